What follows belongs to an exercise in optimizing a design on an open flow for small area; a production flow would make more cautious choices. Function was checked by simulation only, so behaviour that the tests miss may differ from the original. Runs are listed by start time; runs that overlapped did not see each other's results, and the first one shown may already differ from the original design. Some runs may be left out. An edit can pass the tests and still lose a function that they never use. Power figures rest on the tool's default switching activity, not on a simulated workload.

### flow/config.mk
export PLATFORM = sky130hd
export DESIGN_NAME = pe_tile_new_unq1
export DESIGN_NICKNAME = pe_tile_new_unq1
export VERILOG_FILES = /design/flow/design.v
export SDC_FILE = /design/flow/constraint.sdc
export NUM_CORES = 4
export LEC_CHECK = 0
export CAP_MARGIN = 20
export CORE_MARGIN = 2
export CORE_UTILIZATION = 40
export SLEW_MARGIN = 20
### flow/constraint.sdc
create_clock -name core_clock -period 30.0 [get_ports {clk_in}]
set_input_delay 6.0000 -clock core_clock [delete_from_list [all_inputs] [get_ports {clk_in}]]
set_output_delay 6.0000 -clock core_clock [all_outputs]
set_load 0.01 [all_outputs]
### flow/design.v
module test_full_add  #(
  parameter DataWidth = 16
) (
  input  [DataWidth-1:0]        a,
  input  [DataWidth-1:0]        b,
  input                         c_in,
  output logic [DataWidth-1:0]  res,
  output logic                  c_out
);
assign {c_out, res} = a + b + c_in;
endmodule
module  test_cmpr(
  input  a_msb,
  input  b_msb,
  input  diff_msb,
  input  is_signed,
  input  eq,
  output lte,
  output gte
);
logic lte_signed;
logic lte_unsigned;
logic gte_signed;
logic gte_unsigned;
assign lte_unsigned = (~(a_msb ^ b_msb) & diff_msb) |
                      (~a_msb & b_msb) |
                      eq;
assign lte_signed   = (~(a_msb ^ b_msb) & diff_msb) |
                      (a_msb & ~b_msb) |
                      eq;
assign gte_unsigned = (~(a_msb ^ b_msb) & ~diff_msb) |
                      (a_msb & ~b_msb);
assign gte_signed   = (~(a_msb ^ b_msb) & ~diff_msb) |
                      (~a_msb & b_msb);
assign lte = is_signed ? lte_signed : lte_unsigned;
assign gte = is_signed ? gte_signed : gte_unsigned;
endmodule
module  test_mult_add  #(
  parameter DataWidth = 16
) (
  input                  is_signed,
  input  [DataWidth-1:0] a,
  input  [DataWidth-1:0] b,
  output logic [2*DataWidth-1:0] res,
  output logic                   c_out
);
  logic signed [2*(DataWidth+1)-1:0] res_signed;
  logic [1:0] nc_res_signed_msb;
  assign nc_res_signed_msb = res_signed[2*(DataWidth+1)-1:2*(DataWidth+1)-2];
  logic signed [DataWidth:0] a_ext;
  logic signed [DataWidth:0] b_ext;
  assign a_ext = $signed({is_signed & a[DataWidth-1], a});
  assign b_ext = $signed({is_signed & b[DataWidth-1], b});
  assign res_signed = a_ext*b_ext;
  assign res = $unsigned(res_signed[2*DataWidth-1:0]);
  assign c_out = 1'b0;
endmodule
module  test_shifter_unq1  #(
  parameter DataWidth = 16,
  parameter B_MSB = $clog2(DataWidth)-1+0
) (
  input                  is_signed,
  input                  dir_left,
  input  [DataWidth-1:0] a,
  input  [B_MSB:0]       b,
  output logic [DataWidth-1:0] res
);
logic [DataWidth-1:0] lshift_val;
logic [DataWidth-1:0] rshift_val;
logic [DataWidth-1:0] shift_inp;
logic [DataWidth-1:0] shift_res;
logic [DataWidth-1:0] a_reverse;
assign shift_inp = dir_left ? a_reverse : a;
assign shift_res =  is_signed ? (shift_inp >>> b): (shift_inp >> b); 
assign rshift_val = shift_res; 
genvar g_i;
generate
  for(g_i = 0; g_i < DataWidth; g_i++) begin: GEN_L_SHIFT
    assign a_reverse[g_i]  = a[DataWidth-1-g_i];
    assign lshift_val[g_i] = shift_res[DataWidth-1-g_i];
  end
endgenerate
assign res = dir_left ? lshift_val: rshift_val;
endmodule
module   test_pe_comp_unq1  #(
  parameter DataWidth = 16
) (
  input [7:0]                    op_code,
  input  [DataWidth-1:0]         op_a,
  input  [DataWidth-1:0]         op_b,
  input                          op_d_p,
  output logic [0:0]             carry_out,
  output logic [DataWidth-1:0]   res,
  output logic                   ovfl,
  output logic                   res_p
);
localparam DATA_MSB      = DataWidth - 1;
localparam PE_ADD_OP     = 6'h0;
localparam PE_SUB_OP     = 6'h1;
localparam PE_ABS_OP     = 6'h3;
localparam PE_GTE_MAX_OP = 6'h4;
localparam PE_LTE_MIN_OP = 6'h5;
localparam PE_SEL_OP     = 6'h8;
localparam PE_RSHFT_OP   = 6'hF;
localparam PE_LSHFT_OP   = 6'h11;
localparam PE_MULT_0_OP  = 6'hB;
localparam PE_MULT_1_OP  = 6'hC;
localparam PE_MULT_2_OP  = 6'hD;
localparam PE_OR_OP      = 6'h12;
localparam PE_AND_OP     = 6'h13;
localparam PE_XOR_OP     = 6'h14;
logic [2*DataWidth-1:0] mult_res;
logic [7:0]        nc_op_code;
assign             nc_op_code = op_code;
logic [DATA_MSB:0] res_w;
logic              res_p_w;
logic                 is_signed;
logic                 cmpr_lte;
logic                 cmpr_gte;
logic                 cmpr_eq;
localparam NUM_ADDERS = 1;
localparam ADD_MSB = NUM_ADDERS - 1;
logic [DATA_MSB:0]  add_a     [ADD_MSB:0];
logic [DATA_MSB:0]  add_b     [ADD_MSB:0];
logic               add_c_in  [ADD_MSB:0];
wire  [DATA_MSB:0]  add_res   [ADD_MSB:0];
wire                add_c_out [ADD_MSB:0];
genvar ggg;
generate
  for(ggg=0;ggg<NUM_ADDERS;ggg=ggg+1) begin : GEN_ADD
  test_full_add #(.DataWidth(DataWidth)) full_add
    (
      .a     (add_a[ggg]),
      .b     (add_b[ggg]),
      .c_in  (add_c_in[ggg]),
      .res   (add_res[ggg]),
      .c_out (add_c_out[ggg])
    );
  assign carry_out[ggg] = add_c_out[ggg];
  end
endgenerate
assign cmpr_eq   =  ~|(op_a ^ op_b);
test_cmpr  cmpr
(
  .a_msb     (op_a[DATA_MSB]),
  .b_msb     (op_b[DATA_MSB]),
  .diff_msb  (add_res[0][DATA_MSB]),
  .is_signed (is_signed),
  .eq        (cmpr_eq),
  .lte       (cmpr_lte),
  .gte       (cmpr_gte)
);
logic                 mult_c_out;
test_mult_add #(.DataWidth(DataWidth)) test_mult_add
(
  .is_signed (is_signed),
  .a  (op_a),
  .b  (op_b),
  .res   (mult_res),
  .c_out (mult_c_out)
);
logic [DATA_MSB:0] shift_res;
test_shifter_unq1 #(.DataWidth(DataWidth)) test_shifter
(
  .is_signed (is_signed),
  .dir_left(op_code[5:0]==PE_LSHFT_OP),
  .a  (op_a),
  .b   (op_b[$clog2(DataWidth)-1+0:0]),
  .res (shift_res)
);
assign is_signed   = op_code[6];
logic diff_sign;
assign diff_sign = add_res[0][DATA_MSB];
localparam DataMSB = DataWidth-1;
logic [ADD_MSB:0] ovfl_add_signed;
assign ovfl_add_signed[0] = (op_a[DataMSB] == op_b[DataMSB]) &
                            (op_a[DataMSB] != add_res[0][DataMSB]);
logic  ovfl_sub_signed;
always_comb begin
  ovfl_sub_signed = ((op_a[DataMSB] != op_b[DataMSB]) & (op_a[DataMSB] != add_res[0][DataMSB]));
end
always_comb begin : proc_alu
  add_a[0] = op_a;
  add_b[0] = op_b;
  add_c_in[0] = 1'b0;
  res_w   = add_res[ADD_MSB];
  res_p_w = add_c_out[ADD_MSB];
  ovfl = 1'b0;
  unique case (op_code[5:0])
    PE_ADD_OP: begin
        add_c_in[0] = op_d_p;
        res_p_w     = add_c_out[0];
        ovfl        = (is_signed) ? (|ovfl_add_signed) : res_p_w;
      end
    PE_SUB_OP: begin
        add_b[0]    = ~op_b;
        add_c_in[0] = 1'b1;
        ovfl        = (is_signed) ? ovfl_sub_signed : 1'b0;
      end
    PE_ABS_OP: begin
        add_a[0]    = ~op_a;
        add_b[0]    = 0;
        add_c_in[0] = 1'b1;
        res_p_w     = op_a[DATA_MSB];
        res_w       = (diff_sign | !is_signed) ? op_a : add_res[0];
        ovfl        = res_w[DATA_MSB];
    end
    PE_GTE_MAX_OP: begin
        add_b[0]    = ~op_b;
        add_c_in[0] = 1'b1;
        res_p_w     = cmpr_gte;
        res_w       = res_p_w ? op_a : op_b;
      end
    PE_LTE_MIN_OP: begin
        add_b[0]    = ~op_b;
        add_c_in[0] = 1'b1;
        res_p_w     = cmpr_lte;
        res_w       = res_p_w ? op_a : op_b;
      end
      PE_SEL_OP: begin
        res_w = op_d_p ? op_a : op_b;
      end
    PE_RSHFT_OP: begin
        res_w = shift_res;
      end
    PE_LSHFT_OP: begin
        res_w = shift_res;
      end
    PE_MULT_0_OP: begin
        res_w   = mult_res[DATA_MSB:0];
        res_p_w = mult_c_out;
        if (is_signed) begin
          ovfl = (op_a[DATA_MSB] == op_b[DATA_MSB]) ?
                                    mult_res[DATA_MSB] :
                                    ~mult_res[DATA_MSB] & |{op_a, op_b};
        end else begin
          ovfl = |mult_res[2*DataWidth-1:DataWidth];
        end
      end
    PE_MULT_1_OP: begin
        res_w   = mult_res[3*DataWidth/2-1:DataWidth/2];
        res_p_w = mult_c_out;
        if (is_signed) begin
          ovfl = (op_a[DATA_MSB] == op_b[DATA_MSB]) ?
                                    mult_res[DATA_MSB] :
                                    ~mult_res[DATA_MSB] & |{op_a, op_b};
        end else begin
          ovfl = |mult_res[2*DataWidth-1:3*DataWidth/2];
        end
      end
    PE_MULT_2_OP: begin
        res_w   = mult_res[2*DataWidth-1:DataWidth];
        res_p_w = mult_c_out;
        ovfl = 1'b0;
      end
    PE_OR_OP: begin
        res_w = op_a | op_b;
      end
    PE_AND_OP: begin
        res_w = op_a & op_b;
      end
    PE_XOR_OP: begin
        res_w = op_a ^ op_b;
      end
    default: begin
        res_w   = op_a;
        res_p_w = op_d_p;
      end
  endcase
end
assign res   = res_w;
assign res_p = res_p_w;
endmodule
module  test_opt_reg  #(
  parameter DataWidth = 16
) (
  input                  clk,
  input                  clk_en,
  input                  rst_n,
  input                  load,
  input  [DataWidth-1:0] val,
  input  [1:0]           mode,
  input        [DataWidth-1:0] data_in,
  output logic [DataWidth-1:0] res,
  output logic [DataWidth-1:0] reg_data
);
logic [DataWidth-1:0] data_in_reg;
logic [DataWidth-1:0] data_in_reg_next;
logic                 data_in_le;
localparam REG_VALID  = 2'h1;  
localparam REG_BYPASS = 2'h2;  
localparam REG_DELAY  = 2'h3;  
assign data_in_reg_next = load ? val : data_in;
assign data_in_le       = load | (mode == REG_DELAY) |
                          ((mode == REG_VALID) & clk_en);
always_ff @(posedge clk or negedge rst_n) begin
  if(~rst_n) begin
    data_in_reg <= 'h0;
  end else if(data_in_le) begin
    data_in_reg <= data_in_reg_next;
  end
end
assign res = (mode == REG_BYPASS) ? data_in : data_in_reg;
assign reg_data = data_in_reg;
endmodule
module  test_opt_reg_file  #(
  parameter DataWidth = 16
) (
  input                  clk,
  input                  clk_en,
  input                  rst_n,
  input                  load,
  input  [DataWidth-1:0] val,
  input  [2:0]           mode,
  input        [DataWidth-1:0] data_in,
  output logic [DataWidth-1:0] res,
  output logic [DataWidth-1:0] reg_data
);
logic [DataWidth-1:0] data_in_reg [0:0];
logic [DataWidth-1:0] data_in_reg_next;
logic                 data_in_le;
localparam REG_CONST  = 3'h0;  
localparam REG_VALID  = 3'h1;  
localparam REG_BYPASS = 3'h2;  
localparam REG_DELAY  = 3'h3;  
localparam REG_FILE   = 3'h4;
assign data_in_reg_next = load ? val : data_in;
assign data_in_le       = load | (mode == REG_DELAY) |
                          ((mode == REG_VALID) & clk_en);
always_ff @(posedge clk or negedge rst_n) begin
  if(~rst_n) begin
    data_in_reg[0] <= 'h0;
  end else if(data_in_le) begin
    data_in_reg[0] <= data_in_reg_next;
  end
end
assign res = (mode == REG_BYPASS) ? data_in : data_in_reg[0];
assign reg_data = data_in_reg[0];
endmodule
module  test_lut  #(
  parameter DataWidth = 16
) (
  input                  cfg_clk,
  input                  cfg_rst_n,
  input  [31:0]          cfg_d,
  input  [7:0]           cfg_a,
  input                  cfg_en,
  input  [DataWidth-1:0] op_a_in,
  input  [DataWidth-1:0] op_b_in,
  input               op_c_in,
  output logic [31:0] read_data,
  output logic [DataWidth-1:0] res
);
genvar ggg;
generate
  for (ggg = 0; ggg < DataWidth; ggg = ggg +1) begin : GEN_LUT
    logic [7:0] lut;
    always_ff @(posedge cfg_clk or negedge cfg_rst_n) begin
      if(~cfg_rst_n) begin
        lut   <= 8'h0;
      end else if(cfg_en && (cfg_a == $unsigned(ggg/4)) ) begin
        lut   <= cfg_d[7: 0];
      end
    end
    assign res[ggg] = lut[{op_c_in, op_b_in[ggg], op_a_in[ggg]}];
    assign read_data = {24'b0, lut};
  end
endgenerate
logic [31:0] nc_cfg_d;
assign nc_cfg_d = cfg_d;
endmodule
module  test_debug_reg  #(
  parameter DataWidth = 16
) (
  input                  cfg_clk,
  input                  cfg_rst_n,
  input  [DataWidth-1:0] cfg_d,
  input                  cfg_en,
  input  [DataWidth-1:0] data_in,
  output logic           debug_irq,
  output [31:0]          read_data
);
logic [DataWidth-1:0] debug_val;
always_ff @(posedge cfg_clk or negedge cfg_rst_n) begin
  if(~cfg_rst_n) begin
    debug_val <= {DataWidth{1'b0}};
  end else if(cfg_en) begin
    debug_val <= cfg_d[DataWidth-1:0];
  end
end
assign read_data = debug_val;
assign debug_irq = (data_in != debug_val);
logic [15:0] nc_cfg_d;
assign nc_cfg_d = cfg_d;
endmodule
module   test_pe_unq1  #(
  parameter DataWidth = 16
) (
  input                clk,
  input                rst_n,
  input                clk_en,
  input         [31:0] cfg_d,
  input         [7:0]  cfg_a,
  input                cfg_en,
  input  [DataWidth-1:0]        data0, 
  input  [DataWidth-1:0]        data1, 
  input                         bit0, 
  input                         bit1, 
  input                         bit2, 
  output logic [DataWidth-1:0]  res,
  output logic                   irq,
  output logic                   res_p,
  output logic [31:0]  read_data
);
logic  [DataWidth-1:0]        op_a;
logic  [DataWidth-1:0]        op_a_reg;
logic  [DataWidth-1:0]        op_b;
logic  [DataWidth-1:0]        op_b_reg;
logic                         op_d_p;
logic                         op_d_p_reg;
logic                         op_e_p;
logic                         op_e_p_reg;
logic                         op_f_p;
logic                         op_f_p_reg;
logic [DataWidth-1:0] comp_res;
logic                 comp_res_p;
logic                 res_p_w;
  logic [0:0]             carry_out;
logic [15:0] inp_code;
logic [15:0] op_code;
always_ff @(posedge clk or negedge rst_n) begin
  if(~rst_n) begin
    inp_code <= 'h0;
    op_code  <= 'h0;
  end else if(cfg_en && (&cfg_a)) begin  
    inp_code <= cfg_d[31:16];
    op_code  <= cfg_d[15:0];
  end
end
logic [15:0] nc_inp_code;
assign nc_inp_code = inp_code;
logic [15:0] nc_op_code;
assign nc_op_code = op_code;
test_opt_reg #(.DataWidth(DataWidth)) test_opt_reg_a
(
  .clk        (clk),
  .clk_en     (clk_en),
  .rst_n      (rst_n),
  .load       (cfg_en && (cfg_a == 8'hF0)),
  .val        (cfg_d[DataWidth-1:0]),
  .mode       (inp_code[1:0]),
  .data_in    (data0), 
  .res        (op_a),
  .reg_data   (op_a_reg)
);
logic                 op_b_ld;
logic [DataWidth-1:0] op_b_val;
logic en_acc;
assign en_acc = op_code[9:9];
  assign op_b_ld  = (cfg_en && (cfg_a == 8'hF1)) | (clk_en & (en_acc));
  assign op_b_val = (cfg_en && (cfg_a == 8'hF1)) ?
                    cfg_d[DataWidth-1:0] :
                    ((en_acc & op_d_p) ? {DataWidth{1'b0}}: comp_res);
test_opt_reg_file #(.DataWidth(DataWidth)) test_opt_reg_file
(
  .clk        (clk),
  .clk_en     (clk_en),
  .rst_n      (rst_n),
  .load       (op_b_ld),
  .val        (op_b_val),
  .mode       (inp_code[4:2]),
  .data_in    (data1), 
  .res        (op_b),
  .reg_data   (op_b_reg)
);
test_opt_reg #(.DataWidth(1)) test_opt_reg_d
(
  .clk        (clk),
  .clk_en     (clk_en),
  .rst_n      (rst_n),
  .load       (cfg_en && (cfg_a == 8'hF3)),
  .val        (cfg_d[0]),
  .mode       (inp_code[9:8]),
  .data_in    (bit0), 
  .res        (op_d_p),
  .reg_data        (op_d_p_reg)
);
test_opt_reg #(.DataWidth(1)) test_opt_reg_e
(
  .clk        (clk),
  .clk_en     (clk_en),
  .rst_n      (rst_n),
  .load       (cfg_en && (cfg_a == 8'hF4)),
  .val        (cfg_d[0]),
  .mode       (inp_code[11:10]),
  .data_in    (bit1), 
  .res        (op_e_p),
  .reg_data        (op_e_p_reg)
);
test_opt_reg #(.DataWidth(1)) test_opt_reg_f
(
  .clk        (clk),
  .clk_en     (clk_en),
  .rst_n      (rst_n),
  .load       (cfg_en && (cfg_a == 8'hF5)),
  .val        (cfg_d[0]),
  .mode       (inp_code[13:12]),
  .data_in    (bit2), 
  .res        (op_f_p),
  .reg_data        (op_f_p_reg)
);
logic V;
test_pe_comp_unq1  test_pe_comp
(
  .op_code (op_code[7:0]),
  .op_a     (op_a),
  .op_b     (op_b),
  .op_d_p   (op_d_p),
  .carry_out   (carry_out  ),
  .res      (comp_res),
  .ovfl     (V),
  .res_p    (comp_res_p)
);
logic result_flag;
logic res_lut;
    logic Z;
    logic N;
    logic C;
    logic [3:0] flag_sel;
    assign flag_sel = op_code[15: 12];
    assign C = carry_out[0];
    assign Z = ~|comp_res;
    assign N = comp_res[DataWidth-1];
    localparam PE_FLAG_EQ = 4'h0;
    localparam PE_FLAG_NE = 4'h1;
    localparam PE_FLAG_CS = 4'h2;
    localparam PE_FLAG_CC = 4'h3;
    localparam PE_FLAG_MI = 4'h4;
    localparam PE_FLAG_PL = 4'h5;
    localparam PE_FLAG_VS = 4'h6;
    localparam PE_FLAG_VC = 4'h7;
    localparam PE_FLAG_HI = 4'h8;
    localparam PE_FLAG_LS = 4'h9;
    localparam PE_FLAG_GE = 4'hA;
    localparam PE_FLAG_LT = 4'hB;
    localparam PE_FLAG_GT = 4'hC;
    localparam PE_FLAG_LE = 4'hD;
    localparam PE_FLAG_LUT = 4'hE;
    localparam PE_FLAG_PE  = 4'hF;
    always_comb begin
        case (flag_sel)
            PE_FLAG_EQ  : result_flag = Z;
            PE_FLAG_NE  : result_flag = ~Z;
            PE_FLAG_CS  : result_flag = C;
            PE_FLAG_CC  : result_flag = ~C;
            PE_FLAG_MI  : result_flag = N;
            PE_FLAG_PL  : result_flag = ~N;
            PE_FLAG_VS  : result_flag = V;
            PE_FLAG_VC  : result_flag = ~V;
            PE_FLAG_HI  : result_flag = C & ~Z;
            PE_FLAG_LS  : result_flag = ~C | Z;
            PE_FLAG_GE  : result_flag = (N == V);
            PE_FLAG_LT  : result_flag = (N != V);
            PE_FLAG_GT  : result_flag = ~Z & (N == V);
            PE_FLAG_LE  : result_flag = Z | (N != V);
            PE_FLAG_LUT : result_flag = res_lut;
            PE_FLAG_PE  : result_flag = comp_res_p;
            default     : result_flag = comp_res_p;
        endcase
    end
    logic [31:0] read_data_lut;
test_lut #(.DataWidth(1)) test_lut
(
  .cfg_clk  (clk),
  .cfg_rst_n(rst_n),
  .cfg_d    (cfg_d),
  .cfg_a    (cfg_a),
  .cfg_en   (cfg_en),
  .op_a_in  (op_d_p),
  .op_b_in  (op_e_p),
  .op_c_in  (op_f_p),
  .res      (res_lut),
  .read_data (read_data_lut)
);
    assign res   = (en_acc) ? op_b : comp_res;
    always_comb begin
        res_p_w = result_flag;
        res_p = res_p_w;
    end
logic irq_data;
logic irq_bit;
logic [31:0] read_data_debug_data;
test_debug_reg #(.DataWidth(DataWidth)) test_debug_data
(
  .cfg_clk   (clk),
  .cfg_rst_n (rst_n),
  .cfg_d     (cfg_d[DataWidth-1:0]),
  .cfg_en    (cfg_en && (cfg_a == 8'hE0)),
  .data_in   (res),
  .debug_irq (irq_data),
  .read_data (read_data_debug_data)
);
logic [31:0] read_data_debug_bit;
test_debug_reg #(.DataWidth(1)) test_debug_bit
(
  .cfg_clk   (clk),
  .cfg_rst_n (rst_n),
  .cfg_d     (cfg_d[0]),
  .cfg_en    (cfg_en && (cfg_a == 8'hE1)),
  .data_in   (res_p),
  .debug_irq (irq_bit),
  .read_data (read_data_debug_bit)
);
logic [1:0] irq_en;
assign irq_en = op_code[11 :10 ];
assign irq = |({irq_data,irq_bit} & irq_en);
always_comb begin
    case (cfg_a)
        8'h00 : read_data = read_data_lut;
        8'hE0 : read_data = read_data_debug_data;
        8'hE1 : read_data = read_data_debug_bit;
        8'hF0 : read_data = op_a_reg;
        8'hF1 : read_data = op_b_reg;
        8'hF3 : read_data = op_d_p_reg;
        8'hF4 : read_data = op_e_p_reg;
        8'hF5 : read_data = op_f_p_reg;
        8'hFF : read_data = {inp_code, op_code};
        default : read_data = 'h0;
    endcase
end
endmodule
module cb_unq1 (
clk, reset,
in_0,
in_1,
in_2,
in_3,
in_4,
in_5,
in_6,
in_7,
in_8,
in_9,
out,
config_addr,
config_data,
config_en,
read_data
);
  input  clk;
  input  reset;
  input  config_en;
  input [31:0] config_data;
  /*verilator lint_off UNUSED*/
  input [31:0] config_addr;
  /*verilator lint_on UNUSED*/
  output reg [15:0] out;
  input [15:0] in_0;
  input [15:0] in_1;
  input [15:0] in_2;
  input [15:0] in_3;
  input [15:0] in_4;
  input [15:0] in_5;
  input [15:0] in_6;
  input [15:0] in_7;
  input [15:0] in_8;
  input [15:0] in_9;
  output reg [31:0] read_data;
  /*verilator lint_off UNUSED*/
  reg [31:0] config_cb;
  /*verilator lint_on UNUSED*/
  always @(posedge clk or posedge reset) begin
    if (reset==1'b1) begin
        config_cb <= 4'd13;
    end else begin
      if (config_en==1'b1) begin
         case (config_addr[31:24])
           8'd0: config_cb[31:0] <= config_data;
         endcase
      end
    end
  end
  always @(*) begin
    case (config_addr[31:24])
      8'd0: read_data = config_cb[31:0];
      default: read_data = 'h0;
    endcase
  end
  always @(*) begin
    case (config_cb[3:0])
        4'd0: out = in_0;
        4'd1: out = in_1;
        4'd2: out = in_2;
        4'd3: out = in_3;
        4'd4: out = in_4;
        4'd5: out = in_5;
        4'd6: out = in_6;
        4'd7: out = in_7;
        4'd8: out = in_8;
        4'd9: out = in_9;
        default: out = 16'd0;
    endcase
  end
endmodule
module cb_unq2 (
clk, reset,
in_0,
in_1,
in_2,
in_3,
in_4,
in_5,
in_6,
in_7,
in_8,
in_9,
in_10,
in_11,
in_12,
in_13,
out,
config_addr,
config_data,
config_en,
read_data
);
  input  clk;
  input  reset;
  input  config_en;
  input [31:0] config_data;
  /*verilator lint_off UNUSED*/
  input [31:0] config_addr;
  /*verilator lint_on UNUSED*/
  output reg [0:0] out;
  input [0:0] in_0;
  input [0:0] in_1;
  input [0:0] in_2;
  input [0:0] in_3;
  input [0:0] in_4;
  input [0:0] in_5;
  input [0:0] in_6;
  input [0:0] in_7;
  input [0:0] in_8;
  input [0:0] in_9;
  input [0:0] in_10;
  input [0:0] in_11;
  input [0:0] in_12;
  input [0:0] in_13;
  output reg [31:0] read_data;
  /*verilator lint_off UNUSED*/
  reg [31:0] config_cb;
  /*verilator lint_on UNUSED*/
  always @(posedge clk or posedge reset) begin
    if (reset==1'b1) begin
        config_cb <= 4'd13;
    end else begin
      if (config_en==1'b1) begin
         case (config_addr[31:24])
           8'd0: config_cb[31:0] <= config_data;
         endcase
      end
    end
  end
  always @(*) begin
    case (config_addr[31:24])
      8'd0: read_data = config_cb[31:0];
      default: read_data = 'h0;
    endcase
  end
  always @(*) begin
    case (config_cb[3:0])
        4'd0: out = in_0;
        4'd1: out = in_1;
        4'd2: out = in_2;
        4'd3: out = in_3;
        4'd4: out = in_4;
        4'd5: out = in_5;
        4'd6: out = in_6;
        4'd7: out = in_7;
        4'd8: out = in_8;
        4'd9: out = in_9;
        4'd10: out = in_10;
        4'd11: out = in_11;
        4'd12: out = in_12;
        4'd13: out = in_13;
        default: out = 1'd0;
    endcase
  end
endmodule
module sb_unq1 (
clk, clk_en, reset, 
pe_output_0,
out_0_0,
in_0_0,
out_0_1,
in_0_1,
out_0_2,
in_0_2,
out_0_3,
in_0_3,
out_0_4,
in_0_4,
out_1_0,
in_1_0,
out_1_1,
in_1_1,
out_1_2,
in_1_2,
out_1_3,
in_1_3,
out_1_4,
in_1_4,
out_2_0,
in_2_0,
out_2_1,
in_2_1,
out_2_2,
in_2_2,
out_2_3,
in_2_3,
out_2_4,
in_2_4,
out_3_0,
in_3_0,
out_3_1,
in_3_1,
out_3_2,
in_3_2,
out_3_3,
in_3_3,
out_3_4,
in_3_4,
config_addr,
config_data,
config_en,
read_data
);
  input  clk;
  input  clk_en;
  input  reset;
  input  config_en;
  input [31:0] config_data;
  /*verilator lint_off UNUSED*/
  input [31:0] config_addr;
  /*verilator lint_on UNUSED*/
  input [15:0] pe_output_0;
  output [15:0] out_0_0;
  input [15:0] in_0_0;
  output [15:0] out_0_1;
  input [15:0] in_0_1;
  output [15:0] out_0_2;
  input [15:0] in_0_2;
  output [15:0] out_0_3;
  input [15:0] in_0_3;
  output [15:0] out_0_4;
  input [15:0] in_0_4;
  output [15:0] out_1_0;
  input [15:0] in_1_0;
  output [15:0] out_1_1;
  input [15:0] in_1_1;
  output [15:0] out_1_2;
  input [15:0] in_1_2;
  output [15:0] out_1_3;
  input [15:0] in_1_3;
  output [15:0] out_1_4;
  input [15:0] in_1_4;
  output [15:0] out_2_0;
  input [15:0] in_2_0;
  output [15:0] out_2_1;
  input [15:0] in_2_1;
  output [15:0] out_2_2;
  input [15:0] in_2_2;
  output [15:0] out_2_3;
  input [15:0] in_2_3;
  output [15:0] out_2_4;
  input [15:0] in_2_4;
  output [15:0] out_3_0;
  input [15:0] in_3_0;
  output [15:0] out_3_1;
  input [15:0] in_3_1;
  output [15:0] out_3_2;
  input [15:0] in_3_2;
  output [15:0] out_3_3;
  input [15:0] in_3_3;
  output [15:0] out_3_4;
  input [15:0] in_3_4;
  output reg [31:0] read_data;
  reg [63:0] config_sb;
  always @(posedge clk or posedge reset) begin
    if (reset==1'b1) begin
      config_sb <= 64'h000000FFFFFFFFFF;
    end else begin
      if (config_en==1'b1) begin
         case (config_addr[31:24])
           8'd0: config_sb[31:0] <= config_data;
           8'd1: config_sb[63:32] <= config_data;
           default: ;
         endcase
      end
    end
  end
  reg [31:0] config_ungate;
  always @(posedge clk or posedge reset) begin
    if (reset==1'b1) begin
      config_ungate <= 32'h0;
    end else begin
      if (config_en==1'b1) begin
         case (config_addr[31:24])
           8'd2: config_ungate[31:0] <= config_data;
           default: ;
         endcase
      end
    end
  end
  reg [15:0] out_0_0_i;
  always @(*) begin
    case (config_sb[1:0])
        2'd0: out_0_0_i = in_1_0;
        2'd1: out_0_0_i = in_2_0;
        2'd2: out_0_0_i = in_3_0;
        2'd3: out_0_0_i = pe_output_0;
        default: out_0_0_i = 0;
    endcase
  end
  reg [15:0] out_0_0_id1;
  wire out_0_0_le;
  assign out_0_0_le = clk_en | (config_ungate[0]); 
  always @(posedge clk) begin
    if (out_0_0_le)
      out_0_0_id1 <= out_0_0_i;
  end
  assign out_0_0 = config_sb[40]?out_0_0_id1:out_0_0_i; 
  reg [15:0] out_0_1_i;
  always @(*) begin
    case (config_sb[3:2])
        2'd0: out_0_1_i = in_1_1;
        2'd1: out_0_1_i = in_2_1;
        2'd2: out_0_1_i = in_3_1;
        2'd3: out_0_1_i = pe_output_0;
        default: out_0_1_i = 0;
    endcase
  end
  reg [15:0] out_0_1_id1;
  wire out_0_1_le;
  assign out_0_1_le = clk_en | (config_ungate[1]); 
  always @(posedge clk) begin
    if (out_0_1_le)
      out_0_1_id1 <= out_0_1_i;
  end
  assign out_0_1 = config_sb[41]?out_0_1_id1:out_0_1_i; 
  reg [15:0] out_0_2_i;
  always @(*) begin
    case (config_sb[5:4])
        2'd0: out_0_2_i = in_1_2;
        2'd1: out_0_2_i = in_2_2;
        2'd2: out_0_2_i = in_3_2;
        2'd3: out_0_2_i = pe_output_0;
        default: out_0_2_i = 0;
    endcase
  end
  reg [15:0] out_0_2_id1;
  wire out_0_2_le;
  assign out_0_2_le = clk_en | (config_ungate[2]); 
  always @(posedge clk) begin
    if (out_0_2_le)
      out_0_2_id1 <= out_0_2_i;
  end
  assign out_0_2 = config_sb[42]?out_0_2_id1:out_0_2_i; 
  reg [15:0] out_0_3_i;
  always @(*) begin
    case (config_sb[7:6])
        2'd0: out_0_3_i = in_1_3;
        2'd1: out_0_3_i = in_2_3;
        2'd2: out_0_3_i = in_3_3;
        2'd3: out_0_3_i = pe_output_0;
        default: out_0_3_i = 0;
    endcase
  end
  reg [15:0] out_0_3_id1;
  wire out_0_3_le;
  assign out_0_3_le = clk_en | (config_ungate[3]); 
  always @(posedge clk) begin
    if (out_0_3_le)
      out_0_3_id1 <= out_0_3_i;
  end
  assign out_0_3 = config_sb[43]?out_0_3_id1:out_0_3_i; 
  reg [15:0] out_0_4_i;
  always @(*) begin
    case (config_sb[9:8])
        2'd0: out_0_4_i = in_1_4;
        2'd1: out_0_4_i = in_2_4;
        2'd2: out_0_4_i = in_3_4;
        2'd3: out_0_4_i = pe_output_0;
        default: out_0_4_i = 0;
    endcase
  end
  reg [15:0] out_0_4_id1;
  wire out_0_4_le;
  assign out_0_4_le = clk_en | (config_ungate[4]); 
  always @(posedge clk) begin
    if (out_0_4_le)
      out_0_4_id1 <= out_0_4_i;
  end
  assign out_0_4 = config_sb[44]?out_0_4_id1:out_0_4_i; 
  reg [15:0] out_1_0_i;
  always @(*) begin
    case (config_sb[11:10])
        2'd0: out_1_0_i = in_0_0;
        2'd1: out_1_0_i = in_2_0;
        2'd2: out_1_0_i = in_3_0;
        2'd3: out_1_0_i = pe_output_0;
        default: out_1_0_i = 0;
    endcase
  end
  reg [15:0] out_1_0_id1;
  wire out_1_0_le;
  assign out_1_0_le = clk_en | (config_ungate[5]); 
  always @(posedge clk) begin
    if (out_1_0_le)
      out_1_0_id1 <= out_1_0_i;
  end
  assign out_1_0 = config_sb[45]?out_1_0_id1:out_1_0_i; 
  reg [15:0] out_1_1_i;
  always @(*) begin
    case (config_sb[13:12])
        2'd0: out_1_1_i = in_0_1;
        2'd1: out_1_1_i = in_2_1;
        2'd2: out_1_1_i = in_3_1;
        2'd3: out_1_1_i = pe_output_0;
        default: out_1_1_i = 0;
    endcase
  end
  reg [15:0] out_1_1_id1;
  wire out_1_1_le;
  assign out_1_1_le = clk_en | (config_ungate[6]); 
  always @(posedge clk) begin
    if (out_1_1_le)
      out_1_1_id1 <= out_1_1_i;
  end
  assign out_1_1 = config_sb[46]?out_1_1_id1:out_1_1_i; 
  reg [15:0] out_1_2_i;
  always @(*) begin
    case (config_sb[15:14])
        2'd0: out_1_2_i = in_0_2;
        2'd1: out_1_2_i = in_2_2;
        2'd2: out_1_2_i = in_3_2;
        2'd3: out_1_2_i = pe_output_0;
        default: out_1_2_i = 0;
    endcase
  end
  reg [15:0] out_1_2_id1;
  wire out_1_2_le;
  assign out_1_2_le = clk_en | (config_ungate[7]); 
  always @(posedge clk) begin
    if (out_1_2_le)
      out_1_2_id1 <= out_1_2_i;
  end
  assign out_1_2 = config_sb[47]?out_1_2_id1:out_1_2_i; 
  reg [15:0] out_1_3_i;
  always @(*) begin
    case (config_sb[17:16])
        2'd0: out_1_3_i = in_0_3;
        2'd1: out_1_3_i = in_2_3;
        2'd2: out_1_3_i = in_3_3;
        2'd3: out_1_3_i = pe_output_0;
        default: out_1_3_i = 0;
    endcase
  end
  reg [15:0] out_1_3_id1;
  wire out_1_3_le;
  assign out_1_3_le = clk_en | (config_ungate[8]); 
  always @(posedge clk) begin
    if (out_1_3_le)
      out_1_3_id1 <= out_1_3_i;
  end
  assign out_1_3 = config_sb[48]?out_1_3_id1:out_1_3_i; 
  reg [15:0] out_1_4_i;
  always @(*) begin
    case (config_sb[19:18])
        2'd0: out_1_4_i = in_0_4;
        2'd1: out_1_4_i = in_2_4;
        2'd2: out_1_4_i = in_3_4;
        2'd3: out_1_4_i = pe_output_0;
        default: out_1_4_i = 0;
    endcase
  end
  reg [15:0] out_1_4_id1;
  wire out_1_4_le;
  assign out_1_4_le = clk_en | (config_ungate[9]); 
  always @(posedge clk) begin
    if (out_1_4_le)
      out_1_4_id1 <= out_1_4_i;
  end
  assign out_1_4 = config_sb[49]?out_1_4_id1:out_1_4_i; 
  reg [15:0] out_2_0_i;
  always @(*) begin
    case (config_sb[21:20])
        2'd0: out_2_0_i = in_0_0;
        2'd1: out_2_0_i = in_1_0;
        2'd2: out_2_0_i = in_3_0;
        2'd3: out_2_0_i = pe_output_0;
        default: out_2_0_i = 0;
    endcase
  end
  reg [15:0] out_2_0_id1;
  wire out_2_0_le;
  assign out_2_0_le = clk_en | (config_ungate[10]); 
  always @(posedge clk) begin
    if (out_2_0_le)
      out_2_0_id1 <= out_2_0_i;
  end
  assign out_2_0 = config_sb[50]?out_2_0_id1:out_2_0_i; 
  reg [15:0] out_2_1_i;
  always @(*) begin
    case (config_sb[23:22])
        2'd0: out_2_1_i = in_0_1;
        2'd1: out_2_1_i = in_1_1;
        2'd2: out_2_1_i = in_3_1;
        2'd3: out_2_1_i = pe_output_0;
        default: out_2_1_i = 0;
    endcase
  end
  reg [15:0] out_2_1_id1;
  wire out_2_1_le;
  assign out_2_1_le = clk_en | (config_ungate[11]); 
  always @(posedge clk) begin
    if (out_2_1_le)
      out_2_1_id1 <= out_2_1_i;
  end
  assign out_2_1 = config_sb[51]?out_2_1_id1:out_2_1_i; 
  reg [15:0] out_2_2_i;
  always @(*) begin
    case (config_sb[25:24])
        2'd0: out_2_2_i = in_0_2;
        2'd1: out_2_2_i = in_1_2;
        2'd2: out_2_2_i = in_3_2;
        2'd3: out_2_2_i = pe_output_0;
        default: out_2_2_i = 0;
    endcase
  end
  reg [15:0] out_2_2_id1;
  wire out_2_2_le;
  assign out_2_2_le = clk_en | (config_ungate[12]); 
  always @(posedge clk) begin
    if (out_2_2_le)
      out_2_2_id1 <= out_2_2_i;
  end
  assign out_2_2 = config_sb[52]?out_2_2_id1:out_2_2_i; 
  reg [15:0] out_2_3_i;
  always @(*) begin
    case (config_sb[27:26])
        2'd0: out_2_3_i = in_0_3;
        2'd1: out_2_3_i = in_1_3;
        2'd2: out_2_3_i = in_3_3;
        2'd3: out_2_3_i = pe_output_0;
        default: out_2_3_i = 0;
    endcase
  end
  reg [15:0] out_2_3_id1;
  wire out_2_3_le;
  assign out_2_3_le = clk_en | (config_ungate[13]); 
  always @(posedge clk) begin
    if (out_2_3_le)
      out_2_3_id1 <= out_2_3_i;
  end
  assign out_2_3 = config_sb[53]?out_2_3_id1:out_2_3_i; 
  reg [15:0] out_2_4_i;
  always @(*) begin
    case (config_sb[29:28])
        2'd0: out_2_4_i = in_0_4;
        2'd1: out_2_4_i = in_1_4;
        2'd2: out_2_4_i = in_3_4;
        2'd3: out_2_4_i = pe_output_0;
        default: out_2_4_i = 0;
    endcase
  end
  reg [15:0] out_2_4_id1;
  wire out_2_4_le;
  assign out_2_4_le = clk_en | (config_ungate[14]); 
  always @(posedge clk) begin
    if (out_2_4_le)
      out_2_4_id1 <= out_2_4_i;
  end
  assign out_2_4 = config_sb[54]?out_2_4_id1:out_2_4_i; 
  reg [15:0] out_3_0_i;
  always @(*) begin
    case (config_sb[31:30])
        2'd0: out_3_0_i = in_0_0;
        2'd1: out_3_0_i = in_1_0;
        2'd2: out_3_0_i = in_2_0;
        2'd3: out_3_0_i = pe_output_0;
        default: out_3_0_i = 0;
    endcase
  end
  reg [15:0] out_3_0_id1;
  wire out_3_0_le;
  assign out_3_0_le = clk_en | (config_ungate[15]); 
  always @(posedge clk) begin
    if (out_3_0_le)
      out_3_0_id1 <= out_3_0_i;
  end
  assign out_3_0 = config_sb[55]?out_3_0_id1:out_3_0_i; 
  reg [15:0] out_3_1_i;
  always @(*) begin
    case (config_sb[33:32])
        2'd0: out_3_1_i = in_0_1;
        2'd1: out_3_1_i = in_1_1;
        2'd2: out_3_1_i = in_2_1;
        2'd3: out_3_1_i = pe_output_0;
        default: out_3_1_i = 0;
    endcase
  end
  reg [15:0] out_3_1_id1;
  wire out_3_1_le;
  assign out_3_1_le = clk_en | (config_ungate[16]); 
  always @(posedge clk) begin
    if (out_3_1_le)
      out_3_1_id1 <= out_3_1_i;
  end
  assign out_3_1 = config_sb[56]?out_3_1_id1:out_3_1_i; 
  reg [15:0] out_3_2_i;
  always @(*) begin
    case (config_sb[35:34])
        2'd0: out_3_2_i = in_0_2;
        2'd1: out_3_2_i = in_1_2;
        2'd2: out_3_2_i = in_2_2;
        2'd3: out_3_2_i = pe_output_0;
        default: out_3_2_i = 0;
    endcase
  end
  reg [15:0] out_3_2_id1;
  wire out_3_2_le;
  assign out_3_2_le = clk_en | (config_ungate[17]); 
  always @(posedge clk) begin
    if (out_3_2_le)
      out_3_2_id1 <= out_3_2_i;
  end
  assign out_3_2 = config_sb[57]?out_3_2_id1:out_3_2_i; 
  reg [15:0] out_3_3_i;
  always @(*) begin
    case (config_sb[37:36])
        2'd0: out_3_3_i = in_0_3;
        2'd1: out_3_3_i = in_1_3;
        2'd2: out_3_3_i = in_2_3;
        2'd3: out_3_3_i = pe_output_0;
        default: out_3_3_i = 0;
    endcase
  end
  reg [15:0] out_3_3_id1;
  wire out_3_3_le;
  assign out_3_3_le = clk_en | (config_ungate[18]); 
  always @(posedge clk) begin
    if (out_3_3_le)
      out_3_3_id1 <= out_3_3_i;
  end
  assign out_3_3 = config_sb[58]?out_3_3_id1:out_3_3_i; 
  reg [15:0] out_3_4_i;
  always @(*) begin
    case (config_sb[39:38])
        2'd0: out_3_4_i = in_0_4;
        2'd1: out_3_4_i = in_1_4;
        2'd2: out_3_4_i = in_2_4;
        2'd3: out_3_4_i = pe_output_0;
        default: out_3_4_i = 0;
    endcase
  end
  reg [15:0] out_3_4_id1;
  wire out_3_4_le;
  assign out_3_4_le = clk_en | (config_ungate[19]); 
  always @(posedge clk) begin
    if (out_3_4_le)
      out_3_4_id1 <= out_3_4_i;
  end
  assign out_3_4 = config_sb[59]?out_3_4_id1:out_3_4_i; 
  always @ (*) begin
    case (config_addr[31:24])    
         8'd0: read_data = config_sb[31:0];
         8'd1: read_data = config_sb[63:32];
         8'd2: read_data = config_ungate[31:0];
         8'd3 : read_data = out_0_0_id1;
         8'd4 : read_data = out_0_1_id1;
         8'd5 : read_data = out_0_2_id1;
         8'd6 : read_data = out_0_3_id1;
         8'd7 : read_data = out_0_4_id1;
         8'd8 : read_data = out_1_0_id1;
         8'd9 : read_data = out_1_1_id1;
         8'd10 : read_data = out_1_2_id1;
         8'd11 : read_data = out_1_3_id1;
         8'd12 : read_data = out_1_4_id1;
         8'd13 : read_data = out_2_0_id1;
         8'd14 : read_data = out_2_1_id1;
         8'd15 : read_data = out_2_2_id1;
         8'd16 : read_data = out_2_3_id1;
         8'd17 : read_data = out_2_4_id1;
         8'd18 : read_data = out_3_0_id1;
         8'd19 : read_data = out_3_1_id1;
         8'd20 : read_data = out_3_2_id1;
         8'd21 : read_data = out_3_3_id1;
         8'd22 : read_data = out_3_4_id1;
        default : read_data = 'h0;
    endcase
  end
endmodule
module sb_unq2 (
clk, clk_en, reset, 
pe_output_0,
out_0_0,
in_0_0,
out_0_1,
in_0_1,
out_0_2,
in_0_2,
out_0_3,
in_0_3,
out_0_4,
in_0_4,
out_1_0,
in_1_0,
out_1_1,
in_1_1,
out_1_2,
in_1_2,
out_1_3,
in_1_3,
out_1_4,
in_1_4,
out_2_0,
in_2_0,
out_2_1,
in_2_1,
out_2_2,
in_2_2,
out_2_3,
in_2_3,
out_2_4,
in_2_4,
out_3_0,
in_3_0,
out_3_1,
in_3_1,
out_3_2,
in_3_2,
out_3_3,
in_3_3,
out_3_4,
in_3_4,
config_addr,
config_data,
config_en,
read_data
);
  input  clk;
  input  clk_en;
  input  reset;
  input  config_en;
  input [31:0] config_data;
  /*verilator lint_off UNUSED*/
  input [31:0] config_addr;
  /*verilator lint_on UNUSED*/
  input [0:0] pe_output_0;
  output [0:0] out_0_0;
  input [0:0] in_0_0;
  output [0:0] out_0_1;
  input [0:0] in_0_1;
  output [0:0] out_0_2;
  input [0:0] in_0_2;
  output [0:0] out_0_3;
  input [0:0] in_0_3;
  output [0:0] out_0_4;
  input [0:0] in_0_4;
  output [0:0] out_1_0;
  input [0:0] in_1_0;
  output [0:0] out_1_1;
  input [0:0] in_1_1;
  output [0:0] out_1_2;
  input [0:0] in_1_2;
  output [0:0] out_1_3;
  input [0:0] in_1_3;
  output [0:0] out_1_4;
  input [0:0] in_1_4;
  output [0:0] out_2_0;
  input [0:0] in_2_0;
  output [0:0] out_2_1;
  input [0:0] in_2_1;
  output [0:0] out_2_2;
  input [0:0] in_2_2;
  output [0:0] out_2_3;
  input [0:0] in_2_3;
  output [0:0] out_2_4;
  input [0:0] in_2_4;
  output [0:0] out_3_0;
  input [0:0] in_3_0;
  output [0:0] out_3_1;
  input [0:0] in_3_1;
  output [0:0] out_3_2;
  input [0:0] in_3_2;
  output [0:0] out_3_3;
  input [0:0] in_3_3;
  output [0:0] out_3_4;
  input [0:0] in_3_4;
  output reg [31:0] read_data;
  reg [63:0] config_sb;
  always @(posedge clk or posedge reset) begin
    if (reset==1'b1) begin
      config_sb <= 64'h000000FFFFFFFFFF;
    end else begin
      if (config_en==1'b1) begin
         case (config_addr[31:24])
           8'd0: config_sb[31:0] <= config_data;
           8'd1: config_sb[63:32] <= config_data;
           default: ;
         endcase
      end
    end
  end
  reg [31:0] config_ungate;
  always @(posedge clk or posedge reset) begin
    if (reset==1'b1) begin
      config_ungate <= 32'h0;
    end else begin
      if (config_en==1'b1) begin
         case (config_addr[31:24])
           8'd2: config_ungate[31:0] <= config_data;
           default: ;
         endcase
      end
    end
  end
  reg [0:0] out_0_0_i;
  always @(*) begin
    case (config_sb[1:0])
        2'd0: out_0_0_i = in_1_0;
        2'd1: out_0_0_i = in_2_0;
        2'd2: out_0_0_i = in_3_0;
        2'd3: out_0_0_i = pe_output_0;
        default: out_0_0_i = 0;
    endcase
  end
  reg [0:0] out_0_0_id1;
  wire out_0_0_le;
  assign out_0_0_le = clk_en | (config_ungate[0]); 
  always @(posedge clk) begin
    if (out_0_0_le)
      out_0_0_id1 <= out_0_0_i;
  end
  assign out_0_0 = config_sb[40]?out_0_0_id1:out_0_0_i; 
  reg [0:0] out_0_1_i;
  always @(*) begin
    case (config_sb[3:2])
        2'd0: out_0_1_i = in_1_1;
        2'd1: out_0_1_i = in_2_1;
        2'd2: out_0_1_i = in_3_1;
        2'd3: out_0_1_i = pe_output_0;
        default: out_0_1_i = 0;
    endcase
  end
  reg [0:0] out_0_1_id1;
  wire out_0_1_le;
  assign out_0_1_le = clk_en | (config_ungate[1]); 
  always @(posedge clk) begin
    if (out_0_1_le)
      out_0_1_id1 <= out_0_1_i;
  end
  assign out_0_1 = config_sb[41]?out_0_1_id1:out_0_1_i; 
  reg [0:0] out_0_2_i;
  always @(*) begin
    case (config_sb[5:4])
        2'd0: out_0_2_i = in_1_2;
        2'd1: out_0_2_i = in_2_2;
        2'd2: out_0_2_i = in_3_2;
        2'd3: out_0_2_i = pe_output_0;
        default: out_0_2_i = 0;
    endcase
  end
  reg [0:0] out_0_2_id1;
  wire out_0_2_le;
  assign out_0_2_le = clk_en | (config_ungate[2]); 
  always @(posedge clk) begin
    if (out_0_2_le)
      out_0_2_id1 <= out_0_2_i;
  end
  assign out_0_2 = config_sb[42]?out_0_2_id1:out_0_2_i; 
  reg [0:0] out_0_3_i;
  always @(*) begin
    case (config_sb[7:6])
        2'd0: out_0_3_i = in_1_3;
        2'd1: out_0_3_i = in_2_3;
        2'd2: out_0_3_i = in_3_3;
        2'd3: out_0_3_i = pe_output_0;
        default: out_0_3_i = 0;
    endcase
  end
  reg [0:0] out_0_3_id1;
  wire out_0_3_le;
  assign out_0_3_le = clk_en | (config_ungate[3]); 
  always @(posedge clk) begin
    if (out_0_3_le)
      out_0_3_id1 <= out_0_3_i;
  end
  assign out_0_3 = config_sb[43]?out_0_3_id1:out_0_3_i; 
  reg [0:0] out_0_4_i;
  always @(*) begin
    case (config_sb[9:8])
        2'd0: out_0_4_i = in_1_4;
        2'd1: out_0_4_i = in_2_4;
        2'd2: out_0_4_i = in_3_4;
        2'd3: out_0_4_i = pe_output_0;
        default: out_0_4_i = 0;
    endcase
  end
  reg [0:0] out_0_4_id1;
  wire out_0_4_le;
  assign out_0_4_le = clk_en | (config_ungate[4]); 
  always @(posedge clk) begin
    if (out_0_4_le)
      out_0_4_id1 <= out_0_4_i;
  end
  assign out_0_4 = config_sb[44]?out_0_4_id1:out_0_4_i; 
  reg [0:0] out_1_0_i;
  always @(*) begin
    case (config_sb[11:10])
        2'd0: out_1_0_i = in_0_0;
        2'd1: out_1_0_i = in_2_0;
        2'd2: out_1_0_i = in_3_0;
        2'd3: out_1_0_i = pe_output_0;
        default: out_1_0_i = 0;
    endcase
  end
  reg [0:0] out_1_0_id1;
  wire out_1_0_le;
  assign out_1_0_le = clk_en | (config_ungate[5]); 
  always @(posedge clk) begin
    if (out_1_0_le)
      out_1_0_id1 <= out_1_0_i;
  end
  assign out_1_0 = config_sb[45]?out_1_0_id1:out_1_0_i; 
  reg [0:0] out_1_1_i;
  always @(*) begin
    case (config_sb[13:12])
        2'd0: out_1_1_i = in_0_1;
        2'd1: out_1_1_i = in_2_1;
        2'd2: out_1_1_i = in_3_1;
        2'd3: out_1_1_i = pe_output_0;
        default: out_1_1_i = 0;
    endcase
  end
  reg [0:0] out_1_1_id1;
  wire out_1_1_le;
  assign out_1_1_le = clk_en | (config_ungate[6]); 
  always @(posedge clk) begin
    if (out_1_1_le)
      out_1_1_id1 <= out_1_1_i;
  end
  assign out_1_1 = config_sb[46]?out_1_1_id1:out_1_1_i; 
  reg [0:0] out_1_2_i;
  always @(*) begin
    case (config_sb[15:14])
        2'd0: out_1_2_i = in_0_2;
        2'd1: out_1_2_i = in_2_2;
        2'd2: out_1_2_i = in_3_2;
        2'd3: out_1_2_i = pe_output_0;
        default: out_1_2_i = 0;
    endcase
  end
  reg [0:0] out_1_2_id1;
  wire out_1_2_le;
  assign out_1_2_le = clk_en | (config_ungate[7]); 
  always @(posedge clk) begin
    if (out_1_2_le)
      out_1_2_id1 <= out_1_2_i;
  end
  assign out_1_2 = config_sb[47]?out_1_2_id1:out_1_2_i; 
  reg [0:0] out_1_3_i;
  always @(*) begin
    case (config_sb[17:16])
        2'd0: out_1_3_i = in_0_3;
        2'd1: out_1_3_i = in_2_3;
        2'd2: out_1_3_i = in_3_3;
        2'd3: out_1_3_i = pe_output_0;
        default: out_1_3_i = 0;
    endcase
  end
  reg [0:0] out_1_3_id1;
  wire out_1_3_le;
  assign out_1_3_le = clk_en | (config_ungate[8]); 
  always @(posedge clk) begin
    if (out_1_3_le)
      out_1_3_id1 <= out_1_3_i;
  end
  assign out_1_3 = config_sb[48]?out_1_3_id1:out_1_3_i; 
  reg [0:0] out_1_4_i;
  always @(*) begin
    case (config_sb[19:18])
        2'd0: out_1_4_i = in_0_4;
        2'd1: out_1_4_i = in_2_4;
        2'd2: out_1_4_i = in_3_4;
        2'd3: out_1_4_i = pe_output_0;
        default: out_1_4_i = 0;
    endcase
  end
  reg [0:0] out_1_4_id1;
  wire out_1_4_le;
  assign out_1_4_le = clk_en | (config_ungate[9]); 
  always @(posedge clk) begin
    if (out_1_4_le)
      out_1_4_id1 <= out_1_4_i;
  end
  assign out_1_4 = config_sb[49]?out_1_4_id1:out_1_4_i; 
  reg [0:0] out_2_0_i;
  always @(*) begin
    case (config_sb[21:20])
        2'd0: out_2_0_i = in_0_0;
        2'd1: out_2_0_i = in_1_0;
        2'd2: out_2_0_i = in_3_0;
        2'd3: out_2_0_i = pe_output_0;
        default: out_2_0_i = 0;
    endcase
  end
  reg [0:0] out_2_0_id1;
  wire out_2_0_le;
  assign out_2_0_le = clk_en | (config_ungate[10]); 
  always @(posedge clk) begin
    if (out_2_0_le)
      out_2_0_id1 <= out_2_0_i;
  end
  assign out_2_0 = config_sb[50]?out_2_0_id1:out_2_0_i; 
  reg [0:0] out_2_1_i;
  always @(*) begin
    case (config_sb[23:22])
        2'd0: out_2_1_i = in_0_1;
        2'd1: out_2_1_i = in_1_1;
        2'd2: out_2_1_i = in_3_1;
        2'd3: out_2_1_i = pe_output_0;
        default: out_2_1_i = 0;
    endcase
  end
  reg [0:0] out_2_1_id1;
  wire out_2_1_le;
  assign out_2_1_le = clk_en | (config_ungate[11]); 
  always @(posedge clk) begin
    if (out_2_1_le)
      out_2_1_id1 <= out_2_1_i;
  end
  assign out_2_1 = config_sb[51]?out_2_1_id1:out_2_1_i; 
  reg [0:0] out_2_2_i;
  always @(*) begin
    case (config_sb[25:24])
        2'd0: out_2_2_i = in_0_2;
        2'd1: out_2_2_i = in_1_2;
        2'd2: out_2_2_i = in_3_2;
        2'd3: out_2_2_i = pe_output_0;
        default: out_2_2_i = 0;
    endcase
  end
  reg [0:0] out_2_2_id1;
  wire out_2_2_le;
  assign out_2_2_le = clk_en | (config_ungate[12]); 
  always @(posedge clk) begin
    if (out_2_2_le)
      out_2_2_id1 <= out_2_2_i;
  end
  assign out_2_2 = config_sb[52]?out_2_2_id1:out_2_2_i; 
  reg [0:0] out_2_3_i;
  always @(*) begin
    case (config_sb[27:26])
        2'd0: out_2_3_i = in_0_3;
        2'd1: out_2_3_i = in_1_3;
        2'd2: out_2_3_i = in_3_3;
        2'd3: out_2_3_i = pe_output_0;
        default: out_2_3_i = 0;
    endcase
  end
  reg [0:0] out_2_3_id1;
  wire out_2_3_le;
  assign out_2_3_le = clk_en | (config_ungate[13]); 
  always @(posedge clk) begin
    if (out_2_3_le)
      out_2_3_id1 <= out_2_3_i;
  end
  assign out_2_3 = config_sb[53]?out_2_3_id1:out_2_3_i; 
  reg [0:0] out_2_4_i;
  always @(*) begin
    case (config_sb[29:28])
        2'd0: out_2_4_i = in_0_4;
        2'd1: out_2_4_i = in_1_4;
        2'd2: out_2_4_i = in_3_4;
        2'd3: out_2_4_i = pe_output_0;
        default: out_2_4_i = 0;
    endcase
  end
  reg [0:0] out_2_4_id1;
  wire out_2_4_le;
  assign out_2_4_le = clk_en | (config_ungate[14]); 
  always @(posedge clk) begin
    if (out_2_4_le)
      out_2_4_id1 <= out_2_4_i;
  end
  assign out_2_4 = config_sb[54]?out_2_4_id1:out_2_4_i; 
  reg [0:0] out_3_0_i;
  always @(*) begin
    case (config_sb[31:30])
        2'd0: out_3_0_i = in_0_0;
        2'd1: out_3_0_i = in_1_0;
        2'd2: out_3_0_i = in_2_0;
        2'd3: out_3_0_i = pe_output_0;
        default: out_3_0_i = 0;
    endcase
  end
  reg [0:0] out_3_0_id1;
  wire out_3_0_le;
  assign out_3_0_le = clk_en | (config_ungate[15]); 
  always @(posedge clk) begin
    if (out_3_0_le)
      out_3_0_id1 <= out_3_0_i;
  end
  assign out_3_0 = config_sb[55]?out_3_0_id1:out_3_0_i; 
  reg [0:0] out_3_1_i;
  always @(*) begin
    case (config_sb[33:32])
        2'd0: out_3_1_i = in_0_1;
        2'd1: out_3_1_i = in_1_1;
        2'd2: out_3_1_i = in_2_1;
        2'd3: out_3_1_i = pe_output_0;
        default: out_3_1_i = 0;
    endcase
  end
  reg [0:0] out_3_1_id1;
  wire out_3_1_le;
  assign out_3_1_le = clk_en | (config_ungate[16]); 
  always @(posedge clk) begin
    if (out_3_1_le)
      out_3_1_id1 <= out_3_1_i;
  end
  assign out_3_1 = config_sb[56]?out_3_1_id1:out_3_1_i; 
  reg [0:0] out_3_2_i;
  always @(*) begin
    case (config_sb[35:34])
        2'd0: out_3_2_i = in_0_2;
        2'd1: out_3_2_i = in_1_2;
        2'd2: out_3_2_i = in_2_2;
        2'd3: out_3_2_i = pe_output_0;
        default: out_3_2_i = 0;
    endcase
  end
  reg [0:0] out_3_2_id1;
  wire out_3_2_le;
  assign out_3_2_le = clk_en | (config_ungate[17]); 
  always @(posedge clk) begin
    if (out_3_2_le)
      out_3_2_id1 <= out_3_2_i;
  end
  assign out_3_2 = config_sb[57]?out_3_2_id1:out_3_2_i; 
  reg [0:0] out_3_3_i;
  always @(*) begin
    case (config_sb[37:36])
        2'd0: out_3_3_i = in_0_3;
        2'd1: out_3_3_i = in_1_3;
        2'd2: out_3_3_i = in_2_3;
        2'd3: out_3_3_i = pe_output_0;
        default: out_3_3_i = 0;
    endcase
  end
  reg [0:0] out_3_3_id1;
  wire out_3_3_le;
  assign out_3_3_le = clk_en | (config_ungate[18]); 
  always @(posedge clk) begin
    if (out_3_3_le)
      out_3_3_id1 <= out_3_3_i;
  end
  assign out_3_3 = config_sb[58]?out_3_3_id1:out_3_3_i; 
  reg [0:0] out_3_4_i;
  always @(*) begin
    case (config_sb[39:38])
        2'd0: out_3_4_i = in_0_4;
        2'd1: out_3_4_i = in_1_4;
        2'd2: out_3_4_i = in_2_4;
        2'd3: out_3_4_i = pe_output_0;
        default: out_3_4_i = 0;
    endcase
  end
  reg [0:0] out_3_4_id1;
  wire out_3_4_le;
  assign out_3_4_le = clk_en | (config_ungate[19]); 
  always @(posedge clk) begin
    if (out_3_4_le)
      out_3_4_id1 <= out_3_4_i;
  end
  assign out_3_4 = config_sb[59]?out_3_4_id1:out_3_4_i; 
  always @ (*) begin
    case (config_addr[31:24])    
         8'd0: read_data = config_sb[31:0];
         8'd1: read_data = config_sb[63:32];
         8'd2: read_data = config_ungate[31:0];
         8'd3 : read_data = out_0_0_id1;
         8'd4 : read_data = out_0_1_id1;
         8'd5 : read_data = out_0_2_id1;
         8'd6 : read_data = out_0_3_id1;
         8'd7 : read_data = out_0_4_id1;
         8'd8 : read_data = out_1_0_id1;
         8'd9 : read_data = out_1_1_id1;
         8'd10 : read_data = out_1_2_id1;
         8'd11 : read_data = out_1_3_id1;
         8'd12 : read_data = out_1_4_id1;
         8'd13 : read_data = out_2_0_id1;
         8'd14 : read_data = out_2_1_id1;
         8'd15 : read_data = out_2_2_id1;
         8'd16 : read_data = out_2_3_id1;
         8'd17 : read_data = out_2_4_id1;
         8'd18 : read_data = out_3_0_id1;
         8'd19 : read_data = out_3_1_id1;
         8'd20 : read_data = out_3_2_id1;
         8'd21 : read_data = out_3_3_id1;
         8'd22 : read_data = out_3_4_id1;
        default : read_data = 'h0;
    endcase
  end
endmodule
module pe_tile_new_unq1 (
clk_in,
config_addr,
config_data,
config_read,
config_write,
out_BUS1_S0_T0,
in_BUS1_S0_T0,
out_BUS1_S0_T1,
in_BUS1_S0_T1,
out_BUS1_S0_T2,
in_BUS1_S0_T2,
out_BUS1_S0_T3,
in_BUS1_S0_T3,
out_BUS1_S0_T4,
in_BUS1_S0_T4,
out_BUS1_S1_T0,
in_BUS1_S1_T0,
out_BUS1_S1_T1,
in_BUS1_S1_T1,
out_BUS1_S1_T2,
in_BUS1_S1_T2,
out_BUS1_S1_T3,
in_BUS1_S1_T3,
out_BUS1_S1_T4,
in_BUS1_S1_T4,
out_BUS1_S2_T0,
in_BUS1_S2_T0,
out_BUS1_S2_T1,
in_BUS1_S2_T1,
out_BUS1_S2_T2,
in_BUS1_S2_T2,
out_BUS1_S2_T3,
in_BUS1_S2_T3,
out_BUS1_S2_T4,
in_BUS1_S2_T4,
out_BUS1_S3_T0,
in_BUS1_S3_T0,
out_BUS1_S3_T1,
in_BUS1_S3_T1,
out_BUS1_S3_T2,
in_BUS1_S3_T2,
out_BUS1_S3_T3,
in_BUS1_S3_T3,
out_BUS1_S3_T4,
in_BUS1_S3_T4,
out_BUS16_S0_T0,
in_BUS16_S0_T0,
out_BUS16_S0_T1,
in_BUS16_S0_T1,
out_BUS16_S0_T2,
in_BUS16_S0_T2,
out_BUS16_S0_T3,
in_BUS16_S0_T3,
out_BUS16_S0_T4,
in_BUS16_S0_T4,
out_BUS16_S1_T0,
in_BUS16_S1_T0,
out_BUS16_S1_T1,
in_BUS16_S1_T1,
out_BUS16_S1_T2,
in_BUS16_S1_T2,
out_BUS16_S1_T3,
in_BUS16_S1_T3,
out_BUS16_S1_T4,
in_BUS16_S1_T4,
out_BUS16_S2_T0,
in_BUS16_S2_T0,
out_BUS16_S2_T1,
in_BUS16_S2_T1,
out_BUS16_S2_T2,
in_BUS16_S2_T2,
out_BUS16_S2_T3,
in_BUS16_S2_T3,
out_BUS16_S2_T4,
in_BUS16_S2_T4,
out_BUS16_S3_T0,
in_BUS16_S3_T0,
out_BUS16_S3_T1,
in_BUS16_S3_T1,
out_BUS16_S3_T2,
in_BUS16_S3_T2,
out_BUS16_S3_T3,
in_BUS16_S3_T3,
out_BUS16_S3_T4,
in_BUS16_S3_T4,
gin_0,
gin_1,
gin_2,
gin_3,
gout,
reset,
tile_id,
read_data
);
  input clk_in;
  input [31:0] config_addr;
  input [31:0] config_data;
  input config_read;
  input config_write;
  output [0:0] out_BUS1_S0_T0;
  input [0:0] in_BUS1_S0_T0;
  output [0:0] out_BUS1_S0_T1;
  input [0:0] in_BUS1_S0_T1;
  output [0:0] out_BUS1_S0_T2;
  input [0:0] in_BUS1_S0_T2;
  output [0:0] out_BUS1_S0_T3;
  input [0:0] in_BUS1_S0_T3;
  output [0:0] out_BUS1_S0_T4;
  input [0:0] in_BUS1_S0_T4;
  output [0:0] out_BUS1_S1_T0;
  input [0:0] in_BUS1_S1_T0;
  output [0:0] out_BUS1_S1_T1;
  input [0:0] in_BUS1_S1_T1;
  output [0:0] out_BUS1_S1_T2;
  input [0:0] in_BUS1_S1_T2;
  output [0:0] out_BUS1_S1_T3;
  input [0:0] in_BUS1_S1_T3;
  output [0:0] out_BUS1_S1_T4;
  input [0:0] in_BUS1_S1_T4;
  output [0:0] out_BUS1_S2_T0;
  input [0:0] in_BUS1_S2_T0;
  output [0:0] out_BUS1_S2_T1;
  input [0:0] in_BUS1_S2_T1;
  output [0:0] out_BUS1_S2_T2;
  input [0:0] in_BUS1_S2_T2;
  output [0:0] out_BUS1_S2_T3;
  input [0:0] in_BUS1_S2_T3;
  output [0:0] out_BUS1_S2_T4;
  input [0:0] in_BUS1_S2_T4;
  output [0:0] out_BUS1_S3_T0;
  input [0:0] in_BUS1_S3_T0;
  output [0:0] out_BUS1_S3_T1;
  input [0:0] in_BUS1_S3_T1;
  output [0:0] out_BUS1_S3_T2;
  input [0:0] in_BUS1_S3_T2;
  output [0:0] out_BUS1_S3_T3;
  input [0:0] in_BUS1_S3_T3;
  output [0:0] out_BUS1_S3_T4;
  input [0:0] in_BUS1_S3_T4;
  output [15:0] out_BUS16_S0_T0;
  input [15:0] in_BUS16_S0_T0;
  output [15:0] out_BUS16_S0_T1;
  input [15:0] in_BUS16_S0_T1;
  output [15:0] out_BUS16_S0_T2;
  input [15:0] in_BUS16_S0_T2;
  output [15:0] out_BUS16_S0_T3;
  input [15:0] in_BUS16_S0_T3;
  output [15:0] out_BUS16_S0_T4;
  input [15:0] in_BUS16_S0_T4;
  output [15:0] out_BUS16_S1_T0;
  input [15:0] in_BUS16_S1_T0;
  output [15:0] out_BUS16_S1_T1;
  input [15:0] in_BUS16_S1_T1;
  output [15:0] out_BUS16_S1_T2;
  input [15:0] in_BUS16_S1_T2;
  output [15:0] out_BUS16_S1_T3;
  input [15:0] in_BUS16_S1_T3;
  output [15:0] out_BUS16_S1_T4;
  input [15:0] in_BUS16_S1_T4;
  output [15:0] out_BUS16_S2_T0;
  input [15:0] in_BUS16_S2_T0;
  output [15:0] out_BUS16_S2_T1;
  input [15:0] in_BUS16_S2_T1;
  output [15:0] out_BUS16_S2_T2;
  input [15:0] in_BUS16_S2_T2;
  output [15:0] out_BUS16_S2_T3;
  input [15:0] in_BUS16_S2_T3;
  output [15:0] out_BUS16_S2_T4;
  input [15:0] in_BUS16_S2_T4;
  output [15:0] out_BUS16_S3_T0;
  input [15:0] in_BUS16_S3_T0;
  output [15:0] out_BUS16_S3_T1;
  input [15:0] in_BUS16_S3_T1;
  output [15:0] out_BUS16_S3_T2;
  input [15:0] in_BUS16_S3_T2;
  output [15:0] out_BUS16_S3_T3;
  input [15:0] in_BUS16_S3_T3;
  output [15:0] out_BUS16_S3_T4;
  input [15:0] in_BUS16_S3_T4;
  input gin_0;
  input gin_1;
  input gin_2;
  input gin_3;
  output reg gout;
  input [15:0] tile_id;
  input reset;
  output reg [31:0] read_data;
  wire clk_en;
   reg config_en_pe;
   always @(*) begin
     if (reset) begin
        config_en_pe = 1'b0;
     end else begin
        if ((config_addr[15:0]==tile_id)&&(config_addr[23:16]==8'd0)&&config_write) begin
          config_en_pe = 1'b1;
        end else begin
          config_en_pe = 1'b0;
        end
     end
   end
     logic [31:0] read_data_pe;
  reg config_en_cb_data0;
  always @(*) begin
    if (reset) begin
       config_en_cb_data0 = 1'b0;
    end else begin
       if ((config_addr[15:0]==tile_id)&&(config_addr[23:16]==8'd2)&&config_write) begin
         config_en_cb_data0 = 1'b1;
       end else begin
         config_en_cb_data0 = 1'b0;
       end
    end
  end
  logic [31:0] read_data_cb_data0;
  wire [15:0] data0;
  cb_unq1  cb_data0
  (
    .clk(clk_in),
    .reset(reset),
    .out(data0),
    .in_0(in_BUS16_S2_T0),
    .in_1(in_BUS16_S2_T1),
    .in_2(in_BUS16_S2_T2),
    .in_3(in_BUS16_S2_T3),
    .in_4(in_BUS16_S2_T4),
    .in_5(16'd0),
    .in_6(16'd0),
    .in_7(16'd0),
    .in_8(16'd0),
    .in_9(16'd0),
    .config_addr(config_addr),
    .config_data(config_data),
    .config_en(config_en_cb_data0),
    .read_data(read_data_cb_data0)
  );
  reg config_en_cb_data1;
  always @(*) begin
    if (reset) begin
       config_en_cb_data1 = 1'b0;
    end else begin
       if ((config_addr[15:0]==tile_id)&&(config_addr[23:16]==8'd3)&&config_write) begin
         config_en_cb_data1 = 1'b1;
       end else begin
         config_en_cb_data1 = 1'b0;
       end
    end
  end
  logic [31:0] read_data_cb_data1;
  wire [15:0] data1;
  cb_unq1  cb_data1
  (
    .clk(clk_in),
    .reset(reset),
    .out(data1),
    .in_0(in_BUS16_S1_T0),
    .in_1(in_BUS16_S1_T1),
    .in_2(in_BUS16_S1_T2),
    .in_3(in_BUS16_S1_T3),
    .in_4(in_BUS16_S1_T4),
    .in_5(16'd0),
    .in_6(16'd0),
    .in_7(16'd0),
    .in_8(16'd0),
    .in_9(16'd0),
    .config_addr(config_addr),
    .config_data(config_data),
    .config_en(config_en_cb_data1),
    .read_data(read_data_cb_data1)
  );
  reg config_en_cb_bit0;
  always @(*) begin
    if (reset) begin
       config_en_cb_bit0 = 1'b0;
    end else begin
       if ((config_addr[15:0]==tile_id)&&(config_addr[23:16]==8'd4)&&config_write) begin
         config_en_cb_bit0 = 1'b1;
       end else begin
         config_en_cb_bit0 = 1'b0;
       end
    end
  end
  logic [31:0] read_data_cb_bit0;
  wire bit0;
  cb_unq2  cb_bit0
  (
    .clk(clk_in),
    .reset(reset),
    .out(bit0),
    .in_0(in_BUS1_S2_T0),
    .in_1(in_BUS1_S2_T1),
    .in_2(in_BUS1_S2_T2),
    .in_3(in_BUS1_S2_T3),
    .in_4(in_BUS1_S2_T4),
    .in_5(1'b0),
    .in_6(1'b0),
    .in_7(1'b0),
    .in_8(1'b0),
    .in_9(1'b0),
    .in_10(gin_0),
    .in_11(gin_1),
    .in_12(gin_2),
    .in_13(gin_3),
    .config_addr(config_addr),
    .config_data(config_data),
    .config_en(config_en_cb_bit0),
    .read_data(read_data_cb_bit0)
  );
  reg config_en_cb_bit1;
  always @(*) begin
    if (reset) begin
       config_en_cb_bit1 = 1'b0;
    end else begin
       if ((config_addr[15:0]==tile_id)&&(config_addr[23:16]==8'd5)&&config_write) begin
         config_en_cb_bit1 = 1'b1;
       end else begin
         config_en_cb_bit1 = 1'b0;
       end
    end
  end
  logic [31:0] read_data_cb_bit1;
  wire bit1;
  cb_unq2  cb_bit1
  (
    .clk(clk_in),
    .reset(reset),
    .out(bit1),
    .in_0(in_BUS1_S1_T0),
    .in_1(in_BUS1_S1_T1),
    .in_2(in_BUS1_S1_T2),
    .in_3(in_BUS1_S1_T3),
    .in_4(in_BUS1_S1_T4),
    .in_5(1'b0),
    .in_6(1'b0),
    .in_7(1'b0),
    .in_8(1'b0),
    .in_9(1'b0),
    .in_10(gin_0),
    .in_11(gin_1),
    .in_12(gin_2),
    .in_13(gin_3),
    .config_addr(config_addr),
    .config_data(config_data),
    .config_en(config_en_cb_bit1),
    .read_data(read_data_cb_bit1)
  );
  reg config_en_cb_bit2;
  always @(*) begin
    if (reset) begin
       config_en_cb_bit2 = 1'b0;
    end else begin
       if ((config_addr[15:0]==tile_id)&&(config_addr[23:16]==8'd6)&&config_write) begin
         config_en_cb_bit2 = 1'b1;
       end else begin
         config_en_cb_bit2 = 1'b0;
       end
    end
  end
  logic [31:0] read_data_cb_bit2;
  wire bit2;
  cb_unq2  cb_bit2
  (
    .clk(clk_in),
    .reset(reset),
    .out(bit2),
    .in_0(in_BUS1_S2_T0),
    .in_1(in_BUS1_S2_T1),
    .in_2(in_BUS1_S2_T2),
    .in_3(in_BUS1_S2_T3),
    .in_4(in_BUS1_S2_T4),
    .in_5(1'b0),
    .in_6(1'b0),
    .in_7(1'b0),
    .in_8(1'b0),
    .in_9(1'b0),
    .in_10(gin_0),
    .in_11(gin_1),
    .in_12(gin_2),
    .in_13(gin_3),
    .config_addr(config_addr),
    .config_data(config_data),
    .config_en(config_en_cb_bit2),
    .read_data(read_data_cb_bit2)
  );
  reg config_en_cb_cg_en;
  always @(*) begin
    if (reset) begin
       config_en_cb_cg_en = 1'b0;
    end else begin
       if ((config_addr[15:0]==tile_id)&&(config_addr[23:16]==8'd7)&&config_write) begin
         config_en_cb_cg_en = 1'b1;
       end else begin
         config_en_cb_cg_en = 1'b0;
       end
    end
  end
  logic [31:0] read_data_cb_cg_en;
  wire cg_en;
  cb_unq2  cb_cg_en
  (
    .clk(clk_in),
    .reset(reset),
    .out(cg_en),
    .in_0(in_BUS1_S1_T0),
    .in_1(in_BUS1_S1_T1),
    .in_2(in_BUS1_S1_T2),
    .in_3(in_BUS1_S1_T3),
    .in_4(in_BUS1_S1_T4),
    .in_5(out_BUS1_S1_T0),
    .in_6(out_BUS1_S1_T1),
    .in_7(out_BUS1_S1_T2),
    .in_8(out_BUS1_S1_T3),
    .in_9(out_BUS1_S1_T4),
    .in_10(gin_0),
    .in_11(gin_1),
    .in_12(gin_2),
    .in_13(gin_3),
    .config_addr(config_addr),
    .config_data(config_data),
    .config_en(config_en_cb_cg_en),
    .read_data(read_data_cb_cg_en)
  );
    wire pe_out_irq;
  assign clk_en = ~cg_en;
  reg config_en_sb_wide;
  always @(*) begin
    if (reset) begin
       config_en_sb_wide = 1'b0;
    end else begin
       if ((config_addr[15:0]==tile_id)&&(config_addr[23:16]==8'd8)&&config_write) begin
         config_en_sb_wide = 1'b1;
       end else begin
         config_en_sb_wide = 1'b0;
       end
    end
  end
  logic [31:0] read_data_sb_wide;
  wire [15:0] pe_out_res;
  sb_unq1  sb_wide
  (
    .clk(clk_in),
    .clk_en(clk_en),
    .reset(reset),
    .pe_output_0(pe_out_res),
    .out_0_0(out_BUS16_S0_T0),
    .in_0_0(in_BUS16_S0_T0),
    .out_0_1(out_BUS16_S0_T1),
    .in_0_1(in_BUS16_S0_T1),
    .out_0_2(out_BUS16_S0_T2),
    .in_0_2(in_BUS16_S0_T2),
    .out_0_3(out_BUS16_S0_T3),
    .in_0_3(in_BUS16_S0_T3),
    .out_0_4(out_BUS16_S0_T4),
    .in_0_4(in_BUS16_S0_T4),
    .out_1_0(out_BUS16_S1_T0),
    .in_1_0(in_BUS16_S1_T0),
    .out_1_1(out_BUS16_S1_T1),
    .in_1_1(in_BUS16_S1_T1),
    .out_1_2(out_BUS16_S1_T2),
    .in_1_2(in_BUS16_S1_T2),
    .out_1_3(out_BUS16_S1_T3),
    .in_1_3(in_BUS16_S1_T3),
    .out_1_4(out_BUS16_S1_T4),
    .in_1_4(in_BUS16_S1_T4),
    .out_2_0(out_BUS16_S2_T0),
    .in_2_0(in_BUS16_S2_T0),
    .out_2_1(out_BUS16_S2_T1),
    .in_2_1(in_BUS16_S2_T1),
    .out_2_2(out_BUS16_S2_T2),
    .in_2_2(in_BUS16_S2_T2),
    .out_2_3(out_BUS16_S2_T3),
    .in_2_3(in_BUS16_S2_T3),
    .out_2_4(out_BUS16_S2_T4),
    .in_2_4(in_BUS16_S2_T4),
    .out_3_0(out_BUS16_S3_T0),
    .in_3_0(in_BUS16_S3_T0),
    .out_3_1(out_BUS16_S3_T1),
    .in_3_1(in_BUS16_S3_T1),
    .out_3_2(out_BUS16_S3_T2),
    .in_3_2(in_BUS16_S3_T2),
    .out_3_3(out_BUS16_S3_T3),
    .in_3_3(in_BUS16_S3_T3),
    .out_3_4(out_BUS16_S3_T4),
    .in_3_4(in_BUS16_S3_T4),
    .config_addr(config_addr),
    .config_data(config_data),
    .config_en(config_en_sb_wide),
    .read_data(read_data_sb_wide)
  );
  reg config_en_sb_1bit;
  always @(*) begin
    if (reset) begin
       config_en_sb_1bit = 1'b0;
    end else begin
       if ((config_addr[15:0]==tile_id)&&(config_addr[23:16]==8'd9)&&config_write) begin
         config_en_sb_1bit = 1'b1;
       end else begin
         config_en_sb_1bit = 1'b0;
       end
    end
  end
  logic [31:0] read_data_sb_1bit;
  wire pe_out_res_p;
  sb_unq2  sb_1b
  (
    .clk(clk_in),
    .clk_en(clk_en),
    .reset(reset),
    .pe_output_0(pe_out_res_p),
    .out_0_0(out_BUS1_S0_T0),
    .in_0_0(in_BUS1_S0_T0),
    .out_0_1(out_BUS1_S0_T1),
    .in_0_1(in_BUS1_S0_T1),
    .out_0_2(out_BUS1_S0_T2),
    .in_0_2(in_BUS1_S0_T2),
    .out_0_3(out_BUS1_S0_T3),
    .in_0_3(in_BUS1_S0_T3),
    .out_0_4(out_BUS1_S0_T4),
    .in_0_4(in_BUS1_S0_T4),
    .out_1_0(out_BUS1_S1_T0),
    .in_1_0(in_BUS1_S1_T0),
    .out_1_1(out_BUS1_S1_T1),
    .in_1_1(in_BUS1_S1_T1),
    .out_1_2(out_BUS1_S1_T2),
    .in_1_2(in_BUS1_S1_T2),
    .out_1_3(out_BUS1_S1_T3),
    .in_1_3(in_BUS1_S1_T3),
    .out_1_4(out_BUS1_S1_T4),
    .in_1_4(in_BUS1_S1_T4),
    .out_2_0(out_BUS1_S2_T0),
    .in_2_0(in_BUS1_S2_T0),
    .out_2_1(out_BUS1_S2_T1),
    .in_2_1(in_BUS1_S2_T1),
    .out_2_2(out_BUS1_S2_T2),
    .in_2_2(in_BUS1_S2_T2),
    .out_2_3(out_BUS1_S2_T3),
    .in_2_3(in_BUS1_S2_T3),
    .out_2_4(out_BUS1_S2_T4),
    .in_2_4(in_BUS1_S2_T4),
    .out_3_0(out_BUS1_S3_T0),
    .in_3_0(in_BUS1_S3_T0),
    .out_3_1(out_BUS1_S3_T1),
    .in_3_1(in_BUS1_S3_T1),
    .out_3_2(out_BUS1_S3_T2),
    .in_3_2(in_BUS1_S3_T2),
    .out_3_3(out_BUS1_S3_T3),
    .in_3_3(in_BUS1_S3_T3),
    .out_3_4(out_BUS1_S3_T4),
    .in_3_4(in_BUS1_S3_T4),
    .config_addr(config_addr),
    .config_data(config_data),
    .config_en(config_en_sb_1bit),
    .read_data(read_data_sb_1bit)
  );
  reg [0:0] gout_sel;
  always @(posedge clk_in or posedge reset) begin
    if (reset==1'b1) begin
       gout_sel <= 1'd0;
    end else begin
       if ((config_addr[15:0]==tile_id)&&(config_addr[23:16]==8'd10)) begin
         gout_sel  <= config_data[0:0];
       end
    end
  end
  always @(*) begin
    case (gout_sel)
      default: gout = 1'b0;
      1'd0: gout = 1'b0;
      1'd1: gout = pe_out_irq;
    endcase
  end
test_pe_unq1  test_pe
 (
  .clk(clk_in),
  .rst_n(~reset),
  .clk_en(clk_en),
  .cfg_d(config_data[31:0]),
  .cfg_a(config_addr[31:24]),
  .cfg_en(config_en_pe),
  .data0(data0),
  .data1(data1),
  .bit0(bit0),
  .bit1(bit1),
  .bit2(bit2),
  .res(pe_out_res),
  .res_p(pe_out_res_p),
      .irq(pe_out_irq),
  .read_data(read_data_pe)
);
always_comb begin
    if (config_read && (config_addr[15:0]==tile_id)) begin
        case (config_addr[23:16])
          8'd0 : read_data = read_data_pe;
               8'd10 : read_data = gout_sel;
          8'd2 : read_data = read_data_cb_data0;
          8'd3 : read_data = read_data_cb_data1;
          8'd4 : read_data = read_data_cb_bit0;
          8'd5 : read_data = read_data_cb_bit1;
          8'd6 : read_data = read_data_cb_bit2;
          8'd7 : read_data = read_data_cb_cg_en;
          8'd8 : read_data = read_data_sb_wide;
          8'd9 : read_data = read_data_sb_1bit;
          default : read_data = 'd0;
        endcase
    end 
    else
        read_data = 'd0;
end
endmodule
### flow/run.sh
#!/bin/bash
# synth_recipe.tcl (not shown) runs the flow's synth.tcl, then flattens the netlist and writes it again
# the make line also repeats each setting of config.mk as NAME=value (left out here)
make -C /OpenROAD-flow-scripts/flow DESIGN_CONFIG=/design/flow/config.mk WORK_HOME=/design/flow/orfs CLKGATE_MAP_FILE= SYNTH_SCRIPT=/design/flow/synth_recipe.tcl finish
==> summary.txt, run 1 <==
detailed-router iteration count before antenna repair -> 8
startpoint class of the critical path -> input port
Synth Area in XOR/XNOR -> 1.312%
FP Rows -> 149
setup bufs post-CTS -> 0
Clock Tree Root -> clkbuf_16
Max-slew headroom -> 9.224%
total area of multi-input combinational cells -> 40580 um2
vias per cell -> 7.163
dpl ws -> 6246 ps
top cells by count, synth -> mux2_2, inv_1, nor2_1
delay of the slowest cell on the worst path -> 840 ps
Mapped Cells -> 5842
Reg2Reg Depth -> 39
H-tree depth -> 3
CP required -> 24000 ps
overall global routing resource usage -> 44.53%
Worst-Skew Late Latency -> 770 ps
Setup TNS Final -> 0 ps
CORE AREA -> 164400 um2
EDFF count, synth -> 340
CP Capture Type -> output pin
FILL cells -> 15.02k
Sink Count -> 817
Clock Tree Buf Depth -> 3
synth top area cells -> edfxtp_1, dfrtp_1, mux2_2, mux4_2, fa_1
die width -> 410.2 um
final wirelength -> 384700 um
min Tclk post-route -> 24280 ps
sw frac -> 27.72%
PostCTS Resize Cnt -> 0
P_int -> 0.002023 W
critical path's top delay family -> compound AO/OA/AOI/OAI gates
post-synth cell types -> 110
initial antenna violation count -> 66
switching pwr -> 0.0007759 W
reg2reg start -> cb_data1.config_cb[2]
post-synthesis mux area share -> 26.93%
share of the clock period used by the worst path -> 80.94%
CTS buffer count -> 93
Comb pwr share -> 12.9%
peak supply drop -> 0.04520 mV
Final Hold Fails -> 0
Seq cells post-synth -> 817
via count -> 62.69k
yosys warns -> 20
Iter 0 DRT Violations -> 10.70k
number of global-route vias before repair -> 59.84k
syn_area_per_cell -> 11.30 um2
worst-margin pin slew -> 1347 ps
CP max stage cell -> nor2_2
Synth Flop Type -> dfrtp_1
clock share of power -> 43.4%
post-layout util -> 48.67%
post-synthesis compound-gate area fraction -> 13.05%
Antenna Nets Post-Route -> 0
global-route wire length before repair -> 517000 um
detailed placement HPWL -> 289400 um
final number of setup-violating endpoints -> 0
RSZ-0062 raised after global routing -> no
Hold Buf Count CTS -> 0
Synth Cell Area -> 65990 um2
share of layout cells above drive strength 1 -> 26.99%
Ports -> 801
crit path buf inv count -> 7
initial core utilization -> 40.13%
Area after DPL -> 76730 um2
critical path data arrival time -> 18280 ps
PD cells -> 34.98 nW/um2
syn nets -> 6686
Yosys top cell by area -> edfxtp_1
biggest regs -> sb_1b.config_sb x64, sb_wide.config_sb x64
Hold WC Path Type -> reg2reg
most frequent cell after synthesis -> mux2_2
Fmax -> 41.19 MHz
storage element area -> 22270 um2
asr flop ratio synth -> 58.38%
Post-route DRC -> 0
clock skew -> 72.89 ps
largest net degree at the start of global routing -> 139
post-synthesis sequential area ratio -> 33.75%
Worst path depth -> 34
Final Max Tran Viols -> 0
crit path capture -> out_BUS1_S1_T3[0]
register share of total power -> 43.7%
routability cong. -> 1.048
Worst path most repeated cell -> fa_1
fin nets -> 7292
LEAKAGE -> 31.40 nW
Post-Synth Adder-Cell Area -> 11.12%
Die ar. -> 168200 um2
critical path class -> in2out
share of the synthesized area in the top cell type -> 15.47%
grt ovf -> 0
fin area -> 80020 um2
largest family of logic cells by synthesized area -> multiplexers
total power -> 0.002799 W
R2R Path End -> sb_wide.out_1_0_id1[8]
Clk pin slew, worst setup/hold paths -> 60 ps
DR WL/cell -> 43.96 um
Reg2Reg Setup Slack -> 14380 ps
CP Launch Point -> in_BUS16_S1_T2[6]
fin worst setup slack -> 5720 ps
Synth Area in Simple Gates -> 8.523%
outcome -> finished clean
I/O Buffers -> 800
Area Growth Syn to Fin -> 21.27%
CTS tree -> yes
Crit Path Max Fanout -> 14
max-cap viol count -> 0
Die H -> 410.2 um
worst reg2reg max path, delay by kind of cell, from the launching register on:
kind	cells	cell delay [ps]
AOI/OAI and AO/OA	8	3410
buffers and inverters	10	3140
xor gates and xnor gates	1	310
adders and majority gates	7	3200
DFF	1	490
and+or+nand+nor	13	4780
power by group through the flow:
stage	Clock (W)	Combinational (W)	Sequential, W
after floorplan	0	0.000120	0.00123
after global placement	0	0.000341	0.00124
after detailed placement	0	0.000341	0.00124
after CTS	0.00121	0.000343	0.00122
after global routing	0.00125	0.000358	0.00122
final	0.00121	0.000360	0.00122
cell usage in the layout, fill, tap and decap left out, types with 34 or more instances in the layout:
cell type and instances:
a211oi_1 54, a21oi_1 174, a221oi_1 89, a22o_1 67
a22oi_1 241, a31oi_1 53, buf_4 213, clkbuf_16 95
clkdlybuf4s50_1 796, dfrtp_1 379, dfstp_2 97, diode_2 34
edfxtp_1 340, fa_1 284, ha_1 132, inv_1 392
mux2_2 794, mux2i_1 87, mux4_2 342, nand2_1 312
nand2b_1 58, nand3_1 91, nand4_1 63, nor2_1 362
nor3_1 75, o21ai_0 90, o22ai_1 59, xnor2_1 69
metrics by stage:
stage | instances | hold WS, ps
4_1_cts | 8717 | 507.2
3_5_place_dp | 8541 | 493.5
2_1_floorplan | 5842 | 473.7
6_report | 8752 | 503.5
5_1_grt | 8733 | 511.3
3_3_place_gp | 8541 | 482.7
metal layers:
| layer | up-vias | part of all wire [%] | GRT usage, % |
|---|---|---|---|
| met5 | - | 0.12 | 0.3448 |
| met4 | 62 | 9.5 | 34.15 |
| met3 | 1625 | 14 | 17.68 |
| met2 | 5933 | 42 | 64.18 |
| met1 | 31750 | 34 | 53.08 |
| li1 | 23320 | - | - |
area by class of cell:
cell class / count / share of cell area, %
Timing Repair Buffer: 1015 / 12.04
Multi-Input combinational cell: 4111 / 50.71
Clock buffer: 124 / 3.244
Sequential cell: 817 / 27.83
Antenna cell: 34 / 0.1063
Clock inverter: 52 / 0.7130
Tap cell: 2189 / 3.423
Inverter: 410 / 1.936
how the worst min path moves through the flow:
stage / start / endpoint / slack [ps] / cells past startpoint
finish: cb_bit2.config_cb[14] / cb_bit2.config_cb[14] / 500 / 1
global route: cb_bit2.config_cb[14] / cb_bit2.config_cb[14] / 510 / 1
CTS: cb_bit2.config_cb[5] / cb_bit2.config_cb[5] / 510 / 1
detailed placement: cb_bit2.config_cb[25] / cb_bit2.config_cb[25] / 490 / 1
global placement: cb_bit2.config_cb[14] / cb_bit2.config_cb[14] / 480 / 1
floorplan: cb_cg_en.config_cb[14] / cb_cg_en.config_cb[14] / 470 / 1
cell families after synthesis:
| family | Yosys count |
|---|---|
| multiplexers | 1245 |
| flip-flops | 817 |
| XOR/XNOR | 98 |
| adder cells (fa/ha/maj) | 416 |
| AO/OA/AOI/OAI | 1172 |
| AND/OR/NAND/NOR | 1180 |
| buffers and inverters | 914 |
==> run 2, diff against run 1 <==
==> flow/design.v (replaced) <==
module test_mult_add (
  input  [15:0] a,
  input  [15:0] b,
  input         sa,    
  input         sb,    
  output [31:0] p
);
  wire pp1;
  wire pp2;
  wire pp3;
  wire pp4;
  wire pp5;
  wire pp6;
  wire pp7;
  wire pp8;
  wire pp9;
  wire pp10;
  wire pp11;
  wire pp12;
  wire pp13;
  wire pp14;
  wire pp15;
  wire pp16;
  wire pp17;
  wire pp18;
  wire pp19;
  wire pp20;
  wire pp21;
  wire pp22;
  wire pp23;
  wire pp24;
  wire pp25;
  wire pp26;
  wire pp27;
  wire pp28;
  wire pp29;
  wire pp30;
  wire pp31;
  wire pp32;
  wire pp33;
  wire pp34;
  wire pp35;
  wire pp36;
  wire pp37;
  wire pp38;
  wire pp39;
  wire pp40;
  wire pp41;
  wire pp42;
  wire pp43;
  wire pp44;
  wire pp45;
  wire pp46;
  wire pp47;
  wire pp48;
  wire pp49;
  wire pp50;
  wire pp51;
  wire pp52;
  wire pp53;
  wire pp54;
  wire pp55;
  wire pp56;
  wire pp57;
  wire pp58;
  wire pp59;
  wire pp60;
  wire pp61;
  wire pp62;
  wire pp63;
  wire pp64;
  wire pp65;
  wire pp66;
  wire pp67;
  wire pp68;
  wire pp69;
  wire pp70;
  wire pp71;
  wire pp72;
  wire pp73;
  wire pp74;
  wire pp75;
  wire pp76;
  wire pp77;
  wire pp78;
  wire pp79;
  wire pp80;
  wire pp81;
  wire pp82;
  wire pp83;
  wire pp84;
  wire pp85;
  wire pp86;
  wire pp87;
  wire pp88;
  wire pp89;
  wire pp90;
  wire pp91;
  wire pp92;
  wire pp93;
  wire pp94;
  wire pp95;
  wire pp96;
  wire pp97;
  wire pp98;
  wire pp99;
  wire pp100;
  wire pp101;
  wire pp102;
  wire pp103;
  wire pp104;
  wire pp105;
  wire pp106;
  wire pp107;
  wire pp108;
  wire pp109;
  wire pp110;
  wire pp111;
  wire pp112;
  wire pp113;
  wire pp114;
  wire pp115;
  wire pp116;
  wire pp117;
  wire pp118;
  wire pp119;
  wire pp120;
  wire pp121;
  wire pp122;
  wire pp123;
  wire pp124;
  wire pp125;
  wire pp126;
  wire pp127;
  wire pp128;
  wire pp129;
  wire pp130;
  wire pp131;
  wire pp132;
  wire pp133;
  wire pp134;
  wire pp135;
  wire pp136;
  wire pp137;
  wire pp138;
  wire pp139;
  wire pp140;
  wire pp141;
  wire pp142;
  wire pp143;
  wire pp144;
  wire pp145;
  wire pp146;
  wire pp147;
  wire pp148;
  wire pp149;
  wire pp150;
  wire pp151;
  wire pp152;
  wire pp153;
  wire pp154;
  wire pp155;
  wire pp156;
  wire pp157;
  wire pp158;
  wire pp159;
  wire pp160;
  wire pp161;
  wire pp162;
  wire pp163;
  wire pp164;
  wire pp165;
  wire pp166;
  wire pp167;
  wire pp168;
  wire pp169;
  wire pp170;
  wire pp171;
  wire pp172;
  wire pp173;
  wire pp174;
  wire pp175;
  wire pp176;
  wire pp177;
  wire pp178;
  wire pp179;
  wire pp180;
  wire pp181;
  wire pp182;
  wire pp183;
  wire pp184;
  wire pp185;
  wire pp186;
  wire pp187;
  wire pp188;
  wire pp189;
  wire pp190;
  wire pp191;
  wire pp192;
  wire pp193;
  wire pp194;
  wire pp195;
  wire pp196;
  wire pp197;
  wire pp198;
  wire pp199;
  wire pp200;
  wire pp201;
  wire pp202;
  wire pp203;
  wire pp204;
  wire pp205;
  wire pp206;
  wire pp207;
  wire pp208;
  wire pp209;
  wire pp210;
  wire pp211;
  wire pp212;
  wire pp213;
  wire pp214;
  wire pp215;
  wire pp216;
  wire pp217;
  wire pp218;
  wire pp219;
  wire pp220;
  wire pp221;
  wire pp222;
  wire pp223;
  wire pp224;
  wire pp225;
  wire pp226;
  wire pp227;
  wire pp228;
  wire pp229;
  wire pp230;
  wire pp231;
  wire pp232;
  wire pp233;
  wire pp234;
  wire pp235;
  wire pp236;
  wire pp237;
  wire pp238;
  wire pp239;
  wire pp240;
  wire pp241;
  wire pp242;
  wire pp243;
  wire pp244;
  wire pp245;
  wire pp246;
  wire pp247;
  wire pp248;
  wire pp249;
  wire pp250;
  wire pp251;
  wire pp252;
  wire pp253;
  wire pp254;
  wire pp255;
  wire pp256;
  wire cb257;
  wire ca258;
  wire cb259;
  wire ca260;
  wire cb261;
  wire ca262;
  wire cb263;
  wire ca264;
  wire cb265;
  wire ca266;
  wire cb267;
  wire ca268;
  wire cb269;
  wire ca270;
  wire cb271;
  wire ca272;
  wire cb273;
  wire ca274;
  wire cb275;
  wire ca276;
  wire cb277;
  wire ca278;
  wire cb279;
  wire ca280;
  wire cb281;
  wire ca282;
  wire cb283;
  wire ca284;
  wire cb285;
  wire ca286;
  wire cb287;
  wire ca288;
  wire s289;
  wire c290;
  wire s291;
  wire c292;
  wire s293;
  wire c294;
  wire s295;
  wire c296;
  wire s297;
  wire c298;
  wire s299;
  wire c300;
  wire s301;
  wire c302;
  wire s303;
  wire c304;
  wire s305;
  wire c306;
  wire s307;
  wire c308;
  wire s309;
  wire c310;
  wire s311;
  wire c312;
  wire s313;
  wire c314;
  wire s315;
  wire c316;
  wire s317;
  wire c318;
  wire s319;
  wire c320;
  wire s321;
  wire c322;
  wire s323;
  wire c324;
  wire s325;
  wire c326;
  wire s327;
  wire c328;
  wire s329;
  wire c330;
  wire s331;
  wire c332;
  wire s333;
  wire c334;
  wire s335;
  wire c336;
  wire s337;
  wire c338;
  wire s339;
  wire c340;
  wire s341;
  wire c342;
  wire s343;
  wire c344;
  wire s345;
  wire c346;
  wire s347;
  wire c348;
  wire s349;
  wire c350;
  wire s351;
  wire c352;
  wire s353;
  wire c354;
  wire s355;
  wire c356;
  wire s357;
  wire c358;
  wire s359;
  wire c360;
  wire s361;
  wire c362;
  wire s363;
  wire c364;
  wire s365;
  wire c366;
  wire s367;
  wire c368;
  wire s369;
  wire c370;
  wire s371;
  wire c372;
  wire s373;
  wire c374;
  wire s375;
  wire c376;
  wire s377;
  wire c378;
  wire s379;
  wire c380;
  wire s381;
  wire c382;
  wire s383;
  wire c384;
  wire s385;
  wire c386;
  wire s387;
  wire c388;
  wire s389;
  wire c390;
  wire s391;
  wire c392;
  wire s393;
  wire c394;
  wire s395;
  wire c396;
  wire s397;
  wire c398;
  wire s399;
  wire c400;
  wire s401;
  wire c402;
  wire s403;
  wire c404;
  wire s405;
  wire c406;
  wire s407;
  wire c408;
  wire s409;
  wire c410;
  wire s411;
  wire c412;
  wire s413;
  wire c414;
  wire s415;
  wire c416;
  wire s417;
  wire c418;
  wire s419;
  wire c420;
  wire s421;
  wire c422;
  wire s423;
  wire c424;
  wire s425;
  wire c426;
  wire s427;
  wire c428;
  wire s429;
  wire c430;
  wire s431;
  wire c432;
  wire s433;
  wire c434;
  wire s435;
  wire c436;
  wire s437;
  wire c438;
  wire s439;
  wire c440;
  wire s441;
  wire c442;
  wire s443;
  wire c444;
  wire s445;
  wire c446;
  wire s447;
  wire c448;
  wire s449;
  wire c450;
  wire s451;
  wire c452;
  wire s453;
  wire c454;
  wire s455;
  wire c456;
  wire s457;
  wire c458;
  wire s459;
  wire c460;
  wire s461;
  wire c462;
  wire s463;
  wire c464;
  wire s465;
  wire c466;
  wire s467;
  wire c468;
  wire s469;
  wire c470;
  wire s471;
  wire c472;
  wire s473;
  wire c474;
  wire s475;
  wire c476;
  wire s477;
  wire c478;
  wire s479;
  wire c480;
  wire s481;
  wire c482;
  wire s483;
  wire c484;
  wire s485;
  wire c486;
  wire s487;
  wire c488;
  wire s489;
  wire c490;
  wire s491;
  wire c492;
  wire s493;
  wire c494;
  wire s495;
  wire c496;
  wire s497;
  wire c498;
  wire s499;
  wire c500;
  wire s501;
  wire c502;
  wire s503;
  wire c504;
  wire s505;
  wire c506;
  wire s507;
  wire c508;
  wire s509;
  wire c510;
  wire s511;
  wire c512;
  wire s513;
  wire c514;
  wire s515;
  wire c516;
  wire s517;
  wire c518;
  wire s519;
  wire c520;
  wire s521;
  wire c522;
  wire s523;
  wire c524;
  wire s525;
  wire c526;
  wire s527;
  wire c528;
  wire s529;
  wire c530;
  wire s531;
  wire c532;
  wire s533;
  wire c534;
  wire s535;
  wire c536;
  wire s537;
  wire c538;
  wire s539;
  wire c540;
  wire s541;
  wire c542;
  wire s543;
  wire c544;
  wire s545;
  wire c546;
  wire s547;
  wire c548;
  wire s549;
  wire c550;
  wire s551;
  wire c552;
  wire s553;
  wire c554;
  wire s555;
  wire c556;
  wire s557;
  wire c558;
  wire s559;
  wire c560;
  wire s561;
  wire c562;
  wire s563;
  wire c564;
  wire s565;
  wire c566;
  wire s567;
  wire c568;
  wire s569;
  wire c570;
  wire s571;
  wire c572;
  wire s573;
  wire c574;
  wire s575;
  wire c576;
  wire s577;
  wire c578;
  wire s579;
  wire c580;
  wire s581;
  wire c582;
  wire s583;
  wire c584;
  wire s585;
  wire c586;
  wire s587;
  wire c588;
  wire s589;
  wire c590;
  wire s591;
  wire c592;
  wire s593;
  wire c594;
  wire s595;
  wire c596;
  wire s597;
  wire c598;
  wire s599;
  wire c600;
  wire s601;
  wire c602;
  wire s603;
  wire c604;
  wire s605;
  wire c606;
  wire s607;
  wire c608;
  wire s609;
  wire c610;
  wire s611;
  wire c612;
  wire s613;
  wire c614;
  wire s615;
  wire c616;
  wire s617;
  wire c618;
  wire s619;
  wire c620;
  wire s621;
  wire c622;
  wire s623;
  wire c624;
  wire s625;
  wire c626;
  wire s627;
  wire c628;
  wire s629;
  wire c630;
  wire s631;
  wire c632;
  wire s633;
  wire c634;
  wire s635;
  wire c636;
  wire s637;
  wire c638;
  wire s639;
  wire c640;
  wire s641;
  wire c642;
  wire s643;
  wire c644;
  wire s645;
  wire c646;
  wire s647;
  wire c648;
  wire s649;
  wire c650;
  wire s651;
  wire c652;
  wire s653;
  wire c654;
  wire s655;
  wire c656;
  wire s657;
  wire c658;
  wire s659;
  wire c660;
  wire s661;
  wire c662;
  wire s663;
  wire c664;
  wire s665;
  wire c666;
  wire s667;
  wire c668;
  wire s669;
  wire c670;
  wire s671;
  wire c672;
  wire s673;
  wire c674;
  wire s675;
  wire c676;
  wire s677;
  wire c678;
  wire s679;
  wire c680;
  wire s681;
  wire c682;
  wire s683;
  wire c684;
  wire s685;
  wire c686;
  wire s687;
  wire c688;
  wire s689;
  wire c690;
  wire s691;
  wire c692;
  wire s693;
  wire c694;
  wire s695;
  wire c696;
  wire s697;
  wire c698;
  wire s699;
  wire c700;
  wire s701;
  wire c702;
  wire s703;
  wire c704;
  wire s705;
  wire c706;
  wire s707;
  wire c708;
  wire s709;
  wire c710;
  wire s711;
  wire c712;
  wire s713;
  wire c714;
  wire s715;
  wire c716;
  wire s717;
  wire c718;
  wire s719;
  wire c720;
  wire s721;
  wire c722;
  wire s723;
  wire c724;
  wire s725;
  wire c726;
  wire s727;
  wire c728;
  wire s729;
  wire c730;
  wire s731;
  wire c732;
  wire s733;
  wire c734;
  wire s735;
  wire c736;
  wire s737;
  wire c738;
  wire s739;
  wire c740;
  wire s741;
  wire c742;
  wire s743;
  wire c744;
  wire s745;
  wire c746;
  wire s747;
  wire c748;
  wire s749;
  wire c750;
  wire s751;
  wire c752;
  wire s753;
  wire c754;
  wire s755;
  wire c756;
  wire s757;
  wire c758;
  wire s759;
  wire c760;
  wire s761;
  wire c762;
  wire s763;
  wire c764;
  wire s765;
  wire c766;
  wire s767;
  wire c768;
  wire s769;
  wire c770;
  wire s771;
  wire c772;
  wire s773;
  wire c774;
  wire s775;
  wire c776;
  wire s777;
  wire c778;
  wire s779;
  wire c780;
  wire s781;
  wire c782;
  wire s783;
  wire c784;
  wire s785;
  wire c786;
  wire s787;
  wire c788;
  wire s789;
  wire c790;
  wire s791;
  wire c792;
  wire s793;
  wire c794;
  wire s795;
  wire c796;
  wire s797;
  wire c798;
  wire s799;
  wire c800;
  wire s801;
  wire c802;
  wire s803;
  wire c804;
  wire s805;
  wire c806;
  wire s807;
  wire c808;
  wire s809;
  wire c810;
  wire s811;
  wire c812;
  wire s813;
  wire c814;
  wire s815;
  wire c816;
  wire s817;
  wire c818;
  wire s819;
  wire c820;
  wire s821;
  wire c822;
  wire s823;
  wire c824;
  wire s825;
  wire c826;
  wire s827;
  wire c828;
  wire s829;
  wire c830;
  wire cs831;
  wire s832;
  wire c833;
  wire s834;
  wire c835;
  wire s836;
  wire c837;
  wire s838;
  wire c839;
  wire s840;
  wire c841;
  wire s842;
  wire c843;
  wire s844;
  wire c845;
  wire s846;
  wire c847;
  wire s848;
  wire c849;
  wire s850;
  wire c851;
  wire s852;
  wire c853;
  wire s854;
  wire c855;
  wire s856;
  wire c857;
  wire s858;
  wire c859;
  wire s860;
  wire c861;
  wire s862;
  wire c863;
  wire cs864;
  assign pp1 = a[0] & b[0];
  assign pp2 = a[0] & b[1];
  assign pp3 = a[0] & b[2];
  assign pp4 = a[0] & b[3];
  assign pp5 = a[0] & b[4];
  assign pp6 = a[0] & b[5];
  assign pp7 = a[0] & b[6];
  assign pp8 = a[0] & b[7];
  assign pp9 = a[0] & b[8];
  assign pp10 = a[0] & b[9];
  assign pp11 = a[0] & b[10];
  assign pp12 = a[0] & b[11];
  assign pp13 = a[0] & b[12];
  assign pp14 = a[0] & b[13];
  assign pp15 = a[0] & b[14];
  assign pp16 = a[0] & b[15];
  assign pp17 = a[1] & b[0];
  assign pp18 = a[1] & b[1];
  assign pp19 = a[1] & b[2];
  assign pp20 = a[1] & b[3];
  assign pp21 = a[1] & b[4];
  assign pp22 = a[1] & b[5];
  assign pp23 = a[1] & b[6];
  assign pp24 = a[1] & b[7];
  assign pp25 = a[1] & b[8];
  assign pp26 = a[1] & b[9];
  assign pp27 = a[1] & b[10];
  assign pp28 = a[1] & b[11];
  assign pp29 = a[1] & b[12];
  assign pp30 = a[1] & b[13];
  assign pp31 = a[1] & b[14];
  assign pp32 = a[1] & b[15];
  assign pp33 = a[2] & b[0];
  assign pp34 = a[2] & b[1];
  assign pp35 = a[2] & b[2];
  assign pp36 = a[2] & b[3];
  assign pp37 = a[2] & b[4];
  assign pp38 = a[2] & b[5];
  assign pp39 = a[2] & b[6];
  assign pp40 = a[2] & b[7];
  assign pp41 = a[2] & b[8];
  assign pp42 = a[2] & b[9];
  assign pp43 = a[2] & b[10];
  assign pp44 = a[2] & b[11];
  assign pp45 = a[2] & b[12];
  assign pp46 = a[2] & b[13];
  assign pp47 = a[2] & b[14];
  assign pp48 = a[2] & b[15];
  assign pp49 = a[3] & b[0];
  assign pp50 = a[3] & b[1];
  assign pp51 = a[3] & b[2];
  assign pp52 = a[3] & b[3];
  assign pp53 = a[3] & b[4];
  assign pp54 = a[3] & b[5];
  assign pp55 = a[3] & b[6];
  assign pp56 = a[3] & b[7];
  assign pp57 = a[3] & b[8];
  assign pp58 = a[3] & b[9];
  assign pp59 = a[3] & b[10];
  assign pp60 = a[3] & b[11];
  assign pp61 = a[3] & b[12];
  assign pp62 = a[3] & b[13];
  assign pp63 = a[3] & b[14];
  assign pp64 = a[3] & b[15];
  assign pp65 = a[4] & b[0];
  assign pp66 = a[4] & b[1];
  assign pp67 = a[4] & b[2];
  assign pp68 = a[4] & b[3];
  assign pp69 = a[4] & b[4];
  assign pp70 = a[4] & b[5];
  assign pp71 = a[4] & b[6];
  assign pp72 = a[4] & b[7];
  assign pp73 = a[4] & b[8];
  assign pp74 = a[4] & b[9];
  assign pp75 = a[4] & b[10];
  assign pp76 = a[4] & b[11];
  assign pp77 = a[4] & b[12];
  assign pp78 = a[4] & b[13];
  assign pp79 = a[4] & b[14];
  assign pp80 = a[4] & b[15];
  assign pp81 = a[5] & b[0];
  assign pp82 = a[5] & b[1];
  assign pp83 = a[5] & b[2];
  assign pp84 = a[5] & b[3];
  assign pp85 = a[5] & b[4];
  assign pp86 = a[5] & b[5];
  assign pp87 = a[5] & b[6];
  assign pp88 = a[5] & b[7];
  assign pp89 = a[5] & b[8];
  assign pp90 = a[5] & b[9];
  assign pp91 = a[5] & b[10];
  assign pp92 = a[5] & b[11];
  assign pp93 = a[5] & b[12];
  assign pp94 = a[5] & b[13];
  assign pp95 = a[5] & b[14];
  assign pp96 = a[5] & b[15];
  assign pp97 = a[6] & b[0];
  assign pp98 = a[6] & b[1];
  assign pp99 = a[6] & b[2];
  assign pp100 = a[6] & b[3];
  assign pp101 = a[6] & b[4];
  assign pp102 = a[6] & b[5];
  assign pp103 = a[6] & b[6];
  assign pp104 = a[6] & b[7];
  assign pp105 = a[6] & b[8];
  assign pp106 = a[6] & b[9];
  assign pp107 = a[6] & b[10];
  assign pp108 = a[6] & b[11];
  assign pp109 = a[6] & b[12];
  assign pp110 = a[6] & b[13];
  assign pp111 = a[6] & b[14];
  assign pp112 = a[6] & b[15];
  assign pp113 = a[7] & b[0];
  assign pp114 = a[7] & b[1];
  assign pp115 = a[7] & b[2];
  assign pp116 = a[7] & b[3];
  assign pp117 = a[7] & b[4];
  assign pp118 = a[7] & b[5];
  assign pp119 = a[7] & b[6];
  assign pp120 = a[7] & b[7];
  assign pp121 = a[7] & b[8];
  assign pp122 = a[7] & b[9];
  assign pp123 = a[7] & b[10];
  assign pp124 = a[7] & b[11];
  assign pp125 = a[7] & b[12];
  assign pp126 = a[7] & b[13];
  assign pp127 = a[7] & b[14];
  assign pp128 = a[7] & b[15];
  assign pp129 = a[8] & b[0];
  assign pp130 = a[8] & b[1];
  assign pp131 = a[8] & b[2];
  assign pp132 = a[8] & b[3];
  assign pp133 = a[8] & b[4];
  assign pp134 = a[8] & b[5];
  assign pp135 = a[8] & b[6];
  assign pp136 = a[8] & b[7];
  assign pp137 = a[8] & b[8];
  assign pp138 = a[8] & b[9];
  assign pp139 = a[8] & b[10];
  assign pp140 = a[8] & b[11];
  assign pp141 = a[8] & b[12];
  assign pp142 = a[8] & b[13];
  assign pp143 = a[8] & b[14];
  assign pp144 = a[8] & b[15];
  assign pp145 = a[9] & b[0];
  assign pp146 = a[9] & b[1];
  assign pp147 = a[9] & b[2];
  assign pp148 = a[9] & b[3];
  assign pp149 = a[9] & b[4];
  assign pp150 = a[9] & b[5];
  assign pp151 = a[9] & b[6];
  assign pp152 = a[9] & b[7];
  assign pp153 = a[9] & b[8];
  assign pp154 = a[9] & b[9];
  assign pp155 = a[9] & b[10];
  assign pp156 = a[9] & b[11];
  assign pp157 = a[9] & b[12];
  assign pp158 = a[9] & b[13];
  assign pp159 = a[9] & b[14];
  assign pp160 = a[9] & b[15];
  assign pp161 = a[10] & b[0];
  assign pp162 = a[10] & b[1];
  assign pp163 = a[10] & b[2];
  assign pp164 = a[10] & b[3];
  assign pp165 = a[10] & b[4];
  assign pp166 = a[10] & b[5];
  assign pp167 = a[10] & b[6];
  assign pp168 = a[10] & b[7];
  assign pp169 = a[10] & b[8];
  assign pp170 = a[10] & b[9];
  assign pp171 = a[10] & b[10];
  assign pp172 = a[10] & b[11];
  assign pp173 = a[10] & b[12];
  assign pp174 = a[10] & b[13];
  assign pp175 = a[10] & b[14];
  assign pp176 = a[10] & b[15];
  assign pp177 = a[11] & b[0];
  assign pp178 = a[11] & b[1];
  assign pp179 = a[11] & b[2];
  assign pp180 = a[11] & b[3];
  assign pp181 = a[11] & b[4];
  assign pp182 = a[11] & b[5];
  assign pp183 = a[11] & b[6];
  assign pp184 = a[11] & b[7];
  assign pp185 = a[11] & b[8];
  assign pp186 = a[11] & b[9];
  assign pp187 = a[11] & b[10];
  assign pp188 = a[11] & b[11];
  assign pp189 = a[11] & b[12];
  assign pp190 = a[11] & b[13];
  assign pp191 = a[11] & b[14];
  assign pp192 = a[11] & b[15];
  assign pp193 = a[12] & b[0];
  assign pp194 = a[12] & b[1];
  assign pp195 = a[12] & b[2];
  assign pp196 = a[12] & b[3];
  assign pp197 = a[12] & b[4];
  assign pp198 = a[12] & b[5];
  assign pp199 = a[12] & b[6];
  assign pp200 = a[12] & b[7];
  assign pp201 = a[12] & b[8];
  assign pp202 = a[12] & b[9];
  assign pp203 = a[12] & b[10];
  assign pp204 = a[12] & b[11];
  assign pp205 = a[12] & b[12];
  assign pp206 = a[12] & b[13];
  assign pp207 = a[12] & b[14];
  assign pp208 = a[12] & b[15];
  assign pp209 = a[13] & b[0];
  assign pp210 = a[13] & b[1];
  assign pp211 = a[13] & b[2];
  assign pp212 = a[13] & b[3];
  assign pp213 = a[13] & b[4];
  assign pp214 = a[13] & b[5];
  assign pp215 = a[13] & b[6];
  assign pp216 = a[13] & b[7];
  assign pp217 = a[13] & b[8];
  assign pp218 = a[13] & b[9];
  assign pp219 = a[13] & b[10];
  assign pp220 = a[13] & b[11];
  assign pp221 = a[13] & b[12];
  assign pp222 = a[13] & b[13];
  assign pp223 = a[13] & b[14];
  assign pp224 = a[13] & b[15];
  assign pp225 = a[14] & b[0];
  assign pp226 = a[14] & b[1];
  assign pp227 = a[14] & b[2];
  assign pp228 = a[14] & b[3];
  assign pp229 = a[14] & b[4];
  assign pp230 = a[14] & b[5];
  assign pp231 = a[14] & b[6];
  assign pp232 = a[14] & b[7];
  assign pp233 = a[14] & b[8];
  assign pp234 = a[14] & b[9];
  assign pp235 = a[14] & b[10];
  assign pp236 = a[14] & b[11];
  assign pp237 = a[14] & b[12];
  assign pp238 = a[14] & b[13];
  assign pp239 = a[14] & b[14];
  assign pp240 = a[14] & b[15];
  assign pp241 = a[15] & b[0];
  assign pp242 = a[15] & b[1];
  assign pp243 = a[15] & b[2];
  assign pp244 = a[15] & b[3];
  assign pp245 = a[15] & b[4];
  assign pp246 = a[15] & b[5];
  assign pp247 = a[15] & b[6];
  assign pp248 = a[15] & b[7];
  assign pp249 = a[15] & b[8];
  assign pp250 = a[15] & b[9];
  assign pp251 = a[15] & b[10];
  assign pp252 = a[15] & b[11];
  assign pp253 = a[15] & b[12];
  assign pp254 = a[15] & b[13];
  assign pp255 = a[15] & b[14];
  assign pp256 = a[15] & b[15];
  assign cb257 = ~(sa & b[0]);
  assign ca258 = ~(sb & a[0]);
  assign cb259 = ~(sa & b[1]);
  assign ca260 = ~(sb & a[1]);
  assign cb261 = ~(sa & b[2]);
  assign ca262 = ~(sb & a[2]);
  assign cb263 = ~(sa & b[3]);
  assign ca264 = ~(sb & a[3]);
  assign cb265 = ~(sa & b[4]);
  assign ca266 = ~(sb & a[4]);
  assign cb267 = ~(sa & b[5]);
  assign ca268 = ~(sb & a[5]);
  assign cb269 = ~(sa & b[6]);
  assign ca270 = ~(sb & a[6]);
  assign cb271 = ~(sa & b[7]);
  assign ca272 = ~(sb & a[7]);
  assign cb273 = ~(sa & b[8]);
  assign ca274 = ~(sb & a[8]);
  assign cb275 = ~(sa & b[9]);
  assign ca276 = ~(sb & a[9]);
  assign cb277 = ~(sa & b[10]);
  assign ca278 = ~(sb & a[10]);
  assign cb279 = ~(sa & b[11]);
  assign ca280 = ~(sb & a[11]);
  assign cb281 = ~(sa & b[12]);
  assign ca282 = ~(sb & a[12]);
  assign cb283 = ~(sa & b[13]);
  assign ca284 = ~(sb & a[13]);
  assign cb285 = ~(sa & b[14]);
  assign ca286 = ~(sb & a[14]);
  assign cb287 = ~(sa & b[15]);
  assign ca288 = ~(sb & a[15]);
  assign s289 = pp14 ^ pp29;
  assign c290 = pp14 & pp29;
  assign s291 = pp15 ^ pp30 ^ pp45;
  assign c292 = (pp15 & pp30) | (pp15 & pp45) | (pp30 & pp45);
  assign s293 = pp60 ^ pp75;
  assign c294 = pp60 & pp75;
  assign s295 = pp16 ^ pp31 ^ pp46;
  assign c296 = (pp16 & pp31) | (pp16 & pp46) | (pp31 & pp46);
  assign s297 = pp61 ^ pp76 ^ pp91;
  assign c298 = (pp61 & pp76) | (pp61 & pp91) | (pp76 & pp91);
  assign s299 = pp106 ^ pp121;
  assign c300 = pp106 & pp121;
  assign s301 = pp32 ^ pp47 ^ pp62;
  assign c302 = (pp32 & pp47) | (pp32 & pp62) | (pp47 & pp62);
  assign s303 = pp77 ^ pp92 ^ pp107;
  assign c304 = (pp77 & pp92) | (pp77 & pp107) | (pp92 & pp107);
  assign s305 = pp122 ^ pp137 ^ pp152;
  assign c306 = (pp122 & pp137) | (pp122 & pp152) | (pp137 & pp152);
  assign s307 = pp167 ^ pp182;
  assign c308 = pp167 & pp182;
  assign s309 = pp48 ^ pp63 ^ pp78;
  assign c310 = (pp48 & pp63) | (pp48 & pp78) | (pp63 & pp78);
  assign s311 = pp93 ^ pp108 ^ pp123;
  assign c312 = (pp93 & pp108) | (pp93 & pp123) | (pp108 & pp123);
  assign s313 = pp138 ^ pp153 ^ pp168;
  assign c314 = (pp138 & pp153) | (pp138 & pp168) | (pp153 & pp168);
  assign s315 = pp183 ^ pp198 ^ pp213;
  assign c316 = (pp183 & pp198) | (pp183 & pp213) | (pp198 & pp213);
  assign s317 = pp64 ^ pp79 ^ pp94;
  assign c318 = (pp64 & pp79) | (pp64 & pp94) | (pp79 & pp94);
  assign s319 = pp109 ^ pp124 ^ pp139;
  assign c320 = (pp109 & pp124) | (pp109 & pp139) | (pp124 & pp139);
  assign s321 = pp154 ^ pp169 ^ pp184;
  assign c322 = (pp154 & pp169) | (pp154 & pp184) | (pp169 & pp184);
  assign s323 = pp80 ^ pp95 ^ pp110;
  assign c324 = (pp80 & pp95) | (pp80 & pp110) | (pp95 & pp110);
  assign s325 = pp125 ^ pp140 ^ pp155;
  assign c326 = (pp125 & pp140) | (pp125 & pp155) | (pp140 & pp155);
  assign s327 = pp96 ^ pp111 ^ pp126;
  assign c328 = (pp96 & pp111) | (pp96 & pp126) | (pp111 & pp126);
  assign s329 = pp10 ^ pp25;
  assign c330 = pp10 & pp25;
  assign s331 = pp11 ^ pp26 ^ pp41;
  assign c332 = (pp11 & pp26) | (pp11 & pp41) | (pp26 & pp41);
  assign s333 = pp56 ^ pp71;
  assign c334 = pp56 & pp71;
  assign s335 = pp12 ^ pp27 ^ pp42;
  assign c336 = (pp12 & pp27) | (pp12 & pp42) | (pp27 & pp42);
  assign s337 = pp57 ^ pp72 ^ pp87;
  assign c338 = (pp57 & pp72) | (pp57 & pp87) | (pp72 & pp87);
  assign s339 = pp102 ^ pp117;
  assign c340 = pp102 & pp117;
  assign s341 = pp13 ^ pp28 ^ pp43;
  assign c342 = (pp13 & pp28) | (pp13 & pp43) | (pp28 & pp43);
  assign s343 = pp58 ^ pp73 ^ pp88;
  assign c344 = (pp58 & pp73) | (pp58 & pp88) | (pp73 & pp88);
  assign s345 = pp103 ^ pp118 ^ pp133;
  assign c346 = (pp103 & pp118) | (pp103 & pp133) | (pp118 & pp133);
  assign s347 = pp148 ^ pp163;
  assign c348 = pp148 & pp163;
  assign s349 = s289 ^ pp44 ^ pp59;
  assign c350 = (s289 & pp44) | (s289 & pp59) | (pp44 & pp59);
  assign s351 = pp74 ^ pp89 ^ pp104;
  assign c352 = (pp74 & pp89) | (pp74 & pp104) | (pp89 & pp104);
  assign s353 = pp119 ^ pp134 ^ pp149;
  assign c354 = (pp119 & pp134) | (pp119 & pp149) | (pp134 & pp149);
  assign s355 = pp164 ^ pp179 ^ pp194;
  assign c356 = (pp164 & pp179) | (pp164 & pp194) | (pp179 & pp194);
  assign s357 = s291 ^ s293 ^ pp90;
  assign c358 = (s291 & s293) | (s291 & pp90) | (s293 & pp90);
  assign s359 = pp105 ^ pp120 ^ pp135;
  assign c360 = (pp105 & pp120) | (pp105 & pp135) | (pp120 & pp135);
  assign s361 = pp150 ^ pp165 ^ pp180;
  assign c362 = (pp150 & pp165) | (pp150 & pp180) | (pp165 & pp180);
  assign s363 = pp195 ^ pp210 ^ pp225;
  assign c364 = (pp195 & pp210) | (pp195 & pp225) | (pp210 & pp225);
  assign s365 = s295 ^ s297 ^ s299;
  assign c366 = (s295 & s297) | (s295 & s299) | (s297 & s299);
  assign s367 = pp136 ^ pp151 ^ pp166;
  assign c368 = (pp136 & pp151) | (pp136 & pp166) | (pp151 & pp166);
  assign s369 = pp181 ^ pp196 ^ pp211;
  assign c370 = (pp181 & pp196) | (pp181 & pp211) | (pp196 & pp211);
  assign s371 = pp226 ^ pp241 ^ c292;
  assign c372 = (pp226 & pp241) | (pp226 & c292) | (pp241 & c292);
  assign s373 = s301 ^ s303 ^ s305;
  assign c374 = (s301 & s303) | (s301 & s305) | (s303 & s305);
  assign s375 = s307 ^ pp197 ^ pp212;
  assign c376 = (s307 & pp197) | (s307 & pp212) | (pp197 & pp212);
  assign s377 = pp227 ^ pp242 ^ cb257;
  assign c378 = (pp227 & pp242) | (pp227 & cb257) | (pp242 & cb257);
  assign s379 = ca258 ^ c296 ^ c298;
  assign c380 = (ca258 & c296) | (ca258 & c298) | (c296 & c298);
  assign s381 = s309 ^ s311 ^ s313;
  assign c382 = (s309 & s311) | (s309 & s313) | (s311 & s313);
  assign s383 = s315 ^ pp228 ^ pp243;
  assign c384 = (s315 & pp228) | (s315 & pp243) | (pp228 & pp243);
  assign s385 = cb259 ^ ca260 ^ 1'b1;
  assign c386 = (cb259 & ca260) | (cb259 & 1'b1) | (ca260 & 1'b1);
  assign s387 = c302 ^ c304 ^ c306;
  assign c388 = (c302 & c304) | (c302 & c306) | (c304 & c306);
  assign s389 = s317 ^ s319 ^ s321;
  assign c390 = (s317 & s319) | (s317 & s321) | (s319 & s321);
  assign s391 = pp199 ^ pp214 ^ pp229;
  assign c392 = (pp199 & pp214) | (pp199 & pp229) | (pp214 & pp229);
  assign s393 = pp244 ^ cb261 ^ ca262;
  assign c394 = (pp244 & cb261) | (pp244 & ca262) | (cb261 & ca262);
  assign s395 = c310 ^ c312 ^ c314;
  assign c396 = (c310 & c312) | (c310 & c314) | (c312 & c314);
  assign s397 = s323 ^ s325 ^ pp170;
  assign c398 = (s323 & s325) | (s323 & pp170) | (s325 & pp170);
  assign s399 = pp185 ^ pp200 ^ pp215;
  assign c400 = (pp185 & pp200) | (pp185 & pp215) | (pp200 & pp215);
  assign s401 = pp230 ^ pp245 ^ cb263;
  assign c402 = (pp230 & pp245) | (pp230 & cb263) | (pp245 & cb263);
  assign s403 = ca264 ^ c318 ^ c320;
  assign c404 = (ca264 & c318) | (ca264 & c320) | (c318 & c320);
  assign s405 = s327 ^ pp141 ^ pp156;
  assign c406 = (s327 & pp141) | (s327 & pp156) | (pp141 & pp156);
  assign s407 = pp171 ^ pp186 ^ pp201;
  assign c408 = (pp171 & pp186) | (pp171 & pp201) | (pp186 & pp201);
  assign s409 = pp216 ^ pp231 ^ pp246;
  assign c410 = (pp216 & pp231) | (pp216 & pp246) | (pp231 & pp246);
  assign s411 = cb265 ^ ca266 ^ c324;
  assign c412 = (cb265 & ca266) | (cb265 & c324) | (ca266 & c324);
  assign s413 = pp112 ^ pp127 ^ pp142;
  assign c414 = (pp112 & pp127) | (pp112 & pp142) | (pp127 & pp142);
  assign s415 = pp157 ^ pp172 ^ pp187;
  assign c416 = (pp157 & pp172) | (pp157 & pp187) | (pp172 & pp187);
  assign s417 = pp202 ^ pp217 ^ pp232;
  assign c418 = (pp202 & pp217) | (pp202 & pp232) | (pp217 & pp232);
  assign s419 = pp247 ^ cb267 ^ ca268;
  assign c420 = (pp247 & cb267) | (pp247 & ca268) | (cb267 & ca268);
  assign s421 = pp128 ^ pp143 ^ pp158;
  assign c422 = (pp128 & pp143) | (pp128 & pp158) | (pp143 & pp158);
  assign s423 = pp173 ^ pp188 ^ pp203;
  assign c424 = (pp173 & pp188) | (pp173 & pp203) | (pp188 & pp203);
  assign s425 = pp218 ^ pp233 ^ pp248;
  assign c426 = (pp218 & pp233) | (pp218 & pp248) | (pp233 & pp248);
  assign s427 = pp144 ^ pp159 ^ pp174;
  assign c428 = (pp144 & pp159) | (pp144 & pp174) | (pp159 & pp174);
  assign s429 = pp189 ^ pp204 ^ pp219;
  assign c430 = (pp189 & pp204) | (pp189 & pp219) | (pp204 & pp219);
  assign s431 = pp160 ^ pp175 ^ pp190;
  assign c432 = (pp160 & pp175) | (pp160 & pp190) | (pp175 & pp190);
  assign s433 = pp7 ^ pp22;
  assign c434 = pp7 & pp22;
  assign s435 = pp8 ^ pp23 ^ pp38;
  assign c436 = (pp8 & pp23) | (pp8 & pp38) | (pp23 & pp38);
  assign s437 = pp53 ^ pp68;
  assign c438 = pp53 & pp68;
  assign s439 = pp9 ^ pp24 ^ pp39;
  assign c440 = (pp9 & pp24) | (pp9 & pp39) | (pp24 & pp39);
  assign s441 = pp54 ^ pp69 ^ pp84;
  assign c442 = (pp54 & pp69) | (pp54 & pp84) | (pp69 & pp84);
  assign s443 = pp99 ^ pp114;
  assign c444 = pp99 & pp114;
  assign s445 = s329 ^ pp40 ^ pp55;
  assign c446 = (s329 & pp40) | (s329 & pp55) | (pp40 & pp55);
  assign s447 = pp70 ^ pp85 ^ pp100;
  assign c448 = (pp70 & pp85) | (pp70 & pp100) | (pp85 & pp100);
  assign s449 = pp115 ^ pp130 ^ pp145;
  assign c450 = (pp115 & pp130) | (pp115 & pp145) | (pp130 & pp145);
  assign s451 = s331 ^ s333 ^ pp86;
  assign c452 = (s331 & s333) | (s331 & pp86) | (s333 & pp86);
  assign s453 = pp101 ^ pp116 ^ pp131;
  assign c454 = (pp101 & pp116) | (pp101 & pp131) | (pp116 & pp131);
  assign s455 = pp146 ^ pp161 ^ c330;
  assign c456 = (pp146 & pp161) | (pp146 & c330) | (pp161 & c330);
  assign s457 = s335 ^ s337 ^ s339;
  assign c458 = (s335 & s337) | (s335 & s339) | (s337 & s339);
  assign s459 = pp132 ^ pp147 ^ pp162;
  assign c460 = (pp132 & pp147) | (pp132 & pp162) | (pp147 & pp162);
  assign s461 = pp177 ^ c332 ^ c334;
  assign c462 = (pp177 & c332) | (pp177 & c334) | (c332 & c334);
  assign s463 = s341 ^ s343 ^ s345;
  assign c464 = (s341 & s343) | (s341 & s345) | (s343 & s345);
  assign s465 = s347 ^ pp178 ^ pp193;
  assign c466 = (s347 & pp178) | (s347 & pp193) | (pp178 & pp193);
  assign s467 = c336 ^ c338 ^ c340;
  assign c468 = (c336 & c338) | (c336 & c340) | (c338 & c340);
  assign s469 = s349 ^ s351 ^ s353;
  assign c470 = (s349 & s351) | (s349 & s353) | (s351 & s353);
  assign s471 = s355 ^ pp209 ^ c342;
  assign c472 = (s355 & pp209) | (s355 & c342) | (pp209 & c342);
  assign s473 = c344 ^ c346 ^ c348;
  assign c474 = (c344 & c346) | (c344 & c348) | (c346 & c348);
  assign s475 = s357 ^ s359 ^ s361;
  assign c476 = (s357 & s359) | (s357 & s361) | (s359 & s361);
  assign s477 = s363 ^ c290 ^ c350;
  assign c478 = (s363 & c290) | (s363 & c350) | (c290 & c350);
  assign s479 = c352 ^ c354 ^ c356;
  assign c480 = (c352 & c354) | (c352 & c356) | (c354 & c356);
  assign s481 = s365 ^ s367 ^ s369;
  assign c482 = (s365 & s367) | (s365 & s369) | (s367 & s369);
  assign s483 = s371 ^ c294 ^ c358;
  assign c484 = (s371 & c294) | (s371 & c358) | (c294 & c358);
  assign s485 = c360 ^ c362 ^ c364;
  assign c486 = (c360 & c362) | (c360 & c364) | (c362 & c364);
  assign s487 = s373 ^ s375 ^ s377;
  assign c488 = (s373 & s375) | (s373 & s377) | (s375 & s377);
  assign s489 = s379 ^ c300 ^ c366;
  assign c490 = (s379 & c300) | (s379 & c366) | (c300 & c366);
  assign s491 = c368 ^ c370 ^ c372;
  assign c492 = (c368 & c370) | (c368 & c372) | (c370 & c372);
  assign s493 = s381 ^ s383 ^ s385;
  assign c494 = (s381 & s383) | (s381 & s385) | (s383 & s385);
  assign s495 = s387 ^ c308 ^ c374;
  assign c496 = (s387 & c308) | (s387 & c374) | (c308 & c374);
  assign s497 = c376 ^ c378 ^ c380;
  assign c498 = (c376 & c378) | (c376 & c380) | (c378 & c380);
  assign s499 = s389 ^ s391 ^ s393;
  assign c500 = (s389 & s391) | (s389 & s393) | (s391 & s393);
  assign s501 = s395 ^ c316 ^ c382;
  assign c502 = (s395 & c316) | (s395 & c382) | (c316 & c382);
  assign s503 = c384 ^ c386 ^ c388;
  assign c504 = (c384 & c386) | (c384 & c388) | (c386 & c388);
  assign s505 = s397 ^ s399 ^ s401;
  assign c506 = (s397 & s399) | (s397 & s401) | (s399 & s401);
  assign s507 = s403 ^ c322 ^ c390;
  assign c508 = (s403 & c322) | (s403 & c390) | (c322 & c390);
  assign s509 = c392 ^ c394 ^ c396;
  assign c510 = (c392 & c394) | (c392 & c396) | (c394 & c396);
  assign s511 = s405 ^ s407 ^ s409;
  assign c512 = (s405 & s407) | (s405 & s409) | (s407 & s409);
  assign s513 = s411 ^ c326 ^ c398;
  assign c514 = (s411 & c326) | (s411 & c398) | (c326 & c398);
  assign s515 = c400 ^ c402 ^ c404;
  assign c516 = (c400 & c402) | (c400 & c404) | (c402 & c404);
  assign s517 = s413 ^ s415 ^ s417;
  assign c518 = (s413 & s415) | (s413 & s417) | (s415 & s417);
  assign s519 = s419 ^ c328 ^ c406;
  assign c520 = (s419 & c328) | (s419 & c406) | (c328 & c406);
  assign s521 = c408 ^ c410 ^ c412;
  assign c522 = (c408 & c410) | (c408 & c412) | (c410 & c412);
  assign s523 = s421 ^ s423 ^ s425;
  assign c524 = (s421 & s423) | (s421 & s425) | (s423 & s425);
  assign s525 = cb269 ^ ca270 ^ c414;
  assign c526 = (cb269 & ca270) | (cb269 & c414) | (ca270 & c414);
  assign s527 = c416 ^ c418 ^ c420;
  assign c528 = (c416 & c418) | (c416 & c420) | (c418 & c420);
  assign s529 = s427 ^ s429 ^ pp234;
  assign c530 = (s427 & s429) | (s427 & pp234) | (s429 & pp234);
  assign s531 = pp249 ^ cb271 ^ ca272;
  assign c532 = (pp249 & cb271) | (pp249 & ca272) | (cb271 & ca272);
  assign s533 = c422 ^ c424 ^ c426;
  assign c534 = (c422 & c424) | (c422 & c426) | (c424 & c426);
  assign s535 = s431 ^ pp205 ^ pp220;
  assign c536 = (s431 & pp205) | (s431 & pp220) | (pp205 & pp220);
  assign s537 = pp235 ^ pp250 ^ cb273;
  assign c538 = (pp235 & pp250) | (pp235 & cb273) | (pp250 & cb273);
  assign s539 = ca274 ^ c428 ^ c430;
  assign c540 = (ca274 & c428) | (ca274 & c430) | (c428 & c430);
  assign s541 = pp176 ^ pp191 ^ pp206;
  assign c542 = (pp176 & pp191) | (pp176 & pp206) | (pp191 & pp206);
  assign s543 = pp221 ^ pp236 ^ pp251;
  assign c544 = (pp221 & pp236) | (pp221 & pp251) | (pp236 & pp251);
  assign s545 = cb275 ^ ca276 ^ c432;
  assign c546 = (cb275 & ca276) | (cb275 & c432) | (ca276 & c432);
  assign s547 = pp192 ^ pp207 ^ pp222;
  assign c548 = (pp192 & pp207) | (pp192 & pp222) | (pp207 & pp222);
  assign s549 = pp237 ^ pp252 ^ cb277;
  assign c550 = (pp237 & pp252) | (pp237 & cb277) | (pp252 & cb277);
  assign s551 = pp208 ^ pp223 ^ pp238;
  assign c552 = (pp208 & pp223) | (pp208 & pp238) | (pp223 & pp238);
  assign s553 = pp5 ^ pp20;
  assign c554 = pp5 & pp20;
  assign s555 = pp6 ^ pp21 ^ pp36;
  assign c556 = (pp6 & pp21) | (pp6 & pp36) | (pp21 & pp36);
  assign s557 = pp51 ^ pp66;
  assign c558 = pp51 & pp66;
  assign s559 = s433 ^ pp37 ^ pp52;
  assign c560 = (s433 & pp37) | (s433 & pp52) | (pp37 & pp52);
  assign s561 = pp67 ^ pp82 ^ pp97;
  assign c562 = (pp67 & pp82) | (pp67 & pp97) | (pp82 & pp97);
  assign s563 = s435 ^ s437 ^ pp83;
  assign c564 = (s435 & s437) | (s435 & pp83) | (s437 & pp83);
  assign s565 = pp98 ^ pp113 ^ c434;
  assign c566 = (pp98 & pp113) | (pp98 & c434) | (pp113 & c434);
  assign s567 = s439 ^ s441 ^ s443;
  assign c568 = (s439 & s441) | (s439 & s443) | (s441 & s443);
  assign s569 = pp129 ^ c436 ^ c438;
  assign c570 = (pp129 & c436) | (pp129 & c438) | (c436 & c438);
  assign s571 = s445 ^ s447 ^ s449;
  assign c572 = (s445 & s447) | (s445 & s449) | (s447 & s449);
  assign s573 = c440 ^ c442 ^ c444;
  assign c574 = (c440 & c442) | (c440 & c444) | (c442 & c444);
  assign s575 = s451 ^ s453 ^ s455;
  assign c576 = (s451 & s453) | (s451 & s455) | (s453 & s455);
  assign s577 = c446 ^ c448 ^ c450;
  assign c578 = (c446 & c448) | (c446 & c450) | (c448 & c450);
  assign s579 = s457 ^ s459 ^ s461;
  assign c580 = (s457 & s459) | (s457 & s461) | (s459 & s461);
  assign s581 = c452 ^ c454 ^ c456;
  assign c582 = (c452 & c454) | (c452 & c456) | (c454 & c456);
  assign s583 = s463 ^ s465 ^ s467;
  assign c584 = (s463 & s465) | (s463 & s467) | (s465 & s467);
  assign s585 = c458 ^ c460 ^ c462;
  assign c586 = (c458 & c460) | (c458 & c462) | (c460 & c462);
  assign s587 = s469 ^ s471 ^ s473;
  assign c588 = (s469 & s471) | (s469 & s473) | (s471 & s473);
  assign s589 = c464 ^ c466 ^ c468;
  assign c590 = (c464 & c466) | (c464 & c468) | (c466 & c468);
  assign s591 = s475 ^ s477 ^ s479;
  assign c592 = (s475 & s477) | (s475 & s479) | (s477 & s479);
  assign s593 = c470 ^ c472 ^ c474;
  assign c594 = (c470 & c472) | (c470 & c474) | (c472 & c474);
  assign s595 = s481 ^ s483 ^ s485;
  assign c596 = (s481 & s483) | (s481 & s485) | (s483 & s485);
  assign s597 = c476 ^ c478 ^ c480;
  assign c598 = (c476 & c478) | (c476 & c480) | (c478 & c480);
  assign s599 = s487 ^ s489 ^ s491;
  assign c600 = (s487 & s489) | (s487 & s491) | (s489 & s491);
  assign s601 = c482 ^ c484 ^ c486;
  assign c602 = (c482 & c484) | (c482 & c486) | (c484 & c486);
  assign s603 = s493 ^ s495 ^ s497;
  assign c604 = (s493 & s495) | (s493 & s497) | (s495 & s497);
  assign s605 = c488 ^ c490 ^ c492;
  assign c606 = (c488 & c490) | (c488 & c492) | (c490 & c492);
  assign s607 = s499 ^ s501 ^ s503;
  assign c608 = (s499 & s501) | (s499 & s503) | (s501 & s503);
  assign s609 = c494 ^ c496 ^ c498;
  assign c610 = (c494 & c496) | (c494 & c498) | (c496 & c498);
  assign s611 = s505 ^ s507 ^ s509;
  assign c612 = (s505 & s507) | (s505 & s509) | (s507 & s509);
  assign s613 = c500 ^ c502 ^ c504;
  assign c614 = (c500 & c502) | (c500 & c504) | (c502 & c504);
  assign s615 = s511 ^ s513 ^ s515;
  assign c616 = (s511 & s513) | (s511 & s515) | (s513 & s515);
  assign s617 = c506 ^ c508 ^ c510;
  assign c618 = (c506 & c508) | (c506 & c510) | (c508 & c510);
  assign s619 = s517 ^ s519 ^ s521;
  assign c620 = (s517 & s519) | (s517 & s521) | (s519 & s521);
  assign s621 = c512 ^ c514 ^ c516;
  assign c622 = (c512 & c514) | (c512 & c516) | (c514 & c516);
  assign s623 = s523 ^ s525 ^ s527;
  assign c624 = (s523 & s525) | (s523 & s527) | (s525 & s527);
  assign s625 = c518 ^ c520 ^ c522;
  assign c626 = (c518 & c520) | (c518 & c522) | (c520 & c522);
  assign s627 = s529 ^ s531 ^ s533;
  assign c628 = (s529 & s531) | (s529 & s533) | (s531 & s533);
  assign s629 = c524 ^ c526 ^ c528;
  assign c630 = (c524 & c526) | (c524 & c528) | (c526 & c528);
  assign s631 = s535 ^ s537 ^ s539;
  assign c632 = (s535 & s537) | (s535 & s539) | (s537 & s539);
  assign s633 = c530 ^ c532 ^ c534;
  assign c634 = (c530 & c532) | (c530 & c534) | (c532 & c534);
  assign s635 = s541 ^ s543 ^ s545;
  assign c636 = (s541 & s543) | (s541 & s545) | (s543 & s545);
  assign s637 = c536 ^ c538 ^ c540;
  assign c638 = (c536 & c538) | (c536 & c540) | (c538 & c540);
  assign s639 = s547 ^ s549 ^ ca278;
  assign c640 = (s547 & s549) | (s547 & ca278) | (s549 & ca278);
  assign s641 = c542 ^ c544 ^ c546;
  assign c642 = (c542 & c544) | (c542 & c546) | (c544 & c546);
  assign s643 = s551 ^ pp253 ^ cb279;
  assign c644 = (s551 & pp253) | (s551 & cb279) | (pp253 & cb279);
  assign s645 = ca280 ^ c548 ^ c550;
  assign c646 = (ca280 & c548) | (ca280 & c550) | (c548 & c550);
  assign s647 = pp224 ^ pp239 ^ pp254;
  assign c648 = (pp224 & pp239) | (pp224 & pp254) | (pp239 & pp254);
  assign s649 = cb281 ^ ca282 ^ c552;
  assign c650 = (cb281 & ca282) | (cb281 & c552) | (ca282 & c552);
  assign s651 = pp240 ^ pp255 ^ cb283;
  assign c652 = (pp240 & pp255) | (pp240 & cb283) | (pp255 & cb283);
  assign s653 = pp4 ^ pp19;
  assign c654 = pp4 & pp19;
  assign s655 = s553 ^ pp35 ^ pp50;
  assign c656 = (s553 & pp35) | (s553 & pp50) | (pp35 & pp50);
  assign s657 = s555 ^ s557 ^ pp81;
  assign c658 = (s555 & s557) | (s555 & pp81) | (s557 & pp81);
  assign s659 = s559 ^ s561 ^ c556;
  assign c660 = (s559 & s561) | (s559 & c556) | (s561 & c556);
  assign s661 = s563 ^ s565 ^ c560;
  assign c662 = (s563 & s565) | (s563 & c560) | (s565 & c560);
  assign s663 = s567 ^ s569 ^ c564;
  assign c664 = (s567 & s569) | (s567 & c564) | (s569 & c564);
  assign s665 = s571 ^ s573 ^ c568;
  assign c666 = (s571 & s573) | (s571 & c568) | (s573 & c568);
  assign s667 = s575 ^ s577 ^ c572;
  assign c668 = (s575 & s577) | (s575 & c572) | (s577 & c572);
  assign s669 = s579 ^ s581 ^ c576;
  assign c670 = (s579 & s581) | (s579 & c576) | (s581 & c576);
  assign s671 = s583 ^ s585 ^ c580;
  assign c672 = (s583 & s585) | (s583 & c580) | (s585 & c580);
  assign s673 = s587 ^ s589 ^ c584;
  assign c674 = (s587 & s589) | (s587 & c584) | (s589 & c584);
  assign s675 = s591 ^ s593 ^ c588;
  assign c676 = (s591 & s593) | (s591 & c588) | (s593 & c588);
  assign s677 = s595 ^ s597 ^ c592;
  assign c678 = (s595 & s597) | (s595 & c592) | (s597 & c592);
  assign s679 = s599 ^ s601 ^ c596;
  assign c680 = (s599 & s601) | (s599 & c596) | (s601 & c596);
  assign s681 = s603 ^ s605 ^ c600;
  assign c682 = (s603 & s605) | (s603 & c600) | (s605 & c600);
  assign s683 = s607 ^ s609 ^ c604;
  assign c684 = (s607 & s609) | (s607 & c604) | (s609 & c604);
  assign s685 = s611 ^ s613 ^ c608;
  assign c686 = (s611 & s613) | (s611 & c608) | (s613 & c608);
  assign s687 = s615 ^ s617 ^ c612;
  assign c688 = (s615 & s617) | (s615 & c612) | (s617 & c612);
  assign s689 = s619 ^ s621 ^ c616;
  assign c690 = (s619 & s621) | (s619 & c616) | (s621 & c616);
  assign s691 = s623 ^ s625 ^ c620;
  assign c692 = (s623 & s625) | (s623 & c620) | (s625 & c620);
  assign s693 = s627 ^ s629 ^ c624;
  assign c694 = (s627 & s629) | (s627 & c624) | (s629 & c624);
  assign s695 = s631 ^ s633 ^ c628;
  assign c696 = (s631 & s633) | (s631 & c628) | (s633 & c628);
  assign s697 = s635 ^ s637 ^ c632;
  assign c698 = (s635 & s637) | (s635 & c632) | (s637 & c632);
  assign s699 = s639 ^ s641 ^ c636;
  assign c700 = (s639 & s641) | (s639 & c636) | (s641 & c636);
  assign s701 = s643 ^ s645 ^ c640;
  assign c702 = (s643 & s645) | (s643 & c640) | (s645 & c640);
  assign s703 = s647 ^ s649 ^ c644;
  assign c704 = (s647 & s649) | (s647 & c644) | (s649 & c644);
  assign s705 = s651 ^ ca284 ^ c648;
  assign c706 = (s651 & ca284) | (s651 & c648) | (ca284 & c648);
  assign s707 = pp256 ^ cb285 ^ ca286;
  assign c708 = (pp256 & cb285) | (pp256 & ca286) | (cb285 & ca286);
  assign s709 = pp3 ^ pp18;
  assign c710 = pp3 & pp18;
  assign s711 = s653 ^ pp34 ^ pp49;
  assign c712 = (s653 & pp34) | (s653 & pp49) | (pp34 & pp49);
  assign s713 = s655 ^ pp65 ^ c654;
  assign c714 = (s655 & pp65) | (s655 & c654) | (pp65 & c654);
  assign s715 = s657 ^ c554 ^ c656;
  assign c716 = (s657 & c554) | (s657 & c656) | (c554 & c656);
  assign s717 = s659 ^ c558 ^ c658;
  assign c718 = (s659 & c558) | (s659 & c658) | (c558 & c658);
  assign s719 = s661 ^ c562 ^ c660;
  assign c720 = (s661 & c562) | (s661 & c660) | (c562 & c660);
  assign s721 = s663 ^ c566 ^ c662;
  assign c722 = (s663 & c566) | (s663 & c662) | (c566 & c662);
  assign s723 = s665 ^ c570 ^ c664;
  assign c724 = (s665 & c570) | (s665 & c664) | (c570 & c664);
  assign s725 = s667 ^ c574 ^ c666;
  assign c726 = (s667 & c574) | (s667 & c666) | (c574 & c666);
  assign s727 = s669 ^ c578 ^ c668;
  assign c728 = (s669 & c578) | (s669 & c668) | (c578 & c668);
  assign s729 = s671 ^ c582 ^ c670;
  assign c730 = (s671 & c582) | (s671 & c670) | (c582 & c670);
  assign s731 = s673 ^ c586 ^ c672;
  assign c732 = (s673 & c586) | (s673 & c672) | (c586 & c672);
  assign s733 = s675 ^ c590 ^ c674;
  assign c734 = (s675 & c590) | (s675 & c674) | (c590 & c674);
  assign s735 = s677 ^ c594 ^ c676;
  assign c736 = (s677 & c594) | (s677 & c676) | (c594 & c676);
  assign s737 = s679 ^ c598 ^ c678;
  assign c738 = (s679 & c598) | (s679 & c678) | (c598 & c678);
  assign s739 = s681 ^ c602 ^ c680;
  assign c740 = (s681 & c602) | (s681 & c680) | (c602 & c680);
  assign s741 = s683 ^ c606 ^ c682;
  assign c742 = (s683 & c606) | (s683 & c682) | (c606 & c682);
  assign s743 = s685 ^ c610 ^ c684;
  assign c744 = (s685 & c610) | (s685 & c684) | (c610 & c684);
  assign s745 = s687 ^ c614 ^ c686;
  assign c746 = (s687 & c614) | (s687 & c686) | (c614 & c686);
  assign s747 = s689 ^ c618 ^ c688;
  assign c748 = (s689 & c618) | (s689 & c688) | (c618 & c688);
  assign s749 = s691 ^ c622 ^ c690;
  assign c750 = (s691 & c622) | (s691 & c690) | (c622 & c690);
  assign s751 = s693 ^ c626 ^ c692;
  assign c752 = (s693 & c626) | (s693 & c692) | (c626 & c692);
  assign s753 = s695 ^ c630 ^ c694;
  assign c754 = (s695 & c630) | (s695 & c694) | (c630 & c694);
  assign s755 = s697 ^ c634 ^ c696;
  assign c756 = (s697 & c634) | (s697 & c696) | (c634 & c696);
  assign s757 = s699 ^ c638 ^ c698;
  assign c758 = (s699 & c638) | (s699 & c698) | (c638 & c698);
  assign s759 = s701 ^ c642 ^ c700;
  assign c760 = (s701 & c642) | (s701 & c700) | (c642 & c700);
  assign s761 = s703 ^ c646 ^ c702;
  assign c762 = (s703 & c646) | (s703 & c702) | (c646 & c702);
  assign s763 = s705 ^ c650 ^ c704;
  assign c764 = (s705 & c650) | (s705 & c704) | (c650 & c704);
  assign s765 = s707 ^ c652 ^ c706;
  assign c766 = (s707 & c652) | (s707 & c706) | (c652 & c706);
  assign s767 = cb287 ^ ca288 ^ c708;
  assign c768 = (cb287 & ca288) | (cb287 & c708) | (ca288 & c708);
  assign s769 = pp2 ^ pp17;
  assign c770 = pp2 & pp17;
  assign s771 = s709 ^ pp33 ^ c770;
  assign c772 = (s709 & pp33) | (s709 & c770) | (pp33 & c770);
  assign s773 = s711 ^ c710 ^ c772;
  assign c774 = (s711 & c710) | (s711 & c772) | (c710 & c772);
  assign s775 = s713 ^ c712 ^ c774;
  assign c776 = (s713 & c712) | (s713 & c774) | (c712 & c774);
  assign s777 = s715 ^ c714 ^ c776;
  assign c778 = (s715 & c714) | (s715 & c776) | (c714 & c776);
  assign s779 = s717 ^ c716 ^ c778;
  assign c780 = (s717 & c716) | (s717 & c778) | (c716 & c778);
  assign s781 = s719 ^ c718 ^ c780;
  assign c782 = (s719 & c718) | (s719 & c780) | (c718 & c780);
  assign s783 = s721 ^ c720 ^ c782;
  assign c784 = (s721 & c720) | (s721 & c782) | (c720 & c782);
  assign s785 = s723 ^ c722 ^ c784;
  assign c786 = (s723 & c722) | (s723 & c784) | (c722 & c784);
  assign s787 = s725 ^ c724 ^ c786;
  assign c788 = (s725 & c724) | (s725 & c786) | (c724 & c786);
  assign s789 = s727 ^ c726 ^ c788;
  assign c790 = (s727 & c726) | (s727 & c788) | (c726 & c788);
  assign s791 = s729 ^ c728 ^ c790;
  assign c792 = (s729 & c728) | (s729 & c790) | (c728 & c790);
  assign s793 = s731 ^ c730 ^ c792;
  assign c794 = (s731 & c730) | (s731 & c792) | (c730 & c792);
  assign s795 = s733 ^ c732 ^ c794;
  assign c796 = (s733 & c732) | (s733 & c794) | (c732 & c794);
  assign s797 = s735 ^ c734 ^ c796;
  assign c798 = (s735 & c734) | (s735 & c796) | (c734 & c796);
  assign p[0] = pp1;
  assign p[1] = s769;
  assign p[2] = s771;
  assign p[3] = s773;
  assign p[4] = s775;
  assign p[5] = s777;
  assign p[6] = s779;
  assign p[7] = s781;
  assign p[8] = s783;
  assign p[9] = s785;
  assign p[10] = s787;
  assign p[11] = s789;
  assign p[12] = s791;
  assign p[13] = s793;
  assign p[14] = s795;
  assign p[15] = s797;
  assign s799 = s737 ^ c736;
  assign c800 = s737 & c736;
  assign s801 = s739 ^ c738 ^ c800;
  assign c802 = (s739 & c738) | (s739 & c800) | (c738 & c800);
  assign s803 = s741 ^ c740 ^ c802;
  assign c804 = (s741 & c740) | (s741 & c802) | (c740 & c802);
  assign s805 = s743 ^ c742 ^ c804;
  assign c806 = (s743 & c742) | (s743 & c804) | (c742 & c804);
  assign s807 = s745 ^ c744 ^ c806;
  assign c808 = (s745 & c744) | (s745 & c806) | (c744 & c806);
  assign s809 = s747 ^ c746 ^ c808;
  assign c810 = (s747 & c746) | (s747 & c808) | (c746 & c808);
  assign s811 = s749 ^ c748 ^ c810;
  assign c812 = (s749 & c748) | (s749 & c810) | (c748 & c810);
  assign s813 = s751 ^ c750 ^ c812;
  assign c814 = (s751 & c750) | (s751 & c812) | (c750 & c812);
  assign s815 = s737 ^ c736 ^ 1'b1;
  assign c816 = (s737 & c736) | (s737 & 1'b1) | (c736 & 1'b1);
  assign s817 = s739 ^ c738 ^ c816;
  assign c818 = (s739 & c738) | (s739 & c816) | (c738 & c816);
  assign s819 = s741 ^ c740 ^ c818;
  assign c820 = (s741 & c740) | (s741 & c818) | (c740 & c818);
  assign s821 = s743 ^ c742 ^ c820;
  assign c822 = (s743 & c742) | (s743 & c820) | (c742 & c820);
  assign s823 = s745 ^ c744 ^ c822;
  assign c824 = (s745 & c744) | (s745 & c822) | (c744 & c822);
  assign s825 = s747 ^ c746 ^ c824;
  assign c826 = (s747 & c746) | (s747 & c824) | (c746 & c824);
  assign s827 = s749 ^ c748 ^ c826;
  assign c828 = (s749 & c748) | (s749 & c826) | (c748 & c826);
  assign s829 = s751 ^ c750 ^ c828;
  assign c830 = (s751 & c750) | (s751 & c828) | (c750 & c828);
  assign p[16] = c798 ? s815 : s799;
  assign p[17] = c798 ? s817 : s801;
  assign p[18] = c798 ? s819 : s803;
  assign p[19] = c798 ? s821 : s805;
  assign p[20] = c798 ? s823 : s807;
  assign p[21] = c798 ? s825 : s809;
  assign p[22] = c798 ? s827 : s811;
  assign p[23] = c798 ? s829 : s813;
  assign cs831 = c798 ? c830 : c814;
  assign s832 = s753 ^ c752;
  assign c833 = s753 & c752;
  assign s834 = s755 ^ c754 ^ c833;
  assign c835 = (s755 & c754) | (s755 & c833) | (c754 & c833);
  assign s836 = s757 ^ c756 ^ c835;
  assign c837 = (s757 & c756) | (s757 & c835) | (c756 & c835);
  assign s838 = s759 ^ c758 ^ c837;
  assign c839 = (s759 & c758) | (s759 & c837) | (c758 & c837);
  assign s840 = s761 ^ c760 ^ c839;
  assign c841 = (s761 & c760) | (s761 & c839) | (c760 & c839);
  assign s842 = s763 ^ c762 ^ c841;
  assign c843 = (s763 & c762) | (s763 & c841) | (c762 & c841);
  assign s844 = s765 ^ c764 ^ c843;
  assign c845 = (s765 & c764) | (s765 & c843) | (c764 & c843);
  assign s846 = s767 ^ c766 ^ c845;
  assign c847 = (s767 & c766) | (s767 & c845) | (c766 & c845);
  assign s848 = s753 ^ c752 ^ 1'b1;
  assign c849 = (s753 & c752) | (s753 & 1'b1) | (c752 & 1'b1);
  assign s850 = s755 ^ c754 ^ c849;
  assign c851 = (s755 & c754) | (s755 & c849) | (c754 & c849);
  assign s852 = s757 ^ c756 ^ c851;
  assign c853 = (s757 & c756) | (s757 & c851) | (c756 & c851);
  assign s854 = s759 ^ c758 ^ c853;
  assign c855 = (s759 & c758) | (s759 & c853) | (c758 & c853);
  assign s856 = s761 ^ c760 ^ c855;
  assign c857 = (s761 & c760) | (s761 & c855) | (c760 & c855);
  assign s858 = s763 ^ c762 ^ c857;
  assign c859 = (s763 & c762) | (s763 & c857) | (c762 & c857);
  assign s860 = s765 ^ c764 ^ c859;
  assign c861 = (s765 & c764) | (s765 & c859) | (c764 & c859);
  assign s862 = s767 ^ c766 ^ c861;
  assign c863 = (s767 & c766) | (s767 & c861) | (c766 & c861);
  assign p[24] = cs831 ? s848 : s832;
  assign p[25] = cs831 ? s850 : s834;
  assign p[26] = cs831 ? s852 : s836;
  assign p[27] = cs831 ? s854 : s838;
  assign p[28] = cs831 ? s856 : s840;
  assign p[29] = cs831 ? s858 : s842;
  assign p[30] = cs831 ? s860 : s844;
  assign p[31] = cs831 ? s862 : s846;
  assign cs864 = cs831 ? c863 : c847;
endmodule
module test_opt_reg #(
  parameter DataWidth = 16
) (
  input                        clk,
  input                        clk_en,
  input                        reset,
  input                        load,
  input        [DataWidth-1:0] val,
  input        [1:0]           mode,
  input        [DataWidth-1:0] data_in,
  output       [DataWidth-1:0] res,
  output reg   [DataWidth-1:0] reg_data
);
  wire le = load | (mode == 2'h3) | ((mode == 2'h1) & clk_en);
  always @(posedge clk or posedge reset) begin
    if (reset) reg_data <= {DataWidth{1'b0}};
    else if (le) reg_data <= load ? val : data_in;
  end
  assign res = (mode == 2'h2) ? data_in : reg_data;
endmodule
module test_pe_unq1 (
  input             clk,
  input             reset,
  input             clk_en,
  input      [31:0] cfg_d,
  input      [7:0]  cfg_a,
  input             cfg_en,
  input      [15:0] data0,
  input      [15:0] data1,
  input             bit0,
  input             bit1,
  input             bit2,
  output     [15:0] res,
  output reg        res_p,
  output            irq,
  output reg [31:0] read_data
);
  reg [15:0] inp_code, op_code;
  always @(posedge clk or posedge reset) begin
    if (reset) begin
      inp_code <= 16'h0;
      op_code  <= 16'h0;
    end else if (cfg_en && cfg_a == 8'hFF) begin
      inp_code <= cfg_d[31:16];
      op_code  <= cfg_d[15:0];
    end
  end
  reg [7:0] lut;
  always @(posedge clk or posedge reset) begin
    if (reset) lut <= 8'h0;
    else if (cfg_en && cfg_a == 8'h00) lut <= cfg_d[7:0];
  end
  reg [15:0] debug_val;
  always @(posedge clk or posedge reset) begin
    if (reset) debug_val <= 16'h0;
    else if (cfg_en && cfg_a == 8'hE0) debug_val <= cfg_d[15:0];
  end
  reg debug_bit;
  always @(posedge clk or posedge reset) begin
    if (reset) debug_bit <= 1'b0;
    else if (cfg_en && cfg_a == 8'hE1) debug_bit <= cfg_d[0];
  end
  wire [5:0] op        = op_code[5:0];
  wire       is_signed = op_code[6];
  wire       en_acc    = op_code[9];
  wire [3:0] flag_sel  = op_code[15:12];
  wire [15:0] op_a, op_a_reg, op_b, op_b_reg;
  wire        op_d_p, op_d_p_reg, op_e_p, op_e_p_reg, op_f_p, op_f_p_reg;
  wire [15:0] comp_res;
  test_opt_reg #(.DataWidth(16)) test_opt_reg_a (
    .clk(clk), .clk_en(clk_en), .reset(reset),
    .load(cfg_en && cfg_a == 8'hF0), .val(cfg_d[15:0]), .mode(inp_code[1:0]),
    .data_in(data0), .res(op_a), .reg_data(op_a_reg));
  wire        ld_b_cfg = cfg_en && cfg_a == 8'hF1;
  wire        ld_b     = ld_b_cfg | (clk_en & en_acc);
  wire [15:0] val_b    = ld_b_cfg ? cfg_d[15:0] : ((en_acc & op_d_p) ? 16'h0 : comp_res);
  wire [2:0]  mode_b   = inp_code[4:2];
  reg  [15:0] op_b_q;
  always @(posedge clk or posedge reset) begin
    if (reset) op_b_q <= 16'h0;
    else if (ld_b | (mode_b == 3'h3) | ((mode_b == 3'h1) & clk_en))
      op_b_q <= ld_b ? val_b : data1;
  end
  assign op_b_reg = op_b_q;
  assign op_b     = (mode_b == 3'h2) ? data1 : op_b_q;
  test_opt_reg #(.DataWidth(1)) test_opt_reg_d (
    .clk(clk), .clk_en(clk_en), .reset(reset),
    .load(cfg_en && cfg_a == 8'hF3), .val(cfg_d[0]), .mode(inp_code[9:8]),
    .data_in(bit0), .res(op_d_p), .reg_data(op_d_p_reg));
  test_opt_reg #(.DataWidth(1)) test_opt_reg_e (
    .clk(clk), .clk_en(clk_en), .reset(reset),
    .load(cfg_en && cfg_a == 8'hF4), .val(cfg_d[0]), .mode(inp_code[11:10]),
    .data_in(bit1), .res(op_e_p), .reg_data(op_e_p_reg));
  test_opt_reg #(.DataWidth(1)) test_opt_reg_f (
    .clk(clk), .clk_en(clk_en), .reset(reset),
    .load(cfg_en && cfg_a == 8'hF5), .val(cfg_d[0]), .mode(inp_code[13:12]),
    .data_in(bit2), .res(op_f_p), .reg_data(op_f_p_reg));
  localparam PE_ADD_OP     = 6'h0;
  localparam PE_SUB_OP     = 6'h1;
  localparam PE_ABS_OP     = 6'h3;
  localparam PE_GTE_MAX_OP = 6'h4;
  localparam PE_LTE_MIN_OP = 6'h5;
  localparam PE_SEL_OP     = 6'h8;
  localparam PE_RSHFT_OP   = 6'hF;
  localparam PE_LSHFT_OP   = 6'h11;
  localparam PE_MULT_0_OP  = 6'hB;
  localparam PE_MULT_1_OP  = 6'hC;
  localparam PE_MULT_2_OP  = 6'hD;
  localparam PE_OR_OP      = 6'h12;
  localparam PE_AND_OP     = 6'h13;
  localparam PE_XOR_OP     = 6'h14;
  wire is_add  = (op == PE_ADD_OP);
  wire is_cmp  = (op == PE_SUB_OP) | (op == PE_GTE_MAX_OP) | (op == PE_LTE_MIN_OP);
  wire is_abs  = (op == PE_ABS_OP);
  wire is_lsh  = (op == PE_LSHFT_OP);
  wire is_rsh  = (op == PE_RSHFT_OP);
  wire is_sh   = is_lsh | is_rsh;
  wire [15:0] add_a = is_abs ? ~op_a : op_a;
  wire [15:0] add_b = is_cmp ? ~op_b : (is_abs ? 16'h0 : op_b);
  wire        add_c = is_add ? op_d_p : (is_cmp | is_abs);
  wire [16:0] cy;
  wire [15:0] sum;
  assign cy[0] = add_c;
  genvar g;
  generate
    for (g = 0; g < 16; g = g + 1) begin : rca
      assign sum[g]  = add_a[g] ^ add_b[g] ^ cy[g];
      assign cy[g+1] = (add_a[g] & add_b[g]) | (add_a[g] & cy[g]) | (add_b[g] & cy[g]);
    end
  endgenerate
  wire c_out = cy[16];
  wire a15 = op_a[15];
  wire b15 = op_b[15];
  wire d15 = sum[15];
  wire eq  = (op_a == op_b);
  wire lte = is_signed ? ((~(a15 ^ b15) & d15) | (a15 & ~b15) | eq)
                       : ((~(a15 ^ b15) & d15) | (~a15 & b15) | eq);
  wire gte = is_signed ? ((~(a15 ^ b15) & ~d15) | (~a15 & b15))
                       : ((~(a15 ^ b15) & ~d15) | (a15 & ~b15));
  wire [3:0]  sh   = op_b[3:0];
  wire [3:0]  shk  = is_lsh ? sh : (4'd0 - sh);
  wire [15:0] shb  = 16'd1 << shk;
  wire [15:0] mul_b = is_sh ? shb : op_b;
  wire        mul_s = is_signed & ~is_sh;
  wire [31:0] mult;
  test_mult_add test_mult_add (
    .a(op_a), .b(mul_b), .sa(mul_s & a15), .sb(mul_s & mul_b[15]), .p(mult));
  wire mul_ovfl_s = (a15 == b15) ? mult[15] : (~mult[15] & |{op_a, op_b});
  reg [15:0] res_w;
  reg        res_pw;
  reg        ovfl;
  always @(*) begin
    res_w  = sum;
    res_pw = c_out;
    ovfl   = 1'b0;
    case (op)
      PE_ADD_OP: begin
        ovfl = is_signed ? ((a15 == b15) & (a15 != d15)) : c_out;
      end
      PE_SUB_OP: begin
        ovfl = is_signed & (a15 != b15) & (a15 != d15);
      end
      PE_ABS_OP: begin
        res_pw = a15;
        res_w  = (d15 | ~is_signed) ? op_a : sum;
        ovfl   = res_w[15];
      end
      PE_GTE_MAX_OP: begin
        res_pw = gte;
        res_w  = gte ? op_a : op_b;
      end
      PE_LTE_MIN_OP: begin
        res_pw = lte;
        res_w  = lte ? op_a : op_b;
      end
      PE_SEL_OP:   res_w = op_d_p ? op_a : op_b;
      PE_RSHFT_OP: res_w = (sh == 4'd0) ? mult[15:0] : mult[31:16];
      PE_LSHFT_OP: res_w = mult[15:0];
      PE_MULT_0_OP: begin
        res_w  = mult[15:0];
        res_pw = 1'b0;
        ovfl   = is_signed ? mul_ovfl_s : |mult[31:16];
      end
      PE_MULT_1_OP: begin
        res_w  = mult[23:8];
        res_pw = 1'b0;
        ovfl   = is_signed ? mul_ovfl_s : |mult[31:24];
      end
      PE_MULT_2_OP: begin
        res_w  = mult[31:16];
        res_pw = 1'b0;
      end
      PE_OR_OP:  res_w = op_a | op_b;
      PE_AND_OP: res_w = op_a & op_b;
      PE_XOR_OP: res_w = op_a ^ op_b;
      default: begin
        res_w  = op_a;
        res_pw = op_d_p;
      end
    endcase
  end
  assign comp_res = res_w;
  wire Z = ~|comp_res;
  wire N = comp_res[15];
  wire C = c_out;
  wire V = ovfl;
  wire res_lut = lut[{op_f_p, op_e_p, op_d_p}];
  always @(*) begin
    case (flag_sel)
      4'h0: res_p = Z;
      4'h1: res_p = ~Z;
      4'h2: res_p = C;
      4'h3: res_p = ~C;
      4'h4: res_p = N;
      4'h5: res_p = ~N;
      4'h6: res_p = V;
      4'h7: res_p = ~V;
      4'h8: res_p = C & ~Z;
      4'h9: res_p = ~C | Z;
      4'hA: res_p = (N == V);
      4'hB: res_p = (N != V);
      4'hC: res_p = ~Z & (N == V);
      4'hD: res_p = Z | (N != V);
      4'hE: res_p = res_lut;
      default: res_p = res_pw;
    endcase
  end
  assign res = en_acc ? op_b : comp_res;
  wire irq_data = (res != debug_val);
  wire irq_bit  = (res_p != debug_bit);
  assign irq = (irq_data & op_code[11]) | (irq_bit & op_code[10]);
  always @(*) begin
    case (cfg_a)
      8'h00:   read_data = {24'h0, lut};
      8'hE0:   read_data = {16'h0, debug_val};
      8'hE1:   read_data = {31'h0, debug_bit};
      8'hF0:   read_data = {16'h0, op_a_reg};
      8'hF1:   read_data = {16'h0, op_b_reg};
      8'hF3:   read_data = {31'h0, op_d_p_reg};
      8'hF4:   read_data = {31'h0, op_e_p_reg};
      8'hF5:   read_data = {31'h0, op_f_p_reg};
      8'hFF:   read_data = {inp_code, op_code};
      default: read_data = 32'h0;
    endcase
  end
endmodule
module cb_unq1 (
  input             clk,
  input             reset,
  input      [15:0] in_0,
  input      [15:0] in_1,
  input      [15:0] in_2,
  input      [15:0] in_3,
  input      [15:0] in_4,
  output reg [15:0] out,
  input      [7:0]  config_sub,
  input      [31:0] config_data,
  input             config_en,
  output     [31:0] read_data
);
  reg [31:0] config_cb;
  always @(posedge clk or posedge reset) begin
    if (reset) config_cb <= 32'd13;
    else if (config_en && config_sub == 8'd0) config_cb <= config_data;
  end
  assign read_data = (config_sub == 8'd0) ? config_cb : 32'd0;
  always @(*) begin
    case (config_cb[3:0])
      4'd0: out = in_0;
      4'd1: out = in_1;
      4'd2: out = in_2;
      4'd3: out = in_3;
      4'd4: out = in_4;
      default: out = 16'd0;
    endcase
  end
endmodule
module cb_unq2 (
  input         clk,
  input         reset,
  input  [4:0]  in_lo,
  input  [4:0]  in_mid,
  input  [3:0]  in_hi,
  output        out,
  input  [7:0]  config_sub,
  input  [31:0] config_data,
  input         config_en,
  output [31:0] read_data
);
  reg [31:0] config_cb;
  always @(posedge clk or posedge reset) begin
    if (reset) config_cb <= 32'd13;
    else if (config_en && config_sub == 8'd0) config_cb <= config_data;
  end
  assign read_data = (config_sub == 8'd0) ? config_cb : 32'd0;
  wire [15:0] all_in = {2'b00, in_hi, in_mid, in_lo};
  assign out = all_in[config_cb[3:0]];
endmodule
module sb_unq1 #(
  parameter W = 16
) (
  input               clk,
  input               clk_en,
  input               reset,
  input  [W-1:0]      pe_output_0,
  input  [20*W-1:0]   in_flat,
  output [20*W-1:0]   out_flat,
  input  [7:0]        config_sub,
  input  [31:0]       config_data,
  input               config_en,
  output reg [31:0]   read_data
);
  reg [63:0] config_sb;
  reg [31:0] config_ungate;
  always @(posedge clk or posedge reset) begin
    if (reset) begin
      config_sb     <= 64'h000000FFFFFFFFFF;
      config_ungate <= 32'h0;
    end else if (config_en) begin
      if (config_sub == 8'd0) config_sb[31:0]  <= config_data;
      if (config_sub == 8'd1) config_sb[63:32] <= config_data;
      if (config_sub == 8'd2) config_ungate    <= config_data;
    end
  end
  wire [W-1:0] pipe [0:19];
  genvar s, t;
  generate
    for (s = 0; s < 4; s = s + 1) begin : side
      for (t = 0; t < 5; t = t + 1) begin : track
        localparam integer I  = s * 5 + t;
        localparam integer A  = (s == 0) ? 1 : 0;
        localparam integer B  = (s <= 1) ? 2 : 1;
        localparam integer C  = (s <= 2) ? 3 : 2;
        wire [W-1:0] ia = in_flat[(A*5+t)*W +: W];
        wire [W-1:0] ib = in_flat[(B*5+t)*W +: W];
        wire [W-1:0] ic = in_flat[(C*5+t)*W +: W];
        reg  [W-1:0] sel;
        always @(*) begin
          case (config_sb[2*I+1:2*I])
            2'd0: sel = ia;
            2'd1: sel = ib;
            2'd2: sel = ic;
            default: sel = pe_output_0;
          endcase
        end
        reg [W-1:0] id1;
        always @(posedge clk) begin
          if (clk_en | config_ungate[I]) id1 <= sel;
        end
        assign pipe[I] = id1;
        assign out_flat[I*W +: W] = config_sb[40+I] ? id1 : sel;
      end
    end
  endgenerate
  integer k;
  always @(*) begin
    read_data = 32'd0;
    case (config_sub)
      8'd0: read_data = config_sb[31:0];
      8'd1: read_data = config_sb[63:32];
      8'd2: read_data = config_ungate;
      default: begin
        for (k = 0; k < 20; k = k + 1)
          if (config_sub == k + 3) read_data[W-1:0] = pipe[k];
      end
    endcase
  end
endmodule
module pe_tile_new_unq1 (
clk_in,
config_addr,
config_data,
config_read,
config_write,
out_BUS1_S0_T0,
in_BUS1_S0_T0,
out_BUS1_S0_T1,
in_BUS1_S0_T1,
out_BUS1_S0_T2,
in_BUS1_S0_T2,
out_BUS1_S0_T3,
in_BUS1_S0_T3,
out_BUS1_S0_T4,
in_BUS1_S0_T4,
out_BUS1_S1_T0,
in_BUS1_S1_T0,
out_BUS1_S1_T1,
in_BUS1_S1_T1,
out_BUS1_S1_T2,
in_BUS1_S1_T2,
out_BUS1_S1_T3,
in_BUS1_S1_T3,
out_BUS1_S1_T4,
in_BUS1_S1_T4,
out_BUS1_S2_T0,
in_BUS1_S2_T0,
out_BUS1_S2_T1,
in_BUS1_S2_T1,
out_BUS1_S2_T2,
in_BUS1_S2_T2,
out_BUS1_S2_T3,
in_BUS1_S2_T3,
out_BUS1_S2_T4,
in_BUS1_S2_T4,
out_BUS1_S3_T0,
in_BUS1_S3_T0,
out_BUS1_S3_T1,
in_BUS1_S3_T1,
out_BUS1_S3_T2,
in_BUS1_S3_T2,
out_BUS1_S3_T3,
in_BUS1_S3_T3,
out_BUS1_S3_T4,
in_BUS1_S3_T4,
out_BUS16_S0_T0,
in_BUS16_S0_T0,
out_BUS16_S0_T1,
in_BUS16_S0_T1,
out_BUS16_S0_T2,
in_BUS16_S0_T2,
out_BUS16_S0_T3,
in_BUS16_S0_T3,
out_BUS16_S0_T4,
in_BUS16_S0_T4,
out_BUS16_S1_T0,
in_BUS16_S1_T0,
out_BUS16_S1_T1,
in_BUS16_S1_T1,
out_BUS16_S1_T2,
in_BUS16_S1_T2,
out_BUS16_S1_T3,
in_BUS16_S1_T3,
out_BUS16_S1_T4,
in_BUS16_S1_T4,
out_BUS16_S2_T0,
in_BUS16_S2_T0,
out_BUS16_S2_T1,
in_BUS16_S2_T1,
out_BUS16_S2_T2,
in_BUS16_S2_T2,
out_BUS16_S2_T3,
in_BUS16_S2_T3,
out_BUS16_S2_T4,
in_BUS16_S2_T4,
out_BUS16_S3_T0,
in_BUS16_S3_T0,
out_BUS16_S3_T1,
in_BUS16_S3_T1,
out_BUS16_S3_T2,
in_BUS16_S3_T2,
out_BUS16_S3_T3,
in_BUS16_S3_T3,
out_BUS16_S3_T4,
in_BUS16_S3_T4,
gin_0,
gin_1,
gin_2,
gin_3,
gout,
reset,
tile_id,
read_data
);
  input clk_in;
  input [31:0] config_addr;
  input [31:0] config_data;
  input config_read;
  input config_write;
  output [0:0] out_BUS1_S0_T0;
  input [0:0] in_BUS1_S0_T0;
  output [0:0] out_BUS1_S0_T1;
  input [0:0] in_BUS1_S0_T1;
  output [0:0] out_BUS1_S0_T2;
  input [0:0] in_BUS1_S0_T2;
  output [0:0] out_BUS1_S0_T3;
  input [0:0] in_BUS1_S0_T3;
  output [0:0] out_BUS1_S0_T4;
  input [0:0] in_BUS1_S0_T4;
  output [0:0] out_BUS1_S1_T0;
  input [0:0] in_BUS1_S1_T0;
  output [0:0] out_BUS1_S1_T1;
  input [0:0] in_BUS1_S1_T1;
  output [0:0] out_BUS1_S1_T2;
  input [0:0] in_BUS1_S1_T2;
  output [0:0] out_BUS1_S1_T3;
  input [0:0] in_BUS1_S1_T3;
  output [0:0] out_BUS1_S1_T4;
  input [0:0] in_BUS1_S1_T4;
  output [0:0] out_BUS1_S2_T0;
  input [0:0] in_BUS1_S2_T0;
  output [0:0] out_BUS1_S2_T1;
  input [0:0] in_BUS1_S2_T1;
  output [0:0] out_BUS1_S2_T2;
  input [0:0] in_BUS1_S2_T2;
  output [0:0] out_BUS1_S2_T3;
  input [0:0] in_BUS1_S2_T3;
  output [0:0] out_BUS1_S2_T4;
  input [0:0] in_BUS1_S2_T4;
  output [0:0] out_BUS1_S3_T0;
  input [0:0] in_BUS1_S3_T0;
  output [0:0] out_BUS1_S3_T1;
  input [0:0] in_BUS1_S3_T1;
  output [0:0] out_BUS1_S3_T2;
  input [0:0] in_BUS1_S3_T2;
  output [0:0] out_BUS1_S3_T3;
  input [0:0] in_BUS1_S3_T3;
  output [0:0] out_BUS1_S3_T4;
  input [0:0] in_BUS1_S3_T4;
  output [15:0] out_BUS16_S0_T0;
  input [15:0] in_BUS16_S0_T0;
  output [15:0] out_BUS16_S0_T1;
  input [15:0] in_BUS16_S0_T1;
  output [15:0] out_BUS16_S0_T2;
  input [15:0] in_BUS16_S0_T2;
  output [15:0] out_BUS16_S0_T3;
  input [15:0] in_BUS16_S0_T3;
  output [15:0] out_BUS16_S0_T4;
  input [15:0] in_BUS16_S0_T4;
  output [15:0] out_BUS16_S1_T0;
  input [15:0] in_BUS16_S1_T0;
  output [15:0] out_BUS16_S1_T1;
  input [15:0] in_BUS16_S1_T1;
  output [15:0] out_BUS16_S1_T2;
  input [15:0] in_BUS16_S1_T2;
  output [15:0] out_BUS16_S1_T3;
  input [15:0] in_BUS16_S1_T3;
  output [15:0] out_BUS16_S1_T4;
  input [15:0] in_BUS16_S1_T4;
  output [15:0] out_BUS16_S2_T0;
  input [15:0] in_BUS16_S2_T0;
  output [15:0] out_BUS16_S2_T1;
  input [15:0] in_BUS16_S2_T1;
  output [15:0] out_BUS16_S2_T2;
  input [15:0] in_BUS16_S2_T2;
  output [15:0] out_BUS16_S2_T3;
  input [15:0] in_BUS16_S2_T3;
  output [15:0] out_BUS16_S2_T4;
  input [15:0] in_BUS16_S2_T4;
  output [15:0] out_BUS16_S3_T0;
  input [15:0] in_BUS16_S3_T0;
  output [15:0] out_BUS16_S3_T1;
  input [15:0] in_BUS16_S3_T1;
  output [15:0] out_BUS16_S3_T2;
  input [15:0] in_BUS16_S3_T2;
  output [15:0] out_BUS16_S3_T3;
  input [15:0] in_BUS16_S3_T3;
  output [15:0] out_BUS16_S3_T4;
  input [15:0] in_BUS16_S3_T4;
  input gin_0;
  input gin_1;
  input gin_2;
  input gin_3;
  output reg gout;
  input [15:0] tile_id;
  input reset;
  output reg [31:0] read_data;
  wire       tmatch = (config_addr[15:0] == tile_id);
  wire [7:0] feat   = config_addr[23:16];
  wire [7:0] sub    = config_addr[31:24];
  wire       wr     = config_write & tmatch;
  wire       rd     = config_read & tmatch;
  wire [15:0] i16 [0:19];
  wire [15:0] o16 [0:19];
  wire        i1  [0:19];
  wire        o1  [0:19];
  assign i16[0] = in_BUS16_S0_T0;
  assign out_BUS16_S0_T0 = o16[0];
  assign i1[0] = in_BUS1_S0_T0;
  assign out_BUS1_S0_T0 = o1[0];
  assign i16[1] = in_BUS16_S0_T1;
  assign out_BUS16_S0_T1 = o16[1];
  assign i1[1] = in_BUS1_S0_T1;
  assign out_BUS1_S0_T1 = o1[1];
  assign i16[2] = in_BUS16_S0_T2;
  assign out_BUS16_S0_T2 = o16[2];
  assign i1[2] = in_BUS1_S0_T2;
  assign out_BUS1_S0_T2 = o1[2];
  assign i16[3] = in_BUS16_S0_T3;
  assign out_BUS16_S0_T3 = o16[3];
  assign i1[3] = in_BUS1_S0_T3;
  assign out_BUS1_S0_T3 = o1[3];
  assign i16[4] = in_BUS16_S0_T4;
  assign out_BUS16_S0_T4 = o16[4];
  assign i1[4] = in_BUS1_S0_T4;
  assign out_BUS1_S0_T4 = o1[4];
  assign i16[5] = in_BUS16_S1_T0;
  assign out_BUS16_S1_T0 = o16[5];
  assign i1[5] = in_BUS1_S1_T0;
  assign out_BUS1_S1_T0 = o1[5];
  assign i16[6] = in_BUS16_S1_T1;
  assign out_BUS16_S1_T1 = o16[6];
  assign i1[6] = in_BUS1_S1_T1;
  assign out_BUS1_S1_T1 = o1[6];
  assign i16[7] = in_BUS16_S1_T2;
  assign out_BUS16_S1_T2 = o16[7];
  assign i1[7] = in_BUS1_S1_T2;
  assign out_BUS1_S1_T2 = o1[7];
  assign i16[8] = in_BUS16_S1_T3;
  assign out_BUS16_S1_T3 = o16[8];
  assign i1[8] = in_BUS1_S1_T3;
  assign out_BUS1_S1_T3 = o1[8];
  assign i16[9] = in_BUS16_S1_T4;
  assign out_BUS16_S1_T4 = o16[9];
  assign i1[9] = in_BUS1_S1_T4;
  assign out_BUS1_S1_T4 = o1[9];
  assign i16[10] = in_BUS16_S2_T0;
  assign out_BUS16_S2_T0 = o16[10];
  assign i1[10] = in_BUS1_S2_T0;
  assign out_BUS1_S2_T0 = o1[10];
  assign i16[11] = in_BUS16_S2_T1;
  assign out_BUS16_S2_T1 = o16[11];
  assign i1[11] = in_BUS1_S2_T1;
  assign out_BUS1_S2_T1 = o1[11];
  assign i16[12] = in_BUS16_S2_T2;
  assign out_BUS16_S2_T2 = o16[12];
  assign i1[12] = in_BUS1_S2_T2;
  assign out_BUS1_S2_T2 = o1[12];
  assign i16[13] = in_BUS16_S2_T3;
  assign out_BUS16_S2_T3 = o16[13];
  assign i1[13] = in_BUS1_S2_T3;
  assign out_BUS1_S2_T3 = o1[13];
  assign i16[14] = in_BUS16_S2_T4;
  assign out_BUS16_S2_T4 = o16[14];
  assign i1[14] = in_BUS1_S2_T4;
  assign out_BUS1_S2_T4 = o1[14];
  assign i16[15] = in_BUS16_S3_T0;
  assign out_BUS16_S3_T0 = o16[15];
  assign i1[15] = in_BUS1_S3_T0;
  assign out_BUS1_S3_T0 = o1[15];
  assign i16[16] = in_BUS16_S3_T1;
  assign out_BUS16_S3_T1 = o16[16];
  assign i1[16] = in_BUS1_S3_T1;
  assign out_BUS1_S3_T1 = o1[16];
  assign i16[17] = in_BUS16_S3_T2;
  assign out_BUS16_S3_T2 = o16[17];
  assign i1[17] = in_BUS1_S3_T2;
  assign out_BUS1_S3_T2 = o1[17];
  assign i16[18] = in_BUS16_S3_T3;
  assign out_BUS16_S3_T3 = o16[18];
  assign i1[18] = in_BUS1_S3_T3;
  assign out_BUS1_S3_T3 = o1[18];
  assign i16[19] = in_BUS16_S3_T4;
  assign out_BUS16_S3_T4 = o16[19];
  assign i1[19] = in_BUS1_S3_T4;
  assign out_BUS1_S3_T4 = o1[19];
  wire [15:0] data0, data1;
  wire        bit0, bit1, bit2, cg_en;
  wire [31:0] rd_cb_data0, rd_cb_data1, rd_cb_bit0, rd_cb_bit1, rd_cb_bit2, rd_cb_cg_en;
  cb_unq1 cb_data0 (.clk(clk_in), .reset(reset), .out(data0),
    .in_0(i16[10]), .in_1(i16[11]), .in_2(i16[12]), .in_3(i16[13]), .in_4(i16[14]),
    .config_sub(sub), .config_data(config_data), .config_en(wr && feat == 8'd2), .read_data(rd_cb_data0));
  cb_unq1 cb_data1 (.clk(clk_in), .reset(reset), .out(data1),
    .in_0(i16[5]), .in_1(i16[6]), .in_2(i16[7]), .in_3(i16[8]), .in_4(i16[9]),
    .config_sub(sub), .config_data(config_data), .config_en(wr && feat == 8'd3), .read_data(rd_cb_data1));
  cb_unq2 cb_bit0 (.clk(clk_in), .reset(reset), .out(bit0),
    .in_lo({i1[14], i1[13], i1[12], i1[11], i1[10]}), .in_mid(5'd0),
    .in_hi({gin_3, gin_2, gin_1, gin_0}),
    .config_sub(sub), .config_data(config_data), .config_en(wr && feat == 8'd4), .read_data(rd_cb_bit0));
  cb_unq2 cb_bit1 (.clk(clk_in), .reset(reset), .out(bit1),
    .in_lo({i1[9], i1[8], i1[7], i1[6], i1[5]}), .in_mid(5'd0),
    .in_hi({gin_3, gin_2, gin_1, gin_0}),
    .config_sub(sub), .config_data(config_data), .config_en(wr && feat == 8'd5), .read_data(rd_cb_bit1));
  cb_unq2 cb_bit2 (.clk(clk_in), .reset(reset), .out(bit2),
    .in_lo({i1[14], i1[13], i1[12], i1[11], i1[10]}), .in_mid(5'd0),
    .in_hi({gin_3, gin_2, gin_1, gin_0}),
    .config_sub(sub), .config_data(config_data), .config_en(wr && feat == 8'd6), .read_data(rd_cb_bit2));
  cb_unq2 cb_cg_en (.clk(clk_in), .reset(reset), .out(cg_en),
    .in_lo({i1[9], i1[8], i1[7], i1[6], i1[5]}), .in_mid({o1[9], o1[8], o1[7], o1[6], o1[5]}),
    .in_hi({gin_3, gin_2, gin_1, gin_0}),
    .config_sub(sub), .config_data(config_data), .config_en(wr && feat == 8'd7), .read_data(rd_cb_cg_en));
  wire clk_en = ~cg_en;
  wire [15:0] pe_out_res;
  wire        pe_out_res_p;
  wire [31:0] rd_sb_wide, rd_sb_1bit;
  wire [319:0] sbw_in, sbw_out;
  wire [19:0]  sb1_in, sb1_out;
  assign sbw_in[15:0] = i16[0];  assign o16[0] = sbw_out[15:0];
  assign sb1_in[0] = i1[0];  assign o1[0] = sb1_out[0];
  assign sbw_in[31:16] = i16[1];  assign o16[1] = sbw_out[31:16];
  assign sb1_in[1] = i1[1];  assign o1[1] = sb1_out[1];
  assign sbw_in[47:32] = i16[2];  assign o16[2] = sbw_out[47:32];
  assign sb1_in[2] = i1[2];  assign o1[2] = sb1_out[2];
  assign sbw_in[63:48] = i16[3];  assign o16[3] = sbw_out[63:48];
  assign sb1_in[3] = i1[3];  assign o1[3] = sb1_out[3];
  assign sbw_in[79:64] = i16[4];  assign o16[4] = sbw_out[79:64];
  assign sb1_in[4] = i1[4];  assign o1[4] = sb1_out[4];
  assign sbw_in[95:80] = i16[5];  assign o16[5] = sbw_out[95:80];
  assign sb1_in[5] = i1[5];  assign o1[5] = sb1_out[5];
  assign sbw_in[111:96] = i16[6];  assign o16[6] = sbw_out[111:96];
  assign sb1_in[6] = i1[6];  assign o1[6] = sb1_out[6];
  assign sbw_in[127:112] = i16[7];  assign o16[7] = sbw_out[127:112];
  assign sb1_in[7] = i1[7];  assign o1[7] = sb1_out[7];
  assign sbw_in[143:128] = i16[8];  assign o16[8] = sbw_out[143:128];
  assign sb1_in[8] = i1[8];  assign o1[8] = sb1_out[8];
  assign sbw_in[159:144] = i16[9];  assign o16[9] = sbw_out[159:144];
  assign sb1_in[9] = i1[9];  assign o1[9] = sb1_out[9];
  assign sbw_in[175:160] = i16[10];  assign o16[10] = sbw_out[175:160];
  assign sb1_in[10] = i1[10];  assign o1[10] = sb1_out[10];
  assign sbw_in[191:176] = i16[11];  assign o16[11] = sbw_out[191:176];
  assign sb1_in[11] = i1[11];  assign o1[11] = sb1_out[11];
  assign sbw_in[207:192] = i16[12];  assign o16[12] = sbw_out[207:192];
  assign sb1_in[12] = i1[12];  assign o1[12] = sb1_out[12];
  assign sbw_in[223:208] = i16[13];  assign o16[13] = sbw_out[223:208];
  assign sb1_in[13] = i1[13];  assign o1[13] = sb1_out[13];
  assign sbw_in[239:224] = i16[14];  assign o16[14] = sbw_out[239:224];
  assign sb1_in[14] = i1[14];  assign o1[14] = sb1_out[14];
  assign sbw_in[255:240] = i16[15];  assign o16[15] = sbw_out[255:240];
  assign sb1_in[15] = i1[15];  assign o1[15] = sb1_out[15];
  assign sbw_in[271:256] = i16[16];  assign o16[16] = sbw_out[271:256];
  assign sb1_in[16] = i1[16];  assign o1[16] = sb1_out[16];
  assign sbw_in[287:272] = i16[17];  assign o16[17] = sbw_out[287:272];
  assign sb1_in[17] = i1[17];  assign o1[17] = sb1_out[17];
  assign sbw_in[303:288] = i16[18];  assign o16[18] = sbw_out[303:288];
  assign sb1_in[18] = i1[18];  assign o1[18] = sb1_out[18];
  assign sbw_in[319:304] = i16[19];  assign o16[19] = sbw_out[319:304];
  assign sb1_in[19] = i1[19];  assign o1[19] = sb1_out[19];
  sb_unq1 #(.W(16)) sb_wide (.clk(clk_in), .clk_en(clk_en), .reset(reset),
    .pe_output_0(pe_out_res), .in_flat(sbw_in), .out_flat(sbw_out),
    .config_sub(sub), .config_data(config_data), .config_en(wr && feat == 8'd8), .read_data(rd_sb_wide));
  sb_unq1 #(.W(1)) sb_1b (.clk(clk_in), .clk_en(clk_en), .reset(reset),
    .pe_output_0(pe_out_res_p), .in_flat(sb1_in), .out_flat(sb1_out),
    .config_sub(sub), .config_data(config_data), .config_en(wr && feat == 8'd9), .read_data(rd_sb_1bit));
  wire pe_out_irq;
  reg  gout_sel;
  always @(posedge clk_in or posedge reset) begin
    if (reset) gout_sel <= 1'b0;
    else if (tmatch && feat == 8'd10) gout_sel <= config_data[0];
  end
  always @(*) gout = gout_sel & pe_out_irq;
  wire [31:0] rd_pe;
  test_pe_unq1 test_pe (
    .clk(clk_in), .reset(reset), .clk_en(clk_en),
    .cfg_d(config_data), .cfg_a(sub), .cfg_en(wr && feat == 8'd0),
    .data0(data0), .data1(data1), .bit0(bit0), .bit1(bit1), .bit2(bit2),
    .res(pe_out_res), .res_p(pe_out_res_p), .irq(pe_out_irq), .read_data(rd_pe));
  always @(*) begin
    read_data = 32'd0;
    if (rd) begin
      case (feat)
        8'd0:  read_data = rd_pe;
        8'd2:  read_data = rd_cb_data0;
        8'd3:  read_data = rd_cb_data1;
        8'd4:  read_data = rd_cb_bit0;
        8'd5:  read_data = rd_cb_bit1;
        8'd6:  read_data = rd_cb_bit2;
        8'd7:  read_data = rd_cb_cg_en;
        8'd8:  read_data = rd_sb_wide;
        8'd9:  read_data = rd_sb_1bit;
        8'd10: read_data = {31'd0, gout_sel};
        default: read_data = 32'd0;
      endcase
    end
  end
endmodule
==> run 2 against run 1 <==
  * Via count fell by 9.6%
  * Critical path depth up 11
  * Clock power about the same
  * Final cell count down 7.8%
  * Highest routed layer unchanged
==> summary.txt, run 2 <==
outcome -> finished clean
Sink Count -> 817 (unchanged)
grt ovf -> 0 (unchanged)
Max-slew headroom -> 14.83% (+5.6 points)
die width -> 396.4 um (-3.4%)
top cells by count, synth -> mux2_2, nor2_1, dfrtp_1
Post-route DRC -> 0 (unchanged)
global-route wire length before repair -> 475700 um (-8.0%)
post-layout util -> 49.56% (+0.90 points)
fin worst setup slack -> 1517 ps (-4203 ps)
peak supply drop -> 0.04570 mV (+1.1%)
Iter 0 DRT Violations -> 9449 (-12%)
total area of multi-input combinational cells -> 36610 um2 (-9.8%)
Clock Tree Root -> clkbuf_16
fin nets -> 6666 (-8.6%)
post-synthesis sequential area ratio -> 36.16% (+2.4 points)
largest net degree at the start of global routing -> 126 (-9.4%)
LEAKAGE -> 29.00 nW (-7.6%)
most frequent cells in the layout -> mux2_2, clkdlybuf4s50_1, nor2_1
FP Rows -> 143 (-4.0%)
Largest Register -> sb_wide.side.track.id1
Final Hold Fails -> 0 (unchanged)
initial core utilization -> 40.40% (+0.27 points)
final number of setup-violating endpoints -> 0 (unchanged)
syn nets -> 6008 (-10%)
H-tree depth -> 3 (unchanged)
overall global routing resource usage -> 44.41% (-0.12 points)
FILL cells -> 13.74k (-8.5%)
worst-margin pin slew -> 1278 ps (-69.89 ps)
clock skew -> 74.95 ps (+2.061 ps)
Antenna Nets Post-Route -> 0 (unchanged)
Seq cells post-synth -> 817 (unchanged)
CORE AREA -> 152400 um2 (-7.3%)
Worst-Skew Late Latency -> 760 ps (about the same)
EDFF count, synth -> 340 (unchanged)
Worst path most repeated cell -> fa_1
crit path buf inv count -> 5 (-2)
PostCTS Resize Cnt -> 0 (unchanged)
Mapped Cells -> 5257 (-10%)
DR WL/cell -> 44.38 um (+0.96%)
Synth Cell Area -> 61590 um2 (-6.7%)
detailed-router iteration count before antenna repair -> 9 (+1)
Die ar. -> 157100 um2 (-6.6%)
routability cong. -> 1.055 (+0.66%)
I/O Buffers -> 800 (unchanged)
Setup TNS Final -> 0 ps (unchanged)
CP max stage cell -> a222oi_1
delay of the slowest cell on the worst path -> 820 ps (-20 ps)
biggest regs -> sb_wide.side.track.id1 x320, sb_1b.config_sb x64, sb_wide.config_sb x64
critical path data arrival time -> 22480 ps (+4200 ps)
Ports -> 801 (unchanged)
Hold Buf Count CTS -> 0 (unchanged)
Top Layer Used -> met5
met3 wire len -> 47180 um (-14%)
vias per cell -> 7.026 (-1.9%)
critical path class -> in2out
PD cells -> 37.60 nW/um2 (+7.5%)
number of global-route vias before repair -> 53.89k (-9.9%)
critical path's top delay family -> adder cells
startpoint class of the critical path -> input port
Yosys top cell by area -> edfxtp_1
Hold WC Path Type -> reg2reg
CP required -> 24000 ps (about the same)
total power -> 0.002841 W (+1.5%)
detailed placement HPWL -> 265900 um (-8.1%)
Clk pin slew, worst setup/hold paths -> 60 ps (about the same)
syn_area_per_cell -> 11.72 um2 (+3.7%)
RSZ-0062 raised after global routing -> no
share of the clock period used by the worst path -> 94.94% (+14 points)
CTS buffer count -> 95 (+2.2%)
Area Growth Syn to Fin -> 22.68%
min Tclk post-route -> 28480 ps (+4203 ps)
storage element area -> 22270 um2 (unchanged)
final wirelength -> 357900 um (-7.0%)
via count -> 56.67k (-9.6%)
Final Max Tran Viols -> 0 (unchanged)
CTS tree -> yes
Area after DPL -> 72310 um2 (-5.8%)
yosys warns -> 8 (-60%)
setup bufs post-CTS -> 0 (unchanged)
detailed-routed wire length on met2 -> 152800 um (-4.8%)
dpl ws -> 1826 ps (-4420 ps)
CP Capture Type -> output pin
Die H -> 396.4 um (-3.4%)
max-cap viol count -> 0 (unchanged)
most frequent cell after synthesis -> mux2_2
Clock Tree Buf Depth -> 3 (unchanged)
post-synth cell types -> 108 (-1.8%)
Synth Flop Type -> dfrtp_1
initial antenna violation count -> 60 (-9.1%)
Fmax -> 35.11 MHz (-15%)
commonest non-fill, non-tap cell in the layout -> mux2_2
fin area -> 75560 um2 (-5.6%)
share of layout cells above drive strength 1 -> 30.24% (+3.3 points)
number of flip-flops in the largest register -> 320
Metal-1 WL -> 126800 um (-4.3%)
asr flop ratio synth -> 58.38% (unchanged)
synth top area cells -> edfxtp_1, dfrtp_1, mux2_2, mux4_2, fa_1
share of the synthesized area in the top cell type -> 16.58% (+1.1 points)
Crit Path Max Fanout -> 19 (+5)
run 2: cell types whose count changed after synthesis, sizes merged, moves of 44 or more:
cell,before,now
a21oi,196,140
or2,5,63
inv,404,354
ha,132,70
nand4,64,20
a211oi,62,16
nand2,315,251
run 2: stage by stage:
stage	instances	hold slack (ps)
CTS	8026	502.1
detailed placement	7846	487.1
global route	8047	511.2
global placement	7846	481.5
finish	8065	502.5
floorplan	5257	473.6
run 2: final cells by class:
| cell class | count | share of cell area, % |
|---|---|---|
| Multi-Input combinational cell | 3633 | 48.45 |
| Sequential cell | 817 | 29.48 |
| Timing Repair Buffer | 1014 | 12.71 |
| Clock buffer | 138 | 3.565 |
| Tap cell | 2030 | 3.362 |
| Inverter | 354 | 1.769 |
| Clock inverter | 42 | 0.5415 |
| Antenna cell | 37 | 0.1225 |
run 2: worst register-to-register path, delay by kind of cell, from the launching register on:
family	cells	cell delay, ps
buf+inv	4	890
xor+xnor	2	360
flops	1	520
compound gates	11	4480
mux	2	800
fa+ha+maj	15	6810
simple gates	12	4110
run 2: where the power goes:
group          total, W  switching, W  internal [W]
clock           0.00120      0.000530      0.000669
combinational  0.000417      0.000245      0.000172
sequential      0.00122     0.0000257       0.00120
total           0.00284      0.000801       0.00204
run 2: path summary, 6_finish.rpt:
kind / slack (ps) / to / from / depth (start not counted)
setup reg to reg: 11870 / test_pe.op_b_q[8] / cb_data1.config_cb[2] / 46
min in group asynchronous: 5880 / sb_1b.config_sb[50] / reset / 2
hold / removal: 500 / cb_bit1.config_cb[18] / cb_bit1.config_cb[18] / 1
hold reg to reg: 500 / cb_bit1.config_cb[18] / cb_bit1.config_cb[18] / 1
setup / recovery: 1520 / gout / in_BUS16_S1_T4[0] / 45
max in group asynchronous: 21660 / sb_wide.config_ungate[13] / reset / 4
run 2: logic make-up after synthesis:
family,synth area share (%)
AOI/OAI and AO/OA,10.51
xor gates and xnor gates,1.010
adders and majority gates,9.646
buffers and inverters,5.028
DFF,36.16
muxes,29.51
and+or+nand+nor,8.135
run 2: layer usage:
metal	GRT usage (%)	vias to the layer above
li1	-	21050
met1	54.66	29170
met2	64.71	5180
met3	15.72	1221
met4	31.57	46
met5	0	-
==> run 3, diff against run 2 <==
==> flow/flow/run.sh (new file) <==
#!/bin/bash
# Standard ORFS layout (standard.sh, unchanged synthesis), with two changes:
# the port buffers are buf_1 cells, and clock tree synthesis uses smaller
# clock buffers and no dummy loads. Each tool's output is logged under orfs/logs;
# make's own output goes to make.log here.
set -euo pipefail
export BUFFER_PORTS_ARGS="-buffer_cell sky130_fd_sc_hd__buf_1"
export CTS_ARGS="-sink_clustering_enable -repair_clock_nets -dont_use_dummy_load -buf_list sky130_fd_sc_hd__clkbuf_8"
bash standard.sh "BUFFER_PORTS_ARGS=$BUFFER_PORTS_ARGS" "CTS_ARGS=$CTS_ARGS" finish > make.log 2>&1
==> flow/standard.sh (new file) <==
#!/bin/bash
# synth_recipe.tcl (not shown) runs the flow's synth.tcl, then flattens the netlist and writes it again
# the make line also repeats each setting of config.mk as NAME=value (left out here)
make -C /OpenROAD-flow-scripts/flow DESIGN_CONFIG=/design/flow/config.mk WORK_HOME=/design/flow/orfs CLKGATE_MAP_FILE= SYNTH_SCRIPT=/design/flow/synth_recipe.tcl "${@:-finish}"
removed: flow/run.sh
==> run 3 against run 2 <==
  * Sequential cell count is the same
  * Critical path type unchanged
  * Setup slack gained 950 ps
  * Synthesized cell count is the same
  * Hold slack lost 4.8 ps
  * Area after synthesis is the same
  * Design area shrank 7.9%
  * Via count grew 1.2%
==> summary.txt, run 3 <==
outcome -> finished clean
global-route wire length before repair -> 471500 um (-0.90%)
startpoint class of the critical path -> input port
syn_area_per_cell -> 11.72 um2 (unchanged)
Max-slew headroom -> 8.851% (-6.0 points)
EDFF count, synth -> 340 (unchanged)
post-synth cell types -> 108 (unchanged)
asr flop ratio synth -> 58.38% (unchanged)
Hold Buf Count CTS -> 0 (unchanged)
LEAKAGE -> 26.43 nW (-8.9%)
Antenna Nets Post-Route -> 0 (unchanged)
syn nets -> 6008 (unchanged)
max-cap viol count -> 0 (unchanged)
final wirelength -> 355300 um (-0.73%)
fin nets -> 6718 (+0.78%)
DR WL/cell -> 44.21 um (-0.37%)
CTS buffer count -> 152 (+60%)
Ports -> 801 (unchanged)
Synth Area in XOR/XNOR -> 1.010% (unchanged)
Post-route DRC -> 0 (unchanged)
final number of setup-violating endpoints -> 0 (unchanged)
sw frac -> 30.01% (+1.8 points)
detailed placement HPWL -> 265900 um (about the same)
largest family of logic cells by synthesized area -> multiplexers
critical path data arrival time -> 21530 ps (-950 ps)
setup bufs post-CTS -> 0 (unchanged)
Largest Register -> sb_wide.side.track.id1
total power -> 0.002499 W (-12%)
reg2reg start -> cb_data1.config_cb[2]
crit path capture -> out_BUS1_S3_T1[0]
delay of the slowest cell on the worst path -> 820 ps (about the same)
I/O Buffers -> 800 (unchanged)
Reg2Reg Depth -> 46 (unchanged)
switching pwr -> 0.0007501 W (-6.4%)
number of global-route vias before repair -> 53.70k (-0.36%)
H-tree depth -> 4 (+1)
Fmax -> 36.33 MHz (+3.5%)
CP Launch Point -> in_BUS16_S1_T0[0]
synth top area cells -> edfxtp_1, dfrtp_1, mux2_2, mux4_2, fa_1
Worst path most repeated cell -> fa_1
Final Hold Fails -> 0 (unchanged)
commonest non-fill, non-tap cell in the layout -> mux2_2
Seq cells post-synth -> 817 (unchanged)
initial antenna violation count -> 70 (+17%)
FP Rows -> 143 (unchanged)
clock skew -> 142.3 ps (+67.33 ps)
Iter 0 DRT Violations -> 9405 (-0.47%)
Final Max Tran Viols -> 0 (unchanged)
Reg2Reg Setup Slack -> 11000 ps (-870 ps)
die width -> 396.4 um (unchanged)
Crit Path Max Fanout -> 19 (unchanged)
most frequent cell after synthesis -> mux2_2
post-synthesis sequential area ratio -> 36.16% (unchanged)
CP required -> 24000 ps (about the same)
CORE AREA -> 152400 um2 (unchanged)
Die ar. -> 157100 um2 (unchanged)
Post-Synth Adder-Cell Area -> 9.646% (unchanged)
PD cells -> 35.93 nW/um2 (-4.4%)
biggest regs -> sb_wide.side.track.id1 x320, sb_1b.config_sb x64, sb_wide.config_sb x64
min Tclk post-route -> 27530 ps (-954.1 ps)
Worst-Skew Late Latency -> 970 ps (+210 ps)
grt ovf -> 0 (unchanged)
peak supply drop -> 0.03619 mV (-21%)
critical path class -> in2out
Clock Tree Root -> clkbuf_8
clock share of power -> 37.0% (-5.2 points)
worst-margin pin slew -> 1361 ps (+83.38 ps)
most frequent cells in the layout -> mux2_2, buf_1, nor2_1
largest net degree at the start of global routing -> 163 (+29%)
share of layout cells above drive strength 1 -> 30.60% (+0.35 points)
Comb pwr share -> 13.9% (-0.8 points)
Area Growth Syn to Fin -> 12.95%
P_int -> 0.001749 W (-14%)
Setup TNS Final -> 0 ps (unchanged)
CP max stage cell -> a222oi_1
PostCTS Resize Cnt -> 0 (unchanged)
top cells by count, synth -> mux2_2, nor2_1, dfrtp_1
share of the synthesized area in the top cell type -> 16.58% (unchanged)
initial core utilization -> 40.40% (unchanged)
post-synthesis mux area share -> 29.51% (unchanged)
routability cong. -> 1.067 (+1.2%)
share of the clock period used by the worst path -> 91.76% (-3.2 points)
vias per cell -> 7.137 (+1.6%)
R2R Path End -> sb_wide.side[1].track[4].id1[7]
Clk pin slew, worst setup/hold paths -> 50 ps (about the same)
Hold WC Path Type -> reg2reg
RSZ-0062 raised after global routing -> no
via count -> 57.35k (+1.2%)
detailed-router iteration count before antenna repair -> 9 (unchanged)
Yosys top cell by area -> edfxtp_1
Mapped Cells -> 5257 (unchanged)
Synth Cell Area -> 61590 um2 (unchanged)
FILL cells -> 14.51k (+5.7%)
Sink Count -> 817 (unchanged)
post-synthesis compound-gate area fraction -> 10.51% (unchanged)
CTS tree -> yes
register share of total power -> 49.0% (+5.9 points)
overall global routing resource usage -> 44.05% (-0.35 points)
Synth Flop Type -> dfrtp_1
Die H -> 396.4 um (unchanged)
CP Capture Type -> output pin
Synth Area in Simple Gates -> 8.135% (unchanged)
yosys warns -> 8 (unchanged)
Clock Tree Buf Depth -> 3 (unchanged)
number of flip-flops in the largest register -> 320 (unchanged)
[run 3: cell counts after synthesis]
Identical to the previous run, type by type.
[run 3: cell families (layout without fill, tap and decap cells)]
family,after synthesis,in the layout
mux,1283,1283
simple gates,1076,1076
compound gates,880,880
flops,817,817
buf+inv,807,1515
fa+ha+maj,323,323
xor+xnor,71,71
other cells,0,41
[run 3: layout make-up]
| class | instances | area, um2 | share of cell area, % |
|---|---|---|---|
| well taps | 2030 | 2540 | 3.651 |
| multi-input cells | 3633 | 36620 | 52.64 |
| clock buffers | 152 | 2092 | 3.007 |
| diodes | 41 | 102.6 | 0.1475 |
| inverters | 354 | 1336 | 1.921 |
| repair buffers | 1009 | 4601 | 6.614 |
| flip-flops and latches | 817 | 22270 | 32.02 |
[run 3: metal layers]
layer	track usage (%)	share of wire [%]
met1	53.83	35
met2	63.28	42
met3	16.82	14
met4	32.26	9.1
met5	0	0.069
[run 3: power by group through the flow]
stage	Sequential (W)	Combinational, W	Clock, W
final	0.00123	0.000348	0.000925
after global routing	0.00122	0.000349	0.000959
after CTS	0.00122	0.000329	0.000916
after detailed placement	0.00124	0.000327	0
after global placement	0.00124	0.000326	0
after floorplan	0.00123	0.000153	0
[run 3: stage by stage]
stage	hold WS, ps	setup WS, ps	cells	cell area [um2]	util, %
2_1_floorplan	473.6	5026	5257	61590	-
3_3_place_gp	481.3	2823	7843	67320	44.16
3_5_place_dp	489.0	2653	7843	67330	44.17
4_1_cts	501.6	2646	7995	69420	45.54
5_1_grt	513.4	1940	8015	69510	45.60
6_report	497.7	2471	8036	69560	45.63
[run 3: worst min-delay path by stage]
stage                                start                      to  slack, ps  cells after the start
floorplan           cb_cg_en.config_cb[30]  cb_cg_en.config_cb[30]        470                      1
global placement    cb_cg_en.config_cb[27]  cb_cg_en.config_cb[27]        480                      1
detailed placement  cb_cg_en.config_cb[13]  cb_cg_en.config_cb[13]        490                      1
CTS                 cb_cg_en.config_cb[25]  cb_cg_en.config_cb[25]        500                      1
global route          cb_bit2.config_cb[6]    cb_bit2.config_cb[6]        510                      1
finish               cb_bit1.config_cb[22]   cb_bit1.config_cb[22]        500                      1
[run 3: worst max-delay path, delay by kind of cell]
| kind | cells | cell delay, ps |
|---|---|---|
| AND/OR/NAND/NOR | 10 | 2720 |
| XOR/XNOR | 2 | 360 |
| buffers and inverters | 5 | 600 |
| multiplexers | 4 | 1710 |
| AO/OA/AOI/OAI | 8 | 3230 |
| adder cells (fa/ha/maj) | 15 | 6830 |
==> run 4, diff against run 3 <==
==> flow/design.v (replaced) <==
module test_mult_add (
  input  [15:0] a,
  input  [15:0] b,
  input         sa,    
  input         sb,    
  output [31:0] p
);
  wire one1;
  wire two2;
  wire neg3;
  wire pp4;
  wire pp5;
  wire pp6;
  wire pp7;
  wire pp8;
  wire pp9;
  wire pp10;
  wire pp11;
  wire pp12;
  wire pp13;
  wire pp14;
  wire pp15;
  wire pp16;
  wire pp17;
  wire pp18;
  wire pp19;
  wire pp20;
  wire ns21;
  wire one22;
  wire two23;
  wire neg24;
  wire pp25;
  wire pp26;
  wire pp27;
  wire pp28;
  wire pp29;
  wire pp30;
  wire pp31;
  wire pp32;
  wire pp33;
  wire pp34;
  wire pp35;
  wire pp36;
  wire pp37;
  wire pp38;
  wire pp39;
  wire pp40;
  wire pp41;
  wire ns42;
  wire one43;
  wire two44;
  wire neg45;
  wire pp46;
  wire pp47;
  wire pp48;
  wire pp49;
  wire pp50;
  wire pp51;
  wire pp52;
  wire pp53;
  wire pp54;
  wire pp55;
  wire pp56;
  wire pp57;
  wire pp58;
  wire pp59;
  wire pp60;
  wire pp61;
  wire pp62;
  wire ns63;
  wire one64;
  wire two65;
  wire neg66;
  wire pp67;
  wire pp68;
  wire pp69;
  wire pp70;
  wire pp71;
  wire pp72;
  wire pp73;
  wire pp74;
  wire pp75;
  wire pp76;
  wire pp77;
  wire pp78;
  wire pp79;
  wire pp80;
  wire pp81;
  wire pp82;
  wire pp83;
  wire ns84;
  wire one85;
  wire two86;
  wire neg87;
  wire pp88;
  wire pp89;
  wire pp90;
  wire pp91;
  wire pp92;
  wire pp93;
  wire pp94;
  wire pp95;
  wire pp96;
  wire pp97;
  wire pp98;
  wire pp99;
  wire pp100;
  wire pp101;
  wire pp102;
  wire pp103;
  wire pp104;
  wire ns105;
  wire one106;
  wire two107;
  wire neg108;
  wire pp109;
  wire pp110;
  wire pp111;
  wire pp112;
  wire pp113;
  wire pp114;
  wire pp115;
  wire pp116;
  wire pp117;
  wire pp118;
  wire pp119;
  wire pp120;
  wire pp121;
  wire pp122;
  wire pp123;
  wire pp124;
  wire pp125;
  wire ns126;
  wire one127;
  wire two128;
  wire neg129;
  wire pp130;
  wire pp131;
  wire pp132;
  wire pp133;
  wire pp134;
  wire pp135;
  wire pp136;
  wire pp137;
  wire pp138;
  wire pp139;
  wire pp140;
  wire pp141;
  wire pp142;
  wire pp143;
  wire pp144;
  wire pp145;
  wire pp146;
  wire ns147;
  wire one148;
  wire two149;
  wire neg150;
  wire pp151;
  wire pp152;
  wire pp153;
  wire pp154;
  wire pp155;
  wire pp156;
  wire pp157;
  wire pp158;
  wire pp159;
  wire pp160;
  wire pp161;
  wire pp162;
  wire pp163;
  wire pp164;
  wire pp165;
  wire pp166;
  wire pp167;
  wire ns168;
  wire one169;
  wire two170;
  wire neg171;
  wire pp172;
  wire pp173;
  wire pp174;
  wire pp175;
  wire pp176;
  wire pp177;
  wire pp178;
  wire pp179;
  wire pp180;
  wire pp181;
  wire pp182;
  wire pp183;
  wire pp184;
  wire pp185;
  wire pp186;
  wire pp187;
  wire s188;
  wire c189;
  wire s190;
  wire c191;
  wire s192;
  wire c193;
  wire s194;
  wire c195;
  wire s196;
  wire c197;
  wire s198;
  wire c199;
  wire s200;
  wire c201;
  wire s202;
  wire c203;
  wire s204;
  wire c205;
  wire s206;
  wire c207;
  wire s208;
  wire c209;
  wire s210;
  wire c211;
  wire s212;
  wire c213;
  wire s214;
  wire c215;
  wire s216;
  wire c217;
  wire s218;
  wire c219;
  wire s220;
  wire c221;
  wire s222;
  wire c223;
  wire s224;
  wire c225;
  wire s226;
  wire c227;
  wire s228;
  wire c229;
  wire s230;
  wire c231;
  wire s232;
  wire c233;
  wire s234;
  wire c235;
  wire s236;
  wire c237;
  wire s238;
  wire c239;
  wire s240;
  wire c241;
  wire s242;
  wire c243;
  wire s244;
  wire c245;
  wire s246;
  wire c247;
  wire s248;
  wire c249;
  wire s250;
  wire c251;
  wire s252;
  wire c253;
  wire s254;
  wire c255;
  wire s256;
  wire c257;
  wire s258;
  wire c259;
  wire s260;
  wire c261;
  wire s262;
  wire c263;
  wire s264;
  wire c265;
  wire s266;
  wire c267;
  wire s268;
  wire c269;
  wire s270;
  wire c271;
  wire s272;
  wire c273;
  wire s274;
  wire c275;
  wire s276;
  wire c277;
  wire s278;
  wire c279;
  wire s280;
  wire c281;
  wire s282;
  wire c283;
  wire s284;
  wire c285;
  wire s286;
  wire c287;
  wire s288;
  wire c289;
  wire s290;
  wire c291;
  wire s292;
  wire c293;
  wire s294;
  wire c295;
  wire s296;
  wire c297;
  wire s298;
  wire c299;
  wire s300;
  wire c301;
  wire s302;
  wire c303;
  wire s304;
  wire c305;
  wire s306;
  wire c307;
  wire s308;
  wire c309;
  wire s310;
  wire c311;
  wire s312;
  wire c313;
  wire s314;
  wire c315;
  wire s316;
  wire c317;
  wire s318;
  wire c319;
  wire s320;
  wire c321;
  wire s322;
  wire c323;
  wire s324;
  wire c325;
  wire s326;
  wire c327;
  wire s328;
  wire c329;
  wire s330;
  wire c331;
  wire s332;
  wire c333;
  wire s334;
  wire c335;
  wire s336;
  wire c337;
  wire s338;
  wire c339;
  wire s340;
  wire c341;
  wire s342;
  wire c343;
  wire s344;
  wire c345;
  wire s346;
  wire c347;
  wire s348;
  wire c349;
  wire s350;
  wire c351;
  wire s352;
  wire c353;
  wire s354;
  wire c355;
  wire s356;
  wire c357;
  wire s358;
  wire c359;
  wire s360;
  wire c361;
  wire s362;
  wire c363;
  wire s364;
  wire c365;
  wire s366;
  wire c367;
  wire s368;
  wire c369;
  wire s370;
  wire c371;
  wire s372;
  wire c373;
  wire s374;
  wire c375;
  wire s376;
  wire c377;
  wire s378;
  wire c379;
  wire s380;
  wire c381;
  wire s382;
  wire c383;
  wire s384;
  wire c385;
  wire s386;
  wire c387;
  wire s388;
  wire c389;
  wire s390;
  wire c391;
  wire s392;
  wire c393;
  wire s394;
  wire c395;
  wire s396;
  wire c397;
  wire s398;
  wire c399;
  wire s400;
  wire c401;
  wire s402;
  wire c403;
  wire s404;
  wire c405;
  wire s406;
  wire c407;
  wire s408;
  wire c409;
  wire s410;
  wire c411;
  wire s412;
  wire c413;
  wire s414;
  wire c415;
  wire s416;
  wire c417;
  wire s418;
  wire c419;
  wire s420;
  wire c421;
  wire s422;
  wire c423;
  wire s424;
  wire c425;
  wire s426;
  wire c427;
  wire s428;
  wire c429;
  wire s430;
  wire c431;
  wire s432;
  wire c433;
  wire s434;
  wire c435;
  wire s436;
  wire c437;
  wire s438;
  wire c439;
  wire s440;
  wire c441;
  wire s442;
  wire c443;
  wire s444;
  wire c445;
  wire s446;
  wire c447;
  wire s448;
  wire c449;
  wire s450;
  wire c451;
  wire s452;
  wire c453;
  wire s454;
  wire c455;
  wire s456;
  wire c457;
  wire s458;
  wire c459;
  wire s460;
  wire c461;
  wire s462;
  wire c463;
  wire s464;
  wire c465;
  wire s466;
  wire c467;
  wire s468;
  wire c469;
  wire s470;
  wire c471;
  wire s472;
  wire c473;
  wire s474;
  wire c475;
  wire s476;
  wire c477;
  wire s478;
  wire c479;
  wire s480;
  wire c481;
  wire s482;
  wire c483;
  wire s484;
  wire c485;
  wire s486;
  wire c487;
  wire s488;
  wire c489;
  wire s490;
  wire c491;
  wire s492;
  wire c493;
  wire s494;
  wire c495;
  wire s496;
  wire c497;
  wire s498;
  wire c499;
  wire s500;
  wire c501;
  wire s502;
  wire c503;
  wire s504;
  wire c505;
  wire ap506;
  wire ap507;
  wire ap508;
  wire ap509;
  wire ap510;
  wire ap511;
  wire ap512;
  wire ap513;
  wire cs514;
  wire s515;
  wire c516;
  wire s517;
  wire c518;
  wire s519;
  wire c520;
  wire s521;
  wire c522;
  wire s523;
  wire c524;
  wire s525;
  wire c526;
  wire s527;
  wire c528;
  wire s529;
  wire c530;
  wire ap531;
  wire ap532;
  wire ap533;
  wire ap534;
  wire ap535;
  wire ap536;
  wire ap537;
  wire ap538;
  wire cs539;
  assign one1 = b[0] ^ 1'b0;
  assign two2 = (b[1] & ~b[0] & ~1'b0) | (~b[1] & b[0] & 1'b0);
  assign neg3 = b[1] & ~(b[0] & 1'b0);
  assign pp4 = ((one1 & a[0]) | (two2 & 1'b0)) ^ neg3;
  assign pp5 = ((one1 & a[1]) | (two2 & a[0])) ^ neg3;
  assign pp6 = ((one1 & a[2]) | (two2 & a[1])) ^ neg3;
  assign pp7 = ((one1 & a[3]) | (two2 & a[2])) ^ neg3;
  assign pp8 = ((one1 & a[4]) | (two2 & a[3])) ^ neg3;
  assign pp9 = ((one1 & a[5]) | (two2 & a[4])) ^ neg3;
  assign pp10 = ((one1 & a[6]) | (two2 & a[5])) ^ neg3;
  assign pp11 = ((one1 & a[7]) | (two2 & a[6])) ^ neg3;
  assign pp12 = ((one1 & a[8]) | (two2 & a[7])) ^ neg3;
  assign pp13 = ((one1 & a[9]) | (two2 & a[8])) ^ neg3;
  assign pp14 = ((one1 & a[10]) | (two2 & a[9])) ^ neg3;
  assign pp15 = ((one1 & a[11]) | (two2 & a[10])) ^ neg3;
  assign pp16 = ((one1 & a[12]) | (two2 & a[11])) ^ neg3;
  assign pp17 = ((one1 & a[13]) | (two2 & a[12])) ^ neg3;
  assign pp18 = ((one1 & a[14]) | (two2 & a[13])) ^ neg3;
  assign pp19 = ((one1 & a[15]) | (two2 & a[14])) ^ neg3;
  assign pp20 = ((one1 & sa) | (two2 & a[15])) ^ neg3;
  assign ns21 = ~(((one1 | two2) & sa) ^ neg3);
  assign one22 = b[2] ^ b[1];
  assign two23 = (b[3] & ~b[2] & ~b[1]) | (~b[3] & b[2] & b[1]);
  assign neg24 = b[3] & ~(b[2] & b[1]);
  assign pp25 = ((one22 & a[0]) | (two23 & 1'b0)) ^ neg24;
  assign pp26 = ((one22 & a[1]) | (two23 & a[0])) ^ neg24;
  assign pp27 = ((one22 & a[2]) | (two23 & a[1])) ^ neg24;
  assign pp28 = ((one22 & a[3]) | (two23 & a[2])) ^ neg24;
  assign pp29 = ((one22 & a[4]) | (two23 & a[3])) ^ neg24;
  assign pp30 = ((one22 & a[5]) | (two23 & a[4])) ^ neg24;
  assign pp31 = ((one22 & a[6]) | (two23 & a[5])) ^ neg24;
  assign pp32 = ((one22 & a[7]) | (two23 & a[6])) ^ neg24;
  assign pp33 = ((one22 & a[8]) | (two23 & a[7])) ^ neg24;
  assign pp34 = ((one22 & a[9]) | (two23 & a[8])) ^ neg24;
  assign pp35 = ((one22 & a[10]) | (two23 & a[9])) ^ neg24;
  assign pp36 = ((one22 & a[11]) | (two23 & a[10])) ^ neg24;
  assign pp37 = ((one22 & a[12]) | (two23 & a[11])) ^ neg24;
  assign pp38 = ((one22 & a[13]) | (two23 & a[12])) ^ neg24;
  assign pp39 = ((one22 & a[14]) | (two23 & a[13])) ^ neg24;
  assign pp40 = ((one22 & a[15]) | (two23 & a[14])) ^ neg24;
  assign pp41 = ((one22 & sa) | (two23 & a[15])) ^ neg24;
  assign ns42 = ~(((one22 | two23) & sa) ^ neg24);
  assign one43 = b[4] ^ b[3];
  assign two44 = (b[5] & ~b[4] & ~b[3]) | (~b[5] & b[4] & b[3]);
  assign neg45 = b[5] & ~(b[4] & b[3]);
  assign pp46 = ((one43 & a[0]) | (two44 & 1'b0)) ^ neg45;
  assign pp47 = ((one43 & a[1]) | (two44 & a[0])) ^ neg45;
  assign pp48 = ((one43 & a[2]) | (two44 & a[1])) ^ neg45;
  assign pp49 = ((one43 & a[3]) | (two44 & a[2])) ^ neg45;
  assign pp50 = ((one43 & a[4]) | (two44 & a[3])) ^ neg45;
  assign pp51 = ((one43 & a[5]) | (two44 & a[4])) ^ neg45;
  assign pp52 = ((one43 & a[6]) | (two44 & a[5])) ^ neg45;
  assign pp53 = ((one43 & a[7]) | (two44 & a[6])) ^ neg45;
  assign pp54 = ((one43 & a[8]) | (two44 & a[7])) ^ neg45;
  assign pp55 = ((one43 & a[9]) | (two44 & a[8])) ^ neg45;
  assign pp56 = ((one43 & a[10]) | (two44 & a[9])) ^ neg45;
  assign pp57 = ((one43 & a[11]) | (two44 & a[10])) ^ neg45;
  assign pp58 = ((one43 & a[12]) | (two44 & a[11])) ^ neg45;
  assign pp59 = ((one43 & a[13]) | (two44 & a[12])) ^ neg45;
  assign pp60 = ((one43 & a[14]) | (two44 & a[13])) ^ neg45;
  assign pp61 = ((one43 & a[15]) | (two44 & a[14])) ^ neg45;
  assign pp62 = ((one43 & sa) | (two44 & a[15])) ^ neg45;
  assign ns63 = ~(((one43 | two44) & sa) ^ neg45);
  assign one64 = b[6] ^ b[5];
  assign two65 = (b[7] & ~b[6] & ~b[5]) | (~b[7] & b[6] & b[5]);
  assign neg66 = b[7] & ~(b[6] & b[5]);
  assign pp67 = ((one64 & a[0]) | (two65 & 1'b0)) ^ neg66;
  assign pp68 = ((one64 & a[1]) | (two65 & a[0])) ^ neg66;
  assign pp69 = ((one64 & a[2]) | (two65 & a[1])) ^ neg66;
  assign pp70 = ((one64 & a[3]) | (two65 & a[2])) ^ neg66;
  assign pp71 = ((one64 & a[4]) | (two65 & a[3])) ^ neg66;
  assign pp72 = ((one64 & a[5]) | (two65 & a[4])) ^ neg66;
  assign pp73 = ((one64 & a[6]) | (two65 & a[5])) ^ neg66;
  assign pp74 = ((one64 & a[7]) | (two65 & a[6])) ^ neg66;
  assign pp75 = ((one64 & a[8]) | (two65 & a[7])) ^ neg66;
  assign pp76 = ((one64 & a[9]) | (two65 & a[8])) ^ neg66;
  assign pp77 = ((one64 & a[10]) | (two65 & a[9])) ^ neg66;
  assign pp78 = ((one64 & a[11]) | (two65 & a[10])) ^ neg66;
  assign pp79 = ((one64 & a[12]) | (two65 & a[11])) ^ neg66;
  assign pp80 = ((one64 & a[13]) | (two65 & a[12])) ^ neg66;
  assign pp81 = ((one64 & a[14]) | (two65 & a[13])) ^ neg66;
  assign pp82 = ((one64 & a[15]) | (two65 & a[14])) ^ neg66;
  assign pp83 = ((one64 & sa) | (two65 & a[15])) ^ neg66;
  assign ns84 = ~(((one64 | two65) & sa) ^ neg66);
  assign one85 = b[8] ^ b[7];
  assign two86 = (b[9] & ~b[8] & ~b[7]) | (~b[9] & b[8] & b[7]);
  assign neg87 = b[9] & ~(b[8] & b[7]);
  assign pp88 = ((one85 & a[0]) | (two86 & 1'b0)) ^ neg87;
  assign pp89 = ((one85 & a[1]) | (two86 & a[0])) ^ neg87;
  assign pp90 = ((one85 & a[2]) | (two86 & a[1])) ^ neg87;
  assign pp91 = ((one85 & a[3]) | (two86 & a[2])) ^ neg87;
  assign pp92 = ((one85 & a[4]) | (two86 & a[3])) ^ neg87;
  assign pp93 = ((one85 & a[5]) | (two86 & a[4])) ^ neg87;
  assign pp94 = ((one85 & a[6]) | (two86 & a[5])) ^ neg87;
  assign pp95 = ((one85 & a[7]) | (two86 & a[6])) ^ neg87;
  assign pp96 = ((one85 & a[8]) | (two86 & a[7])) ^ neg87;
  assign pp97 = ((one85 & a[9]) | (two86 & a[8])) ^ neg87;
  assign pp98 = ((one85 & a[10]) | (two86 & a[9])) ^ neg87;
  assign pp99 = ((one85 & a[11]) | (two86 & a[10])) ^ neg87;
  assign pp100 = ((one85 & a[12]) | (two86 & a[11])) ^ neg87;
  assign pp101 = ((one85 & a[13]) | (two86 & a[12])) ^ neg87;
  assign pp102 = ((one85 & a[14]) | (two86 & a[13])) ^ neg87;
  assign pp103 = ((one85 & a[15]) | (two86 & a[14])) ^ neg87;
  assign pp104 = ((one85 & sa) | (two86 & a[15])) ^ neg87;
  assign ns105 = ~(((one85 | two86) & sa) ^ neg87);
  assign one106 = b[10] ^ b[9];
  assign two107 = (b[11] & ~b[10] & ~b[9]) | (~b[11] & b[10] & b[9]);
  assign neg108 = b[11] & ~(b[10] & b[9]);
  assign pp109 = ((one106 & a[0]) | (two107 & 1'b0)) ^ neg108;
  assign pp110 = ((one106 & a[1]) | (two107 & a[0])) ^ neg108;
  assign pp111 = ((one106 & a[2]) | (two107 & a[1])) ^ neg108;
  assign pp112 = ((one106 & a[3]) | (two107 & a[2])) ^ neg108;
  assign pp113 = ((one106 & a[4]) | (two107 & a[3])) ^ neg108;
  assign pp114 = ((one106 & a[5]) | (two107 & a[4])) ^ neg108;
  assign pp115 = ((one106 & a[6]) | (two107 & a[5])) ^ neg108;
  assign pp116 = ((one106 & a[7]) | (two107 & a[6])) ^ neg108;
  assign pp117 = ((one106 & a[8]) | (two107 & a[7])) ^ neg108;
  assign pp118 = ((one106 & a[9]) | (two107 & a[8])) ^ neg108;
  assign pp119 = ((one106 & a[10]) | (two107 & a[9])) ^ neg108;
  assign pp120 = ((one106 & a[11]) | (two107 & a[10])) ^ neg108;
  assign pp121 = ((one106 & a[12]) | (two107 & a[11])) ^ neg108;
  assign pp122 = ((one106 & a[13]) | (two107 & a[12])) ^ neg108;
  assign pp123 = ((one106 & a[14]) | (two107 & a[13])) ^ neg108;
  assign pp124 = ((one106 & a[15]) | (two107 & a[14])) ^ neg108;
  assign pp125 = ((one106 & sa) | (two107 & a[15])) ^ neg108;
  assign ns126 = ~(((one106 | two107) & sa) ^ neg108);
  assign one127 = b[12] ^ b[11];
  assign two128 = (b[13] & ~b[12] & ~b[11]) | (~b[13] & b[12] & b[11]);
  assign neg129 = b[13] & ~(b[12] & b[11]);
  assign pp130 = ((one127 & a[0]) | (two128 & 1'b0)) ^ neg129;
  assign pp131 = ((one127 & a[1]) | (two128 & a[0])) ^ neg129;
  assign pp132 = ((one127 & a[2]) | (two128 & a[1])) ^ neg129;
  assign pp133 = ((one127 & a[3]) | (two128 & a[2])) ^ neg129;
  assign pp134 = ((one127 & a[4]) | (two128 & a[3])) ^ neg129;
  assign pp135 = ((one127 & a[5]) | (two128 & a[4])) ^ neg129;
  assign pp136 = ((one127 & a[6]) | (two128 & a[5])) ^ neg129;
  assign pp137 = ((one127 & a[7]) | (two128 & a[6])) ^ neg129;
  assign pp138 = ((one127 & a[8]) | (two128 & a[7])) ^ neg129;
  assign pp139 = ((one127 & a[9]) | (two128 & a[8])) ^ neg129;
  assign pp140 = ((one127 & a[10]) | (two128 & a[9])) ^ neg129;
  assign pp141 = ((one127 & a[11]) | (two128 & a[10])) ^ neg129;
  assign pp142 = ((one127 & a[12]) | (two128 & a[11])) ^ neg129;
  assign pp143 = ((one127 & a[13]) | (two128 & a[12])) ^ neg129;
  assign pp144 = ((one127 & a[14]) | (two128 & a[13])) ^ neg129;
  assign pp145 = ((one127 & a[15]) | (two128 & a[14])) ^ neg129;
  assign pp146 = ((one127 & sa) | (two128 & a[15])) ^ neg129;
  assign ns147 = ~(((one127 | two128) & sa) ^ neg129);
  assign one148 = b[14] ^ b[13];
  assign two149 = (b[15] & ~b[14] & ~b[13]) | (~b[15] & b[14] & b[13]);
  assign neg150 = b[15] & ~(b[14] & b[13]);
  assign pp151 = ((one148 & a[0]) | (two149 & 1'b0)) ^ neg150;
  assign pp152 = ((one148 & a[1]) | (two149 & a[0])) ^ neg150;
  assign pp153 = ((one148 & a[2]) | (two149 & a[1])) ^ neg150;
  assign pp154 = ((one148 & a[3]) | (two149 & a[2])) ^ neg150;
  assign pp155 = ((one148 & a[4]) | (two149 & a[3])) ^ neg150;
  assign pp156 = ((one148 & a[5]) | (two149 & a[4])) ^ neg150;
  assign pp157 = ((one148 & a[6]) | (two149 & a[5])) ^ neg150;
  assign pp158 = ((one148 & a[7]) | (two149 & a[6])) ^ neg150;
  assign pp159 = ((one148 & a[8]) | (two149 & a[7])) ^ neg150;
  assign pp160 = ((one148 & a[9]) | (two149 & a[8])) ^ neg150;
  assign pp161 = ((one148 & a[10]) | (two149 & a[9])) ^ neg150;
  assign pp162 = ((one148 & a[11]) | (two149 & a[10])) ^ neg150;
  assign pp163 = ((one148 & a[12]) | (two149 & a[11])) ^ neg150;
  assign pp164 = ((one148 & a[13]) | (two149 & a[12])) ^ neg150;
  assign pp165 = ((one148 & a[14]) | (two149 & a[13])) ^ neg150;
  assign pp166 = ((one148 & a[15]) | (two149 & a[14])) ^ neg150;
  assign pp167 = ((one148 & sa) | (two149 & a[15])) ^ neg150;
  assign ns168 = ~(((one148 | two149) & sa) ^ neg150);
  assign one169 = sb ^ b[15];
  assign two170 = (sb & ~sb & ~b[15]) | (~sb & sb & b[15]);
  assign neg171 = sb & ~(sb & b[15]);
  assign pp172 = ((one169 & a[0]) | (two170 & 1'b0)) ^ neg171;
  assign pp173 = ((one169 & a[1]) | (two170 & a[0])) ^ neg171;
  assign pp174 = ((one169 & a[2]) | (two170 & a[1])) ^ neg171;
  assign pp175 = ((one169 & a[3]) | (two170 & a[2])) ^ neg171;
  assign pp176 = ((one169 & a[4]) | (two170 & a[3])) ^ neg171;
  assign pp177 = ((one169 & a[5]) | (two170 & a[4])) ^ neg171;
  assign pp178 = ((one169 & a[6]) | (two170 & a[5])) ^ neg171;
  assign pp179 = ((one169 & a[7]) | (two170 & a[6])) ^ neg171;
  assign pp180 = ((one169 & a[8]) | (two170 & a[7])) ^ neg171;
  assign pp181 = ((one169 & a[9]) | (two170 & a[8])) ^ neg171;
  assign pp182 = ((one169 & a[10]) | (two170 & a[9])) ^ neg171;
  assign pp183 = ((one169 & a[11]) | (two170 & a[10])) ^ neg171;
  assign pp184 = ((one169 & a[12]) | (two170 & a[11])) ^ neg171;
  assign pp185 = ((one169 & a[13]) | (two170 & a[12])) ^ neg171;
  assign pp186 = ((one169 & a[14]) | (two170 & a[13])) ^ neg171;
  assign pp187 = ((one169 & a[15]) | (two170 & a[14])) ^ neg171;
  assign s188 = pp20 ^ pp39;
  assign c189 = pp20 & pp39;
  assign s190 = ns21 ^ pp40 ^ pp59;
  assign c191 = (ns21 & pp40) | (ns21 & pp59) | (pp40 & pp59);
  assign s192 = pp41 ^ pp60;
  assign c193 = pp41 & pp60;
  assign s194 = pp14 ^ pp33;
  assign c195 = pp14 & pp33;
  assign s196 = pp15 ^ pp34;
  assign c197 = pp15 & pp34;
  assign s198 = pp16 ^ pp35 ^ pp54;
  assign c199 = (pp16 & pp35) | (pp16 & pp54) | (pp35 & pp54);
  assign s200 = pp73 ^ pp92;
  assign c201 = pp73 & pp92;
  assign s202 = pp17 ^ pp36 ^ pp55;
  assign c203 = (pp17 & pp36) | (pp17 & pp55) | (pp36 & pp55);
  assign s204 = pp74 ^ pp93;
  assign c205 = pp74 & pp93;
  assign s206 = pp18 ^ pp37 ^ pp56;
  assign c207 = (pp18 & pp37) | (pp18 & pp56) | (pp37 & pp56);
  assign s208 = pp75 ^ pp94 ^ pp113;
  assign c209 = (pp75 & pp94) | (pp75 & pp113) | (pp94 & pp113);
  assign s210 = pp132 ^ pp151;
  assign c211 = pp132 & pp151;
  assign s212 = pp19 ^ pp38 ^ pp57;
  assign c213 = (pp19 & pp38) | (pp19 & pp57) | (pp38 & pp57);
  assign s214 = pp76 ^ pp95 ^ pp114;
  assign c215 = (pp76 & pp95) | (pp76 & pp114) | (pp95 & pp114);
  assign s216 = pp133 ^ pp152;
  assign c217 = pp133 & pp152;
  assign s218 = s188 ^ pp58 ^ pp77;
  assign c219 = (s188 & pp58) | (s188 & pp77) | (pp58 & pp77);
  assign s220 = pp96 ^ pp115 ^ pp134;
  assign c221 = (pp96 & pp115) | (pp96 & pp134) | (pp115 & pp134);
  assign s222 = pp153 ^ pp172 ^ neg171;
  assign c223 = (pp153 & pp172) | (pp153 & neg171) | (pp172 & neg171);
  assign s224 = s190 ^ pp78 ^ pp97;
  assign c225 = (s190 & pp78) | (s190 & pp97) | (pp78 & pp97);
  assign s226 = pp116 ^ pp135 ^ pp154;
  assign c227 = (pp116 & pp135) | (pp116 & pp154) | (pp135 & pp154);
  assign s228 = pp173 ^ 1'b1 ^ c189;
  assign c229 = (pp173 & 1'b1) | (pp173 & c189) | (1'b1 & c189);
  assign s230 = s192 ^ pp79 ^ pp98;
  assign c231 = (s192 & pp79) | (s192 & pp98) | (pp79 & pp98);
  assign s232 = pp117 ^ pp136 ^ pp155;
  assign c233 = (pp117 & pp136) | (pp117 & pp155) | (pp136 & pp155);
  assign s234 = pp174 ^ 1'b1 ^ c191;
  assign c235 = (pp174 & 1'b1) | (pp174 & c191) | (1'b1 & c191);
  assign s236 = ns42 ^ pp61 ^ pp80;
  assign c237 = (ns42 & pp61) | (ns42 & pp80) | (pp61 & pp80);
  assign s238 = pp99 ^ pp118 ^ pp137;
  assign c239 = (pp99 & pp118) | (pp99 & pp137) | (pp118 & pp137);
  assign s240 = pp156 ^ pp175 ^ c193;
  assign c241 = (pp156 & pp175) | (pp156 & c193) | (pp175 & c193);
  assign s242 = pp62 ^ pp81 ^ pp100;
  assign c243 = (pp62 & pp81) | (pp62 & pp100) | (pp81 & pp100);
  assign s244 = pp119 ^ pp138 ^ pp157;
  assign c245 = (pp119 & pp138) | (pp119 & pp157) | (pp138 & pp157);
  assign s246 = pp176 ^ 1'b1;
  assign c247 = pp176 & 1'b1;
  assign s248 = ns63 ^ pp82 ^ pp101;
  assign c249 = (ns63 & pp82) | (ns63 & pp101) | (pp82 & pp101);
  assign s250 = pp120 ^ pp139 ^ pp158;
  assign c251 = (pp120 & pp139) | (pp120 & pp158) | (pp139 & pp158);
  assign s252 = pp83 ^ pp102 ^ pp121;
  assign c253 = (pp83 & pp102) | (pp83 & pp121) | (pp102 & pp121);
  assign s254 = pp140 ^ pp159;
  assign c255 = pp140 & pp159;
  assign s256 = ns84 ^ pp103 ^ pp122;
  assign c257 = (ns84 & pp103) | (ns84 & pp122) | (pp103 & pp122);
  assign s258 = pp104 ^ pp123;
  assign c259 = pp104 & pp123;
  assign s260 = pp10 ^ pp29;
  assign c261 = pp10 & pp29;
  assign s262 = pp11 ^ pp30;
  assign c263 = pp11 & pp30;
  assign s264 = pp12 ^ pp31 ^ pp50;
  assign c265 = (pp12 & pp31) | (pp12 & pp50) | (pp31 & pp50);
  assign s266 = pp69 ^ pp88;
  assign c267 = pp69 & pp88;
  assign s268 = pp13 ^ pp32 ^ pp51;
  assign c269 = (pp13 & pp32) | (pp13 & pp51) | (pp32 & pp51);
  assign s270 = pp70 ^ pp89;
  assign c271 = pp70 & pp89;
  assign s272 = s194 ^ pp52 ^ pp71;
  assign c273 = (s194 & pp52) | (s194 & pp71) | (pp52 & pp71);
  assign s274 = pp90 ^ pp109 ^ neg108;
  assign c275 = (pp90 & pp109) | (pp90 & neg108) | (pp109 & neg108);
  assign s276 = s196 ^ pp53 ^ pp72;
  assign c277 = (s196 & pp53) | (s196 & pp72) | (pp53 & pp72);
  assign s278 = pp91 ^ pp110 ^ c195;
  assign c279 = (pp91 & pp110) | (pp91 & c195) | (pp110 & c195);
  assign s280 = s198 ^ s200 ^ pp111;
  assign c281 = (s198 & s200) | (s198 & pp111) | (s200 & pp111);
  assign s282 = pp130 ^ neg129 ^ c197;
  assign c283 = (pp130 & neg129) | (pp130 & c197) | (neg129 & c197);
  assign s284 = s202 ^ s204 ^ pp112;
  assign c285 = (s202 & s204) | (s202 & pp112) | (s204 & pp112);
  assign s286 = pp131 ^ c199 ^ c201;
  assign c287 = (pp131 & c199) | (pp131 & c201) | (c199 & c201);
  assign s288 = s206 ^ s208 ^ s210;
  assign c289 = (s206 & s208) | (s206 & s210) | (s208 & s210);
  assign s290 = neg150 ^ c203 ^ c205;
  assign c291 = (neg150 & c203) | (neg150 & c205) | (c203 & c205);
  assign s292 = s212 ^ s214 ^ s216;
  assign c293 = (s212 & s214) | (s212 & s216) | (s214 & s216);
  assign s294 = c207 ^ c209 ^ c211;
  assign c295 = (c207 & c209) | (c207 & c211) | (c209 & c211);
  assign s296 = s218 ^ s220 ^ s222;
  assign c297 = (s218 & s220) | (s218 & s222) | (s220 & s222);
  assign s298 = c213 ^ c215 ^ c217;
  assign c299 = (c213 & c215) | (c213 & c217) | (c215 & c217);
  assign s300 = s224 ^ s226 ^ s228;
  assign c301 = (s224 & s226) | (s224 & s228) | (s226 & s228);
  assign s302 = c219 ^ c221 ^ c223;
  assign c303 = (c219 & c221) | (c219 & c223) | (c221 & c223);
  assign s304 = s230 ^ s232 ^ s234;
  assign c305 = (s230 & s232) | (s230 & s234) | (s232 & s234);
  assign s306 = c225 ^ c227 ^ c229;
  assign c307 = (c225 & c227) | (c225 & c229) | (c227 & c229);
  assign s308 = s236 ^ s238 ^ s240;
  assign c309 = (s236 & s238) | (s236 & s240) | (s238 & s240);
  assign s310 = c231 ^ c233 ^ c235;
  assign c311 = (c231 & c233) | (c231 & c235) | (c233 & c235);
  assign s312 = s242 ^ s244 ^ s246;
  assign c313 = (s242 & s244) | (s242 & s246) | (s244 & s246);
  assign s314 = c237 ^ c239 ^ c241;
  assign c315 = (c237 & c239) | (c237 & c241) | (c239 & c241);
  assign s316 = s248 ^ s250 ^ pp177;
  assign c317 = (s248 & s250) | (s248 & pp177) | (s250 & pp177);
  assign s318 = c243 ^ c245 ^ c247;
  assign c319 = (c243 & c245) | (c243 & c247) | (c245 & c247);
  assign s320 = s252 ^ s254 ^ pp178;
  assign c321 = (s252 & s254) | (s252 & pp178) | (s254 & pp178);
  assign s322 = 1'b1 ^ c249 ^ c251;
  assign c323 = (1'b1 & c249) | (1'b1 & c251) | (c249 & c251);
  assign s324 = s256 ^ pp141 ^ pp160;
  assign c325 = (s256 & pp141) | (s256 & pp160) | (pp141 & pp160);
  assign s326 = pp179 ^ c253 ^ c255;
  assign c327 = (pp179 & c253) | (pp179 & c255) | (c253 & c255);
  assign s328 = s258 ^ pp142 ^ pp161;
  assign c329 = (s258 & pp142) | (s258 & pp161) | (pp142 & pp161);
  assign s330 = pp180 ^ 1'b1 ^ c257;
  assign c331 = (pp180 & 1'b1) | (pp180 & c257) | (1'b1 & c257);
  assign s332 = ns105 ^ pp124 ^ pp143;
  assign c333 = (ns105 & pp124) | (ns105 & pp143) | (pp124 & pp143);
  assign s334 = pp162 ^ pp181 ^ c259;
  assign c335 = (pp162 & pp181) | (pp162 & c259) | (pp181 & c259);
  assign s336 = pp125 ^ pp144 ^ pp163;
  assign c337 = (pp125 & pp144) | (pp125 & pp163) | (pp144 & pp163);
  assign s338 = pp182 ^ 1'b1;
  assign c339 = pp182 & 1'b1;
  assign s340 = ns126 ^ pp145 ^ pp164;
  assign c341 = (ns126 & pp145) | (ns126 & pp164) | (pp145 & pp164);
  assign s342 = pp146 ^ pp165;
  assign c343 = pp146 & pp165;
  assign s344 = pp8 ^ pp27;
  assign c345 = pp8 & pp27;
  assign s346 = pp9 ^ pp28;
  assign c347 = pp9 & pp28;
  assign s348 = s260 ^ pp48 ^ pp67;
  assign c349 = (s260 & pp48) | (s260 & pp67) | (pp48 & pp67);
  assign s350 = s262 ^ pp49 ^ pp68;
  assign c351 = (s262 & pp49) | (s262 & pp68) | (pp49 & pp68);
  assign s352 = s264 ^ s266 ^ neg87;
  assign c353 = (s264 & s266) | (s264 & neg87) | (s266 & neg87);
  assign s354 = s268 ^ s270 ^ c265;
  assign c355 = (s268 & s270) | (s268 & c265) | (s270 & c265);
  assign s356 = s272 ^ s274 ^ c269;
  assign c357 = (s272 & s274) | (s272 & c269) | (s274 & c269);
  assign s358 = s276 ^ s278 ^ c273;
  assign c359 = (s276 & s278) | (s276 & c273) | (s278 & c273);
  assign s360 = s280 ^ s282 ^ c277;
  assign c361 = (s280 & s282) | (s280 & c277) | (s282 & c277);
  assign s362 = s284 ^ s286 ^ c281;
  assign c363 = (s284 & s286) | (s284 & c281) | (s286 & c281);
  assign s364 = s288 ^ s290 ^ c285;
  assign c365 = (s288 & s290) | (s288 & c285) | (s290 & c285);
  assign s366 = s292 ^ s294 ^ c289;
  assign c367 = (s292 & s294) | (s292 & c289) | (s294 & c289);
  assign s368 = s296 ^ s298 ^ c293;
  assign c369 = (s296 & s298) | (s296 & c293) | (s298 & c293);
  assign s370 = s300 ^ s302 ^ c297;
  assign c371 = (s300 & s302) | (s300 & c297) | (s302 & c297);
  assign s372 = s304 ^ s306 ^ c301;
  assign c373 = (s304 & s306) | (s304 & c301) | (s306 & c301);
  assign s374 = s308 ^ s310 ^ c305;
  assign c375 = (s308 & s310) | (s308 & c305) | (s310 & c305);
  assign s376 = s312 ^ s314 ^ c309;
  assign c377 = (s312 & s314) | (s312 & c309) | (s314 & c309);
  assign s378 = s316 ^ s318 ^ c313;
  assign c379 = (s316 & s318) | (s316 & c313) | (s318 & c313);
  assign s380 = s320 ^ s322 ^ c317;
  assign c381 = (s320 & s322) | (s320 & c317) | (s322 & c317);
  assign s382 = s324 ^ s326 ^ c321;
  assign c383 = (s324 & s326) | (s324 & c321) | (s326 & c321);
  assign s384 = s328 ^ s330 ^ c325;
  assign c385 = (s328 & s330) | (s328 & c325) | (s330 & c325);
  assign s386 = s332 ^ s334 ^ c329;
  assign c387 = (s332 & s334) | (s332 & c329) | (s334 & c329);
  assign s388 = s336 ^ s338 ^ c333;
  assign c389 = (s336 & s338) | (s336 & c333) | (s338 & c333);
  assign s390 = s340 ^ pp183 ^ c337;
  assign c391 = (s340 & pp183) | (s340 & c337) | (pp183 & c337);
  assign s392 = s342 ^ pp184 ^ 1'b1;
  assign c393 = (s342 & pp184) | (s342 & 1'b1) | (pp184 & 1'b1);
  assign s394 = ns147 ^ pp166 ^ pp185;
  assign c395 = (ns147 & pp166) | (ns147 & pp185) | (pp166 & pp185);
  assign s396 = pp167 ^ pp186;
  assign c397 = pp167 & pp186;
  assign s398 = pp6 ^ pp25;
  assign c399 = pp6 & pp25;
  assign s400 = pp7 ^ pp26;
  assign c401 = pp7 & pp26;
  assign s402 = s344 ^ pp46 ^ neg45;
  assign c403 = (s344 & pp46) | (s344 & neg45) | (pp46 & neg45);
  assign s404 = s346 ^ pp47 ^ c345;
  assign c405 = (s346 & pp47) | (s346 & c345) | (pp47 & c345);
  assign s406 = s348 ^ neg66 ^ c347;
  assign c407 = (s348 & neg66) | (s348 & c347) | (neg66 & c347);
  assign s408 = s350 ^ c261 ^ c349;
  assign c409 = (s350 & c261) | (s350 & c349) | (c261 & c349);
  assign s410 = s352 ^ c263 ^ c351;
  assign c411 = (s352 & c263) | (s352 & c351) | (c263 & c351);
  assign s412 = s354 ^ c267 ^ c353;
  assign c413 = (s354 & c267) | (s354 & c353) | (c267 & c353);
  assign s414 = s356 ^ c271 ^ c355;
  assign c415 = (s356 & c271) | (s356 & c355) | (c271 & c355);
  assign s416 = s358 ^ c275 ^ c357;
  assign c417 = (s358 & c275) | (s358 & c357) | (c275 & c357);
  assign s418 = s360 ^ c279 ^ c359;
  assign c419 = (s360 & c279) | (s360 & c359) | (c279 & c359);
  assign s420 = s362 ^ c283 ^ c361;
  assign c421 = (s362 & c283) | (s362 & c361) | (c283 & c361);
  assign s422 = s364 ^ c287 ^ c363;
  assign c423 = (s364 & c287) | (s364 & c363) | (c287 & c363);
  assign s424 = s366 ^ c291 ^ c365;
  assign c425 = (s366 & c291) | (s366 & c365) | (c291 & c365);
  assign s426 = s368 ^ c295 ^ c367;
  assign c427 = (s368 & c295) | (s368 & c367) | (c295 & c367);
  assign s428 = s370 ^ c299 ^ c369;
  assign c429 = (s370 & c299) | (s370 & c369) | (c299 & c369);
  assign s430 = s372 ^ c303 ^ c371;
  assign c431 = (s372 & c303) | (s372 & c371) | (c303 & c371);
  assign s432 = s374 ^ c307 ^ c373;
  assign c433 = (s374 & c307) | (s374 & c373) | (c307 & c373);
  assign s434 = s376 ^ c311 ^ c375;
  assign c435 = (s376 & c311) | (s376 & c375) | (c311 & c375);
  assign s436 = s378 ^ c315 ^ c377;
  assign c437 = (s378 & c315) | (s378 & c377) | (c315 & c377);
  assign s438 = s380 ^ c319 ^ c379;
  assign c439 = (s380 & c319) | (s380 & c379) | (c319 & c379);
  assign s440 = s382 ^ c323 ^ c381;
  assign c441 = (s382 & c323) | (s382 & c381) | (c323 & c381);
  assign s442 = s384 ^ c327 ^ c383;
  assign c443 = (s384 & c327) | (s384 & c383) | (c327 & c383);
  assign s444 = s386 ^ c331 ^ c385;
  assign c445 = (s386 & c331) | (s386 & c385) | (c331 & c385);
  assign s446 = s388 ^ c335 ^ c387;
  assign c447 = (s388 & c335) | (s388 & c387) | (c335 & c387);
  assign s448 = s390 ^ c339 ^ c389;
  assign c449 = (s390 & c339) | (s390 & c389) | (c339 & c389);
  assign s450 = s392 ^ c341 ^ c391;
  assign c451 = (s392 & c341) | (s392 & c391) | (c341 & c391);
  assign s452 = s394 ^ c343 ^ c393;
  assign c453 = (s394 & c343) | (s394 & c393) | (c343 & c393);
  assign s454 = s396 ^ 1'b1 ^ c395;
  assign c455 = (s396 & 1'b1) | (s396 & c395) | (1'b1 & c395);
  assign s456 = ns168 ^ pp187 ^ c397;
  assign c457 = (ns168 & pp187) | (ns168 & c397) | (pp187 & c397);
  assign s458 = pp4 ^ neg3;
  assign c459 = pp4 & neg3;
  assign s460 = pp5 ^ 1'b0 ^ c459;
  assign c461 = (pp5 & 1'b0) | (pp5 & c459) | (1'b0 & c459);
  assign s462 = s398 ^ neg24 ^ c461;
  assign c463 = (s398 & neg24) | (s398 & c461) | (neg24 & c461);
  assign s464 = s400 ^ c399 ^ c463;
  assign c465 = (s400 & c399) | (s400 & c463) | (c399 & c463);
  assign s466 = s402 ^ c401 ^ c465;
  assign c467 = (s402 & c401) | (s402 & c465) | (c401 & c465);
  assign s468 = s404 ^ c403 ^ c467;
  assign c469 = (s404 & c403) | (s404 & c467) | (c403 & c467);
  assign s470 = s406 ^ c405 ^ c469;
  assign c471 = (s406 & c405) | (s406 & c469) | (c405 & c469);
  assign s472 = s408 ^ c407 ^ c471;
  assign c473 = (s408 & c407) | (s408 & c471) | (c407 & c471);
  assign s474 = s410 ^ c409 ^ c473;
  assign c475 = (s410 & c409) | (s410 & c473) | (c409 & c473);
  assign s476 = s412 ^ c411 ^ c475;
  assign c477 = (s412 & c411) | (s412 & c475) | (c411 & c475);
  assign s478 = s414 ^ c413 ^ c477;
  assign c479 = (s414 & c413) | (s414 & c477) | (c413 & c477);
  assign s480 = s416 ^ c415 ^ c479;
  assign c481 = (s416 & c415) | (s416 & c479) | (c415 & c479);
  assign s482 = s418 ^ c417 ^ c481;
  assign c483 = (s418 & c417) | (s418 & c481) | (c417 & c481);
  assign s484 = s420 ^ c419 ^ c483;
  assign c485 = (s420 & c419) | (s420 & c483) | (c419 & c483);
  assign s486 = s422 ^ c421 ^ c485;
  assign c487 = (s422 & c421) | (s422 & c485) | (c421 & c485);
  assign s488 = s424 ^ c423 ^ c487;
  assign c489 = (s424 & c423) | (s424 & c487) | (c423 & c487);
  assign p[0] = s458;
  assign p[1] = s460;
  assign p[2] = s462;
  assign p[3] = s464;
  assign p[4] = s466;
  assign p[5] = s468;
  assign p[6] = s470;
  assign p[7] = s472;
  assign p[8] = s474;
  assign p[9] = s476;
  assign p[10] = s478;
  assign p[11] = s480;
  assign p[12] = s482;
  assign p[13] = s484;
  assign p[14] = s486;
  assign p[15] = s488;
  assign s490 = s426 ^ c425;
  assign c491 = s426 & c425;
  assign s492 = s428 ^ c427 ^ c491;
  assign c493 = (s428 & c427) | (s428 & c491) | (c427 & c491);
  assign s494 = s430 ^ c429 ^ c493;
  assign c495 = (s430 & c429) | (s430 & c493) | (c429 & c493);
  assign s496 = s432 ^ c431 ^ c495;
  assign c497 = (s432 & c431) | (s432 & c495) | (c431 & c495);
  assign s498 = s434 ^ c433 ^ c497;
  assign c499 = (s434 & c433) | (s434 & c497) | (c433 & c497);
  assign s500 = s436 ^ c435 ^ c499;
  assign c501 = (s436 & c435) | (s436 & c499) | (c435 & c499);
  assign s502 = s438 ^ c437 ^ c501;
  assign c503 = (s438 & c437) | (s438 & c501) | (c437 & c501);
  assign s504 = s440 ^ c439 ^ c503;
  assign c505 = (s440 & c439) | (s440 & c503) | (c439 & c503);
  assign p[16] = s490 ^ (c489 & 1'b1);
  assign ap506 = 1'b1 & s490;
  assign p[17] = s492 ^ (c489 & ap506);
  assign ap507 = ap506 & s492;
  assign p[18] = s494 ^ (c489 & ap507);
  assign ap508 = ap507 & s494;
  assign p[19] = s496 ^ (c489 & ap508);
  assign ap509 = ap508 & s496;
  assign p[20] = s498 ^ (c489 & ap509);
  assign ap510 = ap509 & s498;
  assign p[21] = s500 ^ (c489 & ap510);
  assign ap511 = ap510 & s500;
  assign p[22] = s502 ^ (c489 & ap511);
  assign ap512 = ap511 & s502;
  assign p[23] = s504 ^ (c489 & ap512);
  assign ap513 = ap512 & s504;
  assign cs514 = c505 | (c489 & ap513);
  assign s515 = s442 ^ c441;
  assign c516 = s442 & c441;
  assign s517 = s444 ^ c443 ^ c516;
  assign c518 = (s444 & c443) | (s444 & c516) | (c443 & c516);
  assign s519 = s446 ^ c445 ^ c518;
  assign c520 = (s446 & c445) | (s446 & c518) | (c445 & c518);
  assign s521 = s448 ^ c447 ^ c520;
  assign c522 = (s448 & c447) | (s448 & c520) | (c447 & c520);
  assign s523 = s450 ^ c449 ^ c522;
  assign c524 = (s450 & c449) | (s450 & c522) | (c449 & c522);
  assign s525 = s452 ^ c451 ^ c524;
  assign c526 = (s452 & c451) | (s452 & c524) | (c451 & c524);
  assign s527 = s454 ^ c453 ^ c526;
  assign c528 = (s454 & c453) | (s454 & c526) | (c453 & c526);
  assign s529 = s456 ^ c455 ^ c528;
  assign c530 = (s456 & c455) | (s456 & c528) | (c455 & c528);
  assign p[24] = s515 ^ (cs514 & 1'b1);
  assign ap531 = 1'b1 & s515;
  assign p[25] = s517 ^ (cs514 & ap531);
  assign ap532 = ap531 & s517;
  assign p[26] = s519 ^ (cs514 & ap532);
  assign ap533 = ap532 & s519;
  assign p[27] = s521 ^ (cs514 & ap533);
  assign ap534 = ap533 & s521;
  assign p[28] = s523 ^ (cs514 & ap534);
  assign ap535 = ap534 & s523;
  assign p[29] = s525 ^ (cs514 & ap535);
  assign ap536 = ap535 & s525;
  assign p[30] = s527 ^ (cs514 & ap536);
  assign ap537 = ap536 & s527;
  assign p[31] = s529 ^ (cs514 & ap537);
  assign ap538 = ap537 & s529;
  assign cs539 = c530 | (cs514 & ap538);
endmodule
module test_opt_reg #(
  parameter DataWidth = 16
) (
  input                        clk,
  input                        clk_en,
  input                        reset,
  input                        load,
  input        [DataWidth-1:0] val,
  input        [1:0]           mode,
  input        [DataWidth-1:0] data_in,
  output       [DataWidth-1:0] res,
  output reg   [DataWidth-1:0] reg_data
);
  wire le = load | (mode == 2'h3) | ((mode == 2'h1) & clk_en);
  always @(posedge clk or posedge reset) begin
    if (reset) reg_data <= {DataWidth{1'b0}};
    else if (le) reg_data <= load ? val : data_in;
  end
  assign res = (mode == 2'h2) ? data_in : reg_data;
endmodule
module test_pe_unq1 (
  input             clk,
  input             reset,
  input             clk_en,
  input      [31:0] cfg_d,
  input      [7:0]  cfg_a,
  input             cfg_en,
  input             read_en,
  input      [15:0] data0,
  input      [15:0] data1,
  input             bit0,
  input             bit1,
  input             bit2,
  output     [15:0] res,
  output reg        res_p,
  output            irq,
  output reg [31:0] read_data
);
  reg [15:0] inp_code, op_code;
  always @(posedge clk or posedge reset) begin
    if (reset) begin
      inp_code <= 16'h0;
      op_code  <= 16'h0;
    end else if (cfg_en && cfg_a == 8'hFF) begin
      inp_code <= cfg_d[31:16];
      op_code  <= cfg_d[15:0];
    end
  end
  reg [7:0] lut;
  always @(posedge clk or posedge reset) begin
    if (reset) lut <= 8'h0;
    else if (cfg_en && cfg_a == 8'h00) lut <= cfg_d[7:0];
  end
  reg [15:0] debug_val;
  always @(posedge clk or posedge reset) begin
    if (reset) debug_val <= 16'h0;
    else if (cfg_en && cfg_a == 8'hE0) debug_val <= cfg_d[15:0];
  end
  reg debug_bit;
  always @(posedge clk or posedge reset) begin
    if (reset) debug_bit <= 1'b0;
    else if (cfg_en && cfg_a == 8'hE1) debug_bit <= cfg_d[0];
  end
  wire [5:0] op        = op_code[5:0];
  wire       is_signed = op_code[6];
  wire       en_acc    = op_code[9];
  wire [3:0] flag_sel  = op_code[15:12];
  wire [15:0] op_a, op_a_reg, op_b, op_b_reg;
  wire        op_d_p, op_d_p_reg, op_e_p, op_e_p_reg, op_f_p, op_f_p_reg;
  wire [15:0] comp_res;
  test_opt_reg #(.DataWidth(16)) test_opt_reg_a (
    .clk(clk), .clk_en(clk_en), .reset(reset),
    .load(cfg_en && cfg_a == 8'hF0), .val(cfg_d[15:0]), .mode(inp_code[1:0]),
    .data_in(data0), .res(op_a), .reg_data(op_a_reg));
  wire        ld_b_cfg = cfg_en && cfg_a == 8'hF1;
  wire        ld_b     = ld_b_cfg | (clk_en & en_acc);
  wire [15:0] val_b    = ld_b_cfg ? cfg_d[15:0] : ((en_acc & op_d_p) ? 16'h0 : comp_res);
  wire [2:0]  mode_b   = inp_code[4:2];
  reg  [15:0] op_b_q;
  always @(posedge clk or posedge reset) begin
    if (reset) op_b_q <= 16'h0;
    else if (ld_b | (mode_b == 3'h3) | ((mode_b == 3'h1) & clk_en))
      op_b_q <= ld_b ? val_b : data1;
  end
  assign op_b_reg = op_b_q;
  assign op_b     = (mode_b == 3'h2) ? data1 : op_b_q;
  test_opt_reg #(.DataWidth(1)) test_opt_reg_d (
    .clk(clk), .clk_en(clk_en), .reset(reset),
    .load(cfg_en && cfg_a == 8'hF3), .val(cfg_d[0]), .mode(inp_code[9:8]),
    .data_in(bit0), .res(op_d_p), .reg_data(op_d_p_reg));
  test_opt_reg #(.DataWidth(1)) test_opt_reg_e (
    .clk(clk), .clk_en(clk_en), .reset(reset),
    .load(cfg_en && cfg_a == 8'hF4), .val(cfg_d[0]), .mode(inp_code[11:10]),
    .data_in(bit1), .res(op_e_p), .reg_data(op_e_p_reg));
  test_opt_reg #(.DataWidth(1)) test_opt_reg_f (
    .clk(clk), .clk_en(clk_en), .reset(reset),
    .load(cfg_en && cfg_a == 8'hF5), .val(cfg_d[0]), .mode(inp_code[13:12]),
    .data_in(bit2), .res(op_f_p), .reg_data(op_f_p_reg));
  localparam PE_ADD_OP     = 6'h0;
  localparam PE_SUB_OP     = 6'h1;
  localparam PE_ABS_OP     = 6'h3;
  localparam PE_GTE_MAX_OP = 6'h4;
  localparam PE_LTE_MIN_OP = 6'h5;
  localparam PE_SEL_OP     = 6'h8;
  localparam PE_RSHFT_OP   = 6'hF;
  localparam PE_LSHFT_OP   = 6'h11;
  localparam PE_MULT_0_OP  = 6'hB;
  localparam PE_MULT_1_OP  = 6'hC;
  localparam PE_MULT_2_OP  = 6'hD;
  localparam PE_OR_OP      = 6'h12;
  localparam PE_AND_OP     = 6'h13;
  localparam PE_XOR_OP     = 6'h14;
  wire is_add  = (op == PE_ADD_OP);
  wire is_cmp  = (op == PE_SUB_OP) | (op == PE_GTE_MAX_OP) | (op == PE_LTE_MIN_OP);
  wire is_abs  = (op == PE_ABS_OP);
  wire is_lsh  = (op == PE_LSHFT_OP);
  wire is_rsh  = (op == PE_RSHFT_OP);
  wire is_sh   = is_lsh | is_rsh;
  wire [15:0] add_a = is_abs ? ~op_a : op_a;
  wire [15:0] add_b = is_cmp ? ~op_b : (is_abs ? 16'h0 : op_b);
  wire        add_c = is_add ? op_d_p : (is_cmp | is_abs);
  wire [16:0] cy;
  wire [15:0] sum;
  assign cy[0] = add_c;
  genvar g;
  generate
    for (g = 0; g < 16; g = g + 1) begin : rca
      assign sum[g]  = add_a[g] ^ add_b[g] ^ cy[g];
      assign cy[g+1] = (add_a[g] & add_b[g]) | (add_a[g] & cy[g]) | (add_b[g] & cy[g]);
    end
  endgenerate
  wire c_out = cy[16];
  wire a15 = op_a[15];
  wire b15 = op_b[15];
  wire d15 = sum[15];
  wire eq  = ~|sum;   
  wire lte = is_signed ? ((~(a15 ^ b15) & d15) | (a15 & ~b15) | eq)
                       : ((~(a15 ^ b15) & d15) | (~a15 & b15) | eq);
  wire gte = is_signed ? ((~(a15 ^ b15) & ~d15) | (~a15 & b15))
                       : ((~(a15 ^ b15) & ~d15) | (a15 & ~b15));
  wire [3:0]  sh   = op_b[3:0];
  wire [15:0] shb;
  generate
    for (g = 0; g < 16; g = g + 1) begin : shdec
      assign shb[g] = is_lsh ? (sh == g) : (sh == ((16 - g) % 16));
    end
  endgenerate
  wire [15:0] mul_b = is_sh ? shb : op_b;
  wire        mul_s = is_signed & ~is_sh;
  wire [31:0] mult;
  test_mult_add test_mult_add (
    .a(op_a), .b(mul_b), .sa(mul_s & a15), .sb(mul_s & mul_b[15]), .p(mult));
  wire mul_ovfl_s = (a15 == b15) ? mult[15] : (~mult[15] & |{op_a, op_b});
  reg [15:0] res_w;
  reg        res_pw;
  reg        ovfl;
  always @(*) begin
    res_w  = sum;
    res_pw = c_out;
    ovfl   = 1'b0;
    case (op)
      PE_ADD_OP: begin
        ovfl = is_signed ? ((a15 == b15) & (a15 != d15)) : c_out;
      end
      PE_SUB_OP: begin
        ovfl = is_signed & (a15 != b15) & (a15 != d15);
      end
      PE_ABS_OP: begin
        res_pw = a15;
        res_w  = (d15 | ~is_signed) ? op_a : sum;
        ovfl   = res_w[15];
      end
      PE_GTE_MAX_OP: begin
        res_pw = gte;
        res_w  = gte ? op_a : op_b;
      end
      PE_LTE_MIN_OP: begin
        res_pw = lte;
        res_w  = lte ? op_a : op_b;
      end
      PE_SEL_OP:   res_w = op_d_p ? op_a : op_b;
      PE_RSHFT_OP: res_w = (sh == 4'd0) ? mult[15:0] : mult[31:16];
      PE_LSHFT_OP: res_w = mult[15:0];
      PE_MULT_0_OP: begin
        res_w  = mult[15:0];
        res_pw = 1'b0;
        ovfl   = is_signed ? mul_ovfl_s : |mult[31:16];
      end
      PE_MULT_1_OP: begin
        res_w  = mult[23:8];
        res_pw = 1'b0;
        ovfl   = is_signed ? mul_ovfl_s : |mult[31:24];
      end
      PE_MULT_2_OP: begin
        res_w  = mult[31:16];
        res_pw = 1'b0;
      end
      PE_OR_OP:  res_w = op_a | op_b;
      PE_AND_OP: res_w = op_a & op_b;
      PE_XOR_OP: res_w = op_a ^ op_b;
      default: begin
        res_w  = op_a;
        res_pw = op_d_p;
      end
    endcase
  end
  assign comp_res = res_w;
  wire Z = ~|comp_res;
  wire N = comp_res[15];
  wire C = c_out;
  wire V = ovfl;
  wire res_lut = lut[{op_f_p, op_e_p, op_d_p}];
  always @(*) begin
    case (flag_sel)
      4'h0: res_p = Z;
      4'h1: res_p = ~Z;
      4'h2: res_p = C;
      4'h3: res_p = ~C;
      4'h4: res_p = N;
      4'h5: res_p = ~N;
      4'h6: res_p = V;
      4'h7: res_p = ~V;
      4'h8: res_p = C & ~Z;
      4'h9: res_p = ~C | Z;
      4'hA: res_p = (N == V);
      4'hB: res_p = (N != V);
      4'hC: res_p = ~Z & (N == V);
      4'hD: res_p = Z | (N != V);
      4'hE: res_p = res_lut;
      default: res_p = res_pw;
    endcase
  end
  assign res = en_acc ? op_b : comp_res;
  wire irq_data = (res != debug_val);
  wire irq_bit  = (res_p != debug_bit);
  assign irq = (irq_data & op_code[11]) | (irq_bit & op_code[10]);
  always @(*) begin
    read_data = 32'h0;
    if (read_en) begin
      if (cfg_a == 8'h00) read_data = read_data | {24'h0, lut};
      if (cfg_a == 8'hE0) read_data = read_data | {16'h0, debug_val};
      if (cfg_a == 8'hE1) read_data = read_data | {31'h0, debug_bit};
      if (cfg_a == 8'hF0) read_data = read_data | {16'h0, op_a_reg};
      if (cfg_a == 8'hF1) read_data = read_data | {16'h0, op_b_reg};
      if (cfg_a == 8'hF3) read_data = read_data | {31'h0, op_d_p_reg};
      if (cfg_a == 8'hF4) read_data = read_data | {31'h0, op_e_p_reg};
      if (cfg_a == 8'hF5) read_data = read_data | {31'h0, op_f_p_reg};
      if (cfg_a == 8'hFF) read_data = read_data | {inp_code, op_code};
    end
  end
endmodule
module cb_unq1 (
  input             clk,
  input             reset,
  input      [15:0] in_0,
  input      [15:0] in_1,
  input      [15:0] in_2,
  input      [15:0] in_3,
  input      [15:0] in_4,
  output     [15:0] out,
  input      [7:0]  config_sub,
  input      [31:0] config_data,
  input             config_en,
  input             read_en,
  output     [31:0] read_data
);
  wire we = config_en && config_sub == 8'd0;
  reg [3:0]  cb_sel;
  reg [27:0] cb_spare_q;
  reg        cb_spare_set;
  always @(posedge clk or posedge reset) begin
    if (reset) cb_sel <= 4'd13;
    else if (we) cb_sel <= config_data[3:0];
  end
  always @(posedge clk) begin
    if (we) cb_spare_q <= config_data[31:4];
  end
  always @(posedge clk or posedge reset) begin
    if (reset) cb_spare_set <= 1'b0;
    else if (we) cb_spare_set <= 1'b1;
  end
  wire [31:0] config_cb = {cb_spare_set ? cb_spare_q : 28'd0, cb_sel};
  assign read_data = (read_en && config_sub == 8'd0) ? config_cb : 32'd0;
  wire [3:0] s = config_cb[3:0];
  assign out = ({16{s == 4'd0}} & in_0) | ({16{s == 4'd1}} & in_1) |
               ({16{s == 4'd2}} & in_2) | ({16{s == 4'd3}} & in_3) |
               ({16{s == 4'd4}} & in_4);
endmodule
module cb_unq2 (
  input         clk,
  input         reset,
  input  [4:0]  in_lo,
  input  [4:0]  in_mid,
  input  [3:0]  in_hi,
  output        out,
  input  [7:0]  config_sub,
  input  [31:0] config_data,
  input         config_en,
  input         read_en,
  output [31:0] read_data
);
  wire we = config_en && config_sub == 8'd0;
  reg [3:0]  cb_sel;
  reg [27:0] cb_spare_q;
  reg        cb_spare_set;
  always @(posedge clk or posedge reset) begin
    if (reset) cb_sel <= 4'd13;
    else if (we) cb_sel <= config_data[3:0];
  end
  always @(posedge clk) begin
    if (we) cb_spare_q <= config_data[31:4];
  end
  always @(posedge clk or posedge reset) begin
    if (reset) cb_spare_set <= 1'b0;
    else if (we) cb_spare_set <= 1'b1;
  end
  wire [31:0] config_cb = {cb_spare_set ? cb_spare_q : 28'd0, cb_sel};
  assign read_data = (read_en && config_sub == 8'd0) ? config_cb : 32'd0;
  wire [15:0] all_in = {2'b00, in_hi, in_mid, in_lo};
  assign out = all_in[config_cb[3:0]];
endmodule
module sb_unq1 #(
  parameter W = 16
) (
  input               clk,
  input               clk_en,
  input               reset,
  input  [W-1:0]      pe_output_0,
  input  [20*W-1:0]   in_flat,
  output [20*W-1:0]   out_flat,
  input  [7:0]        config_sub,
  input  [31:0]       config_data,
  input               config_en,
  input               read_en,
  output reg [31:0]   read_data
);
  wire we_lo = config_en && config_sub == 8'd0;
  wire we_hi = config_en && config_sub == 8'd1;
  wire we_ug = config_en && config_sub == 8'd2;
  reg [59:0] sb_fn;
  reg [19:0] ungate_fn;
  always @(posedge clk or posedge reset) begin
    if (reset) begin
      sb_fn     <= 60'h000000FFFFFFFFFF;
      ungate_fn <= 20'h0;
    end else begin
      if (we_lo) sb_fn[31:0]  <= config_data;
      if (we_hi) sb_fn[59:32] <= config_data[27:0];
      if (we_ug) ungate_fn    <= config_data[19:0];
    end
  end
  reg [3:0]  sb_spare_q;
  reg [11:0] ungate_spare_q;
  reg        sb_spare_set, ungate_spare_set;
  always @(posedge clk) begin
    if (we_hi) sb_spare_q     <= config_data[31:28];
    if (we_ug) ungate_spare_q <= config_data[31:20];
  end
  always @(posedge clk or posedge reset) begin
    if (reset) begin
      sb_spare_set     <= 1'b0;
      ungate_spare_set <= 1'b0;
    end else begin
      if (we_hi) sb_spare_set     <= 1'b1;
      if (we_ug) ungate_spare_set <= 1'b1;
    end
  end
  wire [63:0] config_sb     = {sb_spare_set ? sb_spare_q : 4'h0, sb_fn};
  wire [31:0] config_ungate = {ungate_spare_set ? ungate_spare_q : 12'h0, ungate_fn};
  wire [W-1:0] pipe [0:19];
  genvar s, t;
  generate
    for (s = 0; s < 4; s = s + 1) begin : side
      for (t = 0; t < 5; t = t + 1) begin : track
        localparam integer I  = s * 5 + t;
        localparam integer A  = (s == 0) ? 1 : 0;
        localparam integer B  = (s <= 1) ? 2 : 1;
        localparam integer C  = (s <= 2) ? 3 : 2;
        wire [W-1:0] ia = in_flat[(A*5+t)*W +: W];
        wire [W-1:0] ib = in_flat[(B*5+t)*W +: W];
        wire [W-1:0] ic = in_flat[(C*5+t)*W +: W];
        wire [1:0]   m  = config_sb[2*I+1:2*I];
        wire [W-1:0] sel = ({W{m == 2'd0}} & ia) | ({W{m == 2'd1}} & ib) |
                           ({W{m == 2'd2}} & ic) | ({W{m == 2'd3}} & pe_output_0);
        reg [W-1:0] id1;
        always @(posedge clk) begin
          if (clk_en | config_ungate[I]) id1 <= sel;
        end
        assign pipe[I] = id1;
        assign out_flat[I*W +: W] = config_sb[40+I] ? id1 : sel;
      end
    end
  endgenerate
  wire [22:0] rs;
  genvar r;
  generate
    for (r = 0; r < 23; r = r + 1) begin : rsel
      assign rs[r] = read_en && config_sub == r;
    end
  endgenerate
  wire [31:0] rd_cfg = ({32{rs[0]}} & config_sb[31:0]) | ({32{rs[1]}} & config_sb[63:32]) |
                       ({32{rs[2]}} & config_ungate);
  reg [W-1:0] rd_pipe;
  integer k;
  always @(*) begin
    rd_pipe = {W{1'b0}};
    for (k = 0; k < 20; k = k + 1)
      rd_pipe = rd_pipe | ({W{rs[k+3]}} & pipe[k]);
  end
  always @(*) begin
    read_data = rd_cfg;
    read_data[W-1:0] = rd_cfg[W-1:0] | rd_pipe;
  end
endmodule
module pe_tile_new_unq1 (
clk_in,
config_addr,
config_data,
config_read,
config_write,
out_BUS1_S0_T0,
in_BUS1_S0_T0,
out_BUS1_S0_T1,
in_BUS1_S0_T1,
out_BUS1_S0_T2,
in_BUS1_S0_T2,
out_BUS1_S0_T3,
in_BUS1_S0_T3,
out_BUS1_S0_T4,
in_BUS1_S0_T4,
out_BUS1_S1_T0,
in_BUS1_S1_T0,
out_BUS1_S1_T1,
in_BUS1_S1_T1,
out_BUS1_S1_T2,
in_BUS1_S1_T2,
out_BUS1_S1_T3,
in_BUS1_S1_T3,
out_BUS1_S1_T4,
in_BUS1_S1_T4,
out_BUS1_S2_T0,
in_BUS1_S2_T0,
out_BUS1_S2_T1,
in_BUS1_S2_T1,
out_BUS1_S2_T2,
in_BUS1_S2_T2,
out_BUS1_S2_T3,
in_BUS1_S2_T3,
out_BUS1_S2_T4,
in_BUS1_S2_T4,
out_BUS1_S3_T0,
in_BUS1_S3_T0,
out_BUS1_S3_T1,
in_BUS1_S3_T1,
out_BUS1_S3_T2,
in_BUS1_S3_T2,
out_BUS1_S3_T3,
in_BUS1_S3_T3,
out_BUS1_S3_T4,
in_BUS1_S3_T4,
out_BUS16_S0_T0,
in_BUS16_S0_T0,
out_BUS16_S0_T1,
in_BUS16_S0_T1,
out_BUS16_S0_T2,
in_BUS16_S0_T2,
out_BUS16_S0_T3,
in_BUS16_S0_T3,
out_BUS16_S0_T4,
in_BUS16_S0_T4,
out_BUS16_S1_T0,
in_BUS16_S1_T0,
out_BUS16_S1_T1,
in_BUS16_S1_T1,
out_BUS16_S1_T2,
in_BUS16_S1_T2,
out_BUS16_S1_T3,
in_BUS16_S1_T3,
out_BUS16_S1_T4,
in_BUS16_S1_T4,
out_BUS16_S2_T0,
in_BUS16_S2_T0,
out_BUS16_S2_T1,
in_BUS16_S2_T1,
out_BUS16_S2_T2,
in_BUS16_S2_T2,
out_BUS16_S2_T3,
in_BUS16_S2_T3,
out_BUS16_S2_T4,
in_BUS16_S2_T4,
out_BUS16_S3_T0,
in_BUS16_S3_T0,
out_BUS16_S3_T1,
in_BUS16_S3_T1,
out_BUS16_S3_T2,
in_BUS16_S3_T2,
out_BUS16_S3_T3,
in_BUS16_S3_T3,
out_BUS16_S3_T4,
in_BUS16_S3_T4,
gin_0,
gin_1,
gin_2,
gin_3,
gout,
reset,
tile_id,
read_data
);
  input clk_in;
  input [31:0] config_addr;
  input [31:0] config_data;
  input config_read;
  input config_write;
  output [0:0] out_BUS1_S0_T0;
  input [0:0] in_BUS1_S0_T0;
  output [0:0] out_BUS1_S0_T1;
  input [0:0] in_BUS1_S0_T1;
  output [0:0] out_BUS1_S0_T2;
  input [0:0] in_BUS1_S0_T2;
  output [0:0] out_BUS1_S0_T3;
  input [0:0] in_BUS1_S0_T3;
  output [0:0] out_BUS1_S0_T4;
  input [0:0] in_BUS1_S0_T4;
  output [0:0] out_BUS1_S1_T0;
  input [0:0] in_BUS1_S1_T0;
  output [0:0] out_BUS1_S1_T1;
  input [0:0] in_BUS1_S1_T1;
  output [0:0] out_BUS1_S1_T2;
  input [0:0] in_BUS1_S1_T2;
  output [0:0] out_BUS1_S1_T3;
  input [0:0] in_BUS1_S1_T3;
  output [0:0] out_BUS1_S1_T4;
  input [0:0] in_BUS1_S1_T4;
  output [0:0] out_BUS1_S2_T0;
  input [0:0] in_BUS1_S2_T0;
  output [0:0] out_BUS1_S2_T1;
  input [0:0] in_BUS1_S2_T1;
  output [0:0] out_BUS1_S2_T2;
  input [0:0] in_BUS1_S2_T2;
  output [0:0] out_BUS1_S2_T3;
  input [0:0] in_BUS1_S2_T3;
  output [0:0] out_BUS1_S2_T4;
  input [0:0] in_BUS1_S2_T4;
  output [0:0] out_BUS1_S3_T0;
  input [0:0] in_BUS1_S3_T0;
  output [0:0] out_BUS1_S3_T1;
  input [0:0] in_BUS1_S3_T1;
  output [0:0] out_BUS1_S3_T2;
  input [0:0] in_BUS1_S3_T2;
  output [0:0] out_BUS1_S3_T3;
  input [0:0] in_BUS1_S3_T3;
  output [0:0] out_BUS1_S3_T4;
  input [0:0] in_BUS1_S3_T4;
  output [15:0] out_BUS16_S0_T0;
  input [15:0] in_BUS16_S0_T0;
  output [15:0] out_BUS16_S0_T1;
  input [15:0] in_BUS16_S0_T1;
  output [15:0] out_BUS16_S0_T2;
  input [15:0] in_BUS16_S0_T2;
  output [15:0] out_BUS16_S0_T3;
  input [15:0] in_BUS16_S0_T3;
  output [15:0] out_BUS16_S0_T4;
  input [15:0] in_BUS16_S0_T4;
  output [15:0] out_BUS16_S1_T0;
  input [15:0] in_BUS16_S1_T0;
  output [15:0] out_BUS16_S1_T1;
  input [15:0] in_BUS16_S1_T1;
  output [15:0] out_BUS16_S1_T2;
  input [15:0] in_BUS16_S1_T2;
  output [15:0] out_BUS16_S1_T3;
  input [15:0] in_BUS16_S1_T3;
  output [15:0] out_BUS16_S1_T4;
  input [15:0] in_BUS16_S1_T4;
  output [15:0] out_BUS16_S2_T0;
  input [15:0] in_BUS16_S2_T0;
  output [15:0] out_BUS16_S2_T1;
  input [15:0] in_BUS16_S2_T1;
  output [15:0] out_BUS16_S2_T2;
  input [15:0] in_BUS16_S2_T2;
  output [15:0] out_BUS16_S2_T3;
  input [15:0] in_BUS16_S2_T3;
  output [15:0] out_BUS16_S2_T4;
  input [15:0] in_BUS16_S2_T4;
  output [15:0] out_BUS16_S3_T0;
  input [15:0] in_BUS16_S3_T0;
  output [15:0] out_BUS16_S3_T1;
  input [15:0] in_BUS16_S3_T1;
  output [15:0] out_BUS16_S3_T2;
  input [15:0] in_BUS16_S3_T2;
  output [15:0] out_BUS16_S3_T3;
  input [15:0] in_BUS16_S3_T3;
  output [15:0] out_BUS16_S3_T4;
  input [15:0] in_BUS16_S3_T4;
  input gin_0;
  input gin_1;
  input gin_2;
  input gin_3;
  output reg gout;
  input [15:0] tile_id;
  input reset;
  output reg [31:0] read_data;
  wire       tmatch = (config_addr[15:0] == tile_id);
  wire [7:0] feat   = config_addr[23:16];
  wire [7:0] sub    = config_addr[31:24];
  wire       wr     = config_write & tmatch;
  wire       rd     = config_read & tmatch;
  wire [15:0] i16 [0:19];
  wire [15:0] o16 [0:19];
  wire        i1  [0:19];
  wire        o1  [0:19];
  assign i16[0] = in_BUS16_S0_T0;
  assign out_BUS16_S0_T0 = o16[0];
  assign i1[0] = in_BUS1_S0_T0;
  assign out_BUS1_S0_T0 = o1[0];
  assign i16[1] = in_BUS16_S0_T1;
  assign out_BUS16_S0_T1 = o16[1];
  assign i1[1] = in_BUS1_S0_T1;
  assign out_BUS1_S0_T1 = o1[1];
  assign i16[2] = in_BUS16_S0_T2;
  assign out_BUS16_S0_T2 = o16[2];
  assign i1[2] = in_BUS1_S0_T2;
  assign out_BUS1_S0_T2 = o1[2];
  assign i16[3] = in_BUS16_S0_T3;
  assign out_BUS16_S0_T3 = o16[3];
  assign i1[3] = in_BUS1_S0_T3;
  assign out_BUS1_S0_T3 = o1[3];
  assign i16[4] = in_BUS16_S0_T4;
  assign out_BUS16_S0_T4 = o16[4];
  assign i1[4] = in_BUS1_S0_T4;
  assign out_BUS1_S0_T4 = o1[4];
  assign i16[5] = in_BUS16_S1_T0;
  assign out_BUS16_S1_T0 = o16[5];
  assign i1[5] = in_BUS1_S1_T0;
  assign out_BUS1_S1_T0 = o1[5];
  assign i16[6] = in_BUS16_S1_T1;
  assign out_BUS16_S1_T1 = o16[6];
  assign i1[6] = in_BUS1_S1_T1;
  assign out_BUS1_S1_T1 = o1[6];
  assign i16[7] = in_BUS16_S1_T2;
  assign out_BUS16_S1_T2 = o16[7];
  assign i1[7] = in_BUS1_S1_T2;
  assign out_BUS1_S1_T2 = o1[7];
  assign i16[8] = in_BUS16_S1_T3;
  assign out_BUS16_S1_T3 = o16[8];
  assign i1[8] = in_BUS1_S1_T3;
  assign out_BUS1_S1_T3 = o1[8];
  assign i16[9] = in_BUS16_S1_T4;
  assign out_BUS16_S1_T4 = o16[9];
  assign i1[9] = in_BUS1_S1_T4;
  assign out_BUS1_S1_T4 = o1[9];
  assign i16[10] = in_BUS16_S2_T0;
  assign out_BUS16_S2_T0 = o16[10];
  assign i1[10] = in_BUS1_S2_T0;
  assign out_BUS1_S2_T0 = o1[10];
  assign i16[11] = in_BUS16_S2_T1;
  assign out_BUS16_S2_T1 = o16[11];
  assign i1[11] = in_BUS1_S2_T1;
  assign out_BUS1_S2_T1 = o1[11];
  assign i16[12] = in_BUS16_S2_T2;
  assign out_BUS16_S2_T2 = o16[12];
  assign i1[12] = in_BUS1_S2_T2;
  assign out_BUS1_S2_T2 = o1[12];
  assign i16[13] = in_BUS16_S2_T3;
  assign out_BUS16_S2_T3 = o16[13];
  assign i1[13] = in_BUS1_S2_T3;
  assign out_BUS1_S2_T3 = o1[13];
  assign i16[14] = in_BUS16_S2_T4;
  assign out_BUS16_S2_T4 = o16[14];
  assign i1[14] = in_BUS1_S2_T4;
  assign out_BUS1_S2_T4 = o1[14];
  assign i16[15] = in_BUS16_S3_T0;
  assign out_BUS16_S3_T0 = o16[15];
  assign i1[15] = in_BUS1_S3_T0;
  assign out_BUS1_S3_T0 = o1[15];
  assign i16[16] = in_BUS16_S3_T1;
  assign out_BUS16_S3_T1 = o16[16];
  assign i1[16] = in_BUS1_S3_T1;
  assign out_BUS1_S3_T1 = o1[16];
  assign i16[17] = in_BUS16_S3_T2;
  assign out_BUS16_S3_T2 = o16[17];
  assign i1[17] = in_BUS1_S3_T2;
  assign out_BUS1_S3_T2 = o1[17];
  assign i16[18] = in_BUS16_S3_T3;
  assign out_BUS16_S3_T3 = o16[18];
  assign i1[18] = in_BUS1_S3_T3;
  assign out_BUS1_S3_T3 = o1[18];
  assign i16[19] = in_BUS16_S3_T4;
  assign out_BUS16_S3_T4 = o16[19];
  assign i1[19] = in_BUS1_S3_T4;
  assign out_BUS1_S3_T4 = o1[19];
  wire [15:0] data0, data1;
  wire        bit0, bit1, bit2, cg_en;
  wire [31:0] rd_cb_data0, rd_cb_data1, rd_cb_bit0, rd_cb_bit1, rd_cb_bit2, rd_cb_cg_en;
  cb_unq1 cb_data0 (.clk(clk_in), .reset(reset), .out(data0),
    .in_0(i16[10]), .in_1(i16[11]), .in_2(i16[12]), .in_3(i16[13]), .in_4(i16[14]),
    .config_sub(sub), .config_data(config_data), .config_en(wr && feat == 8'd2), .read_en(rd && feat == 8'd2), .read_data(rd_cb_data0));
  cb_unq1 cb_data1 (.clk(clk_in), .reset(reset), .out(data1),
    .in_0(i16[5]), .in_1(i16[6]), .in_2(i16[7]), .in_3(i16[8]), .in_4(i16[9]),
    .config_sub(sub), .config_data(config_data), .config_en(wr && feat == 8'd3), .read_en(rd && feat == 8'd3), .read_data(rd_cb_data1));
  cb_unq2 cb_bit0 (.clk(clk_in), .reset(reset), .out(bit0),
    .in_lo({i1[14], i1[13], i1[12], i1[11], i1[10]}), .in_mid(5'd0),
    .in_hi({gin_3, gin_2, gin_1, gin_0}),
    .config_sub(sub), .config_data(config_data), .config_en(wr && feat == 8'd4), .read_en(rd && feat == 8'd4), .read_data(rd_cb_bit0));
  cb_unq2 cb_bit1 (.clk(clk_in), .reset(reset), .out(bit1),
    .in_lo({i1[9], i1[8], i1[7], i1[6], i1[5]}), .in_mid(5'd0),
    .in_hi({gin_3, gin_2, gin_1, gin_0}),
    .config_sub(sub), .config_data(config_data), .config_en(wr && feat == 8'd5), .read_en(rd && feat == 8'd5), .read_data(rd_cb_bit1));
  cb_unq2 cb_bit2 (.clk(clk_in), .reset(reset), .out(bit2),
    .in_lo({i1[14], i1[13], i1[12], i1[11], i1[10]}), .in_mid(5'd0),
    .in_hi({gin_3, gin_2, gin_1, gin_0}),
    .config_sub(sub), .config_data(config_data), .config_en(wr && feat == 8'd6), .read_en(rd && feat == 8'd6), .read_data(rd_cb_bit2));
  cb_unq2 cb_cg_en (.clk(clk_in), .reset(reset), .out(cg_en),
    .in_lo({i1[9], i1[8], i1[7], i1[6], i1[5]}), .in_mid({o1[9], o1[8], o1[7], o1[6], o1[5]}),
    .in_hi({gin_3, gin_2, gin_1, gin_0}),
    .config_sub(sub), .config_data(config_data), .config_en(wr && feat == 8'd7), .read_en(rd && feat == 8'd7), .read_data(rd_cb_cg_en));
  wire clk_en = ~cg_en;
  wire [15:0] pe_out_res;
  wire        pe_out_res_p;
  wire [31:0] rd_sb_wide, rd_sb_1bit;
  wire [319:0] sbw_in, sbw_out;
  wire [19:0]  sb1_in, sb1_out;
  assign sbw_in[15:0] = i16[0];  assign o16[0] = sbw_out[15:0];
  assign sb1_in[0] = i1[0];  assign o1[0] = sb1_out[0];
  assign sbw_in[31:16] = i16[1];  assign o16[1] = sbw_out[31:16];
  assign sb1_in[1] = i1[1];  assign o1[1] = sb1_out[1];
  assign sbw_in[47:32] = i16[2];  assign o16[2] = sbw_out[47:32];
  assign sb1_in[2] = i1[2];  assign o1[2] = sb1_out[2];
  assign sbw_in[63:48] = i16[3];  assign o16[3] = sbw_out[63:48];
  assign sb1_in[3] = i1[3];  assign o1[3] = sb1_out[3];
  assign sbw_in[79:64] = i16[4];  assign o16[4] = sbw_out[79:64];
  assign sb1_in[4] = i1[4];  assign o1[4] = sb1_out[4];
  assign sbw_in[95:80] = i16[5];  assign o16[5] = sbw_out[95:80];
  assign sb1_in[5] = i1[5];  assign o1[5] = sb1_out[5];
  assign sbw_in[111:96] = i16[6];  assign o16[6] = sbw_out[111:96];
  assign sb1_in[6] = i1[6];  assign o1[6] = sb1_out[6];
  assign sbw_in[127:112] = i16[7];  assign o16[7] = sbw_out[127:112];
  assign sb1_in[7] = i1[7];  assign o1[7] = sb1_out[7];
  assign sbw_in[143:128] = i16[8];  assign o16[8] = sbw_out[143:128];
  assign sb1_in[8] = i1[8];  assign o1[8] = sb1_out[8];
  assign sbw_in[159:144] = i16[9];  assign o16[9] = sbw_out[159:144];
  assign sb1_in[9] = i1[9];  assign o1[9] = sb1_out[9];
  assign sbw_in[175:160] = i16[10];  assign o16[10] = sbw_out[175:160];
  assign sb1_in[10] = i1[10];  assign o1[10] = sb1_out[10];
  assign sbw_in[191:176] = i16[11];  assign o16[11] = sbw_out[191:176];
  assign sb1_in[11] = i1[11];  assign o1[11] = sb1_out[11];
  assign sbw_in[207:192] = i16[12];  assign o16[12] = sbw_out[207:192];
  assign sb1_in[12] = i1[12];  assign o1[12] = sb1_out[12];
  assign sbw_in[223:208] = i16[13];  assign o16[13] = sbw_out[223:208];
  assign sb1_in[13] = i1[13];  assign o1[13] = sb1_out[13];
  assign sbw_in[239:224] = i16[14];  assign o16[14] = sbw_out[239:224];
  assign sb1_in[14] = i1[14];  assign o1[14] = sb1_out[14];
  assign sbw_in[255:240] = i16[15];  assign o16[15] = sbw_out[255:240];
  assign sb1_in[15] = i1[15];  assign o1[15] = sb1_out[15];
  assign sbw_in[271:256] = i16[16];  assign o16[16] = sbw_out[271:256];
  assign sb1_in[16] = i1[16];  assign o1[16] = sb1_out[16];
  assign sbw_in[287:272] = i16[17];  assign o16[17] = sbw_out[287:272];
  assign sb1_in[17] = i1[17];  assign o1[17] = sb1_out[17];
  assign sbw_in[303:288] = i16[18];  assign o16[18] = sbw_out[303:288];
  assign sb1_in[18] = i1[18];  assign o1[18] = sb1_out[18];
  assign sbw_in[319:304] = i16[19];  assign o16[19] = sbw_out[319:304];
  assign sb1_in[19] = i1[19];  assign o1[19] = sb1_out[19];
  sb_unq1 #(.W(16)) sb_wide (.clk(clk_in), .clk_en(clk_en), .reset(reset),
    .pe_output_0(pe_out_res), .in_flat(sbw_in), .out_flat(sbw_out),
    .config_sub(sub), .config_data(config_data), .config_en(wr && feat == 8'd8), .read_en(rd && feat == 8'd8), .read_data(rd_sb_wide));
  sb_unq1 #(.W(1)) sb_1b (.clk(clk_in), .clk_en(clk_en), .reset(reset),
    .pe_output_0(pe_out_res_p), .in_flat(sb1_in), .out_flat(sb1_out),
    .config_sub(sub), .config_data(config_data), .config_en(wr && feat == 8'd9), .read_en(rd && feat == 8'd9), .read_data(rd_sb_1bit));
  wire pe_out_irq;
  reg  gout_sel;
  always @(posedge clk_in or posedge reset) begin
    if (reset) gout_sel <= 1'b0;
    else if (tmatch && feat == 8'd10) gout_sel <= config_data[0];
  end
  always @(*) gout = gout_sel & pe_out_irq;
  wire [31:0] rd_pe;
  test_pe_unq1 test_pe (
    .clk(clk_in), .reset(reset), .clk_en(clk_en),
    .cfg_d(config_data), .cfg_a(sub), .cfg_en(wr && feat == 8'd0), .read_en(rd && feat == 8'd0),
    .data0(data0), .data1(data1), .bit0(bit0), .bit1(bit1), .bit2(bit2),
    .res(pe_out_res), .res_p(pe_out_res_p), .irq(pe_out_irq), .read_data(rd_pe));
  always @(*) begin
    read_data = rd_pe | rd_cb_data0 | rd_cb_data1 | rd_cb_bit0 | rd_cb_bit1 |
                rd_cb_bit2 | rd_cb_cg_en | rd_sb_wide | rd_sb_1bit |
                {31'd0, rd && feat == 8'd10 && gout_sel};
  end
endmodule
==> flow/flow/run.sh (replaced) <==
#!/bin/bash
# Standard ORFS layout (standard.sh, unchanged synthesis) with two changes:
# - port buffers are buf_1 cells;
# - clock tree synthesis uses clkbuf_16 buffers, sink clusters of up to 20
#   flip-flops and no dummy loads.
# Each tool's output is logged under orfs/logs; make's own output goes to
# make.log here.
set -euo pipefail
export BUFFER_PORTS_ARGS="-buffer_cell sky130_fd_sc_hd__buf_1"
export CTS_ARGS="-sink_clustering_enable -repair_clock_nets -dont_use_dummy_load -buf_list sky130_fd_sc_hd__clkbuf_16 -sink_clustering_size 20 -sink_clustering_max_diameter 60"
bash standard.sh "BUFFER_PORTS_ARGS=$BUFFER_PORTS_ARGS" "CTS_ARGS=$CTS_ARGS" finish > make.log 2>&1
==> run 4 against run 3 <==
  * Still clean on timing, DRC and antenna
  * Routed wire length decreased by 3.1%
  * Sequential power increased by 3%
  * Fmax about the same
  * Hold slack got worse by 38 ps
  * Sequential share of layout area increased by 3.6 points
  * Clock power decreased by 9.1%
  * Final cell count decreased by 7.1%
  * Setup slack got worse by 1.7 ps
  * Highest routed layer unchanged
==> summary.txt, run 4 <==
Worst path most repeated cell -> fa_1
Antenna Nets Post-Route -> 0 (unchanged)
worst-margin pin slew -> 1377 ps (+16.39 ps)
min Tclk post-route -> 27530 ps (+1.750 ps)
overall global routing resource usage -> 44.68% (+0.63 points)
Die H -> 386.8 um (-2.4%)
most frequent cells in the layout -> buf_1, mux2_2, edfxtp_1
fin nets -> 6151 (-8.4%)
sw frac -> 27.19% (-2.8 points)
critical path class -> in2out
Worst-Skew Late Latency -> 710 ps (-260 ps)
commonest non-fill, non-tap cell in the layout -> buf_1
routability cong. -> 1.056 (-1.1%)
CP max stage cell -> nand3_1
asr flop ratio synth -> 34.70% (-24 points)
top cells by count, synth -> mux2_2, edfxtp_1, nand2_1
Setup TNS Final -> 0 ps (unchanged)
share of the clock period used by the worst path -> 91.77% (about the same)
Iter 0 DRT Violations -> 10.53k (+12%)
HP Start -> cb_bit2.cb_spare_set
DR WL/cell -> 46.11 um (+4.3%)
H-tree depth -> 3 (-1)
biggest regs -> sb_wide.side.track.id1 x320, sb_1b.sb_fn x60, sb_wide.sb_fn x60
CTS buffer count -> 68 (-55%)
Clk pin slew, worst setup/hold paths -> 60 ps (about the same)
outcome -> finished clean
switching pwr -> 0.0006464 W (-14%)
Hold EP -> cb_bit2.cb_spare_set
Seq cells post-synth -> 827 (+1.2%)
initial core utilization -> 40.26% (-0.14 points)
Comb pwr share -> 11.1% (-2.8 points)
global-route wire length before repair -> 458600 um (-2.7%)
EDFF count, synth -> 540 (+59%)
reg2reg start -> cb_data1.cb_sel[1]
post-synthesis sequential area ratio -> 40.13% (+4.0 points)
Synth Cell Area -> 58600 um2 (-4.8%)
final wirelength -> 344400 um (-3.1%)
yosys warns -> 8 (unchanged)
synth top area cells -> edfxtp_1, mux4_2, mux2_2, dfrtp_1, fa_1
Largest Register -> sb_wide.side.track.id1
Post-route DRC -> 0 (unchanged)
Hold Buf Count CTS -> 0 (unchanged)
Hold Path Depth -> 1 (unchanged)
PostCTS Resize Cnt -> 0 (unchanged)
I/O Buffers -> 800 (unchanged)
CORE AREA -> 145600 um2 (-4.5%)
critical path data arrival time -> 21530 ps (about the same)
Final Hold Fails -> 0 (unchanged)
syn nets -> 5519 (-8.1%)
detailed-router iteration count before antenna repair -> 10 (+1)
final number of setup-violating endpoints -> 0 (unchanged)
die width -> 386.8 um (-2.4%)
grt ovf -> 0 (unchanged)
Sink Count -> 827 (+1.2%)
delay of the slowest cell on the worst path -> 820 ps (about the same)
initial antenna violation count -> 76 (+8.6%)
Area after DPL -> 64150 um2 (-4.7%)
via count -> 55.73k (-2.8%)
post-synth cell types -> 98 (-9.3%)
CP Capture Type -> output pin
PD cells -> 36.02 nW/um2 (+0.24%)
clock share of power -> 35.4% (-1.6 points)
P_int -> 0.001731 W (-1.0%)
LEAKAGE -> 23.37 nW (-12%)
Reg2Reg Setup Slack -> 11500 ps (+500 ps)
Max-slew headroom -> 8.182% (-0.67 points)
FP Rows -> 140 (-2.1%)
number of global-route vias before repair -> 51.94k (-3.3%)
largest net degree at the start of global routing -> 107 (-34%)
Final Max Tran Viols -> 0 (unchanged)
Hold WC Path Type -> reg2reg
total power -> 0.002377 W (-4.9%)
Clock Tree Root -> clkbuf_16
Crit Path Max Fanout -> 21 (+2)
Reg2Reg Depth -> 47 (+2.2%)
CTS tree -> yes
syn_area_per_cell -> 12.02 um2 (+2.6%)
Ports -> 801 (unchanged)
most frequent cell after synthesis -> mux2_2
share of the synthesized area in the top cell type -> 27.67% (+11 points)
peak supply drop -> 0.03421 mV (-5.5%)
RSZ-0062 raised after global routing -> no
Yosys top cell by area -> edfxtp_1
Area Growth Syn to Fin -> 12.64%
number of flip-flops in the largest register -> 320 (unchanged)
startpoint class of the critical path -> input port
max-cap viol count -> 0 (unchanged)
Die ar. -> 149600 um2 (-4.8%)
fin area -> 66010 um2 (-5.1%)
Synth Flop Type -> edfxtp_1
Fmax -> 36.32 MHz (about the same)
vias per cell -> 7.462 (+4.6%)
Mapped Cells -> 4876 (-7.2%)
setup bufs post-CTS -> 0 (unchanged)
CP required -> 24000 ps (about the same)
R2R Path End -> sb_wide.side[1].track[1].id1[0]
detailed placement HPWL -> 253000 um (-4.9%)
share of layout cells above drive strength 1 -> 24.85% (-5.7 points)
clock skew -> 101.9 ps (-40.35 ps)
register share of total power -> 53.5% (+4.5 points)
Clock Tree Buf Depth -> 3 (unchanged)
-- run 4: changes by cell type after synthesis, moves of 48 or more --
cell	change
a22oi_1	+74
dfrtp_1	-190
edfxtp_1	+200
fa_1	-108
inv_1	-133
mux2_2	-293
nand2_1	+118
nor2_1	-280
o21ai_0	+72
or2_2	-50
xnor2_1	+74
xor2_1	+48
-- run 4: final cells by class --
type / instances / area (um2)
fill: 13500 / 79560
tap: 1917 / 2399
sequential: 827 / 23520
inverter: 226 / 858.3
clock buffer: 68 / 1702
timing repair buffer: 993 / 4456
antenna: 45 / 112.6
multi-input combinational: 3392 / 32960
-- run 4: how the worst max path moves through the flow --
| stage | startpoint | endpoint |
|---|---|---|
| 2_1_floorplan | in_BUS16_S1_T4[2] | out_BUS1_S0_T0[0] |
| 3_3_place_gp | in_BUS16_S1_T4[2] | gout |
| 3_5_place_dp | in_BUS16_S1_T4[2] | gout |
| 4_1_cts | in_BUS16_S1_T4[2] | gout |
| 5_1_grt | in_BUS16_S1_T3[1] | gout |
| 6_report | in_BUS16_S1_T3[1] | gout |
-- run 4: power groups by stage --
stage / Sequential (W) / Combinational [W] / Clock, W
detailed placement: 0.00129 / 0.000245 / 0
finish: 0.00127 / 0.000265 / 0.000841
CTS: 0.00127 / 0.000247 / 0.000827
floorplan: 0.00128 / 0.000106 / 0
global route: 0.00127 / 0.000260 / 0.000863
global placement: 0.00129 / 0.000243 / 0
-- run 4: metrics by stage --
step,util (%),hold slack (ps),std cells,setup WS (ps)
3_3_place_gp,44.06,441.0,7353,3099
4_1_cts,45.24,462.2,7421,2849
2_1_floorplan,-,425.2,4876,5268
5_1_grt,45.31,472.7,7449,1909
6_report,45.35,459.9,7468,2469
3_5_place_dp,44.07,444.1,7353,2814
-- run 4: cells by family after synthesis --
logic type / Yosys count / synth area share [%]
AOI/OAI and AO/OA: 1035 / 12.98
xor gates and xnor gates: 193 / 2.884
adders and majority gates: 215 / 6.448
buffers and inverters: 657 / 4.306
DFF: 827 / 40.13
muxes: 982 / 25.18
and+or+nand+nor: 967 / 8.071
-- run 4: critical path, delay by kind of cell --
| family | cells | cell delay, ps |
|---|---|---|
| adder cells (fa/ha/maj) | 17 | 7100 |
| AND/OR/NAND/NOR | 8 | 2100 |
| AO/OA/AOI/OAI | 10 | 3530 |
| buffers and inverters | 6 | 800 |
| multiplexers | 2 | 1220 |
| XOR/XNOR | 3 | 730 |
-- run 4: routing by layer --
layer,part of all wire (%),up-vias,global-route usage (%)
met2,41,5797,63.49
li1,-,20200,-
met1,32,27950,51.00
met5,0.22,-,2.520
met4,10,66,35.60
met3,16,1713,21.52
==> run 5, diff against run 4 <==
==> flow/flow/run.sh (replaced) <==
#!/bin/bash
# Standard ORFS layout (standard.sh, unchanged synthesis) with two changes:
# - port buffers are buf_1 cells;
# - clock tree synthesis uses clkbuf_8 buffers, sink clusters of up to 14
#   flip-flops and no dummy loads.
# Each tool's output is logged under orfs/logs; make's own output goes to
# make.log here.
set -euo pipefail
export BUFFER_PORTS_ARGS="-buffer_cell sky130_fd_sc_hd__buf_1"
export CTS_ARGS="-sink_clustering_enable -repair_clock_nets -dont_use_dummy_load -buf_list sky130_fd_sc_hd__clkbuf_8 -sink_clustering_size 14 -sink_clustering_max_diameter 50"
bash standard.sh "BUFFER_PORTS_ARGS=$BUFFER_PORTS_ARGS" "CTS_ARGS=$CTS_ARGS" finish > make.log 2>&1
==> run 5 against run 4 <==
  * Synthesized cell count unchanged
  * Register-to-register slack gained 340 ps
  * Via count rose by 0.38%
  * Die area stayed put
  * Largest cell class unchanged
  * Largest power group unchanged
  * Highest routed layer unchanged
==> summary.txt, run 5 <==
P_int -> 0.001607 W (-7.2%)
post-synthesis sequential area ratio -> 40.13% (unchanged)
initial core utilization -> 40.26% (unchanged)
syn_area_per_cell -> 12.02 um2 (unchanged)
Fmax -> 36.71 MHz (+1.1%)
critical path class -> in2out
Die ar. -> 149600 um2 (unchanged)
EDFF count, synth -> 540 (unchanged)
Hold Buf Count CTS -> 0 (unchanged)
syn nets -> 5519 (unchanged)
setup bufs post-CTS -> 0 (unchanged)
largest net degree at the start of global routing -> 107 (unchanged)
Synth Flop Type -> edfxtp_1
startpoint class of the critical path -> input port
sw frac -> 28.47% (+1.3 points)
Final Hold Fails -> 0 (unchanged)
delay of the slowest cell on the worst path -> 800 ps (-20 ps)
PostCTS Resize Cnt -> 0 (unchanged)
Final Max Tran Viols -> 0 (unchanged)
most frequent cells in the layout -> buf_1, mux2_2, edfxtp_1
global-route wire length before repair -> 456900 um (-0.37%)
number of flip-flops in the largest register -> 320 (unchanged)
Yosys top cell by area -> edfxtp_1
via count -> 55.94k (+0.38%)
I/O Buffers -> 800 (unchanged)
biggest regs -> sb_wide.side.track.id1 x320, sb_1b.sb_fn x60, sb_wide.sb_fn x60
post-synth cell types -> 98 (unchanged)
Comb pwr share -> 11.8% (+0.7 points)
FP Rows -> 140 (unchanged)
CP Capture Type -> output pin
Clk pin slew, worst setup/hold paths -> 30 ps (-30 ps)
register share of total power -> 56.6% (+3.1 points)
DR WL/cell -> 45.82 um (-0.63%)
vias per cell -> 7.455 (about the same)
critical path data arrival time -> 21240 ps (-290 ps)
share of the clock period used by the worst path -> 90.80% (-0.96 points)
FILL cells -> 13.58k (+0.57%)
Post-route DRC -> 0 (unchanged)
peak supply drop -> 0.02750 mV (-20%)
Worst path most repeated cell -> fa_1
RSZ-0062 raised after global routing -> no
yosys warns -> 8 (unchanged)
Crit Path Max Fanout -> 21 (unchanged)
critical path's top delay family -> adder cells
detailed-router iteration count before antenna repair -> 9 (-1)
Seq cells post-synth -> 827 (unchanged)
dpl ws -> 2814 ps (unchanged)
CP required -> 24000 ps (about the same)
Max-slew headroom -> 3.288% (-4.9 points)
Worst-Skew Late Latency -> 880 ps (+170 ps)
overall global routing resource usage -> 44.52% (-0.16 points)
CTS buffer count -> 94 (+38%)
final wirelength -> 343800 um (-0.16%)
Antenna Nets Post-Route -> 0 (unchanged)
Synth Cell Area -> 58600 um2 (unchanged)
max-cap viol count -> 0 (unchanged)
Area Growth Syn to Fin -> 11.98%
share of layout cells above drive strength 1 -> 25.22% (+0.37 points)
asr flop ratio synth -> 34.70% (unchanged)
Clock Tree Buf Depth -> 3 (unchanged)
die width -> 386.8 um (unchanged)
clock share of power -> 31.6% (-3.8 points)
min Tclk post-route -> 27240 ps (-289.3 ps)
CP max stage cell -> nand3_1
H-tree depth -> 3 (unchanged)
commonest non-fill, non-tap cell in the layout -> buf_1
switching pwr -> 0.0006396 W (-1.1%)
Hold WC Path Type -> reg2reg
Largest Register -> sb_wide.side.track.id1
Sink Count -> 827 (unchanged)
LEAKAGE -> 23.20 nW (-0.69%)
detailed placement HPWL -> 253000 um (unchanged)
Clock Tree Root -> clkbuf_8
Ports -> 801 (unchanged)
outcome -> finished clean
clock skew -> 116.1 ps (+14.19 ps)
synth top area cells -> edfxtp_1, mux4_2, mux2_2, dfrtp_1, fa_1
Iter 0 DRT Violations -> 10.47k (-0.62%)
Die H -> 386.8 um (unchanged)
final number of setup-violating endpoints -> 0 (unchanged)
Mapped Cells -> 4876 (unchanged)
routability cong. -> 1.056 (unchanged)
crit path buf inv count -> 8 (+2)
worst-margin pin slew -> 1451 ps (+73.41 ps)
Setup TNS Final -> 0 ps (unchanged)
PD cells -> 34.24 nW/um2 (-4.9%)
fin worst setup slack -> 2759 ps (+289.3 ps)
initial antenna violation count -> 80 (+5.3%)
top cells by count, synth -> mux2_2, edfxtp_1, nand2_1
most frequent cell after synthesis -> mux2_2
number of global-route vias before repair -> 52.06k (+0.23%)
share of the synthesized area in the top cell type -> 27.67% (unchanged)
CTS tree -> yes
fin nets -> 6177 (+0.42%)
grt ovf -> 0 (unchanged)
CORE AREA -> 145600 um2 (unchanged)
run 5: metrics by stage:
step                      cell area [um2]  std cells  utilization, %  total power [W]  hold WS (ps)
after detailed placement            64150       7353           44.07         0.001536         444.1
after global routing                65560       7478           45.04         0.002265         464.9
after global placement              64140       7353           44.06         0.001534         441.0
final                               65620       7503           45.08         0.002247         452.6
after CTS                           65440       7447           44.96         0.002208         455.7
after floorplan                     58600       4876               -         0.001384         425.2
run 5: cell families after synthesis:
family          after synthesis  synth area share (%)
buf+inv                     657                 4.306
fa+ha+maj                   215                 6.448
compound gates             1035                 12.98
flops                       827                 40.13
simple gates                967                 8.071
mux                         982                 25.18
xor+xnor                    193                 2.884
run 5: power groups by stage:
stage | clock network [W] | logic, W | registers (W)
after floorplan | 0 | 0.000106 | 0.00128
after global placement | 0 | 0.000243 | 0.00129
after detailed placement | 0 | 0.000245 | 0.00129
after CTS | 0.000694 | 0.000246 | 0.00127
after global routing | 0.000735 | 0.000260 | 0.00127
final | 0.000710 | 0.000265 | 0.00127
run 5: routing by layer:
| metal | wire, um | GRT usage, % | up-vias |
|---|---|---|---|
| met1 | 112500 | 51.10 | 27940 |
| li1 | - | - | 20250 |
| met2 | 141000 | 62.64 | 5943 |
| met4 | 35990 | 36.93 | 58 |
| met3 | 53830 | 21.05 | 1740 |
| met5 | 511 | 1.818 | - |
run 5: worst paths after layout:
path | cells after the start | from | to | slack (ps)
min | 1 | cb_bit2.cb_spare_set | cb_bit2.cb_spare_set | 450
min in group asynchronous | 2 | reset | test_pe.inp_code[5] | 5250
max | 48 | in_BUS16_S1_T4[2] | gout | 2760
max reg2reg | 48 | cb_data1.cb_sel[1] | sb_wide.side[1].track[1].id1[3] | 11840
min reg2reg | 1 | cb_bit2.cb_spare_set | cb_bit2.cb_spare_set | 450
max in group asynchronous | 3 | reset | cb_data1.cb_sel[1] | 22950
run 5: area by class of cell:
type	instances	area, um2	area share (%)
diodes	54	135.1	0.2059
inverters	226	858.3	1.308
multi-input cells	3392	32960	50.23
clock buffers	94	1294	1.971
well taps	1917	2399	3.655
repair buffers	993	4456	6.789
flip-flops and latches	827	23520	35.84
==> run 6, diff against run 5 <==
==> flow/flow/run.sh (replaced) <==
#!/bin/bash
# Standard ORFS layout (standard.sh, unchanged synthesis) with two changes:
# - port buffers are buf_1 cells;
# - clock tree synthesis uses clkbuf_16 buffers, sink clusters of up to 20
#   flip-flops and no dummy loads.
# Each tool's output is logged under orfs/logs; make's own output goes to
# make.log here.
set -euo pipefail
export BUFFER_PORTS_ARGS="-buffer_cell sky130_fd_sc_hd__buf_1"
export CTS_ARGS="-sink_clustering_enable -repair_clock_nets -dont_use_dummy_load -buf_list sky130_fd_sc_hd__clkbuf_16 -sink_clustering_size 20 -sink_clustering_max_diameter 60"
bash standard.sh "BUFFER_PORTS_ARGS=$BUFFER_PORTS_ARGS" "CTS_ARGS=$CTS_ARGS" finish > make.log 2>&1
--- a/flow/config.mk
+++ b/flow/config.mk
@@ -6,6 +6,6 @@
 export NUM_CORES = 4
 export LEC_CHECK = 0
-export CAP_MARGIN = 20
+export CAP_MARGIN = 10
 export CORE_MARGIN = 2
 export CORE_UTILIZATION = 40
-export SLEW_MARGIN = 20
+export SLEW_MARGIN = 10
==> run 6 against run 5 <==
  * Now fails the layout checks on capacitance limit, slew limit
  * Die area unchanged
  * Global-route usage about the same
  * Sequential share of layout area is 0.19 points lower
  * Non-clock buffer count fell by 1
  * Total power is 5.8% higher
  * Routed wire length decreased by 0.19%
  * Critical path type unchanged
  * Largest power group unchanged
  * Clock-buffer cell count is 26 lower
  * Highest routed layer unchanged
  * Final cell count shrank 0.37%
  * Sequential power about the same
  * First-iteration DRC count increased by 1.8%
  * Hold slack improved by 5.7 ps
  * Clock power is 18% higher
==> summary.txt, run 6 <==
startpoint class of the critical path -> input port
Worst-Skew Late Latency -> 710 ps (-170 ps)
vias per cell -> 7.437 (-0.24%)
DR WL/cell -> 45.90 um (+0.18%)
crit path capture -> gout
syn_area_per_cell -> 12.02 um2 (unchanged)
most frequent cells in the layout -> buf_1, mux2_2, edfxtp_1
Post-Synth Adder-Cell Area -> 6.448% (unchanged)
post-synth cell types -> 98 (unchanged)
commonest non-fill, non-tap cell in the layout -> buf_1
initial antenna violation count -> 79 (-1.3%)
Clock Tree Buf Depth -> 3 (unchanged)
most frequent cell after synthesis -> mux2_2
synth top area cells -> edfxtp_1, mux4_2, mux2_2, dfrtp_1, fa_1
max-cap viol count -> 1 (+1)
min Tclk post-route -> 27190 ps (-53.88 ps)
grt ovf -> 0 (unchanged)
Clk pin slew, worst setup/hold paths -> 60 ps (+30 ps)
Clock Tree Root -> clkbuf_16
post-synthesis compound-gate area fraction -> 12.98% (unchanged)
initial core utilization -> 40.26% (unchanged)
Seq cells post-synth -> 827 (unchanged)
CP Launch Point -> in_BUS16_S1_T3[1]
Iter 0 DRT Violations -> 10.65k (+1.8%)
setup bufs post-CTS -> 0 (unchanged)
post-synthesis mux area share -> 25.18% (unchanged)
fin nets -> 6150 (-0.44%)
Die ar. -> 149600 um2 (unchanged)
via count -> 55.59k (-0.62%)
R2R Path End -> sb_wide.side[1].track[1].id1[1]
final wirelength -> 343100 um (-0.19%)
RSZ-0062 raised after global routing -> no
number of flip-flops in the largest register -> 320 (unchanged)
total power -> 0.002377 W (+5.8%)
CP max stage cell -> nand3_1
share of the clock period used by the worst path -> 90.62% (-0.18 points)
Worst path most repeated cell -> fa_1
LEAKAGE -> 23.36 nW (+0.65%)
Fmax -> 36.78 MHz (+0.20%)
biggest regs -> sb_wide.side.track.id1 x320, sb_1b.sb_fn x60, sb_wide.sb_fn x60
Synth Cell Area -> 58600 um2 (unchanged)
Mapped Cells -> 4876 (unchanged)
critical path data arrival time -> 21190 ps (-50 ps)
Ports -> 801 (unchanged)
critical path class -> in2out
syn nets -> 5519 (unchanged)
PD cells -> 36.02 nW/um2 (+5.2%)
Synth Flop Type -> edfxtp_1
worst-margin pin slew -> 1520 ps (+69.43 ps)
routability cong. -> 1.056 (unchanged)
Die H -> 386.8 um (unchanged)
Area Growth Syn to Fin -> 12.59%
CP Capture Type -> output pin
Reg2Reg Setup Slack -> 11630 ps (-210 ps)
Yosys top cell by area -> edfxtp_1
yosys warns -> 8 (unchanged)
delay of the slowest cell on the worst path -> 780 ps (-20 ps)
CTS tree -> yes
FP Rows -> 140 (unchanged)
Final Max Tran Viols -> 18 (+18)
Hold WC Path Type -> reg2reg
number of global-route vias before repair -> 51.66k (-0.76%)
CP required -> 24000 ps (about the same)
H-tree depth -> 3 (unchanged)
largest family of logic cells by synthesized area -> multiplexers
overall global routing resource usage -> 44.52% (about the same)
Synth Area in XOR/XNOR -> 2.884% (unchanged)
Antenna Nets Post-Route -> 0 (unchanged)
Synth Area in Simple Gates -> 8.071% (unchanged)
Reg2Reg Depth -> 49 (+2.1%)
SO Viols -> capacitance limit, slew limit
FILL cells -> 13.62k (+0.28%)
CTS buffer count -> 68 (-28%)
PostCTS Resize Cnt -> 0 (unchanged)
die width -> 386.8 um (unchanged)
detailed-router iteration count before antenna repair -> 9 (unchanged)
share of the synthesized area in the top cell type -> 27.67% (unchanged)
I/O Buffers -> 800 (unchanged)
top cells by count, synth -> mux2_2, edfxtp_1, nand2_1
post-layout util -> 45.33% (+0.25 points)
Sink Count -> 827 (unchanged)
share of layout cells above drive strength 1 -> 24.76% (-0.46 points)
Max-slew headroom -> -1.341% (-4.6 points)
Final Hold Fails -> 0 (unchanged)
post-synthesis sequential area ratio -> 40.13% (unchanged)
EDFF count, synth -> 540 (unchanged)
Largest Register -> sb_wide.side.track.id1
peak supply drop -> 0.03366 mV (+22%)
reg2reg start -> cb_data1.cb_sel[1]
Crit Path Max Fanout -> 21 (unchanged)
Post-route DRC -> 0 (unchanged)
detailed placement HPWL -> 253000 um (about the same)
clock skew -> 84.26 ps (-31.86 ps)
asr flop ratio synth -> 34.70% (unchanged)
final number of setup-violating endpoints -> 0 (unchanged)
CORE AREA -> 145600 um2 (unchanged)
Hold Buf Count CTS -> 0 (unchanged)
Setup TNS Final -> 0 ps (unchanged)
outcome -> failed layout checks
largest net degree at the start of global routing -> 107 (unchanged)
global-route wire length before repair -> 456600 um (about the same)
-- run 6: cell types whose count changed in the layout (fill, tap and decap cells not counted), moves of 2 or more --
cell	delta
a21oi_2	+2
clkbuf_16	+68
clkbuf_8	-94
buf_2	-2
nor4_1	+2
nor4_2	-2
a21oi_4	-2
-- run 6: stage by stage --
step | hold slack [ps] | setup WS (ps) | cell area (um2) | instances
6_report | 458.3 | 2813 | 65980 | 7475
5_1_grt | 473.0 | 2003 | 65910 | 7447
4_1_cts | 463.0 | 2947 | 65840 | 7421
3_5_place_dp | 444.1 | 2961 | 64140 | 7353
3_3_place_gp | 441.0 | 3099 | 64140 | 7353
2_1_floorplan | 425.2 | 5268 | 58600 | 4876
-- run 6: worst min-delay path by stage --
stage	startpoint	end	cells after the start
2_1_floorplan	cb_bit0.cb_spare_set	cb_bit0.cb_spare_set	1
3_3_place_gp	cb_data0.cb_spare_set	cb_data0.cb_spare_set	1
3_5_place_dp	cb_data0.cb_spare_set	cb_data0.cb_spare_set	1
4_1_cts	cb_cg_en.cb_spare_set	cb_cg_en.cb_spare_set	1
5_1_grt	cb_bit2.cb_spare_set	cb_bit2.cb_spare_set	1
6_report	cb_bit2.cb_spare_set	cb_bit2.cb_spare_set	1
-- run 6: critical path, delay by kind of cell --
kind	cells	cell delay [ps]
adder cells (fa/ha/maj)	17	7060
AO/OA/AOI/OAI	10	3400
AND/OR/NAND/NOR	8	2050
multiplexers	2	1090
buffers and inverters	6	810
XOR/XNOR	3	690
-- run 6: area by class of cell --
type | instances | area [um2] | area share [%]
timing repair buffer | 992 | 4446 | 6.737
antenna | 53 | 132.6 | 0.2010
multi-input combinational | 3392 | 32920 | 49.90
tap | 1917 | 2399 | 3.635
clock buffer | 68 | 1702 | 2.579
sequential | 827 | 23520 | 35.65
inverter | 226 | 858.3 | 1.301
-- run 6: cell families (layout without fill, tap and decap cells) --
family                     Yosys count  after routing
AOI/OAI and AO/OA                 1035           1035
and+or+nand+nor                    967            967
xor gates and xnor gates           193            193
other                                0             53
DFF                                827            827
muxes                              982            982
buffers and inverters              657           1286
adders and majority gates          215            215
-- run 6: routing by layer --
layer / global-route usage (%) / vias to the layer above / wire length, um
met5: 0.4147 / - / 569
met4: 35.94 / 63 / 36510
met3: 21.00 / 1704 / 54240
met2: 62.84 / 5817 / 140000
met1: 51.46 / 27790 / 111800
li1: - / 20220 / -
-- run 6: report_power, final --
part | leakage (nW) | total [W] | internal [W] | switching [W]
logic | 13.8 | 0.000264 | 0.0000822 | 0.000182
clock network | 0.838 | 0.000841 | 0.000401 | 0.000441
registers | 8.67 | 0.00127 | 0.00125 | 0.0000231
==> run 7, diff against run 6 <==
==> flow/flow/run.sh (replaced) <==
#!/bin/bash
# Standard ORFS layout (standard.sh, unchanged synthesis) with two changes:
# - port buffers are buf_1 cells;
# - clock tree synthesis uses clkbuf_4 buffers, sink clusters of up to 8
#   flip-flops and no dummy loads.
# Each tool's output is logged under orfs/logs; make's own output goes to
# make.log here.
set -euo pipefail
export BUFFER_PORTS_ARGS="-buffer_cell sky130_fd_sc_hd__buf_1"
export CTS_ARGS="-sink_clustering_enable -repair_clock_nets -dont_use_dummy_load -buf_list sky130_fd_sc_hd__clkbuf_4 -sink_clustering_size 8 -sink_clustering_max_diameter 40"
bash standard.sh "BUFFER_PORTS_ARGS=$BUFFER_PORTS_ARGS" "CTS_ARGS=$CTS_ARGS" finish > make.log 2>&1
--- a/flow/config.mk
+++ b/flow/config.mk
@@ -6,6 +6,6 @@
 export NUM_CORES = 4
 export LEC_CHECK = 0
-export CAP_MARGIN = 10
+export CAP_MARGIN = 20
 export CORE_MARGIN = 2
 export CORE_UTILIZATION = 40
-export SLEW_MARGIN = 10
+export SLEW_MARGIN = 20
==> run 7 against run 6 <==
  * Now clean on timing, DRC and antenna
  * Final cell count increased by 1.0%
  * Combinational power about the same
  * Global-route usage up 0.27 points
  * Sequential power hardly changed
  * Largest cell class unchanged
==> summary.txt, run 7 <==
outcome -> finished clean
register share of total power -> 58.1% (+4.6 points)
total area of multi-input combinational cells -> 32960 um2 (+0.11%)
Worst path most repeated cell -> fa_1
PostCTS Resize Cnt -> 0 (unchanged)
PD cells -> 33.47 nW/um2 (-7.1%)
setup bufs post-CTS -> 0 (unchanged)
overall global routing resource usage -> 44.78% (+0.27 points)
Final Hold Fails -> 0 (unchanged)
biggest regs -> sb_wide.side.track.id1 x320, sb_1b.sb_fn x60, sb_wide.sb_fn x60
crit path capture -> gout
Seq cells post-synth -> 827 (unchanged)
top cells by count, synth -> mux2_2, edfxtp_1, nand2_1
switching pwr -> 0.0006433 W (-0.41%)
share of the synthesized area in the top cell type -> 27.67% (unchanged)
post-synthesis sequential area ratio -> 40.13% (unchanged)
global-route wire length before repair -> 458800 um (+0.48%)
Fmax -> 36.66 MHz (-0.34%)
Synth Flop Type -> edfxtp_1
via count -> 56.08k (+0.88%)
Die H -> 386.8 um (unchanged)
EDFF count, synth -> 540 (unchanged)
H-tree depth -> 4 (+1)
CTS tree -> yes
Yosys top cell by area -> edfxtp_1
fin nets -> 6224 (+1.2%)
FILL cells -> 13.62k (-0.015%)
CP Launch Point -> in_BUS16_S1_T4[2]
Crit Path Max Fanout -> 21 (unchanged)
Largest Register -> sb_wide.side.track.id1
Antenna Nets Post-Route -> 0 (unchanged)
Hold WS -> 461.8 ps (+3.430 ps)
share of layout cells above drive strength 1 -> 25.85% (+1.1 points)
Post-route DRC -> 0 (unchanged)
min Tclk post-route -> 27280 ps (+91.61 ps)
critical path class -> in2out
max-cap viol count -> 0 (-1)
commonest non-fill, non-tap cell in the layout -> buf_1
R2R Path End -> sb_wide.side[3].track[4].id1[3]
Mapped Cells -> 4876 (unchanged)
post-synth cell types -> 98 (unchanged)
Hold Buf Count CTS -> 0 (unchanged)
clock share of power -> 29.8% (-5.6 points)
Setup TNS Final -> 0 ps (unchanged)
Iter 0 DRT Violations -> 10.65k (-0.056%)
grt ovf -> 0 (unchanged)
I/O Buffers -> 800 (unchanged)
P_int -> 0.001545 W (-11%)
Reg2Reg Setup Slack -> 11850 ps (+220 ps)
FP Rows -> 140 (unchanged)
most frequent cells in the layout -> buf_1, mux2_2, edfxtp_1
Max-slew headroom -> 7.183% (+8.5 points)
share of the clock period used by the worst path -> 90.93% (+0.31 points)
synth top area cells -> edfxtp_1, mux4_2, mux2_2, dfrtp_1, fa_1
initial core utilization -> 40.26% (unchanged)
critical path data arrival time -> 21280 ps (+90 ps)
yosys warns -> 8 (unchanged)
LEAKAGE -> 23.18 nW (-0.77%)
CORE AREA -> 145600 um2 (unchanged)
Hold WC Path Type -> reg2reg
Sink Count -> 827 (unchanged)
vias per cell -> 7.428 (-0.12%)
Clock Tree Buf Depth -> 3 (unchanged)
number of global-route vias before repair -> 52.63k (+1.9%)
worst-margin pin slew -> 1392 ps (-127.9 ps)
startpoint class of the critical path -> input port
CP required -> 24000 ps (about the same)
detailed placement HPWL -> 253000 um (about the same)
number of flip-flops in the largest register -> 320 (unchanged)
die width -> 386.8 um (unchanged)
peak supply drop -> 0.03544 mV (+5.3%)
DR WL/cell -> 45.64 um (-0.57%)
most frequent cell after synthesis -> mux2_2
Ports -> 801 (unchanged)
CP max stage cell -> nand3_1
Comb pwr share -> 12.1% (+1.0 points)
delay of the slowest cell on the worst path -> 790 ps (about the same)
clock skew -> 154.5 ps (+70.24 ps)
Synth Cell Area -> 58600 um2 (unchanged)
Area Growth Syn to Fin -> 11.58%
sw frac -> 29.40% (+2.2 points)
Final Max Tran Viols -> 0 (-18)
syn_area_per_cell -> 12.02 um2 (unchanged)
Clock Tree Root -> clkbuf_4
routability cong. -> 1.056 (unchanged)
initial antenna violation count -> 87 (+10%)
detailed-router iteration count before antenna repair -> 12 (+3)
syn nets -> 5519 (unchanged)
CTS buffer count -> 141 (+110%)
Reg2Reg Depth -> 49 (unchanged)
Worst-Skew Late Latency -> 1240 ps (+530 ps)
Clk pin slew, worst setup/hold paths -> 70 ps (about the same)
final wirelength -> 344600 um (+0.42%)
CP Capture Type -> output pin
final number of setup-violating endpoints -> 0 (unchanged)
storage element area -> 23520 um2 (unchanged)
RSZ-0062 raised after global routing -> no
Die ar. -> 149600 um2 (unchanged)
reg2reg start -> cb_data1.cb_sel[1]
largest net degree at the start of global routing -> 107 (unchanged)
asr flop ratio synth -> 34.70% (unchanged)
-- run 7: stage by stage --
stage | std cells | total power (W) | setup slack (ps) | util, % | area (um2)
after global placement | 7353 | 0.001534 | 3099 | 44.06 | 64140
after detailed placement | 7353 | 0.001536 | 2814 | 44.07 | 64150
after CTS | 7494 | 0.002152 | 2849 | 44.80 | 65210
after floorplan | 4876 | 0.001384 | 5268 | - | 58600
after global routing | 7529 | 0.002211 | 2025 | 44.88 | 65340
final | 7550 | 0.002188 | 2721 | 44.92 | 65390
-- run 7: cell families after synthesis --
| group | synth area share, % |
|---|---|
| xor gates and xnor gates | 2.884 |
| adders and majority gates | 6.448 |
| and+or+nand+nor | 8.071 |
| buffers and inverters | 4.306 |
| DFF | 40.13 |
| AOI/OAI and AO/OA | 12.98 |
| muxes | 25.18 |
-- run 7: final cells by class --
class | count | share of cell area (%)
timing repair buffer | 993 | 6.814
multi-input combinational | 3392 | 50.41
inverter | 226 | 1.313
sequential | 827 | 35.97
tap | 1917 | 3.668
clock buffer | 141 | 1.619
antenna | 54 | 0.2067
-- run 7: critical path: cells and delay by family --
family / cells / cell delay, ps
adder cells (fa/ha/maj): 17 / 7100
AO/OA/AOI/OAI: 10 / 3160
buffers and inverters: 8 / 1430
AND/OR/NAND/NOR: 8 / 2070
multiplexers: 2 / 750
XOR/XNOR: 3 / 720
-- run 7: power by group through the flow --
| stage | clock network [W] | logic, W | registers [W] |
|---|---|---|---|
| 3_5_place_dp | 0 | 0.000245 | 0.00129 |
| 2_1_floorplan | 0 | 0.000106 | 0.00128 |
| 3_3_place_gp | 0 | 0.000243 | 0.00129 |
| 5_1_grt | 0.000680 | 0.000260 | 0.00127 |
| 4_1_cts | 0.000639 | 0.000246 | 0.00127 |
| 6_report | 0.000653 | 0.000265 | 0.00127 |
-- run 7: per-layer routing --
metal	global-route usage, %	share of wire, %	up-vias
met5	2.520	0.16	-
met4	36.14	11	70
met3	22.11	16	1791
met1	51.10	32	27810
met2	63.02	41	5991
li1	-	-	20420
-- run 7: worst min-delay path by stage --
stage / from / to / slack (ps) / cells past startpoint
6_report: cb_bit2.cb_spare_set / cb_bit2.cb_spare_set / 460 / 1
5_1_grt: cb_bit2.cb_spare_set / cb_bit2.cb_spare_set / 480 / 1
4_1_cts: cb_cg_en.cb_spare_set / cb_cg_en.cb_spare_set / 460 / 1
3_5_place_dp: cb_data0.cb_spare_set / cb_data0.cb_spare_set / 440 / 1
3_3_place_gp: cb_data0.cb_spare_set / cb_data0.cb_spare_set / 440 / 1
2_1_floorplan: cb_bit0.cb_spare_set / cb_bit0.cb_spare_set / 430 / 1

[separate check: timing with driven ports]
The flow's constraints put no driver on any port. The routed layouts listed below were extracted and timed again, unchanged, in two steps.
Step 1 sets driving cells, clkbuf_16 on the clock port and buf_2 on the other inputs (assumed; they add their load-dependent delay and slew).
Step 2 times the ports against the registers' clock, not the clock port: input delays grow and output delays shrink by t, the midpoint of the rising clock arrivals with the driver on.
Three values: ideal ports, drivers, drivers and shift; two values: the first two.
run | t (ns) | setup slack, ns | worst setup path after step 2 | slew at the worst register clock pin (ns)
run 1 | 0.821 | 5.719 / 5.606 / 5.606 | input to output | 0.07 / 0.07
run 2 | 0.811 | 1.517 / 1.477 / 1.477 | input to output | 0.07 / 0.07
run 3 | 0.982 | 2.471 / 2.437 / 2.437 | input to output | 0.07 / 0.07
run 4 | 0.740 | 2.469 / 2.420 / 2.420 | input to output | 0.09 / 0.09
run 5 | 0.910 | 2.759 / 2.710 / 2.710 | input to output | 0.10 / 0.10
run 6 | 0.750 | 2.813 / 2.765 / 2.765 | input to output | 0.09 / 0.09
run 7 | 1.240 | 2.721 / 2.678 / 2.678 | input to output | 0.11 / 0.11
The setup slack of run 1, which loses most, moves by -0.113 ns with the drivers and by -0.113 ns with both steps.
